What follows belongs to an exercise in optimizing a design on an open flow for small area, a short achievable clock period and few clock cycles; a production flow would make more cautious choices. Only simulation tests tie the RTL to the original design; equivalence was not proved. The runs stand in the order in which they began. Some may have run side by side, so a run need not build on the results above it, and the first need not be the original design. Not every run is shown, and edits may drop behaviour that the tests do not exercise. Power is estimated from default activity; no workload was simulated.

==> design/flow/run.sh <==
#!/bin/bash
# synth_recipe.tcl (not shown) runs the flow's synth.tcl, then flattens the netlist and writes it again
# the make line also repeats each setting of config.mk as NAME=value (left out here)
make -C /OpenROAD-flow-scripts/flow DESIGN_CONFIG=/design/flow/config.mk WORK_HOME=/design/flow/orfs CLKGATE_MAP_FILE= SYNTH_SCRIPT=/design/flow/synth_recipe.tcl finish
==> design/flow/config.mk <==
export PLATFORM = sky130hd
export DESIGN_NAME = trimuldiv
export DESIGN_NICKNAME = trimuldiv
export VERILOG_FILES = /design/flow/design.v
export SDC_FILE = /design/flow/constraint.sdc
export NUM_CORES = 4
export LEC_CHECK = 0
export CAP_MARGIN = 20
export CORE_MARGIN = 2
export CORE_UTILIZATION = 40
export SLEW_MARGIN = 20
==> design/flow/constraint.sdc <==
create_clock -name core_clock -period 17.0 [get_ports {clk}]
set_input_delay 3.4000 -clock core_clock [delete_from_list [all_inputs] [get_ports {clk}]]
set_output_delay 3.4000 -clock core_clock [all_outputs]
set_load 0.01 [all_outputs]
==> design/flow/design.v <==
function [0:0] util_trit_0(input signed [1:0] trit);
	begin
		util_trit_0 = 'hx;
		case (trit)
		2'b00: util_trit_0 = 1;
		2'b01: util_trit_0 = 0;
		2'b11: util_trit_0 = 0;
		endcase
	end
endfunction
function [0:0] util_trit_1(input signed [1:0] trit);
	begin
		util_trit_1 = 'hx;
		case (trit)
		2'b00: util_trit_1 = 0;
		2'b01: util_trit_1 = 1;
		2'b11: util_trit_1 = 0;
		endcase
	end
endfunction
function [0:0] util_trit_m1(input signed [1:0] trit);
	begin
		util_trit_m1 = 'hx;
		case (trit)
		2'b00: util_trit_m1 = 0;
		2'b01: util_trit_m1 = 0;
		2'b11: util_trit_m1 = 1;
		endcase
	end
endfunction
function signed [1:0] util_trit_sign(input signed [1:0] trit);
	begin
		util_trit_sign = 'hx;
		case (trit)
		2'b00: util_trit_sign = 2'b00;
		2'b01: util_trit_sign = 2'b01;
		2'b11: util_trit_sign = 2'b11;
		endcase
	end
endfunction
function signed [1:0] util_trit_usf(
	input signed [1:0] sf,
	input signed [1:0] trit
);
	begin
		util_trit_usf = 'hx;
		case (trit)
		2'b00: util_trit_usf = sf;
		2'b01: util_trit_usf = 2'b01;
		2'b11: util_trit_usf = 2'b11;
		endcase
	end
endfunction
function [17:0] util_tryte_check(input [17:0] tryte);
	integer ii;
	reg valid;
	begin
		valid = 1;
		for (ii = 17; ii > 0; ii = ii - 2) begin
			if (tryte[ii-:2] == 2'b10)
				valid = 0;
		end
		if (valid)
			util_tryte_check = tryte;
		else
			util_tryte_check = 'hxxxxx;
	end
endfunction
function signed [1:0] util_trit_neg(input signed [1:0] trit);
	begin
		util_trit_neg = 'hx;
		case (trit)
		2'b00: util_trit_neg = 2'b00;
		2'b01: util_trit_neg = 2'b11;
		2'b11: util_trit_neg = 2'b01;
		endcase
	end
endfunction
function signed [1:0] util_trit_neg_cond(
	input [0:0] neg,
	input signed [1:0] trit
);
	begin
		util_trit_neg_cond = 'hx;
		case (trit)
		2'b00: util_trit_neg_cond = 2'b00;
		2'b01: util_trit_neg_cond = neg ? 2'b11 : 2'b01;
		2'b11: util_trit_neg_cond = neg ? 2'b01 : 2'b11;
		endcase
	end
endfunction
function [3:0] util_halfadder(
	input signed [1:0] t0,
	input signed [1:0] t1,
	input signed [1:0] t2,
	input signed [1:0] t3
);
	begin
		util_halfadder = 'hx;
		case ({t0, t1, t2, t3})
		8'b11111111: util_halfadder = 4'b1111;
		8'b11111100: util_halfadder = 4'b1100;
		8'b11111101: util_halfadder = 4'b1101;
		8'b11110011: util_halfadder = 4'b1100;
		8'b11110000: util_halfadder = 4'b1101;
		8'b11110001: util_halfadder = 4'b0011;
		8'b11110111: util_halfadder = 4'b1101;
		8'b11110100: util_halfadder = 4'b0011;
		8'b11110101: util_halfadder = 4'b0000;
		8'b11001111: util_halfadder = 4'b1100;
		8'b11001100: util_halfadder = 4'b1101;
		8'b11001101: util_halfadder = 4'b0011;
		8'b11000011: util_halfadder = 4'b1101;
		8'b11000000: util_halfadder = 4'b0011;
		8'b11000001: util_halfadder = 4'b0000;
		8'b11000111: util_halfadder = 4'b0011;
		8'b11000100: util_halfadder = 4'b0000;
		8'b11000101: util_halfadder = 4'b0001;
		8'b11011111: util_halfadder = 4'b1101;
		8'b11011100: util_halfadder = 4'b0011;
		8'b11011101: util_halfadder = 4'b0000;
		8'b11010011: util_halfadder = 4'b0011;
		8'b11010000: util_halfadder = 4'b0000;
		8'b11010001: util_halfadder = 4'b0001;
		8'b11010111: util_halfadder = 4'b0000;
		8'b11010100: util_halfadder = 4'b0001;
		8'b11010101: util_halfadder = 4'b0111;
		8'b00111111: util_halfadder = 4'b1100;
		8'b00111100: util_halfadder = 4'b1101;
		8'b00111101: util_halfadder = 4'b0011;
		8'b00110011: util_halfadder = 4'b1101;
		8'b00110000: util_halfadder = 4'b0011;
		8'b00110001: util_halfadder = 4'b0000;
		8'b00110111: util_halfadder = 4'b0011;
		8'b00110100: util_halfadder = 4'b0000;
		8'b00110101: util_halfadder = 4'b0001;
		8'b00001111: util_halfadder = 4'b1101;
		8'b00001100: util_halfadder = 4'b0011;
		8'b00001101: util_halfadder = 4'b0000;
		8'b00000011: util_halfadder = 4'b0011;
		8'b00000000: util_halfadder = 4'b0000;
		8'b00000001: util_halfadder = 4'b0001;
		8'b00000111: util_halfadder = 4'b0000;
		8'b00000100: util_halfadder = 4'b0001;
		8'b00000101: util_halfadder = 4'b0111;
		8'b00011111: util_halfadder = 4'b0011;
		8'b00011100: util_halfadder = 4'b0000;
		8'b00011101: util_halfadder = 4'b0001;
		8'b00010011: util_halfadder = 4'b0000;
		8'b00010000: util_halfadder = 4'b0001;
		8'b00010001: util_halfadder = 4'b0111;
		8'b00010111: util_halfadder = 4'b0001;
		8'b00010100: util_halfadder = 4'b0111;
		8'b00010101: util_halfadder = 4'b0100;
		8'b01111111: util_halfadder = 4'b1101;
		8'b01111100: util_halfadder = 4'b0011;
		8'b01111101: util_halfadder = 4'b0000;
		8'b01110011: util_halfadder = 4'b0011;
		8'b01110000: util_halfadder = 4'b0000;
		8'b01110001: util_halfadder = 4'b0001;
		8'b01110111: util_halfadder = 4'b0000;
		8'b01110100: util_halfadder = 4'b0001;
		8'b01110101: util_halfadder = 4'b0111;
		8'b01001111: util_halfadder = 4'b0011;
		8'b01001100: util_halfadder = 4'b0000;
		8'b01001101: util_halfadder = 4'b0001;
		8'b01000011: util_halfadder = 4'b0000;
		8'b01000000: util_halfadder = 4'b0001;
		8'b01000001: util_halfadder = 4'b0111;
		8'b01000111: util_halfadder = 4'b0001;
		8'b01000100: util_halfadder = 4'b0111;
		8'b01000101: util_halfadder = 4'b0100;
		8'b01011111: util_halfadder = 4'b0000;
		8'b01011100: util_halfadder = 4'b0001;
		8'b01011101: util_halfadder = 4'b0111;
		8'b01010011: util_halfadder = 4'b0001;
		8'b01010000: util_halfadder = 4'b0111;
		8'b01010001: util_halfadder = 4'b0100;
		8'b01010111: util_halfadder = 4'b0111;
		8'b01010100: util_halfadder = 4'b0100;
		8'b01010101: util_halfadder = 4'b0101;
		endcase
	end
endfunction
function signed [4:0] util_3trits_to_5bits(input [5:0] trits);
	integer ii;
	begin
		util_3trits_to_5bits = 0;
		for (ii = 5; ii > 0; ii = ii - 2) begin
			util_3trits_to_5bits =
				$signed(trits[ii-:2]) + 3*util_3trits_to_5bits;
		end
	end
endfunction
function signed [7:0] util_5trits_to_8bits(input [9:0] trits);
	integer ii;
	begin
		util_5trits_to_8bits = 0;
		for (ii = 9; ii > 0; ii = ii - 2) begin
			util_5trits_to_8bits =
				$signed(trits[ii-:2]) + 3*util_5trits_to_8bits;
		end
	end
endfunction
function [17:0] util_int_to_tryte(input integer n);
	integer ii;
	begin
		util_int_to_tryte = 'hxxxxx;
		for (ii = 0; ii < 18; ii = ii + 2) begin
			case (n % 3)
			0: begin
				util_int_to_tryte[ii+:2] = 2'b00;
			end
			-2: begin
				util_int_to_tryte[ii+:2] = 2'b01;
				n = n - 1;
			end
			1: begin
				util_int_to_tryte[ii+:2] = 2'b01;
				n = n - 1;
			end
			-1: begin
				util_int_to_tryte[ii+:2] = 2'b11;
				n = n + 1;
			end
			2: begin
				util_int_to_tryte[ii+:2] = 2'b11;
				n = n + 1;
			end
			endcase
			n = n / 3;
		end
	end
endfunction
function [19:0] util_int_to_trits10(input integer n);
	integer ii;
	begin
		util_int_to_trits10 = 'hxxxxx;
		for (ii = 0; ii < 20; ii = ii + 2) begin
			case (n % 3)
			0: begin
				util_int_to_trits10[ii+:2] = 2'b00;
			end
			-2: begin
				util_int_to_trits10[ii+:2] = 2'b01;
				n = n - 1;
			end
			1: begin
				util_int_to_trits10[ii+:2] = 2'b01;
				n = n - 1;
			end
			-1: begin
				util_int_to_trits10[ii+:2] = 2'b11;
				n = n + 1;
			end
			2: begin
				util_int_to_trits10[ii+:2] = 2'b11;
				n = n + 1;
			end
			endcase
			n = n / 3;
		end
	end
endfunction
`timescale 1ps / 1ps
`default_nettype none
module tricomp0_sync#(parameter N = 9) (
	input wire [2*N-1:0] in,
	output reg pos,
	output reg zero,
	output reg neg
);
integer ii;
reg flag;
always @* begin
	pos = 'hx;
	zero = 'hx;
	neg = 'hx;
	flag = 0;
	for (ii = 2*N-2; ii >= 0; ii = ii - 2) begin
		if (!flag) begin
			case (in[ii+:2])
			2'b00: if (ii == 0) begin
				pos = 0;
				zero = 1;
				neg = 0;
			end
			2'b01: begin
				pos = 1;
				zero = 0;
				neg = 0;
				flag = 1;
			end
			2'b11: begin
				pos = 0;
				zero = 0;
				neg = 1;
				flag = 1;
			end
			default: flag = 1;
			endcase
		end
	end
end
endmodule
module trisfcomp_sync#(parameter N = 9) (
	input wire [2*N-1:0] in,
	output reg signed [1:0] sf
);
wire pos;
wire zero;
wire neg;
tricomp0_sync#(.N(N)) comp0(
	.in(in),
	.pos(pos), .zero(zero), .neg(neg)
);
always @* begin
	sf = 'hx;
	case ({pos, zero, neg})
	3'b100: sf = 2'b01;
	3'b010: sf = 2'b00;
	3'b001: sf = 2'b11;
	endcase
end
endmodule
module tricomp_sync#(parameter N = 9) (
	input wire [2*N-1:0] lhs,
	input wire neg_rhs,
	input wire [2*N-1:0] rhs,
	output reg gt,
	output reg eq,
	output reg lt
);
 function [0:0] util_trit_0(input signed [1:0] trit);
	begin
		util_trit_0 = 'hx;
		case (trit)
		2'b00: util_trit_0 = 1;
		2'b01: util_trit_0 = 0;
		2'b11: util_trit_0 = 0;
		endcase
	end
endfunction
function [0:0] util_trit_1(input signed [1:0] trit);
	begin
		util_trit_1 = 'hx;
		case (trit)
		2'b00: util_trit_1 = 0;
		2'b01: util_trit_1 = 1;
		2'b11: util_trit_1 = 0;
		endcase
	end
endfunction
function [0:0] util_trit_m1(input signed [1:0] trit);
	begin
		util_trit_m1 = 'hx;
		case (trit)
		2'b00: util_trit_m1 = 0;
		2'b01: util_trit_m1 = 0;
		2'b11: util_trit_m1 = 1;
		endcase
	end
endfunction
function signed [1:0] util_trit_sign(input signed [1:0] trit);
	begin
		util_trit_sign = 'hx;
		case (trit)
		2'b00: util_trit_sign = 2'b00;
		2'b01: util_trit_sign = 2'b01;
		2'b11: util_trit_sign = 2'b11;
		endcase
	end
endfunction
function signed [1:0] util_trit_usf(
	input signed [1:0] sf,
	input signed [1:0] trit
);
	begin
		util_trit_usf = 'hx;
		case (trit)
		2'b00: util_trit_usf = sf;
		2'b01: util_trit_usf = 2'b01;
		2'b11: util_trit_usf = 2'b11;
		endcase
	end
endfunction
function [17:0] util_tryte_check(input [17:0] tryte);
	integer ii;
	reg valid;
	begin
		valid = 1;
		for (ii = 17; ii > 0; ii = ii - 2) begin
			if (tryte[ii-:2] == 2'b10)
				valid = 0;
		end
		if (valid)
			util_tryte_check = tryte;
		else
			util_tryte_check = 'hxxxxx;
	end
endfunction
function signed [1:0] util_trit_neg(input signed [1:0] trit);
	begin
		util_trit_neg = 'hx;
		case (trit)
		2'b00: util_trit_neg = 2'b00;
		2'b01: util_trit_neg = 2'b11;
		2'b11: util_trit_neg = 2'b01;
		endcase
	end
endfunction
function signed [1:0] util_trit_neg_cond(
	input [0:0] neg,
	input signed [1:0] trit
);
	begin
		util_trit_neg_cond = 'hx;
		case (trit)
		2'b00: util_trit_neg_cond = 2'b00;
		2'b01: util_trit_neg_cond = neg ? 2'b11 : 2'b01;
		2'b11: util_trit_neg_cond = neg ? 2'b01 : 2'b11;
		endcase
	end
endfunction
function [3:0] util_halfadder(
	input signed [1:0] t0,
	input signed [1:0] t1,
	input signed [1:0] t2,
	input signed [1:0] t3
);
	begin
		util_halfadder = 'hx;
		case ({t0, t1, t2, t3})
		8'b11111111: util_halfadder = 4'b1111;
		8'b11111100: util_halfadder = 4'b1100;
		8'b11111101: util_halfadder = 4'b1101;
		8'b11110011: util_halfadder = 4'b1100;
		8'b11110000: util_halfadder = 4'b1101;
		8'b11110001: util_halfadder = 4'b0011;
		8'b11110111: util_halfadder = 4'b1101;
		8'b11110100: util_halfadder = 4'b0011;
		8'b11110101: util_halfadder = 4'b0000;
		8'b11001111: util_halfadder = 4'b1100;
		8'b11001100: util_halfadder = 4'b1101;
		8'b11001101: util_halfadder = 4'b0011;
		8'b11000011: util_halfadder = 4'b1101;
		8'b11000000: util_halfadder = 4'b0011;
		8'b11000001: util_halfadder = 4'b0000;
		8'b11000111: util_halfadder = 4'b0011;
		8'b11000100: util_halfadder = 4'b0000;
		8'b11000101: util_halfadder = 4'b0001;
		8'b11011111: util_halfadder = 4'b1101;
		8'b11011100: util_halfadder = 4'b0011;
		8'b11011101: util_halfadder = 4'b0000;
		8'b11010011: util_halfadder = 4'b0011;
		8'b11010000: util_halfadder = 4'b0000;
		8'b11010001: util_halfadder = 4'b0001;
		8'b11010111: util_halfadder = 4'b0000;
		8'b11010100: util_halfadder = 4'b0001;
		8'b11010101: util_halfadder = 4'b0111;
		8'b00111111: util_halfadder = 4'b1100;
		8'b00111100: util_halfadder = 4'b1101;
		8'b00111101: util_halfadder = 4'b0011;
		8'b00110011: util_halfadder = 4'b1101;
		8'b00110000: util_halfadder = 4'b0011;
		8'b00110001: util_halfadder = 4'b0000;
		8'b00110111: util_halfadder = 4'b0011;
		8'b00110100: util_halfadder = 4'b0000;
		8'b00110101: util_halfadder = 4'b0001;
		8'b00001111: util_halfadder = 4'b1101;
		8'b00001100: util_halfadder = 4'b0011;
		8'b00001101: util_halfadder = 4'b0000;
		8'b00000011: util_halfadder = 4'b0011;
		8'b00000000: util_halfadder = 4'b0000;
		8'b00000001: util_halfadder = 4'b0001;
		8'b00000111: util_halfadder = 4'b0000;
		8'b00000100: util_halfadder = 4'b0001;
		8'b00000101: util_halfadder = 4'b0111;
		8'b00011111: util_halfadder = 4'b0011;
		8'b00011100: util_halfadder = 4'b0000;
		8'b00011101: util_halfadder = 4'b0001;
		8'b00010011: util_halfadder = 4'b0000;
		8'b00010000: util_halfadder = 4'b0001;
		8'b00010001: util_halfadder = 4'b0111;
		8'b00010111: util_halfadder = 4'b0001;
		8'b00010100: util_halfadder = 4'b0111;
		8'b00010101: util_halfadder = 4'b0100;
		8'b01111111: util_halfadder = 4'b1101;
		8'b01111100: util_halfadder = 4'b0011;
		8'b01111101: util_halfadder = 4'b0000;
		8'b01110011: util_halfadder = 4'b0011;
		8'b01110000: util_halfadder = 4'b0000;
		8'b01110001: util_halfadder = 4'b0001;
		8'b01110111: util_halfadder = 4'b0000;
		8'b01110100: util_halfadder = 4'b0001;
		8'b01110101: util_halfadder = 4'b0111;
		8'b01001111: util_halfadder = 4'b0011;
		8'b01001100: util_halfadder = 4'b0000;
		8'b01001101: util_halfadder = 4'b0001;
		8'b01000011: util_halfadder = 4'b0000;
		8'b01000000: util_halfadder = 4'b0001;
		8'b01000001: util_halfadder = 4'b0111;
		8'b01000111: util_halfadder = 4'b0001;
		8'b01000100: util_halfadder = 4'b0111;
		8'b01000101: util_halfadder = 4'b0100;
		8'b01011111: util_halfadder = 4'b0000;
		8'b01011100: util_halfadder = 4'b0001;
		8'b01011101: util_halfadder = 4'b0111;
		8'b01010011: util_halfadder = 4'b0001;
		8'b01010000: util_halfadder = 4'b0111;
		8'b01010001: util_halfadder = 4'b0100;
		8'b01010111: util_halfadder = 4'b0111;
		8'b01010100: util_halfadder = 4'b0100;
		8'b01010101: util_halfadder = 4'b0101;
		endcase
	end
endfunction
function signed [4:0] util_3trits_to_5bits(input [5:0] trits);
	integer ii;
	begin
		util_3trits_to_5bits = 0;
		for (ii = 5; ii > 0; ii = ii - 2) begin
			util_3trits_to_5bits =
				$signed(trits[ii-:2]) + 3*util_3trits_to_5bits;
		end
	end
endfunction
function signed [7:0] util_5trits_to_8bits(input [9:0] trits);
	integer ii;
	begin
		util_5trits_to_8bits = 0;
		for (ii = 9; ii > 0; ii = ii - 2) begin
			util_5trits_to_8bits =
				$signed(trits[ii-:2]) + 3*util_5trits_to_8bits;
		end
	end
endfunction
function [17:0] util_int_to_tryte(input integer n);
	integer ii;
	begin
		util_int_to_tryte = 'hxxxxx;
		for (ii = 0; ii < 18; ii = ii + 2) begin
			case (n % 3)
			0: begin
				util_int_to_tryte[ii+:2] = 2'b00;
			end
			-2: begin
				util_int_to_tryte[ii+:2] = 2'b01;
				n = n - 1;
			end
			1: begin
				util_int_to_tryte[ii+:2] = 2'b01;
				n = n - 1;
			end
			-1: begin
				util_int_to_tryte[ii+:2] = 2'b11;
				n = n + 1;
			end
			2: begin
				util_int_to_tryte[ii+:2] = 2'b11;
				n = n + 1;
			end
			endcase
			n = n / 3;
		end
	end
endfunction
function [19:0] util_int_to_trits10(input integer n);
	integer ii;
	begin
		util_int_to_trits10 = 'hxxxxx;
		for (ii = 0; ii < 20; ii = ii + 2) begin
			case (n % 3)
			0: begin
				util_int_to_trits10[ii+:2] = 2'b00;
			end
			-2: begin
				util_int_to_trits10[ii+:2] = 2'b01;
				n = n - 1;
			end
			1: begin
				util_int_to_trits10[ii+:2] = 2'b01;
				n = n - 1;
			end
			-1: begin
				util_int_to_trits10[ii+:2] = 2'b11;
				n = n + 1;
			end
			2: begin
				util_int_to_trits10[ii+:2] = 2'b11;
				n = n + 1;
			end
			endcase
			n = n / 3;
		end
	end
endfunction
integer ii;
function signed [1:0] cast_rhs(input [0:0] neg_rhs, input signed [1:0] trit);
	begin
		cast_rhs = util_trit_neg_cond(neg_rhs, trit);
	end
endfunction
reg flag;
always @* begin
	gt = 'hx;
	eq = 'hx;
	lt = 'hx;
	flag = 0;
	for (ii = 2*N-2; ii >= 0; ii = ii - 2) begin
		if (!flag) begin
			case ({lhs[ii+:2], cast_rhs(neg_rhs, rhs[ii+:2])})
			4'b0000: if (ii == 0) begin
				gt = 0;
				eq = 1;
				lt = 0;
			end
			4'b0100: begin
				gt = 1;
				eq = 0;
				lt = 0;
				flag = 1;
			end
			4'b1100: begin
				gt = 0;
				eq = 0;
				lt = 1;
				flag = 1;
			end
			4'b0001: begin
				gt = 0;
				eq = 0;
				lt = 1;
				flag = 1;
			end
			4'b0101: if (ii == 0) begin
				gt = 0;
				eq = 1;
				lt = 0;
			end
			4'b1101: begin
				gt = 0;
				eq = 0;
				lt = 1;
				flag = 1;
			end
			4'b0011: begin
				gt = 1;
				eq = 0;
				lt = 0;
				flag = 1;
			end
			4'b0111: begin
				gt = 1;
				eq = 0;
				lt = 0;
				flag = 1;
			end
			4'b1111: if (ii == 0) begin
				gt = 0;
				eq = 1;
				lt = 0;
			end
			default: flag = 1;
			endcase
		end
	end
end
endmodule
module triadd_sync#(parameter N = 9) (
	input wire signed [1:0] cf_i,
	input wire signed [1:0] cf_mode,
	input wire [2*N-1:0] lhs,
	input wire sub,
	input wire [2*N-1:0] rhs,
	output reg [2*N-1:0] res,
	output reg signed [1:0] cf,
	output reg signed [1:0] sf
);
 function [0:0] util_trit_0(input signed [1:0] trit);
	begin
		util_trit_0 = 'hx;
		case (trit)
		2'b00: util_trit_0 = 1;
		2'b01: util_trit_0 = 0;
		2'b11: util_trit_0 = 0;
		endcase
	end
endfunction
function [0:0] util_trit_1(input signed [1:0] trit);
	begin
		util_trit_1 = 'hx;
		case (trit)
		2'b00: util_trit_1 = 0;
		2'b01: util_trit_1 = 1;
		2'b11: util_trit_1 = 0;
		endcase
	end
endfunction
function [0:0] util_trit_m1(input signed [1:0] trit);
	begin
		util_trit_m1 = 'hx;
		case (trit)
		2'b00: util_trit_m1 = 0;
		2'b01: util_trit_m1 = 0;
		2'b11: util_trit_m1 = 1;
		endcase
	end
endfunction
function signed [1:0] util_trit_sign(input signed [1:0] trit);
	begin
		util_trit_sign = 'hx;
		case (trit)
		2'b00: util_trit_sign = 2'b00;
		2'b01: util_trit_sign = 2'b01;
		2'b11: util_trit_sign = 2'b11;
		endcase
	end
endfunction
function signed [1:0] util_trit_usf(
	input signed [1:0] sf,
	input signed [1:0] trit
);
	begin
		util_trit_usf = 'hx;
		case (trit)
		2'b00: util_trit_usf = sf;
		2'b01: util_trit_usf = 2'b01;
		2'b11: util_trit_usf = 2'b11;
		endcase
	end
endfunction
function [17:0] util_tryte_check(input [17:0] tryte);
	integer ii;
	reg valid;
	begin
		valid = 1;
		for (ii = 17; ii > 0; ii = ii - 2) begin
			if (tryte[ii-:2] == 2'b10)
				valid = 0;
		end
		if (valid)
			util_tryte_check = tryte;
		else
			util_tryte_check = 'hxxxxx;
	end
endfunction
function signed [1:0] util_trit_neg(input signed [1:0] trit);
	begin
		util_trit_neg = 'hx;
		case (trit)
		2'b00: util_trit_neg = 2'b00;
		2'b01: util_trit_neg = 2'b11;
		2'b11: util_trit_neg = 2'b01;
		endcase
	end
endfunction
function signed [1:0] util_trit_neg_cond(
	input [0:0] neg,
	input signed [1:0] trit
);
	begin
		util_trit_neg_cond = 'hx;
		case (trit)
		2'b00: util_trit_neg_cond = 2'b00;
		2'b01: util_trit_neg_cond = neg ? 2'b11 : 2'b01;
		2'b11: util_trit_neg_cond = neg ? 2'b01 : 2'b11;
		endcase
	end
endfunction
function [3:0] util_halfadder(
	input signed [1:0] t0,
	input signed [1:0] t1,
	input signed [1:0] t2,
	input signed [1:0] t3
);
	begin
		util_halfadder = 'hx;
		case ({t0, t1, t2, t3})
		8'b11111111: util_halfadder = 4'b1111;
		8'b11111100: util_halfadder = 4'b1100;
		8'b11111101: util_halfadder = 4'b1101;
		8'b11110011: util_halfadder = 4'b1100;
		8'b11110000: util_halfadder = 4'b1101;
		8'b11110001: util_halfadder = 4'b0011;
		8'b11110111: util_halfadder = 4'b1101;
		8'b11110100: util_halfadder = 4'b0011;
		8'b11110101: util_halfadder = 4'b0000;
		8'b11001111: util_halfadder = 4'b1100;
		8'b11001100: util_halfadder = 4'b1101;
		8'b11001101: util_halfadder = 4'b0011;
		8'b11000011: util_halfadder = 4'b1101;
		8'b11000000: util_halfadder = 4'b0011;
		8'b11000001: util_halfadder = 4'b0000;
		8'b11000111: util_halfadder = 4'b0011;
		8'b11000100: util_halfadder = 4'b0000;
		8'b11000101: util_halfadder = 4'b0001;
		8'b11011111: util_halfadder = 4'b1101;
		8'b11011100: util_halfadder = 4'b0011;
		8'b11011101: util_halfadder = 4'b0000;
		8'b11010011: util_halfadder = 4'b0011;
		8'b11010000: util_halfadder = 4'b0000;
		8'b11010001: util_halfadder = 4'b0001;
		8'b11010111: util_halfadder = 4'b0000;
		8'b11010100: util_halfadder = 4'b0001;
		8'b11010101: util_halfadder = 4'b0111;
		8'b00111111: util_halfadder = 4'b1100;
		8'b00111100: util_halfadder = 4'b1101;
		8'b00111101: util_halfadder = 4'b0011;
		8'b00110011: util_halfadder = 4'b1101;
		8'b00110000: util_halfadder = 4'b0011;
		8'b00110001: util_halfadder = 4'b0000;
		8'b00110111: util_halfadder = 4'b0011;
		8'b00110100: util_halfadder = 4'b0000;
		8'b00110101: util_halfadder = 4'b0001;
		8'b00001111: util_halfadder = 4'b1101;
		8'b00001100: util_halfadder = 4'b0011;
		8'b00001101: util_halfadder = 4'b0000;
		8'b00000011: util_halfadder = 4'b0011;
		8'b00000000: util_halfadder = 4'b0000;
		8'b00000001: util_halfadder = 4'b0001;
		8'b00000111: util_halfadder = 4'b0000;
		8'b00000100: util_halfadder = 4'b0001;
		8'b00000101: util_halfadder = 4'b0111;
		8'b00011111: util_halfadder = 4'b0011;
		8'b00011100: util_halfadder = 4'b0000;
		8'b00011101: util_halfadder = 4'b0001;
		8'b00010011: util_halfadder = 4'b0000;
		8'b00010000: util_halfadder = 4'b0001;
		8'b00010001: util_halfadder = 4'b0111;
		8'b00010111: util_halfadder = 4'b0001;
		8'b00010100: util_halfadder = 4'b0111;
		8'b00010101: util_halfadder = 4'b0100;
		8'b01111111: util_halfadder = 4'b1101;
		8'b01111100: util_halfadder = 4'b0011;
		8'b01111101: util_halfadder = 4'b0000;
		8'b01110011: util_halfadder = 4'b0011;
		8'b01110000: util_halfadder = 4'b0000;
		8'b01110001: util_halfadder = 4'b0001;
		8'b01110111: util_halfadder = 4'b0000;
		8'b01110100: util_halfadder = 4'b0001;
		8'b01110101: util_halfadder = 4'b0111;
		8'b01001111: util_halfadder = 4'b0011;
		8'b01001100: util_halfadder = 4'b0000;
		8'b01001101: util_halfadder = 4'b0001;
		8'b01000011: util_halfadder = 4'b0000;
		8'b01000000: util_halfadder = 4'b0001;
		8'b01000001: util_halfadder = 4'b0111;
		8'b01000111: util_halfadder = 4'b0001;
		8'b01000100: util_halfadder = 4'b0111;
		8'b01000101: util_halfadder = 4'b0100;
		8'b01011111: util_halfadder = 4'b0000;
		8'b01011100: util_halfadder = 4'b0001;
		8'b01011101: util_halfadder = 4'b0111;
		8'b01010011: util_halfadder = 4'b0001;
		8'b01010000: util_halfadder = 4'b0111;
		8'b01010001: util_halfadder = 4'b0100;
		8'b01010111: util_halfadder = 4'b0111;
		8'b01010100: util_halfadder = 4'b0100;
		8'b01010101: util_halfadder = 4'b0101;
		endcase
	end
endfunction
function signed [4:0] util_3trits_to_5bits(input [5:0] trits);
	integer ii;
	begin
		util_3trits_to_5bits = 0;
		for (ii = 5; ii > 0; ii = ii - 2) begin
			util_3trits_to_5bits =
				$signed(trits[ii-:2]) + 3*util_3trits_to_5bits;
		end
	end
endfunction
function signed [7:0] util_5trits_to_8bits(input [9:0] trits);
	integer ii;
	begin
		util_5trits_to_8bits = 0;
		for (ii = 9; ii > 0; ii = ii - 2) begin
			util_5trits_to_8bits =
				$signed(trits[ii-:2]) + 3*util_5trits_to_8bits;
		end
	end
endfunction
function [17:0] util_int_to_tryte(input integer n);
	integer ii;
	begin
		util_int_to_tryte = 'hxxxxx;
		for (ii = 0; ii < 18; ii = ii + 2) begin
			case (n % 3)
			0: begin
				util_int_to_tryte[ii+:2] = 2'b00;
			end
			-2: begin
				util_int_to_tryte[ii+:2] = 2'b01;
				n = n - 1;
			end
			1: begin
				util_int_to_tryte[ii+:2] = 2'b01;
				n = n - 1;
			end
			-1: begin
				util_int_to_tryte[ii+:2] = 2'b11;
				n = n + 1;
			end
			2: begin
				util_int_to_tryte[ii+:2] = 2'b11;
				n = n + 1;
			end
			endcase
			n = n / 3;
		end
	end
endfunction
function [19:0] util_int_to_trits10(input integer n);
	integer ii;
	begin
		util_int_to_trits10 = 'hxxxxx;
		for (ii = 0; ii < 20; ii = ii + 2) begin
			case (n % 3)
			0: begin
				util_int_to_trits10[ii+:2] = 2'b00;
			end
			-2: begin
				util_int_to_trits10[ii+:2] = 2'b01;
				n = n - 1;
			end
			1: begin
				util_int_to_trits10[ii+:2] = 2'b01;
				n = n - 1;
			end
			-1: begin
				util_int_to_trits10[ii+:2] = 2'b11;
				n = n + 1;
			end
			2: begin
				util_int_to_trits10[ii+:2] = 2'b11;
				n = n + 1;
			end
			endcase
			n = n / 3;
		end
	end
endfunction
integer ii;
reg [3:0] extrit;
always @* begin
	cf = 0;
	if (util_trit_1(cf_mode))
		cf = cf_i;
	sf = 0;
	for (ii = 0; ii < 2*N; ii = ii + 2) begin
		extrit = util_halfadder(
			lhs[ii+:2],
			util_trit_neg_cond(sub, rhs[ii+:2]),
			cf,
			2'b00
		);
		res[ii+:2] = extrit[1:0];
		cf = extrit[3:2];
		sf = util_trit_usf(sf, res[ii+:2]);
	end
	if (util_trit_m1(cf_mode)) begin
		extrit = util_halfadder(cf, cf_i, 2'b00, 2'b00);
		cf = extrit[1:0];
	end
	sf = util_trit_usf(sf, cf);
end
endmodule
module triaddtri_sync#(parameter N = 9) (
	input wire lsub,
	input wire [2*N-1:0] lhs,
	input wire msub,
	input wire [2*N-1:0] mhs,
	input wire rsub,
	input wire [2*N-1:0] rhs,
	output reg [2*N-1:0] res,
	output reg signed [1:0] cf,
	output reg signed [1:0] sf
);
 function [0:0] util_trit_0(input signed [1:0] trit);
	begin
		util_trit_0 = 'hx;
		case (trit)
		2'b00: util_trit_0 = 1;
		2'b01: util_trit_0 = 0;
		2'b11: util_trit_0 = 0;
		endcase
	end
endfunction
function [0:0] util_trit_1(input signed [1:0] trit);
	begin
		util_trit_1 = 'hx;
		case (trit)
		2'b00: util_trit_1 = 0;
		2'b01: util_trit_1 = 1;
		2'b11: util_trit_1 = 0;
		endcase
	end
endfunction
function [0:0] util_trit_m1(input signed [1:0] trit);
	begin
		util_trit_m1 = 'hx;
		case (trit)
		2'b00: util_trit_m1 = 0;
		2'b01: util_trit_m1 = 0;
		2'b11: util_trit_m1 = 1;
		endcase
	end
endfunction
function signed [1:0] util_trit_sign(input signed [1:0] trit);
	begin
		util_trit_sign = 'hx;
		case (trit)
		2'b00: util_trit_sign = 2'b00;
		2'b01: util_trit_sign = 2'b01;
		2'b11: util_trit_sign = 2'b11;
		endcase
	end
endfunction
function signed [1:0] util_trit_usf(
	input signed [1:0] sf,
	input signed [1:0] trit
);
	begin
		util_trit_usf = 'hx;
		case (trit)
		2'b00: util_trit_usf = sf;
		2'b01: util_trit_usf = 2'b01;
		2'b11: util_trit_usf = 2'b11;
		endcase
	end
endfunction
function [17:0] util_tryte_check(input [17:0] tryte);
	integer ii;
	reg valid;
	begin
		valid = 1;
		for (ii = 17; ii > 0; ii = ii - 2) begin
			if (tryte[ii-:2] == 2'b10)
				valid = 0;
		end
		if (valid)
			util_tryte_check = tryte;
		else
			util_tryte_check = 'hxxxxx;
	end
endfunction
function signed [1:0] util_trit_neg(input signed [1:0] trit);
	begin
		util_trit_neg = 'hx;
		case (trit)
		2'b00: util_trit_neg = 2'b00;
		2'b01: util_trit_neg = 2'b11;
		2'b11: util_trit_neg = 2'b01;
		endcase
	end
endfunction
function signed [1:0] util_trit_neg_cond(
	input [0:0] neg,
	input signed [1:0] trit
);
	begin
		util_trit_neg_cond = 'hx;
		case (trit)
		2'b00: util_trit_neg_cond = 2'b00;
		2'b01: util_trit_neg_cond = neg ? 2'b11 : 2'b01;
		2'b11: util_trit_neg_cond = neg ? 2'b01 : 2'b11;
		endcase
	end
endfunction
function [3:0] util_halfadder(
	input signed [1:0] t0,
	input signed [1:0] t1,
	input signed [1:0] t2,
	input signed [1:0] t3
);
	begin
		util_halfadder = 'hx;
		case ({t0, t1, t2, t3})
		8'b11111111: util_halfadder = 4'b1111;
		8'b11111100: util_halfadder = 4'b1100;
		8'b11111101: util_halfadder = 4'b1101;
		8'b11110011: util_halfadder = 4'b1100;
		8'b11110000: util_halfadder = 4'b1101;
		8'b11110001: util_halfadder = 4'b0011;
		8'b11110111: util_halfadder = 4'b1101;
		8'b11110100: util_halfadder = 4'b0011;
		8'b11110101: util_halfadder = 4'b0000;
		8'b11001111: util_halfadder = 4'b1100;
		8'b11001100: util_halfadder = 4'b1101;
		8'b11001101: util_halfadder = 4'b0011;
		8'b11000011: util_halfadder = 4'b1101;
		8'b11000000: util_halfadder = 4'b0011;
		8'b11000001: util_halfadder = 4'b0000;
		8'b11000111: util_halfadder = 4'b0011;
		8'b11000100: util_halfadder = 4'b0000;
		8'b11000101: util_halfadder = 4'b0001;
		8'b11011111: util_halfadder = 4'b1101;
		8'b11011100: util_halfadder = 4'b0011;
		8'b11011101: util_halfadder = 4'b0000;
		8'b11010011: util_halfadder = 4'b0011;
		8'b11010000: util_halfadder = 4'b0000;
		8'b11010001: util_halfadder = 4'b0001;
		8'b11010111: util_halfadder = 4'b0000;
		8'b11010100: util_halfadder = 4'b0001;
		8'b11010101: util_halfadder = 4'b0111;
		8'b00111111: util_halfadder = 4'b1100;
		8'b00111100: util_halfadder = 4'b1101;
		8'b00111101: util_halfadder = 4'b0011;
		8'b00110011: util_halfadder = 4'b1101;
		8'b00110000: util_halfadder = 4'b0011;
		8'b00110001: util_halfadder = 4'b0000;
		8'b00110111: util_halfadder = 4'b0011;
		8'b00110100: util_halfadder = 4'b0000;
		8'b00110101: util_halfadder = 4'b0001;
		8'b00001111: util_halfadder = 4'b1101;
		8'b00001100: util_halfadder = 4'b0011;
		8'b00001101: util_halfadder = 4'b0000;
		8'b00000011: util_halfadder = 4'b0011;
		8'b00000000: util_halfadder = 4'b0000;
		8'b00000001: util_halfadder = 4'b0001;
		8'b00000111: util_halfadder = 4'b0000;
		8'b00000100: util_halfadder = 4'b0001;
		8'b00000101: util_halfadder = 4'b0111;
		8'b00011111: util_halfadder = 4'b0011;
		8'b00011100: util_halfadder = 4'b0000;
		8'b00011101: util_halfadder = 4'b0001;
		8'b00010011: util_halfadder = 4'b0000;
		8'b00010000: util_halfadder = 4'b0001;
		8'b00010001: util_halfadder = 4'b0111;
		8'b00010111: util_halfadder = 4'b0001;
		8'b00010100: util_halfadder = 4'b0111;
		8'b00010101: util_halfadder = 4'b0100;
		8'b01111111: util_halfadder = 4'b1101;
		8'b01111100: util_halfadder = 4'b0011;
		8'b01111101: util_halfadder = 4'b0000;
		8'b01110011: util_halfadder = 4'b0011;
		8'b01110000: util_halfadder = 4'b0000;
		8'b01110001: util_halfadder = 4'b0001;
		8'b01110111: util_halfadder = 4'b0000;
		8'b01110100: util_halfadder = 4'b0001;
		8'b01110101: util_halfadder = 4'b0111;
		8'b01001111: util_halfadder = 4'b0011;
		8'b01001100: util_halfadder = 4'b0000;
		8'b01001101: util_halfadder = 4'b0001;
		8'b01000011: util_halfadder = 4'b0000;
		8'b01000000: util_halfadder = 4'b0001;
		8'b01000001: util_halfadder = 4'b0111;
		8'b01000111: util_halfadder = 4'b0001;
		8'b01000100: util_halfadder = 4'b0111;
		8'b01000101: util_halfadder = 4'b0100;
		8'b01011111: util_halfadder = 4'b0000;
		8'b01011100: util_halfadder = 4'b0001;
		8'b01011101: util_halfadder = 4'b0111;
		8'b01010011: util_halfadder = 4'b0001;
		8'b01010000: util_halfadder = 4'b0111;
		8'b01010001: util_halfadder = 4'b0100;
		8'b01010111: util_halfadder = 4'b0111;
		8'b01010100: util_halfadder = 4'b0100;
		8'b01010101: util_halfadder = 4'b0101;
		endcase
	end
endfunction
function signed [4:0] util_3trits_to_5bits(input [5:0] trits);
	integer ii;
	begin
		util_3trits_to_5bits = 0;
		for (ii = 5; ii > 0; ii = ii - 2) begin
			util_3trits_to_5bits =
				$signed(trits[ii-:2]) + 3*util_3trits_to_5bits;
		end
	end
endfunction
function signed [7:0] util_5trits_to_8bits(input [9:0] trits);
	integer ii;
	begin
		util_5trits_to_8bits = 0;
		for (ii = 9; ii > 0; ii = ii - 2) begin
			util_5trits_to_8bits =
				$signed(trits[ii-:2]) + 3*util_5trits_to_8bits;
		end
	end
endfunction
function [17:0] util_int_to_tryte(input integer n);
	integer ii;
	begin
		util_int_to_tryte = 'hxxxxx;
		for (ii = 0; ii < 18; ii = ii + 2) begin
			case (n % 3)
			0: begin
				util_int_to_tryte[ii+:2] = 2'b00;
			end
			-2: begin
				util_int_to_tryte[ii+:2] = 2'b01;
				n = n - 1;
			end
			1: begin
				util_int_to_tryte[ii+:2] = 2'b01;
				n = n - 1;
			end
			-1: begin
				util_int_to_tryte[ii+:2] = 2'b11;
				n = n + 1;
			end
			2: begin
				util_int_to_tryte[ii+:2] = 2'b11;
				n = n + 1;
			end
			endcase
			n = n / 3;
		end
	end
endfunction
function [19:0] util_int_to_trits10(input integer n);
	integer ii;
	begin
		util_int_to_trits10 = 'hxxxxx;
		for (ii = 0; ii < 20; ii = ii + 2) begin
			case (n % 3)
			0: begin
				util_int_to_trits10[ii+:2] = 2'b00;
			end
			-2: begin
				util_int_to_trits10[ii+:2] = 2'b01;
				n = n - 1;
			end
			1: begin
				util_int_to_trits10[ii+:2] = 2'b01;
				n = n - 1;
			end
			-1: begin
				util_int_to_trits10[ii+:2] = 2'b11;
				n = n + 1;
			end
			2: begin
				util_int_to_trits10[ii+:2] = 2'b11;
				n = n + 1;
			end
			endcase
			n = n / 3;
		end
	end
endfunction
integer ii;
reg [3:0] extrit;
always @* begin
	cf = 0;
	sf = 0;
	for (ii = 0; ii < 2*N; ii = ii + 2) begin
		extrit = util_halfadder(
			util_trit_neg_cond(lsub, lhs[ii+:2]),
			util_trit_neg_cond(msub, mhs[ii+:2]),
			util_trit_neg_cond(rsub, rhs[ii+:2]),
			cf
		);
		res[ii+:2] = extrit[1:0];
		cf = extrit[3:2];
		sf = util_trit_usf(sf, res[ii+:2]);
	end
	sf = util_trit_usf(sf, cf);
end
endmodule
module triaddtri#(parameter N = 9) (
	input wire clk,
	input wire rst,
	input wire e,
	input wire lsub,
	input wire [2*N-1:0] lhs,
	input wire msub,
	input wire [2*N-1:0] mhs,
	input wire rsub,
	input wire [2*N-1:0] rhs,
	output reg o,
	output reg [2*N-1:0] res,
	output reg signed [1:0] cf,
	output reg signed [1:0] sf
);
wire [2*N-1:0] res0;
wire signed [1:0] cf0;
wire signed [1:0] sf0;
triaddtri_sync#(.N(N)) addtri(
	.lsub(lsub), .lhs(lhs), .msub(msub), .mhs(mhs), .rsub(rsub), .rhs(rhs),
	.res(res0), .cf(cf0), .sf(sf0)
);
always @(posedge clk) begin
	if (rst) begin
		o <= 0;
		res <= 'hxxxxx;
		cf <= 'hx;
		sf <= 'hx;
	end else begin
		o <= 0;
		if (e) begin
			o <= 1;
			res <= res0;
			cf <= cf0;
			sf <= sf0;
		end
	end
end
endmodule
module trimul (
	input wire clk,
	input wire rst,
	input wire e,
	input wire [17:0] lhs,
	input wire [17:0] rhs,
	output wire o,
	output wire [17:0] res,
	output wire signed [1:0] cf,
	output reg signed [1:0] sf
);
function [0:0] opsub(input signed [1:0] trit);
	begin
		opsub = 'hx;
		case (trit)
		2'b00: opsub = 'hx;
		2'b01: opsub = 1'b0;
		2'b11: opsub = 1'b1;
		endcase
	end
endfunction
function [17:0] ophs(input signed [1:0] trit, input [17:0] hs);
	begin
		ophs = 'hxxxxx;
		case (trit)
		2'b00: ophs = 0;
		2'b01: ophs = hs;
		2'b11: ophs = hs;
		endcase
	end
endfunction
function [0:0] f_acc_enable(
	input [0:0] lhs_ready,
	input [0:0] mhs_ready,
	input [0:0] rhs_ready
);
	begin
		f_acc_enable = 'hx;
		case ({lhs_ready, mhs_ready, rhs_ready})
		3'b000: f_acc_enable = 0;
		3'b111: f_acc_enable = 1;
		endcase
	end
endfunction
wire [17:0] temp_lhs;
wire temp_lhs_ready;
wire [17:0] temp_mhs;
wire temp_mhs_ready;
wire [17:0] temp_rhs;
wire temp_rhs_ready;
assign cf = 0;
wire acc_enable = f_acc_enable(temp_lhs_ready, temp_mhs_ready, temp_rhs_ready);
wire signed [1:0] lsf;
wire signed [1:0] rsf;
trisfcomp_sync trisfcomp_l(lhs, lsf);
trisfcomp_sync trisfcomp_r(rhs, rsf);
triaddtri l_add(
	.clk(clk), .rst(rst),
	.e(e),
	.lsub(opsub(rhs[0+:2])), .lhs(ophs(rhs[0+:2], lhs << 0)),
	.msub(opsub(rhs[2+:2])), .mhs(ophs(rhs[2+:2], lhs << 2)),
	.rsub(opsub(rhs[4+:2])), .rhs(ophs(rhs[4+:2], lhs << 4)),
	.o(temp_lhs_ready),
	.res(temp_lhs)
);
triaddtri m_add(
	.clk(clk), .rst(rst),
	.e(e),
	.lsub(opsub(rhs[6+:2])), .lhs(ophs(rhs[6+:2], lhs << 6)),
	.msub(opsub(rhs[8+:2])), .mhs(ophs(rhs[8+:2], lhs << 8)),
	.rsub(opsub(rhs[10+:2])), .rhs(ophs(rhs[10+:2], lhs << 10)),
	.o(temp_mhs_ready),
	.res(temp_mhs)
);
triaddtri r_add(
	.clk(clk), .rst(rst),
	.e(e),
	.lsub(opsub(rhs[12+:2])), .lhs(ophs(rhs[12+:2], lhs << 12)),
	.msub(opsub(rhs[14+:2])), .mhs(ophs(rhs[14+:2], lhs << 14)),
	.rsub(opsub(rhs[16+:2])), .rhs(ophs(rhs[16+:2], lhs << 16)),
	.o(temp_rhs_ready),
	.res(temp_rhs)
);
triaddtri acc_add(
	.clk(clk), .rst(rst),
	.e(acc_enable),
	.lsub(1'b0), .lhs(temp_lhs),
	.msub(1'b0), .mhs(temp_mhs),
	.rsub(1'b0), .rhs(temp_rhs),
	.o(o),
	.res(res)
);
function signed [1:0] bit_and(input signed [1:0] lhs, input signed [1:0] rhs);
	begin
		bit_and = 'hx;
		case ({lhs, rhs})
		4'b0000: bit_and = 2'b00;
		4'b0100: bit_and = 2'b00;
		4'b1100: bit_and = 2'b00;
		4'b0001: bit_and = 2'b00;
		4'b0101: bit_and = 2'b01;
		4'b1101: bit_and = 2'b11;
		4'b0011: bit_and = 2'b00;
		4'b0111: bit_and = 2'b11;
		4'b1111: bit_and = 2'b01;
		endcase
	end
endfunction
always @(posedge clk) begin
	if (e) begin
		sf <= bit_and(lsf, rsf);
	end
end
endmodule
module tridiv (
	input wire clk,
	input wire rst,
	input wire e,
	input wire [17:0] lhs,
	input wire [17:0] rhs,
	output reg o,
	output reg divby0,
	output reg [17:0] quo_o,
	output reg signed [1:0] quo_cf_o,
	output reg signed [1:0] quo_sf_o,
	output reg [17:0] rem_o,
	output reg signed [1:0] rem_cf_o,
	output reg signed [1:0] rem_sf_o
);
 function [0:0] util_trit_0(input signed [1:0] trit);
	begin
		util_trit_0 = 'hx;
		case (trit)
		2'b00: util_trit_0 = 1;
		2'b01: util_trit_0 = 0;
		2'b11: util_trit_0 = 0;
		endcase
	end
endfunction
function [0:0] util_trit_1(input signed [1:0] trit);
	begin
		util_trit_1 = 'hx;
		case (trit)
		2'b00: util_trit_1 = 0;
		2'b01: util_trit_1 = 1;
		2'b11: util_trit_1 = 0;
		endcase
	end
endfunction
function [0:0] util_trit_m1(input signed [1:0] trit);
	begin
		util_trit_m1 = 'hx;
		case (trit)
		2'b00: util_trit_m1 = 0;
		2'b01: util_trit_m1 = 0;
		2'b11: util_trit_m1 = 1;
		endcase
	end
endfunction
function signed [1:0] util_trit_sign(input signed [1:0] trit);
	begin
		util_trit_sign = 'hx;
		case (trit)
		2'b00: util_trit_sign = 2'b00;
		2'b01: util_trit_sign = 2'b01;
		2'b11: util_trit_sign = 2'b11;
		endcase
	end
endfunction
function signed [1:0] util_trit_usf(
	input signed [1:0] sf,
	input signed [1:0] trit
);
	begin
		util_trit_usf = 'hx;
		case (trit)
		2'b00: util_trit_usf = sf;
		2'b01: util_trit_usf = 2'b01;
		2'b11: util_trit_usf = 2'b11;
		endcase
	end
endfunction
function [17:0] util_tryte_check(input [17:0] tryte);
	integer ii;
	reg valid;
	begin
		valid = 1;
		for (ii = 17; ii > 0; ii = ii - 2) begin
			if (tryte[ii-:2] == 2'b10)
				valid = 0;
		end
		if (valid)
			util_tryte_check = tryte;
		else
			util_tryte_check = 'hxxxxx;
	end
endfunction
function signed [1:0] util_trit_neg(input signed [1:0] trit);
	begin
		util_trit_neg = 'hx;
		case (trit)
		2'b00: util_trit_neg = 2'b00;
		2'b01: util_trit_neg = 2'b11;
		2'b11: util_trit_neg = 2'b01;
		endcase
	end
endfunction
function signed [1:0] util_trit_neg_cond(
	input [0:0] neg,
	input signed [1:0] trit
);
	begin
		util_trit_neg_cond = 'hx;
		case (trit)
		2'b00: util_trit_neg_cond = 2'b00;
		2'b01: util_trit_neg_cond = neg ? 2'b11 : 2'b01;
		2'b11: util_trit_neg_cond = neg ? 2'b01 : 2'b11;
		endcase
	end
endfunction
function [3:0] util_halfadder(
	input signed [1:0] t0,
	input signed [1:0] t1,
	input signed [1:0] t2,
	input signed [1:0] t3
);
	begin
		util_halfadder = 'hx;
		case ({t0, t1, t2, t3})
		8'b11111111: util_halfadder = 4'b1111;
		8'b11111100: util_halfadder = 4'b1100;
		8'b11111101: util_halfadder = 4'b1101;
		8'b11110011: util_halfadder = 4'b1100;
		8'b11110000: util_halfadder = 4'b1101;
		8'b11110001: util_halfadder = 4'b0011;
		8'b11110111: util_halfadder = 4'b1101;
		8'b11110100: util_halfadder = 4'b0011;
		8'b11110101: util_halfadder = 4'b0000;
		8'b11001111: util_halfadder = 4'b1100;
		8'b11001100: util_halfadder = 4'b1101;
		8'b11001101: util_halfadder = 4'b0011;
		8'b11000011: util_halfadder = 4'b1101;
		8'b11000000: util_halfadder = 4'b0011;
		8'b11000001: util_halfadder = 4'b0000;
		8'b11000111: util_halfadder = 4'b0011;
		8'b11000100: util_halfadder = 4'b0000;
		8'b11000101: util_halfadder = 4'b0001;
		8'b11011111: util_halfadder = 4'b1101;
		8'b11011100: util_halfadder = 4'b0011;
		8'b11011101: util_halfadder = 4'b0000;
		8'b11010011: util_halfadder = 4'b0011;
		8'b11010000: util_halfadder = 4'b0000;
		8'b11010001: util_halfadder = 4'b0001;
		8'b11010111: util_halfadder = 4'b0000;
		8'b11010100: util_halfadder = 4'b0001;
		8'b11010101: util_halfadder = 4'b0111;
		8'b00111111: util_halfadder = 4'b1100;
		8'b00111100: util_halfadder = 4'b1101;
		8'b00111101: util_halfadder = 4'b0011;
		8'b00110011: util_halfadder = 4'b1101;
		8'b00110000: util_halfadder = 4'b0011;
		8'b00110001: util_halfadder = 4'b0000;
		8'b00110111: util_halfadder = 4'b0011;
		8'b00110100: util_halfadder = 4'b0000;
		8'b00110101: util_halfadder = 4'b0001;
		8'b00001111: util_halfadder = 4'b1101;
		8'b00001100: util_halfadder = 4'b0011;
		8'b00001101: util_halfadder = 4'b0000;
		8'b00000011: util_halfadder = 4'b0011;
		8'b00000000: util_halfadder = 4'b0000;
		8'b00000001: util_halfadder = 4'b0001;
		8'b00000111: util_halfadder = 4'b0000;
		8'b00000100: util_halfadder = 4'b0001;
		8'b00000101: util_halfadder = 4'b0111;
		8'b00011111: util_halfadder = 4'b0011;
		8'b00011100: util_halfadder = 4'b0000;
		8'b00011101: util_halfadder = 4'b0001;
		8'b00010011: util_halfadder = 4'b0000;
		8'b00010000: util_halfadder = 4'b0001;
		8'b00010001: util_halfadder = 4'b0111;
		8'b00010111: util_halfadder = 4'b0001;
		8'b00010100: util_halfadder = 4'b0111;
		8'b00010101: util_halfadder = 4'b0100;
		8'b01111111: util_halfadder = 4'b1101;
		8'b01111100: util_halfadder = 4'b0011;
		8'b01111101: util_halfadder = 4'b0000;
		8'b01110011: util_halfadder = 4'b0011;
		8'b01110000: util_halfadder = 4'b0000;
		8'b01110001: util_halfadder = 4'b0001;
		8'b01110111: util_halfadder = 4'b0000;
		8'b01110100: util_halfadder = 4'b0001;
		8'b01110101: util_halfadder = 4'b0111;
		8'b01001111: util_halfadder = 4'b0011;
		8'b01001100: util_halfadder = 4'b0000;
		8'b01001101: util_halfadder = 4'b0001;
		8'b01000011: util_halfadder = 4'b0000;
		8'b01000000: util_halfadder = 4'b0001;
		8'b01000001: util_halfadder = 4'b0111;
		8'b01000111: util_halfadder = 4'b0001;
		8'b01000100: util_halfadder = 4'b0111;
		8'b01000101: util_halfadder = 4'b0100;
		8'b01011111: util_halfadder = 4'b0000;
		8'b01011100: util_halfadder = 4'b0001;
		8'b01011101: util_halfadder = 4'b0111;
		8'b01010011: util_halfadder = 4'b0001;
		8'b01010000: util_halfadder = 4'b0111;
		8'b01010001: util_halfadder = 4'b0100;
		8'b01010111: util_halfadder = 4'b0111;
		8'b01010100: util_halfadder = 4'b0100;
		8'b01010101: util_halfadder = 4'b0101;
		endcase
	end
endfunction
function signed [4:0] util_3trits_to_5bits(input [5:0] trits);
	integer ii;
	begin
		util_3trits_to_5bits = 0;
		for (ii = 5; ii > 0; ii = ii - 2) begin
			util_3trits_to_5bits =
				$signed(trits[ii-:2]) + 3*util_3trits_to_5bits;
		end
	end
endfunction
function signed [7:0] util_5trits_to_8bits(input [9:0] trits);
	integer ii;
	begin
		util_5trits_to_8bits = 0;
		for (ii = 9; ii > 0; ii = ii - 2) begin
			util_5trits_to_8bits =
				$signed(trits[ii-:2]) + 3*util_5trits_to_8bits;
		end
	end
endfunction
function [17:0] util_int_to_tryte(input integer n);
	integer ii;
	begin
		util_int_to_tryte = 'hxxxxx;
		for (ii = 0; ii < 18; ii = ii + 2) begin
			case (n % 3)
			0: begin
				util_int_to_tryte[ii+:2] = 2'b00;
			end
			-2: begin
				util_int_to_tryte[ii+:2] = 2'b01;
				n = n - 1;
			end
			1: begin
				util_int_to_tryte[ii+:2] = 2'b01;
				n = n - 1;
			end
			-1: begin
				util_int_to_tryte[ii+:2] = 2'b11;
				n = n + 1;
			end
			2: begin
				util_int_to_tryte[ii+:2] = 2'b11;
				n = n + 1;
			end
			endcase
			n = n / 3;
		end
	end
endfunction
function [19:0] util_int_to_trits10(input integer n);
	integer ii;
	begin
		util_int_to_trits10 = 'hxxxxx;
		for (ii = 0; ii < 20; ii = ii + 2) begin
			case (n % 3)
			0: begin
				util_int_to_trits10[ii+:2] = 2'b00;
			end
			-2: begin
				util_int_to_trits10[ii+:2] = 2'b01;
				n = n - 1;
			end
			1: begin
				util_int_to_trits10[ii+:2] = 2'b01;
				n = n - 1;
			end
			-1: begin
				util_int_to_trits10[ii+:2] = 2'b11;
				n = n + 1;
			end
			2: begin
				util_int_to_trits10[ii+:2] = 2'b11;
				n = n + 1;
			end
			endcase
			n = n / 3;
		end
	end
endfunction
integer ii;
localparam ST = 9;
reg [17:0] div;
wire div_zero;
wire div_neg;
tricomp0_sync div_comp0(
	.in(div),
	.zero(div_zero), .neg(div_neg)
);
reg [17:0] quo;
wire quo_pos;
wire quo_zero;
wire quo_neg;
tricomp0_sync quo_comp0(
	.in(quo),
	.pos(quo_pos), .zero(quo_zero), .neg(quo_neg)
);
reg [17:0] rem;
wire rem_pos;
wire rem_neg;
tricomp0_sync rem_comp0(
	.in(rem),
	.pos(rem_pos), .neg(rem_neg)
);
reg [17:0] add_lhs;
reg add_sub;
reg [17:0] add_rhs;
wire [17:0] add_res;
triadd_sync add(
	.cf_i(2'b00), .cf_mode(2'b00),
	.lhs(add_lhs), .sub(add_sub), .rhs(add_rhs),
	.res(add_res)
);
reg [17:0] comp_lhs;
reg comp_neg_rhs;
reg [17:0] comp_rhs;
wire comp_gt;
wire comp_eq;
wire comp_lt;
tricomp_sync comp(
	.lhs(comp_lhs), .neg_rhs(comp_neg_rhs), .rhs(comp_rhs),
	.gt(comp_gt), .eq(comp_eq), .lt(comp_lt)
);
reg signed [1:0] next_quo_trit;
reg [17:0] next_quo;
reg [17:0] next_rem;
reg [ST-2:0] state_reg;
wire [ST-1:0] state = {state_reg, e};
reg [17:0] quo_acc;
reg [17:0] rem_acc;
reg [17:0] rhs_acc;
wire signed [1:0] next_quo_sf;
wire signed [1:0] next_rem_sf;
trisfcomp_sync quo_sfcomp(next_quo, next_quo_sf);
trisfcomp_sync rem_sfcomp(next_rem, next_rem_sf);
always @* begin
	divby0 = 0;
	o = 0;
	div = state[0] ? rhs : rhs_acc;
	quo_o = 'hxxxxx;
	quo_cf_o = 'hx;
	quo_sf_o = 'hx;
	rem_o = 'hxxxxx;
	rem_cf_o = 'hx;
	rem_sf_o = 'hx;
	add_lhs = 'hxxxxx;
	add_sub = 'hx;
	add_rhs = 'hxxxxx;
	comp_lhs = 'hxxxxx;
	comp_neg_rhs = 'hx;
	comp_rhs = 'hxxxxx;
	quo = 'hxxxxx;
	rem = 'hxxxxx;
	next_quo_trit = 'hx;
	next_quo = 'hxxxxx;
	next_rem = 'hxxxxx;
	if (|state) begin
		if (state[0]) begin
			quo = {lhs[15:0], 2'b00};
			rem = {16'h0, lhs[17-:2]};
		end else begin
			quo = {quo_acc[15:0], 2'b00};
			rem = {rem_acc[15:0], quo_acc[17-:2]};
		end
		o = state[ST-1];
		if (o)
			divby0 = 0;
		next_quo_trit = 2'b00;
		next_rem = rem;
		if (rem_pos) begin
			add_lhs = rem;
			add_sub = !div_neg;
			add_rhs = div;
			comp_lhs = add_res;
			comp_neg_rhs = 1;
			comp_rhs = rem;
			if (comp_gt || (comp_eq && quo_pos)) begin
				next_quo_trit = div_neg ? 2'b11 : 2'b01;
				next_rem = add_res;
			end
		end else if (rem_neg) begin
			add_lhs = rem;
			add_sub = div_neg;
			add_rhs = div;
			comp_lhs = add_res;
			comp_neg_rhs = 1;
			comp_rhs = rem;
			if (comp_lt || (comp_eq && quo_neg)) begin
				next_quo_trit = div_neg ? 2'b01 : 2'b11;
				next_rem = add_res;
			end
		end
		next_quo = {quo[17:2], next_quo_trit};
		if (o) begin
			quo_o = next_quo;
			quo_cf_o = 0;
			quo_sf_o = next_quo_sf;
			rem_o = next_rem;
			rem_cf_o = 0;
			rem_sf_o = next_rem_sf;
		end
		if (div_zero) begin
			o = 1;
			divby0 = 1;
			quo_o = 'hxxxxx;
			quo_cf_o = 'hx;
			quo_sf_o = 'hx;
			rem_o = 'hxxxxx;
			rem_cf_o = 'hx;
			rem_sf_o = 'hx;
		end
	end
end
always @(posedge clk) begin
	if (rst || (|state && o && divby0)) begin
		state_reg <= 0;
	end else begin
		state_reg <= state[ST-2:0];
		if (state[0]) begin
			rhs_acc <= rhs;
		end
	end
	quo_acc <= next_quo;
	rem_acc <= next_rem;
end
endmodule
`timescale 1ps / 1ps
`default_nettype none
module trimuldiv (
	input wire clk,
	input wire rst,
	input wire mul_start,
	input wire div_start,
	input wire [17:0] lhs,
	input wire [17:0] rhs,
	output wire mul_done,
	output wire [17:0] mul_res,
	output wire signed [1:0] mul_sf,
	output wire div_done,
	output wire div_by0,
	output wire [17:0] div_quo,
	output wire signed [1:0] div_quo_sf,
	output wire [17:0] div_rem,
	output wire signed [1:0] div_rem_sf
);
wire signed [1:0] mul_cf;
trimul mul(
	.clk(clk), .rst(rst),
	.e(mul_start),
	.lhs(lhs), .rhs(rhs),
	.o(mul_done),
	.res(mul_res),
	.cf(mul_cf), .sf(mul_sf)
);
wire signed [1:0] div_quo_cf;
wire signed [1:0] div_rem_cf;
tridiv div(
	.clk(clk), .rst(rst),
	.e(div_start),
	.lhs(lhs), .rhs(rhs),
	.o(div_done), .divby0(div_by0),
	.quo_o(div_quo), .quo_cf_o(div_quo_cf), .quo_sf_o(div_quo_sf),
	.rem_o(div_rem), .rem_cf_o(div_rem_cf), .rem_sf_o(div_rem_sf)
);
endmodule
==> results.toml, run 1 <==
[layout]
nets = 2542
fin_cells = 3040
diodes = 0
syn_to_final_growth_pct = 17.1
drive_gt1_share_pct = 12.2

[global_routing]
antenna_found_initial = 0
grt_max_degree = 37
grt_pass1_wl_um = 90500
grt_pass1_vias = 17202
grt_overflow = 0
grt_use_total_pct = 25.3

[critical_path]
startpoint_type = "input pin"
cp_max_fo = 17
critPathCaptureType = "output port"
cpMostUsedCell = "buf_4"
critPathSlowestCell = "or4_4"
critPathMaxStageDelay_ns = 0.58
r2r.worst_path.cells = 34
worstReg2RegStart = "div.rem_acc[15]"
critPathArrivalTime_ns = 13.16
timing.rr.end = "div.rem_acc[5]"
crit_family = "compound AO/OA/AOI/OAI gates"
path_class = "in -> out"
crit_required_ns = 13.60
reg2reg_slack_ns = 7.45
path_buf_inv = 7

[synthesis]
synth_edf_count = 74
syn_avg_cell_area_um2 = 6.91
ys_ff_latch = 118
ys_types = 115
synthArstFlopShare_pct = 0
syn_area_um2 = 16700
synth_warnings = 9
yosysSeqAreaShare_pct = 18.6
postSynthCellCount = 2408
ys.flop_type = "edfxtp_1"

[routing]
dr_total_vias = 18930
drc = 0
vias_per_cell = 6.23
final_antenna_net_count = 0
detail_route.iter0.violations = 1681
finalWirelength_um = 56700
drt_first_pass_iters = 6
post_drt_wl_per_cell_um = 18.6

[sta]
final.setup.tns_ns = 0
hold_viol = 0
slew_viol_final = 0
max_slew_margin_pct = 35.8
finalSetupViolCount = 0
rsz0062_at_grt = "false"
finalCriticalPeriod_ns = 16.56
finalCritPeriodShare_pct = 97.4
tightest_slew_ns = 0.959
skew_ns = 0.0112
fmax_mhz = 60.4

[cts]
holdBufCountCts = 0
cts_buffers = 17
clockRootBuffer = "clkbuf_16"
insertion_delay_ns = 0.45
cts_tree = "yes"
cts.path.max_buffers = 2
cts_num_sinks = 118
cts_max_level = 4
clkTransAtPathRegs_ns = 0.06

[die]
ios = 103
dieWidth_um = 208
dieArea_um2 = 43300
rows = 74
dieHeight_um = 208
initial_core_util_pct = 40.7
coreArea_um2 = 40900

[pwr]
design_power_total_uw = 3420
p_leak_uw = 0.00719
power-per-cell-area_nw_per_um2 = 175
power_switching_uw = 1670
peakVddDrop_mv = 0.281
power.internal_uw = 1750
p_sw_share_pct = 48.9
p_clk_share_pct = 10.0
combPwrFrac_pct = 76.3
seq_power_share_pct = 13.7

[hold_path]
hp-start = "mul.l_add.res[2]"
holdPathStages = 0
holdPathEnd = "mul.acc_add.res[2]"
hold_class = "reg -> reg"

[run_status]
status = "complete, no violations"

[placed_design]
dp_cells = 3005
dp_hpwl_um = 42800
io_buffers = 102
routabilityCongestion = 0.972

[job]
maxCapViolCount = 0
per-stage QoR:
stage | worst slack (ns) | hold WS [ns] | instance area [um2] | utilization [%]
after global placement | 0.245 | 0.426 | 18700 | 45.6
after CTS | 0.0441 | 0.442 | 19200 | 46.9
after detailed placement | 0.124 | 0.427 | 18700 | 45.6
final | 0.444 | 0.441 | 19500 | 47.6
after floorplan | 1.47 | 0.429 | 16700 | -
after global routing | 0.0753 | 0.461 | 19500 | 47.6
synth_stat cells, drive strengths merged, types with 11 or more instances:
| cell type | n | share of area (%) |
|---|---|---|
| nand2 | 330 | 7.4 |
| nor2 | 292 | 6.6 |
| a21oi | 236 | 7.1 |
| o21ai | 213 | 6.5 |
| clkbuf | 133 | 3.0 |
| mux2i | 84 | 5.2 |
| nor3 | 82 | 2.6 |
| edfxtp | 74 | 13 |
| nand3 | 70 | 2.1 |
| and2 | 58 | 2.2 |
| xnor2 | 54 | 2.9 |
| inv | 47 | 1.1 |
| o22ai | 46 | 1.7 |
| dfxtp | 44 | 5.3 |
| xor2 | 44 | 2.3 |
| mux2 | 41 | 2.8 |
| a31oi | 40 | 1.6 |
| o211ai | 40 | 1.8 |
| buf | 33 | 1.1 |
| nor2b | 31 | 1.2 |
| nand2b | 28 | 1.1 |
| a211oi | 26 | 1.2 |
| nor4 | 26 | 1.0 |
| mux4 | 17 | 2.3 |
| o21a | 17 | 0.77 |
| nand4 | 16 | 0.60 |
| a22oi | 14 | 0.63 |
| and3 | 14 | 0.56 |
| a221oi | 13 | 0.76 |
| o31ai | 13 | 0.67 |
| a21o | 12 | 0.54 |
| o221ai | 12 | 0.63 |
| or2 | 12 | 0.45 |
| o311ai | 11 | 0.58 |
| or3 | 11 | 0.41 |
cell families after synthesis:
kind of cell / after synthesis / share of synthesized area (%)
AOI/OAI and AO/OA: 817 / 31.6
buffers and inverters: 216 / 5.21
and+or+nand+nor: 1003 / 27.8
muxes: 142 / 10.3
adders and majority gates: 8 / 0.586
DFF: 118 / 18.6
xor gates and xnor gates: 102 / 5.75
other: 2 / 0.0451
power by group through the flow:
stage               registers (uW)  logic, uW  clock network [uW]
global placement               470       2440                   0
global route                   480       2820                 360
CTS                            466       2470                 348
floorplan                      412       1600                   0
finish                         469       2610                 341
detailed placement             472       2450                   0
layout by cell type (no fill, tap or decap), types with 17 or more instances in the layout:
master and instances:
mux2i_1 78, nor2_1 289, clkdlybuf4s50_1 99, nand2_1 330, nand3_1 70, xnor2_1 53
inv_1 43, o211ai_1 40, mux2_2 39, nor4_1 22, a21oi_1 234, buf_4 123
mux4_2 17, nor3_1 79, and2_1 51, edfxtp_1 74, o21ai_0 197, xor2_1 43
a31oi_1 37, dfxtp_1 44, clkbuf_16 17, a211oi_1 23, o22ai_1 46, nand2b_1 27
nor2b_1 31
final cells by class:
class,instances,area (um2)
Fill cell,4063,21400
Multi-Input combinational cell,2079,13000
Sequential cell,118,3100
Timing Repair Buffer,229,2030
Tap cell,532,666
Clock buffer,17,425
Inverter,50,188
Clock inverter,15,108
worst reg2reg max path: cells and delay by family (launching register included):
family | cells | cell delay (ns)
simple gates | 10 | 2.63
buf+inv | 4 | 0.75
xor+xnor | 1 | 0.34
flops | 1 | 0.49
compound gates | 19 | 5.25
repair_timing:
item | in CTS | in global routing
gates resized for setup | 0 | 48
setup endpoints to repair | 0 | 20
setup buffers | 0 | 3
worst max-delay path by stage:
stage | cells after the start | slack [ns] | startpoint | end
4_1_cts | 37 | 0.04 | rhs[16] | div_rem_sf[1]
5_1_grt | 37 | 0.08 | rhs[16] | div_rem[5]
3_3_place_gp | 37 | 0.25 | rhs[16] | div_rem_sf[1]
6_report | 37 | 0.44 | rhs[16] | div_rem[5]
2_1_floorplan | 35 | 1.47 | rhs[17] | div_rem_sf[1]
3_5_place_dp | 37 | 0.12 | rhs[16] | div_rem_sf[1]
per-layer routing:
layer	part of all wire (%)	global-route usage [%]
met5	0	0
met1	42	32.0
met4	3.5	10.0
met3	6.0	3.28
met2	48	43.5
Testbench counts, summed over its fixed seeds: cycles 19,158.
==> run 2, diff against run 1 <==
==> design/flow/design.v (replaced) <==
function [3:0] tri_fa(input [1:0] a, input [1:0] b, input [1:0] c);
	integer v;
	begin
		v = (a == 2'b01 ? 1 : a == 2'b11 ? -1 : 0)
		  + (b == 2'b01 ? 1 : b == 2'b11 ? -1 : 0)
		  + (c == 2'b01 ? 1 : c == 2'b11 ? -1 : 0);
		case (v)
		-3: tri_fa = 4'b11_00;
		-2: tri_fa = 4'b11_01;
		-1: tri_fa = 4'b00_11;
		 1: tri_fa = 4'b00_01;
		 2: tri_fa = 4'b01_11;
		 3: tri_fa = 4'b01_00;
		default: tri_fa = 4'b00_00;
		endcase
	end
endfunction
`timescale 1ps / 1ps
`default_nettype none
module trisign #(parameter N = 9) (
	input wire [2*N-1:0] in,
	output reg pos,
	output reg neg
);
integer i;
always @* begin
	pos = 0;
	neg = 0;
	for (i = 0; i < N; i = i + 1) begin
		if (in[2*i]) begin
			pos = !in[2*i+1];
			neg = in[2*i+1];
		end
	end
end
endmodule
`timescale 1ps / 1ps
`default_nettype none
module trimuldiv (
	input wire clk,
	input wire rst,
	input wire mul_start,
	input wire div_start,
	input wire [17:0] lhs,
	input wire [17:0] rhs,
	output wire mul_done,
	output wire [17:0] mul_res,
	output wire signed [1:0] mul_sf,
	output wire div_done,
	output wire div_by0,
	output wire [17:0] div_quo,
	output wire signed [1:0] div_quo_sf,
	output wire [17:0] div_rem,
	output wire signed [1:0] div_rem_sf
);
function [3:0] tri_fa(input [1:0] a, input [1:0] b, input [1:0] c);
	integer v;
	begin
		v = (a == 2'b01 ? 1 : a == 2'b11 ? -1 : 0)
		  + (b == 2'b01 ? 1 : b == 2'b11 ? -1 : 0)
		  + (c == 2'b01 ? 1 : c == 2'b11 ? -1 : 0);
		case (v)
		-3: tri_fa = 4'b11_00;
		-2: tri_fa = 4'b11_01;
		-1: tri_fa = 4'b00_11;
		 1: tri_fa = 4'b00_01;
		 2: tri_fa = 4'b01_11;
		 3: tri_fa = 4'b01_00;
		default: tri_fa = 4'b00_00;
		endcase
	end
endfunction
integer i;
reg [17:0] R;
reg [17:0] Q;
reg [17:0] D;
reg [3:0] cnt;
reg busy;
reg isdiv;
reg dm, dd;
reg [1:0] msf;
wire start = mul_start | div_start;
wire [1:0] qtop = Q[17:16];
wire [17:0] R1 = {R[15:0], isdiv ? qtop : 2'b00};
wire [17:0] Q1 = {Q[15:0], 2'b00};
wire s_pos, s_neg;
trisign sgn_r1(.in(R1), .pos(s_pos), .neg(s_neg));
wire d_pos, d_neg;
trisign sgn_d(.in(D), .pos(d_pos), .neg(d_neg));
wire q1_pos, q1_neg;
trisign sgn_q1(.in(Q1), .pos(q1_pos), .neg(q1_neg));
wire ng = isdiv ? (s_pos ^ d_neg) : qtop[1];
reg [17:0] N;
always @* begin
	for (i = 0; i < 9; i = i + 1)
		N[2*i+:2] = {D[2*i+1] ^ (ng & D[2*i]), D[2*i]};
end
reg [17:0] L;
reg [1:0] c;
reg [3:0] fa;
always @* begin
	c = 2'b00;
	for (i = 0; i < 9; i = i + 1) begin
		fa = tri_fa(R1[2*i+:2], N[2*i+:2], c);
		L[2*i+:2] = fa[1:0];
		c = fa[3:2];
	end
end
reg signed [2:0] rv, nv, tv, uv, tp;
reg signed [3:0] wv;
reg signed [3:0] z [0:9];
reg w_pos, w_neg;
always @* begin
	tp = 0;
	for (i = 0; i < 9; i = i + 1) begin
		rv = R1[2*i] ? (R1[2*i+1] ? -3'sd1 : 3'sd1) : 3'sd0;
		nv = N[2*i] ? (N[2*i+1] ? -3'sd1 : 3'sd1) : 3'sd0;
		wv = 2*rv + nv;
		tv = (wv >= 2) ? 3'sd1 : (wv <= -2) ? -3'sd1 : 3'sd0;
		uv = wv - 3*tv;
		z[i] = uv + tp;
		tp = tv;
	end
	z[9] = tp;
	w_pos = 0;
	w_neg = 0;
	for (i = 0; i < 10; i = i + 1) begin
		if (z[i] != 0) begin
			w_pos = z[i] > 0;
			w_neg = z[i] < 0;
		end
	end
end
wire w_zero = !w_pos && !w_neg;
wire choose_div = (w_pos && s_pos) || (w_neg && s_neg)
	|| (w_zero && ((q1_pos && s_pos) || (q1_neg && s_neg)));
wire choose = isdiv ? choose_div : qtop[0];
wire [1:0] qtrit = (isdiv && choose_div) ? {!ng, 1'b1} : 2'b00;
wire [17:0] R_next = choose ? L : R1;
wire [17:0] Q_next = {Q[15:0], qtrit};
wire l_pos, l_neg, r_pos, r_neg;
trisign sgn_l(.in(lhs), .pos(l_pos), .neg(l_neg));
trisign sgn_r(.in(rhs), .pos(r_pos), .neg(r_neg));
always @(posedge clk) begin
	if (start) begin
		R <= 0;
		Q <= lhs;
		D <= rhs;
		isdiv <= div_start;
		msf <= {(l_pos && r_neg) || (l_neg && r_pos),
			(l_pos || l_neg) && (r_pos || r_neg)};
	end else begin
		R <= R_next;
		Q <= Q_next;
	end
	if (rst) begin
		busy <= 0;
		dm <= 0;
		dd <= 0;
		cnt <= 0;
	end else begin
		dm <= 0;
		dd <= 0;
		if (start) begin
			busy <= 1;
			cnt <= 8;
		end else if (busy) begin
			cnt <= cnt - 1;
			if (cnt == 0) begin
				busy <= 0;
				dm <= !isdiv;
				dd <= isdiv;
			end
		end
	end
end
assign mul_done = dm;
assign mul_res = R;
assign mul_sf = msf;
assign div_done = dd;
assign div_by0 = !(|D);
assign div_quo = Q;
assign div_rem = R;
wire qo_pos, qo_neg, ro_pos, ro_neg;
trisign sgn_qo(.in(Q), .pos(qo_pos), .neg(qo_neg));
trisign sgn_ro(.in(R), .pos(ro_pos), .neg(ro_neg));
assign div_quo_sf = {qo_neg, qo_pos | qo_neg};
assign div_rem_sf = {ro_neg, ro_pos | ro_neg};
endmodule
==> results.toml, run 2 <==
[run_status]
status = "complete, no violations"

[global_routing]
grt_max_degree = 46
grt_overflow = 0
antenna_found_initial = 0
grt_pass1_vias = 6523
grt_pass1_wl_um = 33000
grt_use_total_pct = 20.6

[synthesis]
postSynthCellCount = 917
ys_types = 76
yosysMostFrequentCell = "inv_1"
synthArstFlopShare_pct = 0
yosys-top-cells-area = "fa_1 (17%), dfxtp_1 (11%), ha_1 (8.4%), edfxtp_1 (8.3%), inv_1 (6.1%)"
synth_area_leader_cell = "fa_1"
ys.flop_type = "dfxtp_1"
synth_commonest_cells = "inv_1 (124), nand2_1 (123), fa_1 (66), nor2_1 (59), a21oi_1 (54)"
syn_area_um2 = 7630
yosys.area.top_type_share_pct = 17.3
ys_ff_latch = 64
synth_warnings = 3
yosysSeqAreaShare_pct = 19.5
synth_edf_count = 21
syn_avg_cell_area_um2 = 8.33

[placed_design]
dp_cells = 1263
routabilityCongestion = 0.893
dpl_cell_area_um2 = 9170
io_buffers = 102
dp_hpwl_um = 16000

[sta]
rsz0062_at_grt = "true"
max_slew_margin_pct = 57.6
skew_ns = 0.00744
finalSetupViolCount = 0
tightest_slew_ns = 0.630
finalCritPeriodShare_pct = 98.0
slew_viol_final = 0
fmax_mhz = 60.0
hold_viol = 0
finalCriticalPeriod_ns = 16.67

[layout]
syn_to_final_growth_pct = 27.8
largestRegisters = "D x18, Q x18, R x18"
final_common_cell = "inv_1"
layout_common_cells = "inv_1 (120), nand2_1 (117), clkdlybuf4s50_1 (102)"
final_area_um2 = 9760
fin_cells = 1297
drive_gt1_share_pct = 16.7
diodes = 0
nets = 1215

[routing]
vias_per_cell = 5.16
dr_total_vias = 6687
drc = 0
drt_first_pass_iters = 6
finalWirelength_um = 20300
final_antenna_net_count = 0
detail_route.iter0.violations = 353
post_drt_wl_per_cell_um = 15.6

[die]
rows = 50
dieHeight_um = 142
dieWidth_um = 142
dieArea_um2 = 20200
initial_core_util_pct = 40.8
ios = 103
coreArea_um2 = 18700

[critical_path]
cp.depth = 71
crit_required_ns = 17.26
startpoint_type = "flop"
critPathMaxStageDelay_ns = 0.59
path_buf_inv = 8
cpMostUsedCell = "fa_2"
crit_family = "adder cells"
critPathCaptureType = "flop"
critPathSlowestCell = "fa_2"
cp_max_fo = 4
path_class = "reg -> reg"
critPathArrivalTime_ns = 16.93
r2r.worst_path.cells = 71

[cts]
cts.path.max_buffers = 2
cts_num_sinks = 64
cts_buffers = 9
cts_tree = "yes"
clockRootBuffer = "clkbuf_16"
insertion_delay_ns = 0.34
cts_max_level = 3
clkTransAtPathRegs_ns = 0.06

[pwr]
power-per-cell-area_nw_per_um2 = 239
p_leak_uw = 0.00409
peakVddDrop_mv = 0.0906

[job]
maxCapViolCount = 0

[hold_path]
hold_class = "reg -> reg"
holdPathStages = 2
-- run 2: cell count changes in the layout (fill, tap and decap cells not counted), sizes merged, moves of 63 or more --
cell / before / now
inv: 50 / 126
a21oi: 236 / 54
o21ai: 213 / 49
mux2i: 84 / 21
nor2: 292 / 59
fa: 0 / 66
nor3: 82 / 18
nand2: 330 / 124
-- run 2: logic make-up after synthesis --
logic type      Yosys count  synth area share (%)
flops                    64                  19.5
mux                      26                  3.49
fa+ha+maj               120                  26.1
simple gates            286                  17.8
compound gates          176                  14.8
buf+inv                 172                  9.77
xor+xnor                 73                  8.55
-- run 2: metrics by stage --
step	power [uW]	hold slack, ns	TNS, ns	setup WS (ns)	utilization [%]
final	2330	0.475	0	0.334	52.2
after global routing	2620	0.503	-0.421	-0.280	52.2
after CTS	2270	0.481	-0.149	-0.149	51.0
after detailed placement	2040	0.478	-0.743	-0.464	49.0
after global placement	2030	0.474	0	0.0594	49.0
after floorplan	1630	0.486	0	0.0000249	-
-- run 2: final cells by class --
type                            instances  area (um2)
Fill cell                            1756        8950
Clock inverter                          6        60.1
Clock buffer                           10         229
Timing Repair Buffer                  177        1580
Inverter                              125         469
Multi-Input combinational cell        681        5630
Sequential cell                        64        1500
Tap cell                              234         293
-- run 2: timing repair --
item,4_1_cts,5_1_grt
pin swaps,0,18
setup buffers,7,11
setup endpoints to repair,2,2
hold buffers,0,0
gates resized for setup,8,44
-- run 2: final timing paths --
check	start	to	slack, ns
worst min register to register	Q[15]	Q[17]	0.47
worst max register to register	D[4]	R[16]	0.33
worst max-delay path	D[4]	R[16]	0.33
worst min-delay path	Q[15]	Q[17]	0.47
-- run 2: worst register-to-register path: cells and delay by family, from the launching register on --
kind | cells | cell delay [ns]
AND/OR/NAND/NOR | 22 | 2.30
multiplexers | 1 | 0.22
adder cells (fa/ha/maj) | 33 | 12.18
buffers and inverters | 8 | 0.36
AO/OA/AOI/OAI | 5 | 0.86
flip-flops | 1 | 0.44
XOR/XNOR | 2 | 0.25
-- run 2: report_power, final --
part	internal (uW)	switching, uW	total [uW]
Combinational	876	1070	1940
Sequential	179	22.0	201
Clock	113	75.9	189
Total	1170	1170	2330
-- run 2: routing by layer --
metal  up-vias  part of all wire [%]  track usage, %
li1       3337                     -               -
met1      3173                    46            27.3
met2       156                    48            35.3
met3        21                   4.7            3.87
met4         0                   1.3            3.79
met5         -                     0               0
Testbench counts for the RTL of run 2, summed over its fixed seeds: cycles 35,200.
==> run 3, diff against run 2 <==
==> design/flow/design.v (replaced) <==
function tp_(input [1:0] t); tp_ = t[0] & !t[1]; endfunction
function tn_(input [1:0] t); tn_ = t[1]; endfunction
function tz_(input [1:0] t); tz_ = !t[0]; endfunction
function [3:0] tfa(input [1:0] a, input [1:0] b, input cp, input ge);
	reg w2, w1, w0, wm1, wm2, c1, c0, cm, sp, sn, cpo, geo;
	begin
		w2 = tp_(a) & tp_(b);
		wm2 = tn_(a) & tn_(b);
		w1 = (tp_(a) & tz_(b)) | (tz_(a) & tp_(b));
		wm1 = (tn_(a) & tz_(b)) | (tz_(a) & tn_(b));
		w0 = !(w2 | wm2 | w1 | wm1);
		c1 = cp;
		c0 = ge & !cp;
		cm = !ge;
		sp = (w1 & c0) | (w0 & c1) | (w2 & cm) | (wm2 & c0) | (wm1 & cm);
		sn = (wm1 & c0) | (w0 & cm) | (wm2 & c1) | (w2 & c0) | (w1 & c1);
		cpo = (w2 & ge) | (w1 & cp);
		geo = !((wm2 & !cp) | (wm1 & !ge));
		tfa = {cpo, geo, sn, sp | sn};
	end
endfunction
`timescale 1ps / 1ps
`default_nettype none
module trisign #(parameter N = 9) (
	input wire [N-1:0] p,
	input wire [N-1:0] n,
	output reg pos,
	output reg neg
);
integer i;
always @* begin
	pos = 0;
	neg = 0;
	for (i = 0; i < N; i = i + 1) begin
		if (p[i] | n[i]) begin
			pos = p[i];
			neg = n[i];
		end
	end
end
endmodule
`timescale 1ps / 1ps
`default_nettype none
module trimuldiv (
	input wire clk,
	input wire rst,
	input wire mul_start,
	input wire div_start,
	input wire [17:0] lhs,
	input wire [17:0] rhs,
	output wire mul_done,
	output wire [17:0] mul_res,
	output wire signed [1:0] mul_sf,
	output wire div_done,
	output wire div_by0,
	output wire [17:0] div_quo,
	output wire signed [1:0] div_quo_sf,
	output wire [17:0] div_rem,
	output wire signed [1:0] div_rem_sf
);
function tp_(input [1:0] t); tp_ = t[0] & !t[1]; endfunction
function tn_(input [1:0] t); tn_ = t[1]; endfunction
function tz_(input [1:0] t); tz_ = !t[0]; endfunction
function [3:0] tfa(input [1:0] a, input [1:0] b, input cp, input ge);
	reg w2, w1, w0, wm1, wm2, c1, c0, cm, sp, sn, cpo, geo;
	begin
		w2 = tp_(a) & tp_(b);
		wm2 = tn_(a) & tn_(b);
		w1 = (tp_(a) & tz_(b)) | (tz_(a) & tp_(b));
		wm1 = (tn_(a) & tz_(b)) | (tz_(a) & tn_(b));
		w0 = !(w2 | wm2 | w1 | wm1);
		c1 = cp;
		c0 = ge & !cp;
		cm = !ge;
		sp = (w1 & c0) | (w0 & c1) | (w2 & cm) | (wm2 & c0) | (wm1 & cm);
		sn = (wm1 & c0) | (w0 & cm) | (wm2 & c1) | (w2 & c0) | (w1 & c1);
		cpo = (w2 & ge) | (w1 & cp);
		geo = !((wm2 & !cp) | (wm1 & !ge));
		tfa = {cpo, geo, sn, sp | sn};
	end
endfunction
integer i;
reg [17:0] R;
reg [17:0] Q;
reg [17:0] D;
reg [3:0] cnt;
reg busy;
reg isdiv;
reg dm, dd;
reg dz;
reg rsp, rsn;	 
reg qsp, qsn;	 
reg msp, msn;	 
wire [1:0] qtop = Q[17:16];
wire tp = isdiv & tp_(qtop);
wire tn = isdiv & tn_(qtop);
wire [17:0] R1 = {R[15:0], tn, tp | tn};
wire [17:0] Q1 = {Q[15:0], 2'b00};
wire s_pos = rsp | (!rsn & tp);
wire s_neg = rsn | (!rsp & tn);
reg [8:0] dp, dn, q1p, q1n;
always @* begin
	for (i = 0; i < 9; i = i + 1) begin
		dp[i] = tp_(D[2*i+:2]);
		dn[i] = tn_(D[2*i+:2]);
		q1p[i] = tp_(Q1[2*i+:2]);
		q1n[i] = tn_(Q1[2*i+:2]);
	end
end
wire d_pos, d_neg;
trisign sgn_d(.p(dp), .n(dn), .pos(d_pos), .neg(d_neg));
wire q1_pos, q1_neg;
trisign sgn_q1(.p(q1p), .n(q1n), .pos(q1_pos), .neg(q1_neg));
wire ng = isdiv ? (s_pos ^ d_neg) : qtop[1];
reg [17:0] N;
always @* begin
	for (i = 0; i < 9; i = i + 1)
		N[2*i+:2] = {D[2*i+1] ^ (ng & D[2*i]), D[2*i]};
end
reg [17:0] L;
reg cp, ge;
reg [3:0] fa;
always @* begin
	cp = 0;
	ge = 1;
	for (i = 0; i < 9; i = i + 1) begin
		fa = tfa(R1[2*i+:2], N[2*i+:2], cp, ge);
		L[2*i+:2] = fa[1:0];
		cp = fa[3];
		ge = fa[2];
	end
end
reg [8:0] lp, ln, wp, wn;
always @* begin
	for (i = 0; i < 9; i = i + 1) begin
		lp[i] = tp_(L[2*i+:2]);
		ln[i] = tn_(L[2*i+:2]);
		wp[i] = (tp_(R1[2*i+:2]) & !ln[i]) | (lp[i] & !tn_(R1[2*i+:2]));
		wn[i] = (tn_(R1[2*i+:2]) & !lp[i]) | (ln[i] & !tp_(R1[2*i+:2]));
	end
end
wire l_pos, l_neg, w_pos, w_neg;
trisign sgn_l(.p(lp), .n(ln), .pos(l_pos), .neg(l_neg));
trisign sgn_w(.p(wp), .n(wn), .pos(w_pos), .neg(w_neg));
wire w_zero = !w_pos && !w_neg;
wire choose_div = (w_pos && s_pos) || (w_neg && s_neg)
	|| (w_zero && ((q1_pos && s_pos) || (q1_neg && s_neg)));
wire choose = isdiv ? choose_div : qtop[0];
wire qt_nz = isdiv && choose_div;
wire [1:0] qtrit = {qt_nz & !ng, qt_nz};
wire [17:0] R_next = choose ? L : R1;
wire [17:0] Q_next = {Q[15:0], qtrit};
wire start = mul_start | div_start;
always @(posedge clk) begin
	if (busy) begin
		R <= R_next;
		Q <= Q_next;
		rsp <= choose ? l_pos : s_pos;
		rsn <= choose ? l_neg : s_neg;
		if (!qsp && !qsn) begin
			qsp <= qt_nz & ng;
			qsn <= qt_nz & !ng;
		end
		if (!msp && !msn) begin
			msp <= (tp_(qtop) & d_pos) | (tn_(qtop) & d_neg);
			msn <= (tp_(qtop) & d_neg) | (tn_(qtop) & d_pos);
		end
		cnt <= cnt - 1;
	end else begin
		R <= 0;
		Q <= lhs;
		D <= rhs;
		rsp <= 0;
		rsn <= 0;
		qsp <= 0;
		qsn <= 0;
		msp <= 0;
		msn <= 0;
		isdiv <= div_start;
		cnt <= 8;
	end
	dz <= !(|D);
	if (rst) begin
		busy <= 0;
		dm <= 0;
		dd <= 0;
	end else begin
		busy <= busy ? (cnt != 0) : start;
		dm <= busy && cnt == 0 && !isdiv;
		dd <= busy && cnt == 0 && isdiv;
	end
end
assign mul_done = dm;
assign mul_res = R;
assign mul_sf = {msn, msp | msn};
assign div_done = dd;
assign div_by0 = dz;
assign div_quo = Q;
assign div_rem = R;
assign div_quo_sf = {qsn, qsp | qsn};
assign div_rem_sf = {rsn, rsp | rsn};
endmodule
--- a/design/flow/config.mk
+++ b/design/flow/config.mk
@@ -7,2 +7,3 @@
 export LEC_CHECK = 0
+export ABC_AREA = 1
 export CAP_MARGIN = 20
==> results.toml, run 3 <==
[synthesis]
synth_top_family_by_area = "simple AND/OR/NAND/NOR gates"
ys.flop_type = "dfxtp_1"
synth_area_leader_cell = "dfxtp_1"
synth_commonest_cells = "nand2_1 (189), nor2_1 (98), nand3_1 (77), inv_1 (75), dfxtp_1 (50)"
syn_avg_cell_area_um2 = 6.72
ys_ff_latch = 69
synth_xor_area_share_pct = 1.04
yosys-top-cells-area = "dfxtp_1 (20%), nand2_1 (14%), edfxtp_1 (11%), nand3_1 (7.7%), nor2_1 (7.3%)"
synthArstFlopShare_pct = 0
synth_fa_ha_area_share_pct = 0.497
synth_compound_area_share_pct = 10.6
yosysMostFrequentCell = "nand2_1"
postSynthCellCount = 749
yosysSeqAreaShare_pct = 31.2
yosys.area.top_type_share_pct = 19.9
synth_warnings = 2
muxShareOfSynthArea_pct = 0
ys_types = 47
synth-simple-area-share_pct = 43.2
synth_edf_count = 19
syn_area_um2 = 5040

[cts]
insertion_delay_ns = 0.33
cts_buffers = 9
cts_num_sinks = 69
clockRootBuffer = "clkbuf_16"
clkTransAtPathRegs_ns = 0.05
cts_resized = 0
cts.path.max_buffers = 2
post_cts_buffers = 0
cts_max_level = 3
cts_tree = "yes"
holdBufCountCts = 0

[sta]
fmax_mhz = 206
max_slew_margin_pct = 60.8
slew_viol_final = 0
finalCritPeriodShare_pct = 28.6
whs_ns = 0.415
finalCriticalPeriod_ns = 4.86
finalSetupViolCount = 0
rsz0062_at_grt = "false"
skew_ns = 0.00455
hold_viol = 0
tightest_slew_ns = 0.587
final.setup.tns_ns = 0

[die]
initial_core_util_pct = 41.4
dieArea_um2 = 13500
dieWidth_um = 116
rows = 40
coreArea_um2 = 12200
ios = 103
dieHeight_um = 116

[routing]
drc = 0
finalWirelength_um = 14100
post_drt_wl_per_cell_um = 14.3
dr_total_vias = 4937
vias_per_cell = 5.00
drt_first_pass_iters = 5
detail_route.iter0.violations = 332
final_antenna_net_count = 0

[layout]
drive_gt1_share_pct = 13.2
diodes = 0
nets = 856
layout_common_cells = "nand2_1 (189), clkdlybuf4s50_1 (102), nor2_1 (98)"
syn_to_final_growth_pct = 23.6
final_common_cell = "nand2_1"
largestRegisters = "D x18, Q x18, R x18"

[critical_path]
path_class = "reg -> out"
critPathMaxStageDelay_ns = 0.49
reg2reg_slack_ns = 12.33
critPathSlowestCell = "clkdlybuf4s50_1"
path_cells = "or2_2 -> clkdlybuf4s50_1"
cp_max_fo = 3
critPathCaptureType = "output port"
r2r.worst_path.cells = 31
path_buf_inv = 1
timing.rr.end = "R[17]"
crit_family = "buffers and inverters"
worstReg2RegStart = "isdiv"
critPathArrivalTime_ns = 1.46
crit_required_ns = 13.60
startpoint_type = "flop"

[global_routing]
grt.met1_usage_pct = 28.2
met2_usage_pct = 36.0
grt_use_total_pct = 21.6
busiest_layer = "met2"
antenna_found_initial = 0
grt_overflow = 0
grt_pass1_vias = 4709
grt_pass1_wl_um = 22900
grt_max_degree = 41
grtUsageMet3_pct = 4.88

[placed_design]
routabilityCongestion = 0.991
dp_hpwl_um = 11200
io_buffers = 102

[hold_path]
holdPathStages = 1
hold_class = "reg -> reg"
holdPathEnd = "cnt[0]"
hp-start = "cnt[0]"

[pwr]
p_leak_uw = 0.00288
peakVddDrop_mv = 0.0640
power-per-cell-area_nw_per_um2 = 187

[run_status]
status = "complete, no violations"

[job]
maxCapViolCount = 0
## run 3: layer usage
layer / part of all wire [%] / wire length [um] / up-vias
li1: - / - / 2517
met1: 47 / 6630 / 2252
met2: 46 / 6470 / 154
met3: 6.0 / 854 / 14
met4: 1.2 / 166 / 0
met5: 0 / 0 / -
## run 3: kinds of logic after synthesis
logic type,count (synthesis)
buffers and inverters,136
adders and majority gates,2
and+or+nand+nor,451
AOI/OAI and AO/OA,85
xor gates and xnor gates,6
DFF,69
## run 3: layout make-up
class,count,area [um2]
well taps,168,210
flip-flops and latches,69,1570
inverters,86,325
fillers,1257,5940
repair buffers,104,1040
clock inverters,1,30.0
multi-input cells,544,2790
clock buffers,15,268
## run 3: worst max-delay path by stage
stage                from       endpoint  slack, ns  cells after the start
floorplan             qsn  div_quo_sf[0]      12.98                      1
global placement    D[12]           R[0]      12.43                     33
detailed placement  isdiv          R[17]      12.32                     31
CTS                   qsn  div_quo_sf[0]      12.13                      2
global route        isdiv          R[17]      11.86                     33
finish                qsn  div_quo_sf[0]      12.14                      2
## run 3: metrics by stage
step                utilization (%)  total power [uW]  setup WS [ns]  area, um2  cells
floorplan                         -               784          12.98       5040    749
global placement               48.7               977          12.43       5930    971
detailed placement             48.7               977          12.32       5930    971
CTS                            51.2              1170          12.13       6230    987
global route                   51.2              1270          11.86       6230    987
finish                         51.2              1170          12.14       6230    987
## run 3: report_power, final
part	leakage (uW)	total (uW)	internal (uW)	switching, uW
Clock	0.000144	189	122	66.7
Sequential	0.000604	251	206	44.5
Combinational	0.00213	728	282	446
Total	0.00288	1170	610	557
## run 3: worst register-to-register path: cells and delay by family (launching register included)
kind                   cells  cell delay [ns]
AO/OA/AOI/OAI              2             0.41
AND/OR/NAND/NOR           25             2.94
XOR/XNOR                   1             0.25
flip-flops                 1             0.59
buffers and inverters      3             0.39
Testbench counts for the RTL of run 3, summed over its fixed seeds: cycles 35,200.
==> run 4, diff against run 3 <==
--- a/design/flow/config.mk
+++ b/design/flow/config.mk
@@ -7,3 +7,2 @@
 export LEC_CHECK = 0
-export ABC_AREA = 1
 export CAP_MARGIN = 20
==> results.toml, run 4 <==
[run_status]
status = "complete, no violations"

[routing]
dr_total_vias = 6689
drc = 0
finalWirelength_um = 21200
post_drt_wl_per_cell_um = 19.6
vias_per_cell = 6.19
drt_first_pass_iters = 5
detail_route.iter0.violations = 654
final_antenna_net_count = 0

[sta]
tightest_slew_ns = 0.982
rsz0062_at_grt = "false"
hold_viol = 0
skew_ns = 0.00986
final.setup.tns_ns = 0
worst_slack_ns = 8.63
finalSetupViolCount = 0
finalCritPeriodShare_pct = 49.2
max_slew_margin_pct = 34.5
slew_viol_final = 0
finalCriticalPeriod_ns = 8.37
fmax_mhz = 120

[pwr]
power-per-cell-area_nw_per_um2 = 183
p_leak_uw = 0.00271
peakVddDrop_mv = 0.0788

[cts]
holdBufCountCts = 0
cts_buffers = 9
clockRootBuffer = "clkbuf_16"
cts_num_sinks = 69
post_cts_buffers = 0
cts_tree = "yes"
cts_resized = 0
insertion_delay_ns = 0.35
cts.path.max_buffers = 2
clkTransAtPathRegs_ns = 0.06
cts_max_level = 3

[die]
dieArea_um2 = 17200
dieHeight_um = 131
dieWidth_um = 131
ios = 103
rows = 46
initial_core_util_pct = 40.8
coreArea_um2 = 15800

[layout]
syn_to_final_growth_pct = 17.0
largestRegisters = "D x18, Q x18, R x18"
diodes = 0
final_area_um2 = 7560
nets = 902
drive_gt1_share_pct = 10.2
final_common_cell = "clkdlybuf4s50_1"
postLayoutCoreUtil_pct = 47.8
layout_common_cells = "clkdlybuf4s50_1 (102), nor2_1 (82), nand2_1 (75)"

[global_routing]
antenna_found_initial = 0
grt_overflow = 0
grt_use_total_pct = 23.8
grt_pass1_wl_um = 33400
grt_max_degree = 42
grt_pass1_vias = 6242

[synthesis]
yosysSeqAreaShare_pct = 24.3
postSynthCellCount = 828
ys_ff_latch = 69
yosys.area.top_type_share_pct = 15.5
syn_avg_cell_area_um2 = 7.81
ys_types = 104
synth_warnings = 2
yosys-top-cells-area = "dfxtp_1 (15%), edfxtp_1 (8.8%), buf_4 (4.8%), nor2_1 (4.8%), nand2_1 (4.4%)"
yosysMostFrequentCell = "nor2_1"
synth_commonest_cells = "nor2_1 (82), nand2_1 (75), dfxtp_1 (50), a21oi_1 (42)"
synth_edf_count = 19
syn_area_um2 = 6460
synth_area_leader_cell = "dfxtp_1"
synthArstFlopShare_pct = 0
ys.flop_type = "dfxtp_1"

[placed_design]
dpl_worst_slack_ns = 8.34
dpl_cell_area_um2 = 7270
dp_hpwl_um = 15500
io_buffers = 102
routabilityCongestion = 0.884

[critical_path]
crit_family = "compound AO/OA/AOI/OAI gates"
critPathMaxStageDelay_ns = 0.89
path_buf_inv = 0
critPathSlowestCell = "edfxtp_1"
critPathArrivalTime_ns = 8.63
critPathCaptureType = "flop"
path_cells = "nand3b_1 -> o21bai_2 -> nor3_1 -> o22ai_2 -> nand2_2 -> nor2_1 -> o32a_1 -> o221a_1 -> nor3_1 -> or4b_1 -> and2_4 -> a21boi_2 -> a2bb2oi_2 -> nand4_1 -> a221oi_2 -> a31oi_1 -> and3_1 -> a211oi_2 -> a21o_1 -> mux2i_1"
cp_max_fo = 27
startpoint_type = "flop"
path_class = "reg -> reg"
cpMostUsedCell = "nor3_1"
crit_required_ns = 17.27

[job]
maxCapViolCount = 0

[hold_path]
hold_class = "reg -> reg"
## run 4: routing by layer
| layer | global-route usage, % | up-vias | share of wire [%] |
|---|---|---|---|
| met2 | 36.6 | 298 | 44 |
| met3 | 3.51 | 38 | 7.0 |
| li1 | - | 3177 | - |
| met5 | 0 | - | 0 |
| met4 | 8.57 | 0 | 2.4 |
| met1 | 34.0 | 3176 | 46 |
## run 4: stage by stage
stage                     power [uW]  hold WS, ns  std cells
after floorplan                  941        0.398        828
after global placement          1170        0.409       1065
after detailed placement        1180        0.432       1065
after CTS                       1370        0.447       1081
after global routing            1480        0.466       1081
final                           1380        0.442       1081
## run 4: logic make-up (layout without fill, tap and decap cells)
logic type | Yosys count | after routing | synth area share (%)
fa+ha+maj | 2 | 2 | 0.387
mux | 30 | 30 | 5.03
simple gates | 301 | 301 | 23.2
buf+inv | 120 | 157 | 10.1
flops | 69 | 69 | 24.3
xor+xnor | 17 | 17 | 2.30
compound gates | 289 | 289 | 34.6
## run 4: path summary, 6_finish.rpt
path              startpoint      to  slack (ns)  depth (start not counted)
setup / recovery       isdiv   R[14]        8.63                         20
hold / removal        cnt[0]  cnt[0]        0.44                          1
setup reg to reg       isdiv   R[14]        8.63                         20
hold reg to reg       cnt[0]  cnt[0]        0.44                          1
## run 4: worst register-to-register path, stage by stage (launching register included)
cell	delay, ns
edfxtp_1	0.89
nand3b_1	0.30
o21bai_2	0.33
nor3_1	0.17
o22ai_2	0.54
nand2_2	0.57
nor2_1	0.34
o32a_1	0.47
o221a_1	0.37
nor3_1	0.10
or4b_1	0.70
and2_4	0.26
a21boi_2	0.28
a2bb2oi_2	0.25
nand4_1	0.14
a221oi_2	0.40
a31oi_1	0.14
and3_1	0.17
a211oi_2	0.80
a21o_1	0.78
mux2i_1	0.28
## run 4: report_power, final
group          total, uW  internal [uW]  switching, uW
Combinational        902            379            523
Clock                188            102           85.7
Sequential           292            208           84.3
Total               1380            689            693
## run 4: layout make-up
| class | count | area, um2 |
|---|---|---|
| fillers | 1574 | 8260 |
| multi-input cells | 639 | 4250 |
| flip-flops and latches | 69 | 1570 |
| repair buffers | 107 | 1060 |
| well taps | 216 | 270 |
| clock buffers | 9 | 225 |
| inverters | 34 | 128 |
| clock inverters | 7 | 62.6 |
==> run 5, diff against run 4 <==
==> design/flow/flow/run.sh (new file) <==
#!/bin/bash
# Standard layout, but with a small buffer cell on every port.
set -euo pipefail
export BUFFER_PORTS_ARGS="-buffer_cell sky130_fd_sc_hd__buf_2"
bash standard.sh > standard.log 2>&1
==> design/flow/standard.sh (new file) <==
#!/bin/bash
# synth_recipe.tcl (not shown) runs the flow's synth.tcl, then flattens the netlist and writes it again
# the make line also repeats each setting of config.mk as NAME=value (left out here)
make -C /OpenROAD-flow-scripts/flow DESIGN_CONFIG=/design/flow/config.mk WORK_HOME=/design/flow/orfs CLKGATE_MAP_FILE= SYNTH_SCRIPT=/design/flow/synth_recipe.tcl "${@:-finish}"
--- a/design/flow/config.mk
+++ b/design/flow/config.mk
@@ -7,2 +7,3 @@
 export LEC_CHECK = 0
+export ABC_AREA = 1
 export CAP_MARGIN = 20
removed: design/flow/run.sh
==> results.toml, run 5 <==
[critical_path]
timing.rr.end = "R[17]"
path_class = "reg -> reg"
critPathSlowestCell = "edfxtp_1"
crit_required_ns = 17.23
critPathMaxStageDelay_ns = 0.61
critPathArrivalTime_ns = 4.97
cp_max_fo = 13
worstReg2RegStart = "isdiv"
cpMostUsedCell = "nand2_1"
r2r.worst_path.cells = 33
reg2reg_slack_ns = 12.26
critPathCaptureType = "flop"
startpoint_type = "flop"

[global_routing]
grt_pass1_vias = 4600
antenna_found_initial = 0
grt_use_total_pct = 21.0
grt_max_degree = 43
grt_overflow = 0
grt_pass1_wl_um = 22000

[layout]
multiInputGateArea_um2 = 2790
num-fill-cells = 1285
layout_common_cells = "nand2_1 (189), buf_2 (102), nor2_1 (98)"
final_common_cell = "nand2_1"
nets = 856
ff_latch_area_um2 = 1570
syn_to_final_growth_pct = 13.0
drive_gt1_share_pct = 26.3
largestRegisters = "D x18, Q x18, R x18"
diodes = 0

[synthesis]
postSynthCellCount = 749
syn_area_um2 = 5040
yosysSeqAreaShare_pct = 31.2
ys_types = 47
synth_warnings = 2
synth_area_leader_cell = "dfxtp_1"
yosysMostFrequentCell = "nand2_1"
ys.flop_type = "dfxtp_1"
yosys-top-cells-area = "dfxtp_1 (20%), nand2_1 (14%), edfxtp_1 (11%), nand3_1 (7.7%), nor2_1 (7.3%)"
synth_commonest_cells = "nand2_1 (189), nor2_1 (98), nand3_1 (77), inv_1 (75), dfxtp_1 (50)"
synthArstFlopShare_pct = 0
synth_edf_count = 19
syn_avg_cell_area_um2 = 6.72
yosys.area.top_type_share_pct = 19.9
ys_ff_latch = 69

[pwr]
power_switching_uw = 564
p_clk_share_pct = 15.9
peakVddDrop_mv = 0.0694
p_sw_share_pct = 51.2
combPwrFrac_pct = 61.5
p_leak_uw = 0.00296
power.internal_uw = 536
seq_power_share_pct = 22.6
power-per-cell-area_nw_per_um2 = 193

[sta]
slew_viol_final = 0
finalSetupViolCount = 0
finalCriticalPeriod_ns = 4.74
final.setup.tns_ns = 0
hold_viol = 0
worst_slack_ns = 12.26
skew_ns = 0.00854
tightest_slew_ns = 0.646
max_slew_margin_pct = 56.8
fmax_mhz = 211
finalCritPeriodShare_pct = 27.9
rsz0062_at_grt = "false"

[placed_design]
dp_hpwl_um = 10700
dpl_worst_slack_ns = 12.29
routabilityCongestion = 0.906
io_buffers = 102

[die]
rows = 40
dieWidth_um = 116
initial_core_util_pct = 41.4
dieHeight_um = 116
coreArea_um2 = 12200
ios = 103
dieArea_um2 = 13500

[routing]
detail_route.iter0.violations = 326
finalWirelength_um = 13800
dr_total_vias = 4945
drt_first_pass_iters = 6
vias_per_cell = 5.01
drc = 0
final_antenna_net_count = 0
post_drt_wl_per_cell_um = 14.0

[cts]
insertion_delay_ns = 0.34
post_cts_buffers = 0
cts_max_level = 3
cts_tree = "yes"
clockRootBuffer = "clkbuf_16"
clkTransAtPathRegs_ns = 0.06
holdBufCountCts = 0
cts_num_sinks = 69
cts.path.max_buffers = 2
cts_resized = 0
cts_buffers = 9

[hold_path]
hp-start = "cnt[0]"
holdPathEnd = "cnt[0]"
hold_class = "reg -> reg"
holdPathStages = 1

[job]
maxCapViolCount = 0

[run_status]
status = "complete, no violations"
[run 5: cell types whose count changed after synthesis, sizes merged, moves of 13 or more]
cell	previous run	this run
a211oi	28	0
a21oi	43	15
clkbuf	29	5
inv	33	86
mux2	17	0
mux2i	13	0
nand2	77	232
nand2b	13	0
nand3	27	92
nor2	83	107
nor3	31	4
xnor2	15	1
[run 5: power by group through the flow]
stage,sequential (uW),clock [uW],combinational [uW]
2_1_floorplan,247,0,536
3_3_place_gp,252,0,666
3_5_place_dp,252,0,668
4_1_cts,249,180,672
5_1_grt,255,186,765
6_report,248,175,677
[run 5: cells by family after synthesis]
kind of cell               after synthesis  share of synthesized area, %
DFF                                     69                          31.2
buffers and inverters                  136                          13.5
adders and majority gates                2                         0.497
AOI/OAI and AO/OA                       85                          10.6
and+or+nand+nor                        451                          43.2
xor gates and xnor gates                 6                          1.04
[run 5: area by class of cell]
class                   instances  area share [%]
clock inverters                 7           0.814
repair buffers                104            9.23
inverters                      86            5.72
multi-input cells             544            48.9
well taps                     168            3.69
clock buffers                   9            3.96
flip-flops and latches         69            27.6
[run 5: metrics by stage]
step           hold WS (ns)  cells  total power (uW)  utilization, %  instance area (um2)
2_1_floorplan         0.393    749               784               -                 5040
3_3_place_gp          0.403    971               919            44.6                 5420
3_5_place_dp          0.404    971               921            44.6                 5420
4_1_cts               0.412    987              1100            46.8                 5690
5_1_grt               0.430    987              1210            46.8                 5690
6_report              0.411    987              1100            46.8                 5690
[run 5: how the worst max path moves through the flow]
stage,slack [ns],cells after the start,to,startpoint
after floorplan,12.98,1,div_quo_sf[0],qsn
after global placement,12.29,31,R[17],isdiv
after detailed placement,12.29,32,R[17],isdiv
after CTS,12.29,32,R[17],isdiv
after global routing,11.79,33,R[17],isdiv
final,12.26,33,R[17],isdiv
[run 5: worst max-delay path, delay by kind of cell (launching register included)]
kind                      cells  cell delay [ns]
xor gates and xnor gates      1             0.25
AOI/OAI and AO/OA             5             0.95
and+or+nand+nor              24             2.38
buffers and inverters         3             0.39
DFF                           1             0.61
[run 5: routing by layer]
metal	wire (um)	global-route usage, %	up-vias
met5	0	0	-
met4	265	8.65	0
met3	875	3.74	24
met2	6360	34.9	169
met1	6270	27.0	2230
li1	-	-	2522
==> run 6, diff against run 5 <==
==> design/flow/flow/run.sh (replaced) <==
#!/bin/bash
# Standard layout, but with a small buffer cell on every port.
set -euo pipefail
export BUFFER_PORTS_ARGS="-buffer_cell sky130_fd_sc_hd__buf_1"
bash standard.sh > standard.log 2>&1
==> results.toml, run 6 <==
[run_status]
status = "complete, no violations"

[layout]
nets = 856
drive_gt1_share_pct = 13.6
largestRegisters = "D x18, Q x18, R x18"
syn_to_final_growth_pct = 11.6
diodes = 0
layout_common_cells = "nand2_1 (189), buf_1 (102), nor2_1 (98)"
final_area_um2 = 5620
final_common_cell = "nand2_1"

[sta]
finalCritPeriodShare_pct = 27.4
finalCriticalPeriod_ns = 4.65
max_slew_margin_pct = 55.9
skew_ns = 0.00934
hold_viol = 0
whs_ns = 0.409
finalSetupViolCount = 0
slew_viol_final = 0
fmax_mhz = 215
tightest_slew_ns = 0.660
final.setup.tns_ns = 0
rsz0062_at_grt = "false"

[routing]
final_antenna_net_count = 0
detail_route.iter0.violations = 273
drt_first_pass_iters = 6
drc = 0
post_drt_wl_per_cell_um = 13.5
finalWirelength_um = 13300
vias_per_cell = 4.89
dr_total_vias = 4823

[global_routing]
grt_max_degree = 42
antenna_found_initial = 0
grt_overflow = 0
grt_use_total_pct = 20.3
grt_pass1_vias = 4436
grt_pass1_wl_um = 21500

[pwr]
p_leak_uw = 0.00264
peakVddDrop_mv = 0.0693
power-per-cell-area_nw_per_um2 = 197

[die]
dieArea_um2 = 13500
coreArea_um2 = 12200
dieWidth_um = 116
ios = 103
initial_core_util_pct = 41.4
rows = 40
dieHeight_um = 116

[critical_path]
cp.depth = 31
startpoint_type = "flop"
crit_required_ns = 17.23
path_class = "reg -> reg"
critPathCaptureType = "flop"
critPathArrivalTime_ns = 4.89
critPathSlowestCell = "edfxtp_1"
path_buf_inv = 4
critPathMaxStageDelay_ns = 0.61
r2r.worst_path.cells = 31
cpMostUsedCell = "nand2_1"
cp_max_fo = 13
crit_family = "simple AND/OR/NAND/NOR gates"

[synthesis]
ys_types = 47
ys_ff_latch = 69
yosysSeqAreaShare_pct = 31.2
synth_commonest_cells = "nand2_1 (189), nor2_1 (98), nand3_1 (77), inv_1 (75), dfxtp_1 (50)"
yosys-top-cells-area = "dfxtp_1 (20%), nand2_1 (14%), edfxtp_1 (11%), nand3_1 (7.7%), nor2_1 (7.3%)"
syn_avg_cell_area_um2 = 6.72
yosys.area.top_type_share_pct = 19.9
syn_area_um2 = 5040
synth_warnings = 2
synthArstFlopShare_pct = 0
postSynthCellCount = 749
synth_area_leader_cell = "dfxtp_1"
ys.flop_type = "dfxtp_1"
yosysMostFrequentCell = "nand2_1"
synth_edf_count = 19

[hold_path]
holdPathStages = 1
hold_class = "reg -> reg"

[cts]
clkTransAtPathRegs_ns = 0.06
cts_num_sinks = 69
cts_buffers = 9
holdBufCountCts = 0
clockRootBuffer = "clkbuf_16"
cts_tree = "yes"
cts_resized = 0
insertion_delay_ns = 0.34
post_cts_buffers = 0
cts_max_level = 3
cts.path.max_buffers = 2

[placed_design]
dp_hpwl_um = 10500
io_buffers = 102
routabilityCongestion = 0.927
dpl_cell_area_um2 = 5290

[job]
maxCapViolCount = 0
## run 6: cell counts after synthesis
Identical to the previous run, type by type.
## run 6: logic make-up (layout without fill, tap and decap cells)
group,Yosys count,in the layout,share of synthesized area (%)
buffers and inverters,136,206,13.5
xor gates and xnor gates,6,6,1.04
DFF,69,69,31.2
adders and majority gates,2,2,0.497
AOI/OAI and AO/OA,85,85,10.6
and+or+nand+nor,451,451,43.2
## run 6: final cells by class
class / count / area [um2]
inverter: 86 / 325
tap: 168 / 210
timing repair buffer: 104 / 398
multi-input combinational: 544 / 2790
fill: 1265 / 6540
sequential: 69 / 1570
clock inverter: 4 / 50.0
clock buffer: 12 / 279
## run 6: routing by layer
| metal | part of all wire (%) | GRT usage, % |
|---|---|---|
| met5 | 0 | 0 |
| met4 | 1.9 | 6.51 |
| met3 | 6.0 | 4.36 |
| met2 | 43 | 32.7 |
| met1 | 49 | 27.3 |
## run 6: worst paths after layout
kind / start / end / slack, ns
worst max register to register: isdiv / R[5] / 12.35
worst min-delay path: cnt[0] / cnt[0] / 0.41
worst min register to register: cnt[0] / cnt[0] / 0.41
worst max-delay path: isdiv / R[5] / 12.35
## run 6: worst reg2reg max path, delay by kind of cell, from the launching register on
family | cells | cell delay [ns]
buf+inv | 4 | 0.45
compound gates | 4 | 0.89
simple gates | 22 | 2.25
flops | 1 | 0.61
xor+xnor | 1 | 0.32
## run 6: report_power, final
part	total, uW	switching (uW)	internal (uW)
clock	205	73.8	132
sequential	251	44.5	206
combinational	653	436	217
## run 6: per-stage QoR
step	worst slack [ns]	power, uW	utilization (%)	instances
after floorplan	12.98	784	-	749
after global placement	12.34	908	43.5	971
after detailed placement	12.38	903	43.5	971
after CTS	12.37	1110	46.2	987
after global routing	11.88	1210	46.2	987
final	12.35	1110	46.2	987
==> run 7, diff against run 6 <==
--- a/design/flow/design.v
+++ b/design/flow/design.v
@@ -90,5 +90,6 @@
 reg dz;
-reg rsp, rsn;	 
-reg qsp, qsn;	 
-reg msp, msn;	 
+reg [1:0] S;	 
+reg ng;		 
+reg [1:0] QS;	 
+reg [1:0] MS;	 
 wire [1:0] qtop = Q[17:16];
@@ -98,4 +99,4 @@
 wire [17:0] Q1 = {Q[15:0], 2'b00};
-wire s_pos = rsp | (!rsn & tp);
-wire s_neg = rsn | (!rsp & tn);
+wire s_pos = tp_(S);
+wire s_neg = tn_(S);
 reg [8:0] dp, dn, q1p, q1n;
@@ -113,3 +114,2 @@
 trisign sgn_q1(.p(q1p), .n(q1n), .pos(q1_pos), .neg(q1_neg));
-wire ng = isdiv ? (s_pos ^ d_neg) : qtop[1];
 reg [17:0] N;
@@ -152,2 +152,24 @@
 wire [17:0] Q_next = {Q[15:0], qtrit};
+wire tx = isdiv && cnt != 0;
+wire txp = tx & tp_(Q[15:14]);
+wire txn = tx & tn_(Q[15:14]);
+wire sa_pos = l_pos | (!l_neg & txp);	 
+wire sa_neg = l_neg | (!l_pos & txn);
+wire sb_pos = s_pos | (!s_neg & txp);	 
+wire sb_neg = s_neg | (!s_pos & txn);
+wire sn_pos = choose ? sa_pos : sb_pos;
+wire sn_neg = choose ? sa_neg : sb_neg;
+wire ng_a = sa_pos ^ d_neg;
+wire ng_b = sb_pos ^ d_neg;
+wire ng_next = isdiv ? (choose_div ? ng_a : ng_b) : Q[15];
+reg [8:0] rp_in, rn_in;
+always @* begin
+	for (i = 0; i < 9; i = i + 1) begin
+		rp_in[i] = tp_(rhs[2*i+:2]);
+		rn_in[i] = tn_(rhs[2*i+:2]);
+	end
+end
+wire rhs_pos, rhs_neg;
+trisign sgn_rhs(.p(rp_in), .n(rn_in), .pos(rhs_pos), .neg(rhs_neg));
+wire ng_start = lhs[17] ^ (div_start & !rhs_neg);
 wire start = mul_start | div_start;
@@ -157,12 +179,9 @@
 		Q <= Q_next;
-		rsp <= choose ? l_pos : s_pos;
-		rsn <= choose ? l_neg : s_neg;
-		if (!qsp && !qsn) begin
-			qsp <= qt_nz & ng;
-			qsn <= qt_nz & !ng;
-		end
-		if (!msp && !msn) begin
-			msp <= (tp_(qtop) & d_pos) | (tn_(qtop) & d_neg);
-			msn <= (tp_(qtop) & d_neg) | (tn_(qtop) & d_pos);
-		end
+		S <= {sn_neg, sn_pos | sn_neg};
+		ng <= ng_next;
+		if (!QS[0])
+			QS <= qtrit;
+		if (!MS[0])
+			MS <= {(tp_(qtop) & d_neg) | (tn_(qtop) & d_pos),
+				(tp_(qtop) & d_pos) | (tn_(qtop) & d_neg) | (tp_(qtop) & d_neg) | (tn_(qtop) & d_pos)};
 		cnt <= cnt - 1;
@@ -172,8 +191,6 @@
 		D <= rhs;
-		rsp <= 0;
-		rsn <= 0;
-		qsp <= 0;
-		qsn <= 0;
-		msp <= 0;
-		msn <= 0;
+		S <= lhs[17:16];
+		ng <= ng_start;
+		QS <= 0;
+		MS <= 0;
 		isdiv <= div_start;
@@ -194,3 +211,3 @@
 assign mul_res = R;
-assign mul_sf = {msn, msp | msn};
+assign mul_sf = MS;
 assign div_done = dd;
@@ -199,4 +216,4 @@
 assign div_rem = R;
-assign div_quo_sf = {qsn, qsp | qsn};
-assign div_rem_sf = {rsn, rsp | rsn};
+assign div_quo_sf = QS;
+assign div_rem_sf = S;
 endmodule
==> results.toml, run 7 <==
[synthesis]
yosys.area.top_type_share_pct = 21.3
synthArstFlopShare_pct = 0
ys_ff_latch = 70
yosysMostFrequentCell = "nand2_1"
syn_avg_cell_area_um2 = 6.44
synth_warnings = 2
synth_commonest_cells = "nand2_1 (194), inv_1 (94), nand3_1 (75), nor2_1 (70), dfxtp_1 (51)"
ys_types = 41
synth_edf_count = 19
synth_area_leader_cell = "dfxtp_1"
ys.flop_type = "dfxtp_1"
yosysSeqAreaShare_pct = 33.2
syn_area_um2 = 4790
yosys-top-cells-area = "dfxtp_1 (21%), nand2_1 (15%), edfxtp_1 (12%), nand3_1 (7.8%), inv_1 (7.4%)"
postSynthCellCount = 743

[sta]
slew_viol_final = 0
finalCritPeriodShare_pct = 27.3
fmax_mhz = 216
final.setup.tns_ns = 0
rsz0062_at_grt = "false"
tightest_slew_ns = 1.05
max_slew_margin_pct = 29.6
finalCriticalPeriod_ns = 4.64
finalSetupViolCount = 0
skew_ns = 0.00707
hold_viol = 0

[critical_path]
path_class = "in -> reg"
cpMostUsedCell = "a21oi_1"
cp_max_fo = 2
critPathCaptureType = "flop"
critPathMaxStageDelay_ns = 0.20
crit_required_ns = 17.24
critPathSlowestCell = "o21bai_1"
path_cells = "buf_1 -> inv_1 -> o21bai_1 -> a21oi_1 -> o21bai_1 -> a21oi_1 -> o21bai_1 -> a21oi_1 -> nor2_1 -> nor2_1 -> o211ai_1 -> a21oi_1 -> o21ai_0 -> nand2_1"
startpoint_type = "input pin"
timing.rr.end = "R[2]"
reg2reg_slack_ns = 12.63
path_buf_inv = 2
worstReg2RegStart = "ng"
crit_family = "compound AO/OA/AOI/OAI gates"
cp.depth = 14
r2r.worst_path.cells = 28
critPathArrivalTime_ns = 4.88

[global_routing]
grt_overflow = 0
grt_pass1_vias = 4580
grt_max_degree = 59
antenna_found_initial = 0
grt_use_total_pct = 20.6
grt_pass1_wl_um = 21200

[pwr]
p_leak_uw = 0.00256
power-per-cell-area_nw_per_um2 = 201
design_power_total_uw = 1080
peakVddDrop_mv = 0.0794

[routing]
final_antenna_net_count = 0
vias_per_cell = 5.07
finalWirelength_um = 12900
wl_met3_um = 793
drt_first_pass_iters = 5
maxUsedRoutingLayer = "met4"
route.met2.wl_um = 6010
wl_met1_um = 5880
detail_route.iter0.violations = 367
dr_total_vias = 4869
drc = 0
post_drt_wl_per_cell_um = 13.4

[layout]
nets = 853
largestRegisters = "D x18, Q x18, R x18"
final_common_cell = "nand2_1"
diodes = 0
syn_to_final_growth_pct = 11.6
drive_gt1_share_pct = 7.71
final_area_um2 = 5350
layout_common_cells = "nand2_1 (194), buf_1 (102), inv_1 (93)"
fin_cells = 960

[cts]
cts_tree = "yes"
clkTransAtPathRegs_ns = 0.06
cts_num_sinks = 70
cts_resized = 0
holdBufCountCts = 0
clockRootBuffer = "clkbuf_16"
post_cts_buffers = 0
cts_buffers = 9
cts.path.max_buffers = 2
insertion_delay_ns = 0.35
cts_max_level = 3

[run_status]
status = "complete, no violations"

[hold_path]
hp-start = "cnt[0]"
holdPathEnd = "cnt[0]"
holdPathStages = 1
hold_class = "reg -> reg"

[placed_design]
dp_hpwl_um = 9900
dp_cells = 944
dpl_cell_area_um2 = 5030
routabilityCongestion = 0.943
io_buffers = 102

[die]
initial_core_util_pct = 41.4
ios = 103
coreArea_um2 = 11600
dieWidth_um = 113
dieHeight_um = 113
dieArea_um2 = 12900
rows = 39

[job]
maxCapViolCount = 0
-- run 7: cell count changes in the layout (fill, tap and decap cells not counted), moves of 3 or more --
| cell | change |
|---|---|
| nand2_1 | +5 |
| nor2_2 | -6 |
| o21ai_1 | +6 |
| a21oi_1 | +27 |
| inv_1 | +19 |
| a31oi_1 | +3 |
| o21ai_0 | +21 |
| inv_2 | -5 |
| nand3_2 | -11 |
| nand2_4 | -11 |
| nor2_1 | -28 |
| nand4_1 | -7 |
| a21oi_2 | -3 |
| a21boi_0 | +3 |
-- run 7: layout make-up --
| class | instances | area, um2 |
|---|---|---|
| clock buffers | 12 | 279 |
| clock inverters | 4 | 32.5 |
| fillers | 1191 | 6220 |
| inverters | 100 | 377 |
| multi-input cells | 528 | 2500 |
| flip-flops and latches | 70 | 1590 |
| well taps | 143 | 179 |
| repair buffers | 103 | 390 |
-- run 7: per-layer routing --
layer,vias to the layer above,GRT usage [%]
met1,2195,26.9
met5,-,0
met4,0,7.40
met2,147,33.8
met3,13,4.20
li1,2514,-
-- run 7: worst register-to-register path, delay by kind of cell (launching register included) --
family	cells	cell delay, ns
AOI/OAI and AO/OA	3	0.50
and+or+nand+nor	23	2.75
buffers and inverters	2	0.32
DFF	1	0.70
-- run 7: stage by stage --
step	util [%]	setup WS [ns]	hold slack, ns
3_5_place_dp	43.5	11.97	0.402
5_1_grt	46.2	12.07	0.429
6_report	46.2	12.36	0.410
4_1_cts	46.2	12.32	0.411
3_3_place_gp	43.5	12.00	0.401
2_1_floorplan	-	12.45	0.393
-- run 7: how the worst max path moves through the flow --
stage | start | end | slack, ns
after floorplan | rhs[1] | ng | 12.45
after detailed placement | rhs[1] | ng | 11.97
final | rhs[1] | ng | 12.36
after global routing | ng | R[8] | 12.07
after global placement | rhs[1] | ng | 12.00
after CTS | rhs[1] | ng | 12.32
-- run 7: logic make-up (layout without fill, tap and decap cells) --
| group | Yosys count | count (layout) | synth area share [%] |
|---|---|---|---|
| AOI/OAI and AO/OA | 135 | 135 | 15.8 |
| xor gates and xnor gates | 4 | 4 | 0.732 |
| adders and majority gates | 1 | 1 | 0.261 |
| buffers and inverters | 145 | 219 | 14.6 |
| DFF | 70 | 70 | 33.2 |
| and+or+nand+nor | 388 | 388 | 35.4 |
-- run 7: report_power, final --
group / internal [uW] / leakage, uW / total, uW / switching (uW)
sequential: 211 / 0.000613 / 261 / 50.3
combinational: 196 / 0.00179 / 618 / 422
clock: 118 / 0.000154 / 197 / 79.2
total: 525 / 0.00256 / 1080 / 552
Testbench counts for the RTL of run 7, summed over its fixed seeds: cycles 35,200.
==> run 8, diff against run 7 <==
==> design/flow/flow/run.sh (replaced) <==
#!/bin/bash
# Standard layout with a small buffer on every port; after floorplan every
# cell is downsized to its smallest variant, and the later timing repairs
# size the critical ones back up.
set -euo pipefail
HERE=$(pwd)
export BUFFER_PORTS_ARGS="-buffer_cell sky130_fd_sc_hd__buf_1"
export POST_FLOORPLAN_TCL=$HERE/flow/downsize.tcl
export SETUP_SLACK_MARGIN=${SETUP_SLACK_MARGIN:-12.5}
bash standard.sh > standard.log 2>&1
==> design/flow/flow/downsize.tcl (new file) <==
# Downsize every standard cell to the smallest cell of the same function.
proc my_downsize_all {} {
  set total 0
  set changed 0
  foreach inst [get_cells *] {
    set lc [get_lib_cells -of_objects $inst]
    if {$lc == "NULL" || $lc == ""} { continue }
    set name [get_name $lc]
    if {![regexp {^(sky130_fd_sc_hd__[a-z0-9]+)_([0-9]+)$} $name -> base drv]} { continue }
    set best $name
    set barea [get_property $lc area]
    foreach c [get_lib_cells */${base}_*] {
      set cn [get_name $c]
      if {![regexp "^${base}_\[0-9\]+\$" $cn]} { continue }
      if {[string match "*lpflow*" $cn] || [string match "*probe*" $cn]} { continue }
      set a [get_property $c area]
      if {$a < $barea} { set best $cn; set barea $a }
    }
    if {$best ne $name} {
      replace_cell $inst $best
      incr changed
    }
  }
  puts "my_downsize_all: replaced $changed cells"
}
my_downsize_all
==> results.toml, run 8 <==
[cts]
insertion_delay_ns = 0.34
clockRootBuffer = "clkbuf_16"
cts_buffers = 9
holdBufCountCts = 0
cts.path.max_buffers = 2
cts_tree = "yes"
clkTransAtPathRegs_ns = 0.06
cts_num_sinks = 70
cts_max_level = 3

[synthesis]
syn_avg_cell_area_um2 = 6.44
yosysSeqAreaShare_pct = 33.2
synth_area_leader_cell = "dfxtp_1"
yosysMostFrequentCell = "nand2_1"
postSynthCellCount = 743
ys_ff_latch = 70
syn_area_um2 = 4790
synth_edf_count = 19
synthArstFlopShare_pct = 0
yosys-top-cells-area = "dfxtp_1 (21%), nand2_1 (15%), edfxtp_1 (12%), nand3_1 (7.8%), inv_1 (7.4%)"
ys.flop_type = "dfxtp_1"
yosys.area.top_type_share_pct = 21.3
synth_warnings = 2
synth_commonest_cells = "nand2_1 (194), inv_1 (94), nand3_1 (75), nor2_1 (70), dfxtp_1 (51)"
ys_types = 41

[sta]
whs_ns = 0.416
rsz0062_at_grt = "true"
max_slew_margin_pct = 29.9
slew_viol_final = 0
final.setup.tns_ns = 0
finalCriticalPeriod_ns = 4.67
skew_ns = 0.00585
fmax_mhz = 214
hold_viol = 0
finalCritPeriodShare_pct = 27.5
tightest_slew_ns = 1.05
finalSetupViolCount = 0

[routing]
vias_per_cell = 5.14
drc = 0
detail_route.iter0.violations = 422
dr_total_vias = 4985
drt_first_pass_iters = 5
finalWirelength_um = 13800
post_drt_wl_per_cell_um = 14.3
final_antenna_net_count = 0

[layout]
fin_cells = 969
largestRegisters = "D x18, Q x18, R x18"
layout_common_cells = "nand2_1 (220), buf_1 (100), inv_1 (93)"
final_common_cell = "nand2_1"
diodes = 0
drive_gt1_share_pct = 6.54
syn_to_final_growth_pct = 12.7
final_area_um2 = 5400
nets = 862

[placed_design]
dp_hpwl_um = 10200
routabilityCongestion = 0.945
io_buffers = 102
dp_cells = 944
dpl_cell_area_um2 = 4900

[die]
dieWidth_um = 113
ios = 103
dieArea_um2 = 12900
initial_core_util_pct = 41.4
coreArea_um2 = 11600
dieHeight_um = 113
rows = 39

[critical_path]
critPathMaxStageDelay_ns = 0.18
critPathArrivalTime_ns = 4.95
crit_required_ns = 17.28
critPathCaptureType = "flop"
path_class = "in -> reg"
cp_max_fo = 2
crit_start = "rhs[3]"
critPathSlowestCell = "a21oi_2"
path_cells = "buf_6 -> o21bai_1 -> a21oi_2 -> o21bai_1 -> a21oi_1 -> o21bai_1 -> a21oi_1 -> nor2_1 -> nor2_1 -> o211ai_1 -> a21oi_1 -> o21ai_1 -> nand2_1"
startpoint_type = "input pin"
worstReg2RegStart = "D[0]"

[global_routing]
grt_use_total_pct = 21.0
antenna_found_initial = 0
grt_overflow = 0
grt_max_degree = 59
grt_pass1_vias = 4555
grt_pass1_wl_um = 21600

[pwr]
combPwrFrac_pct = 58.9
p_sw_share_pct = 50.9
seq_power_share_pct = 24.1
design_power_total_uw = 1090
p_clk_share_pct = 17.1
power.internal_uw = 535
power_switching_uw = 554
power-per-cell-area_nw_per_um2 = 202
p_leak_uw = 0.00261
peakVddDrop_mv = 0.0866

[run_status]
status = "complete, no violations"

[hold_path]
hold_class = "reg -> reg"
hp-start = "cnt[0]"

[job]
maxCapViolCount = 0
-- run 8: cell counts after synthesis --
Identical to the previous run, type by type.
-- run 8: logic make-up after synthesis --
kind of cell | after synthesis | share of synthesized area, %
XOR/XNOR | 4 | 0.732
AO/OA/AOI/OAI | 135 | 15.8
adder cells (fa/ha/maj) | 1 | 0.261
flip-flops | 70 | 33.2
buffers and inverters | 145 | 14.6
AND/OR/NAND/NOR | 388 | 35.4
-- run 8: worst max-delay path: cells and delay by family --
| family | cells | cell delay, ns |
|---|---|---|
| AND/OR/NAND/NOR | 3 | 0.29 |
| AO/OA/AOI/OAI | 9 | 1.17 |
| buffers and inverters | 1 | 0.09 |
-- run 8: area by class of cell --
cell class	count	area, um2
clock inverter	4	27.5
sequential	70	1600
clock buffer	12	268
multi-input combinational	529	2460
fill	1225	6170
inverter	100	383
tap	143	179
timing repair buffer	111	478
-- run 8: routing by layer --
metal	up-vias	GRT usage [%]	wire, um
met5	-	0	0
met4	0	6.26	176
met3	17	5.63	1050
met2	188	33.3	6240
met1	2244	28.2	6350
li1	2536	-	-
-- run 8: what timing repair did --
item	4_1_cts	5_1_grt
setup buffers	0	8
endpoints found under the setup margin	21	26
gates resized for setup	4	33
gates cloned	0	1
pin swaps	0	2
-- run 8: stage by stage --
step           worst slack, ns  util, %
4_1_cts                  12.38     45.0
3_3_place_gp             11.99     42.4
6_report                 12.33     46.7
2_1_floorplan            12.45        -
5_1_grt                  12.23     46.7
3_5_place_dp             11.81     42.4
-- run 8: power by group through the flow --
| stage | logic (uW) | clock network (uW) | registers [uW] |
|---|---|---|---|
| after detailed placement | 577 | 0 | 264 |
| after global placement | 573 | 0 | 264 |
| after global routing | 733 | 198 | 268 |
| after CTS | 583 | 190 | 261 |
| after floorplan | 498 | 0 | 260 |
| final | 641 | 186 | 262 |
-- run 8: final timing paths --
| check | end | slack [ns] | cells past startpoint |
|---|---|---|---|
| setup / recovery | ng | 12.33 | 13 |
| setup reg to reg | R[5] | 12.88 | 34 |
| hold / removal | cnt[0] | 0.42 | 1 |
| hold reg to reg | cnt[0] | 0.42 | 1 |
==> run 9, diff against run 8 <==
--- a/design/flow/design.v
+++ b/design/flow/design.v
@@ -26,16 +26,18 @@
 	input wire [N-1:0] n,
-	output reg pos,
-	output reg neg
+	output wire pos,
+	output wire neg
 );
-integer i;
-always @* begin
-	pos = 0;
-	neg = 0;
-	for (i = 0; i < N; i = i + 1) begin
-		if (p[i] | n[i]) begin
-			pos = p[i];
-			neg = n[i];
-		end
-	end
-end
+generate
+	if (N == 1) begin : leaf
+		assign pos = p[0];
+		assign neg = n[0];
+	end else begin : node
+		localparam NL = N / 2;
+		wire lp, ln, hp, hn;
+		trisign #(.N(NL)) lo(.p(p[NL-1:0]), .n(n[NL-1:0]), .pos(lp), .neg(ln));
+		trisign #(.N(N-NL)) hi(.p(p[N-1:NL]), .n(n[N-1:NL]), .pos(hp), .neg(hn));
+		assign pos = hp | (!hn & lp);
+		assign neg = hn | (!hp & ln);
+	end
+endgenerate
 endmodule
@@ -89,3 +91,4 @@
 reg dm, dd;
-reg dz;
+reg dz;		 
+reg dneg;	 
 reg [1:0] S;	 
@@ -101,7 +104,5 @@
 wire s_neg = tn_(S);
-reg [8:0] dp, dn, q1p, q1n;
-always @* begin
-	for (i = 0; i < 9; i = i + 1) begin
-		dp[i] = tp_(D[2*i+:2]);
-		dn[i] = tn_(D[2*i+:2]);
+reg [8:0] q1p, q1n;
+always @* begin
+	for (i = 0; i < 9; i = i + 1) begin
 		q1p[i] = tp_(Q1[2*i+:2]);
@@ -110,4 +111,4 @@
 end
-wire d_pos, d_neg;
-trisign sgn_d(.p(dp), .n(dn), .pos(d_pos), .neg(d_neg));
+wire d_neg = dneg;
+wire d_pos = !dneg & !dz;
 wire q1_pos, q1_neg;
@@ -191,2 +192,4 @@
 		D <= rhs;
+		dz <= !rhs_pos & !rhs_neg;
+		dneg <= rhs_neg;
 		S <= lhs[17:16];
@@ -198,3 +201,2 @@
 	end
-	dz <= !(|D);
 	if (rst) begin
==> design/flow/flow/run.sh (replaced) <==
#!/bin/bash
# Standard layout, but with a small buffer cell on every port.
set -euo pipefail
export BUFFER_PORTS_ARGS="-buffer_cell sky130_fd_sc_hd__buf_1"
bash standard.sh > standard.log 2>&1
removed: design/flow/flow/downsize.tcl
==> results.toml, run 9 <==
[routing]
drt_first_pass_iters = 4
finalWirelength_um = 12500
drc = 0
dr_total_vias = 4598
detail_route.iter0.violations = 224
post_drt_wl_per_cell_um = 12.9
vias_per_cell = 4.78
final_antenna_net_count = 0

[critical_path]
critPathArrivalTime_ns = 4.72
worstReg2RegStart = "ng"
crit_required_ns = 17.24
crit_start = "rhs[17]"
path_class = "in -> reg"
critPathCaptureType = "flop"
cp_max_fo = 3
startpoint_type = "input pin"

[synthesis]
yosys.area.top_type_share_pct = 19.7
synth_fa_ha_area_share_pct = 0.246
synth_area_leader_cell = "dfxtp_1"
synth_compound_area_share_pct = 16.1
synthArstFlopShare_pct = 0
syn_area_um2 = 5090
synth_top_family_by_area = "simple AND/OR/NAND/NOR gates"
yosysSeqAreaShare_pct = 32.1
ys_ff_latch = 71
yosys-top-cells-area = "dfxtp_1 (20%), edfxtp_1 (12%), nand2_1 (12%), inv_1 (7.3%), nand2_4 (5.5%)"
synth_commonest_cells = "nand2_1 (158), inv_1 (99), nor2_1 (69), dfxtp_1 (50), o21ai_0 (43)"
muxShareOfSynthArea_pct = 0
synth_xor_area_share_pct = 0.836
synth-simple-area-share_pct = 35.4
yosysMostFrequentCell = "nand2_1"
postSynthCellCount = 715
ys.flop_type = "dfxtp_1"
synth_warnings = 1
synth_edf_count = 21
ys_types = 49
syn_avg_cell_area_um2 = 7.12

[layout]
nets = 826
fin_cells = 962
layout_common_cells = "nand2_1 (158), buf_1 (102), inv_1 (98)"
diodes = 0
final_area_um2 = 5610
final_common_cell = "nand2_1"
num-fill-cells = 1353
postLayoutCoreUtil_pct = 44.8
syn_to_final_growth_pct = 10.2
drive_gt1_share_pct = 15.2
largestRegisters = "D x18, Q x18, R x18"

[placed_design]
dpl_cell_area_um2 = 5340
io_buffers = 102
routabilityCongestion = 0.841
dp_hpwl_um = 9590
dp_cells = 946

[die]
dieHeight_um = 117
dieWidth_um = 117
initial_core_util_pct = 40.7
dieArea_um2 = 13600
ios = 103
coreArea_um2 = 12500
rows = 41

[job]
maxCapViolCount = 0

[cts]
cts_resized = 0
cts_num_sinks = 71
cts.path.max_buffers = 2
cts_tree = "yes"
clockRootBuffer = "clkbuf_16"
post_cts_buffers = 0
cts_max_level = 3
clkTransAtPathRegs_ns = 0.06
holdBufCountCts = 0
insertion_delay_ns = 0.35
cts_buffers = 9

[global_routing]
grt_max_degree = 49
antenna_found_initial = 0
grt_overflow = 0
grt_pass1_vias = 4082
grt_use_total_pct = 18.7
grt_pass1_wl_um = 19700

[sta]
finalCriticalPeriod_ns = 4.47
tightest_slew_ns = 0.625
hold_viol = 0
final.setup.tns_ns = 0
rsz0062_at_grt = "false"
finalSetupViolCount = 0
finalCritPeriodShare_pct = 26.3
fmax_mhz = 224
slew_viol_final = 0
skew_ns = 0.0111
max_slew_margin_pct = 58.3
whs_ns = 0.415

[pwr]
p_leak_uw = 0.00262
peakVddDrop_mv = 0.0598
power-per-cell-area_nw_per_um2 = 199

[run_status]
status = "complete, no violations"

[hold_path]
hold_class = "reg -> reg"
hp-start = "cnt[0]"
[run 9: cell types whose count changed in the layout (fill, tap and decap cells not counted), sizes merged, moves of 5 or more]
| cell | before | now |
|---|---|---|
| o22ai | 9 | 18 |
| nand3 | 77 | 51 |
| nand2 | 227 | 203 |
| nor3 | 6 | 11 |
| inv | 100 | 112 |
| buf | 111 | 104 |
| nor2 | 72 | 77 |
| a21oi | 39 | 32 |
| a22oi | 1 | 6 |
| o21ai | 66 | 57 |
[run 9: worst paths after layout]
path	end	slack [ns]	cells past startpoint
worst min register to register	cnt[0]	0.42	1
worst min-delay path	cnt[0]	0.42	1
worst max-delay path	ng	12.53	11
worst max register to register	R[16]	12.57	41
[run 9: area by class of cell]
class	instances	area, um2	share of cell area (%)
flip-flops and latches	71	1630	29.1
inverters	111	418	7.46
multi-input cells	488	2680	47.7
well taps	172	215	3.84
clock buffers	13	250	4.46
clock inverters	3	17.5	0.312
repair buffers	104	398	7.10
[run 9: per-stage QoR]
step / setup slack [ns] / power [uW]
2_1_floorplan: 12.53 / 831
3_3_place_gp: 12.23 / 941
3_5_place_dp: 12.16 / 944
4_1_cts: 12.53 / 1120
5_1_grt: 12.09 / 1230
6_report: 12.53 / 1120
[run 9: worst max-delay path, cell delays in order]
cell and delay (ns):
buf_1 0.10, inv_1 0.05, nand2_1 0.06, nand2_1 0.09, or2_2 0.30, nor3_1 0.23, nand3_1 0.14, nand3_1 0.13
a21oi_1 0.07, o21ai_0 0.08, nand2_1 0.06
[run 9: report_power, final]
| part | leakage [uW] | internal [uW] | switching (uW) |
|---|---|---|---|
| registers | 0.000625 | 213 | 49.4 |
| logic | 0.00186 | 225 | 456 |
| clock network | 0.000134 | 103 | 71.9 |
| total | 0.00262 | 540 | 577 |
[run 9: logic make-up after synthesis]
logic type,count (synthesis)
AOI/OAI and AO/OA,133
xor gates and xnor gates,4
adders and majority gates,1
buffers and inverters,156
DFF,71
and+or+nand+nor,350
[run 9: per-layer routing]
layer / wire length (um) / part of all wire (%) / GRT usage [%] / vias to the layer above
met5: 0 / 0 / 0 / -
met4: 189 / 1.5 / 6.12 / 0
met3: 452 / 3.6 / 3.45 / 16
met2: 5810 / 47 / 30.6 / 89
met1: 6010 / 48 / 25.1 / 2070
li1: - / - / - / 2423
Testbench counts for the RTL of run 9, summed over its fixed seeds: cycles 35,200.
==> run 10, diff against run 9 <==
==> design/flow/flow/run.sh (replaced) <==
#!/bin/bash
# Standard layout with a small buffer on every port; after floorplan every
# cell is downsized to its smallest variant, and the later timing repairs
# size the critical ones back up.
set -euo pipefail
HERE=$(pwd)
export BUFFER_PORTS_ARGS="-buffer_cell sky130_fd_sc_hd__buf_1"
export POST_FLOORPLAN_TCL=$HERE/flow/downsize.tcl
export SETUP_SLACK_MARGIN=${SETUP_SLACK_MARGIN:-0}
bash standard.sh > standard.log 2>&1
==> design/flow/flow/downsize.tcl (new file) <==
# Downsize every standard cell to the smallest cell of the same function.
proc my_downsize_all {} {
  set total 0
  set changed 0
  foreach inst [get_cells *] {
    set lc [get_lib_cells -of_objects $inst]
    if {$lc == "NULL" || $lc == ""} { continue }
    set name [get_name $lc]
    if {![regexp {^(sky130_fd_sc_hd__[a-z0-9]+)_([0-9]+)$} $name -> base drv]} { continue }
    set best $name
    set barea [get_property $lc area]
    foreach c [get_lib_cells */${base}_*] {
      set cn [get_name $c]
      if {![regexp "^${base}_\[0-9\]+\$" $cn]} { continue }
      if {[string match "*lpflow*" $cn] || [string match "*probe*" $cn]} { continue }
      set a [get_property $c area]
      if {$a < $barea} { set best $cn; set barea $a }
    }
    if {$best ne $name} {
      replace_cell $inst $best
      incr changed
    }
  }
  puts "my_downsize_all: replaced $changed cells"
}
my_downsize_all
==> results.toml, run 10 <==
[cts]
holdBufCountCts = 0
clkTransAtPathRegs_ns = 0.06
insertion_delay_ns = 0.34
cts.path.max_buffers = 2
cts_tree = "yes"
cts_max_level = 3
post_cts_buffers = 0
cts_num_sinks = 71
clockRootBuffer = "clkbuf_16"
cts_buffers = 9
cts_resized = 0

[critical_path]
timing.rr.end = "R[16]"
critPathMaxStageDelay_ns = 0.66
crit_start = "ng"
critPathSlowestCell = "nand2_1"
worstReg2RegStart = "ng"
r2r.worst_path.cells = 38
critPathArrivalTime_ns = 5.66
path_class = "reg -> reg"
cpMostUsedCell = "nand2_1"
crit_required_ns = 17.22
critPathCaptureType = "flop"
cp_max_fo = 28
startpoint_type = "flop"
reg2reg_slack_ns = 11.56

[global_routing]
grt_max_degree = 62
antenna_found_initial = 0
grt_overflow = 0
grt_pass1_wl_um = 18900
grt_use_total_pct = 17.7
grt_pass1_vias = 4027

[layout]
final_area_um2 = 5190
diodes = 0
largestRegisters = "D x18, Q x18, R x18"
syn_to_final_growth_pct = 2.04
layout_common_cells = "nand2_1 (203), buf_1 (102), inv_1 (98)"
drive_gt1_share_pct = 3.93
nets = 824
num-fill-cells = 1373
final_common_cell = "nand2_1"
postLayoutCoreUtil_pct = 41.5

[routing]
vias_per_cell = 4.72
dr_total_vias = 4531
detail_route.iter0.violations = 297
post_drt_wl_per_cell_um = 12.4
drt_first_pass_iters = 4
finalWirelength_um = 11900
final_antenna_net_count = 0
drc = 0

[synthesis]
ys.flop_type = "dfxtp_1"
synth_commonest_cells = "nand2_1 (158), inv_1 (99), nor2_1 (69), dfxtp_1 (50), o21ai_0 (43)"
syn_area_um2 = 5090
synth_edf_count = 21
yosysSeqAreaShare_pct = 32.1
synth_warnings = 1
yosys.area.top_type_share_pct = 19.7
synthArstFlopShare_pct = 0
yosys-top-cells-area = "dfxtp_1 (20%), edfxtp_1 (12%), nand2_1 (12%), inv_1 (7.3%), nand2_4 (5.5%)"
postSynthCellCount = 715
syn_avg_cell_area_um2 = 7.12
yosysMostFrequentCell = "nand2_1"
synth_area_leader_cell = "dfxtp_1"
ys_types = 49
ys_ff_latch = 71

[hold_path]
holdPathEnd = "cnt[0]"
hold_class = "reg -> reg"
hp-start = "cnt[0]"
holdPathStages = 1

[sta]
final.setup.tns_ns = 0
hold_viol = 0
fmax_mhz = 184
skew_ns = 0.00925
finalCritPeriodShare_pct = 32.0
finalSetupViolCount = 0
finalCriticalPeriod_ns = 5.44
tightest_slew_ns = 0.916
max_slew_margin_pct = 39.0
rsz0062_at_grt = "false"
slew_viol_final = 0
worst_slack_ns = 11.56

[die]
ios = 103
initial_core_util_pct = 40.7
rows = 41
dieHeight_um = 117
dieArea_um2 = 13600
dieWidth_um = 117
coreArea_um2 = 12500

[placed_design]
dp_hpwl_um = 9090
io_buffers = 102
routabilityCongestion = 0.882
dpl_worst_slack_ns = 11.64
dpl_cell_area_um2 = 4870

[job]
maxCapViolCount = 0

[pwr]
peakVddDrop_mv = 0.0607
power-per-cell-area_nw_per_um2 = 202
p_leak_uw = 0.00245

[run_status]
status = "complete, no violations"
-- run 10: changes by cell type in the layout (fill, tap and decap cells not counted), sizes merged --
| cell | previous run | this run |
|---|---|---|
| clkinv | 2 | 4 |
| clkbuf | 13 | 11 |
| bufinv | 0 | 1 |
| buf | 104 | 102 |
| clkinvlp | 0 | 1 |
| inv | 112 | 110 |
-- run 10: power by group --
part           internal (uW)  switching, uW
Sequential               213           49.7
Combinational            191            394
Clock                    124           77.0
Total                    528            521
-- run 10: logic make-up (layout without fill, tap and decap cells) --
group,after synthesis,after routing,share of synthesized area (%)
compound gates,133,133,16.1
xor+xnor,4,4,0.836
fa+ha+maj,1,1,0.246
buf+inv,156,229,15.4
flops,71,71,32.1
simple gates,350,350,35.4
-- run 10: per-layer routing --
| layer | up-vias | global-route usage [%] | wire length, um |
|---|---|---|---|
| li1 | 2422 | - | - |
| met5 | - | 0 | 0 |
| met4 | 0 | 6.12 | 187 |
| met1 | 2010 | 24.3 | 5850 |
| met3 | 11 | 2.42 | 378 |
| met2 | 88 | 28.7 | 5450 |
-- run 10: stage by stage --
| stage | cells | power, uW | hold slack, ns |
|---|---|---|---|
| floorplan | 715 | 831 | 0.393 |
| global placement | 944 | 848 | 0.401 |
| detailed placement | 944 | 845 | 0.404 |
| CTS | 960 | 1050 | 0.412 |
| global route | 960 | 1150 | 0.433 |
| finish | 960 | 1050 | 0.411 |
-- run 10: critical path: cells and delay by family (launching register included) --
family | cells | cell delay [ns]
buffers and inverters | 3 | 0.36
AOI/OAI and AO/OA | 1 | 0.08
and+or+nand+nor | 34 | 4.20
DFF | 1 | 0.65
-- run 10: worst max-delay path by stage --
| stage | end | slack, ns | depth (start not counted) |
|---|---|---|---|
| after floorplan | ng | 12.53 | 10 |
| after global placement | R[16] | 11.81 | 38 |
| after detailed placement | R[14] | 11.64 | 38 |
| after CTS | R[14] | 11.60 | 39 |
| after global routing | R[12] | 10.81 | 41 |
| final | R[16] | 11.56 | 38 |
-- run 10: final cells by class --
class	count	area (um2)	share of cell area [%]
Clock buffer	11	254	4.89
Clock inverter	5	63.8	1.23
Inverter	111	418	8.05
Multi-Input combinational cell	488	2230	42.9
Sequential cell	71	1630	31.4
Tap cell	172	215	4.14
Timing Repair Buffer	102	383	7.37
==> run 11, diff against run 10 <==
--- a/design/flow/design.v
+++ b/design/flow/design.v
@@ -153,5 +153,8 @@
 wire [17:0] Q_next = {Q[15:0], qtrit};
-wire tx = isdiv && cnt != 0;
-wire txp = tx & tp_(Q[15:14]);
-wire txn = tx & tn_(Q[15:14]);
+wire skip = !S[0] && !Q[16] && !Q[14] && cnt != 0;
+wire last = cnt == 0 || (skip && cnt == 1);
+wire [1:0] t_next = skip ? Q[13:12] : Q[15:14];
+wire tx = isdiv && !last;
+wire txp = tx & tp_(t_next);
+wire txn = tx & tn_(t_next);
 wire sa_pos = l_pos | (!l_neg & txp);	 
@@ -164,3 +167,3 @@
 wire ng_b = sb_pos ^ d_neg;
-wire ng_next = isdiv ? (choose_div ? ng_a : ng_b) : Q[15];
+wire ng_next = isdiv ? (choose_div ? ng_a : ng_b) : t_next[1];
 reg [8:0] rp_in, rn_in;
@@ -179,3 +182,3 @@
 		R <= R_next;
-		Q <= Q_next;
+		Q <= skip ? {Q[13:0], 4'b0} : Q_next;
 		S <= {sn_neg, sn_pos | sn_neg};
@@ -187,3 +190,3 @@
 				(tp_(qtop) & d_pos) | (tn_(qtop) & d_neg) | (tp_(qtop) & d_neg) | (tn_(qtop) & d_pos)};
-		cnt <= cnt - 1;
+		cnt <= cnt - (skip ? 4'd2 : 4'd1);
 	end else begin
@@ -194,3 +197,3 @@
 		dneg <= rhs_neg;
-		S <= lhs[17:16];
+		S <= div_start ? lhs[17:16] : 2'b00;
 		ng <= ng_start;
@@ -206,5 +209,5 @@
 	end else begin
-		busy <= busy ? (cnt != 0) : start;
-		dm <= busy && cnt == 0 && !isdiv;
-		dd <= busy && cnt == 0 && isdiv;
+		busy <= busy ? !last : start;
+		dm <= busy && last && !isdiv;
+		dd <= busy && last && isdiv;
 	end
==> design/flow/flow/run.sh (replaced) <==
#!/bin/bash
# Standard layout, but with a small buffer cell on every port.
set -euo pipefail
export BUFFER_PORTS_ARGS="-buffer_cell sky130_fd_sc_hd__buf_1"
bash standard.sh > standard.log 2>&1
removed: design/flow/flow/downsize.tcl
==> results.toml, run 11 <==
[run_status]
status = "complete, no violations"

[critical_path]
critPathMaxStageDelay_ns = 0.83
reg2reg_slack_ns = 12.30
crit_required_ns = 17.21
r2r.worst_path.cells = 35
path_class = "reg -> reg"
cp_max_fo = 27
critPathArrivalTime_ns = 4.91
worstReg2RegStart = "ng"
startpoint_type = "flop"
critPathSlowestCell = "dfxtp_1"
critPathCaptureType = "flop"
timing.rr.end = "R[12]"
cpMostUsedCell = "nand2_2"

[sta]
tightest_slew_ns = 0.784
finalCriticalPeriod_ns = 4.70
fmax_mhz = 213
whs_ns = 0.482
finalCritPeriodShare_pct = 27.7
final.setup.tns_ns = 0
max_slew_margin_pct = 47.7
skew_ns = 0.00876
rsz0062_at_grt = "false"
finalSetupViolCount = 0
slew_viol_final = 0
hold_viol = 0

[placed_design]
dp_hpwl_um = 10100
routabilityCongestion = 0.884
io_buffers = 102

[routing]
wl_met1_um = 5920
vias_per_cell = 4.98
drt_first_pass_iters = 5
route.met2.wl_um = 6250
detail_route.iter0.violations = 372
drc = 0
final_antenna_net_count = 0
finalWirelength_um = 13100
dr_total_vias = 4909
maxUsedRoutingLayer = "met4"
wl_met3_um = 639
post_drt_wl_per_cell_um = 13.2

[layout]
multiInputGateArea_um2 = 2610
final_common_cell = "nand2_1"
diodes = 0
num-fill-cells = 1281
drive_gt1_share_pct = 11.0
syn_to_final_growth_pct = 10.9
largestRegisters = "D x18, Q x18, R x18"
ff_latch_area_um2 = 1630
layout_common_cells = "nand2_1 (153), buf_1 (102), inv_1 (101)"
nets = 856

[synthesis]
postSynthCellCount = 746
synthArstFlopShare_pct = 0
synth_area_leader_cell = "dfxtp_1"
synth_commonest_cells = "nand2_1 (153), inv_1 (101), nor2_1 (80), a21oi_1 (55), dfxtp_1 (50)"
yosys-top-cells-area = "dfxtp_1 (20%), edfxtp_1 (13%), nand2_1 (11%), inv_1 (7.6%), nor2_1 (6.0%)"
yosysSeqAreaShare_pct = 32.6
synth_edf_count = 21
synth_warnings = 1
yosysMostFrequentCell = "nand2_1"
syn_avg_cell_area_um2 = 6.71
ys_ff_latch = 71
syn_area_um2 = 5010
ys_types = 47
yosys.area.top_type_share_pct = 20.0
ys.flop_type = "dfxtp_1"

[global_routing]
grt_max_degree = 39
grt_use_total_pct = 20.1
grt_overflow = 0
grt_pass1_wl_um = 21500
antenna_found_initial = 0
grt_pass1_vias = 4544

[pwr]
p_sw_share_pct = 52.4
p_leak_uw = 0.00254
power_switching_uw = 642
peakVddDrop_mv = 0.0854
combPwrFrac_pct = 62.3
power-per-cell-area_nw_per_um2 = 220
p_clk_share_pct = 14.4
seq_power_share_pct = 23.3
power.internal_uw = 582

[cts]
cts_buffers = 9
cts_max_level = 3
post_cts_buffers = 0
clockRootBuffer = "clkbuf_16"
cts.path.max_buffers = 2
cts_resized = 0
insertion_delay_ns = 0.33
cts_tree = "yes"
clkTransAtPathRegs_ns = 0.06
holdBufCountCts = 0
cts_num_sinks = 71

[die]
dieWidth_um = 116
rows = 40
coreArea_um2 = 12100
initial_core_util_pct = 41.4
ios = 103
dieArea_um2 = 13400
dieHeight_um = 116

[hold_path]
holdPathStages = 2
holdPathEnd = "QS[1]"
hp-start = "QS[1]"
hold_class = "reg -> reg"

[job]
maxCapViolCount = 0
==> run 11: power groups by stage <==
stage	clock network (uW)	registers [uW]	logic, uW
global route	190	293	881
floorplan	0	279	632
global placement	0	287	742
detailed placement	0	289	758
finish	176	285	762
CTS	180	285	764
==> run 11: final cells by class <==
class | count | area share (%)
Multi-Input combinational cell | 512 | 46.9
Sequential cell | 71 | 29.4
Inverter | 115 | 7.81
Clock buffer | 13 | 4.71
Clock inverter | 3 | 0.293
Tap cell | 168 | 3.78
Timing Repair Buffer | 104 | 7.16
==> run 11: metal layers <==
layer  track usage, %  vias up
met3             3.35       20
li1                 -     2520
met2             33.1      132
met1             26.7     2237
met5                0        -
met4             7.06        0
==> run 11: worst max path at each step <==
stage | startpoint | end | cells past startpoint
3_5_place_dp | rhs[17] | ng | 12
3_3_place_gp | rhs[17] | ng | 12
6_report | ng | R[12] | 35
4_1_cts | ng | R[12] | 35
5_1_grt | ng | R[12] | 35
2_1_floorplan | rhs[17] | ng | 11
==> run 11: logic make-up (layout without fill, tap and decap cells) <==
family	count (synthesis)	count (layout)	share of synthesized area [%]
AND/OR/NAND/NOR	343	343	31.3
buffers and inverters	163	235	15.4
AO/OA/AOI/OAI	160	160	18.6
flip-flops	71	71	32.6
XOR/XNOR	6	6	1.20
adder cells (fa/ha/maj)	3	3	0.899
==> run 11: critical path: cells and delay by family, from the launching register on <==
kind / cells / cell delay, ns
and+or+nand+nor: 30 / 3.23
DFF: 1 / 0.83
buffers and inverters: 4 / 0.41
AOI/OAI and AO/OA: 1 / 0.08
==> run 11: per-stage QoR <==
stage | area (um2) | util, % | std cells | total power (uW) | setup WS [ns]
4_1_cts | 5560 | 45.9 | 986 | 1230 | 12.27
3_3_place_gp | 5280 | 43.6 | 970 | 1030 | 12.13
5_1_grt | 5560 | 45.9 | 986 | 1360 | 11.62
6_report | 5560 | 45.9 | 986 | 1220 | 12.30
3_5_place_dp | 5280 | 43.6 | 970 | 1050 | 12.02
2_1_floorplan | 5010 | - | 746 | 911 | 12.41
Testbench counts for the RTL of run 11, summed over its fixed seeds: cycles 32,955.
==> run 12, diff against run 11 <==
--- a/design/flow/config.mk
+++ b/design/flow/config.mk
@@ -10,3 +10,3 @@
 export CORE_MARGIN = 2
-export CORE_UTILIZATION = 40
+export CORE_UTILIZATION = 65
 export SLEW_MARGIN = 20
==> results.toml, run 12 <==
[sta]
skew_ns = 0.00853
final.setup.tns_ns = 0
max_slew_margin_pct = 49.9
finalCriticalPeriod_ns = 4.64
tightest_slew_ns = 0.751
fmax_mhz = 215
rsz0062_at_grt = "false"
finalSetupViolCount = 0
slew_viol_final = 0
finalCritPeriodShare_pct = 27.3
hold_viol = 0

[global_routing]
grt_pass1_wl_um = 20600
grt_use_total_pct = 29.9
grt_overflow = 0
antenna_found_initial = 0
grt_max_degree = 64
grt_pass1_vias = 4638

[pwr]
seq_power_share_pct = 23.9
design_power_total_uw = 1180
p_sw_share_pct = 54.6
p_clk_share_pct = 11.1
power.internal_uw = 536
p_leak_uw = 0.00250
combPwrFrac_pct = 65.0
power-per-cell-area_nw_per_um2 = 220
power_switching_uw = 646
peakVddDrop_mv = 0.0952

[placed_design]
dpl_cell_area_um2 = 5200
io_buffers = 102
routabilityCongestion = 0.914
dp_hpwl_um = 9200

[critical_path]
cp.depth = 35
critPathMaxStageDelay_ns = 0.81
crit_family = "simple AND/OR/NAND/NOR gates"
startpoint_type = "flop"
critPathArrivalTime_ns = 4.88
crit_required_ns = 17.24
critPathSlowestCell = "dfxtp_1"
path_class = "reg -> reg"
cpMostUsedCell = "nand2_2"
r2r.worst_path.cells = 35
path_buf_inv = 5
critPathCaptureType = "flop"
cp_max_fo = 27

[cts]
holdBufCountCts = 0
cts_max_level = 3
cts_num_sinks = 71
insertion_delay_ns = 0.35
clockRootBuffer = "clkbuf_8"
cts.path.max_buffers = 2
cts_resized = 0
clkTransAtPathRegs_ns = 0.08
cts_tree = "yes"
post_cts_buffers = 0
cts_buffers = 9

[layout]
layout_common_cells = "nand2_1 (153), buf_1 (102), inv_1 (101)"
nets = 856
largestRegisters = "D x18, Q x18, R x18"
diodes = 0
final_area_um2 = 5380
drive_gt1_share_pct = 11.4
syn_to_final_growth_pct = 7.49
final_common_cell = "nand2_1"

[run_status]
status = "complete, no violations"

[job]
maxCapViolCount = 0

[routing]
detail_route.iter0.violations = 358
drc = 0
vias_per_cell = 5.44
final_antenna_net_count = 0
dr_total_vias = 5006
drt_first_pass_iters = 5
post_drt_wl_per_cell_um = 13.4
finalWirelength_um = 12400

[synthesis]
synth_commonest_cells = "nand2_1 (153), inv_1 (101), nor2_1 (80), a21oi_1 (55), dfxtp_1 (50)"
yosys-top-cells-area = "dfxtp_1 (20%), edfxtp_1 (13%), nand2_1 (11%), inv_1 (7.6%), nor2_1 (6.0%)"
syn_area_um2 = 5010
yosysSeqAreaShare_pct = 32.6
synth_warnings = 1
synth_area_leader_cell = "dfxtp_1"
ys.flop_type = "dfxtp_1"
ys_types = 47
yosysMostFrequentCell = "nand2_1"
synth_edf_count = 21
syn_avg_cell_area_um2 = 6.71
synthArstFlopShare_pct = 0
yosys.area.top_type_share_pct = 20.0
postSynthCellCount = 746
ys_ff_latch = 71

[die]
initial_core_util_pct = 65.8
dieWidth_um = 91.8
dieHeight_um = 91.8
dieArea_um2 = 8420
coreArea_um2 = 7610
rows = 32
ios = 103

[hold_path]
holdPathStages = 2
hold_class = "reg -> reg"
run 12: cell types whose count changed in the layout (fill, tap and decap cells not counted):
cell       before  now
clkinv_4        0    1
clkinv_2        4    3
clkbuf_1        3    0
clkbuf_16      10    1
clkbuf_8        0    9
inv_4           1    4
run 12: kinds of logic (layout without fill, tap and decap cells):
kind of cell / count (synthesis) / in the layout / share of synthesized area, %
and+or+nand+nor: 343 / 343 / 31.3
buffers and inverters: 163 / 235 / 15.4
AOI/OAI and AO/OA: 160 / 160 / 18.6
DFF: 71 / 71 / 32.6
xor gates and xnor gates: 6 / 6 / 1.20
adders and majority gates: 3 / 3 / 0.899
run 12: layout make-up:
type | instances | area (um2)
Inverter | 115 | 434
Sequential cell | 71 | 1630
Multi-Input combinational cell | 512 | 2610
Fill cell | 662 | 2220
Tap cell | 102 | 128
Clock buffer | 10 | 149
Clock inverter | 6 | 38.8
Timing Repair Buffer | 104 | 398
run 12: final timing paths:
kind	endpoint	from	slack [ns]
setup / recovery	R[12]	ng	12.36
hold / removal	Q[5]	Q[1]	0.49
setup reg to reg	R[12]	ng	12.36
hold reg to reg	Q[5]	Q[1]	0.49
run 12: stage by stage:
| stage | hold slack [ns] | instances | util, % | worst slack, ns |
|---|---|---|---|---|
| 6_report | 0.486 | 920 | 70.8 | 12.36 |
| 5_1_grt | 0.517 | 920 | 70.8 | 11.81 |
| 4_1_cts | 0.485 | 920 | 70.8 | 12.38 |
| 3_5_place_dp | 0.464 | 904 | 68.3 | 12.04 |
| 3_3_place_gp | 0.465 | 904 | 68.3 | 12.14 |
| 2_1_floorplan | 0.447 | 746 | - | 12.41 |
run 12: worst register-to-register path: cells and delay by family (launching register included):
kind	cells	cell delay, ns
compound gates	1	0.08
flops	1	0.81
simple gates	29	3.17
buf+inv	5	0.45
run 12: metal layers:
metal / vias to the layer above / track usage [%] / wire length, um / share of wire [%]
li1: 2522 / - / - / -
met1: 2282 / 38.4 / 5440 / 44
met2: 180 / 52.1 / 5990 / 48
met3: 22 / 3.20 / 687 / 5.6
met4: 0 / 10.9 / 246 / 2.0
met5: - / 0 / 0 / 0
run 12: power by group through the flow:
stage	sequential [uW]	combinational (uW)	clock, uW
after floorplan	279	632	0
final	282	769	131
after CTS	280	760	132
after detailed placement	284	754	0
after global routing	290	869	140
after global placement	282	731	0
==> run 13, diff against run 12 <==
==> design/flow/flow/run.sh (replaced) <==
#!/bin/bash
# Standard layout with a small buffer on every port; the timing repairs aim
# for extra setup slack.
set -euo pipefail
export BUFFER_PORTS_ARGS="-buffer_cell sky130_fd_sc_hd__buf_1"
export SETUP_SLACK_MARGIN=12.8
bash standard.sh > standard.log 2>&1
--- a/design/flow/config.mk
+++ b/design/flow/config.mk
@@ -10,3 +10,3 @@
 export CORE_MARGIN = 2
-export CORE_UTILIZATION = 65
+export CORE_UTILIZATION = 40
 export SLEW_MARGIN = 20
==> results.toml, run 13 <==
[sta]
finalCritPeriodShare_pct = 25.6
finalCriticalPeriod_ns = 4.35
whs_ns = 0.486
rsz0062_at_grt = "true"
slew_viol_final = 0
tightest_slew_ns = 0.624
hold_viol = 0
max_slew_margin_pct = 58.3
worst_slack_ns = 12.65
final.setup.tns_ns = 0
finalSetupViolCount = 0
skew_ns = 0.00949
fmax_mhz = 230

[cts]
holdBufCountCts = 0
cts_tree = "yes"
cts.path.max_buffers = 2
cts_buffers = 9
clockRootBuffer = "clkbuf_16"
clkTransAtPathRegs_ns = 0.06
cts_max_level = 3
cts_num_sinks = 71
insertion_delay_ns = 0.34

[routing]
vias_per_cell = 5.12
detail_route.iter0.violations = 539
post_drt_wl_per_cell_um = 14.9
drt_first_pass_iters = 5
final_antenna_net_count = 0
dr_total_vias = 5395
finalWirelength_um = 15700
drc = 0

[pwr]
peakVddDrop_mv = 0.105
power-per-cell-area_nw_per_um2 = 227
design_power_total_uw = 1650
p_leak_uw = 0.00342

[critical_path]
critPathArrivalTime_ns = 0.95
crit_required_ns = 13.60
path_buf_inv = 1
critPathSlowestCell = "edfxtp_1"
critPathMaxStageDelay_ns = 0.45
crit_family = "flip-flops"
startpoint_type = "flop"
cp_max_fo = 2
path_cells = "buf_1"
path_class = "reg -> out"
critPathCaptureType = "output port"

[synthesis]
syn_avg_cell_area_um2 = 6.71
ys_ff_latch = 71
postSynthCellCount = 746
ys.flop_type = "dfxtp_1"
syn_area_um2 = 5010
synth_warnings = 1
ys_types = 47
yosys-top-cells-area = "dfxtp_1 (20%), edfxtp_1 (13%), nand2_1 (11%), inv_1 (7.6%), nor2_1 (6.0%)"
synthArstFlopShare_pct = 0
synth_area_leader_cell = "dfxtp_1"
yosysMostFrequentCell = "nand2_1"
synth_commonest_cells = "nand2_1 (153), inv_1 (101), nor2_1 (80), a21oi_1 (55), dfxtp_1 (50)"
yosysSeqAreaShare_pct = 32.6
synth_edf_count = 21
yosys.area.top_type_share_pct = 20.0

[die]
rows = 40
dieArea_um2 = 13400
dieHeight_um = 116
ios = 103
initial_core_util_pct = 41.4
coreArea_um2 = 12100
dieWidth_um = 116

[layout]
num-fill-cells = 1119
nets = 924
syn_to_final_growth_pct = 45.1
drive_gt1_share_pct = 39.4
largestRegisters = "D x18, Q x18, R x18"
diodes = 0
layout_common_cells = "nand2_1 (127), inv_1 (95), nor2_1 (72)"
final_common_cell = "nand2_1"
final_area_um2 = 7270

[global_routing]
antenna_found_initial = 0
grt_max_degree = 39
grt_use_total_pct = 21.9
grt_overflow = 0
grt_pass1_vias = 4924
grt_pass1_wl_um = 23300

[placed_design]
dpl_worst_slack_ns = 12.13
routabilityCongestion = 0.856
io_buffers = 102
dpl_cell_area_um2 = 5300
dp_hpwl_um = 10100

[job]
maxCapViolCount = 0

[hold_path]
hold_class = "reg -> reg"

[run_status]
status = "complete, no violations"
[run 13: path summary, 6_finish.rpt]
kind / startpoint / end / slack, ns / depth (start not counted)
max: dz / div_by0 / 12.65 / 1
min reg2reg: Q[1] / Q[5] / 0.49 / 2
max reg2reg: Q[17] / R[17] / 13.02 / 40
min: Q[1] / Q[5] / 0.49 / 2
[run 13: cell families (layout without fill, tap and decap cells)]
group	after synthesis	count (layout)	synth area share, %
adder cells (fa/ha/maj)	3	3	0.899
AO/OA/AOI/OAI	160	160	18.6
XOR/XNOR	6	6	1.20
AND/OR/NAND/NOR	343	345	31.3
flip-flops	71	71	32.6
buffers and inverters	163	301	15.4
[run 13: per-layer routing]
layer	GRT usage, %	vias to the layer above	part of all wire, %
met3	3.56	44	5.6
met4	9.13	0	3.5
met5	0	-	0
li1	-	2680	-
met1	27.4	2495	41
met2	37.7	176	49
[run 13: what timing repair did]
action | in CTS | in global routing
resized for setup | 185 | 150
setup buffers | 33 | 32
pin swaps | 1 | 39
cloned | 0 | 3
endpoints found under the setup margin | 89 | 86
[run 13: layout make-up]
class	count	area (um2)	area share, %
inverters	115	458	6.30
well taps	168	210	2.89
repair buffers	169	1400	19.3
clock buffers	12	258	3.55
multi-input cells	514	3140	43.2
clock inverters	4	50.0	0.689
repair inverters	1	8.76	0.121
flip-flops and latches	71	1740	23.9
[run 13: metrics by stage]
step,util [%],instances
5_1_grt,60.0,1054
6_report,60.0,1054
4_1_cts,52.6,1019
2_1_floorplan,-,746
3_5_place_dp,43.8,970
3_3_place_gp,43.8,970
[run 13: power breakdown]
part / total [uW] / internal, uW / switching (uW)
registers: 293 / 240 / 52.7
logic: 1160 / 470 / 688
clock network: 199 / 123 / 76.5
total: 1650 / 833 / 817
==> run 14, diff against run 13 <==
--- a/design/flow/flow/run.sh
+++ b/design/flow/flow/run.sh
@@ -5,3 +5,4 @@
 export BUFFER_PORTS_ARGS="-buffer_cell sky130_fd_sc_hd__buf_1"
-export SETUP_SLACK_MARGIN=12.8
+export SETUP_SLACK_MARGIN=12.45
+export TNS_END_PERCENT=100
 bash standard.sh > standard.log 2>&1
==> results.toml, run 14 <==
[global_routing]
grt_pass1_wl_um = 21300
grt_pass1_vias = 4471
grt_use_total_pct = 20.1
antenna_found_initial = 0
grt_max_degree = 51
grt_overflow = 0

[routing]
post_drt_wl_per_cell_um = 13.3
drc = 0
dr_total_vias = 4931
vias_per_cell = 4.97
final_antenna_net_count = 0
drt_first_pass_iters = 5
finalWirelength_um = 13200
detail_route.iter0.violations = 385

[cts]
cts_buffers = 9
clkTransAtPathRegs_ns = 0.06
holdBufCountCts = 0
clockRootBuffer = "clkbuf_16"
insertion_delay_ns = 0.34
cts.path.max_buffers = 2
cts_num_sinks = 71
cts_max_level = 3
cts_tree = "yes"

[synthesis]
syn_area_um2 = 5010
ys_types = 47
ys_ff_latch = 71
ys.flop_type = "dfxtp_1"
synth_warnings = 1
yosysMostFrequentCell = "nand2_1"
synth_commonest_cells = "nand2_1 (153), inv_1 (101), nor2_1 (80), a21oi_1 (55), dfxtp_1 (50)"
yosys.area.top_type_share_pct = 20.0
synth_top_family_by_area = "simple AND/OR/NAND/NOR gates"
synthArstFlopShare_pct = 0
yosysSeqAreaShare_pct = 32.6
synth_area_leader_cell = "dfxtp_1"
syn_avg_cell_area_um2 = 6.71
synth_compound_area_share_pct = 18.6
synth_fa_ha_area_share_pct = 0.899
synth-simple-area-share_pct = 31.3
postSynthCellCount = 746
muxShareOfSynthArea_pct = 0
synth_edf_count = 21
yosys-top-cells-area = "dfxtp_1 (20%), edfxtp_1 (13%), nand2_1 (11%), inv_1 (7.6%), nor2_1 (6.0%)"
synth_xor_area_share_pct = 1.20

[pwr]
power-per-cell-area_nw_per_um2 = 219
peakVddDrop_mv = 0.0875
p_leak_uw = 0.00259

[hold_path]
hold_class = "reg -> reg"
hp-start = "Q[1]"

[sta]
tightest_slew_ns = 0.614
finalCritPeriodShare_pct = 26.0
whs_ns = 0.492
hold_viol = 0
finalCriticalPeriod_ns = 4.43
skew_ns = 0.00929
max_slew_margin_pct = 59.0
fmax_mhz = 226
finalSetupViolCount = 0
slew_viol_final = 0
final.setup.tns_ns = 0
rsz0062_at_grt = "false"

[critical_path]
reg2reg_slack_ns = 12.93
critPathSlowestCell = "dfxtp_1"
crit_family = "flip-flops"
path_cells = "buf_1"
path_class = "reg -> out"
crit_start = "R[1]"
critPathArrivalTime_ns = 1.03
critPathMaxStageDelay_ns = 0.49
path_buf_inv = 1
worstReg2RegStart = "ng"
cp_max_fo = 7
critPathCaptureType = "output port"
crit_required_ns = 13.60
startpoint_type = "flop"

[run_status]
status = "complete, no violations"

[layout]
num-fill-cells = 1265
layout_common_cells = "nand2_1 (151), inv_1 (101), buf_1 (101)"
final_common_cell = "nand2_1"
nets = 862
syn_to_final_growth_pct = 13.2
drive_gt1_share_pct = 13.1
multiInputGateArea_um2 = 2640
ff_latch_area_um2 = 1640
diodes = 0
largestRegisters = "D x18, Q x18, R x18"

[placed_design]
io_buffers = 102
routabilityCongestion = 0.866
dp_hpwl_um = 10000

[die]
coreArea_um2 = 12100
dieArea_um2 = 13400
dieWidth_um = 116
rows = 40
dieHeight_um = 116
initial_core_util_pct = 41.4
ios = 103

[job]
maxCapViolCount = 0
[run 14: cell count changes in the layout (fill, tap and decap cells not counted), sizes merged]
| cell | before | now |
|---|---|---|
| buf | 168 | 110 |
| clkinv | 1 | 5 |
| clkinvlp | 2 | 0 |
| inv | 116 | 114 |
| nand2 | 194 | 192 |
| bufinv | 1 | 0 |
| clkbuf | 13 | 12 |
[run 14: final timing paths]
| path | to | cells after the start |
|---|---|---|
| setup / recovery | mul_res[1] | 1 |
| setup reg to reg | R[12] | 39 |
| hold / removal | Q[5] | 2 |
| hold reg to reg | Q[5] | 2 |
[run 14: cell families (layout without fill, tap and decap cells)]
logic type               after synthesis  count (layout)
AO/OA/AOI/OAI                        160             160
XOR/XNOR                               6               6
adder cells (fa/ha/maj)                3               3
buffers and inverters                163             241
flip-flops                            71              71
AND/OR/NAND/NOR                      343             343
[run 14: final cells by class]
| type | count | share of cell area, % |
|---|---|---|
| inverter | 115 | 7.68 |
| tap | 168 | 3.71 |
| clock buffer | 12 | 4.72 |
| timing repair buffer | 110 | 7.94 |
| multi-input combinational | 512 | 46.6 |
| clock inverter | 4 | 0.485 |
| sequential | 71 | 28.9 |
[run 14: power by group]
part	internal (uW)	leakage, uW	switching (uW)
clock	112	0.000148	72.6
sequential	225	0.000625	59.5
combinational	255	0.00182	516
total	592	0.00259	648
[run 14: what timing repair did]
| action | CTS | global route |
|---|---|---|
| pin swaps | 0 | 5 |
| setup endpoints to repair | 12 | 24 |
| buffers inserted | 0 | 6 |
| gates resized for setup | 1 | 15 |
[run 14: per-layer routing]
layer,GRT usage [%],share of wire [%],up-vias
li1,-,-,2542
met1,26.2,45,2258
met2,34.3,49,117
met3,2.25,4.2,14
met4,8.02,1.9,0
met5,0,0,-
[run 14: metrics by stage]
stage               total power [uW]  instance area, um2  std cells  util, %  worst slack [ns]
finish                          1240                5670        992     46.8             12.57
floorplan                        911                5010        746        -             12.46
CTS                             1230                5580        986     46.1             12.46
global route                    1370                5670        992     46.8             12.45
global placement                1030                5280        970     43.6             12.18
detailed placement              1040                5280        970     43.6             12.09
==> run 15, diff against run 14 <==
==> design/flow/flow/run.sh (replaced) <==
#!/bin/bash
# Standard layout with a small buffer on every port; the timing repairs aim
# for extra setup slack.
set -euo pipefail
export BUFFER_PORTS_ARGS="-buffer_cell sky130_fd_sc_hd__buf_1"
export SETUP_SLACK_MARGIN=12.7
export TNS_END_PERCENT=0
bash standard.sh > standard.log 2>&1
==> results.toml, run 15 <==
[hold_path]
holdPathEnd = "Q[5]"
hold_class = "reg -> reg"
holdPathStages = 2
hp-start = "Q[1]"

[pwr]
p_leak_uw = 0.00263
p_sw_share_pct = 52.1
power-per-cell-area_nw_per_um2 = 220
power_switching_uw = 667
peakVddDrop_mv = 0.0780
power.internal_uw = 614
design_power_total_uw = 1280
seq_power_share_pct = 22.2
p_clk_share_pct = 15.3
combPwrFrac_pct = 62.5

[synthesis]
syn_avg_cell_area_um2 = 6.71
synth_commonest_cells = "nand2_1 (153), inv_1 (101), nor2_1 (80), a21oi_1 (55), dfxtp_1 (50)"
postSynthCellCount = 746
synth_warnings = 1
synth_area_leader_cell = "dfxtp_1"
syn_area_um2 = 5010
yosys-top-cells-area = "dfxtp_1 (20%), edfxtp_1 (13%), nand2_1 (11%), inv_1 (7.6%), nor2_1 (6.0%)"
ys_types = 47
synthArstFlopShare_pct = 0
yosys.area.top_type_share_pct = 20.0
yosysMostFrequentCell = "nand2_1"
synth_edf_count = 21
ys.flop_type = "dfxtp_1"
yosysSeqAreaShare_pct = 32.6
ys_ff_latch = 71

[cts]
clockRootBuffer = "clkbuf_16"
cts_buffers = 9
cts_tree = "yes"
cts.path.max_buffers = 2
clkTransAtPathRegs_ns = 0.06
cts_num_sinks = 71
insertion_delay_ns = 0.33
cts_max_level = 3

[run_status]
status = "complete, no violations"

[routing]
post_drt_wl_per_cell_um = 13.8
drt_first_pass_iters = 5
drc = 0
vias_per_cell = 5.02
dr_total_vias = 5000
final_antenna_net_count = 0
finalWirelength_um = 13700
detail_route.iter0.violations = 418

[global_routing]
grt_max_degree = 39
grt_pass1_wl_um = 21700
grt_use_total_pct = 20.4
grt_pass1_vias = 4674
busiest_layer = "met2"
antenna_found_initial = 0
met2_usage_pct = 34.9
grt_overflow = 0
grtUsageMet3_pct = 3.87
grt.met1_usage_pct = 25.9

[critical_path]
critPathSlowestCell = "dfxtp_1"
path_class = "reg -> out"
path_buf_inv = 1
r2r.worst_path.cells = 38
worstReg2RegStart = "D[0]"
critPathArrivalTime_ns = 0.95
crit_required_ns = 13.60
crit_family = "flip-flops"
cp_max_fo = 6
startpoint_type = "flop"
timing.rr.end = "R[12]"
reg2reg_slack_ns = 13.04
path_cells = "buf_1"
critPathMaxStageDelay_ns = 0.44
critPathCaptureType = "output port"

[layout]
drive_gt1_share_pct = 15.8
layout_common_cells = "nand2_1 (151), buf_1 (101), inv_1 (100)"
largestRegisters = "D x18, Q x18, R x18"
num-fill-cells = 1289
nets = 867
fin_cells = 997
final_common_cell = "nand2_1"
diodes = 0
syn_to_final_growth_pct = 16.1
final_area_um2 = 5810

[sta]
final.setup.tns_ns = 0
max_slew_margin_pct = 59.0
slew_viol_final = 0
rsz0062_at_grt = "true"
finalSetupViolCount = 0
fmax_mhz = 230
skew_ns = 0.00589
finalCriticalPeriod_ns = 4.35
whs_ns = 0.483
hold_viol = 0
tightest_slew_ns = 0.613
finalCritPeriodShare_pct = 25.6

[die]
dieWidth_um = 116
ios = 103
rows = 40
dieArea_um2 = 13400
coreArea_um2 = 12100
dieHeight_um = 116
initial_core_util_pct = 41.4

[placed_design]
dp_cells = 970
dpl_cell_area_um2 = 5290
routabilityCongestion = 0.871
io_buffers = 102
dp_hpwl_um = 10100

[job]
maxCapViolCount = 0
run 15: area by class of cell:
class                      count  area, um2  share of cell area, %
timing repair buffer         113        473                   8.14
tap                          168        210                   3.62
sequential                    71       1650                   28.3
clock buffer                  15        310                   5.34
multi-input combinational    514       2730                   46.9
inverter                     115        440                   7.58
clock inverter                 1       5.00                 0.0861
run 15: what timing repair did:
action                     CTS  global route
gates resized for setup      9            29
hold buffers                 0             0
pin swaps                    7             6
cloned                       0             2
setup endpoints to repair   68            79
buffers inserted             3             6
run 15: metal layers:
metal / part of all wire [%] / vias to the layer above / wire, um
met3: 5.0 / 16 / 693
met4: 1.6 / 0 / 224
met1: 45 / 2309 / 6200
met5: 0 / - / 0
li1: - / 2547 / -
met2: 48 / 128 / 6620
run 15: worst max-delay path by stage:
| stage | from | endpoint | slack [ns] | depth (start not counted) |
|---|---|---|---|---|
| floorplan | rhs[17] | ng | 12.47 | 11 |
| finish | R[6] | div_rem[6] | 12.65 | 1 |
| CTS | rhs[17] | ng | 12.60 | 12 |
| detailed placement | rhs[17] | ng | 12.13 | 12 |
| global placement | rhs[17] | ng | 12.20 | 12 |
| global route | rhs[17] | ng | 12.57 | 12 |
run 15: logic make-up after synthesis:
family / Yosys count / synth area share, %
simple gates: 343 / 31.3
buf+inv: 163 / 15.4
compound gates: 160 / 18.6
flops: 71 / 32.6
xor+xnor: 6 / 1.20
fa+ha+maj: 3 / 0.899
run 15: per-stage QoR:
step / setup slack, ns / util (%)
floorplan: 12.47 / -
global placement: 12.20 / 43.7
detailed placement: 12.13 / 43.7
CTS: 12.60 / 46.7
global route: 12.57 / 48.0
finish: 12.65 / 48.0
run 15: power groups by stage:
| stage | logic, uW | registers (uW) | clock network, uW |
|---|---|---|---|
| final | 801 | 285 | 196 |
| after detailed placement | 756 | 289 | 0 |
| after floorplan | 632 | 279 | 0 |
| after CTS | 763 | 286 | 198 |
| after global placement | 743 | 287 | 0 |
| after global routing | 917 | 291 | 207 |
==> run 16, diff against run 15 <==
--- a/design/flow/design.v
+++ b/design/flow/design.v
@@ -92,3 +92,3 @@
 reg dz;		 
-reg dneg;	 
+reg first;	 
 reg [1:0] S;	 
@@ -111,4 +111,11 @@
 end
-wire d_neg = dneg;
-wire d_pos = !dneg & !dz;
+reg [8:0] dp, dn;
+always @* begin
+	for (i = 0; i < 9; i = i + 1) begin
+		dp[i] = tp_(D[2*i+:2]);
+		dn[i] = tn_(D[2*i+:2]);
+	end
+end
+wire d_pos, d_neg;
+trisign sgn_d(.p(dp), .n(dn), .pos(d_pos), .neg(d_neg));
 wire q1_pos, q1_neg;
@@ -150,4 +157,15 @@
 wire qt_nz = isdiv && choose_div;
-wire [1:0] qtrit = {qt_nz & !ng, qt_nz};
-wire [17:0] R_next = choose ? L : R1;
+wire [1:0] qtrit_n = {qt_nz & !ng, qt_nz};
+wire fd = first & isdiv;
+wire ftp = tp_(qtop);
+wire ftn = tn_(qtop);
+wire d_hi0 = !(D[16] | D[14] | D[12] | D[10] | D[8] | D[6] | D[4]);
+wire d_is1 = d_hi0 & !D[2] & D[0];
+wire d_is2 = d_hi0 & D[2] & D[0] & (D[3] ^ D[1]);
+wire f_tie = (q1_pos & ftp) | (q1_neg & ftn);
+wire f_ch = (ftp | ftn) & (d_is1 | (d_is2 & f_tie));
+wire [1:0] f_r0 = f_ch ? (d_is2 ? {ftp, 1'b1} : 2'b00) : qtop;
+wire [1:0] f_qtrit = {f_ch & ((ftp & d_neg) | (ftn & d_pos)), f_ch};
+wire [1:0] qtrit = fd ? f_qtrit : qtrit_n;
+wire [17:0] R_next = fd ? {16'b0, f_r0} : choose ? L : R1;
 wire [17:0] Q_next = {Q[15:0], qtrit};
@@ -163,17 +181,10 @@
 wire sb_neg = s_neg | (!s_pos & txn);
-wire sn_pos = choose ? sa_pos : sb_pos;
-wire sn_neg = choose ? sa_neg : sb_neg;
+wire sf_pos = tp_(f_r0) | (!tn_(f_r0) & txp);	 
+wire sf_neg = tn_(f_r0) | (!tp_(f_r0) & txn);
+wire sn_pos = fd ? sf_pos : choose ? sa_pos : sb_pos;
+wire sn_neg = fd ? sf_neg : choose ? sa_neg : sb_neg;
 wire ng_a = sa_pos ^ d_neg;
 wire ng_b = sb_pos ^ d_neg;
-wire ng_next = isdiv ? (choose_div ? ng_a : ng_b) : t_next[1];
-reg [8:0] rp_in, rn_in;
-always @* begin
-	for (i = 0; i < 9; i = i + 1) begin
-		rp_in[i] = tp_(rhs[2*i+:2]);
-		rn_in[i] = tn_(rhs[2*i+:2]);
-	end
-end
-wire rhs_pos, rhs_neg;
-trisign sgn_rhs(.p(rp_in), .n(rn_in), .pos(rhs_pos), .neg(rhs_neg));
-wire ng_start = lhs[17] ^ (div_start & !rhs_neg);
+wire ng_f = sf_pos ^ d_neg;
+wire ng_next = isdiv ? (fd ? ng_f : choose_div ? ng_a : ng_b) : t_next[1];
 wire start = mul_start | div_start;
@@ -195,6 +206,4 @@
 		D <= rhs;
-		dz <= !rhs_pos & !rhs_neg;
-		dneg <= rhs_neg;
 		S <= div_start ? lhs[17:16] : 2'b00;
-		ng <= ng_start;
+		ng <= lhs[17];
 		QS <= 0;
@@ -204,2 +213,4 @@
 	end
+	dz <= !d_pos & !d_neg;
+	first <= !busy;
 	if (rst) begin
==> design/flow/flow/run.sh (replaced) <==
#!/bin/bash
# Standard layout with a small buffer on every port; the timing repairs aim
# for extra setup slack.
set -euo pipefail
export BUFFER_PORTS_ARGS="-buffer_cell sky130_fd_sc_hd__buf_1"
export SETUP_SLACK_MARGIN=12.45
export TNS_END_PERCENT=100
bash standard.sh > standard.log 2>&1
==> results.toml, run 16 <==
[run_status]
status = "complete, no violations"

[cts]
cts.path.max_buffers = 2
cts_tree = "yes"
cts_max_level = 3
cts_num_sinks = 71
cts_buffers = 9
insertion_delay_ns = 0.35
clkTransAtPathRegs_ns = 0.06
clockRootBuffer = "clkbuf_16"
holdBufCountCts = 0

[job]
maxCapViolCount = 0

[global_routing]
grt_overflow = 0
grt_pass1_wl_um = 22200
grtUsageMet3_pct = 3.20
grt_pass1_vias = 4560
grt_max_degree = 52
met2_usage_pct = 31.1
grt.met1_usage_pct = 27.0
antenna_found_initial = 0
busiest_layer = "met2"
grt_use_total_pct = 19.9

[synthesis]
ys_types = 50
syn_avg_cell_area_um2 = 6.62
ys_ff_latch = 71
synth_edf_count = 19
postSynthCellCount = 783
syn_area_um2 = 5190
synth_warnings = 1
yosysSeqAreaShare_pct = 31.1
synthArstFlopShare_pct = 0
yosys-top-cells-area = "dfxtp_1 (20%), nand2_1 (11%), edfxtp_1 (11%), inv_1 (7.7%), nor2_1 (6.8%)"
synth_area_leader_cell = "dfxtp_1"
yosysMostFrequentCell = "nand2_1"
synth_commonest_cells = "nand2_1 (158), inv_1 (107), nor2_1 (94), o21ai_0 (60), a21oi_1 (58)"
yosys.area.top_type_share_pct = 20.1
ys.flop_type = "dfxtp_1"

[sta]
slew_viol_final = 0
fmax_mhz = 223
worst_slack_ns = 12.51
final.setup.tns_ns = 0
finalCritPeriodShare_pct = 26.4
tightest_slew_ns = 0.883
hold_viol = 0
finalCriticalPeriod_ns = 4.49
max_slew_margin_pct = 40.9
rsz0062_at_grt = "false"
finalSetupViolCount = 0
skew_ns = 0.0111

[die]
dieWidth_um = 118
coreArea_um2 = 12600
rows = 41
ios = 103
dieHeight_um = 118
initial_core_util_pct = 41.1
dieArea_um2 = 13900

[routing]
post_drt_wl_per_cell_um = 13.2
drt_first_pass_iters = 5
drc = 0
final_antenna_net_count = 0
finalWirelength_um = 13600
detail_route.iter0.violations = 354
vias_per_cell = 4.94
dr_total_vias = 5097

[layout]
ff_latch_area_um2 = 1620
num-fill-cells = 1359
multiInputGateArea_um2 = 2780
largestRegisters = "D x18, Q x18, R x18"
diodes = 0
drive_gt1_share_pct = 12.2
nets = 898
syn_to_final_growth_pct = 12.5
layout_common_cells = "nand2_1 (158), inv_1 (106), buf_1 (102)"
final_common_cell = "nand2_1"
final_area_um2 = 5830

[critical_path]
cp_max_fo = 7
path_cells = "buf_1"
critPathMaxStageDelay_ns = 0.54
critPathArrivalTime_ns = 1.09
path_buf_inv = 1
crit_family = "flip-flops"
path_class = "reg -> out"
startpoint_type = "flop"
critPathSlowestCell = "dfxtp_1"
critPathCaptureType = "output port"
crit_required_ns = 13.60

[pwr]
power.internal_uw = 556
p_clk_share_pct = 18.9
peakVddDrop_mv = 0.0716
power-per-cell-area_nw_per_um2 = 191
p_leak_uw = 0.00270
design_power_total_uw = 1110
combPwrFrac_pct = 56.7
p_sw_share_pct = 50.1
seq_power_share_pct = 24.4
power_switching_uw = 558

[placed_design]
dp_hpwl_um = 10400
dpl_worst_slack_ns = 12.60
routabilityCongestion = 0.859
dpl_cell_area_um2 = 5440
io_buffers = 102

[hold_path]
hold_class = "reg -> reg"
[run 16: cell count changes after synthesis, sizes merged, moves of 4 or more]
cell,change
a211oi,+5
inv,+7
nand2,+8
nand3,-4
nand4,+4
nor2,+13
o211ai,-4
o21ai,+15
[run 16: layout make-up]
class / count / area share, %
clock inverter: 7 / 1.74
timing repair buffer: 110 / 7.59
tap: 172 / 3.69
inverter: 119 / 7.79
clock buffer: 9 / 3.86
multi-input combinational: 544 / 47.6
sequential: 71 / 27.7
[run 16: kinds of logic (layout without fill, tap and decap cells)]
kind of cell	after synthesis	count (layout)	share of synthesized area (%)
and+or+nand+nor	367	367	32.9
adders and majority gates	3	3	0.868
xor gates and xnor gates	5	5	0.989
buffers and inverters	168	245	15.5
AOI/OAI and AO/OA	168	168	18.4
muxes	1	1	0.193
DFF	71	71	31.1
[run 16: final timing paths]
check,startpoint,endpoint,slack (ns),depth (start not counted)
hold / removal,cnt[3],cnt[3],0.48,1
setup / recovery,R[1],mul_res[1],12.51,1
setup reg to reg,isdiv,S[1],12.99,37
hold reg to reg,cnt[3],cnt[3],0.48,1
[run 16: metrics by stage]
step | utilization (%) | cells | hold WS, ns
after global routing | 46.2 | 1032 | 0.506
after detailed placement | 43.1 | 1009 | 0.475
after global placement | 43.1 | 1009 | 0.473
after CTS | 45.7 | 1025 | 0.485
final | 46.2 | 1032 | 0.479
after floorplan | - | 783 | 0.447
[run 16: power by group through the flow]
stage | sequential [uW] | combinational, uW | clock [uW]
5_1_grt | 279 | 716 | 222
3_5_place_dp | 275 | 619 | 0
3_3_place_gp | 275 | 619 | 0
4_1_cts | 271 | 621 | 216
2_1_floorplan | 263 | 521 | 0
6_report | 271 | 631 | 211
[run 16: timing repair]
item | 4_1_cts | 5_1_grt
buffers inserted | 0 | 7
endpoints found under the setup margin | 0 | 25
gates resized for setup | 0 | 8
endpoints found under the hold margin | 0 | 0
[run 16: per-layer routing]
metal | vias to the layer above | share of wire (%)
met2 | 131 | 44
met1 | 2295 | 49
met4 | 0 | 2.2
met5 | - | 0
met3 | 18 | 4.6
li1 | 2653 | -
Testbench counts for the RTL of run 16, summed over its fixed seeds: cycles 32,955.
==> run 17, diff against run 16 <==
==> design/flow/flow/run.sh (replaced) <==
#!/bin/bash
# Standard layout with a small buffer on every port; the timing repairs aim
# for extra setup slack.
set -euo pipefail
export BUFFER_PORTS_ARGS="-buffer_cell sky130_fd_sc_hd__buf_1"
export SETUP_SLACK_MARGIN=12.8
export TNS_END_PERCENT=0
bash standard.sh > standard.log 2>&1
==> results.toml, run 17 <==
[run_status]
status = "complete, no violations"

[sta]
slew_viol_final = 0
hold_viol = 0
max_slew_margin_pct = 41.7
fmax_mhz = 234
finalCriticalPeriod_ns = 4.28
finalSetupViolCount = 0
tightest_slew_ns = 0.871
rsz0062_at_grt = "true"
skew_ns = 0.00898
final.setup.tns_ns = 0
whs_ns = 0.478
finalCritPeriodShare_pct = 25.2

[synthesis]
yosys.area.top_type_share_pct = 20.1
postSynthCellCount = 783
yosys-top-cells-area = "dfxtp_1 (20%), nand2_1 (11%), edfxtp_1 (11%), inv_1 (7.7%), nor2_1 (6.8%)"
syn_avg_cell_area_um2 = 6.62
synthArstFlopShare_pct = 0
synth_area_leader_cell = "dfxtp_1"
ys.flop_type = "dfxtp_1"
ys_ff_latch = 71
synth_warnings = 1
yosysMostFrequentCell = "nand2_1"
yosysSeqAreaShare_pct = 31.1
syn_area_um2 = 5190
synth_commonest_cells = "nand2_1 (158), inv_1 (107), nor2_1 (94), o21ai_0 (60), a21oi_1 (58)"
ys_types = 50
synth_edf_count = 19

[die]
dieHeight_um = 118
ios = 103
coreArea_um2 = 12600
rows = 41
initial_core_util_pct = 41.1
dieWidth_um = 118
dieArea_um2 = 13900

[cts]
insertion_delay_ns = 0.35
cts_tree = "yes"
cts_buffers = 9
clkTransAtPathRegs_ns = 0.06
clockRootBuffer = "clkbuf_16"
cts_max_level = 3
cts_num_sinks = 71
cts.path.max_buffers = 2
holdBufCountCts = 0

[global_routing]
grt_pass1_vias = 4614
grt_use_total_pct = 20.0
grt_overflow = 0
grt_max_degree = 52
antenna_found_initial = 0
grt_pass1_wl_um = 22400

[critical_path]
cp_max_fo = 5
critPathArrivalTime_ns = 0.88
startpoint_type = "flop"
path_class = "reg -> out"
path_buf_inv = 1
crit_family = "flip-flops"
critPathCaptureType = "output port"
path_cells = "buf_6"
critPathMaxStageDelay_ns = 0.41
critPathSlowestCell = "dfxtp_4"
crit_required_ns = 13.60

[placed_design]
dpl_cell_area_um2 = 5440
dp_hpwl_um = 10400
routabilityCongestion = 0.859
io_buffers = 102

[routing]
finalWirelength_um = 14800
post_drt_wl_per_cell_um = 13.9
drt_first_pass_iters = 5
dr_total_vias = 5299
drc = 0
final_antenna_net_count = 0
vias_per_cell = 5.00
detail_route.iter0.violations = 374

[layout]
layout_common_cells = "nand2_1 (146), inv_1 (103), nor2_1 (90)"
nets = 925
drive_gt1_share_pct = 27.6
diodes = 0
final_common_cell = "nand2_1"
ff_latch_area_um2 = 1690
syn_to_final_growth_pct = 23.6
final_area_um2 = 6410
multiInputGateArea_um2 = 3000
num-fill-cells = 1315
largestRegisters = "D x18, Q x18, R x18"

[pwr]
peakVddDrop_mv = 0.0727
p_leak_uw = 0.00307
power-per-cell-area_nw_per_um2 = 190

[hold_path]
hold_class = "reg -> reg"

[job]
maxCapViolCount = 0
-- run 17: cell counts after synthesis --
No cell type changed its count.
-- run 17: worst reg2reg max path: cells and delay by family, from the launching register on --
family	cells	cell delay, ns
buffers and inverters	5	0.61
and+or+nand+nor	30	2.67
DFF	1	0.47
AOI/OAI and AO/OA	2	0.17
-- run 17: logic make-up after synthesis --
group / Yosys count / share of synthesized area, %
buffers and inverters: 168 / 15.5
adder cells (fa/ha/maj): 3 / 0.868
AND/OR/NAND/NOR: 367 / 32.9
AO/OA/AOI/OAI: 168 / 18.4
XOR/XNOR: 5 / 0.989
flip-flops: 71 / 31.1
multiplexers: 1 / 0.193
-- run 17: per-layer routing --
layer,vias to the layer above,wire length [um],track usage [%]
met5,-,0,0
met4,0,362,8.66
met3,26,771,3.15
met2,153,6710,31.3
met1,2403,6920,27.4
li1,2717,-,-
-- run 17: area by class of cell --
type	instances	share of cell area [%]
timing repair inverter	1	0.137
timing repair buffer	134	11.2
inverter	119	7.16
tap	172	3.36
clock inverter	7	1.58
clock buffer	9	3.51
sequential	71	26.4
multi-input combinational	546	46.7
-- run 17: stage by stage --
step,instances,utilization (%),setup WS [ns],power [uW]
3_3_place_gp,1009,43.1,12.68,894
4_1_cts,1027,46.7,12.71,1130
2_1_floorplan,783,-,12.96,783
3_5_place_dp,1009,43.1,12.60,894
6_report,1059,50.8,12.72,1220
5_1_grt,1059,50.8,12.60,1320
-- run 17: timing repair --
| item | 4_1_cts | 5_1_grt |
|---|---|---|
| setup buffers | 2 | 29 |
| resized for setup | 75 | 83 |
| gates cloned | 0 | 3 |
| pin swaps | 0 | 24 |
| endpoints found under the setup margin | 82 | 88 |
-- run 17: path summary, 6_finish.rpt --
check	startpoint	slack, ns	end	cells past startpoint
min	Q[0]	0.48	Q[4]	2
min reg2reg	Q[0]	0.48	Q[4]	2
max reg2reg	D[2]	12.95	R[8]	37
max	R[1]	12.72	mul_res[1]	1
-- run 17: where the power goes --
group	total [uW]	switching [uW]	internal, uW
combinational	732	474	258
clock	212	82.0	130
sequential	274	49.0	226
==> run 18, diff against run 17 <==
--- a/design/flow/design.v
+++ b/design/flow/design.v
@@ -153,4 +153,6 @@
 wire w_zero = !w_pos && !w_neg;
-wire choose_div = (w_pos && s_pos) || (w_neg && s_neg)
-	|| (w_zero && ((q1_pos && s_pos) || (q1_neg && s_neg)));
+wire c_pos = s_pos & !first;
+wire c_neg = s_neg & !first;
+wire choose_div = (w_pos && c_pos) || (w_neg && c_neg)
+	|| (w_zero && ((q1_pos && c_pos) || (q1_neg && c_neg)));
 wire choose = isdiv ? choose_div : qtop[0];
@@ -169,7 +171,19 @@
 wire [1:0] qtrit = fd ? f_qtrit : qtrit_n;
-wire [17:0] R_next = fd ? {16'b0, f_r0} : choose ? L : R1;
-wire [17:0] Q_next = {Q[15:0], qtrit};
-wire skip = !S[0] && !Q[16] && !Q[14] && cnt != 0;
+reg [9:0] dsuf;	 
+reg r_small;
+always @* begin
+	dsuf[9] = 0;
+	for (i = 8; i >= 0; i = i - 1)
+		dsuf[i] = dsuf[i+1] | D[2*i];
+	r_small = dsuf[3];
+	for (i = 0; i < 9; i = i + 1)
+		r_small = r_small & (!R[2*i] | (i + 4 <= 8 ? dsuf[(i + 4 <= 8) ? i + 4 : 9] : 1'b0));
+end
+wire skip = cnt != 0 && (isdiv ? (r_small || (!S[0] && !Q[14])) : (!Q[16] && !Q[14]));
 wire last = cnt == 0 || (skip && cnt == 1);
 wire [1:0] t_next = skip ? Q[13:12] : Q[15:14];
+wire [17:0] R_sh2 = {R[13:0], isdiv ? Q[17:14] : 4'b0};
+wire [17:0] R_alt = skip ? R_sh2 : fd ? {16'b0, f_r0} : R1;
+wire [17:0] R_next = choose ? L : R_alt;
+wire [17:0] Q_next = skip ? {Q[13:0], 4'b0} : {Q[15:0], qtrit};
 wire tx = isdiv && !last;
@@ -183,8 +197,13 @@
 wire sf_neg = tn_(f_r0) | (!tp_(f_r0) & txn);
-wire sn_pos = fd ? sf_pos : choose ? sa_pos : sb_pos;
-wire sn_neg = fd ? sf_neg : choose ? sa_neg : sb_neg;
+wire k_pos = s_pos | (!s_neg & isdiv & tp_(Q[15:14]));	 
+wire k_neg = s_neg | (!s_pos & isdiv & tn_(Q[15:14]));
+wire sk_pos = k_pos | (!k_neg & txp);	 
+wire sk_neg = k_neg | (!k_pos & txn);
+wire so_pos = skip ? sk_pos : fd ? sf_pos : sb_pos;
+wire so_neg = skip ? sk_neg : fd ? sf_neg : sb_neg;
+wire sn_pos = choose ? sa_pos : so_pos;
+wire sn_neg = choose ? sa_neg : so_neg;
 wire ng_a = sa_pos ^ d_neg;
-wire ng_b = sb_pos ^ d_neg;
-wire ng_f = sf_pos ^ d_neg;
-wire ng_next = isdiv ? (fd ? ng_f : choose_div ? ng_a : ng_b) : t_next[1];
+wire ng_o = so_pos ^ d_neg;
+wire ng_next = isdiv ? (choose_div ? ng_a : ng_o) : t_next[1];
 wire start = mul_start | div_start;
@@ -193,3 +212,3 @@
 		R <= R_next;
-		Q <= skip ? {Q[13:0], 4'b0} : Q_next;
+		Q <= Q_next;
 		S <= {sn_neg, sn_pos | sn_neg};
==> design/flow/flow/run.sh (replaced) <==
#!/bin/bash
# Standard layout with a small buffer on every port; the timing repairs aim
# for extra setup slack on the worst paths; a smaller clock tree without
# dummy loads.
set -euo pipefail
export BUFFER_PORTS_ARGS="-buffer_cell sky130_fd_sc_hd__buf_1"
export SETUP_SLACK_MARGIN=12.5
export TNS_END_PERCENT=0
export CTS_ARGS="-sink_clustering_enable -repair_clock_nets -dont_use_dummy_load -sink_clustering_size 30 -buf_list sky130_fd_sc_hd__clkbuf_8"
bash standard.sh > standard.log 2>&1
==> results.toml, run 18 <==
[placed_design]
io_buffers = 102
dpl_cell_area_um2 = 5740
dp_cells = 1085
dp_hpwl_um = 11900
routabilityCongestion = 0.917

[critical_path]
crit_family = "flip-flops"
path_buf_inv = 1
critPathMaxStageDelay_ns = 0.51
crit_start = "R[12]"
crit_required_ns = 13.60
timing.rr.end = "R[0]"
critPathArrivalTime_ns = 1.08
path_cells = "buf_1"
reg2reg_slack_ns = 12.96
startpoint_type = "flop"
worstReg2RegStart = "D[2]"
cp_max_fo = 7
path_class = "reg -> out"
r2r.worst_path.cells = 38
critPathCaptureType = "output port"
critPathSlowestCell = "dfxtp_1"

[sta]
tightest_slew_ns = 1.02
finalSetupViolCount = 0
fmax_mhz = 223
finalCriticalPeriod_ns = 4.48
skew_ns = 0.0254
max_slew_margin_pct = 31.7
slew_viol_final = 0
finalCritPeriodShare_pct = 26.4
rsz0062_at_grt = "true"
whs_ns = 0.500
hold_viol = 0
final.setup.tns_ns = 0

[synthesis]
yosysMostFrequentCell = "nand2_1"
synth_compound_area_share_pct = 19.6
ys_types = 51
syn_avg_cell_area_um2 = 6.38
synthArstFlopShare_pct = 0
synth_commonest_cells = "nand2_1 (177), inv_1 (117), o21ai_0 (99), nor2_1 (97), nand3_1 (61)"
synth_top_family_by_area = "simple AND/OR/NAND/NOR gates"
muxShareOfSynthArea_pct = 0.184
synth_fa_ha_area_share_pct = 0.827
synth-simple-area-share_pct = 34.4
synth_xor_area_share_pct = 0.643
ys.flop_type = "dfxtp_1"
yosysSeqAreaShare_pct = 29.6
synth_warnings = 1
synth_area_leader_cell = "dfxtp_1"
postSynthCellCount = 854
synth_edf_count = 19
ys_ff_latch = 71
yosys-top-cells-area = "dfxtp_1 (19%), nand2_1 (12%), edfxtp_1 (10%), o21ai_0 (9.1%), inv_1 (8.1%)"
syn_area_um2 = 5450
yosys.area.top_type_share_pct = 19.1

[routing]
drc = 0
vias_per_cell = 5.06
dr_total_vias = 5576
final_antenna_net_count = 0
drt_first_pass_iters = 4
post_drt_wl_per_cell_um = 14.0
finalWirelength_um = 15500
detail_route.iter0.violations = 315

[pwr]
peakVddDrop_mv = 0.0698
power-per-cell-area_nw_per_um2 = 211
p_leak_uw = 0.00277

[die]
dieArea_um2 = 14600
rows = 42
coreArea_um2 = 13200
initial_core_util_pct = 41.1
dieHeight_um = 121
dieWidth_um = 121
ios = 103

[global_routing]
antenna_found_initial = 0
grt_pass1_wl_um = 24800
grt_pass1_vias = 4973
grt_use_total_pct = 21.4
grt_overflow = 0
grt_max_degree = 60

[run_status]
status = "complete, no violations"

[cts]
clockRootBuffer = "clkbuf_8"
clkTransAtPathRegs_ns = 0.07
cts_max_level = 3
cts_num_sinks = 71
insertion_delay_ns = 0.36
holdBufCountCts = 0
cts_tree = "yes"
cts_buffers = 9
cts.path.max_buffers = 2

[hold_path]
holdPathEnd = "cnt[3]"
hold_class = "reg -> reg"
holdPathStages = 1
hp-start = "cnt[3]"

[layout]
syn_to_final_growth_pct = 9.33
num-fill-cells = 1472
diodes = 0
fin_cells = 1101
layout_common_cells = "nand2_1 (177), inv_1 (116), buf_1 (102)"
postLayoutCoreUtil_pct = 45.0
final_common_cell = "nand2_1"
drive_gt1_share_pct = 9.84
nets = 970
largestRegisters = "D x18, Q x18, R x18"
final_area_um2 = 5950

[job]
maxCapViolCount = 0
-- run 18: changes by cell type in the layout (fill, tap and decap cells not counted), sizes merged, moves of 5 or more --
cell,before,now
o211ai,0,6
nor3,13,8
o21ai,68,103
nand3,45,68
buf,122,110
clkbuf,21,9
nand2,202,223
a21oi,59,39
-- run 18: stage by stage --
| stage | setup slack [ns] | total power, uW |
|---|---|---|
| 3_3_place_gp | 12.56 | 1130 |
| 3_5_place_dp | 12.55 | 1130 |
| 5_1_grt | 12.49 | 1400 |
| 2_1_floorplan | 12.97 | 957 |
| 6_report | 12.52 | 1260 |
| 4_1_cts | 12.51 | 1240 |
-- run 18: layout make-up --
class / count / area [um2] / share of cell area (%)
multi-input cells: 608 / 3060 / 51.5
clock buffers: 9 / 124 / 2.08
inverters: 127 / 478 / 8.03
well taps: 176 / 220 / 3.70
flip-flops and latches: 71 / 1620 / 27.2
repair buffers: 110 / 450 / 7.57
-- run 18: report_power, final --
| group | total, uW | switching (uW) | internal [uW] | leakage (uW) |
|---|---|---|---|---|
| combinational | 853 | 574 | 279 | 0.00209 |
| clock | 107 | 59.3 | 47.3 | 0.0000647 |
| sequential | 299 | 72.8 | 226 | 0.000622 |
-- run 18: repair_timing --
action,CTS,global route
endpoints found under the hold margin,0,0
endpoints found under the setup margin,0,26
setup buffers,0,5
gates resized for setup,0,6
-- run 18: cell families (layout without fill, tap and decap cells) --
family	after synthesis	in the layout
xor+xnor	4	4
mux	1	1
buf+inv	176	246
flops	71	71
fa+ha+maj	3	3
compound gates	190	190
simple gates	409	410
-- run 18: how the worst max path moves through the flow --
stage / endpoint / slack (ns) / cells after the start
2_1_floorplan: mul_res[2] / 12.97 / 1
3_3_place_gp: R[0] / 12.56 / 37
3_5_place_dp: R[0] / 12.55 / 37
4_1_cts: mul_res[12] / 12.51 / 1
5_1_grt: mul_res[12] / 12.49 / 1
6_report: mul_res[12] / 12.52 / 1
-- run 18: layer usage --
layer  wire (um)  global-route usage, %  vias up
li1            -                      -     2905
met5           0                      0        -
met2        7110                   34.5      143
met3         707                   2.26       21
met1        7330                   29.7     2507
met4         303                   7.56        0
Testbench counts for the RTL of run 18, summed over its fixed seeds: cycles 28,495.
==> run 19, diff against run 18 <==
==> design/flow/flow/run.sh (replaced) <==
#!/bin/bash
# Standard layout with a small buffer on every port; the timing repairs aim
# for extra setup slack on the worst paths.
set -euo pipefail
export BUFFER_PORTS_ARGS="-buffer_cell sky130_fd_sc_hd__buf_1"
export SETUP_SLACK_MARGIN=12.5
export TNS_END_PERCENT=0
bash standard.sh > standard.log 2>&1
==> results.toml, run 19 <==
[synthesis]
yosys.area.top_type_share_pct = 19.1
postSynthCellCount = 854
synth_warnings = 1
syn_avg_cell_area_um2 = 6.38
ys_types = 51
ys.flop_type = "dfxtp_1"
synth_commonest_cells = "nand2_1 (177), inv_1 (117), o21ai_0 (99), nor2_1 (97), nand3_1 (61)"
ys_ff_latch = 71
synth_edf_count = 19
synthArstFlopShare_pct = 0
syn_area_um2 = 5450
yosys-top-cells-area = "dfxtp_1 (19%), nand2_1 (12%), edfxtp_1 (10%), o21ai_0 (9.1%), inv_1 (8.1%)"
yosysMostFrequentCell = "nand2_1"
synth_area_leader_cell = "dfxtp_1"
yosysSeqAreaShare_pct = 29.6

[sta]
slew_viol_final = 0
finalCritPeriodShare_pct = 26.3
skew_ns = 0.00414
finalSetupViolCount = 0
fmax_mhz = 224
hold_viol = 0
whs_ns = 0.508
worst_slack_ns = 12.53
max_slew_margin_pct = 32.2
final.setup.tns_ns = 0
finalCriticalPeriod_ns = 4.47
tightest_slew_ns = 1.02
rsz0062_at_grt = "true"

[critical_path]
crit_family = "flip-flops"
r2r.worst_path.cells = 33
worstReg2RegStart = "Q[16]"
critPathSlowestCell = "dfxtp_1"
endpoint = "mul_res[12]"
startpoint_type = "flop"
critPathArrivalTime_ns = 1.07
path_class = "reg -> out"
crit_start = "R[12]"
critPathCaptureType = "output port"
critPathMaxStageDelay_ns = 0.52
timing.rr.end = "R[0]"
reg2reg_slack_ns = 12.91
crit_required_ns = 13.60
cp.depth = 1
cp_max_fo = 7
path_buf_inv = 1
path_cells = "buf_1"

[cts]
insertion_delay_ns = 0.34
cts.path.max_buffers = 2
cts_buffers = 9
holdBufCountCts = 0
cts_tree = "yes"
cts_num_sinks = 71
cts_max_level = 3
clockRootBuffer = "clkbuf_16"
clkTransAtPathRegs_ns = 0.06

[layout]
num-fill-cells = 1450
largestRegisters = "D x18, Q x18, R x18"
final_common_cell = "nand2_1"
ff_latch_area_um2 = 1620
syn_to_final_growth_pct = 13.0
multiInputGateArea_um2 = 3060
layout_common_cells = "nand2_1 (177), inv_1 (116), buf_1 (102)"
drive_gt1_share_pct = 10.2
nets = 968
diodes = 0

[routing]
finalWirelength_um = 15500
drt_first_pass_iters = 5
dr_total_vias = 5590
drc = 0
post_drt_wl_per_cell_um = 14.0
final_antenna_net_count = 0
vias_per_cell = 5.05
detail_route.iter0.violations = 381

[global_routing]
grt_pass1_wl_um = 24900
antenna_found_initial = 0
grt_pass1_vias = 5000
grt_use_total_pct = 21.6
grt_overflow = 0
grt_max_degree = 60

[pwr]
peakVddDrop_mv = 0.0790
power-per-cell-area_nw_per_um2 = 223
p_leak_uw = 0.00287

[job]
maxCapViolCount = 0

[die]
dieArea_um2 = 14600
ios = 103
coreArea_um2 = 13200
rows = 42
dieHeight_um = 121
initial_core_util_pct = 41.1
dieWidth_um = 121

[placed_design]
routabilityCongestion = 0.917
io_buffers = 102
dp_hpwl_um = 11900
dpl_worst_slack_ns = 12.55

[hold_path]
hold_class = "reg -> reg"
holdPathStages = 1

[run_status]
status = "complete, no violations"
[run 19: cell counts after synthesis]
Identical to the previous run, type by type.
[run 19: metrics by stage]
| stage | instances | power (uW) | area (um2) | util [%] |
|---|---|---|---|---|
| finish | 1106 | 1370 | 6150 | 46.5 |
| global route | 1106 | 1510 | 6150 | 46.5 |
| CTS | 1101 | 1360 | 6090 | 46.0 |
| detailed placement | 1085 | 1130 | 5740 | 43.4 |
| global placement | 1085 | 1130 | 5740 | 43.4 |
| floorplan | 854 | 957 | 5450 | - |
[run 19: logic make-up (layout without fill, tap and decap cells)]
kind of cell             after synthesis  in the layout  synth area share, %
AO/OA/AOI/OAI                        190            190                 19.6
XOR/XNOR                               4              4                0.643
adder cells (fa/ha/maj)                3              3                0.827
buffers and inverters                176            251                 14.7
flip-flops                            71             71                 29.6
multiplexers                           1              1                0.184
AND/OR/NAND/NOR                      409            410                 34.4
[run 19: area by class of cell]
class                           instances  share of cell area, %
Multi-Input combinational cell        608                   49.7
Clock buffer                            9                   3.66
Clock inverter                          7                   1.95
Inverter                              127                   7.77
Sequential cell                        71                   26.3
Timing Repair Buffer                  108                   7.08
Tap cell                              176                   3.58
[run 19: worst reg2reg max path, delay by kind of cell (launching register included)]
kind                   cells  cell delay, ns
and+or+nand+nor           25            2.60
AOI/OAI and AO/OA          3            0.50
DFF                        1            0.48
buffers and inverters      5            0.39
[run 19: metal layers]
| layer | vias up | GRT usage [%] | routed length, um |
|---|---|---|---|
| li1 | 2919 | - | - |
| met1 | 2498 | 29.8 | 7490 |
| met2 | 153 | 34.7 | 7070 |
| met3 | 20 | 2.17 | 632 |
| met4 | 0 | 8.21 | 291 |
| met5 | - | 0 | 0 |
[run 19: worst min path at each step]
stage                  end  slack, ns   start
floorplan           cnt[3]       0.46  cnt[3]
global placement    cnt[3]       0.47  cnt[3]
detailed placement  cnt[3]       0.49  cnt[3]
CTS                 cnt[3]       0.51  cnt[3]
global route         MS[0]       0.55   MS[0]
finish              cnt[3]       0.51  cnt[3]
[run 19: where the power goes]
| part | switching [uW] | internal [uW] | leakage, uW |
|---|---|---|---|
| Clock | 77.0 | 144 | 0.000166 |
| Combinational | 574 | 278 | 0.00208 |
| Sequential | 73.2 | 226 | 0.000622 |
[run 19: repair_timing]
| action | in CTS | in global routing |
|---|---|---|
| setup buffers | 0 | 3 |
| setup endpoints to repair | 0 | 25 |
| resized for setup | 0 | 5 |
==> run 20, diff against run 19 <==
==> design/flow/flow/run.sh (replaced) <==
#!/bin/bash
# Standard layout with a small buffer on every port; the timing repairs aim
# for extra setup slack on the worst paths; a smaller clock tree without
# dummy loads; after global placement, stronger output buffers and
# stronger flip-flops driving them.
set -euo pipefail
HERE=$(pwd)
export BUFFER_PORTS_ARGS="-buffer_cell sky130_fd_sc_hd__buf_1"
export SETUP_SLACK_MARGIN=12.5
export TNS_END_PERCENT=0
export CTS_ARGS="-sink_clustering_enable -repair_clock_nets -dont_use_dummy_load -sink_clustering_size 30 -buf_list sky130_fd_sc_hd__clkbuf_8"
export POST_GLOBAL_PLACE_TCL=$HERE/flow/upsize_out.tcl
bash standard.sh > standard.log 2>&1
==> design/flow/flow/upsize_out.tcl (new file) <==
# Output ports: a stronger port buffer, and a stronger flip-flop driving it.
proc my_upsize_outputs {} {
  set nb 0
  set nf 0
  set block [ord::get_db_block]
  foreach bt [$block getBTerms] {
    if {[$bt getIoType] != "OUTPUT"} { continue }
    set net [$bt getNet]
    foreach it [$net getITerms] {
      if {![$it isOutputSignal]} { continue }
      set inst [$it getInst]
      if {[[$inst getMaster] getName] == "sky130_fd_sc_hd__buf_1"} {
        replace_cell [get_cells [$inst getName]] sky130_fd_sc_hd__buf_2
        incr nb
      }
      foreach it2 [$inst getITerms] {
        if {![$it2 isInputSignal]} { continue }
        set n2 [$it2 getNet]
        if {$n2 == "NULL"} { continue }
        foreach it3 [$n2 getITerms] {
          if {![$it3 isOutputSignal]} { continue }
          set i3 [$it3 getInst]
          if {[regexp {^sky130_fd_sc_hd__dfxtp_1$} [[$i3 getMaster] getName]]} {
            replace_cell [get_cells [$i3 getName]] sky130_fd_sc_hd__dfxtp_2
            incr nf
          }
        }
      }
    }
  }
  puts "my_upsize_outputs: $nb buffers, $nf flip-flops"
}
my_upsize_outputs
--- a/design/flow/config.mk
+++ b/design/flow/config.mk
@@ -10,3 +10,3 @@
 export CORE_MARGIN = 2
-export CORE_UTILIZATION = 40
+export CORE_UTILIZATION = 65
 export SLEW_MARGIN = 20
==> results.toml, run 20 <==
[cts]
clkTransAtPathRegs_ns = 0.07
cts_num_sinks = 71
cts_max_level = 3
holdBufCountCts = 0
cts_tree = "yes"
cts.path.max_buffers = 2
clockRootBuffer = "clkbuf_8"
insertion_delay_ns = 0.34
cts_buffers = 9

[sta]
rsz0062_at_grt = "true"
skew_ns = 0.0191
hold_viol = 0
finalSetupViolCount = 0
max_slew_margin_pct = 31.2
fmax_mhz = 231
slew_viol_final = 0
whs_ns = 0.497
finalCriticalPeriod_ns = 4.32
final.setup.tns_ns = 0
finalCritPeriodShare_pct = 25.4
tightest_slew_ns = 1.03

[synthesis]
ys.flop_type = "dfxtp_1"
syn_area_um2 = 5450
ys_types = 51
yosysSeqAreaShare_pct = 29.6
yosysMostFrequentCell = "nand2_1"
syn_avg_cell_area_um2 = 6.38
synth_commonest_cells = "nand2_1 (177), inv_1 (117), o21ai_0 (99), nor2_1 (97), nand3_1 (61)"
postSynthCellCount = 854
synth_warnings = 1
synthArstFlopShare_pct = 0
ys_ff_latch = 71
synth_area_leader_cell = "dfxtp_1"
synth_edf_count = 19
yosys-top-cells-area = "dfxtp_1 (19%), nand2_1 (12%), edfxtp_1 (10%), o21ai_0 (9.1%), inv_1 (8.1%)"
yosys.area.top_type_share_pct = 19.1

[die]
coreArea_um2 = 8180
dieArea_um2 = 9130
ios = 103
rows = 33
initial_core_util_pct = 66.6
dieHeight_um = 95.5
dieWidth_um = 95.5

[layout]
syn_to_final_growth_pct = 9.67
multiInputGateArea_um2 = 3050
drive_gt1_share_pct = 21.5
final_common_cell = "nand2_1"
layout_common_cells = "nand2_1 (177), inv_1 (116), o21ai_0 (98)"
ff_latch_area_um2 = 1670
num-fill-cells = 710
largestRegisters = "D x18, Q x18, R x18"
nets = 968

[critical_path]
critPathMaxStageDelay_ns = 0.42
crit_start = "R[12]"
path_class = "reg -> out"
crit_family = "flip-flops"
cp_max_fo = 7
worstReg2RegStart = "D[2]"
critPathSlowestCell = "dfxtp_2"
path_cells = "buf_2"
critPathArrivalTime_ns = 0.92
crit_required_ns = 13.60
startpoint_type = "flop"
critPathCaptureType = "output port"
path_buf_inv = 1

[global_routing]
grt_max_degree = 67
grt_pass1_wl_um = 23600
grt_pass1_vias = 5155
grt_use_total_pct = 32.9
grt_overflow = 0
antenna_found_initial = 0

[pwr]
peakVddDrop_mv = 0.143
power-per-cell-area_nw_per_um2 = 215
p_clk_share_pct = 8.2
design_power_total_uw = 1280
p_leak_uw = 0.00300
combPwrFrac_pct = 68.2
seq_power_share_pct = 23.7
power_switching_uw = 713
p_sw_share_pct = 55.6
power.internal_uw = 570

[routing]
drt_first_pass_iters = 6
final_antenna_net_count = 0
maxUsedRoutingLayer = "met4"
vias_per_cell = 5.66
finalWirelength_um = 15300
wl_met3_um = 1310
route.met2.wl_um = 7200
wl_met1_um = 6360
dr_total_vias = 5824
drc = 0
post_drt_wl_per_cell_um = 14.9
detail_route.iter0.violations = 532

[hold_path]
hp-start = "QS[0]"
hold_class = "reg -> reg"

[job]
maxCapViolCount = 0

[placed_design]
dp_hpwl_um = 11600
io_buffers = 102

[run_status]
status = "complete, no violations"
==> run 20: cell types whose count changed in the layout (fill, tap and decap cells not counted), moves of 2 or more <==
cell	change
buf_4	+2
dfxtp_1	-45
buf_1	-63
bufinv_16	-3
buf_2	+63
clkbuf_16	-9
clkbuf_8	+9
dfxtp_2	+45
==> run 20: cells by family after synthesis <==
| family | after synthesis | share of synthesized area (%) |
|---|---|---|
| flops | 71 | 29.6 |
| compound gates | 190 | 19.6 |
| xor+xnor | 4 | 0.643 |
| fa+ha+maj | 3 | 0.827 |
| simple gates | 409 | 34.4 |
| buf+inv | 176 | 14.7 |
| mux | 1 | 0.184 |
==> run 20: layer usage <==
layer  vias up  GRT usage, %
li1       2895             -
met1      2593          42.5
met2       295          54.0
met3        41          6.64
met4         0          12.9
met5         -             0
==> run 20: what timing repair did <==
| item | CTS | global route |
|---|---|---|
| endpoints found under the hold margin | 0 | 0 |
| endpoints found under the setup margin | 4 | 25 |
| gates resized for setup | 2 | 4 |
| buffers inserted | 0 | 5 |
| pin swaps | 0 | 0 |
==> run 20: power by group through the flow <==
stage	sequential [uW]	clock (uW)	combinational, uW
floorplan	287	0	670
global placement	295	0	804
detailed placement	304	0	842
CTS	301	105	848
global route	310	111	974
finish	303	105	875
==> run 20: final timing paths <==
check / endpoint / slack [ns] / depth (start not counted)
worst max-delay path: mul_res[12] / 12.68 / 1
worst min-delay path: QS[1] / 0.50 / 2
worst max register to register: R[0] / 12.87 / 38
worst min register to register: QS[1] / 0.50 / 2
==> run 20: final cells by class <==
| type | count | area share [%] |
|---|---|---|
| Antenna cell | 1 | 0.0419 |
| Inverter | 127 | 8.00 |
| Timing Repair Buffer | 109 | 8.61 |
| Tap cell | 105 | 2.20 |
| Multi-Input combinational cell | 607 | 51.1 |
| Sequential cell | 71 | 28.0 |
| Clock buffer | 9 | 2.07 |
==> run 20: through the flow <==
stage                     std cells  setup WS [ns]  utilization [%]  cell area [um2]
after floorplan                 854          12.97                -             5450
after global placement         1014          12.68             69.1             5650
after detailed placement       1014          12.43             70.8             5790
after CTS                      1023          12.56             72.3             5910
after global routing           1028          12.45             73.0             5970
final                          1029          12.68             73.0             5970
==> run 21, diff against run 20 <==
--- a/design/flow/design.v
+++ b/design/flow/design.v
@@ -172,3 +172,3 @@
 reg [9:0] dsuf;	 
-reg r_small;
+reg r_small, r_tiny;
 always @* begin
@@ -178,12 +178,17 @@
 	r_small = dsuf[3];
-	for (i = 0; i < 9; i = i + 1)
+	r_tiny = dsuf[4];
+	for (i = 0; i < 9; i = i + 1) begin
 		r_small = r_small & (!R[2*i] | (i + 4 <= 8 ? dsuf[(i + 4 <= 8) ? i + 4 : 9] : 1'b0));
-end
-wire skip = cnt != 0 && (isdiv ? (r_small || (!S[0] && !Q[14])) : (!Q[16] && !Q[14]));
-wire last = cnt == 0 || (skip && cnt == 1);
-wire [1:0] t_next = skip ? Q[13:12] : Q[15:14];
+		r_tiny = r_tiny & (!R[2*i] | (i + 5 <= 8 ? dsuf[(i + 5 <= 8) ? i + 5 : 9] : 1'b0));
+	end
+end
+wire skip3 = cnt > 1 && (isdiv ? r_tiny : (!Q[16] && !Q[14] && !Q[12]));
+wire skip = !skip3 && cnt != 0 && (isdiv ? (r_small || (!S[0] && !Q[14])) : (!Q[16] && !Q[14]));
+wire last = cnt == 0 || (skip && cnt == 1) || (skip3 && cnt == 2);
+wire [1:0] t_next = skip3 ? Q[11:10] : skip ? Q[13:12] : Q[15:14];
 wire [17:0] R_sh2 = {R[13:0], isdiv ? Q[17:14] : 4'b0};
-wire [17:0] R_alt = skip ? R_sh2 : fd ? {16'b0, f_r0} : R1;
+wire [17:0] R_sh3 = {R[11:0], isdiv ? Q[17:12] : 6'b0};
+wire [17:0] R_alt = skip3 ? R_sh3 : skip ? R_sh2 : fd ? {16'b0, f_r0} : R1;
 wire [17:0] R_next = choose ? L : R_alt;
-wire [17:0] Q_next = skip ? {Q[13:0], 4'b0} : {Q[15:0], qtrit};
+wire [17:0] Q_next = skip3 ? {Q[11:0], 6'b0} : skip ? {Q[13:0], 4'b0} : {Q[15:0], qtrit};
 wire tx = isdiv && !last;
@@ -199,6 +204,10 @@
 wire k_neg = s_neg | (!s_pos & isdiv & tn_(Q[15:14]));
-wire sk_pos = k_pos | (!k_neg & txp);	 
-wire sk_neg = k_neg | (!k_pos & txn);
-wire so_pos = skip ? sk_pos : fd ? sf_pos : sb_pos;
-wire so_neg = skip ? sk_neg : fd ? sf_neg : sb_neg;
+wire k3_pos = k_pos | (!k_neg & isdiv & tp_(Q[13:12]));	 
+wire k3_neg = k_neg | (!k_pos & isdiv & tn_(Q[13:12]));
+wire kk_pos = skip3 ? k3_pos : k_pos;
+wire kk_neg = skip3 ? k3_neg : k_neg;
+wire sk_pos = kk_pos | (!kk_neg & txp);	 
+wire sk_neg = kk_neg | (!kk_pos & txn);
+wire so_pos = (skip | skip3) ? sk_pos : fd ? sf_pos : sb_pos;
+wire so_neg = (skip | skip3) ? sk_neg : fd ? sf_neg : sb_neg;
 wire sn_pos = choose ? sa_pos : so_pos;
@@ -220,3 +229,3 @@
 				(tp_(qtop) & d_pos) | (tn_(qtop) & d_neg) | (tp_(qtop) & d_neg) | (tn_(qtop) & d_pos)};
-		cnt <= cnt - (skip ? 4'd2 : 4'd1);
+		cnt <= cnt - (skip3 ? 4'd3 : skip ? 4'd2 : 4'd1);
 	end else begin
==> results.toml, run 21 <==
[sta]
rsz0062_at_grt = "true"
skew_ns = 0.0254
finalSetupViolCount = 0
finalCriticalPeriod_ns = 4.37
max_slew_margin_pct = 37.0
slew_viol_final = 0
fmax_mhz = 229
finalCritPeriodShare_pct = 25.7
hold_viol = 0
final.setup.tns_ns = 0
tightest_slew_ns = 0.944

[critical_path]
endpoint = "mul_res[2]"
r2r.worst_path.cells = 36
critPathCaptureType = "output port"
timing.rr.end = "R[17]"
path_class = "reg -> out"
critPathMaxStageDelay_ns = 0.44
crit_family = "flip-flops"
critPathSlowestCell = "dfxtp_2"
startpoint_type = "flop"
critPathArrivalTime_ns = 0.97
crit_required_ns = 13.60
cp_max_fo = 9
reg2reg_slack_ns = 12.80
worstReg2RegStart = "D[4]"
path_cells = "buf_2"
cp.depth = 1
path_buf_inv = 1
crit_start = "R[2]"

[routing]
dr_total_vias = 6414
drt_first_pass_iters = 7
detail_route.iter0.violations = 588
drc = 0
vias_per_cell = 6.01
post_drt_wl_per_cell_um = 16.3
final_antenna_net_count = 0
finalWirelength_um = 17400

[die]
dieHeight_um = 98.4
rows = 34
dieArea_um2 = 9680
coreArea_um2 = 8680
dieWidth_um = 98.4
initial_core_util_pct = 66.7
ios = 103

[synthesis]
ys_types = 49
yosys-top-cells-area = "dfxtp_1 (18%), nand2_1 (9.9%), edfxtp_1 (9.9%), inv_1 (8.7%), nor2_1 (6.5%)"
yosysSeqAreaShare_pct = 27.8
synth_commonest_cells = "nand2_1 (153), inv_1 (134), nor2_1 (101), o21ai_0 (65), nand3_1 (53)"
synthArstFlopShare_pct = 0
postSynthCellCount = 885
synth_edf_count = 19
yosysMostFrequentCell = "nand2_1"
synth_warnings = 1
yosys.area.top_type_share_pct = 18.0
syn_avg_cell_area_um2 = 6.54
syn_area_um2 = 5790
ys_ff_latch = 71
synth_area_leader_cell = "dfxtp_1"
ys.flop_type = "dfxtp_1"

[layout]
largestRegisters = "D x18, Q x18, R x18"
final_common_cell = "nand2_1"
diodes = 0
syn_to_final_growth_pct = 10.1
nets = 1004
fin_cells = 1067
layout_common_cells = "nand2_1 (152), inv_1 (133), nor2_1 (97)"
final_area_um2 = 6380
drive_gt1_share_pct = 24.1

[pwr]
peakVddDrop_mv = 0.142
power-per-cell-area_nw_per_um2 = 240
p_leak_uw = 0.00314

[placed_design]
dp_hpwl_um = 13100
io_buffers = 102
dp_cells = 1045
dpl_cell_area_um2 = 6110

[cts]
holdBufCountCts = 0
cts.path.max_buffers = 2
cts_max_level = 3
cts_buffers = 9
cts_tree = "yes"
cts_num_sinks = 71
clockRootBuffer = "clkbuf_8"
clkTransAtPathRegs_ns = 0.07
insertion_delay_ns = 0.36

[global_routing]
grt_pass1_wl_um = 28200
grt_overflow = 0
grt_max_degree = 48
grt_pass1_vias = 6004
antenna_found_initial = 0
grt_use_total_pct = 35.8

[hold_path]
hold_class = "reg -> reg"

[run_status]
status = "complete, no violations"

[job]
maxCapViolCount = 0
==> run 21: changes by cell type after synthesis, sizes merged, moves of 11 or more <==
cell,change
o21ai,-31
nand2,-23
inv,+22
a221oi,+13
o221ai,+11
o22ai,+11
==> run 21: logic make-up after synthesis <==
family | after synthesis | synth area share [%]
simple gates | 390 | 31.4
compound gates | 217 | 23.9
flops | 71 | 27.8
fa+ha+maj | 3 | 0.778
buf+inv | 201 | 15.7
xor+xnor | 3 | 0.454
==> run 21: where the power goes <==
part	total (uW)	switching [uW]	internal (uW)	leakage, uW
sequential	316	75.5	240	0.000632
clock	106	58.6	47.3	0.0000647
combinational	1110	745	362	0.00244
==> run 21: through the flow <==
step	total power (uW)	worst slack [ns]	hold WS [ns]	util (%)
finish	1530	12.63	0.490	73.5
global route	1650	12.38	0.515	73.5
CTS	1470	12.27	0.492	72.1
detailed placement	1360	11.32	0.478	70.4
global placement	1290	11.73	0.464	68.8
floorplan	1110	12.95	0.445	-
==> run 21: metal layers <==
metal	share of wire [%]	wire length, um	GRT usage [%]
met1	40	7000	47.2
met2	47	8150	58.2
met3	9.4	1640	5.94
met4	3.6	628	15.3
met5	0	0	0
==> run 21: worst min path at each step <==
stage	depth (start not counted)	startpoint	slack, ns	to
2_1_floorplan	1	cnt[3]	0.45	cnt[3]
3_3_place_gp	1	cnt[3]	0.46	cnt[3]
3_5_place_dp	2	Q[2]	0.48	Q[6]
4_1_cts	1	cnt[3]	0.49	cnt[3]
5_1_grt	2	Q[3]	0.51	Q[7]
6_report	1	cnt[3]	0.49	cnt[3]
==> run 21: layout make-up <==
type	count	area, um2
sequential	71	1670
timing repair buffer	116	567
inverter	149	569
clock buffer	9	124
multi-input combinational	613	3300
timing repair inverter	1	5.00
tap	108	135
fill	774	2300
==> run 21: repair_timing <==
action                     in CTS  in global routing
resized for setup               5                 12
setup endpoints to repair      35                 24
setup buffers                   1                 11
pin swaps                       0                  2
gates cloned                    0                  1
Testbench counts for the RTL of run 21, summed over its fixed seeds: cycles 26,400.
==> run 22, diff against run 21 <==
--- a/design/flow/design.v
+++ b/design/flow/design.v
@@ -172,3 +172,3 @@
 reg [9:0] dsuf;	 
-reg r_small, r_tiny;
+reg r_tiny;
 always @* begin
@@ -177,18 +177,13 @@
 		dsuf[i] = dsuf[i+1] | D[2*i];
-	r_small = dsuf[3];
 	r_tiny = dsuf[4];
-	for (i = 0; i < 9; i = i + 1) begin
-		r_small = r_small & (!R[2*i] | (i + 4 <= 8 ? dsuf[(i + 4 <= 8) ? i + 4 : 9] : 1'b0));
+	for (i = 0; i < 9; i = i + 1)
 		r_tiny = r_tiny & (!R[2*i] | (i + 5 <= 8 ? dsuf[(i + 5 <= 8) ? i + 5 : 9] : 1'b0));
-	end
 end
 wire skip3 = cnt > 1 && (isdiv ? r_tiny : (!Q[16] && !Q[14] && !Q[12]));
-wire skip = !skip3 && cnt != 0 && (isdiv ? (r_small || (!S[0] && !Q[14])) : (!Q[16] && !Q[14]));
-wire last = cnt == 0 || (skip && cnt == 1) || (skip3 && cnt == 2);
-wire [1:0] t_next = skip3 ? Q[11:10] : skip ? Q[13:12] : Q[15:14];
-wire [17:0] R_sh2 = {R[13:0], isdiv ? Q[17:14] : 4'b0};
+wire last = cnt == 0 || (skip3 && cnt == 2);
+wire [1:0] t_next = skip3 ? Q[11:10] : Q[15:14];
 wire [17:0] R_sh3 = {R[11:0], isdiv ? Q[17:12] : 6'b0};
-wire [17:0] R_alt = skip3 ? R_sh3 : skip ? R_sh2 : fd ? {16'b0, f_r0} : R1;
+wire [17:0] R_alt = skip3 ? R_sh3 : fd ? {16'b0, f_r0} : R1;
 wire [17:0] R_next = choose ? L : R_alt;
-wire [17:0] Q_next = skip3 ? {Q[11:0], 6'b0} : skip ? {Q[13:0], 4'b0} : {Q[15:0], qtrit};
+wire [17:0] Q_next = skip3 ? {Q[11:0], 6'b0} : {Q[15:0], qtrit};
 wire tx = isdiv && !last;
@@ -202,12 +197,10 @@
 wire sf_neg = tn_(f_r0) | (!tp_(f_r0) & txn);
-wire k_pos = s_pos | (!s_neg & isdiv & tp_(Q[15:14]));	 
-wire k_neg = s_neg | (!s_pos & isdiv & tn_(Q[15:14]));
-wire k3_pos = k_pos | (!k_neg & isdiv & tp_(Q[13:12]));	 
-wire k3_neg = k_neg | (!k_pos & isdiv & tn_(Q[13:12]));
-wire kk_pos = skip3 ? k3_pos : k_pos;
-wire kk_neg = skip3 ? k3_neg : k_neg;
-wire sk_pos = kk_pos | (!kk_neg & txp);	 
-wire sk_neg = kk_neg | (!kk_pos & txn);
-wire so_pos = (skip | skip3) ? sk_pos : fd ? sf_pos : sb_pos;
-wire so_neg = (skip | skip3) ? sk_neg : fd ? sf_neg : sb_neg;
+wire k1_pos = s_pos | (!s_neg & isdiv & tp_(Q[15:14]));
+wire k1_neg = s_neg | (!s_pos & isdiv & tn_(Q[15:14]));
+wire k_pos = k1_pos | (!k1_neg & isdiv & tp_(Q[13:12]));	 
+wire k_neg = k1_neg | (!k1_pos & isdiv & tn_(Q[13:12]));
+wire sk_pos = k_pos | (!k_neg & txp);	 
+wire sk_neg = k_neg | (!k_pos & txn);
+wire so_pos = skip3 ? sk_pos : fd ? sf_pos : sb_pos;
+wire so_neg = skip3 ? sk_neg : fd ? sf_neg : sb_neg;
 wire sn_pos = choose ? sa_pos : so_pos;
@@ -229,3 +222,3 @@
 				(tp_(qtop) & d_pos) | (tn_(qtop) & d_neg) | (tp_(qtop) & d_neg) | (tn_(qtop) & d_pos)};
-		cnt <= cnt - (skip3 ? 4'd3 : skip ? 4'd2 : 4'd1);
+		cnt <= cnt - (skip3 ? 4'd3 : 4'd1);
 	end else begin
==> results.toml, run 22 <==
[synthesis]
yosysMostFrequentCell = "nand2_1"
synth_warnings = 1
ys.flop_type = "dfxtp_1"
synthArstFlopShare_pct = 0
synth_area_leader_cell = "dfxtp_1"
yosys.area.top_type_share_pct = 19.1
ys_types = 48
yosysSeqAreaShare_pct = 29.6
syn_area_um2 = 5440
syn_avg_cell_area_um2 = 6.38
yosys-top-cells-area = "dfxtp_1 (19%), nand2_1 (11%), edfxtp_1 (10%), o21ai_0 (9.9%), inv_1 (8.7%)"
synth_edf_count = 19
ys_ff_latch = 71
synth_commonest_cells = "nand2_1 (153), inv_1 (126), o21ai_0 (108), nor2_1 (107), nand3_1 (54)"
postSynthCellCount = 853

[layout]
final_common_cell = "nand2_1"
drive_gt1_share_pct = 22.2
diodes = 0
nets = 969
fin_cells = 1030
largestRegisters = "D x18, Q x18, R x18"
num-fill-cells = 717
layout_common_cells = "nand2_1 (152), inv_1 (125), nor2_1 (107)"
syn_to_final_growth_pct = 9.95

[cts]
clockRootBuffer = "clkbuf_8"
cts_num_sinks = 71
insertion_delay_ns = 0.35
cts_buffers = 9
clkTransAtPathRegs_ns = 0.07
cts.path.max_buffers = 2
cts_tree = "yes"
cts_max_level = 3

[global_routing]
grt_overflow = 0
grt_use_total_pct = 34.2
grt_pass1_vias = 5209
antenna_found_initial = 0
grt_max_degree = 37
grt_pass1_wl_um = 24200

[hold_path]
hold_class = "reg -> reg"

[pwr]
p_leak_uw = 0.00301
power.internal_uw = 564
seq_power_share_pct = 24.0
power_switching_uw = 705
p_clk_share_pct = 8.3
peakVddDrop_mv = 0.107
combPwrFrac_pct = 67.7
p_sw_share_pct = 55.5
power-per-cell-area_nw_per_um2 = 212

[critical_path]
critPathCaptureType = "output port"
path_class = "reg -> out"
crit_family = "flip-flops"
critPathArrivalTime_ns = 0.99
startpoint_type = "flop"
cp_max_fo = 8
critPathSlowestCell = "dfxtp_2"
path_buf_inv = 1
crit_required_ns = 13.60
critPathMaxStageDelay_ns = 0.47
path_cells = "buf_2"

[placed_design]
io_buffers = 102
dp_hpwl_um = 11900
dp_cells = 1014

[sta]
rsz0062_at_grt = "true"
finalSetupViolCount = 0
max_slew_margin_pct = 45.6
slew_viol_final = 0
hold_viol = 0
final.setup.tns_ns = 0
tightest_slew_ns = 0.811
skew_ns = 0.0306
finalCriticalPeriod_ns = 4.39
fmax_mhz = 228
finalCritPeriodShare_pct = 25.8

[routing]
detail_route.iter0.violations = 444
post_drt_wl_per_cell_um = 15.2
finalWirelength_um = 15600
drc = 0
vias_per_cell = 5.77
drt_first_pass_iters = 7
dr_total_vias = 5942
final_antenna_net_count = 0

[die]
dieArea_um2 = 9120
initial_core_util_pct = 66.6
rows = 33
ios = 103
coreArea_um2 = 8180
dieWidth_um = 95.5
dieHeight_um = 95.5

[run_status]
status = "complete, no violations"

[job]
maxCapViolCount = 0
[run 22: power groups by stage]
stage | registers, uW | clock network, uW | logic, uW
after global placement | 296 | 0 | 793
final | 304 | 106 | 859
after CTS | 302 | 106 | 833
after detailed placement | 305 | 0 | 828
after global routing | 312 | 110 | 959
after floorplan | 288 | 0 | 652
[run 22: layer usage]
metal | routed length, um | track usage (%)
met1 | 6470 | 43.7
met2 | 7270 | 55.9
met3 | 1330 | 6.80
met4 | 549 | 15.4
met5 | 0 | 0
[run 22: final timing paths]
path,from,end,slack (ns),cells after the start
max reg2reg,D[14],ng,12.79,24
min reg2reg,cnt[0],cnt[0],0.46,1
max,R[4],div_rem[4],12.61,1
min,cnt[0],cnt[0],0.46,1
[run 22: metrics by stage]
step,hold WS (ns),power [uW],util [%],worst slack [ns],cell area (um2)
floorplan,0.414,940,-,12.94,5440
global placement,0.433,1090,69.2,12.74,5660
detailed placement,0.455,1130,70.9,12.66,5790
CTS,0.468,1240,72.4,12.60,5920
global route,0.485,1380,73.2,12.39,5990
finish,0.465,1270,73.2,12.61,5990
[run 22: what timing repair did]
action                                 CTS  global route
setup buffers                            0             7
endpoints found under the hold margin    0             0
setup endpoints to repair                0            25
hold buffers                             0             0
gates resized for setup                  0             6
[run 22: kinds of logic after synthesis]
logic type               share of synthesized area (%)
AO/OA/AOI/OAI                                     21.5
XOR/XNOR                                         0.483
buffers and inverters                             15.5
AND/OR/NAND/NOR                                   32.3
flip-flops                                        29.6
adder cells (fa/ha/maj)                          0.598
[run 22: area by class of cell]
cell class	instances	area, um2	share of cell area, %
clock buffers	9	124	2.07
well taps	105	131	2.19
repair buffers	112	537	8.97
multi-input cells	594	3000	50.1
inverters	139	522	8.72
flip-flops and latches	71	1670	27.9
Testbench counts for the RTL of run 22, summed over its fixed seeds: cycles 27,762.
==> run 23, diff against run 22 <==
--- a/design/flow/flow/run.sh
+++ b/design/flow/flow/run.sh
@@ -8,3 +8,3 @@
 export BUFFER_PORTS_ARGS="-buffer_cell sky130_fd_sc_hd__buf_1"
-export SETUP_SLACK_MARGIN=12.5
+export SETUP_SLACK_MARGIN=12.75
 export TNS_END_PERCENT=0
--- a/design/flow/flow/upsize_out.tcl
+++ b/design/flow/flow/upsize_out.tcl
@@ -23,3 +23,3 @@
           if {[regexp {^sky130_fd_sc_hd__dfxtp_1$} [[$i3 getMaster] getName]]} {
-            replace_cell [get_cells [$i3 getName]] sky130_fd_sc_hd__dfxtp_2
+            replace_cell [get_cells [$i3 getName]] sky130_fd_sc_hd__dfxtp_4
             incr nf
==> results.toml, run 23 <==
[die]
rows = 33
coreArea_um2 = 8180
ios = 103
initial_core_util_pct = 66.6
dieArea_um2 = 9120
dieWidth_um = 95.5
dieHeight_um = 95.5

[synthesis]
synth_warnings = 1
synth_xor_area_share_pct = 0.483
ys_types = 48
yosys-top-cells-area = "dfxtp_1 (19%), nand2_1 (11%), edfxtp_1 (10%), o21ai_0 (9.9%), inv_1 (8.7%)"
synth_top_family_by_area = "simple AND/OR/NAND/NOR gates"
ys_ff_latch = 71
postSynthCellCount = 853
ys.flop_type = "dfxtp_1"
synth_fa_ha_area_share_pct = 0.598
yosys.area.top_type_share_pct = 19.1
yosysSeqAreaShare_pct = 29.6
synth_area_leader_cell = "dfxtp_1"
muxShareOfSynthArea_pct = 0
syn_avg_cell_area_um2 = 6.38
yosysMostFrequentCell = "nand2_1"
synth-simple-area-share_pct = 32.3
synth_compound_area_share_pct = 21.5
synth_edf_count = 19
synthArstFlopShare_pct = 0
syn_area_um2 = 5440
synth_commonest_cells = "nand2_1 (153), inv_1 (126), o21ai_0 (108), nor2_1 (107), nand3_1 (54)"

[layout]
largestRegisters = "D x18, Q x18, R x18"
postLayoutCoreUtil_pct = 78.0
nets = 983
drive_gt1_share_pct = 25.8
diodes = 0
layout_common_cells = "nand2_1 (147), inv_1 (124), nor2_1 (106)"
final_common_cell = "nand2_1"
syn_to_final_growth_pct = 17.1

[placed_design]
io_buffers = 102
dp_hpwl_um = 12100
dpl_worst_slack_ns = 12.67

[sta]
finalCritPeriodShare_pct = 25.2
rsz0062_at_grt = "true"
worst_slack_ns = 12.71
finalCriticalPeriod_ns = 4.29
fmax_mhz = 233
max_slew_margin_pct = 43.6
tightest_slew_ns = 0.841
final.setup.tns_ns = 0
slew_viol_final = 0
finalSetupViolCount = 0
skew_ns = 0.0269
hold_viol = 0

[routing]
detail_route.iter0.violations = 438
vias_per_cell = 5.84
wl_met1_um = 6710
wl_met3_um = 1300
drc = 0
drt_first_pass_iters = 5
final_antenna_net_count = 0
maxUsedRoutingLayer = "met4"
dr_total_vias = 6100
route.met2.wl_um = 8060
post_drt_wl_per_cell_um = 15.9
finalWirelength_um = 16600

[global_routing]
grt_overflow = 0
antenna_found_initial = 0
grt_pass1_vias = 5338
grt_pass1_wl_um = 24700
grt_use_total_pct = 34.6
grt_max_degree = 37

[critical_path]
crit_required_ns = 13.60
critPathCaptureType = "output port"
critPathSlowestCell = "dfxtp_4"
startpoint_type = "flop"
cp_max_fo = 8
path_buf_inv = 1
critPathMaxStageDelay_ns = 0.41
path_class = "reg -> out"
crit_family = "flip-flops"
r2r.worst_path.cells = 38
critPathArrivalTime_ns = 0.89
path_cells = "buf_2"
cp.depth = 1

[pwr]
peakVddDrop_mv = 0.128
design_power_total_uw = 1360
power-per-cell-area_nw_per_um2 = 213
p_leak_uw = 0.00314

[cts]
holdBufCountCts = 0
clkTransAtPathRegs_ns = 0.08
cts.path.max_buffers = 2
cts_tree = "yes"
clockRootBuffer = "clkbuf_8"
cts_buffers = 9
insertion_delay_ns = 0.35
cts_num_sinks = 71
cts_max_level = 3

[job]
maxCapViolCount = 0

[hold_path]
hold_class = "reg -> reg"
holdPathStages = 1

[run_status]
status = "complete, no violations"
## run 23: layer usage
layer,global-route usage (%),up-vias
met5,0,-
met4,13.9,0
met3,4.51,47
met2,58.9,338
met1,44.5,2765
li1,-,2950
## run 23: repair_timing
| action | in CTS | in global routing |
|---|---|---|
| setup endpoints to repair | 42 | 65 |
| setup buffers | 0 | 18 |
| gates cloned | 0 | 3 |
| resized for setup | 1 | 58 |
| pin swaps | 0 | 14 |
| hold endpoints to repair | 0 | 0 |
## run 23: final cells by class
type / count / area (um2)
inverter: 139 / 534
timing repair inverter: 1 / 8.76
tap: 105 / 131
fill: 639 / 1800
timing repair buffer: 123 / 619
multi-input combinational: 596 / 3170
clock buffer: 9 / 124
sequential: 71 / 1780
## run 23: metrics by stage
step | hold WS, ns | area [um2] | instances
6_report | 0.456 | 6370 | 1044
5_1_grt | 0.481 | 6370 | 1044
2_1_floorplan | 0.414 | 5440 | 853
3_5_place_dp | 0.446 | 5910 | 1014
3_3_place_gp | 0.433 | 5660 | 1014
4_1_cts | 0.462 | 6030 | 1023
## run 23: report_power, final
group | leakage (uW) | switching, uW | internal, uW
registers | 0.000647 | 66.7 | 247
logic | 0.00243 | 626 | 311
clock network | 0.0000647 | 59.2 | 47.3
## run 23: worst paths after layout
check	start	to	slack, ns
worst max-delay path	R[1]	mul_res[1]	12.71
worst min-delay path	cnt[0]	cnt[0]	0.46
worst max register to register	D[6]	R[0]	12.91
worst min register to register	cnt[0]	cnt[0]	0.46
## run 23: cell families after synthesis
family / count (synthesis)
simple gates: 387
flops: 71
xor+xnor: 3
fa+ha+maj: 2
buf+inv: 188
compound gates: 202
==> run 24, diff against run 23 <==
--- a/design/flow/flow/run.sh
+++ b/design/flow/flow/run.sh
@@ -8,3 +8,3 @@
 export BUFFER_PORTS_ARGS="-buffer_cell sky130_fd_sc_hd__buf_1"
-export SETUP_SLACK_MARGIN=12.75
+export SETUP_SLACK_MARGIN=12.65
 export TNS_END_PERCENT=0
--- a/design/flow/flow/upsize_out.tcl
+++ b/design/flow/flow/upsize_out.tcl
@@ -23,3 +23,3 @@
           if {[regexp {^sky130_fd_sc_hd__dfxtp_1$} [[$i3 getMaster] getName]]} {
-            replace_cell [get_cells [$i3 getName]] sky130_fd_sc_hd__dfxtp_4
+            replace_cell [get_cells [$i3 getName]] sky130_fd_sc_hd__dfxtp_2
             incr nf
--- a/design/flow/config.mk
+++ b/design/flow/config.mk
@@ -10,3 +10,3 @@
 export CORE_MARGIN = 2
-export CORE_UTILIZATION = 65
+export CORE_UTILIZATION = 58
 export SLEW_MARGIN = 20
==> results.toml, run 24 <==
[run_status]
status = "complete, no violations"

[pwr]
peakVddDrop_mv = 0.103
power-per-cell-area_nw_per_um2 = 213
p_leak_uw = 0.00305
design_power_total_uw = 1300

[synthesis]
synth_edf_count = 19
syn_area_um2 = 5440
syn_avg_cell_area_um2 = 6.38
synth_fa_ha_area_share_pct = 0.598
synthArstFlopShare_pct = 0
synth_commonest_cells = "nand2_1 (153), inv_1 (126), o21ai_0 (108), nor2_1 (107), nand3_1 (54)"
synth_xor_area_share_pct = 0.483
synth_compound_area_share_pct = 21.5
yosysMostFrequentCell = "nand2_1"
synth_warnings = 1
ys_ff_latch = 71
synth_area_leader_cell = "dfxtp_1"
yosys.area.top_type_share_pct = 19.1
synth_top_family_by_area = "simple AND/OR/NAND/NOR gates"
muxShareOfSynthArea_pct = 0
ys.flop_type = "dfxtp_1"
yosysSeqAreaShare_pct = 29.6
ys_types = 48
yosys-top-cells-area = "dfxtp_1 (19%), nand2_1 (11%), edfxtp_1 (10%), o21ai_0 (9.9%), inv_1 (8.7%)"
synth-simple-area-share_pct = 32.3
postSynthCellCount = 853

[critical_path]
worstReg2RegStart = "D[6]"
cp_max_fo = 8
critPathMaxStageDelay_ns = 0.44
crit_family = "flip-flops"
path_class = "reg -> out"
critPathSlowestCell = "dfxtp_2"
path_cells = "buf_2"
crit_start = "R[4]"
critPathCaptureType = "output port"
crit_required_ns = 13.60
path_buf_inv = 1
startpoint_type = "flop"
critPathArrivalTime_ns = 0.94

[global_routing]
grt_use_total_pct = 31.7
grt_pass1_wl_um = 25700
grt_overflow = 0
grt_max_degree = 41
grt_pass1_vias = 5457
antenna_found_initial = 0

[routing]
drt_first_pass_iters = 8
post_drt_wl_per_cell_um = 15.6
vias_per_cell = 5.74
dr_total_vias = 5971
detail_route.iter0.violations = 482
finalWirelength_um = 16300
final_antenna_net_count = 0
drc = 0

[sta]
fmax_mhz = 231
slew_viol_final = 0
final.setup.tns_ns = 0
tightest_slew_ns = 0.701
finalCriticalPeriod_ns = 4.34
rsz0062_at_grt = "true"
skew_ns = 0.0184
finalSetupViolCount = 0
hold_viol = 0
max_slew_margin_pct = 52.7
finalCritPeriodShare_pct = 25.5
whs_ns = 0.459

[cts]
insertion_delay_ns = 0.35
cts_max_level = 3
clkTransAtPathRegs_ns = 0.07
holdBufCountCts = 0
cts.path.max_buffers = 2
cts_buffers = 9
cts_num_sinks = 71
cts_tree = "yes"
clockRootBuffer = "clkbuf_8"

[die]
dieHeight_um = 101
dieArea_um2 = 10200
coreArea_um2 = 9150
ios = 103
dieWidth_um = 101
rows = 35
initial_core_util_pct = 59.5

[layout]
largestRegisters = "D x18, Q x18, R x18"
diodes = 0
final_common_cell = "nand2_1"
drive_gt1_share_pct = 23.8
multiInputGateArea_um2 = 3100
postLayoutCoreUtil_pct = 66.7
layout_common_cells = "nand2_1 (152), inv_1 (125), nor2_1 (105)"
nets = 974
syn_to_final_growth_pct = 12.2
num-fill-cells = 860
ff_latch_area_um2 = 1670

[placed_design]
io_buffers = 102
dp_hpwl_um = 12000

[hold_path]
hold_class = "reg -> reg"
hp-start = "cnt[0]"

[job]
maxCapViolCount = 0
-- run 24: cell counts after synthesis --
Identical to the previous run, type by type.
-- run 24: stage by stage --
step           cell area, um2  setup WS [ns]  instances
3_3_place_gp             5670          12.55       1020
3_5_place_dp             5800          12.47       1020
6_report                 6110          12.66       1041
2_1_floorplan            5440          12.94        853
4_1_cts                  5950          12.65       1032
5_1_grt                  6110          12.58       1041
-- run 24: area by class of cell --
class / count / share of cell area [%]
clock buffers: 9 / 2.03
inverters: 139 / 8.58
multi-input cells: 597 / 50.7
flip-flops and latches: 71 / 27.4
well taps: 111 / 2.27
repair buffers: 114 / 9.03
-- run 24: cells by family (layout without fill, tap and decap cells) --
logic type,after synthesis,count (layout)
AND/OR/NAND/NOR,387,390
adder cells (fa/ha/maj),2,2
buffers and inverters,188,262
AO/OA/AOI/OAI,202,202
flip-flops,71,71
XOR/XNOR,3,3
-- run 24: worst paths after layout --
path                                    to  slack (ns)  cells after the start
worst max-delay path            div_rem[4]       12.66                      1
worst min-delay path                cnt[0]        0.46                      1
worst max register to register       R[14]       12.98                     26
worst min register to register      cnt[0]        0.46                      1
-- run 24: routing by layer --
layer  part of all wire (%)  track usage, %
met2                     48            53.0
met3                    7.7            3.54
met5                      0               0
met1                     42            41.7
met4                    2.7            13.0
-- run 24: power breakdown --
part / internal [uW] / switching, uW
logic: 296 / 595
clock network: 47.3 / 58.5
registers: 235 / 69.4
total: 578 / 723
-- run 24: what timing repair did --
item / CTS / global route
resized for setup: 1 / 23
setup buffers: 3 / 6
pin swaps: 0 / 3
endpoints found under the hold margin: 0 / 0
cloned: 0 / 3
endpoints found under the setup margin: 20 / 32
==> run 25, diff against run 24 <==
--- a/design/flow/flow/run.sh
+++ b/design/flow/flow/run.sh
@@ -8,3 +8,3 @@
 export BUFFER_PORTS_ARGS="-buffer_cell sky130_fd_sc_hd__buf_1"
-export SETUP_SLACK_MARGIN=12.65
+export SETUP_SLACK_MARGIN=12.35
 export TNS_END_PERCENT=0
--- a/design/flow/config.mk
+++ b/design/flow/config.mk
@@ -10,3 +10,3 @@
 export CORE_MARGIN = 2
-export CORE_UTILIZATION = 58
+export CORE_UTILIZATION = 65
 export SLEW_MARGIN = 20
==> results.toml, run 25 <==
[run_status]
status = "complete, no violations"

[sta]
finalSetupViolCount = 0
tightest_slew_ns = 0.839
max_slew_margin_pct = 43.7
hold_viol = 0
finalCriticalPeriod_ns = 4.39
whs_ns = 0.460
skew_ns = 0.0306
final.setup.tns_ns = 0
fmax_mhz = 228
slew_viol_final = 0
rsz0062_at_grt = "false"
finalCritPeriodShare_pct = 25.8

[routing]
dr_total_vias = 5941
finalWirelength_um = 15600
detail_route.iter0.violations = 451
drc = 0
final_antenna_net_count = 0
post_drt_wl_per_cell_um = 15.1
vias_per_cell = 5.77
drt_first_pass_iters = 5

[layout]
num-fill-cells = 717
final_area_um2 = 5990
layout_common_cells = "nand2_1 (152), inv_1 (125), o21ai_0 (108)"
nets = 969
syn_to_final_growth_pct = 9.95
diodes = 0
largestRegisters = "D x18, Q x18, R x18"
final_common_cell = "nand2_1"
drive_gt1_share_pct = 22.2
fin_cells = 1030

[synthesis]
postSynthCellCount = 853
yosysMostFrequentCell = "nand2_1"
syn_area_um2 = 5440
synth_warnings = 1
ys_types = 48
yosys-top-cells-area = "dfxtp_1 (19%), nand2_1 (11%), edfxtp_1 (10%), o21ai_0 (9.9%), inv_1 (8.7%)"
yosys.area.top_type_share_pct = 19.1
synth_edf_count = 19
synth_area_leader_cell = "dfxtp_1"
synth_commonest_cells = "nand2_1 (153), inv_1 (126), o21ai_0 (108), nor2_1 (107), nand3_1 (54)"
ys_ff_latch = 71
synthArstFlopShare_pct = 0
yosysSeqAreaShare_pct = 29.6
syn_avg_cell_area_um2 = 6.38
ys.flop_type = "dfxtp_1"

[global_routing]
antenna_found_initial = 0
grt_pass1_vias = 5209
grt_use_total_pct = 34.2
grt_overflow = 0
grt_pass1_wl_um = 24200
grt_max_degree = 37

[placed_design]
dp_hpwl_um = 11900
dpl_cell_area_um2 = 5790
dp_cells = 1014
io_buffers = 102

[critical_path]
critPathArrivalTime_ns = 0.99
crit_family = "flip-flops"
critPathCaptureType = "output port"
path_buf_inv = 1
path_class = "reg -> out"
critPathMaxStageDelay_ns = 0.47
cp_max_fo = 8
crit_required_ns = 13.60
critPathSlowestCell = "dfxtp_2"
path_cells = "buf_2"
startpoint_type = "flop"

[pwr]
peakVddDrop_mv = 0.106
seq_power_share_pct = 24.0
design_power_total_uw = 1270
power_switching_uw = 702
power-per-cell-area_nw_per_um2 = 212
combPwrFrac_pct = 67.7
p_sw_share_pct = 55.4
power.internal_uw = 564
p_leak_uw = 0.00301
p_clk_share_pct = 8.3

[die]
coreArea_um2 = 8180
dieWidth_um = 95.5
rows = 33
dieHeight_um = 95.5
ios = 103
dieArea_um2 = 9120
initial_core_util_pct = 66.6

[cts]
cts.path.max_buffers = 2
cts_num_sinks = 71
cts_max_level = 3
cts_tree = "yes"
clockRootBuffer = "clkbuf_8"
insertion_delay_ns = 0.36
clkTransAtPathRegs_ns = 0.07
cts_buffers = 9

[job]
maxCapViolCount = 0

[hold_path]
hold_class = "reg -> reg"
-- run 25: cell counts after synthesis --
Identical to the previous run, type by type.
-- run 25: what timing repair did --
| action | CTS | global route |
|---|---|---|
| setup endpoints to repair | 0 | 24 |
| resized for setup | 0 | 4 |
| endpoints found under the hold margin | 0 | 0 |
| setup buffers | 0 | 7 |
| hold buffers | 0 | 0 |
-- run 25: final timing paths --
path                              endpoint    from  depth (start not counted)  slack [ns]
worst max-delay path            mul_res[4]    R[4]                          1       12.61
worst min-delay path                cnt[0]  cnt[0]                          1        0.46
worst max register to register          ng   D[14]                         19       12.77
worst min register to register      cnt[0]  cnt[0]                          1        0.46
-- run 25: kinds of logic after synthesis --
| kind of cell | after synthesis | synth area share, % |
|---|---|---|
| and+or+nand+nor | 387 | 32.3 |
| adders and majority gates | 2 | 0.598 |
| buffers and inverters | 188 | 15.5 |
| DFF | 71 | 29.6 |
| xor gates and xnor gates | 3 | 0.483 |
| AOI/OAI and AO/OA | 202 | 21.5 |
-- run 25: routing by layer --
| layer | GRT usage (%) | vias up | share of wire, % |
|---|---|---|---|
| li1 | - | 2905 | - |
| met1 | 43.7 | 2671 | 41 |
| met2 | 55.9 | 311 | 47 |
| met3 | 6.80 | 54 | 8.6 |
| met4 | 15.4 | 0 | 3.6 |
| met5 | 0 | - | 0 |
-- run 25: power by group through the flow --
| stage | Combinational, uW | Sequential, uW | Clock [uW] |
|---|---|---|---|
| floorplan | 652 | 288 | 0 |
| global placement | 793 | 296 | 0 |
| detailed placement | 828 | 305 | 0 |
| CTS | 833 | 302 | 106 |
| global route | 959 | 312 | 110 |
| finish | 857 | 304 | 105 |
-- run 25: stage by stage --
stage | utilization (%) | setup WS, ns
6_report | 73.2 | 12.61
4_1_cts | 72.4 | 12.60
3_3_place_gp | 69.2 | 12.74
2_1_floorplan | - | 12.94
5_1_grt | 73.2 | 12.35
3_5_place_dp | 70.9 | 12.66
-- run 25: final cells by class --
type                    instances  area, um2  area share (%)
repair buffers                112        537            8.97
inverters                     139        522            8.72
clock buffers                   9        124            2.07
well taps                     105        131            2.19
flip-flops and latches         71       1670            27.9
multi-input cells             594       3000            50.1
==> run 26, diff against run 25 <==
==> design/flow/flow/run.sh (replaced) <==
#!/bin/bash
# Standard layout with a small buffer on every port; the timing repairs aim
# for extra setup slack on the worst paths; a smaller clock tree without
# stronger flip-flops driving them.
set -euo pipefail
HERE=$(pwd)
export BUFFER_PORTS_ARGS="-buffer_cell sky130_fd_sc_hd__buf_1"
export SETUP_SLACK_MARGIN=12.5
export TNS_END_PERCENT=0
export CTS_ARGS="-sink_clustering_enable -repair_clock_nets -dont_use_dummy_load -sink_clustering_size 30 -buf_list sky130_fd_sc_hd__clkbuf_8"
bash standard.sh > standard.log 2>&1
removed: design/flow/flow/upsize_out.tcl
==> results.toml, run 26 <==
[run_status]
status = "complete, no violations"

[sta]
worst_slack_ns = 12.53
final.setup.tns_ns = 0
slew_viol_final = 0
rsz0062_at_grt = "true"
fmax_mhz = 224
finalCriticalPeriod_ns = 4.47
finalSetupViolCount = 0
hold_viol = 0
finalCritPeriodShare_pct = 26.3
skew_ns = 0.0332
tightest_slew_ns = 0.823
max_slew_margin_pct = 44.8
whs_ns = 0.454

[hold_path]
holdPathStages = 1
hp-start = "cnt[0]"
hold_class = "reg -> reg"
holdPathEnd = "cnt[0]"

[global_routing]
grt_overflow = 0
grt_pass1_vias = 5207
grtUsageMet3_pct = 5.93
grt_pass1_wl_um = 23900
grt_max_degree = 37
grt.met1_usage_pct = 42.9
met2_usage_pct = 56.7
grt_use_total_pct = 33.6
antenna_found_initial = 0
busiest_layer = "met2"

[layout]
syn_to_final_growth_pct = 6.46
layout_common_cells = "nand2_1 (152), inv_1 (125), o21ai_0 (108)"
fin_cells = 1024
num-fill-cells = 746
diodes = 0
postLayoutCoreUtil_pct = 70.9
drive_gt1_share_pct = 10.0
final_common_cell = "nand2_1"
nets = 963
largestRegisters = "D x18, Q x18, R x18"

[placed_design]
io_buffers = 102
dp_cells = 1014
dpl_worst_slack_ns = 12.67
dp_hpwl_um = 11800
routabilityCongestion = 1.07

[synthesis]
yosys-top-cells-area = "dfxtp_1 (19%), nand2_1 (11%), edfxtp_1 (10%), o21ai_0 (9.9%), inv_1 (8.7%)"
synth_area_leader_cell = "dfxtp_1"
ys.flop_type = "dfxtp_1"
postSynthCellCount = 853
synth_warnings = 1
syn_avg_cell_area_um2 = 6.38
ys_types = 48
ys_ff_latch = 71
synth_commonest_cells = "nand2_1 (153), inv_1 (126), o21ai_0 (108), nor2_1 (107), nand3_1 (54)"
yosysMostFrequentCell = "nand2_1"
synthArstFlopShare_pct = 0
yosys.area.top_type_share_pct = 19.1
yosysSeqAreaShare_pct = 29.6
syn_area_um2 = 5440
synth_edf_count = 19

[routing]
finalWirelength_um = 15300
drt_first_pass_iters = 7
drc = 0
final_antenna_net_count = 0
vias_per_cell = 5.67
dr_total_vias = 5810
detail_route.iter0.violations = 426
post_drt_wl_per_cell_um = 14.9

[critical_path]
worstReg2RegStart = "ng"
critPathSlowestCell = "dfxtp_1"
path_class = "reg -> out"
crit_family = "flip-flops"
critPathCaptureType = "output port"
path_buf_inv = 1
crit_required_ns = 13.60
critPathMaxStageDelay_ns = 0.53
critPathArrivalTime_ns = 1.07
path_cells = "buf_1"
startpoint_type = "flop"
timing.rr.end = "R[0]"
reg2reg_slack_ns = 12.73
r2r.worst_path.cells = 31
cp.depth = 1
cp_max_fo = 8

[pwr]
p_leak_uw = 0.00274
power-per-cell-area_nw_per_um2 = 213
peakVddDrop_mv = 0.104

[cts]
clkTransAtPathRegs_ns = 0.08
cts_tree = "yes"
insertion_delay_ns = 0.36
cts.path.max_buffers = 2
holdBufCountCts = 0
cts_max_level = 3
cts_buffers = 9
clockRootBuffer = "clkbuf_8"
cts_num_sinks = 71

[die]
ios = 103
dieWidth_um = 95.5
dieArea_um2 = 9120
coreArea_um2 = 8180
dieHeight_um = 95.5
initial_core_util_pct = 66.6
rows = 33

[job]
maxCapViolCount = 0
run 26: cells by family (layout without fill, tap and decap cells):
family                     count (synthesis)  after routing  share of synthesized area, %
and+or+nand+nor                          387            387                          32.3
adders and majority gates                  2              2                         0.598
AOI/OAI and AO/OA                        202            202                          21.5
buffers and inverters                    188            254                          15.5
DFF                                       71             71                          29.6
xor gates and xnor gates                   3              3                         0.483
run 26: cell type report:
class | count | area [um2] | share of cell area, %
clock buffers | 9 | 124 | 2.14
inverters | 139 | 522 | 9.00
multi-input cells | 594 | 2990 | 51.6
flip-flops and latches | 71 | 1610 | 27.8
well taps | 105 | 131 | 2.27
repair buffers | 106 | 413 | 7.12
run 26: worst max path at each step:
stage | endpoint | start | slack (ns)
6_report | mul_res[2] | R[2] | 12.53
5_1_grt | R[0] | ng | 12.26
4_1_cts | mul_res[2] | R[2] | 12.55
3_5_place_dp | R[0] | ng | 12.67
3_3_place_gp | ng | R[4] | 12.74
2_1_floorplan | mul_res[4] | R[4] | 12.94
run 26: metrics by stage:
step | area (um2) | power [uW]
floorplan | 5440 | 940
global placement | 5660 | 1090
detailed placement | 5660 | 1110
CTS | 5780 | 1210
global route | 5800 | 1350
finish | 5800 | 1240
run 26: power by group:
part	switching, uW	internal (uW)
Combinational	570	265
Sequential	71.0	226
Clock	58.4	47.3
run 26: timing repair:
item,in CTS,in global routing
buffers inserted,0,1
gates resized for setup,1,2
setup endpoints to repair,2,25
run 26: metal layers:
layer  up-vias  share of wire (%)
li1       2886                  -
met1      2597                 42
met2       289                 47
met3        38                8.8
met4         0                2.7
met5         -                  0
==> run 27, diff against run 26 <==
--- a/design/flow/flow/run.sh
+++ b/design/flow/flow/run.sh
@@ -3,5 +3,4 @@
 # for extra setup slack on the worst paths; a smaller clock tree without
-# stronger flip-flops driving them.
+# dummy loads.
 set -euo pipefail
-HERE=$(pwd)
 export BUFFER_PORTS_ARGS="-buffer_cell sky130_fd_sc_hd__buf_1"
==> results.toml, run 27 <==
[run_status]
status = "complete, no violations"

[synthesis]
postSynthCellCount = 853
ys.flop_type = "dfxtp_1"
synth_commonest_cells = "nand2_1 (153), inv_1 (126), o21ai_0 (108), nor2_1 (107), nand3_1 (54)"
synth_edf_count = 19
syn_avg_cell_area_um2 = 6.38
ys_ff_latch = 71
synth_area_leader_cell = "dfxtp_1"
syn_area_um2 = 5440
synth_warnings = 1
yosys-top-cells-area = "dfxtp_1 (19%), nand2_1 (11%), edfxtp_1 (10%), o21ai_0 (9.9%), inv_1 (8.7%)"
synthArstFlopShare_pct = 0
yosysMostFrequentCell = "nand2_1"
ys_types = 48
yosysSeqAreaShare_pct = 29.6
yosys.area.top_type_share_pct = 19.1

[placed_design]
dp_hpwl_um = 11800
io_buffers = 102
dpl_worst_slack_ns = 12.67
routabilityCongestion = 1.07

[cts]
insertion_delay_ns = 0.36
holdBufCountCts = 0
cts_tree = "yes"
cts_buffers = 9
cts_num_sinks = 71
clockRootBuffer = "clkbuf_8"
cts_max_level = 3
cts.path.max_buffers = 2
clkTransAtPathRegs_ns = 0.08

[critical_path]
crit_family = "flip-flops"
path_cells = "buf_1"
crit_required_ns = 13.60
critPathMaxStageDelay_ns = 0.53
startpoint_type = "flop"
critPathCaptureType = "output port"
critPathArrivalTime_ns = 1.07
path_buf_inv = 1
critPathSlowestCell = "dfxtp_1"
cp_max_fo = 8
path_class = "reg -> out"
reg2reg_slack_ns = 12.73

[job]
maxCapViolCount = 0

[layout]
num-fill-cells = 746
drive_gt1_share_pct = 10.0
layout_common_cells = "nand2_1 (152), inv_1 (125), o21ai_0 (108)"
largestRegisters = "D x18, Q x18, R x18"
diodes = 0
nets = 963
syn_to_final_growth_pct = 6.46
final_common_cell = "nand2_1"
postLayoutCoreUtil_pct = 70.9

[die]
initial_core_util_pct = 66.6
dieWidth_um = 95.5
coreArea_um2 = 8180
dieArea_um2 = 9120
rows = 33
dieHeight_um = 95.5
ios = 103

[pwr]
design_power_total_uw = 1240
seq_power_share_pct = 24.0
p_leak_uw = 0.00274
p_sw_share_pct = 56.5
power-per-cell-area_nw_per_um2 = 213
combPwrFrac_pct = 67.5
p_clk_share_pct = 8.5
power.internal_uw = 538
power_switching_uw = 699
peakVddDrop_mv = 0.104

[global_routing]
grt_overflow = 0
grt_max_degree = 37
grt_use_total_pct = 33.6
grt_pass1_wl_um = 23900
grt_pass1_vias = 5207
antenna_found_initial = 0

[sta]
rsz0062_at_grt = "true"
skew_ns = 0.0332
tightest_slew_ns = 0.823
finalSetupViolCount = 0
fmax_mhz = 224
hold_viol = 0
worst_slack_ns = 12.53
finalCritPeriodShare_pct = 26.3
final.setup.tns_ns = 0
whs_ns = 0.454
max_slew_margin_pct = 44.8
finalCriticalPeriod_ns = 4.47
slew_viol_final = 0

[routing]
detail_route.iter0.violations = 426
dr_total_vias = 5810
post_drt_wl_per_cell_um = 14.9
drc = 0
finalWirelength_um = 15300
vias_per_cell = 5.67
drt_first_pass_iters = 7
final_antenna_net_count = 0

[hold_path]
hold_class = "reg -> reg"
==> run 27: cell counts after synthesis <==
Identical to the previous run, type by type.
==> run 27: repair_timing <==
item / 4_1_cts / 5_1_grt
setup buffers: 0 / 1
resized for setup: 1 / 2
setup endpoints to repair: 2 / 25
==> run 27: stage by stage <==
stage | instances | area, um2
after floorplan | 853 | 5440
after global placement | 1014 | 5660
after detailed placement | 1014 | 5660
after CTS | 1023 | 5780
after global routing | 1024 | 5800
final | 1024 | 5800
==> run 27: power by group through the flow <==
stage               combinational, uW  sequential [uW]  clock, uW
floorplan                         652              288          0
global placement                  793              296          0
detailed placement                809              298          0
CTS                               815              295        105
global route                      935              304        111
finish                            834              297        106
==> run 27: worst paths after layout <==
path | from | end | cells after the start
setup reg to reg | ng | R[0] | 31
setup / recovery | R[2] | mul_res[2] | 1
hold / removal | cnt[0] | cnt[0] | 1
hold reg to reg | cnt[0] | cnt[0] | 1
==> run 27: final cells by class <==
type                            instances  area (um2)  area share [%]
Clock buffer                            9         124            2.14
Inverter                              139         522            9.00
Multi-Input combinational cell        594        2990            51.6
Sequential cell                        71        1610            27.8
Tap cell                              105         131            2.27
Timing Repair Buffer                  106         413            7.12
==> run 27: logic make-up (layout without fill, tap and decap cells) <==
kind of cell / count (synthesis) / in the layout / synth area share [%]
buffers and inverters: 188 / 254 / 15.5
AOI/OAI and AO/OA: 202 / 202 / 21.5
DFF: 71 / 71 / 29.6
xor gates and xnor gates: 3 / 3 / 0.483
adders and majority gates: 2 / 2 / 0.598
and+or+nand+nor: 387 / 387 / 32.3
==> run 27: per-layer routing <==
layer | track usage, % | vias up | wire (um)
li1 | - | 2886 | -
met1 | 42.9 | 2597 | 6350
met2 | 56.7 | 289 | 7160
met3 | 5.93 | 38 | 1340
met4 | 12.4 | 0 | 418
met5 | 0 | - | 0
==> run 28, diff against run 27 <==
--- a/design/flow/config.mk
+++ b/design/flow/config.mk
@@ -10,3 +10,3 @@
 export CORE_MARGIN = 2
-export CORE_UTILIZATION = 65
+export CORE_UTILIZATION = 70
 export SLEW_MARGIN = 20
==> results.toml, run 28 <==
[routing]
finalWirelength_um = 15400
wl_met1_um = 6070
wl_met3_um = 1490
vias_per_cell = 5.85
maxUsedRoutingLayer = "met4"
drt_first_pass_iters = 5
final_antenna_net_count = 0
drc = 0
detail_route.iter0.violations = 611
dr_total_vias = 6002
post_drt_wl_per_cell_um = 15.0
route.met2.wl_um = 7140

[critical_path]
cp_max_fo = 8
critPathCaptureType = "output port"
path_cells = "buf_1"
critPathMaxStageDelay_ns = 0.53
critPathArrivalTime_ns = 1.06
startpoint_type = "flop"
crit_family = "flip-flops"
path_buf_inv = 1
critPathSlowestCell = "dfxtp_1"
path_class = "reg -> out"
crit_required_ns = 13.60

[sta]
rsz0062_at_grt = "true"
slew_viol_final = 0
finalSetupViolCount = 0
final.setup.tns_ns = 0
max_slew_margin_pct = 38.7
finalCriticalPeriod_ns = 4.46
fmax_mhz = 224
skew_ns = 0.0208
tightest_slew_ns = 0.918
hold_viol = 0
finalCritPeriodShare_pct = 26.2

[synthesis]
synthArstFlopShare_pct = 0
ys_ff_latch = 71
synth_area_leader_cell = "dfxtp_1"
ys_types = 48
yosysSeqAreaShare_pct = 29.6
synth_commonest_cells = "nand2_1 (153), inv_1 (126), o21ai_0 (108), nor2_1 (107), nand3_1 (54)"
yosysMostFrequentCell = "nand2_1"
postSynthCellCount = 853
synth_edf_count = 19
ys.flop_type = "dfxtp_1"
yosys.area.top_type_share_pct = 19.1
synth_warnings = 1
yosys-top-cells-area = "dfxtp_1 (19%), nand2_1 (11%), edfxtp_1 (10%), o21ai_0 (9.9%), inv_1 (8.7%)"
syn_avg_cell_area_um2 = 6.38
syn_area_um2 = 5440

[placed_design]
io_buffers = 102
dp_cells = 1011
routabilityCongestion = 0.912
dp_hpwl_um = 11400

[layout]
drive_gt1_share_pct = 10.5
final_common_cell = "nand2_1"
diodes = 0
nets = 968
layout_common_cells = "nand2_1 (152), inv_1 (126), o21ai_0 (108)"
largestRegisters = "D x18, Q x18, R x18"
syn_to_final_growth_pct = 7.38
fin_cells = 1026

[hold_path]
hold_class = "reg -> reg"

[die]
dieHeight_um = 92.2
dieWidth_um = 92.2
dieArea_um2 = 8500
rows = 32
initial_core_util_pct = 71.2
ios = 103
coreArea_um2 = 7650

[cts]
clockRootBuffer = "clkbuf_8"
clkTransAtPathRegs_ns = 0.08
cts.path.max_buffers = 2
insertion_delay_ns = 0.35
cts_max_level = 3
cts_tree = "yes"
holdBufCountCts = 0
cts_num_sinks = 71
cts_buffers = 9

[global_routing]
grt_pass1_vias = 5313
grt_pass1_wl_um = 24000
grt_max_degree = 37
antenna_found_initial = 0
grt_overflow = 0
grt_use_total_pct = 35.2

[run_status]
status = "complete, no violations"

[job]
maxCapViolCount = 0

[pwr]
power-per-cell-area_nw_per_um2 = 214
peakVddDrop_mv = 0.120
p_leak_uw = 0.00277
run 28: where the power goes:
group	internal (uW)	switching, uW
Clock	47.3	57.9
Sequential	226	71.7
Combinational	269	581
run 28: cells by family after synthesis:
family          synth area share, %
compound gates                 21.5
fa+ha+maj                     0.598
simple gates                   32.3
flops                          29.6
buf+inv                        15.5
xor+xnor                      0.483
run 28: area by class of cell:
type	instances	area, um2
clock buffers	9	124
fillers	653	1800
inverters	139	522
multi-input cells	595	3010
flip-flops and latches	71	1620
well taps	102	128
repair buffers	110	443
run 28: timing repair:
action	CTS	global route
setup endpoints to repair	3	25
gates resized for setup	1	5
setup buffers	0	5
hold endpoints to repair	0	0
gates cloned	0	1
run 28: stage by stage:
stage	util (%)	power [uW]	hold slack [ns]	cell area (um2)	setup slack [ns]
finish	76.4	1250	0.468	5850	12.54
global route	76.4	1360	0.481	5850	12.39
detailed placement	74.0	1110	0.455	5660	12.56
floorplan	-	940	0.414	5440	12.94
CTS	75.6	1220	0.468	5780	12.49
global placement	74.0	1080	0.429	5660	12.74
run 28: worst paths after layout:
check	start	end	slack (ns)	cells past startpoint
max	R[1]	div_rem[1]	12.54	1
min	cnt[0]	cnt[0]	0.47	1
max reg2reg	D[0]	R[1]	12.78	35
min reg2reg	cnt[0]	cnt[0]	0.47	1
run 28: routing by layer:
metal / global-route usage [%] / vias to the layer above
met4: 15.3 / 0
met2: 58.8 / 355
li1: - / 2895
met5: 0 / -
met1: 44.1 / 2682
met3: 7.07 / 70
==> run 29, diff against run 28 <==
--- a/design/flow/flow/run.sh
+++ b/design/flow/flow/run.sh
@@ -6,3 +6,3 @@
 export BUFFER_PORTS_ARGS="-buffer_cell sky130_fd_sc_hd__buf_1"
-export SETUP_SLACK_MARGIN=12.5
+export SETUP_SLACK_MARGIN=12.6
 export TNS_END_PERCENT=0
--- a/design/flow/config.mk
+++ b/design/flow/config.mk
@@ -10,3 +10,3 @@
 export CORE_MARGIN = 2
-export CORE_UTILIZATION = 70
+export CORE_UTILIZATION = 65
 export SLEW_MARGIN = 20
==> results.toml, run 29 <==
[critical_path]
critPathMaxStageDelay_ns = 0.52
path_class = "reg -> out"
path_buf_inv = 1
crit_required_ns = 13.60
path_cells = "buf_1"
critPathCaptureType = "output port"
crit_family = "flip-flops"
cp_max_fo = 8
startpoint_type = "flop"
critPathArrivalTime_ns = 1.03
critPathSlowestCell = "dfxtp_1"

[cts]
clkTransAtPathRegs_ns = 0.06
holdBufCountCts = 0
insertion_delay_ns = 0.35
cts_max_level = 3
clockRootBuffer = "clkbuf_8"
cts_num_sinks = 71
cts.path.max_buffers = 2
cts_tree = "yes"
cts_buffers = 9

[synthesis]
ys.flop_type = "dfxtp_1"
yosysMostFrequentCell = "nand2_1"
synth_commonest_cells = "nand2_1 (153), inv_1 (126), o21ai_0 (108), nor2_1 (107), nand3_1 (54)"
synth_edf_count = 19
synthArstFlopShare_pct = 0
synth-simple-area-share_pct = 32.3
syn_avg_cell_area_um2 = 6.38
syn_area_um2 = 5440
muxShareOfSynthArea_pct = 0
ys_ff_latch = 71
postSynthCellCount = 853
yosysSeqAreaShare_pct = 29.6
synth_warnings = 1
synth_area_leader_cell = "dfxtp_1"
yosys.area.top_type_share_pct = 19.1
synth_top_family_by_area = "simple AND/OR/NAND/NOR gates"
synth_xor_area_share_pct = 0.483
synth_fa_ha_area_share_pct = 0.598
synth_compound_area_share_pct = 21.5
ys_types = 48
yosys-top-cells-area = "dfxtp_1 (19%), nand2_1 (11%), edfxtp_1 (10%), o21ai_0 (9.9%), inv_1 (8.7%)"

[sta]
rsz0062_at_grt = "true"
slew_viol_final = 0
max_slew_margin_pct = 43.9
skew_ns = 0.0330
final.setup.tns_ns = 0
hold_viol = 0
whs_ns = 0.454
finalCritPeriodShare_pct = 26.1
finalSetupViolCount = 0
fmax_mhz = 226
tightest_slew_ns = 0.837
finalCriticalPeriod_ns = 4.43

[job]
maxCapViolCount = 0

[layout]
diodes = 0
drive_gt1_share_pct = 10.9
largestRegisters = "D x18, Q x18, R x18"
final_common_cell = "nand2_1"
postLayoutCoreUtil_pct = 71.7
nets = 969
syn_to_final_growth_pct = 7.75
num-fill-cells = 737
layout_common_cells = "nand2_1 (152), inv_1 (125), o21ai_0 (107)"

[global_routing]
grt_use_total_pct = 33.6
antenna_found_initial = 0
grt_max_degree = 37
grt_pass1_wl_um = 23900
grt_pass1_vias = 5207
grt_overflow = 0

[die]
dieWidth_um = 95.5
rows = 33
dieHeight_um = 95.5
coreArea_um2 = 8180
initial_core_util_pct = 66.6
ios = 103
dieArea_um2 = 9120

[routing]
dr_total_vias = 5885
drc = 0
drt_first_pass_iters = 7
vias_per_cell = 5.71
finalWirelength_um = 15500
final_antenna_net_count = 0
detail_route.iter0.violations = 502
post_drt_wl_per_cell_um = 15.0

[run_status]
status = "complete, no violations"

[placed_design]
io_buffers = 102
routabilityCongestion = 1.07
dp_hpwl_um = 11800

[pwr]
p_leak_uw = 0.00277
peakVddDrop_mv = 0.108
power-per-cell-area_nw_per_um2 = 213

[hold_path]
hold_class = "reg -> reg"
-- run 29: per-layer routing --
layer | global-route usage, % | up-vias | wire length [um]
li1 | - | 2901 | -
met1 | 42.9 | 2662 | 6410
met2 | 56.7 | 293 | 7360
met3 | 5.93 | 29 | 1320
met4 | 12.4 | 0 | 377
met5 | 0 | - | 0
-- run 29: kinds of logic after synthesis --
group,after synthesis
AND/OR/NAND/NOR,387
AO/OA/AOI/OAI,202
buffers and inverters,188
flip-flops,71
XOR/XNOR,3
adder cells (fa/ha/maj),2
-- run 29: worst paths after layout --
path,start,endpoint,slack [ns],cells after the start
max reg2reg,D[14],ng,12.80,19
min reg2reg,cnt[0],cnt[0],0.45,1
max,R[1],div_rem[1],12.57,1
min,cnt[0],cnt[0],0.45,1
-- run 29: repair_timing --
action,CTS,global route
gates resized for setup,1,8
gates cloned,0,2
setup buffers,0,5
pin swaps,0,1
endpoints found under the setup margin,14,51
-- run 29: cell type report --
class,instances,area (um2),share of cell area (%)
multi-input cells,596,3030,51.6
flip-flops and latches,71,1620,27.6
repair buffers,110,443,7.55
inverters,139,522,8.90
well taps,105,131,2.24
clock buffers,9,124,2.11
-- run 29: power by group --
| part | switching (uW) | total [uW] | internal, uW |
|---|---|---|---|
| combinational | 578 | 849 | 271 |
| clock | 57.6 | 105 | 47.3 |
| sequential | 71.1 | 297 | 226 |
-- run 29: stage by stage --
step	instances	cell area (um2)	power, uW	setup slack [ns]
floorplan	853	5440	940	12.94
global placement	1014	5660	1090	12.74
detailed placement	1014	5660	1110	12.67
CTS	1023	5780	1210	12.55
global route	1030	5870	1370	12.47
finish	1030	5870	1250	12.57
==> run 30, diff against run 29 <==
--- a/design/flow/flow/run.sh
+++ b/design/flow/flow/run.sh
@@ -6,4 +6,4 @@
 export BUFFER_PORTS_ARGS="-buffer_cell sky130_fd_sc_hd__buf_1"
-export SETUP_SLACK_MARGIN=12.6
-export TNS_END_PERCENT=0
+export SETUP_SLACK_MARGIN=12.5
+export TNS_END_PERCENT=100
 export CTS_ARGS="-sink_clustering_enable -repair_clock_nets -dont_use_dummy_load -sink_clustering_size 30 -buf_list sky130_fd_sc_hd__clkbuf_8"
==> results.toml, run 30 <==
[sta]
hold_viol = 0
tightest_slew_ns = 0.849
slew_viol_final = 0
final.setup.tns_ns = 0
finalSetupViolCount = 0
finalCritPeriodShare_pct = 26.3
fmax_mhz = 223
max_slew_margin_pct = 43.0
skew_ns = 0.0320
rsz0062_at_grt = "true"
finalCriticalPeriod_ns = 4.48

[critical_path]
worstReg2RegStart = "D[14]"
crit_start = "R[2]"
crit_family = "flip-flops"
critPathCaptureType = "output port"
cp_max_fo = 8
path_class = "reg -> out"
startpoint_type = "flop"
r2r.worst_path.cells = 19
path_cells = "buf_1"
critPathMaxStageDelay_ns = 0.54
reg2reg_slack_ns = 12.83
timing.rr.end = "ng"
critPathArrivalTime_ns = 1.08
critPathSlowestCell = "dfxtp_1"
path_buf_inv = 1
crit_required_ns = 13.60

[routing]
route.met2.wl_um = 7220
detail_route.iter0.violations = 430
drc = 0
maxUsedRoutingLayer = "met4"
wl_met1_um = 6400
post_drt_wl_per_cell_um = 14.9
wl_met3_um = 1300
dr_total_vias = 5861
final_antenna_net_count = 0
drt_first_pass_iters = 8
finalWirelength_um = 15300
vias_per_cell = 5.70

[cts]
clkTransAtPathRegs_ns = 0.07
cts_max_level = 3
holdBufCountCts = 0
cts_num_sinks = 71
cts.path.max_buffers = 2
clockRootBuffer = "clkbuf_8"
cts_tree = "yes"
cts_buffers = 9
insertion_delay_ns = 0.36

[layout]
syn_to_final_growth_pct = 7.33
largestRegisters = "D x18, Q x18, R x18"
final_area_um2 = 5840
final_common_cell = "nand2_1"
num-fill-cells = 740
nets = 967
diodes = 0
drive_gt1_share_pct = 10.5
layout_common_cells = "nand2_1 (152), inv_1 (125), o21ai_0 (108)"

[synthesis]
yosys.area.top_type_share_pct = 19.1
ys_types = 48
synth_commonest_cells = "nand2_1 (153), inv_1 (126), o21ai_0 (108), nor2_1 (107), nand3_1 (54)"
yosysSeqAreaShare_pct = 29.6
synth_warnings = 1
syn_area_um2 = 5440
syn_avg_cell_area_um2 = 6.38
synth_area_leader_cell = "dfxtp_1"
postSynthCellCount = 853
synthArstFlopShare_pct = 0
synth_edf_count = 19
ys.flop_type = "dfxtp_1"
yosysMostFrequentCell = "nand2_1"
ys_ff_latch = 71
yosys-top-cells-area = "dfxtp_1 (19%), nand2_1 (11%), edfxtp_1 (10%), o21ai_0 (9.9%), inv_1 (8.7%)"

[hold_path]
hp-start = "cnt[0]"
holdPathEnd = "cnt[0]"
hold_class = "reg -> reg"
holdPathStages = 1

[job]
maxCapViolCount = 0

[die]
dieHeight_um = 95.5
coreArea_um2 = 8180
ios = 103
dieWidth_um = 95.5
dieArea_um2 = 9120
rows = 33
initial_core_util_pct = 66.6

[placed_design]
dpl_cell_area_um2 = 5660
dp_hpwl_um = 11800
routabilityCongestion = 1.07
io_buffers = 102

[global_routing]
antenna_found_initial = 0
grt_pass1_vias = 5207
grt_use_total_pct = 33.6
grt_overflow = 0
grt_pass1_wl_um = 23900
grt_max_degree = 37

[pwr]
power-per-cell-area_nw_per_um2 = 213
p_leak_uw = 0.00276
peakVddDrop_mv = 0.105

[run_status]
status = "complete, no violations"
run 30: cells by family (layout without fill, tap and decap cells):
logic type / count (synthesis) / count (layout) / share of synthesized area [%]
AND/OR/NAND/NOR: 387 / 388 / 32.3
AO/OA/AOI/OAI: 202 / 202 / 21.5
buffers and inverters: 188 / 257 / 15.5
flip-flops: 71 / 71 / 29.6
XOR/XNOR: 3 / 3 / 0.483
adder cells (fa/ha/maj): 2 / 2 / 0.598
run 30: layer usage:
layer	GRT usage [%]	vias to the layer above
li1	-	2895
met1	42.9	2639
met4	12.4	0
met5	0	-
met2	56.7	292
met3	5.93	35
run 30: power breakdown:
| part | total [uW] | internal, uW | leakage [uW] | switching, uW |
|---|---|---|---|---|
| clock network | 106 | 47.3 | 0.0000647 | 58.8 |
| logic | 839 | 268 | 0.00207 | 571 |
| registers | 297 | 226 | 0.000622 | 71.0 |
run 30: cell type report:
| class | count | area [um2] | area share (%) |
|---|---|---|---|
| Multi-Input combinational cell | 595 | 3010 | 51.6 |
| Inverter | 139 | 522 | 8.93 |
| Timing Repair Buffer | 109 | 435 | 7.45 |
| Tap cell | 105 | 131 | 2.25 |
| Sequential cell | 71 | 1620 | 27.7 |
| Clock buffer | 9 | 124 | 2.12 |
run 30: worst max path at each step:
stage	endpoint	depth (start not counted)
floorplan	mul_res[4]	1
global placement	ng	18
detailed placement	R[0]	35
CTS	mul_res[2]	1
global route	R[0]	36
finish	mul_res[2]	1
run 30: per-stage QoR:
stage	utilization [%]	setup WS [ns]	hold WS (ns)	cells	power, uW
5_1_grt	71.5	12.46	0.484	1028	1360
4_1_cts	70.8	12.55	0.460	1023	1210
6_report	71.5	12.52	0.455	1028	1240
3_3_place_gp	69.2	12.74	0.433	1014	1090
2_1_floorplan	-	12.94	0.414	853	940
3_5_place_dp	69.2	12.67	0.451	1014	1110
run 30: repair_timing:
| action | in CTS | in global routing |
|---|---|---|
| resized for setup | 1 | 5 |
| setup buffers | 0 | 4 |
| cloned | 0 | 1 |
| setup endpoints to repair | 2 | 25 |

[static timing again, ports no longer ideal]
How much do the figures lean on ideal ports? The routed layouts below were timed once more, with nothing changed but the port constraints. Step 1 assumes that a clkbuf_16 drives the clock port and a buf_2 every other input. Step 2 adds t to the input delays and takes it off the output delays; t is the mean of the earliest and latest rising clock arrival at the registers after step 1. Input paths then give back, and output paths get back, about the clock's delay inside the block. a / b / c = ideal ports / drivers / drivers and shift; a / b = the first two.
run	t (ns)	setup slack, ns	clock arrival spread, ns	slew at the worst register clock pin (ns)	cell pins on the clock port's net
run 1	0.496	0.444 / 0.419 / 0.419	0.014 / 0.014	0.07 / 0.07	1
run 2	0.371	0.334 / 0.334 / 0.334	0.008 / 0.008	0.06 / 0.06	1
run 3	0.361	12.137 / 12.101 / 12.328	0.004 / 0.005	0.06 / 0.06	1
run 4	0.387	8.635 / 8.635 / 8.635	0.010 / 0.010	0.07 / 0.07	1
run 5	0.374	12.258 / 12.258 / 12.258	0.009 / 0.008	0.06 / 0.06	1
run 6	0.370	12.347 / 12.347 / 12.347	0.009 / 0.010	0.06 / 0.06	1
run 7	0.384	12.362 / 12.381 / 11.997	0.007 / 0.007	0.06 / 0.06	1
run 8	0.376	12.331 / 12.335 / 11.959	0.006 / 0.006	0.06 / 0.06	1
run 9	0.383	12.529 / 12.514 / 12.131	0.011 / 0.011	0.06 / 0.06	1
run 10	0.374	11.561 / 11.561 / 11.561	0.009 / 0.010	0.06 / 0.06	1
run 11	0.367	12.296 / 12.296 / 11.995	0.009 / 0.009	0.06 / 0.06	1
run 12	0.381	12.355 / 12.355 / 12.049	0.008 / 0.008	0.08 / 0.08	1
run 13	0.377	12.645 / 12.605 / 12.314	0.009 / 0.010	0.06 / 0.06	1
run 14	0.369	12.574 / 12.536 / 12.201	0.009 / 0.009	0.06 / 0.06	1
run 15	0.368	12.653 / 12.614 / 12.306	0.006 / 0.006	0.06 / 0.06	1
run 16	0.387	12.511 / 12.472 / 12.859	0.011 / 0.011	0.07 / 0.07	1
run 17	0.390	12.721 / 12.681 / 12.954	0.009 / 0.009	0.06 / 0.06	1
run 18	0.383	12.520 / 12.484 / 12.867	0.025 / 0.026	0.08 / 0.08	1
run 19	0.375	12.533 / 12.495 / 12.870	0.004 / 0.004	0.06 / 0.06	1
run 20	0.369	12.680 / 12.646 / 12.865	0.019 / 0.020	0.08 / 0.08	1
run 21	0.386	12.634 / 12.598 / 12.801	0.025 / 0.025	0.08 / 0.08	1
run 22	0.374	12.613 / 12.578 / 12.795	0.031 / 0.031	0.09 / 0.09	1
run 23	0.373	12.709 / 12.676 / 12.911	0.027 / 0.027	0.09 / 0.09	1
run 24	0.371	12.663 / 12.628 / 12.976	0.018 / 0.018	0.08 / 0.08	1
run 25	0.379	12.608 / 12.572 / 12.769	0.030 / 0.031	0.09 / 0.09	1
run 26	0.371	12.529 / 12.496 / 12.731	0.033 / 0.033	0.09 / 0.09	1
run 27	0.371	12.529 / 12.496 / 12.731	0.033 / 0.033	0.09 / 0.09	1
run 28	0.374	12.538 / 12.505 / 12.782	0.021 / 0.021	0.08 / 0.08	1
run 29	0.368	12.567 / 12.534 / 12.803	0.033 / 0.033	0.09 / 0.09	1
run 30	0.376	12.521 / 12.487 / 12.830	0.032 / 0.032	0.09 / 0.09	1
After both steps every run listed still meets setup and hold. The setup slack of run 9, which loses most, moves by -0.015 ns with the drivers and by -0.398 ns with both steps.
